Source: an optimization exercise on an open RTL-to-GDS flow (aim: a short achievable clock period and few clock cycles). Production flows keep margins and buffers that such runs may drop. Where RTL was checked, it was by simulation tests only, not by an equivalence proof against the original. Order is by start time. A run may have started before the one above it ended, and the first run may already hold edits. Not every run is shown, and edits may drop behaviour that the tests do not exercise. Only the layout flow was run in runs 3 to 6, 8 and 9; the RTL was not checked for function there. Power figures rest on the tool's default switching activity, not on a simulated workload.

### flow/design.v
module adder #(
    parameter  WIDTH = 32
) (
    input  [WIDTH-1:0] operand_a,
    input  [WIDTH-1:0] operand_b,
    output [WIDTH-1:0] result
);
    assign result = operand_a + operand_b;
endmodule
module multiplexer #(
    parameter  WIDTH    = 32,
    parameter  CHANNELS = 2) (
        input  [(CHANNELS * WIDTH) - 1:0]   in_bus,
        input  [$clog2(CHANNELS) - 1:0]     sel,
        output [WIDTH - 1:0]                out
);
    genvar ig;
    logic  [WIDTH - 1:0] input_array [0:CHANNELS - 1];
    assign out = input_array[sel];
    for(ig = 0; ig < CHANNELS; ig = ig + 1) begin: array_assignments
        assign input_array[(CHANNELS - 1) - ig] = in_bus[(ig * WIDTH) +: WIDTH];
    end
endmodule
module multiplexer2 #(
    parameter  WIDTH = 32
) (
    input  [WIDTH-1:0] in0,
    input  [WIDTH-1:0] in1,
    input              sel,
    output [WIDTH-1:0] out
);
    multiplexer #(
        .WIDTH(WIDTH),
        .CHANNELS(2)
    ) multiplexer (
        .in_bus({in0, in1}),
        .sel(sel),
        .out(out)
    );
endmodule
module multiplexer4 #(
    parameter  WIDTH = 32
) (
    input  [WIDTH-1:0] in0,
    input  [WIDTH-1:0] in1,
    input  [WIDTH-1:0] in2,
    input  [WIDTH-1:0] in3,
    input  [1:0]       sel,
    output [WIDTH-1:0] out
);
    multiplexer #(
        .WIDTH(WIDTH),
        .CHANNELS(4)
    ) multiplexer (
        .in_bus({in0, in1, in2, in3}),
        .sel(sel),
        .out(out)
    );
endmodule
module multiplexer8 #(
    parameter  WIDTH = 32
) (
    input  [WIDTH-1:0] in0,
    input  [WIDTH-1:0] in1,
    input  [WIDTH-1:0] in2,
    input  [WIDTH-1:0] in3,
    input  [WIDTH-1:0] in4,
    input  [WIDTH-1:0] in5,
    input  [WIDTH-1:0] in6,
    input  [WIDTH-1:0] in7,
    input  [2:0]       sel,
    output [WIDTH-1:0] out
);
    multiplexer #(
        .WIDTH(WIDTH),
        .CHANNELS(8)
    ) multiplexer (
        .in_bus({in0, in1, in2, in3, in4, in5, in6, in7}),
        .sel(sel),
        .out(out)
    );
endmodule
module alu (
    input        [4:0]  alu_function,
    input signed [31:0] operand_a,
    input signed [31:0] operand_b,
    output logic [31:0] result,
    output              result_equal_zero
);
    assign result_equal_zero = (result == 32'b0);
    always_comb begin
        result = 32'b0;
        case (alu_function)
            5'b00001:   result = operand_a +    operand_b;
            5'b00010:   result = operand_a -    operand_b;
            5'b00011:   result = operand_a <<   operand_b[4:0];
            5'b00100:   result = operand_a >>   operand_b[4:0];
            5'b00101:   result = operand_a >>>  operand_b[4:0];
            5'b00110:   result = {31'b0, operand_a == operand_b};
            5'b00111:   result = {31'b0, operand_a < operand_b};
            5'b01000:  result = {31'b0, $unsigned(operand_a) < $unsigned(operand_b)};
            5'b01001:   result = operand_a ^    operand_b;
            5'b01010:    result = operand_a |    operand_b;
            5'b01011:   result = operand_a &    operand_b;
            default:
                result = 32'b0;
        endcase
    end
endmodule
module alu_control (
    input        [1:0] alu_op_type,
    input        [2:0] inst_funct3,
    input        [6:0] inst_funct7,
    output logic [4:0] alu_function
);
    logic [4:0] default_funct;
    logic [4:0] secondary_funct;
    logic [4:0] op_funct;
    logic [4:0] op_imm_funct;
    logic [4:0] branch_funct;
    always_comb
        case (alu_op_type)
            2'b00:           alu_function = 5'b00001;
            2'b10:            alu_function = op_funct;
            2'b11:        alu_function = op_imm_funct;
            2'b01:        alu_function = branch_funct;
            default:                alu_function = 5'bx;
        endcase
    always_comb
        if (inst_funct7[5])     op_funct = secondary_funct;
        else                    op_funct = default_funct;
    always_comb
        if (inst_funct7[5] && inst_funct3[1:0] == 2'b01)
                op_imm_funct = secondary_funct;
        else    op_imm_funct = default_funct;
    always_comb
        case (inst_funct3)
            3'b000:    default_funct = 5'b00001;
            3'b001:        default_funct = 5'b00011;
            3'b010:        default_funct = 5'b00111;
            3'b011:       default_funct = 5'b01000;
            3'b100:        default_funct = 5'b01001;
            3'b101:     default_funct = 5'b00100;
            3'b110:         default_funct = 5'b01010;
            3'b111:        default_funct = 5'b01011;
            default:                default_funct = 5'bx;
        endcase
    always_comb
        case (inst_funct3)
            3'b000:    secondary_funct = 5'b00010;
            3'b101:     secondary_funct = 5'b00101;
            default:                secondary_funct = 5'bx;
        endcase
    always_comb
        case (inst_funct3)
            3'b000:  branch_funct = 5'b00110;
            3'b001:  branch_funct = 5'b00110;
            3'b100:  branch_funct = 5'b00111;
            3'b101:  branch_funct = 5'b00111;
            3'b110: branch_funct = 5'b01000;
            3'b111: branch_funct = 5'b01000;
            default:            branch_funct = 5'bx;
        endcase
endmodule
module control_transfer (
    input  result_equal_zero,
    input  [2:0] inst_funct3,
    output logic take_branch
);
    always_comb
        case (inst_funct3)
            3'b000:  take_branch = !result_equal_zero;
            3'b001:  take_branch = result_equal_zero;
            3'b100:  take_branch = !result_equal_zero;
            3'b101:  take_branch = result_equal_zero;
            3'b110: take_branch = !result_equal_zero;
            3'b111: take_branch = result_equal_zero;
            default: take_branch = 1'bx;
        endcase
endmodule
module immediate_generator (
    input        [31:0] inst,
    output logic [31:0] immediate
);
    always_comb begin
        immediate = 32'b0;
        case (inst[6:0])  
            7'b0000011,
            7'b0000111,
            7'b0010011,
            7'b1100111:    
                immediate = { {21{inst[31]}}, inst[30:25], inst[24:20] };
            7'b0100111,
            7'b0100011:   
                immediate = { {21{inst[31]}}, inst[30:25], inst[11:7] };
            7'b1100011:  
                immediate = { {20{inst[31]}}, inst[7], inst[30:25], inst[11:8], 1'b0 };
            7'b0010111,
            7'b0110111:     
                immediate = { {1{inst[31]}}, inst[30:20], inst[19:12], 12'b0 };
            7'b1101111:     
                immediate = { {12{inst[31]}}, inst[19:12], inst[20], inst[30:25], inst[24:21], 1'b0 };
            default: immediate = 32'b0;
        endcase
    end
endmodule
module instruction_decoder(
    input [31:0] inst,
    output [6:0] inst_opcode,
    output [2:0] inst_funct3,
    output [6:0] inst_funct7,
    output [4:0] inst_rd,
    output [4:0] inst_rs1,
    output [4:0] inst_rs2
);
    assign inst_opcode = inst[6:0];
    assign inst_funct3 = inst[14:12];
    assign inst_funct7 = inst[31:25];
    assign inst_rd     = inst[11:7];
    assign inst_rs1    = inst[19:15];
    assign inst_rs2    = inst[24:20];
endmodule
module regfile (
    input  clock,
    input  write_enable,
    input  [4:0] rd_address,
    input  [4:0] rs1_address,
    input  [4:0] rs2_address,
    input  [31:0] rd_data,
    output [31:0] rs1_data,
    output [31:0] rs2_data
);
    logic [31:0] register [1:31];
    assign rs1_data = rs1_address == 5'b0 ? 32'b0 : register[rs1_address];
    assign rs2_data = rs2_address == 5'b0 ? 32'b0 : register[rs2_address];
    always_ff @(posedge clock)
        if (write_enable)
            if (rd_address != 5'b0) register[rd_address] <= rd_data;
endmodule
module register #(
    parameter  WIDTH    = 32,
    parameter  INITIAL  = 0
) (
    input  clock,
    input  reset,
    input  write_enable,
    input  [WIDTH-1:0] next,
    output logic [WIDTH-1:0] value
);
   always_ff @ (posedge clock or posedge reset)
       if (reset) value <= INITIAL;
       else if (write_enable) value <= next;
endmodule
module data_memory_interface (
    input  clock,
    input  read_enable,
    input  write_enable,
    input  [2:0]  data_format,
    input  [31:0] address,
    input  [31:0] write_data,
    output [31:0] read_data,
    output       [31:0] bus_address,
    input        [31:0] bus_read_data,
    output       [31:0] bus_write_data,
    output logic [3:0]  bus_byte_enable,
    output              bus_read_enable,
    output              bus_write_enable
);
    logic [31:0] position_fix;
    logic [31:0] sign_fix;
    assign bus_address      = address;
    assign bus_write_enable = write_enable;
    assign bus_read_enable  = read_enable;
    assign bus_write_data   = write_data << (8*address[1:0]);
    always_comb begin
       bus_byte_enable = 4'b0000;
       case (data_format[1:0])
           2'b00:   bus_byte_enable = 4'b0001 << address[1:0];
           2'b01:   bus_byte_enable = 4'b0011 << address[1:0];
           2'b10:   bus_byte_enable = 4'b1111 << address[1:0];
           default: bus_byte_enable = 4'b0000;
       endcase
    end
    always_comb begin
       position_fix = bus_read_data >> (8*address[1:0]);
    end
    always_comb begin
       case (data_format[1:0])
           2'b00:   sign_fix = {{24{~data_format[2] & position_fix[7]}}, position_fix[7:0]};
           2'b01:   sign_fix = {{16{~data_format[2] & position_fix[15]}}, position_fix[15:0]};
           2'b10:   sign_fix = position_fix[31:0];
           default: sign_fix = 32'bx;
       endcase
    end
    assign read_data = sign_fix;
endmodule
module pipeline_control (
    input  [6:0] inst_opcode,
    input  take_branch,
    input  [1:0] branch_status,
    input  want_stall,
    output logic pc_write_enable,
    output logic no_stall,
    output logic jump_start,
    output logic inject_bubble,
    output logic regfile_write_enable,
    output logic alu_operand_a_select,
    output logic alu_operand_b_select,
    output logic [1:0] alu_op_type,
    output logic data_mem_read_enable,
    output logic data_mem_write_enable,
    output logic [2:0] reg_writeback_select,
    output logic [1:0] next_pc_select
);
    always_comb
        if (branch_status[0])
        case (inst_opcode)
            7'b1100011: next_pc_select = take_branch ? 2'b01 : 2'b11;
            7'b1100111:   next_pc_select = 2'b10;
            7'b1101111:    next_pc_select = 2'b01;
            default:        next_pc_select = 2'b00;
        endcase
        else next_pc_select = 2'b00;
    always_comb begin
        pc_write_enable         = 1'b1;
        no_stall                = 1'b1;
        jump_start              = 1'b0;
        inject_bubble           = 1'b0;
        if (want_stall && !(|branch_status)) begin
            pc_write_enable = 1'b0;
            no_stall        = 1'b0;
            inject_bubble   = 1'b1;
        end else case (inst_opcode)
            7'b1100011, 7'b1100111, 7'b1101111:
            begin
                pc_write_enable         = |branch_status;
                no_stall                = branch_status[1];
                jump_start              = !(|branch_status);
            end
            default: ;
        endcase
    end
    always_comb begin
        regfile_write_enable    = 1'b0;
        data_mem_read_enable    = 1'b0;
        data_mem_write_enable   = 1'b0;
        case (inst_opcode)
            7'b0000011:
            begin
                regfile_write_enable    = 1'b1;
                data_mem_read_enable    = 1'b1;
            end
            7'b0100011:
                data_mem_write_enable   = 1'b1;
            7'b0110011, 7'b0010011, 7'b0110111, 7'b0010111:
                regfile_write_enable    = 1'b1;
            7'b1100111, 7'b1101111:
                regfile_write_enable    = !(|branch_status);
            default: ;
        endcase
    end
    always_comb begin
        alu_operand_a_select    = 1'b1;  
        alu_operand_b_select    = 1'b1;  
        alu_op_type             = 2'bx;
        reg_writeback_select    = 3'bx;
        case (inst_opcode)
            7'b0000011:
            begin
                alu_operand_a_select    = 1'b0;
                alu_operand_b_select    = 1'b1;
                alu_op_type             = 2'b00;
                reg_writeback_select    = 3'b001;
            end
            7'b0001111:
            begin
            end
            7'b0010011:
            begin
                alu_operand_a_select    = 1'b0;
                alu_operand_b_select    = 1'b1;
                alu_op_type             = 2'b11;
                reg_writeback_select    = 3'b000;
            end
            7'b0010111:
            begin
                alu_operand_a_select    = 1'b1;
                alu_operand_b_select    = 1'b1;
                alu_op_type             = 2'b00;
                reg_writeback_select    = 3'b000;
            end
            7'b0100011:
            begin
                alu_operand_a_select    = 1'b0;
                alu_operand_b_select    = 1'b1;
                alu_op_type             = 2'b00;
            end
            7'b0110011:
            begin
                alu_operand_a_select    = 1'b0;
                alu_operand_b_select    = 1'b0;
                reg_writeback_select    = 3'b000;
                alu_op_type             = 2'b10;
            end
            7'b0110111:
            begin
                alu_operand_a_select    = 1'b0;
                alu_operand_b_select    = 1'b0;
                reg_writeback_select    = 3'b011;
            end
            7'b1100011:
            begin
                alu_operand_a_select    = 1'b0;
                alu_operand_b_select    = 1'b0;
                alu_op_type             = 2'b01;
            end
            7'b1100111:
            begin
                alu_operand_a_select    = 1'b0;
                alu_operand_b_select    = 1'b1;
                alu_op_type             = 2'b00;
                reg_writeback_select    = 3'b010;
            end
            7'b1101111:
            begin
                alu_operand_a_select    = 1'b1;
                alu_operand_b_select    = 1'b1;
                alu_op_type             = 2'b00;
                reg_writeback_select    = 3'b010;
            end
            default: ;
        endcase
    end
endmodule
module pipeline_ctlpath (
    input  [6:0] inst_opcode,
    input  [2:0] inst_funct3,
    input  [6:0] inst_funct7,
    input  alu_result_equal_zero,
    input  [1:0] branch_status,
    input  want_stall,
    output pc_write_enable,
    output no_stall,
    output jump_start,
    output inject_bubble,
    output regfile_write_enable,
    output alu_operand_a_select,
    output alu_operand_b_select,
    output data_mem_read_enable,
    output data_mem_write_enable,
    output [2:0] reg_writeback_select,
    output [4:0] alu_function,
    output [1:0] next_pc_select
);
    logic take_branch;
    logic [1:0] alu_op_type;
    pipeline_control pipeline_control(
        .inst_opcode            (inst_opcode),
        .pc_write_enable        (pc_write_enable),
        .no_stall               (no_stall),
        .want_stall             (want_stall),
        .jump_start             (jump_start),
        .inject_bubble          (inject_bubble),
        .regfile_write_enable   (regfile_write_enable),
        .alu_operand_a_select   (alu_operand_a_select),
        .alu_operand_b_select   (alu_operand_b_select),
        .alu_op_type            (alu_op_type),
        .data_mem_read_enable   (data_mem_read_enable),
        .data_mem_write_enable  (data_mem_write_enable),
        .reg_writeback_select   (reg_writeback_select),
        .take_branch            (take_branch),
        .next_pc_select         (next_pc_select),
        .branch_status          (branch_status)
    );
    control_transfer control_transfer (
        .result_equal_zero  (alu_result_equal_zero),
        .inst_funct3        (inst_funct3),
        .take_branch        (take_branch)
    );
    alu_control alu_control(
        .alu_op_type        (alu_op_type),
        .inst_funct3        (inst_funct3),
        .inst_funct7        (inst_funct7),
        .alu_function       (alu_function)
    );
endmodule
module pipeline_datapath (
    input  clock,
    input  reset,
    input  [31:0] _data_mem_read_data,
    output [31:0] _data_mem_address,
    output [31:0] _data_mem_write_data,
    output _data_mem_read_enable,
    output _data_mem_write_enable,
    output [2:0] _data_mem_format,
    input  [31:0] _inst,
    output [31:0] _pc,
    output [6:0] inst_opcode,
    output [2:0] inst_funct3,
    output [6:0] inst_funct7,
    output alu_result_equal_zero,
    output [1:0] _branch_status,
    output want_stall,
    input pc_write_enable,
    input no_stall,
    input jump_start,
    input inject_bubble,
    input _regfile_write_enable,
    input _alu_operand_a_select,
    input _alu_operand_b_select,
    input [2:0] _reg_writeback_select,
    input [1:0] next_pc_select,
    input [4:0] _alu_function,
    input _read_enable,
    input _write_enable
);
    localparam PL_IF  = 0;  
    localparam PL_ID  = 1;  
    localparam PL_EX  = 2;  
    localparam PL_MEM = 3;  
    localparam PL_WB  = 4;  
    logic [31:0] inst[PL_IF:PL_ID];
    logic [31:0] pc[PL_IF:PL_EX];
    logic [31:0] data_mem_read_data[PL_MEM:PL_WB];
    logic regfile_write_enable[PL_ID:PL_WB];
    logic alu_operand_a_select[PL_ID:PL_EX];
    logic alu_operand_b_select[PL_ID:PL_EX];
    logic [4:0] alu_function[PL_ID:PL_EX];
    logic [2:0] reg_writeback_select[PL_ID:PL_WB];
    logic [2:0] data_mem_format[PL_ID:PL_MEM];
    logic data_mem_read_enable[PL_ID:PL_MEM];
    logic data_mem_write_enable[PL_ID:PL_MEM];
    logic branch_status[PL_ID:PL_MEM];
    logic [31:0] rd_data[PL_WB:PL_WB];
    logic [31:0] rs1_data[PL_ID:PL_EX];
    logic [31:0] rs2_data[PL_ID:PL_MEM];
    logic [31:0] pc_plus_4[PL_IF:PL_WB];
    logic [31:0] pc_plus_immediate[PL_EX:PL_EX];
    logic [31:0] next_pc;
    logic [4:0] inst_rd[PL_ID:PL_WB];
    logic [4:0] inst_rs1[PL_ID:PL_ID];
    logic [4:0] inst_rs2[PL_ID:PL_ID];
    logic [31:0] alu_operand_a[PL_EX:PL_EX];
    logic [31:0] alu_operand_b[PL_EX:PL_EX];
    logic [31:0] alu_result[PL_EX:PL_WB];
    logic [31:0] immediate[PL_ID:PL_WB];
    always_ff @(posedge clock or posedge reset) if (reset) begin
        inst[PL_ID] <= 32'h00000013;  
    end else if (no_stall) begin
        inst[PL_ID] <= inst[PL_IF];
        pc[PL_ID] <= pc[PL_IF];
        pc_plus_4[PL_ID] <= pc_plus_4[PL_IF];
    end
    always_ff @(posedge clock or posedge reset) if (reset) begin
        regfile_write_enable[PL_EX] <= 1'b0;
        data_mem_read_enable[PL_EX] <= 1'b0;
        data_mem_write_enable[PL_EX] <= 1'b0;
        branch_status[PL_EX] <= 1'b0;
    end else begin
        rs1_data[PL_EX] <= rs1_data[PL_ID];
        rs2_data[PL_EX] <= rs2_data[PL_ID];
        immediate[PL_EX] <= immediate[PL_ID];
        pc[PL_EX] <= pc[PL_ID];
        pc_plus_4[PL_EX] <= pc_plus_4[PL_ID];
        inst_rd[PL_EX] <= inst_rd[PL_ID];
        regfile_write_enable[PL_EX] <= regfile_write_enable[PL_ID];
        alu_operand_a_select[PL_EX] <= alu_operand_a_select[PL_ID];
        alu_operand_b_select[PL_EX] <= alu_operand_b_select[PL_ID];
        alu_function[PL_EX] <= alu_function[PL_ID];
        reg_writeback_select[PL_EX] <= reg_writeback_select[PL_ID];
        data_mem_format[PL_EX] <= data_mem_format[PL_ID];
        data_mem_read_enable[PL_EX] <= data_mem_read_enable[PL_ID];
        data_mem_write_enable[PL_EX] <= data_mem_write_enable[PL_ID];
        branch_status[PL_EX] <= branch_status[PL_ID];
        if (inject_bubble) begin
            branch_status[PL_EX] <= 1'b0;
            regfile_write_enable[PL_EX] <= 1'b0;
            data_mem_read_enable[PL_EX] <= 1'b0;
            data_mem_write_enable[PL_EX] <= 1'b0;
        end
    end
    always_ff @(posedge clock or posedge reset) if (reset) begin
        regfile_write_enable[PL_MEM] <= 1'b0;
        data_mem_read_enable[PL_MEM] <= 1'b0;
        data_mem_write_enable[PL_MEM] <= 1'b0;
    end else begin
        rs2_data[PL_MEM] <= rs2_data[PL_EX];
        immediate[PL_MEM] <= immediate[PL_EX];
        alu_result[PL_MEM] <= alu_result[PL_EX];
        pc_plus_4[PL_MEM] <= pc_plus_4[PL_EX];
        inst_rd[PL_MEM] <= inst_rd[PL_EX];
        regfile_write_enable[PL_MEM] <= regfile_write_enable[PL_EX];
        reg_writeback_select[PL_MEM] <= reg_writeback_select[PL_EX];
        data_mem_format[PL_MEM] <= data_mem_format[PL_EX];
        data_mem_read_enable[PL_MEM] <= data_mem_read_enable[PL_EX];
        data_mem_write_enable[PL_MEM] <= data_mem_write_enable[PL_EX];
        branch_status[PL_MEM] <= branch_status[PL_EX];
    end
    always_ff @(posedge clock or posedge reset) if (reset) begin
        regfile_write_enable[PL_WB] <= 1'b0;
    end else begin
        immediate[PL_WB] <= immediate[PL_MEM];
        alu_result[PL_WB] <= alu_result[PL_MEM];
        data_mem_read_data[PL_WB] <= data_mem_read_data[PL_MEM];
        pc_plus_4[PL_WB] <= pc_plus_4[PL_MEM];
        inst_rd[PL_WB] <= inst_rd[PL_MEM];
        regfile_write_enable[PL_WB] <= regfile_write_enable[PL_MEM];
        reg_writeback_select[PL_WB] <= reg_writeback_select[PL_MEM];
    end
    assign inst[PL_IF] = _inst;
    assign data_mem_read_data[PL_MEM]   = _data_mem_read_data;
    assign regfile_write_enable[PL_ID]  = _regfile_write_enable;
    assign alu_operand_a_select[PL_ID]  = _alu_operand_a_select;
    assign alu_operand_b_select[PL_ID]  = _alu_operand_b_select;
    assign alu_function[PL_ID]          = _alu_function;
    assign reg_writeback_select[PL_ID]  = _reg_writeback_select;
    assign data_mem_read_enable[PL_ID]  = _read_enable;
    assign data_mem_write_enable[PL_ID] = _write_enable;
    assign data_mem_format[PL_ID] = inst_funct3;
    assign branch_status[PL_ID] = jump_start;
    assign _pc = pc[PL_IF];
    assign _data_mem_address      = alu_result[PL_MEM];
    assign _data_mem_write_data   = rs2_data[PL_MEM];
    assign _data_mem_format       = data_mem_format[PL_MEM];
    assign _data_mem_read_enable  = data_mem_read_enable[PL_MEM];
    assign _data_mem_write_enable = data_mem_write_enable[PL_MEM];
    assign _branch_status         = {branch_status[PL_MEM], branch_status[PL_EX]};
    assign want_stall =
           regfile_write_enable[PL_MEM] && inst_rd[PL_MEM] == inst_rs1[PL_ID] && |inst_rd[PL_MEM] && alu_operand_a_select[PL_ID] == 1'b0
        || regfile_write_enable[PL_MEM] && inst_rd[PL_MEM] == inst_rs2[PL_ID] && |inst_rd[PL_MEM] && alu_operand_b_select[PL_ID] == 1'b0
        || regfile_write_enable[PL_MEM] && inst_rd[PL_MEM] == inst_rs2[PL_ID] && |inst_rd[PL_MEM] && (data_mem_read_enable[PL_ID] || data_mem_write_enable[PL_ID])
        || regfile_write_enable[PL_EX] && inst_rd[PL_EX] == inst_rs1[PL_ID] && |inst_rd[PL_EX] && alu_operand_a_select[PL_ID] == 1'b0
        || regfile_write_enable[PL_EX] && inst_rd[PL_EX] == inst_rs2[PL_ID] && |inst_rd[PL_EX] && alu_operand_b_select[PL_ID] == 1'b0
        || regfile_write_enable[PL_EX] && inst_rd[PL_EX] == inst_rs2[PL_ID] && |inst_rd[PL_EX] && (data_mem_read_enable[PL_ID] || data_mem_write_enable[PL_ID])
        || regfile_write_enable[PL_WB] && inst_rd[PL_WB] == inst_rs1[PL_ID] && |inst_rd[PL_WB] && alu_operand_a_select[PL_ID] == 1'b0
        || regfile_write_enable[PL_WB] && inst_rd[PL_WB] == inst_rs2[PL_ID] && |inst_rd[PL_WB] && alu_operand_b_select[PL_ID] == 1'b0
        || regfile_write_enable[PL_WB] && inst_rd[PL_WB] == inst_rs2[PL_ID] && |inst_rd[PL_WB] && (data_mem_read_enable[PL_ID] || data_mem_write_enable[PL_ID]);
    adder #(
        .WIDTH(32)
    ) adder_pc_plus_4 (
        .operand_a      (32'h00000004),
        .operand_b      (pc[PL_IF]),
        .result         (pc_plus_4[PL_IF])
    );
    adder #(
       .WIDTH(32)
    ) adder_pc_plus_immediate (
        .operand_a      (pc[PL_EX]),
        .operand_b      (immediate[PL_EX]),
        .result         (pc_plus_immediate[PL_EX])
    );
    alu alu(
        .alu_function       (alu_function[PL_EX]),
        .operand_a          (alu_operand_a[PL_EX]),
        .operand_b          (alu_operand_b[PL_EX]),
        .result             (alu_result[PL_EX]),
        .result_equal_zero  (alu_result_equal_zero)
    );
    multiplexer4 #(
        .WIDTH(32)
    ) mux_next_pc_select (
        .in0 (pc_plus_4[PL_IF]),
        .in1 (pc_plus_immediate[PL_EX]),
        .in2 ({alu_result[PL_EX][31:1], 1'b0}),
        .in3 (pc_plus_4[PL_EX]),
        .sel (next_pc_select),
        .out (next_pc)
    );
    multiplexer2 #(
        .WIDTH(32)
    ) mux_operand_a (
        .in0 (rs1_data[PL_EX]),
        .in1 (pc[PL_EX]),
        .sel (alu_operand_a_select[PL_EX]),
        .out (alu_operand_a[PL_EX])
    );
    multiplexer2 #(
        .WIDTH(32)
    ) mux_operand_b (
        .in0 (rs2_data[PL_EX]),
        .in1 (immediate[PL_EX]),
        .sel (alu_operand_b_select[PL_EX]),
        .out (alu_operand_b[PL_EX])
    );
    multiplexer8 #(
        .WIDTH(32)
    ) mux_reg_writeback (
        .in0 (alu_result[PL_WB]),
        .in1 (data_mem_read_data[PL_WB]),
        .in2 (pc_plus_4[PL_WB]),
        .in3 (immediate[PL_WB]),
        .in4 (32'b0),
        .in5 (32'b0),
        .in6 (32'b0),
        .in7 (32'b0),
        .sel (reg_writeback_select[PL_WB]),
        .out (rd_data[PL_WB])
    );
    register #(
        .WIDTH(32),
        .INITIAL(32'h00400000)
    ) program_counter(
        .clock              (clock),
        .reset              (reset),
        .write_enable       (pc_write_enable),
        .next               (next_pc),
        .value              (pc[PL_IF])
    );
    regfile regfile(
        .clock              (clock),
        .write_enable       (regfile_write_enable[PL_WB]),
        .rd_address         (inst_rd[PL_WB]),
        .rs1_address        (inst_rs1[PL_ID]),
        .rs2_address        (inst_rs2[PL_ID]),
        .rd_data            (rd_data[PL_WB]),
        .rs1_data           (rs1_data[PL_ID]),
        .rs2_data           (rs2_data[PL_ID])
    );
    instruction_decoder instruction_decoder(
        .inst                   (inst[PL_ID]),
        .inst_opcode            (inst_opcode),
        .inst_funct7            (inst_funct7),
        .inst_funct3            (inst_funct3),
        .inst_rd                (inst_rd[PL_ID]),
        .inst_rs1               (inst_rs1[PL_ID]),
        .inst_rs2               (inst_rs2[PL_ID])
    );
    immediate_generator immediate_generator(
        .inst                   (inst[PL_ID]),
        .immediate              (immediate[PL_ID])
    );
endmodule
module riscv_core (
    input  clock,
    input  reset,
    output [31:0] bus_address,
    input  [31:0] bus_read_data,
    output [31:0] bus_write_data,
    output [3:0]  bus_byte_enable,
    output        bus_read_enable,
    output        bus_write_enable,
    input  [31:0] inst,
    output [31:0] pc
);
    logic pc_write_enable;
    logic regfile_write_enable;
    logic alu_operand_a_select;
    logic alu_operand_b_select;
    logic [2:0] reg_writeback_select;
    logic [6:0] inst_opcode;
    logic [2:0] inst_funct3;
    logic [2:0] data_format;
    logic [6:0] inst_funct7;
    logic [1:0] next_pc_select;
    logic [4:0] alu_function;
    logic alu_result_equal_zero;
    logic [31:0] read_data;
    logic [31:0] write_data;
    logic [31:0] address;
    logic read_enable_id;
    logic write_enable_id;
    logic read_enable;
    logic write_enable;
    logic [1:0] branch_status;
    logic no_stall;
    logic jump_start;
    logic want_stall;
    logic inject_bubble;
    pipeline_datapath pipeline_datapath (
        .clock                  (clock),
        .reset                  (reset),
        ._inst                  (inst),
        ._data_mem_read_data    (read_data),
        ._data_mem_address      (address),
        ._data_mem_write_data   (write_data),
        ._data_mem_read_enable  (read_enable),
        ._data_mem_write_enable (write_enable),
        ._data_mem_format       (data_format),
        ._pc                    (pc),
        .inst_opcode            (inst_opcode),
        .inst_funct3            (inst_funct3),
        .inst_funct7            (inst_funct7),
        .pc_write_enable        (pc_write_enable),
        ._regfile_write_enable  (regfile_write_enable),
        ._alu_operand_a_select  (alu_operand_a_select),
        ._alu_operand_b_select  (alu_operand_b_select),
        ._reg_writeback_select  (reg_writeback_select),
        .next_pc_select         (next_pc_select),
        .alu_result_equal_zero  (alu_result_equal_zero),
        ._alu_function          (alu_function),
        ._read_enable           (read_enable_id),
        ._write_enable          (write_enable_id),
        ._branch_status         (branch_status),
        .no_stall               (no_stall),
        .jump_start             (jump_start),
        .want_stall             (want_stall),
        .inject_bubble          (inject_bubble)
    );
    pipeline_ctlpath pipeline_ctlpath(
        .inst_opcode            (inst_opcode),
        .inst_funct3            (inst_funct3),
        .inst_funct7            (inst_funct7),
        .alu_result_equal_zero  (alu_result_equal_zero),
        .pc_write_enable        (pc_write_enable),
        .regfile_write_enable   (regfile_write_enable),
        .alu_operand_a_select   (alu_operand_a_select),
        .alu_operand_b_select   (alu_operand_b_select),
        .data_mem_read_enable   (read_enable_id),
        .data_mem_write_enable  (write_enable_id),
        .reg_writeback_select   (reg_writeback_select),
        .alu_function           (alu_function),
        .next_pc_select         (next_pc_select),
        .branch_status          (branch_status),
        .no_stall               (no_stall),
        .jump_start             (jump_start),
        .want_stall             (want_stall),
        .inject_bubble          (inject_bubble)
    );
    data_memory_interface data_memory_interface (
        .clock                  (clock),
        .read_enable            (read_enable),
        .write_enable           (write_enable),
        .data_format            (data_format),
        .address                (address),
        .write_data             (write_data),
        .read_data              (read_data),
        .bus_address            (bus_address),
        .bus_read_data          (bus_read_data),
        .bus_write_data         (bus_write_data),
        .bus_read_enable        (bus_read_enable),
        .bus_write_enable       (bus_write_enable),
        .bus_byte_enable        (bus_byte_enable)
    );
endmodule
### flow/run.sh
#!/bin/bash
# synth_recipe.tcl (not shown) runs the flow's synth.tcl, then flattens the netlist and writes it again
# the make line also repeats each setting of config.mk as NAME=value (left out here)
make -C /OpenROAD-flow-scripts/flow DESIGN_CONFIG=/design/flow/config.mk WORK_HOME=/design/flow/orfs CLKGATE_MAP_FILE= SYNTH_SCRIPT=/design/flow/synth_recipe.tcl finish
### flow/config.mk
export PLATFORM = sky130hd
export DESIGN_NAME = riscv_core
export DESIGN_NICKNAME = riscv_core
export VERILOG_FILES = /design/flow/design.v
export SDC_FILE = /design/flow/constraint.sdc
export NUM_CORES = 8
export LEC_CHECK = 0
export CAP_MARGIN = 20
export CORE_MARGIN = 2
export CORE_UTILIZATION = 40
export SLEW_MARGIN = 20
### flow/constraint.sdc
create_clock -name core_clock -period 9.0 [get_ports {clock}]
set_input_delay 1.8000 -clock core_clock [delete_from_list [all_inputs] [get_ports {clock}]]
set_output_delay 1.8000 -clock core_clock [all_outputs]
set_load 0.01 [all_outputs]
==> impl_metrics.tcl, run 1 <==
set metrics [dict create \
    yosys_register_bits 1574 \
    post-place-ws_ns 1.30 \
    worst_setup_hold_path_clk_slew_ns 0.06 \
    grt_max_degree 172 \
    die_width_um 454 \
    report.final.hold_viol_count 0 \
    synth-warning-count 86 \
    via_count 55700 \
    period_needed_ns 7.97 \
    finalWirelength_mm 319 \
    async_flop_share_pct 4.57 \
    synth_mux_area_share_pct 21.9 \
    crit_chain "buf_4, mux2i_1, inv_1, buf_4, ha_1, a21oi_1, o21ai_0, a311oi_1, o22ai_1, o21ai_0, a211oi_1, a211oi_2, and3_1, a41oi_1, or4b_4, o31a_1, nor3_4, o21ai_0, o211a_1" \
    antenna_found_initial 14 \
    critical_path.n_buffers_inverters 3 \
    worst_margin_slew_ns 1.21 \
    clk-insertion-delay-late_ns 0.83 \
    postSynth.topFlopCell "sky130_fd_sc_hd__edfxtp_1" \
    clockBufferDepth 3 \
    cp_slowest_cell "sky130_fd_sc_hd__nor3_4" \
    worst_path_arrival_ns 8.69 \
    critical_path_class "reg2reg" \
    gp_routability_congestion 1.10 \
    routed_wire_length_per_instance_um 38.0 \
    most_frequent_cp_cell "sky130_fd_sc_hd__o21ai_0" \
    cp_top_family "compound AO/OA/AOI/OAI gates" \
    routed-wl-met3_mm 31.2 \
    fin_worst_skew_ns 0.0383 \
    leakagePower_nw 31.4 \
    syn_area_per_cell_um2 14.8 \
    start_util_pct 40.2 \
    powerDensity_mw_per_mm2 210 \
    detailedRoute.firstPassIterationCount 8 \
    synth_top_family_by_area "multiplexers" \
    final.period_utilization_pct 88.6 \
    initialDrtViolationCount 8283 \
    hpwlAfterDp_mm 220 \
    core_area_mm2 0.202 \
    vertical_die_dimension_um 454 \
    cts.root.buffer_cell "sky130_fd_sc_hd__clkbuf_16" \
    first_global_vias 53200 \
    nNetsFinal 5790 \
    cts.htree.levels 4 \
    ir_worst_vdd_mv 0.217 \
    syn_inst 5460 \
    cts_tree "done" \
    detailroute.wirelength.met2_mm 147 \
    post_synth_fa_ha_maj_area_fraction_pct 2.33 \
    worst-path-max-fanout 24 \
    synth_edf_count 1502 \
    detail_route.wirelength.met1_mm 119 \
    tritoncts_num_sinks 1574 \
    grt_usage_pct 30.4 \
    final_layout_size_suffix_gt1_share_pct 19.9 \
    drc_errors 0 \
    syn_area_mm2 0.0811 \
    cts_post_setup_buffers_inserted 0 \
    design.die.area_mm2 0.206 \
    crit_path_end_kind "register" \
    max-cap-violations 0 \
    grt_setup_unrepaired "false" \
    status "complete, no violations" \
    synth-seq-area-share_pct 57.9 \
    worst_hold_slack_ns 0.344 \
    max_stage_delay_ns 0.90 \
    flow.area_growth_from_synthesis_pct 13.0 \
    timing.hold.worst.class "reg2reg" \
    fin_ws_ns 1.03 \
    cts-buffers-inserted 165 \
    synth_compound_gate_area_share_pct 8.28 \
    number_of_hold_repair_buffers_added_at_the_cts_stage 0 \
    cts_resized 0 \
    final_count_of_negative_setup_slack_endpoints 0 \
    synth_simple_gate_area_share_pct 6.06 \
    portbufs 167 \
    drv_slew 0 \
    std_cell_rows 165 \
    via_per_inst 6.64 \
    req_time_crit_path_ns 9.72 \
    crit_path_start_kind "register" \
    fmax_mhz 125 \
    grt_first_pass_wirelength_mm 435 \
    top_signal_layer_used "met5" \
    ios 168 \
    synth_cell_types 102 \
    maxSlewHeadroom_pct 18.7 \
    synth-xor-area-share_pct 1.02 \
    grt.overflow.total 0 \
    ant_nets 0 \
    utilization_pct 45.4 \
]
==> where the power goes <==
| part | leakage (nW) | switching, mW | internal, mW | total (mW) |
|---|---|---|---|---|
| Sequential | 14.9 | 0.446 | 8.52 | 8.96 |
| Clock | 2.63 | 2.97 | 4.01 | 6.98 |
| Combinational | 13.9 | 2.14 | 1.14 | 3.28 |
| Total | 31.4 | 5.55 | 13.7 | 19.2 |
==> worst reg2reg max path, cell delays in order, from the launching register on <==
cell,delay [ns]
sky130_fd_sc_hd__edfxtp_1,0.89
sky130_fd_sc_hd__buf_4,0.36
sky130_fd_sc_hd__mux2i_1,0.68
sky130_fd_sc_hd__inv_1,0.09
sky130_fd_sc_hd__buf_4,0.24
sky130_fd_sc_hd__ha_1,0.23
sky130_fd_sc_hd__a21oi_1,0.15
sky130_fd_sc_hd__o21ai_0,0.21
sky130_fd_sc_hd__a311oi_1,0.89
sky130_fd_sc_hd__o22ai_1,0.22
sky130_fd_sc_hd__o21ai_0,0.48
sky130_fd_sc_hd__a211oi_1,0.16
sky130_fd_sc_hd__a211oi_2,0.43
sky130_fd_sc_hd__and3_1,0.24
sky130_fd_sc_hd__a41oi_1,0.18
sky130_fd_sc_hd__or4b_4,0.64
sky130_fd_sc_hd__o31a_1,0.35
sky130_fd_sc_hd__nor3_4,0.90
sky130_fd_sc_hd__o21ai_0,0.33
sky130_fd_sc_hd__o211a_1,0.20
==> cell type report <==
cell class              count  area [um^2]
diodes                      6         15.0
clock buffers             210         4350
clock inverters            85         1090
fillers                 17700       110000
inverters                 128          489
multi-input cells        3379        32400
flip-flops and latches   1574        46900
well taps                2672         3340
repair buffers            327         2960
==> cells in the final DEF (no fill, tap or decap), types with 26 or more instances in the layout <==
| cell type | count |
|---|---|
| sky130_fd_sc_hd__inv_1 | 122 |
| sky130_fd_sc_hd__o21ai_0 | 183 |
| sky130_fd_sc_hd__a211oi_1 | 48 |
| sky130_fd_sc_hd__o221ai_1 | 34 |
| sky130_fd_sc_hd__a21o_1 | 48 |
| sky130_fd_sc_hd__ha_1 | 146 |
| sky130_fd_sc_hd__xnor2_1 | 63 |
| sky130_fd_sc_hd__edfxtp_1 | 1502 |
| sky130_fd_sc_hd__o22ai_1 | 79 |
| sky130_fd_sc_hd__o211ai_1 | 35 |
| sky130_fd_sc_hd__nor2_4 | 31 |
| sky130_fd_sc_hd__nor4_1 | 26 |
| sky130_fd_sc_hd__nor2_1 | 395 |
| sky130_fd_sc_hd__mux2_2 | 56 |
| sky130_fd_sc_hd__clkdlybuf4s50_1 | 167 |
| sky130_fd_sc_hd__and2_1 | 26 |
| sky130_fd_sc_hd__mux2i_1 | 404 |
| sky130_fd_sc_hd__a221oi_1 | 26 |
| sky130_fd_sc_hd__mux4_2 | 568 |
| sky130_fd_sc_hd__nand3_1 | 82 |
| sky130_fd_sc_hd__xor2_1 | 31 |
| sky130_fd_sc_hd__dfrtp_1 | 58 |
| sky130_fd_sc_hd__buf_4 | 153 |
| sky130_fd_sc_hd__a21oi_1 | 295 |
| sky130_fd_sc_hd__clkbuf_1 | 41 |
| sky130_fd_sc_hd__a31oi_1 | 39 |
| sky130_fd_sc_hd__clkbuf_16 | 166 |
| sky130_fd_sc_hd__nand2_1 | 247 |
| sky130_fd_sc_hd__nor3_1 | 72 |
==> registers in the layout, indices dropped and copies added (netlist names), 2 cells and up <==
name,count
pipeline_datapath.program_counter.value,32
pipeline_datapath.rs2_data,64
pipeline_datapath.data_mem_read_enable,2
pipeline_datapath.alu_result,64
pipeline_datapath.regfile.register,992
pipeline_datapath.data_mem_write_enable,2
pipeline_datapath.data_mem_format,6
pipeline_datapath.inst,32
pipeline_datapath.data_mem_read_data,32
pipeline_datapath.inst_rd,15
pipeline_datapath.branch_status,2
pipeline_datapath.regfile_write_enable,3
pipeline_datapath.immediate,96
pipeline_datapath.pc_plus_4,128
pipeline_datapath.pc,60
pipeline_datapath.rs1_data,32
pipeline_datapath.reg_writeback_select,6
pipeline_datapath.alu_function,4
==> synth_stat cells, drive strengths merged, types with 9 or more instances <==
cell type | instances | area share (%)
a31oi | 40 | 0.33
xor2 | 31 | 0.33
nand3 | 83 | 0.51
nor2 | 427 | 2.0
o311ai | 10 | 0.11
a221o | 14 | 0.17
and3 | 21 | 0.16
or3 | 22 | 0.17
nand2 | 249 | 1.2
a221oi | 28 | 0.32
or2 | 12 | 0.093
nor4 | 30 | 0.26
a211oi | 51 | 0.49
nor3 | 76 | 0.49
a22oi | 19 | 0.18
clkbuf | 265 | 1.2
o32ai | 12 | 0.13
inv | 126 | 0.59
a32oi | 10 | 0.11
xnor2 | 63 | 0.68
nand2b | 25 | 0.19
o211ai | 35 | 0.32
mux2i | 424 | 5.3
o221ai | 34 | 0.37
mux4 | 568 | 16
o21a | 14 | 0.13
a311oi | 12 | 0.13
nand4 | 25 | 0.19
ha | 146 | 2.3
edfxtp | 1502 | 56
o21bai | 23 | 0.21
a21o | 48 | 0.44
o21ai | 184 | 1.1
nor2b | 24 | 0.19
a21oi | 297 | 1.8
a22o | 11 | 0.12
and2 | 28 | 0.22
a211o | 10 | 0.11
dfrtp | 68 | 2.1
o31ai | 12 | 0.12
buf | 114 | 0.75
mux2 | 56 | 0.78
o22ai | 79 | 0.61
o2111ai | 9 | 0.097
==> worst paths after layout <==
| kind | depth (start not counted) | slack [ns] | from | to |
|---|---|---|---|---|
| worst max-delay path | 19 | 1.03 | pipeline_datapath.alu_operand_b_select[2] | pipeline_datapath.program_counter.value[4] |
| worst min-delay path | 0 | 0.34 | pipeline_datapath.data_mem_write_enable[2] | pipeline_datapath.data_mem_write_enable[3] |
| worst max register to register | 19 | 1.03 | pipeline_datapath.alu_operand_b_select[2] | pipeline_datapath.program_counter.value[4] |
| worst min register to register | 0 | 0.34 | pipeline_datapath.data_mem_write_enable[2] | pipeline_datapath.data_mem_write_enable[3] |
| max in group asynchronous | 4 | 5.96 | reset | pipeline_datapath.regfile_write_enable[2] |
| min in group asynchronous | 2 | 1.47 | reset | pipeline_datapath.program_counter.value[30] |
==> per-stage QoR <==
stage               power [mW]  cells  instance area [um^2]  TNS (ns)
global route              19.7   8375                 91600         0
finish                    19.2   8381                 91600         0
floorplan                 10.7   5460                 81100   -565.99
CTS                       19.2   8375                 91600         0
detailed placement        12.3   8080                 86100         0
global placement          12.3   8080                 86100         0
==> routing by layer <==
| metal | vias up | global-route usage [%] |
|---|---|---|
| li1 | 22200 | - |
| met1 | 29000 | 39.7 |
| met2 | 3602 | 47.5 |
| met3 | 797 | 5.87 |
| met4 | 8 | 17.4 |
| met5 | - | 0 |
==> kinds of logic (layout without fill, tap and decap cells) <==
family                     after synthesis  in the layout
AOI/OAI and AO/OA                     1023           1023
xor gates and xnor gates                94             94
buffers and inverters                  507            750
and+or+nand+nor                       1065           1065
muxes                                 1048           1048
DFF                                   1574           1574
adders and majority gates              149            149
other                                    0              6
Testbench counts, summed over its fixed seeds: cycles 334,902.
==> run 2, diff against run 1 <==
==> flow/design.v (replaced) <==
module riscv_core (
    input  clock,
    input  reset,
    output [31:0] bus_address,
    input  [31:0] bus_read_data,
    output [31:0] bus_write_data,
    output [3:0]  bus_byte_enable,
    output        bus_read_enable,
    output        bus_write_enable,
    input  [31:0] inst,
    output [31:0] pc
);
    localparam [29:0] RESET_PC = 30'h00100000;  
    logic [31:2] pc_f;
    logic        btb_valid [0:31];
    logic [8:0]  btb_tag   [0:31];
    logic [31:2] btb_tgt   [0:31];
    logic [1:0]  btb_ctr   [0:31];
    logic        valid_d;
    logic [31:0] inst_d;
    logic [31:2] pc_d;
    logic        pt_d;        
    logic        ph_d;        
    logic [1:0]  pc_ctr_d;    
    logic [31:2] ptgt_d;      
    logic        valid_x;
    logic [31:0] opa_x, opb_x, sd_x;
    logic        fa_m_x, fa_w_x, fb_m_x, fb_w_x, fs_m_x, fs_w_x;
    logic [31:2] pc_x;
    logic [31:2] pc4_x;
    logic [31:2] pcimm_x;
    logic        pt_x, ph_x;
    logic [1:0]  ctr_x;
    logic [31:2] ptgt_x;
    logic        is_branch_x, is_jal_x, is_jalr_x, is_load_x, is_store_x, is_link_x;
    logic        wr_x;
    logic [4:0]  rd_x;
    logic [2:0]  f3_x;
    logic        op_add_x, op_sll_x, op_srl_x, op_sra_x, op_slt_x, op_sltu_x;
    logic        op_xor_x, op_or_x, op_and_x;
    logic        sub_x;
    logic        c_eq_x, c_ne_x, c_lt_x, c_ge_x, c_ltu_x, c_geu_x;
    logic        valid_m;
    logic [31:0] res_m;
    logic        wr_m;
    logic [4:0]  rd_m;
    logic        re_m, we_m;
    logic [31:0] wdata_m;
    logic [3:0]  be_m;
    logic [2:0]  f3_m;
    logic        jalr_m;
    logic        pt_m;
    logic [31:2] ptgt_m;
    logic [31:2] jtgt_m;
    logic [31:2] pc_m;
    logic [31:0] res_w;
    logic        wr_w;
    logic [4:0]  rd_w;
    logic [31:0] regs [1:31];
    logic        upd_v;
    logic [4:0]  upd_idx;
    logic [8:0]  upd_tag;
    logic [31:2] upd_tgt;
    logic [1:0]  upd_ctr;
    logic        upd_valid;
    assign pc = {pc_f, 2'b00};
    logic [4:0]  f_idx;
    logic        f_hit, f_taken;
    logic [31:2] f_tgt;
    logic [1:0]  f_ctr;
    logic [31:2] pc4_f;
    assign f_idx   = pc_f[6:2];
    assign f_hit   = btb_valid[f_idx] && btb_tag[f_idx] == pc_f[15:7];
    assign f_ctr   = btb_ctr[f_idx];
    assign f_taken = f_hit && f_ctr[1];
    assign f_tgt   = btb_tgt[f_idx];
    assign pc4_f   = pc_f + 30'd1;
    logic [6:0] opcode_d;
    logic [4:0] rd_d, rs1_d, rs2_d;
    logic [2:0] f3_d;
    logic       f7b5_d;
    assign opcode_d = inst_d[6:0];
    assign rd_d     = inst_d[11:7];
    assign f3_d     = inst_d[14:12];
    assign rs1_d    = inst_d[19:15];
    assign rs2_d    = inst_d[24:20];
    assign f7b5_d   = inst_d[30];
    logic is_lui_d, is_auipc_d, is_jal_d, is_jalr_d, is_branch_d, is_load_d;
    logic is_store_d, is_opimm_d, is_op_d;
    assign is_lui_d    = opcode_d == 7'b0110111;
    assign is_auipc_d  = opcode_d == 7'b0010111;
    assign is_jal_d    = opcode_d == 7'b1101111;
    assign is_jalr_d   = opcode_d == 7'b1100111;
    assign is_branch_d = opcode_d == 7'b1100011;
    assign is_load_d   = opcode_d == 7'b0000011;
    assign is_store_d  = opcode_d == 7'b0100011;
    assign is_opimm_d  = opcode_d == 7'b0010011;
    assign is_op_d     = opcode_d == 7'b0110011;
    logic writes_d, uses1_d, uses2_d;
    assign writes_d = (is_lui_d | is_auipc_d | is_jal_d | is_jalr_d | is_load_d |
                       is_opimm_d | is_op_d) && rd_d != 5'd0;
    assign uses1_d  = (is_jalr_d | is_branch_d | is_load_d | is_store_d | is_opimm_d |
                       is_op_d) && rs1_d != 5'd0;
    assign uses2_d  = (is_branch_d | is_store_d | is_op_d) && rs2_d != 5'd0;
    logic [31:0] imm_d;
    always_comb begin
        if (is_store_d)
            imm_d = {{21{inst_d[31]}}, inst_d[30:25], inst_d[11:7]};
        else if (is_branch_d)
            imm_d = {{20{inst_d[31]}}, inst_d[7], inst_d[30:25], inst_d[11:8], 1'b0};
        else if (is_lui_d | is_auipc_d)
            imm_d = {inst_d[31:12], 12'b0};
        else if (is_jal_d)
            imm_d = {{12{inst_d[31]}}, inst_d[19:12], inst_d[20], inst_d[30:21], 1'b0};
        else
            imm_d = {{21{inst_d[31]}}, inst_d[30:20]};
    end
    logic [31:2] pcimm_d;
    assign pcimm_d = pc_d + imm_d[31:2];
    logic [31:0] rf1_d, rf2_d, rs1v_d, rs2v_d;
    assign rf1_d = rs1_d == 5'd0 ? 32'b0 : regs[rs1_d];
    assign rf2_d = rs2_d == 5'd0 ? 32'b0 : regs[rs2_d];
    assign rs1v_d = (wr_w && rd_w == rs1_d) ? res_w : rf1_d;
    assign rs2v_d = (wr_w && rd_w == rs2_d) ? res_w : rf2_d;
    logic hx1, hx2, hm1, hm2;
    assign hx1 = valid_x && wr_x && rd_x == rs1_d;
    assign hx2 = valid_x && wr_x && rd_x == rs2_d;
    assign hm1 = valid_m && wr_m && rd_m == rs1_d;
    assign hm2 = valid_m && wr_m && rd_m == rs2_d;
    logic a_rs1_d, b_rs2_d;
    assign a_rs1_d = is_jalr_d | is_branch_d | is_load_d | is_store_d | is_opimm_d | is_op_d;
    assign b_rs2_d = is_branch_d | is_op_d;
    logic stall_d;
    assign stall_d = valid_d && valid_x && is_load_x && wr_x &&
                     ((uses1_d && rd_x == rs1_d) || (uses2_d && rd_x == rs2_d));
    logic [31:0] a_x, b_x, s_x;
    assign a_x = fa_m_x ? res_m : fa_w_x ? res_w : opa_x;
    assign b_x = fb_m_x ? res_m : fb_w_x ? res_w : opb_x;
    assign s_x = fs_m_x ? res_m : fs_w_x ? res_w : sd_x;
    logic [32:0] sum33_x;
    logic [31:0] sum_x;
    assign sum33_x = {a_x, 1'b1} + {b_x ^ {32{sub_x}}, sub_x};
    assign sum_x   = sum33_x[32:1];
    logic eq_x, ltu_x, lt_x;
    assign eq_x  = a_x == b_x;
    assign ltu_x = a_x < b_x;
    assign lt_x  = (a_x[31] ^ b_x[31]) ? a_x[31] : ltu_x;
    logic [31:0] sll_x, srl_x, sra_x;
    logic [63:0] sra64_x;
    assign sll_x   = a_x << b_x[4:0];
    assign srl_x   = a_x >> b_x[4:0];
    assign sra64_x = {{32{a_x[31]}}, a_x} >> b_x[4:0];
    assign sra_x   = sra64_x[31:0];
    logic [31:0] result_x;
    assign result_x = ({32{op_add_x}}  & sum_x)
                    | ({32{op_sll_x}}  & sll_x)
                    | ({32{op_srl_x}}  & srl_x)
                    | ({32{op_sra_x}}  & sra_x)
                    | ({32{op_slt_x}}  & {31'b0, lt_x})
                    | ({32{op_sltu_x}} & {31'b0, ltu_x})
                    | ({32{op_xor_x}}  & (a_x ^ b_x))
                    | ({32{op_or_x}}   & (a_x | b_x))
                    | ({32{op_and_x}}  & (a_x & b_x))
                    | ({32{is_link_x}} & {pc4_x, 2'b00});
    logic cond_x;
    assign cond_x = (c_eq_x & eq_x) | (c_ne_x & ~eq_x) | (c_lt_x & lt_x) | (c_ge_x & ~lt_x)
                  | (c_ltu_x & ltu_x) | (c_geu_x & ~ltu_x);
    logic redirect_m;
    logic tgt_ok_x, taken_x, mis_x, redirect_x;
    logic [31:2] rtgt_x;
    assign tgt_ok_x   = ptgt_x == pcimm_x;
    assign taken_x    = is_branch_x ? cond_x : is_jal_x;
    assign mis_x      = is_jalr_x ? 1'b0 :
                        taken_x ? !(pt_x && tgt_ok_x) : pt_x;
    assign redirect_x = valid_x && !redirect_m && mis_x;
    assign rtgt_x     = taken_x ? pcimm_x : pc4_x;
    assign redirect_m = jalr_m && !(pt_m && ptgt_m == jtgt_m);
    assign bus_address      = res_m;
    assign bus_read_enable  = re_m;
    assign bus_write_enable = we_m;
    assign bus_write_data   = wdata_m;
    assign bus_byte_enable  = be_m;
    logic [31:0] ld_sh_m, ld_m;
    assign ld_sh_m = bus_read_data >> {res_m[1:0], 3'b000};
    always_comb
        case (f3_m[1:0])
            2'b00:   ld_m = {{24{~f3_m[2] & ld_sh_m[7]}}, ld_sh_m[7:0]};
            2'b01:   ld_m = {{16{~f3_m[2] & ld_sh_m[15]}}, ld_sh_m[15:0]};
            default: ld_m = bus_read_data;
        endcase
    always_ff @(posedge clock or posedge reset)
        if (reset)
            pc_f <= RESET_PC;
        else if (redirect_m)
            pc_f <= jtgt_m;
        else if (redirect_x)
            pc_f <= rtgt_x;
        else if (!stall_d)
            pc_f <= f_taken ? f_tgt : pc4_f;
    always_ff @(posedge clock or posedge reset)
        if (reset) begin
            valid_d <= 1'b0;
            valid_x <= 1'b0;
            valid_m <= 1'b0;
            re_m    <= 1'b0;
            we_m    <= 1'b0;
            wr_m    <= 1'b0;
            jalr_m  <= 1'b0;
            wr_w    <= 1'b0;
            upd_v   <= 1'b0;
        end else begin
            if (redirect_m || redirect_x)
                valid_d <= 1'b0;
            else if (!stall_d)
                valid_d <= 1'b1;
            valid_x <= valid_d && !stall_d && !redirect_m && !redirect_x;
            valid_m <= valid_x && !redirect_m;
            re_m    <= valid_x && !redirect_m && is_load_x;
            we_m    <= valid_x && !redirect_m && is_store_x;
            wr_m    <= valid_x && !redirect_m && wr_x;
            jalr_m  <= valid_x && !redirect_m && is_jalr_x;
            wr_w    <= wr_m;
            if (redirect_m) begin
                upd_v <= 1'b1;
            end else begin
                upd_v <= valid_x && (is_jal_x || (is_branch_x && (cond_x || ph_x)));
            end
        end
    always_ff @(posedge clock)
        if (!stall_d) begin
            inst_d   <= inst;
            pc_d     <= pc_f;
            pt_d     <= f_taken;
            ph_d     <= f_hit;
            pc_ctr_d <= f_ctr;
            ptgt_d   <= f_tgt;
        end
    always_ff @(posedge clock) begin
        opa_x   <= is_lui_d ? 32'b0 : is_auipc_d ? {pc_d, 2'b00} : rs1v_d;
        opb_x   <= b_rs2_d ? rs2v_d : imm_d;
        sd_x    <= rs2v_d;
        fa_m_x  <= a_rs1_d && hx1;
        fa_w_x  <= a_rs1_d && !hx1 && hm1;
        fb_m_x  <= b_rs2_d && hx2;
        fb_w_x  <= b_rs2_d && !hx2 && hm2;
        fs_m_x  <= hx2;
        fs_w_x  <= !hx2 && hm2;
        pc_x    <= pc_d;
        pc4_x   <= pc_d + 30'd1;
        pcimm_x <= pcimm_d;
        pt_x    <= pt_d;
        ph_x    <= ph_d;
        ctr_x   <= pc_ctr_d;
        ptgt_x  <= ptgt_d;
        is_branch_x <= is_branch_d;
        is_jal_x    <= is_jal_d;
        is_jalr_x   <= is_jalr_d;
        is_load_x   <= is_load_d;
        is_store_x  <= is_store_d;
        is_link_x   <= is_jal_d | is_jalr_d;
        wr_x    <= writes_d;
        rd_x    <= rd_d;
        f3_x    <= f3_d;
        sub_x   <= is_op_d && f3_d == 3'b000 && f7b5_d;
        op_add_x  <= !(is_op_d || is_opimm_d) ? !(is_jal_d | is_jalr_d) : f3_d == 3'b000;
        op_sll_x  <= (is_op_d || is_opimm_d) && f3_d == 3'b001;
        op_slt_x  <= (is_op_d || is_opimm_d) && f3_d == 3'b010;
        op_sltu_x <= (is_op_d || is_opimm_d) && f3_d == 3'b011;
        op_xor_x  <= (is_op_d || is_opimm_d) && f3_d == 3'b100;
        op_srl_x  <= (is_op_d || is_opimm_d) && f3_d == 3'b101 && !f7b5_d;
        op_sra_x  <= (is_op_d || is_opimm_d) && f3_d == 3'b101 && f7b5_d;
        op_or_x   <= (is_op_d || is_opimm_d) && f3_d == 3'b110;
        op_and_x  <= (is_op_d || is_opimm_d) && f3_d == 3'b111;
        c_eq_x  <= f3_d == 3'b000;
        c_ne_x  <= f3_d == 3'b001;
        c_lt_x  <= f3_d == 3'b100;
        c_ge_x  <= f3_d == 3'b101;
        c_ltu_x <= f3_d == 3'b110;
        c_geu_x <= f3_d == 3'b111;
    end
    always_ff @(posedge clock) begin
        res_m  <= result_x;
        rd_m   <= rd_x;
        f3_m   <= f3_x;
        pt_m   <= pt_x;
        ptgt_m <= ptgt_x;
        jtgt_m <= sum_x[31:2];
        pc_m   <= pc_x;
        case (f3_x[1:0])
            2'b00:   wdata_m <= {4{s_x[7:0]}};
            2'b01:   wdata_m <= {2{s_x[15:0]}};
            default: wdata_m <= s_x;
        endcase
        case (f3_x[1:0])
            2'b00:   be_m <= 4'b0001 << sum_x[1:0];
            2'b01:   be_m <= sum_x[1] ? 4'b1100 : 4'b0011;
            default: be_m <= 4'b1111;
        endcase
    end
    always_ff @(posedge clock) begin
        res_w <= re_m ? ld_m : res_m;
        rd_w  <= rd_m;
    end
    always_ff @(posedge clock)
        if (wr_w)
            regs[rd_w] <= res_w;
    always_ff @(posedge clock)
        if (redirect_m) begin
            upd_idx   <= pc_m[6:2];
            upd_tag   <= pc_m[15:7];
            upd_tgt   <= jtgt_m;
            upd_ctr   <= 2'b11;
            upd_valid <= 1'b1;
        end else begin
            upd_idx   <= pc_x[6:2];
            upd_tag   <= pc_x[15:7];
            upd_tgt   <= pcimm_x;
            upd_valid <= 1'b1;
            if (is_jal_x)
                upd_ctr <= 2'b11;
            else if (cond_x)
                upd_ctr <= !ph_x ? 2'b10 : (ctr_x == 2'b11 ? 2'b11 : ctr_x + 2'd1);
            else
                upd_ctr <= ctr_x == 2'b00 ? 2'b00 : ctr_x - 2'd1;
        end
    always_ff @(posedge clock or posedge reset)
        if (reset) begin
            for (int i = 0; i < 32; i++) btb_valid[i] <= 1'b0;
        end else if (upd_v) begin
            btb_valid[upd_idx] <= upd_valid;
        end
    always_ff @(posedge clock)
        if (upd_v) begin
            btb_tag[upd_idx] <= upd_tag;
            btb_tgt[upd_idx] <= upd_tgt;
            btb_ctr[upd_idx] <= upd_ctr;
        end
endmodule
--- a/flow/config.mk
+++ b/flow/config.mk
@@ -6,6 +6,8 @@
 export NUM_CORES = 8
 export LEC_CHECK = 0
+export ABC_CLOCK_PERIOD_IN_PS = 2500
 export CAP_MARGIN = 20
 export CORE_MARGIN = 2
 export CORE_UTILIZATION = 40
+export SETUP_SLACK_MARGIN = 5
 export SLEW_MARGIN = 20
==> run 2 against run 1 <==
Against the previous run: maximum frequency up 65%; area after synthesis up 60%; non-clock buffer count up 168; clock power up 91%; still clean on timing, DRC and antenna; clock skew up 0.019 ns; largest power group unchanged; clock-buffer cell count up 219; critical path depth down 2; combinational power rose to 3.1 times the previous value; register-to-register slack better by 3.1 ns; highest routed layer unchanged; via count up 42%; critical path type unchanged.
==> impl_metrics.tcl, run 2 <==
set metrics [dict create \
    grt_usage_pct 26.5 \
    hpwlAfterDp_mm 270 \
    tritoncts_num_sinks 2956 \
    synth_edf_count 2400 \
    vertical_die_dimension_um 573 \
    share_of_yosys_cell_area_claimed_by_the_top_area_cell_type_pct 55.6 \
    biggestRegsByFlops "regs x992, btb_tgt x960, btb_tag x288" \
    cts.htree.levels 5 \
    syn_area_mm2 0.130 \
    clk-insertion-delay-late_ns 0.92 \
    gp_routability_congestion 1.01 \
    crit_chain "buf_4, mux2_2, mux2i_4, ha_1, nor4_4, nand4_1, buf_4, nor3_4, mux2i_2, nand2_1, o31ai_4, buf_12, o21a_4, buf_12, or3b_4, buf_12, mux2_4" \
    design.die.area_mm2 0.328 \
    r2r-end "pc_f[11]" \
    req_time_crit_path_ns 9.78 \
    most_common_library_cell_in_the_layout_ignoring_fill_and_taps "sky130_fd_sc_hd__edfxtp_1" \
    ant_nets 0 \
    std_cell_rows 208 \
    async_flop_share_pct 2.40 \
    holdPathStages 0 \
    top_register "regs" \
    clockBufferDepth 4 \
    largest_register_ff_count 992 \
    postSynth.topFlopCell "sky130_fd_sc_hd__edfxtp_1" \
    initialDrtViolationCount 10900 \
    grt_setup_unrepaired "true" \
    antenna_found_initial 39 \
    worst_hold_slack_ns 0.316 \
    routed_wire_length_per_instance_um 35.2 \
    post_route_setup_tns_ns 0 \
    total_power_mw 43.4 \
    syn_area_per_cell_um2 16.5 \
    reg2regPathDepth 17 \
    final_count_of_negative_setup_slack_endpoints 0 \
    max_stage_delay_ns 0.46 \
    fin_ws_ns 4.15 \
    period_needed_ns 4.85 \
    ir_worst_vdd_mv 0.263 \
    via_count 79000 \
    worst_setup_hold_path_clk_slew_ns 0.07 \
    drv_slew 0 \
    ios 168 \
    portbufs 165 \
    powerDensity_mw_per_mm2 288 \
    crit_path_start_kind "register" \
    fmax_mhz 206 \
    rrSetupSlack_ns 4.15 \
    crit_start "fa_w_x" \
    start_util_pct 40.3 \
    leakagePower_nw 50.9 \
    syn_inst 7842 \
    grt_max_degree 126 \
    synth_top_cell_by_area "sky130_fd_sc_hd__edfxtp_1" \
    crit_path_end_kind "register" \
    drc_errors 0 \
    finalWirelength_mm 448 \
    detailedRoute.firstPassIterationCount 8 \
    yosys_register_bits 2956 \
    yosys-top-cells-count "2400 x sky130_fd_sc_hd__edfxtp_1, 915 x sky130_fd_sc_hd__mux4_2, 485 x sky130_fd_sc_hd__dfxtp_1" \
    most-common-layout-cells "2400 x sky130_fd_sc_hd__edfxtp_1, 915 x sky130_fd_sc_hd__mux4_2, 462 x sky130_fd_sc_hd__nand2_1" \
    fin_worst_skew_ns 0.0578 \
    most_frequent_cp_cell "sky130_fd_sc_hd__buf_12" \
    grt_first_pass_wirelength_mm 618 \
    maxSlewHeadroom_pct 17.0 \
    worst-path-max-fanout 25 \
    flow.area_growth_from_synthesis_pct 16.3 \
    cts.root.buffer_cell "sky130_fd_sc_hd__clkbuf_16" \
    post-place-ws_ns 2.67 \
    die_width_um 573 \
    core_area_mm2 0.322 \
    synth_cell_types 95 \
    critical_path_class "reg2reg" \
    final.period_utilization_pct 53.9 \
    synth.area.top_cells "sky130_fd_sc_hd__edfxtp_1 56%, sky130_fd_sc_hd__mux4_2 16%, sky130_fd_sc_hd__dfxtp_1 7.5%" \
    cts-buffers-inserted 318 \
    synth-seq-area-share_pct 64.5 \
    synth-warning-count 2 \
    status "complete, no violations" \
    timing.hold.worst.class "reg2reg" \
    final_layout_size_suffix_gt1_share_pct 26.1 \
    nNetsFinal 8391 \
    max-cap-violations 0 \
    worst_path_arrival_ns 5.63 \
    hold-path-endpoint "ptgt_x[3]" \
    grt.overflow.total 0 \
    via_per_inst 6.20 \
    worst_margin_slew_ns 1.23 \
    first_global_vias 77900 \
    reg2reg_from "fa_w_x" \
    utilization_pct 46.8 \
    report.final.hold_viol_count 0 \
    synth.most_common_cell "sky130_fd_sc_hd__edfxtp_1" \
    cp_slowest_cell "sky130_fd_sc_hd__dfxtp_4" \
    cts_tree "done" \
    timing.hold.worst.start "ptgt_d[3]" \
]
==> run 2: changes by cell type after synthesis, sizes merged, moves of 36 or more <==
| cell | change |
|---|---|
| mux4 | +356 |
| edfxtp | +898 |
| dfxtp | +485 |
| mux2 | +52 |
| mux2i | -56 |
| buf | +88 |
| nand2 | +217 |
| xnor2 | +119 |
| a22oi | +37 |
| o21ai | +44 |
| o22ai | -46 |
| clkbuf | +36 |
==> run 2: cells by family after synthesis <==
family	count (synthesis)	share of synthesized area [%]
adders and majority gates	165	1.60
other	1	0.00290
buffers and inverters	653	2.14
muxes	1400	19.9
xor gates and xnor gates	240	1.63
and+or+nand+nor	1305	4.62
AOI/OAI and AO/OA	1122	5.62
DFF	2956	64.5
==> run 2: per-layer routing <==
| layer | GRT usage (%) | routed length [um] |
|---|---|---|
| met3 | 5.11 | 42100 |
| met2 | 41.6 | 207000 |
| met5 | 0 | 166 |
| met4 | 11.7 | 23000 |
| met1 | 36.1 | 176000 |
==> run 2: cell type report <==
| type | instances | area, um^2 |
|---|---|---|
| Tap cell | 4305 | 5390 |
| Fill cell | 27200 | 171000 |
| Clock buffer | 429 | 8890 |
| Antenna cell | 11 | 27.5 |
| Sequential cell | 2956 | 83700 |
| Inverter | 150 | 568 |
| Clock inverter | 151 | 1690 |
| Multi-Input combinational cell | 4239 | 45000 |
| Timing Repair Buffer | 495 | 5350 |
==> run 2: power breakdown <==
part | switching, mW | internal, mW
Sequential | 2.52 | 17.4
Clock | 5.51 | 7.82
Combinational | 5.94 | 4.26
Total | 14.0 | 29.5
==> run 2: repair_timing <==
item                                   in CTS  in global routing
setup buffers                              89                 37
setup endpoints to repair                 197                 80
cloned                                     19                  3
hold buffers                                0                  0
gates resized for setup                   262                 81
endpoints found under the hold margin       0                  0
pin swaps                                  39                 51
==> run 2: worst max-delay path, delay by kind of cell (launching register included) <==
kind            cells  cell delay, ns
compound gates      2            0.55
fa+ha+maj           1            0.33
buf+inv             5            0.81
flops               1            0.46
mux                 4            1.18
simple gates        5            1.40
==> run 2: how the worst max path moves through the flow <==
stage | slack, ns | end | depth (start not counted)
floorplan | 4.81 | pc_f[16] | 18
global placement | 2.69 | pc_f[8] | 16
detailed placement | 2.67 | pc_f[9] | 17
CTS | 4.27 | pc_f[11] | 19
global route | 4.13 | pc_f[11] | 17
finish | 4.15 | pc_f[11] | 17
==> run 2: stage by stage <==
step	instance area [um^2]	instances
2_1_floorplan	130000	7843
3_3_place_gp	137000	12000
3_5_place_dp	137000	12000
4_1_cts	150000	12700
5_1_grt	151000	12700
6_report	151000	12700
Testbench counts for the RTL of run 2, summed over its fixed seeds: cycles 139,780.
==> run 3, diff against run 2 <==
==> flow/design.v (replaced) <==
module riscv_core (
    input  clock,
    input  reset,
    output [31:0] bus_address,
    input  [31:0] bus_read_data,
    output [31:0] bus_write_data,
    output [3:0]  bus_byte_enable,
    output        bus_read_enable,
    output        bus_write_enable,
    input  [31:0] inst,
    output [31:0] pc
);
    localparam [29:0] RESET_PC = 30'h00100000;  
    logic [31:2] pc_f;
    logic        btb_valid [0:31];
    logic [8:0]  btb_tag   [0:31];
    logic [31:2] btb_tgt   [0:31];
    logic [1:0]  btb_ctr   [0:31];
    logic        valid_d;
    logic        stall_r;     
    logic [31:0] inst_d;
    logic [31:0] oh1_d, oh2_d;    
    logic [31:2] pc_d, pc4_d;
    logic        pt_d;        
    logic        ph_d;        
    logic [1:0]  ctr_d;       
    logic [31:2] ptgt_d;      
    logic        valid_x;
    logic [31:0] opa_x, opb_x, sd_x, rs1v_x, imm_x;
    logic        fa_m_x, fa_w_x, fb_m_x, fb_w_x, fs_m_x, fs_w_x, fj_m_x, fj_w_x;
    logic [31:2] pc_x, pc4_x, pcimm_x, ptgt_x;
    logic        pt_x, ph_x;
    logic [1:0]  ctr_x;
    logic        is_branch_x, is_jal_x, is_jalr_x, is_load_x, is_store_x, is_sfb_x;
    logic        wr_x;
    logic [4:0]  rd_x;
    logic [2:0]  f3_x;
    logic        op_add_x, op_sll_x, op_sr_x, op_sra_x, op_slt_x, op_sltu_x, sub_x;
    logic [3:0]  lut_x;       
    logic        c_eq_x, c_ne_x, c_lt_x, c_ge_x, c_ltu_x, c_geu_x;
    logic [31:0] res_m;
    logic        wr_m;
    logic [4:0]  rd_m;
    logic        re_m, we_m;
    logic [31:0] wdata_m;
    logic [3:0]  be_m;
    logic [2:0]  f3_m;
    logic        jalr_m;
    logic        pt_m;
    logic [31:2] ptgt_m, jtgt_m, pc_m;
    logic [31:0] res_w;
    logic [31:0] regs [1:31];
    logic        upd_v;
    logic [4:0]  upd_idx;
    logic [8:0]  upd_tag;
    logic [31:2] upd_tgt;
    logic [1:0]  upd_ctr;
    assign pc = {pc_f, 2'b00};
    logic [4:0]  f_idx;
    logic        f_hit, f_taken;
    logic [31:2] f_tgt;
    logic [1:0]  f_ctr;
    logic [31:2] pc4_f;
    assign f_idx   = pc_f[6:2];
    assign f_hit   = btb_valid[f_idx] && btb_tag[f_idx] == pc_f[15:7];
    assign f_ctr   = btb_ctr[f_idx];
    assign f_taken = f_hit && f_ctr[1];
    assign f_tgt   = btb_tgt[f_idx];
    assign pc4_f   = pc_f + 30'd1;
    logic [6:0] opcode_f;
    logic [4:0] rs1_f, rs2_f;
    logic       uses1_f, uses2_f;
    logic [31:0] oh1_f, oh2_f;
    assign opcode_f = inst[6:0];
    assign rs1_f    = inst[19:15];
    assign rs2_f    = inst[24:20];
    assign uses1_f  = opcode_f == 7'b1100111 || opcode_f == 7'b1100011 ||
                      opcode_f == 7'b0000011 || opcode_f == 7'b0100011 ||
                      opcode_f == 7'b0010011 || opcode_f == 7'b0110011;
    assign uses2_f  = opcode_f == 7'b1100011 || opcode_f == 7'b0100011 ||
                      opcode_f == 7'b0110011;
    always_comb begin
        for (int i = 0; i < 32; i++) begin
            oh1_f[i] = i != 0 && rs1_f == i;
            oh2_f[i] = i != 0 && rs2_f == i;
        end
    end
    logic [6:0] opcode_d;
    logic [4:0] rd_d, rs1_d, rs2_d;
    logic [2:0] f3_d;
    logic       f7b5_d;
    assign opcode_d = inst_d[6:0];
    assign rd_d     = inst_d[11:7];
    assign f3_d     = inst_d[14:12];
    assign rs1_d    = inst_d[19:15];
    assign rs2_d    = inst_d[24:20];
    assign f7b5_d   = inst_d[30];
    logic is_lui_d, is_auipc_d, is_jal_d, is_jalr_d, is_branch_d, is_load_d;
    logic is_store_d, is_opimm_d, is_op_d, is_alu_d;
    assign is_lui_d    = opcode_d == 7'b0110111;
    assign is_auipc_d  = opcode_d == 7'b0010111;
    assign is_jal_d    = opcode_d == 7'b1101111;
    assign is_jalr_d   = opcode_d == 7'b1100111;
    assign is_branch_d = opcode_d == 7'b1100011;
    assign is_load_d   = opcode_d == 7'b0000011;
    assign is_store_d  = opcode_d == 7'b0100011;
    assign is_opimm_d  = opcode_d == 7'b0010011;
    assign is_op_d     = opcode_d == 7'b0110011;
    assign is_alu_d    = is_op_d | is_opimm_d;
    logic writes_d;
    assign writes_d = (is_lui_d | is_auipc_d | is_jal_d | is_jalr_d | is_load_d | is_alu_d)
                      && rd_d != 5'd0;
    logic is_sfb_d;
    assign is_sfb_d = is_branch_d && inst_d[31:25] == 7'b0 && inst_d[11:7] == 5'b01000;
    logic [31:0] imm_d;
    always_comb begin
        if (is_store_d)
            imm_d = {{21{inst_d[31]}}, inst_d[30:25], inst_d[11:7]};
        else if (is_branch_d)
            imm_d = {{20{inst_d[31]}}, inst_d[7], inst_d[30:25], inst_d[11:8], 1'b0};
        else if (is_lui_d | is_auipc_d)
            imm_d = {inst_d[31:12], 12'b0};
        else if (is_jal_d)
            imm_d = {{12{inst_d[31]}}, inst_d[19:12], inst_d[20], inst_d[30:21], 1'b0};
        else
            imm_d = {{21{inst_d[31]}}, inst_d[30:20]};
    end
    logic [31:2] pcimm_d;
    assign pcimm_d = pc_d + imm_d[31:2];
    logic [31:0] rf1_d, rf2_d;
    always_comb begin
        rf1_d = 32'b0;
        rf2_d = 32'b0;
        for (int i = 1; i < 32; i++) begin
            rf1_d = rf1_d | ({32{oh1_d[i]}} & regs[i]);
            rf2_d = rf2_d | ({32{oh2_d[i]}} & regs[i]);
        end
    end
    logic hx1, hx2, hm1, hm2;
    assign hx1 = valid_x && wr_x && rd_x == rs1_d;
    assign hx2 = valid_x && wr_x && rd_x == rs2_d;
    assign hm1 = wr_m && rd_m == rs1_d;
    assign hm2 = wr_m && rd_m == rs2_d;
    logic a_rs1_d, b_rs2_d, link_d;
    assign a_rs1_d = is_branch_d | is_load_d | is_store_d | is_alu_d;
    assign b_rs2_d = is_branch_d | is_op_d;
    assign link_d  = is_jal_d | is_jalr_d;
    logic [31:0] a_x, b_x, s_x, j_x;
    assign a_x = fa_m_x ? res_m : fa_w_x ? res_w : opa_x;
    assign b_x = fb_m_x ? res_m : fb_w_x ? res_w : opb_x;
    assign s_x = fs_m_x ? res_m : fs_w_x ? res_w : sd_x;
    assign j_x = fj_m_x ? res_m : fj_w_x ? res_w : rs1v_x;
    logic [32:0] sum33_x;
    logic [31:0] sum_x;
    assign sum33_x = {a_x, 1'b1} + {b_x ^ {32{sub_x}}, sub_x};
    assign sum_x   = sum33_x[32:1];
    logic eq_x, ltu_x, lt_x;
    assign eq_x  = a_x == b_x;
    assign ltu_x = a_x < b_x;
    assign lt_x  = (a_x[31] ^ b_x[31]) ? a_x[31] : ltu_x;
    logic [31:0] sll_x, sr_x;
    logic [63:0] sr64_x;
    assign sll_x  = a_x << b_x[4:0];
    assign sr64_x = {{32{op_sra_x & a_x[31]}}, a_x} >> b_x[4:0];
    assign sr_x   = sr64_x[31:0];
    logic [31:0] lg_x;
    assign lg_x = ({32{lut_x[3]}} &  a_x &  b_x) | ({32{lut_x[2]}} &  a_x & ~b_x)
                | ({32{lut_x[1]}} & ~a_x &  b_x) | ({32{lut_x[0]}} & ~a_x & ~b_x);
    logic [31:0] result_x;
    assign result_x = ({32{op_add_x}} & sum_x)
                    | ({32{op_sll_x}} & sll_x)
                    | ({32{op_sr_x}}  & sr_x)
                    | lg_x
                    | {31'b0, (op_slt_x & lt_x) | (op_sltu_x & ltu_x)};
    logic cond_x;
    assign cond_x = (c_eq_x & eq_x) | (c_ne_x & ~eq_x) | (c_lt_x & lt_x) | (c_ge_x & ~lt_x)
                  | (c_ltu_x & ltu_x) | (c_geu_x & ~ltu_x);
    logic [31:0] jt_x;
    assign jt_x = j_x + imm_x;
    logic redirect_m;
    logic tgt_ok_x, taken_x, sfb_ok_x, mis_x, redirect_x, kill_d;
    logic [31:2] rtgt_x;
    assign tgt_ok_x   = ptgt_x == pcimm_x;
    assign taken_x    = is_branch_x ? cond_x : is_jal_x;
    assign sfb_ok_x   = is_sfb_x && valid_d && !pt_d;
    assign mis_x      = is_jalr_x || sfb_ok_x ? 1'b0 :
                        taken_x ? !(pt_x && tgt_ok_x) : pt_x;
    assign redirect_x = valid_x && !redirect_m && mis_x;
    assign kill_d     = valid_x && !redirect_m && sfb_ok_x && cond_x;
    assign rtgt_x     = taken_x ? pcimm_x : pc4_x;
    assign redirect_m = jalr_m && !(pt_m && ptgt_m == jtgt_m);
    assign bus_address      = res_m;
    assign bus_read_enable  = re_m;
    assign bus_write_enable = we_m;
    assign bus_write_data   = wdata_m;
    assign bus_byte_enable  = be_m;
    logic [31:0] ld_sh_m, ld_m, mres_m;
    assign ld_sh_m = bus_read_data >> {res_m[1:0], 3'b000};
    always_comb
        case (f3_m[1:0])
            2'b00:   ld_m = {{24{~f3_m[2] & ld_sh_m[7]}}, ld_sh_m[7:0]};
            2'b01:   ld_m = {{16{~f3_m[2] & ld_sh_m[15]}}, ld_sh_m[15:0]};
            default: ld_m = bus_read_data;
        endcase
    assign mres_m = re_m ? ld_m : res_m;
    logic stall_next;
    assign stall_next = !stall_r && valid_d && is_load_d && writes_d &&
                        !redirect_m && !redirect_x && !kill_d &&
                        ((uses1_f && rs1_f == rd_d) || (uses2_f && rs2_f == rd_d));
    always_ff @(posedge clock or posedge reset)
        if (reset)
            pc_f <= RESET_PC;
        else if (redirect_x)
            pc_f <= rtgt_x;
        else if (redirect_m)
            pc_f <= jtgt_m;
        else if (!stall_r)
            pc_f <= f_taken ? f_tgt : pc4_f;
    always_ff @(posedge clock or posedge reset)
        if (reset) begin
            valid_d <= 1'b0;
            stall_r <= 1'b0;
            valid_x <= 1'b0;
            re_m    <= 1'b0;
            we_m    <= 1'b0;
            wr_m    <= 1'b0;
            jalr_m  <= 1'b0;
            upd_v   <= 1'b0;
        end else begin
            if (redirect_m || redirect_x)
                valid_d <= 1'b0;
            else if (!stall_r)
                valid_d <= 1'b1;
            stall_r <= stall_next;
            valid_x <= valid_d && !stall_r && !redirect_m && !redirect_x && !kill_d;
            re_m    <= valid_x && !redirect_m && is_load_x;
            we_m    <= valid_x && !redirect_m && is_store_x;
            wr_m    <= valid_x && !redirect_m && wr_x;
            jalr_m  <= valid_x && !redirect_m && is_jalr_x;
            upd_v   <= redirect_m ||
                       (valid_x && !is_sfb_x && (is_jal_x || (is_branch_x && (cond_x || ph_x))));
        end
    always_ff @(posedge clock)
        if (!stall_r) begin
            inst_d <= inst;
            oh1_d  <= oh1_f;
            oh2_d  <= oh2_f;
            pc_d   <= pc_f;
            pc4_d  <= pc4_f;
            pt_d   <= f_taken;
            ph_d   <= f_hit;
            ctr_d  <= f_ctr;
            ptgt_d <= f_tgt;
        end
    always_ff @(posedge clock) begin
        opa_x   <= is_lui_d ? 32'b0 : is_auipc_d ? {pc_d, 2'b00} : link_d ? {pc4_d, 2'b00} : rf1_d;
        opb_x   <= b_rs2_d ? rf2_d : link_d ? 32'b0 : imm_d;
        sd_x    <= rf2_d;
        rs1v_x  <= rf1_d;
        imm_x   <= imm_d;
        fa_m_x  <= a_rs1_d && hx1;
        fa_w_x  <= a_rs1_d && !hx1 && hm1;
        fb_m_x  <= b_rs2_d && hx2;
        fb_w_x  <= b_rs2_d && !hx2 && hm2;
        fs_m_x  <= hx2;
        fs_w_x  <= !hx2 && hm2;
        fj_m_x  <= hx1;
        fj_w_x  <= !hx1 && hm1;
        pc_x    <= pc_d;
        pc4_x   <= pc4_d;
        pcimm_x <= pcimm_d;
        pt_x    <= pt_d;
        ph_x    <= ph_d;
        ctr_x   <= ctr_d;
        ptgt_x  <= ptgt_d;
        is_branch_x <= is_branch_d;
        is_jal_x    <= is_jal_d;
        is_jalr_x   <= is_jalr_d;
        is_load_x   <= is_load_d;
        is_store_x  <= is_store_d;
        is_sfb_x    <= is_sfb_d && !pt_d;
        wr_x    <= writes_d;
        rd_x    <= rd_d;
        f3_x    <= f3_d;
        sub_x     <= is_op_d && f3_d == 3'b000 && f7b5_d;
        op_add_x  <= !is_alu_d || f3_d == 3'b000;
        op_sll_x  <= is_alu_d && f3_d == 3'b001;
        op_slt_x  <= is_alu_d && f3_d == 3'b010;
        op_sltu_x <= is_alu_d && f3_d == 3'b011;
        op_sr_x   <= is_alu_d && f3_d == 3'b101;
        op_sra_x  <= f7b5_d;
        lut_x[3]  <= is_alu_d && (f3_d == 3'b110 || f3_d == 3'b111);
        lut_x[2]  <= is_alu_d && (f3_d == 3'b100 || f3_d == 3'b110);
        lut_x[1]  <= is_alu_d && (f3_d == 3'b100 || f3_d == 3'b110);
        lut_x[0]  <= 1'b0;
        c_eq_x  <= f3_d == 3'b000;
        c_ne_x  <= f3_d == 3'b001;
        c_lt_x  <= f3_d == 3'b100;
        c_ge_x  <= f3_d == 3'b101;
        c_ltu_x <= f3_d == 3'b110;
        c_geu_x <= f3_d == 3'b111;
    end
    always_ff @(posedge clock) begin
        res_m  <= result_x;
        rd_m   <= rd_x;
        f3_m   <= f3_x;
        pt_m   <= pt_x;
        ptgt_m <= ptgt_x;
        jtgt_m <= jt_x[31:2];
        pc_m   <= pc_x;
        case (f3_x[1:0])
            2'b00:   wdata_m <= {4{s_x[7:0]}};
            2'b01:   wdata_m <= {2{s_x[15:0]}};
            default: wdata_m <= s_x;
        endcase
        case (f3_x[1:0])
            2'b00:   be_m <= 4'b0001 << sum_x[1:0];
            2'b01:   be_m <= sum_x[1] ? 4'b1100 : 4'b0011;
            default: be_m <= 4'b1111;
        endcase
    end
    always_ff @(posedge clock) begin
        res_w <= mres_m;
        if (wr_m)
            regs[rd_m] <= mres_m;
    end
    always_ff @(posedge clock)
        if (redirect_m) begin
            upd_idx <= pc_m[6:2];
            upd_tag <= pc_m[15:7];
            upd_tgt <= jtgt_m;
            upd_ctr <= 2'b11;
        end else begin
            upd_idx <= pc_x[6:2];
            upd_tag <= pc_x[15:7];
            upd_tgt <= pcimm_x;
            if (is_jal_x)
                upd_ctr <= 2'b11;
            else if (cond_x)
                upd_ctr <= !ph_x ? 2'b10 : (ctr_x == 2'b11 ? 2'b11 : ctr_x + 2'd1);
            else
                upd_ctr <= ctr_x == 2'b00 ? 2'b00 : ctr_x - 2'd1;
        end
    always_ff @(posedge clock or posedge reset)
        if (reset) begin
            for (int i = 0; i < 32; i++) btb_valid[i] <= 1'b0;
        end else if (upd_v) begin
            btb_valid[upd_idx] <= 1'b1;
        end
    always_ff @(posedge clock)
        if (upd_v) begin
            btb_tag[upd_idx] <= upd_tag;
            btb_tgt[upd_idx] <= upd_tgt;
            btb_ctr[upd_idx] <= upd_ctr;
        end
endmodule
==> run 3 against run 2 <==
Against the previous run: total power grew 1.4%; largest power group unchanged; clock power is essentially flat; worst hold slack gained 0.019 ns; clock skew grew 0.027 ns; non-clock buffer count grew 95; still clean; routed wire length grew 15%; critical path depth is the same; combinational power is essentially flat; via count grew 12%.
==> impl_metrics.tcl, run 3 <==
set metrics [dict create \
    power.switching_mw 14.1 \
    most_common_library_cell_in_the_layout_ignoring_fill_and_taps "sky130_fd_sc_hd__edfxtp_1" \
    via_per_inst 6.65 \
    design.die.area_mm2 0.325 \
    finalWirelength_mm 514 \
    total_power_mw 44.0 \
    share_of_yosys_cell_area_claimed_by_the_top_area_cell_type_pct 58.4 \
    internal_power_mw 30.0 \
    fin_worst_skew_ns 0.0850 \
    number_of_hold_repair_buffers_added_at_the_cts_stage 0 \
    start_util_pct 40.2 \
    synth_edf_count 2492 \
    via_count 88600 \
    synth_cell_types 83 \
    synth_top_cell_by_area "sky130_fd_sc_hd__edfxtp_1" \
    synth.most_common_cell "sky130_fd_sc_hd__edfxtp_1" \
    timing.hold.worst.class "reg2reg" \
    top_register "regs" \
    netSwitchingFraction_pct 32.0 \
    worst_margin_slew_ns 1.22 \
    synth-seq-area-share_pct 68.1 \
    fmax_mhz 243 \
    req_time_crit_path_ns 9.78 \
    power.clock.fraction_pct 30.5 \
    fill_cells 27200 \
    grt_usage_pct 30.5 \
    final_layout_size_suffix_gt1_share_pct 19.8 \
    status "complete, no violations" \
    clockBufferDepth 4 \
    nNetsFinal 9061 \
    cts.root.buffer_cell "sky130_fd_sc_hd__clkbuf_16" \
    gp_routability_congestion 0.952 \
    period_needed_ns 4.11 \
    grt.overflow.total 0 \
    post_route_setup_tns_ns 0 \
    cts_tree "done" \
    worst_setup_hold_path_clk_slew_ns 0.06 \
    p_comb_share_pct 22.9 \
    post-place-ws_ns 3.33 \
    clk-insertion-delay-late_ns 0.95 \
    drv_slew 0 \
    routed_wire_length_per_instance_um 38.6 \
    ios 168 \
    crit_path_end_kind "register" \
    final.period_utilization_pct 45.7 \
    antenna_found_initial 26 \
    flow.area_growth_from_synthesis_pct 17.5 \
    synth.area.top_cells "sky130_fd_sc_hd__edfxtp_1 58%, sky130_fd_sc_hd__dfxtp_1 8.4%, sky130_fd_sc_hd__mux4_2 6.7%" \
    cts-buffers-inserted 323 \
    grt_max_degree 80 \
    leakagePower_nw 51.2 \
    fin_ws_ns 4.89 \
    core_area_mm2 0.319 \
    final_count_of_negative_setup_slack_endpoints 0 \
    synth-warning-count 2 \
    initialDrtViolationCount 17100 \
    most-common-layout-cells "2492 x sky130_fd_sc_hd__edfxtp_1, 658 x sky130_fd_sc_hd__a22oi_1, 490 x sky130_fd_sc_hd__nand2_1" \
    die_width_um 570 \
    yosys_register_bits 3097 \
    hpwlAfterDp_mm 286 \
    critical_path_class "reg2reg" \
    grt_first_pass_wirelength_mm 693 \
    detailedRoute.firstPassIterationCount 13 \
    ant_nets 0 \
    postSynth.topFlopCell "sky130_fd_sc_hd__edfxtp_1" \
    max-cap-violations 0 \
    vertical_die_dimension_um 570 \
    grt_setup_unrepaired "true" \
    ir_worst_vdd_mv 0.180 \
    first_global_vias 84500 \
    largest_register_ff_count 992 \
    async_flop_share_pct 2.26 \
    syn_area_mm2 0.128 \
    std_cell_rows 207 \
    portbufs 165 \
    biggestRegsByFlops "regs x992, btb_tgt x960, btb_tag x288" \
    powerDensity_mw_per_mm2 292 \
    cts.htree.levels 5 \
    syn_area_per_cell_um2 15.1 \
    worst-path-max-fanout 7 \
    drc_errors 0 \
    report.final.hold_viol_count 0 \
    seq_power_share_pct 46.6 \
    crit_path_start_kind "register" \
    syn_inst 8469 \
    yosys-top-cells-count "2492 x sky130_fd_sc_hd__edfxtp_1, 658 x sky130_fd_sc_hd__a22oi_1, 535 x sky130_fd_sc_hd__dfxtp_1" \
    maxSlewHeadroom_pct 18.7 \
    worst_path_arrival_ns 4.89 \
    tritoncts_num_sinks 3097 \
]
[run 3: cell types whose count changed in the layout (fill, tap and decap cells not counted), moves of 64 or more]
cell	change
sky130_fd_sc_hd__a22o_1	+119
sky130_fd_sc_hd__or4_1	+64
sky130_fd_sc_hd__nand3_1	+190
sky130_fd_sc_hd__mux4_2	-536
sky130_fd_sc_hd__edfxtp_1	+92
sky130_fd_sc_hd__buf_4	+98
sky130_fd_sc_hd__inv_1	-86
sky130_fd_sc_hd__a221oi_1	+107
sky130_fd_sc_hd__a22oi_1	+603
sky130_fd_sc_hd__a21oi_1	-79
[run 3: worst paths after layout]
| kind | start | to | slack, ns | cells past startpoint |
|---|---|---|---|---|
| setup reg to reg | res_w[25] | pc_f[20] | 4.89 | 17 |
| hold reg to reg | ptgt_d[23] | ptgt_x[23] | 0.34 | 0 |
| hold / removal | ptgt_d[23] | ptgt_x[23] | 0.34 | 0 |
| min in group asynchronous | reset | btb_valid[10] | 1.12 | 2 |
| setup / recovery | res_w[25] | pc_f[20] | 4.89 | 17 |
| max in group asynchronous | reset | pc_f[22] | 6.89 | 4 |
[run 3: logic make-up after synthesis]
family                     synth area share, %
AOI/OAI and AO/OA                         10.6
xor gates and xnor gates                  1.78
adders and majority gates                 1.27
buffers and inverters                     1.82
DFF                                       68.1
muxes                                     10.1
other                                  0.00292
and+or+nand+nor                           6.34
[run 3: layout make-up]
type                       instances  area [um^2]  share of cell area (%)
tap                             4180         5230                    3.47
antenna                           19         47.5                  0.0316
clock buffer                     430         8970                    5.95
inverter                          68          338                   0.224
timing repair inverter             3         43.8                  0.0291
timing repair buffer             590         6210                    4.12
sequential                      3097        87400                    58.0
clock inverter                   158         1520                    1.01
multi-input combinational       4782        40900                    27.1
[run 3: metrics by stage]
stage               hold slack (ns)  area, um^2  utilization, %  cells
floorplan                     0.310      128000               -   8470
global placement              0.324      136000            42.6  12500
detailed placement            0.327      136000            42.6  12500
CTS                           0.331      149000            46.7  13200
global route                  0.345      151000            47.3  13300
finish                        0.335      151000            47.3  13300
[run 3: per-layer routing]
layer	part of all wire, %	wire length, um	global-route usage, %	vias up
met5	0.034	174	0.149	-
met3	13	65200	8.11	1853
met4	7.7	39400	18.4	11
li1	-	-	-	34800
met1	37	190000	40.4	44700
met2	43	220000	45.0	7291
[run 3: timing repair]
item,CTS,global route
endpoints found under the setup margin,176,60
pin swaps,28,51
gates resized for setup,303,186
gates cloned,25,15
setup buffers,82,65
[run 3: critical path, stage by stage, from the launching register on]
cell and delay (ns):
sky130_fd_sc_hd__dfxtp_1 0.69, sky130_fd_sc_hd__mux2i_1 0.18, sky130_fd_sc_hd__nor2_1 0.16, sky130_fd_sc_hd__a21oi_2 0.07, sky130_fd_sc_hd__ha_1 0.34, sky130_fd_sc_hd__nand4_1 0.11
sky130_fd_sc_hd__buf_6 0.15, sky130_fd_sc_hd__nor4b_4 0.33, sky130_fd_sc_hd__nand3_2 0.14, sky130_fd_sc_hd__mux2i_1 0.22, sky130_fd_sc_hd__nand2b_1 0.13, sky130_fd_sc_hd__mux2i_4 0.25
sky130_fd_sc_hd__buf_6 0.14, sky130_fd_sc_hd__a21o_1 0.14, sky130_fd_sc_hd__nand3_4 0.23, sky130_fd_sc_hd__buf_6 0.21, sky130_fd_sc_hd__clkbuf_16 0.18, sky130_fd_sc_hd__a221oi_2 0.28
[run 3: power by group through the flow]
stage	Clock, mW	Combinational (mW)	Sequential (mW)
global placement	0	8.83	20.7
CTS	13.5	9.61	20.4
global route	14.0	10.5	20.6
finish	13.4	10.1	20.5
floorplan	0	5.52	19.5
detailed placement	0	8.90	20.8
==> run 4, diff against run 3 <==
==> flow/flow/run.sh (new file) <==
#!/bin/bash
# Standard layout, with timing repair aimed well below the 9 ns clock.
set -euo pipefail
bash standard.sh SETUP_SLACK_MARGIN=6.5 finish > standard_flow.log 2>&1
==> flow/standard.sh (new file) <==
#!/bin/bash
# synth_recipe.tcl (not shown) runs the flow's synth.tcl, then flattens the netlist and writes it again
# the make line also repeats each setting of config.mk as NAME=value (left out here)
make -C /OpenROAD-flow-scripts/flow DESIGN_CONFIG=/design/flow/config.mk WORK_HOME=/design/flow/orfs CLKGATE_MAP_FILE= SYNTH_SCRIPT=/design/flow/synth_recipe.tcl "${@:-finish}"
removed: flow/run.sh
==> run 4 against run 3 <==
Against the previous run: core utilization rose by 3.9 points; first-iteration DRC count rose by 9.4%; maximum frequency fell by 1.0%; synthesized cell count did not move; combinational power rose by 45%; largest power group unchanged.
==> impl_metrics.tcl, run 4 <==
set metrics [dict create \
    hpwlAfterDp_mm 290 \
    syn_area_per_cell_um2 15.1 \
    synth_edf_count 2492 \
    clockBufferDepth 4 \
    design.die.area_mm2 0.325 \
    synth.most_common_cell "sky130_fd_sc_hd__edfxtp_1" \
    routed_wire_length_per_instance_um 41.5 \
    crit_path_end_kind "register" \
    critical_path_class "reg2reg" \
    worst_path_arrival_ns 4.96 \
    drc_errors 0 \
    nNetsFinal 9639 \
    cts-buffers-inserted 328 \
    final.period_utilization_pct 46.1 \
    first_global_vias 90400 \
    worst-path-max-fanout 7 \
    most_common_library_cell_in_the_layout_ignoring_fill_and_taps "sky130_fd_sc_hd__edfxtp_1" \
    leakagePower_nw 56.6 \
    detailedRoute.firstPassIterationCount 14 \
    grt_setup_unrepaired "true" \
    via_per_inst 6.86 \
    via_count 95600 \
    cts_tree "done" \
    utilization_pct 51.2 \
    syn_inst 8469 \
    share_of_yosys_cell_area_claimed_by_the_top_area_cell_type_pct 58.4 \
    clk-insertion-delay-late_ns 0.96 \
    most-common-layout-cells "2492 x sky130_fd_sc_hd__edfxtp_1, 652 x sky130_fd_sc_hd__a22oi_1, 458 x sky130_fd_sc_hd__dfxtp_1" \
    std_cell_rows 207 \
    final_layout_size_suffix_gt1_share_pct 31.2 \
    synth-warning-count 2 \
    crit_path_start_kind "register" \
    gp_routability_congestion 0.977 \
    synth_top_cell_by_area "sky130_fd_sc_hd__edfxtp_1" \
    timing.hold.worst.class "reg2reg" \
    tritoncts_num_sinks 3097 \
    fin_worst_skew_ns 0.101 \
    max-cap-violations 0 \
    worst_hold_slack_ns 0.334 \
    grt_max_degree 93 \
    finalWirelength_mm 577 \
    req_time_crit_path_ns 9.81 \
    synth_cell_types 83 \
    grt_first_pass_wirelength_mm 766 \
    syn_area_mm2 0.128 \
    portbufs 165 \
    postSynth.topFlopCell "sky130_fd_sc_hd__edfxtp_1" \
    post_route_setup_tns_ns 0 \
    antenna_found_initial 40 \
    top_register "regs" \
    yosys-top-cells-count "2492 x sky130_fd_sc_hd__edfxtp_1, 658 x sky130_fd_sc_hd__a22oi_1, 535 x sky130_fd_sc_hd__dfxtp_1" \
    start_util_pct 40.2 \
    yosys_register_bits 3097 \
    flow.area_growth_from_synthesis_pct 27.3 \
    status "complete, no violations" \
    cts.root.buffer_cell "sky130_fd_sc_hd__clkbuf_16" \
    powerDensity_mw_per_mm2 299 \
    synth-seq-area-share_pct 68.1 \
    report.final.hold_viol_count 0 \
    maxSlewHeadroom_pct 13.7 \
    async_flop_share_pct 2.26 \
    worst_setup_hold_path_clk_slew_ns 0.06 \
    biggestRegsByFlops "regs x992, btb_tgt x960, btb_tag x288" \
    cts.htree.levels 5 \
    grt.overflow.total 0 \
    grt_usage_pct 34.2 \
    core_area_mm2 0.319 \
    placed_cell_area_mm2 0.136 \
    die_width_um 570 \
    final_count_of_negative_setup_slack_endpoints 0 \
    vertical_die_dimension_um 570 \
    synth.area.top_cells "sky130_fd_sc_hd__edfxtp_1 58%, sky130_fd_sc_hd__dfxtp_1 8.4%, sky130_fd_sc_hd__mux4_2 6.7%" \
    final-instance-count-excl-fill 13900 \
    ir_worst_vdd_mv 0.211 \
    largest_register_ff_count 992 \
    number_of_hold_repair_buffers_added_at_the_cts_stage 0 \
    ios 168 \
    initialDrtViolationCount 18800 \
    ant_nets 0 \
    worst_margin_slew_ns 1.29 \
    fmax_mhz 241 \
    final_design_area_no_fill_mm2 0.163 \
    post-place-cells 12500 \
    period_needed_ns 4.15 \
    drv_slew 0 \
]
## run 4: metal layers
layer | up-vias | part of all wire, % | track usage [%]
met4 | 20 | 9.3 | 23.8
li1 | 36100 | - | -
met3 | 2476 | 14 | 11.7
met1 | 48000 | 34 | 42.9
met5 | - | 0.027 | 0.0446
met2 | 8923 | 42 | 49.6
## run 4: path summary, 6_finish.rpt
kind | slack [ns] | end | startpoint | cells past startpoint
max | 4.85 | pc_f[26] | fb_w_x | 22
min | 0.33 | f3_m[2] | f3_x[2] | 0
max reg2reg | 4.85 | pc_f[26] | fb_w_x | 22
min reg2reg | 0.33 | f3_m[2] | f3_x[2] | 0
max in group asynchronous | 6.70 | pc_f[28] | reset | 3
min in group asynchronous | 1.20 | pc_f[2] | reset | 2
## run 4: power breakdown
part	internal (mW)	switching, mW	leakage, nW	total (mW)
logic	6.34	8.30	23.0	14.6
registers	18.3	1.95	28.2	20.2
clock network	8.01	5.88	5.32	13.9
## run 4: cell type report
| type | count | area [um^2] |
|---|---|---|
| Fill cell | 25700 | 155000 |
| Sequential cell | 3097 | 87500 |
| Multi-Input combinational cell | 4836 | 44800 |
| Timing Repair Buffer | 1112 | 14300 |
| Clock buffer | 437 | 9170 |
| Tap cell | 4180 | 5230 |
| Clock inverter | 166 | 1770 |
| Inverter | 68 | 313 |
| Antenna cell | 26 | 65.1 |
## run 4: metrics by stage
| stage | setup WS, ns | power, mW |
|---|---|---|
| after CTS | 5.08 | 46.9 |
| after global placement | 3.08 | 29.7 |
| after global routing | 4.80 | 49.7 |
| final | 4.85 | 48.7 |
| after detailed placement | 3.18 | 29.8 |
| after floorplan | 5.39 | 25.4 |
## run 4: what timing repair did
item,4_1_cts,5_1_grt
cloned,129,25
resized for setup,1733,565
buffers inserted,431,202
pin swaps,211,242
hold endpoints to repair,0,0
setup endpoints to repair,3411,1710
## run 4: cells by family (layout without fill, tap and decap cells)
kind of cell,after synthesis,count (layout),synth area share [%]
AND/OR/NAND/NOR,1685,1691,6.34
flip-flops,3097,3097,68.1
XOR/XNOR,261,261,1.78
AO/OA/AOI/OAI,1893,1920,10.6
other,1,28,0.00292
buffers and inverters,592,1783,1.82
multiplexers,810,832,10.1
adder cells (fa/ha/maj),130,130,1.27
## run 4: worst max-delay path: stages (launching register included)
cell and delay (ns):
sky130_fd_sc_hd__dfxtp_4 0.37, sky130_fd_sc_hd__buf_6 0.13, sky130_fd_sc_hd__buf_6 0.11, sky130_fd_sc_hd__buf_12 0.11, sky130_fd_sc_hd__mux2i_2 0.14, sky130_fd_sc_hd__o21ai_2 0.21, sky130_fd_sc_hd__buf_6 0.15, sky130_fd_sc_hd__inv_8 0.05
sky130_fd_sc_hd__ha_4 0.23, sky130_fd_sc_hd__nor2b_1 0.13, sky130_fd_sc_hd__o211ai_1 0.20, sky130_fd_sc_hd__a21bo_2 0.18, sky130_fd_sc_hd__o211ai_1 0.09, sky130_fd_sc_hd__buf_4 0.17, sky130_fd_sc_hd__a21oi_4 0.23, sky130_fd_sc_hd__mux2i_4 0.35
sky130_fd_sc_hd__buf_6 0.14, sky130_fd_sc_hd__and2_4 0.15, sky130_fd_sc_hd__a21oi_4 0.06, sky130_fd_sc_hd__buf_6 0.16, sky130_fd_sc_hd__buf_12 0.15, sky130_fd_sc_hd__mux2i_2 0.16, sky130_fd_sc_hd__a221oi_4 0.28
==> run 5, diff against run 4 <==
--- a/flow/design.v
+++ b/flow/design.v
@@ -28,5 +28,7 @@
     logic        valid_x;
     logic [31:0] opa_x, opb_x, sd_x, rs1v_x, imm_x;
-    logic        fa_m_x, fa_w_x, fb_m_x, fb_w_x, fs_m_x, fs_w_x, fj_m_x, fj_w_x;
+    logic        fa_m_x, fa_w_x, fb_m_x, fb_w_x, fs_l_x, fs_m_x, fs_w_x, fj_m_x, fj_w_x;
+    logic        emis_x;      
+    logic [31:2] etgt_x;
     logic [31:2] pc_x, pc4_x, pcimm_x, ptgt_x;
     logic        pt_x, ph_x;
@@ -46,7 +48,6 @@
     logic [3:0]  be_m;
     logic [2:0]  f3_m;
-    logic        jalr_m;
-    logic        pt_m;
-    logic [31:2] ptgt_m, jtgt_m, pc_m;
+    logic        mis_m;       
+    logic [31:2] tgt_m;
     logic [31:0] res_w;
     logic [31:0] regs [1:31];
@@ -78,6 +79,5 @@
                       opcode_f == 7'b0000011 || opcode_f == 7'b0100011 ||
                       opcode_f == 7'b0010011 || opcode_f == 7'b0110011;
-    assign uses2_f  = opcode_f == 7'b1100011 || opcode_f == 7'b0100011 ||
-                      opcode_f == 7'b0110011;
+    assign uses2_f  = opcode_f == 7'b1100011 || opcode_f == 7'b0110011;
     always_comb begin
         for (int i = 0; i < 32; i++) begin
@@ -128,4 +128,7 @@
     logic [31:2] pcimm_d;
     assign pcimm_d = pc_d + imm_d[31:2];
+    logic emis_d;
+    assign emis_d = is_jal_d ? !(pt_d && ptgt_d == pcimm_d) :
+                    pt_d && !(is_branch_d || is_jalr_d);
     logic [31:0] rf1_d, rf2_d;
     always_comb begin
@@ -149,5 +152,6 @@
     assign a_x = fa_m_x ? res_m : fa_w_x ? res_w : opa_x;
     assign b_x = fb_m_x ? res_m : fb_w_x ? res_w : opb_x;
-    assign s_x = fs_m_x ? res_m : fs_w_x ? res_w : sd_x;
+    logic [31:0] ld_m;
+    assign s_x = fs_l_x ? ld_m : fs_m_x ? res_m : fs_w_x ? res_w : sd_x;
     assign j_x = fj_m_x ? res_m : fj_w_x ? res_w : rs1v_x;
     logic [32:0] sum33_x;
@@ -179,15 +183,12 @@
     assign jt_x = j_x + imm_x;
     logic redirect_m;
-    logic tgt_ok_x, taken_x, sfb_ok_x, mis_x, redirect_x, kill_d;
-    logic [31:2] rtgt_x;
+    logic tgt_ok_x, sfb_ok_x, bmis_x, jmis_x, redirect_x, kill_d;
     assign tgt_ok_x   = ptgt_x == pcimm_x;
-    assign taken_x    = is_branch_x ? cond_x : is_jal_x;
     assign sfb_ok_x   = is_sfb_x && valid_d && !pt_d;
-    assign mis_x      = is_jalr_x || sfb_ok_x ? 1'b0 :
-                        taken_x ? !(pt_x && tgt_ok_x) : pt_x;
-    assign redirect_x = valid_x && !redirect_m && mis_x;
+    assign bmis_x     = is_branch_x && !sfb_ok_x && (cond_x ? !(pt_x && tgt_ok_x) : pt_x);
+    assign jmis_x     = is_jalr_x && !(pt_x && ptgt_x == jt_x[31:2]);
+    assign redirect_x = valid_x && !redirect_m && emis_x;
     assign kill_d     = valid_x && !redirect_m && sfb_ok_x && cond_x;
-    assign rtgt_x     = taken_x ? pcimm_x : pc4_x;
-    assign redirect_m = jalr_m && !(pt_m && ptgt_m == jtgt_m);
+    assign redirect_m = mis_m;
     assign bus_address      = res_m;
     assign bus_read_enable  = re_m;
@@ -195,5 +196,5 @@
     assign bus_write_data   = wdata_m;
     assign bus_byte_enable  = be_m;
-    logic [31:0] ld_sh_m, ld_m, mres_m;
+    logic [31:0] ld_sh_m, mres_m;
     assign ld_sh_m = bus_read_data >> {res_m[1:0], 3'b000};
     always_comb
@@ -211,8 +212,8 @@
         if (reset)
             pc_f <= RESET_PC;
-        else if (redirect_x)
-            pc_f <= rtgt_x;
         else if (redirect_m)
-            pc_f <= jtgt_m;
+            pc_f <= tgt_m;
+        else if (redirect_x)
+            pc_f <= etgt_x;
         else if (!stall_r)
             pc_f <= f_taken ? f_tgt : pc4_f;
@@ -225,5 +226,5 @@
             we_m    <= 1'b0;
             wr_m    <= 1'b0;
-            jalr_m  <= 1'b0;
+            mis_m   <= 1'b0;
             upd_v   <= 1'b0;
         end else begin
@@ -237,7 +238,7 @@
             we_m    <= valid_x && !redirect_m && is_store_x;
             wr_m    <= valid_x && !redirect_m && wr_x;
-            jalr_m  <= valid_x && !redirect_m && is_jalr_x;
-            upd_v   <= redirect_m ||
-                       (valid_x && !is_sfb_x && (is_jal_x || (is_branch_x && (cond_x || ph_x))));
+            mis_m   <= valid_x && !redirect_m && (bmis_x || jmis_x);
+            upd_v   <= valid_x && !redirect_m && !is_sfb_x &&
+                       (is_jal_x || (is_branch_x && (cond_x || ph_x)) || jmis_x);
         end
     always_ff @(posedge clock)
@@ -263,6 +264,9 @@
         fb_m_x  <= b_rs2_d && hx2;
         fb_w_x  <= b_rs2_d && !hx2 && hm2;
-        fs_m_x  <= hx2;
+        fs_l_x  <= hx2 && is_load_x;
+        fs_m_x  <= hx2 && !is_load_x;
         fs_w_x  <= !hx2 && hm2;
+        emis_x  <= emis_d;
+        etgt_x  <= is_jal_d ? pcimm_d : pc4_d;
         fj_m_x  <= hx1;
         fj_w_x  <= !hx1 && hm1;
@@ -305,8 +309,5 @@
         rd_m   <= rd_x;
         f3_m   <= f3_x;
-        pt_m   <= pt_x;
-        ptgt_m <= ptgt_x;
-        jtgt_m <= jt_x[31:2];
-        pc_m   <= pc_x;
+        tgt_m  <= is_jalr_x ? jt_x[31:2] : cond_x ? pcimm_x : pc4_x;
         case (f3_x[1:0])
             2'b00:   wdata_m <= {4{s_x[7:0]}};
@@ -325,15 +326,9 @@
             regs[rd_m] <= mres_m;
     end
-    always_ff @(posedge clock)
-        if (redirect_m) begin
-            upd_idx <= pc_m[6:2];
-            upd_tag <= pc_m[15:7];
-            upd_tgt <= jtgt_m;
-            upd_ctr <= 2'b11;
-        end else begin
+    always_ff @(posedge clock) begin
             upd_idx <= pc_x[6:2];
             upd_tag <= pc_x[15:7];
-            upd_tgt <= pcimm_x;
-            if (is_jal_x)
+            upd_tgt <= is_jalr_x ? jt_x[31:2] : pcimm_x;
+            if (is_jal_x || is_jalr_x)
                 upd_ctr <= 2'b11;
             else if (cond_x)
==> run 5 against run 4 <==
Against the previous run: still clean on timing, DRC and antenna; non-clock buffer count is 85 higher; core utilization is 0.44 points higher; critical endpoint is now mis_m; largest cell class unchanged; maximum frequency is 6.8% lower; global-route usage is 0.38 points lower; flip-flop and latch count is 13 lower; final cell count is 5.3% higher.
==> impl_metrics.tcl, run 5 <==
set metrics [dict create \
    status "complete, no violations" \
    worst-path-max-fanout 10 \
    clk-insertion-delay-late_ns 0.98 \
    design.die.area_mm2 0.331 \
    syn_inst 8990 \
    fmax_mhz 224 \
    number_of_hold_repair_buffers_added_at_the_cts_stage 0 \
    yosys-top-cells-count "2492 x sky130_fd_sc_hd__edfxtp_1, 650 x sky130_fd_sc_hd__a22oi_1, 593 x sky130_fd_sc_hd__nand2_1" \
    nNetsFinal 10200 \
    synth_edf_count 2492 \
    gp_routability_congestion 0.983 \
    tritoncts_num_sinks 3084 \
    std_cell_rows 209 \
    final_count_of_negative_setup_slack_endpoints 0 \
    period_needed_ns 4.45 \
    cts_tree "done" \
    core_area_mm2 0.325 \
    maxSlewHeadroom_pct 21.7 \
    first_global_vias 94400 \
    yosys_register_bits 3084 \
    async_flop_share_pct 2.27 \
    grt_first_pass_wirelength_mm 779 \
    grt_setup_unrepaired "true" \
    top_register "regs" \
    synth-warning-count 2 \
    syn_area_mm2 0.131 \
    via_per_inst 6.85 \
    final_design_area_no_fill_mm2 0.168 \
    worst_hold_slack_ns 0.315 \
    regArea_mm2 0.0873 \
    fill_cells 26100 \
    fin_worst_skew_ns 0.123 \
    grt_usage_pct 33.8 \
    max-cap-violations 0 \
    drv_slew 0 \
    req_time_crit_path_ns 9.79 \
    drc_errors 0 \
    placed_cell_area_mm2 0.139 \
    detailedRoute.firstPassIterationCount 17 \
    final.period_utilization_pct 49.5 \
    worst_path_arrival_ns 5.24 \
    cts-buffers-inserted 332 \
    report.final.hold_viol_count 0 \
    synth.most_common_cell "sky130_fd_sc_hd__edfxtp_1" \
    post_route_setup_tns_ns 0 \
    postSynth.topFlopCell "sky130_fd_sc_hd__edfxtp_1" \
    crit_path_start_kind "register" \
    ant_nets 0 \
    clockBufferDepth 4 \
    synth-seq-area-share_pct 66.6 \
    syn_area_per_cell_um2 14.5 \
    via_count 100000 \
    worst_setup_hold_path_clk_slew_ns 0.07 \
    cts.htree.levels 5 \
    synth_top_cell_by_area "sky130_fd_sc_hd__edfxtp_1" \
    worst_margin_slew_ns 1.18 \
    ios 168 \
    most-common-layout-cells "2492 x sky130_fd_sc_hd__edfxtp_1, 647 x sky130_fd_sc_hd__a22oi_1, 484 x sky130_fd_sc_hd__buf_4" \
    start_util_pct 40.2 \
    biggestRegsByFlops "regs x992, btb_tgt x960, btb_tag x288" \
    antenna_found_initial 40 \
    hpwlAfterDp_mm 303 \
    critical_path_class "reg2reg" \
    powerDensity_mw_per_mm2 301 \
    ir_worst_vdd_mv 0.176 \
    cts.root.buffer_cell "sky130_fd_sc_hd__clkbuf_16" \
    portbufs 165 \
    finalWirelength_mm 586 \
    final_layout_size_suffix_gt1_share_pct 31.7 \
    leakagePower_nw 57.9 \
    crit_path_end_kind "register" \
    most_common_library_cell_in_the_layout_ignoring_fill_and_taps "sky130_fd_sc_hd__edfxtp_1" \
    largest_register_ff_count 992 \
    synth.area.top_cells "sky130_fd_sc_hd__edfxtp_1 57%, sky130_fd_sc_hd__dfxtp_1 8.0%, sky130_fd_sc_hd__mux4_2 7.1%" \
    die_width_um 575 \
    vertical_die_dimension_um 575 \
    routed_wire_length_per_instance_um 40.0 \
    initialDrtViolationCount 20100 \
    share_of_yosys_cell_area_claimed_by_the_top_area_cell_type_pct 57.3 \
    grt_max_degree 87 \
    flow.area_growth_from_synthesis_pct 28.4 \
    grt.overflow.total 0 \
    synth_cell_types 91 \
    multiInputGateArea_mm2 0.0486 \
    timing.hold.worst.class "reg2reg" \
]
run 5: cell count changes in the layout (fill, tap and decap cells not counted), moves of 39 or more:
cell | previous run | this run
sky130_fd_sc_hd__a21oi_1 | 124 | 221
sky130_fd_sc_hd__buf_4 | 422 | 484
sky130_fd_sc_hd__inv_1 | 52 | 91
sky130_fd_sc_hd__mux2i_1 | 306 | 247
sky130_fd_sc_hd__nand2_1 | 401 | 451
sky130_fd_sc_hd__nand2_2 | 50 | 93
sky130_fd_sc_hd__nor2_1 | 307 | 359
sky130_fd_sc_hd__o21ai_0 | 136 | 198
sky130_fd_sc_hd__o21ai_1 | 55 | 118
sky130_fd_sc_hd__xnor2_1 | 178 | 135
run 5: layout make-up:
class / instances / share of cell area [%]
Antenna cell: 38 / 0.0567
Clock buffer: 429 / 5.40
Clock inverter: 182 / 1.04
Inverter: 112 / 0.312
Multi-Input combinational cell: 5288 / 29.0
Sequential cell: 3084 / 52.1
Tap cell: 4325 / 3.23
Timing Repair Buffer: 1197 / 8.91
Timing Repair inverter: 2 / 0.0104
run 5: cell families after synthesis:
logic type	Yosys count	share of synthesized area (%)
xor+xnor	288	1.98
other cells	1	0.00287
simple gates	1877	6.80
flops	3084	66.6
buf+inv	683	2.04
compound gates	2162	11.4
mux	765	9.86
fa+ha+maj	130	1.25
run 5: what timing repair did:
item / CTS / global route
pin swaps: 234 / 235
gates resized for setup: 1967 / 536
setup buffers: 518 / 189
endpoints found under the setup margin: 3122 / 1617
cloned: 138 / 31
run 5: path summary, 6_finish.rpt:
| path | from | to | slack (ns) | cells after the start |
|---|---|---|---|---|
| max in group asynchronous | reset | pc_f[29] | 6.63 | 3 |
| max | fj_w_x | mis_m | 4.55 | 16 |
| min | pc_x[0] | upd_idx[0] | 0.31 | 0 |
| min in group asynchronous | reset | re_m | 1.20 | 2 |
| min reg2reg | pc_x[0] | upd_idx[0] | 0.31 | 0 |
| max reg2reg | fj_w_x | mis_m | 4.55 | 16 |
run 5: per-stage QoR:
step	util, %	setup slack [ns]	cells	power (mW)
floorplan	-	4.86	8991	26.3
global placement	42.8	3.21	13100	30.7
detailed placement	42.8	3.17	13100	30.8
CTS	50.2	4.68	14400	48.6
global route	51.6	4.44	14600	51.5
finish	51.7	4.55	14700	50.4
run 5: where the power goes:
group / total [mW] / switching (mW) / internal (mW)
logic: 16.4 / 8.97 / 7.39
clock network: 13.8 / 5.91 / 7.85
registers: 20.3 / 2.16 / 18.1
run 5: routing by layer:
layer	part of all wire, %	vias to the layer above	global-route usage (%)
met4	8.6	29	21.8
met1	35	50400	42.9
met5	0.053	-	0.172
met3	15	2560	12.2
li1	-	38100	-
met2	42	9302	49.0
run 5: worst max-delay path: stages (launching register included):
cell and delay (ns):
sky130_fd_sc_hd__dfxtp_4 0.38, sky130_fd_sc_hd__buf_12 0.13, sky130_fd_sc_hd__buf_16 0.15, sky130_fd_sc_hd__mux2i_1 0.22
sky130_fd_sc_hd__o21ai_1 0.14, sky130_fd_sc_hd__ha_4 0.39, sky130_fd_sc_hd__xnor2_1 0.20, sky130_fd_sc_hd__a2111o_1 0.46
sky130_fd_sc_hd__a2111o_1 0.30, sky130_fd_sc_hd__nor4_2 0.18, sky130_fd_sc_hd__o311ai_1 0.17, sky130_fd_sc_hd__or4_1 0.53
sky130_fd_sc_hd__nor4_2 0.19, sky130_fd_sc_hd__nand4_1 0.20, sky130_fd_sc_hd__o41ai_4 0.33, sky130_fd_sc_hd__buf_6 0.18
sky130_fd_sc_hd__a31oi_1 0.08
==> run 6, diff against run 5 <==
--- a/flow/design.v
+++ b/flow/design.v
@@ -13,8 +13,6 @@
     localparam [29:0] RESET_PC = 30'h00100000;  
     logic [31:2] pc_f;
-    logic        btb_valid [0:31];
-    logic [8:0]  btb_tag   [0:31];
-    logic [31:2] btb_tgt   [0:31];
-    logic [1:0]  btb_ctr   [0:31];
+    logic [1:0]  btb_ctr [0:31];
+    logic [15:2] btb_tgt [0:31];
     logic        valid_d;
     logic        stall_r;     
@@ -23,14 +21,14 @@
     logic [31:2] pc_d, pc4_d;
     logic        pt_d;        
-    logic        ph_d;        
     logic [1:0]  ctr_d;       
     logic [31:2] ptgt_d;      
     logic        valid_x;
-    logic [31:0] opa_x, opb_x, sd_x, rs1v_x, imm_x;
-    logic        fa_m_x, fa_w_x, fb_m_x, fb_w_x, fs_l_x, fs_m_x, fs_w_x, fj_m_x, fj_w_x;
-    logic        emis_x;      
-    logic [31:2] etgt_x;
+    logic [31:0] opa_x, opb_x;    
+    logic [31:0] sha_x;           
+    logic [4:0]  shl_x, shr_x;    
+    logic [31:0] sd_x, rs1v_x, imm_x;
+    logic        fs_l_x;      
     logic [31:2] pc_x, pc4_x, pcimm_x, ptgt_x;
-    logic        pt_x, ph_x;
+    logic        pt_x;
     logic [1:0]  ctr_x;
     logic        is_branch_x, is_jal_x, is_jalr_x, is_load_x, is_store_x, is_sfb_x;
@@ -49,23 +47,22 @@
     logic [2:0]  f3_m;
     logic        mis_m;       
+    logic        jalr_m, tk_m;
+    logic [31:2] jt_m, pcimm_m, pc4_m;
     logic [31:2] tgt_m;
-    logic [31:0] res_w;
     logic [31:0] regs [1:31];
     logic        upd_v;
     logic [4:0]  upd_idx;
-    logic [8:0]  upd_tag;
-    logic [31:2] upd_tgt;
+    logic [15:2] upd_tgt;
     logic [1:0]  upd_ctr;
     assign pc = {pc_f, 2'b00};
     logic [4:0]  f_idx;
-    logic        f_hit, f_taken;
+    logic        f_taken;
     logic [31:2] f_tgt;
     logic [1:0]  f_ctr;
     logic [31:2] pc4_f;
     assign f_idx   = pc_f[6:2];
-    assign f_hit   = btb_valid[f_idx] && btb_tag[f_idx] == pc_f[15:7];
     assign f_ctr   = btb_ctr[f_idx];
-    assign f_taken = f_hit && f_ctr[1];
-    assign f_tgt   = btb_tgt[f_idx];
+    assign f_taken = f_ctr[1];
+    assign f_tgt   = {pc_f[31:16], btb_tgt[f_idx]};
     assign pc4_f   = pc_f + 30'd1;
     logic [6:0] opcode_f;
@@ -113,4 +110,7 @@
     logic is_sfb_d;
     assign is_sfb_d = is_branch_d && inst_d[31:25] == 7'b0 && inst_d[11:7] == 5'b01000;
+    logic is_sll_d, is_sr_d;
+    assign is_sll_d = is_alu_d && f3_d == 3'b001;
+    assign is_sr_d  = is_alu_d && f3_d == 3'b101;
     logic [31:0] imm_d;
     always_comb begin
@@ -128,7 +128,4 @@
     logic [31:2] pcimm_d;
     assign pcimm_d = pc_d + imm_d[31:2];
-    logic emis_d;
-    assign emis_d = is_jal_d ? !(pt_d && ptgt_d == pcimm_d) :
-                    pt_d && !(is_branch_d || is_jalr_d);
     logic [31:0] rf1_d, rf2_d;
     always_comb begin
@@ -149,10 +146,15 @@
     assign b_rs2_d = is_branch_d | is_op_d;
     assign link_d  = is_jal_d | is_jalr_d;
-    logic [31:0] a_x, b_x, s_x, j_x;
-    assign a_x = fa_m_x ? res_m : fa_w_x ? res_w : opa_x;
-    assign b_x = fb_m_x ? res_m : fb_w_x ? res_w : opb_x;
+    logic [31:0] result_x, mres_m;
+    logic [31:0] r1_d, r2_d;
+    assign r1_d = hx1 ? result_x : hm1 ? mres_m : rf1_d;
+    assign r2_d = hx2 ? result_x : hm2 ? mres_m : rf2_d;
+    logic [31:0] opb_d;
+    assign opb_d = b_rs2_d ? r2_d : link_d ? 32'b0 : imm_d;
     logic [31:0] ld_m;
-    assign s_x = fs_l_x ? ld_m : fs_m_x ? res_m : fs_w_x ? res_w : sd_x;
-    assign j_x = fj_m_x ? res_m : fj_w_x ? res_w : rs1v_x;
+    logic [31:0] a_x, b_x, s_x;
+    assign a_x = opa_x;
+    assign b_x = opb_x;
+    assign s_x = fs_l_x ? ld_m : sd_x;
     logic [32:0] sum33_x;
     logic [31:0] sum_x;
@@ -165,11 +167,10 @@
     logic [31:0] sll_x, sr_x;
     logic [63:0] sr64_x;
-    assign sll_x  = a_x << b_x[4:0];
-    assign sr64_x = {{32{op_sra_x & a_x[31]}}, a_x} >> b_x[4:0];
+    assign sll_x  = sha_x << shl_x;
+    assign sr64_x = {{32{op_sra_x & sha_x[31]}}, sha_x} >> shr_x;
     assign sr_x   = sr64_x[31:0];
     logic [31:0] lg_x;
     assign lg_x = ({32{lut_x[3]}} &  a_x &  b_x) | ({32{lut_x[2]}} &  a_x & ~b_x)
                 | ({32{lut_x[1]}} & ~a_x &  b_x) | ({32{lut_x[0]}} & ~a_x & ~b_x);
-    logic [31:0] result_x;
     assign result_x = ({32{op_add_x}} & sum_x)
                     | ({32{op_sll_x}} & sll_x)
@@ -181,14 +182,27 @@
                   | (c_ltu_x & ltu_x) | (c_geu_x & ~ltu_x);
     logic [31:0] jt_x;
-    assign jt_x = j_x + imm_x;
+    assign jt_x = rs1v_x + imm_x;
+    logic        jc2_x;
+    logic [29:0] ja_x, jb_x, jk_x, jco_x;
+    logic        jok_x;
+    assign jc2_x = (rs1v_x[1] & imm_x[1]) | ((rs1v_x[1] ^ imm_x[1]) & rs1v_x[0] & imm_x[0]);
+    assign ja_x  = rs1v_x[31:2];
+    assign jb_x  = imm_x[31:2];
+    assign jk_x  = ptgt_x;
+    assign jco_x = (ja_x & jb_x) | ((ja_x ^ jb_x) & ~jk_x);
+    assign jok_x = (ja_x ^ jb_x ^ jk_x) == {jco_x[28:0], jc2_x};
     logic redirect_m;
-    logic tgt_ok_x, sfb_ok_x, bmis_x, jmis_x, redirect_x, kill_d;
+    logic tgt_ok_x, sfb_ok_x, bmis_x, jmis_x, emis_x, redirect_x, kill_d;
+    logic [31:2] etgt_x;
     assign tgt_ok_x   = ptgt_x == pcimm_x;
     assign sfb_ok_x   = is_sfb_x && valid_d && !pt_d;
     assign bmis_x     = is_branch_x && !sfb_ok_x && (cond_x ? !(pt_x && tgt_ok_x) : pt_x);
-    assign jmis_x     = is_jalr_x && !(pt_x && ptgt_x == jt_x[31:2]);
+    assign jmis_x     = is_jalr_x && !(pt_x && jok_x);
+    assign emis_x     = is_jal_x ? !(pt_x && tgt_ok_x) : pt_x && !is_branch_x && !is_jalr_x;
+    assign etgt_x     = is_jal_x ? pcimm_x : pc4_x;
     assign redirect_x = valid_x && !redirect_m && emis_x;
     assign kill_d     = valid_x && !redirect_m && sfb_ok_x && cond_x;
     assign redirect_m = mis_m;
+    assign tgt_m      = jalr_m ? jt_m : tk_m ? pcimm_m : pc4_m;
     assign bus_address      = res_m;
     assign bus_read_enable  = re_m;
@@ -196,5 +210,5 @@
     assign bus_write_data   = wdata_m;
     assign bus_byte_enable  = be_m;
-    logic [31:0] ld_sh_m, mres_m;
+    logic [31:0] ld_sh_m;
     assign ld_sh_m = bus_read_data >> {res_m[1:0], 3'b000};
     always_comb
@@ -240,5 +254,5 @@
             mis_m   <= valid_x && !redirect_m && (bmis_x || jmis_x);
             upd_v   <= valid_x && !redirect_m && !is_sfb_x &&
-                       (is_jal_x || (is_branch_x && (cond_x || ph_x)) || jmis_x);
+                       (is_jal_x || is_branch_x || jmis_x || emis_x);
         end
     always_ff @(posedge clock)
@@ -250,30 +264,22 @@
             pc4_d  <= pc4_f;
             pt_d   <= f_taken;
-            ph_d   <= f_hit;
             ctr_d  <= f_ctr;
             ptgt_d <= f_tgt;
         end
     always_ff @(posedge clock) begin
-        opa_x   <= is_lui_d ? 32'b0 : is_auipc_d ? {pc_d, 2'b00} : link_d ? {pc4_d, 2'b00} : rf1_d;
-        opb_x   <= b_rs2_d ? rf2_d : link_d ? 32'b0 : imm_d;
-        sd_x    <= rf2_d;
-        rs1v_x  <= rf1_d;
+        opa_x   <= a_rs1_d ? r1_d :
+                   is_lui_d ? 32'b0 : is_auipc_d ? {pc_d, 2'b00} : {pc4_d, 2'b00};
+        opb_x   <= opb_d;
+        sha_x   <= is_sll_d | is_sr_d ? r1_d : 32'b0;
+        shl_x   <= is_sll_d ? opb_d[4:0] : 5'b0;
+        shr_x   <= is_sr_d ? opb_d[4:0] : 5'b0;
+        sd_x    <= r2_d;
+        rs1v_x  <= r1_d;
         imm_x   <= imm_d;
-        fa_m_x  <= a_rs1_d && hx1;
-        fa_w_x  <= a_rs1_d && !hx1 && hm1;
-        fb_m_x  <= b_rs2_d && hx2;
-        fb_w_x  <= b_rs2_d && !hx2 && hm2;
         fs_l_x  <= hx2 && is_load_x;
-        fs_m_x  <= hx2 && !is_load_x;
-        fs_w_x  <= !hx2 && hm2;
-        emis_x  <= emis_d;
-        etgt_x  <= is_jal_d ? pcimm_d : pc4_d;
-        fj_m_x  <= hx1;
-        fj_w_x  <= !hx1 && hm1;
         pc_x    <= pc_d;
         pc4_x   <= pc4_d;
         pcimm_x <= pcimm_d;
         pt_x    <= pt_d;
-        ph_x    <= ph_d;
         ctr_x   <= ctr_d;
         ptgt_x  <= ptgt_d;
@@ -289,8 +295,8 @@
         sub_x     <= is_op_d && f3_d == 3'b000 && f7b5_d;
         op_add_x  <= !is_alu_d || f3_d == 3'b000;
-        op_sll_x  <= is_alu_d && f3_d == 3'b001;
+        op_sll_x  <= is_sll_d;
         op_slt_x  <= is_alu_d && f3_d == 3'b010;
         op_sltu_x <= is_alu_d && f3_d == 3'b011;
-        op_sr_x   <= is_alu_d && f3_d == 3'b101;
+        op_sr_x   <= is_sr_d;
         op_sra_x  <= f7b5_d;
         lut_x[3]  <= is_alu_d && (f3_d == 3'b110 || f3_d == 3'b111);
@@ -309,5 +315,9 @@
         rd_m   <= rd_x;
         f3_m   <= f3_x;
-        tgt_m  <= is_jalr_x ? jt_x[31:2] : cond_x ? pcimm_x : pc4_x;
+        jalr_m  <= is_jalr_x;
+        tk_m    <= cond_x;
+        jt_m    <= jt_x[31:2];
+        pcimm_m <= pcimm_x;
+        pc4_m   <= pc4_x;
         case (f3_x[1:0])
             2'b00:   wdata_m <= {4{s_x[7:0]}};
@@ -321,31 +331,27 @@
         endcase
     end
-    always_ff @(posedge clock) begin
-        res_w <= mres_m;
+    always_ff @(posedge clock)
         if (wr_m)
             regs[rd_m] <= mres_m;
-    end
     always_ff @(posedge clock) begin
-            upd_idx <= pc_x[6:2];
-            upd_tag <= pc_x[15:7];
-            upd_tgt <= is_jalr_x ? jt_x[31:2] : pcimm_x;
-            if (is_jal_x || is_jalr_x)
-                upd_ctr <= 2'b11;
-            else if (cond_x)
-                upd_ctr <= !ph_x ? 2'b10 : (ctr_x == 2'b11 ? 2'b11 : ctr_x + 2'd1);
-            else
-                upd_ctr <= ctr_x == 2'b00 ? 2'b00 : ctr_x - 2'd1;
-        end
+        upd_idx <= pc_x[6:2];
+        upd_tgt <= is_jalr_x ? jt_x[15:2] : pcimm_x[15:2];
+        if (is_jal_x || is_jalr_x)
+            upd_ctr <= 2'b11;
+        else if (!is_branch_x)
+            upd_ctr <= 2'b01;
+        else if (cond_x)
+            upd_ctr <= ctr_x == 2'b11 ? 2'b11 : ctr_x + 2'd1;
+        else
+            upd_ctr <= ctr_x == 2'b00 ? 2'b00 : ctr_x - 2'd1;
+    end
     always_ff @(posedge clock or posedge reset)
         if (reset) begin
-            for (int i = 0; i < 32; i++) btb_valid[i] <= 1'b0;
+            for (int i = 0; i < 32; i++) btb_ctr[i] <= 2'b01;
         end else if (upd_v) begin
-            btb_valid[upd_idx] <= 1'b1;
+            btb_ctr[upd_idx] <= upd_ctr;
         end
     always_ff @(posedge clock)
-        if (upd_v) begin
-            btb_tag[upd_idx] <= upd_tag;
+        if (upd_v)
             btb_tgt[upd_idx] <= upd_tgt;
-            btb_ctr[upd_idx] <= upd_ctr;
-        end
 endmodule
==> run 6 against run 5 <==
Against the previous run: register-to-register slack gained 0.72 ns; clock skew decreased by 0.040 ns; total power down 26%; core utilization grew 0.48 points; clock power fell by 31%; first-iteration DRC count is 16% lower; routed wire length down 21%; sequential power fell by 28%; critical endpoint is now pcimm_x[31]; largest cell class unchanged; highest routed layer unchanged.
==> impl_metrics.tcl, run 6 <==
set metrics [dict create \
    portbufs 165 \
    powerDensity_mw_per_mm2 295 \
    finalWirelength_mm 460 \
    period_needed_ns 3.74 \
    synth_top_cell_by_area "sky130_fd_sc_hd__edfxtp_1" \
    grt_first_pass_wirelength_mm 610 \
    critical_path_class "reg2reg" \
    via_per_inst 7.03 \
    fin_worst_skew_ns 0.0833 \
    start_util_pct 40.3 \
    hold-path-endpoint "pc4_m[11]" \
    worst_margin_slew_ns 1.33 \
    worst_setup_hold_path_clk_slew_ns 0.07 \
    most_common_library_cell_in_the_layout_ignoring_fill_and_taps "sky130_fd_sc_hd__edfxtp_1" \
    synth_edf_count 1610 \
    yosys_register_bits 2231 \
    final_layout_size_suffix_gt1_share_pct 34.5 \
    status "complete, no violations" \
    grt_usage_pct 35.8 \
    ir_worst_vdd_mv 0.219 \
    grt_max_degree 88 \
    cts-buffers-inserted 217 \
    max-cap-violations 0 \
    clockBufferDepth 3 \
    hpwlAfterDp_mm 253 \
    timing.hold.worst.class "reg2reg" \
    total_power_mw 37.1 \
    via_count 80200 \
    largest_register_ff_count 992 \
    reg2reg_from "inst_d[4]" \
    clk-insertion-delay-late_ns 0.90 \
    yosys-top-cells-count "1610 x sky130_fd_sc_hd__edfxtp_1, 519 x sky130_fd_sc_hd__dfxtp_1, 392 x sky130_fd_sc_hd__a22oi_1, 392 x sky130_fd_sc_hd__clkbuf_1, 368 x sky130_fd_sc_hd__nor2_1" \
    final_count_of_negative_setup_slack_endpoints 0 \
    design.die.area_mm2 0.246 \
    synth.most_common_cell "sky130_fd_sc_hd__edfxtp_1" \
    syn_area_mm2 0.0970 \
    drv_slew 0 \
    routed_wire_length_per_instance_um 40.3 \
    reg2regPathDepth 18 \
    crit_start "inst_d[4]" \
    worst_path_arrival_ns 4.55 \
    antenna_found_initial 33 \
    synth-warning-count 2 \
    post-place-cells 10200 \
    flow.area_growth_from_synthesis_pct 29.4 \
    req_time_crit_path_ns 9.82 \
    cts.htree.levels 4 \
    fmax_mhz 268 \
    gp_routability_congestion 1.02 \
    initialDrtViolationCount 16800 \
    first_global_vias 75100 \
    grt.overflow.total 0 \
    ios 168 \
    std_cell_rows 180 \
    rrSetupSlack_ns 5.26 \
    cts.root.buffer_cell "sky130_fd_sc_hd__clkbuf_16" \
    core_area_mm2 0.241 \
    biggestRegsByFlops "regs x992, btb_tgt x448, btb_ctr x64" \
    drc_errors 0 \
    vertical_die_dimension_um 496 \
    timing.hold.worst.start "pc4_x[11]" \
    holdPathStages 0 \
    postSynth.topFlopCell "sky130_fd_sc_hd__edfxtp_1" \
    report.final.hold_viol_count 0 \
    number_of_hold_repair_buffers_added_at_the_cts_stage 0 \
    async_flop_share_pct 4.57 \
    ant_nets 0 \
    synth.area.top_cells "sky130_fd_sc_hd__edfxtp_1 50%, sky130_fd_sc_hd__dfxtp_1 11%, sky130_fd_sc_hd__mux4_2 4.6%" \
    top_register "regs" \
    crit_path_start_kind "register" \
    maxSlewHeadroom_pct 11.1 \
    post_route_setup_tns_ns 0 \
    crit_path_end_kind "register" \
    final-instance-count-excl-fill 11400 \
    share_of_yosys_cell_area_claimed_by_the_top_area_cell_type_pct 49.9 \
    r2r-end "pcimm_x[31]" \
    syn_inst 7108 \
    final.period_utilization_pct 41.5 \
    tritoncts_num_sinks 2231 \
    nNetsFinal 8237 \
    most-common-layout-cells "1610 x sky130_fd_sc_hd__edfxtp_1, 486 x sky130_fd_sc_hd__buf_4, 379 x sky130_fd_sc_hd__buf_6" \
    detailedRoute.firstPassIterationCount 15 \
    grt_setup_unrepaired "true" \
    die_width_um 496 \
    leakagePower_nw 44.4 \
    worst-path-max-fanout 5 \
    synth-seq-area-share_pct 63.2 \
    cts_tree "done" \
    synth_cell_types 85 \
    syn_area_per_cell_um2 13.6 \
]
==> run 6: power by group <==
group          total, mW  internal (mW)  switching (mW)
sequential          14.6           13.2            1.39
combinational       12.9           5.94            7.00
clock               9.54           5.38            4.16
==> run 6: critical path, stage by stage (launching register included) <==
cell and delay (ns):
sky130_fd_sc_hd__edfxtp_1 0.45, sky130_fd_sc_hd__buf_6 0.16, sky130_fd_sc_hd__nand2b_4 0.17, sky130_fd_sc_hd__nor2_4 0.14, sky130_fd_sc_hd__and3_4 0.22, sky130_fd_sc_hd__nand2_4 0.09, sky130_fd_sc_hd__mux2i_2 0.16, sky130_fd_sc_hd__o31ai_2 0.27
sky130_fd_sc_hd__buf_4 0.21, sky130_fd_sc_hd__ha_4 0.22, sky130_fd_sc_hd__buf_4 0.17, sky130_fd_sc_hd__nand2_1 0.17, sky130_fd_sc_hd__o31ai_4 0.09, sky130_fd_sc_hd__a41oi_2 0.26, sky130_fd_sc_hd__a31oi_4 0.18, sky130_fd_sc_hd__a221oi_4 0.30
sky130_fd_sc_hd__o21ai_1 0.13, sky130_fd_sc_hd__a21oi_2 0.14, sky130_fd_sc_hd__xnor2_1 0.12
==> run 6: worst max-delay path by stage <==
stage                   to  slack, ns  cells past startpoint
2_1_floorplan    opb_x[25]       5.28                      8
3_3_place_gp     opb_x[16]       3.71                     11
3_5_place_dp     opb_x[30]       3.66                     10
4_1_cts        pcimm_x[31]       5.29                     16
5_1_grt        pcimm_x[29]       5.19                     18
6_report       pcimm_x[31]       5.26                     18
==> run 6: cell families after synthesis <==
family / synth area share (%)
adder cells (fa/ha/maj): 2.29
multiplexers: 8.30
AND/OR/NAND/NOR: 6.63
AO/OA/AOI/OAI: 15.0
XOR/XNOR: 1.95
buffers and inverters: 2.63
flip-flops: 63.2
other: 0.00387
==> run 6: routing by layer <==
| layer | global-route usage, % | wire (um) |
|---|---|---|
| met5 | 0.251 | 276 |
| met4 | 23.9 | 42000 |
| met1 | 44.4 | 154000 |
| met2 | 49.8 | 186000 |
| met3 | 16.4 | 77800 |
==> run 6: layout make-up <==
class	instances	area, um^2
clock buffers	282	6040
well taps	3185	3990
clock inverters	124	1360
repair inverters	4	31.3
fillers	19500	115000
diodes	21	52.6
multi-input cells	4270	39400
flip-flops and latches	2231	61700
repair buffers	1105	12100
inverters	184	769
==> run 6: timing repair <==
action,CTS,global route
cloned,95,12
buffers inserted,469,196
gates resized for setup,1773,498
endpoints found under the setup margin,2503,1702
pin swaps,310,276
==> run 6: through the flow <==
step / instance area [um^2] / worst slack [ns] / util, % / hold WS (ns)
global placement: 104000 / 3.71 / 43.1 / 0.317
global route: 125000 / 5.19 / 52.1 / 0.344
floorplan: 98500 / 5.28 / - / 0.310
detailed placement: 104000 / 3.66 / 43.1 / 0.313
finish: 126000 / 5.26 / 52.1 / 0.331
CTS: 122000 / 5.29 / 50.5 / 0.332
==> run 7, diff against run 6 <==
--- a/flow/design.v
+++ b/flow/design.v
@@ -47,6 +47,4 @@
     logic [2:0]  f3_m;
     logic        mis_m;       
-    logic        jalr_m, tk_m;
-    logic [31:2] jt_m, pcimm_m, pc4_m;
     logic [31:2] tgt_m;
     logic [31:0] regs [1:31];
@@ -204,5 +202,4 @@
     assign kill_d     = valid_x && !redirect_m && sfb_ok_x && cond_x;
     assign redirect_m = mis_m;
-    assign tgt_m      = jalr_m ? jt_m : tk_m ? pcimm_m : pc4_m;
     assign bus_address      = res_m;
     assign bus_read_enable  = re_m;
@@ -315,9 +312,5 @@
         rd_m   <= rd_x;
         f3_m   <= f3_x;
-        jalr_m  <= is_jalr_x;
-        tk_m    <= cond_x;
-        jt_m    <= jt_x[31:2];
-        pcimm_m <= pcimm_x;
-        pc4_m   <= pc4_x;
+        tgt_m  <= is_jalr_x ? jt_x[31:2] : cond_x ? pcimm_x : pc4_x;
         case (f3_x[1:0])
             2'b00:   wdata_m <= {4{s_x[7:0]}};
==> run 7 against run 6 <==
Against the previous run: area after synthesis shrank 0.91%; core utilization grew 0.14 points; final cell count decreased by 0.65%; register-to-register slack improved by 0.11 ns; sequential share of layout area is 0.61 points lower; sequential power is essentially flat; worst hold slack improved by 0.0082 ns; routed wire length down 0.59%; maximum frequency grew 3.2%; largest power group unchanged; largest cell class unchanged; die area shrank 0.91%; combinational power is 3% higher.
==> impl_metrics.tcl, run 7 <==
set metrics [dict create \
    post-place-ws_ns 3.82 \
    nNetsFinal 8177 \
    fmax_mhz 276 \
    req_time_crit_path_ns 9.79 \
    post_route_setup_tns_ns 0 \
    most-common-layout-cells "1610 x sky130_fd_sc_hd__edfxtp_1, 465 x sky130_fd_sc_hd__buf_4, 384 x sky130_fd_sc_hd__a22oi_1" \
    worst_margin_slew_ns 1.27 \
    worst-path-max-fanout 4 \
    final.period_utilization_pct 40.3 \
    final_design_area_no_fill_mm2 0.125 \
    synth.most_common_cell "sky130_fd_sc_hd__edfxtp_1" \
    placed_cell_area_mm2 0.103 \
    antenna_found_initial 22 \
    synth.area.top_cells "sky130_fd_sc_hd__edfxtp_1 50%, sky130_fd_sc_hd__dfxtp_1 9.5%, sky130_fd_sc_hd__mux4_2 4.7%" \
    via_per_inst 7.00 \
    maxSlewHeadroom_pct 15.3 \
    portbufs 165 \
    grt.overflow.total 0 \
    tritoncts_num_sinks 2169 \
    cts-buffers-inserted 218 \
    crit_chain "nor2b_4, nor4b_4, nand2_2, o2111a_1, a311o_2, ha_4, and4_4, and2_4, a31oi_4, o21ai_4, a211oi_4, or3_4, and3_4, a311oi_2" \
    crit_path_end_kind "register" \
    share_of_yosys_cell_area_claimed_by_the_top_area_cell_type_pct 50.3 \
    critical_path_class "reg2reg" \
    timing.hold.worst.start "ptgt_d[6]" \
    grt_usage_pct 36.0 \
    postSynth.topFlopCell "sky130_fd_sc_hd__edfxtp_1" \
    ios 168 \
    yosys_register_bits 2169 \
    most_common_library_cell_in_the_layout_ignoring_fill_and_taps "sky130_fd_sc_hd__edfxtp_1" \
    worst_hold_slack_ns 0.339 \
    powerDensity_mw_per_mm2 299 \
    vertical_die_dimension_um 494 \
    initialDrtViolationCount 16900 \
    clockBufferDepth 3 \
    max_stage_delay_ns 0.45 \
    via_count 79400 \
    crit_path_start_kind "register" \
    hpwlAfterDp_mm 251 \
    start_util_pct 40.3 \
    cp_slowest_cell "sky130_fd_sc_hd__edfxtp_1" \
    syn_area_per_cell_um2 13.6 \
    synth_top_cell_by_area "sky130_fd_sc_hd__edfxtp_1" \
    max-cap-violations 0 \
    ir_worst_vdd_mv 0.235 \
    final_count_of_negative_setup_slack_endpoints 0 \
    post-place-cells 10200 \
    cts_tree "done" \
    biggestRegsByFlops "regs x992, btb_tgt x448, btb_ctr x64" \
    first_global_vias 74400 \
    drv_slew 0 \
    die_width_um 494 \
    number_of_hold_repair_buffers_added_at_the_cts_stage 0 \
    final-instance-count-excl-fill 11300 \
    largest_register_ff_count 992 \
    status "complete, no violations" \
    critical_path.n_buffers_inverters 0 \
    detailedRoute.firstPassIterationCount 17 \
    fin_ws_ns 5.38 \
    yosys-top-cells-count "1610 x sky130_fd_sc_hd__edfxtp_1, 457 x sky130_fd_sc_hd__dfxtp_1, 395 x sky130_fd_sc_hd__a22oi_1" \
    leakagePower_nw 44.1 \
    timing.hold.worst.class "reg2reg" \
    syn_inst 7088 \
    grt_setup_unrepaired "true" \
    async_flop_share_pct 4.70 \
    core_area_mm2 0.238 \
    report.final.hold_viol_count 0 \
    cts.htree.levels 4 \
    cts.root.buffer_cell "sky130_fd_sc_hd__clkbuf_16" \
    clk-insertion-delay-late_ns 0.91 \
    flow.area_growth_from_synthesis_pct 29.6 \
    top_register "regs" \
    finalWirelength_mm 457 \
    fin_worst_skew_ns 0.118 \
    std_cell_rows 179 \
    design.die.area_mm2 0.244 \
    ant_nets 0 \
    synth-seq-area-share_pct 62.5 \
    routed_wire_length_per_instance_um 40.3 \
    worst_path_arrival_ns 4.42 \
    syn_area_mm2 0.0961 \
    gp_routability_congestion 0.996 \
    grt_first_pass_wirelength_mm 611 \
    rrSetupSlack_ns 5.38 \
    worst_setup_hold_path_clk_slew_ns 0.06 \
    period_needed_ns 3.62 \
    final_layout_size_suffix_gt1_share_pct 33.9 \
    synth_edf_count 1610 \
    drc_errors 0 \
    cp_top_family "simple AND/OR/NAND/NOR gates" \
    grt_max_degree 153 \
    synth-warning-count 2 \
    crit_start "inst_d[4]" \
    synth_cell_types 101 \
    reg2reg_from "inst_d[4]" \
]
## run 7: cell types whose count changed after synthesis, sizes merged, moves of 36 or more
cell    previous run  this run
mux2             184       120
dfxtp            519       457
mux2i            147       203
nor2             368       325
nand2            316       357
inv              178       215
a21oi            321       285
buf               82       118
clkbuf           392       356
## run 7: area by class of cell
cell class,instances,area [um^2]
multi-input combinational,4278,39700
fill,19600,114000
clock inverter,131,1660
timing repair buffer,1066,11900
antenna,20,50.0
tap,3167,3960
sequential,2169,60500
inverter,216,872
timing repair inverter,4,37.5
clock buffer,281,5930
## run 7: kinds of logic (layout without fill, tap and decap cells)
logic type                 Yosys count  count (layout)  share of synthesized area (%)
AOI/OAI and AO/OA                 1953            1974                           15.1
xor gates and xnor gates           210             210                           1.91
adders and majority gates          160             160                           2.31
buffers and inverters              690            1698                           2.86
DFF                               2169            2169                           62.5
muxes                              525             549                           8.25
other                                1              22                        0.00390
and+or+nand+nor                   1380            1383                           7.06
## run 7: final timing paths
check	to	cells after the start
min in group asynchronous	we_m	2
worst min register to register	ptgt_x[6]	0
max in group asynchronous	pc_f[3]	3
worst min-delay path	ptgt_x[6]	0
worst max register to register	pcimm_x[31]	14
worst max-delay path	pcimm_x[31]	14
## run 7: per-stage QoR
step	util [%]	total power [mW]
after floorplan	-	18.8
after global placement	43.2	22.2
after detailed placement	43.2	22.3
after CTS	50.5	35.3
after global routing	52.3	38.1
final	52.3	37.3
## run 7: power by group
group	total (mW)	switching [mW]	internal, mW
Sequential	14.3	1.46	12.9
Clock	9.65	4.13	5.52
Combinational	13.3	7.21	6.11
Total	37.3	12.8	24.5
## run 7: repair_timing
action	4_1_cts	5_1_grt
resized for setup	1753	518
pin swaps	260	279
buffers inserted	421	193
setup endpoints to repair	2507	1565
cloned	85	15
## run 7: per-layer routing
layer | track usage, % | part of all wire, %
met4 | 24.2 | 9.4
met1 | 45.0 | 34
met3 | 15.1 | 16
met2 | 50.7 | 40
met5 | 0.450 | 0.089
Testbench counts for the RTL of run 7, summed over its fixed seeds: cycles 138,391.
==> run 8, diff against run 7 <==
--- a/flow/design.v
+++ b/flow/design.v
@@ -13,4 +13,5 @@
     localparam [29:0] RESET_PC = 30'h00100000;  
     logic [31:2] pc_f;
+    logic [31:0] idx_f;       
     logic [1:0]  btb_ctr [0:31];
     logic [15:2] btb_tgt [0:31];
@@ -43,8 +44,12 @@
     logic [4:0]  rd_m;
     logic        re_m, we_m;
+    logic        ld_m_sel;    
+    logic [31:0] addr_m;      
     logic [31:0] wdata_m;
     logic [3:0]  be_m;
     logic [2:0]  f3_m;
     logic        mis_m;       
+    logic        jalr_m, tk_m;
+    logic [31:2] jt_m, pcimm_m, pc4_m;
     logic [31:2] tgt_m;
     logic [31:0] regs [1:31];
@@ -54,13 +59,19 @@
     logic [1:0]  upd_ctr;
     assign pc = {pc_f, 2'b00};
-    logic [4:0]  f_idx;
     logic        f_taken;
     logic [31:2] f_tgt;
     logic [1:0]  f_ctr;
     logic [31:2] pc4_f;
-    assign f_idx   = pc_f[6:2];
-    assign f_ctr   = btb_ctr[f_idx];
+    logic [15:2] f_tgtl;
+    always_comb begin
+        f_ctr  = 2'b00;
+        f_tgtl = 14'b0;
+        for (int i = 0; i < 32; i++) begin
+            f_ctr  = f_ctr  | ({2{idx_f[i]}} & btb_ctr[i]);
+            f_tgtl = f_tgtl | ({14{idx_f[i]}} & btb_tgt[i]);
+        end
+    end
     assign f_taken = f_ctr[1];
-    assign f_tgt   = {pc_f[31:16], btb_tgt[f_idx]};
+    assign f_tgt   = {pc_f[31:16], f_tgtl};
     assign pc4_f   = pc_f + 30'd1;
     logic [6:0] opcode_f;
@@ -81,47 +92,51 @@
         end
     end
-    logic [6:0] opcode_d;
-    logic [4:0] rd_d, rs1_d, rs2_d;
-    logic [2:0] f3_d;
-    logic       f7b5_d;
-    assign opcode_d = inst_d[6:0];
-    assign rd_d     = inst_d[11:7];
-    assign f3_d     = inst_d[14:12];
-    assign rs1_d    = inst_d[19:15];
-    assign rs2_d    = inst_d[24:20];
-    assign f7b5_d   = inst_d[30];
-    logic is_lui_d, is_auipc_d, is_jal_d, is_jalr_d, is_branch_d, is_load_d;
-    logic is_store_d, is_opimm_d, is_op_d, is_alu_d;
-    assign is_lui_d    = opcode_d == 7'b0110111;
-    assign is_auipc_d  = opcode_d == 7'b0010111;
-    assign is_jal_d    = opcode_d == 7'b1101111;
-    assign is_jalr_d   = opcode_d == 7'b1100111;
-    assign is_branch_d = opcode_d == 7'b1100011;
-    assign is_load_d   = opcode_d == 7'b0000011;
-    assign is_store_d  = opcode_d == 7'b0100011;
-    assign is_opimm_d  = opcode_d == 7'b0010011;
-    assign is_op_d     = opcode_d == 7'b0110011;
-    assign is_alu_d    = is_op_d | is_opimm_d;
-    logic writes_d;
-    assign writes_d = (is_lui_d | is_auipc_d | is_jal_d | is_jalr_d | is_load_d | is_alu_d)
-                      && rd_d != 5'd0;
-    logic is_sfb_d;
-    assign is_sfb_d = is_branch_d && inst_d[31:25] == 7'b0 && inst_d[11:7] == 5'b01000;
-    logic is_sll_d, is_sr_d;
-    assign is_sll_d = is_alu_d && f3_d == 3'b001;
-    assign is_sr_d  = is_alu_d && f3_d == 3'b101;
-    logic [31:0] imm_d;
+    logic [4:0] rd_f;
+    logic [2:0] f3_f;
+    logic       f7b5_f;
+    assign rd_f   = inst[11:7];
+    assign f3_f   = inst[14:12];
+    assign f7b5_f = inst[30];
+    logic is_lui_f, is_auipc_f, is_jal_f, is_jalr_f, is_branch_f, is_load_f;
+    logic is_store_f, is_opimm_f, is_op_f, is_alu_f;
+    assign is_lui_f    = opcode_f == 7'b0110111;
+    assign is_auipc_f  = opcode_f == 7'b0010111;
+    assign is_jal_f    = opcode_f == 7'b1101111;
+    assign is_jalr_f   = opcode_f == 7'b1100111;
+    assign is_branch_f = opcode_f == 7'b1100011;
+    assign is_load_f   = opcode_f == 7'b0000011;
+    assign is_store_f  = opcode_f == 7'b0100011;
+    assign is_opimm_f  = opcode_f == 7'b0010011;
+    assign is_op_f     = opcode_f == 7'b0110011;
+    assign is_alu_f    = is_op_f | is_opimm_f;
+    logic writes_f;
+    assign writes_f = (is_lui_f | is_auipc_f | is_jal_f | is_jalr_f | is_load_f | is_alu_f)
+                      && rd_f != 5'd0;
+    logic is_sfb_f;
+    assign is_sfb_f = is_branch_f && inst[31:25] == 7'b0 && inst[11:7] == 5'b01000;
+    logic [31:0] imm_f;
     always_comb begin
-        if (is_store_d)
-            imm_d = {{21{inst_d[31]}}, inst_d[30:25], inst_d[11:7]};
-        else if (is_branch_d)
-            imm_d = {{20{inst_d[31]}}, inst_d[7], inst_d[30:25], inst_d[11:8], 1'b0};
-        else if (is_lui_d | is_auipc_d)
-            imm_d = {inst_d[31:12], 12'b0};
-        else if (is_jal_d)
-            imm_d = {{12{inst_d[31]}}, inst_d[19:12], inst_d[20], inst_d[30:21], 1'b0};
+        if (is_store_f)
+            imm_f = {{21{inst[31]}}, inst[30:25], inst[11:7]};
+        else if (is_branch_f)
+            imm_f = {{20{inst[31]}}, inst[7], inst[30:25], inst[11:8], 1'b0};
+        else if (is_lui_f | is_auipc_f)
+            imm_f = {inst[31:12], 12'b0};
+        else if (is_jal_f)
+            imm_f = {{12{inst[31]}}, inst[19:12], inst[20], inst[30:21], 1'b0};
         else
-            imm_d = {{21{inst_d[31]}}, inst_d[30:20]};
+            imm_f = {{21{inst[31]}}, inst[30:20]};
     end
+    logic       is_lui_d, is_auipc_d, is_jal_d, is_jalr_d, is_branch_d, is_load_d, is_store_d;
+    logic       writes_d, is_sfb_d, is_sll_d, is_sr_d, a_rs1_d, b_rs2_d, link_d;
+    logic [31:0] imm_d;
+    logic [2:0] f3_d;
+    logic       sub_d, op_add_d, op_slt_d, op_sltu_d, op_sra_d;
+    logic [3:1] lut_d;
+    logic [5:0] cond_d;    
+    logic [4:0] rd_d, rs1_d, rs2_d;
+    assign rd_d  = inst_d[11:7];
+    assign rs1_d = inst_d[19:15];
+    assign rs2_d = inst_d[24:20];
     logic [31:2] pcimm_d;
     assign pcimm_d = pc_d + imm_d[31:2];
@@ -140,8 +155,4 @@
     assign hm1 = wr_m && rd_m == rs1_d;
     assign hm2 = wr_m && rd_m == rs2_d;
-    logic a_rs1_d, b_rs2_d, link_d;
-    assign a_rs1_d = is_branch_d | is_load_d | is_store_d | is_alu_d;
-    assign b_rs2_d = is_branch_d | is_op_d;
-    assign link_d  = is_jal_d | is_jalr_d;
     logic [31:0] result_x, mres_m;
     logic [31:0] r1_d, r2_d;
@@ -155,8 +166,7 @@
     assign b_x = opb_x;
     assign s_x = fs_l_x ? ld_m : sd_x;
-    logic [32:0] sum33_x;
-    logic [31:0] sum_x;
-    assign sum33_x = {a_x, 1'b1} + {b_x ^ {32{sub_x}}, sub_x};
-    assign sum_x   = sum33_x[32:1];
+    logic [31:0] sum_x, dif_x;
+    assign sum_x = a_x + b_x;
+    assign dif_x = a_x - b_x;
     logic eq_x, ltu_x, lt_x;
     assign eq_x  = a_x == b_x;
@@ -172,4 +182,5 @@
                 | ({32{lut_x[1]}} & ~a_x &  b_x) | ({32{lut_x[0]}} & ~a_x & ~b_x);
     assign result_x = ({32{op_add_x}} & sum_x)
+                    | ({32{sub_x}}    & dif_x)
                     | ({32{op_sll_x}} & sll_x)
                     | ({32{op_sr_x}}  & sr_x)
@@ -202,5 +213,6 @@
     assign kill_d     = valid_x && !redirect_m && sfb_ok_x && cond_x;
     assign redirect_m = mis_m;
-    assign bus_address      = res_m;
+    assign tgt_m      = jalr_m ? jt_m : tk_m ? pcimm_m : pc4_m;
+    assign bus_address      = addr_m;
     assign bus_read_enable  = re_m;
     assign bus_write_enable = we_m;
@@ -215,8 +227,8 @@
             default: ld_m = bus_read_data;
         endcase
-    assign mres_m = re_m ? ld_m : res_m;
+    assign mres_m = ld_m_sel ? ld_m : res_m;
     logic stall_next;
     assign stall_next = !stall_r && valid_d && is_load_d && writes_d &&
-                        !redirect_m && !redirect_x && !kill_d &&
+                        !redirect_m && !redirect_x &&
                         ((uses1_f && rs1_f == rd_d) || (uses2_f && rs2_f == rd_d));
     always_ff @(posedge clock or posedge reset)
@@ -229,4 +241,16 @@
         else if (!stall_r)
             pc_f <= f_taken ? f_tgt : pc4_f;
+    function automatic logic [31:0] onehot5(input logic [4:0] v);
+        onehot5 = 32'b1 << v;
+    endfunction
+    always_ff @(posedge clock or posedge reset)
+        if (reset)
+            idx_f <= onehot5(RESET_PC[4:0]);
+        else if (redirect_m)
+            idx_f <= onehot5(tgt_m[6:2]);
+        else if (redirect_x)
+            idx_f <= onehot5(etgt_x[6:2]);
+        else if (!stall_r)
+            idx_f <= f_taken ? onehot5(f_tgtl[6:2]) : {idx_f[30:0], idx_f[31]};
     always_ff @(posedge clock or posedge reset)
         if (reset) begin
@@ -263,4 +287,30 @@
             ctr_d  <= f_ctr;
             ptgt_d <= f_tgt;
+            is_lui_d    <= is_lui_f;
+            is_auipc_d  <= is_auipc_f;
+            is_jal_d    <= is_jal_f;
+            is_jalr_d   <= is_jalr_f;
+            is_branch_d <= is_branch_f;
+            is_load_d   <= is_load_f;
+            is_store_d  <= is_store_f;
+            writes_d    <= writes_f;
+            is_sfb_d    <= is_sfb_f;
+            is_sll_d    <= is_alu_f && f3_f == 3'b001;
+            is_sr_d     <= is_alu_f && f3_f == 3'b101;
+            a_rs1_d     <= is_branch_f | is_load_f | is_store_f | is_alu_f;
+            b_rs2_d     <= is_branch_f | is_op_f;
+            link_d      <= is_jal_f | is_jalr_f;
+            imm_d       <= imm_f;
+            f3_d        <= f3_f;
+            sub_d       <= is_op_f && f3_f == 3'b000 && f7b5_f;
+            op_add_d    <= (!is_alu_f || f3_f == 3'b000) && !(is_op_f && f3_f == 3'b000 && f7b5_f);
+            op_slt_d    <= is_alu_f && f3_f == 3'b010;
+            op_sltu_d   <= is_alu_f && f3_f == 3'b011;
+            op_sra_d    <= f7b5_f;
+            lut_d[3]    <= is_alu_f && (f3_f == 3'b110 || f3_f == 3'b111);
+            lut_d[2]    <= is_alu_f && (f3_f == 3'b100 || f3_f == 3'b110);
+            lut_d[1]    <= is_alu_f && (f3_f == 3'b100 || f3_f == 3'b110);
+            cond_d      <= {f3_f == 3'b111, f3_f == 3'b110, f3_f == 3'b101,
+                            f3_f == 3'b100, f3_f == 3'b001, f3_f == 3'b000};
         end
     always_ff @(posedge clock) begin
@@ -290,21 +340,21 @@
         rd_x    <= rd_d;
         f3_x    <= f3_d;
-        sub_x     <= is_op_d && f3_d == 3'b000 && f7b5_d;
-        op_add_x  <= !is_alu_d || f3_d == 3'b000;
+        sub_x     <= sub_d;
+        op_add_x  <= op_add_d;
         op_sll_x  <= is_sll_d;
-        op_slt_x  <= is_alu_d && f3_d == 3'b010;
-        op_sltu_x <= is_alu_d && f3_d == 3'b011;
+        op_slt_x  <= op_slt_d;
+        op_sltu_x <= op_sltu_d;
         op_sr_x   <= is_sr_d;
-        op_sra_x  <= f7b5_d;
-        lut_x[3]  <= is_alu_d && (f3_d == 3'b110 || f3_d == 3'b111);
-        lut_x[2]  <= is_alu_d && (f3_d == 3'b100 || f3_d == 3'b110);
-        lut_x[1]  <= is_alu_d && (f3_d == 3'b100 || f3_d == 3'b110);
+        op_sra_x  <= op_sra_d;
+        lut_x[3]  <= lut_d[3];
+        lut_x[2]  <= lut_d[2];
+        lut_x[1]  <= lut_d[1];
         lut_x[0]  <= 1'b0;
-        c_eq_x  <= f3_d == 3'b000;
-        c_ne_x  <= f3_d == 3'b001;
-        c_lt_x  <= f3_d == 3'b100;
-        c_ge_x  <= f3_d == 3'b101;
-        c_ltu_x <= f3_d == 3'b110;
-        c_geu_x <= f3_d == 3'b111;
+        c_eq_x  <= cond_d[0];
+        c_ne_x  <= cond_d[1];
+        c_lt_x  <= cond_d[2];
+        c_ge_x  <= cond_d[3];
+        c_ltu_x <= cond_d[4];
+        c_geu_x <= cond_d[5];
     end
     always_ff @(posedge clock) begin
@@ -312,5 +362,11 @@
         rd_m   <= rd_x;
         f3_m   <= f3_x;
-        tgt_m  <= is_jalr_x ? jt_x[31:2] : cond_x ? pcimm_x : pc4_x;
+        addr_m <= sum_x;
+        ld_m_sel <= is_load_x;
+        jalr_m  <= is_jalr_x;
+        tk_m    <= cond_x;
+        jt_m    <= jt_x[31:2];
+        pcimm_m <= pcimm_x;
+        pc4_m   <= pc4_x;
         case (f3_x[1:0])
             2'b00:   wdata_m <= {4{s_x[7:0]}};
==> run 8 against run 7 <==
Against the previous run: die area increased by 5.5%; sequential share of layout area grew 1.0 points; routed wire length rose by 14%; sequential power is 3% higher; largest power group unchanged; synthesized cell count rose by 9.5%; clock skew down 0.016 ns; critical path depth did not move; critical endpoint is now opa_x[26]; area after synthesis rose by 5.5%; highest routed layer unchanged.
==> impl_metrics.tcl, run 8 <==
set metrics [dict create \
    largest_register_ff_count 992 \
    grt_setup_unrepaired "true" \
    final.period_utilization_pct 41.3 \
    maxSlewHeadroom_pct 12.8 \
    yosys_register_bits 2341 \
    clk-insertion-delay-late_ns 0.95 \
    via_per_inst 7.18 \
    cp_top_family "compound AO/OA/AOI/OAI gates" \
    initialDrtViolationCount 18500 \
    share_of_yosys_cell_area_claimed_by_the_top_area_cell_type_pct 49.0 \
    critical_path.n_buffers_inverters 3 \
    biggestRegsByFlops "regs x992, btb_tgt x448, btb_ctr x64" \
    cts.root.buffer_cell "sky130_fd_sc_hd__clkbuf_16" \
    portbufs 165 \
    worst_hold_slack_ns 0.317 \
    post_route_setup_tns_ns 0 \
    worst_setup_hold_path_clk_slew_ns 0.07 \
    powerDensity_mw_per_mm2 272 \
    drc_errors 0 \
    antenna_found_initial 24 \
    cp_slowest_cell "sky130_fd_sc_hd__a221o_1" \
    worst_margin_slew_ns 1.31 \
    cts.htree.levels 4 \
    crit_path_end_kind "register" \
    core_area_mm2 0.252 \
    leakagePower_nw 45.8 \
    crit_chain "ha_4, inv_2, fa_2, a21o_1, a221o_1, a211o_4, buf_12, o211a_4, buf_6, or3_4, a31oi_4, o21ai_2, a31oi_4, o22ai_1" \
    regArea_mm2 0.0645 \
    ant_nets 0 \
    nNetsFinal 8745 \
    via_count 87000 \
    syn_area_per_cell_um2 13.1 \
    cts-buffers-inserted 236 \
    tritoncts_num_sinks 2341 \
    yosys-top-cells-count "1655 x sky130_fd_sc_hd__edfxtp_1, 552 x sky130_fd_sc_hd__dfxtp_1, 537 x sky130_fd_sc_hd__a22oi_1" \
    synth-seq-area-share_pct 63.3 \
    fmax_mhz 269 \
    ios 168 \
    flow.area_growth_from_synthesis_pct 28.3 \
    die_width_um 507 \
    crit_path_start_kind "register" \
    syn_inst 7760 \
    design.die.area_mm2 0.257 \
    first_global_vias 81100 \
    clockBufferDepth 3 \
    multiInputGateArea_mm2 0.0412 \
    detailedRoute.firstPassIterationCount 15 \
    cts_tree "done" \
    timing.hold.worst.class "reg2reg" \
    final_layout_size_suffix_gt1_share_pct 30.3 \
    period_needed_ns 3.72 \
    max-cap-violations 0 \
    grt_max_degree 90 \
    most_common_library_cell_in_the_layout_ignoring_fill_and_taps "sky130_fd_sc_hd__edfxtp_1" \
    fin_worst_skew_ns 0.102 \
    final-instance-count-excl-fill 12100 \
    synth-warning-count 2 \
    hpwlAfterDp_mm 297 \
    fill_cells 20900 \
    req_time_crit_path_ns 9.70 \
    synth.area.top_cells "sky130_fd_sc_hd__edfxtp_1 49%, sky130_fd_sc_hd__dfxtp_1 11%, sky130_fd_sc_hd__a22oi_1 4.0%" \
    postSynth.topFlopCell "sky130_fd_sc_hd__edfxtp_1" \
    syn_area_mm2 0.101 \
    total_power_mw 35.3 \
    post-place-cells 11000 \
    grt_usage_pct 38.6 \
    most_frequent_cp_cell "sky130_fd_sc_hd__a31oi_4" \
    worst-path-max-fanout 4 \
    synth_cell_types 95 \
    max_stage_delay_ns 0.41 \
    worst_path_arrival_ns 4.41 \
    most-common-layout-cells "1655 x sky130_fd_sc_hd__edfxtp_1, 526 x sky130_fd_sc_hd__a22oi_1, 402 x sky130_fd_sc_hd__dfxtp_1, 402 x sky130_fd_sc_hd__buf_4, 343 x sky130_fd_sc_hd__a22o_1" \
    critical_path_class "reg2reg" \
    std_cell_rows 184 \
    status "complete, no violations" \
    grt_first_pass_wirelength_mm 684 \
    number_of_hold_repair_buffers_added_at_the_cts_stage 0 \
    ir_worst_vdd_mv 0.204 \
    top_register "regs" \
    synth_top_cell_by_area "sky130_fd_sc_hd__edfxtp_1" \
    grt.overflow.total 0 \
    routed_wire_length_per_instance_um 42.9 \
    synth.most_common_cell "sky130_fd_sc_hd__edfxtp_1" \
    start_util_pct 40.3 \
    drv_slew 0 \
    gp_routability_congestion 0.982 \
    finalWirelength_mm 520 \
    synth_edf_count 1655 \
    vertical_die_dimension_um 507 \
    final_count_of_negative_setup_slack_endpoints 0 \
    report.final.hold_viol_count 0 \
    async_flop_share_pct 5.72 \
]
## run 8: through the flow
step	cell area (um^2)	util [%]	setup slack, ns
2_1_floorplan	103000	-	4.23
3_3_place_gp	109000	43.2	3.68
3_5_place_dp	109000	43.2	3.61
4_1_cts	126000	50.0	5.35
5_1_grt	130000	51.7	5.22
6_report	130000	51.7	5.28
## run 8: repair_timing
| action | CTS | global route |
|---|---|---|
| pin swaps | 247 | 289 |
| endpoints found under the setup margin | 2806 | 1844 |
| gates cloned | 78 | 28 |
| buffers inserted | 376 | 152 |
| gates resized for setup | 1788 | 620 |
## run 8: cell families (layout without fill, tap and decap cells)
family	Yosys count	in the layout	share of synthesized area, %
buffers and inverters	745	1670	2.87
DFF	2341	2341	63.3
other	1	25	0.00370
adders and majority gates	156	156	2.16
AOI/OAI and AO/OA	2376	2395	17.6
and+or+nand+nor	1530	1541	7.38
muxes	410	430	4.98
xor gates and xnor gates	201	201	1.74
## run 8: cell type report
class                           instances  share of cell area (%)
Tap cell                             3348                    3.22
Clock buffer                          298                    4.82
Inverter                              215                   0.698
Timing Repair inverter                  8                  0.0587
Clock inverter                        152                    1.31
Sequential cell                      2341                    49.6
Timing Repair Buffer                  997                    8.59
Antenna cell                           23                  0.0443
Multi-Input combinational cell       4725                    31.7
## run 8: worst paths after layout
check                                endpoint  cells past startpoint  slack, ns   startpoint
worst max-delay path                opa_x[26]                     14       5.28     opb_x[0]
worst min-delay path              pcimm_m[30]                      0       0.32  pcimm_x[30]
worst max register to register      opa_x[26]                     14       5.28     opb_x[0]
worst min register to register    pcimm_m[30]                      0       0.32  pcimm_x[30]
max in group asynchronous       btb_ctr[0][0]                      4       6.71        reset
min in group asynchronous            idx_f[6]                      3       1.39        reset
## run 8: metal layers
layer / vias up / GRT usage, % / routed length [um]
met1: 42900 / 46.8 / 174000
met4: 24 / 27.7 / 51000
li1: 32600 / - / -
met5: - / 0.667 / 422
met2: 8766 / 54.8 / 212000
met3: 2585 / 16.6 / 82900
## run 8: power by group
part           total [mW]  internal (mW)  switching (mW)  leakage (nW)
sequential           14.8           13.5            1.28          21.7
combinational        10.3           4.25            6.05          20.3
clock                10.2           5.76            4.45          3.89
total                35.3           23.5            11.8          45.8
==> run 9, diff against run 8 <==
--- a/flow/design.v
+++ b/flow/design.v
@@ -1,2 +1,78 @@
+module fetch_decode (
+    input  [31:0]  in,
+    output [164:0] dec
+);
+    logic [6:0] op;
+    logic [4:0] rd, rs1, rs2;
+    logic [2:0] f3;
+    logic       f7b5;
+    assign op   = in[6:0];
+    assign rd   = in[11:7];
+    assign f3   = in[14:12];
+    assign rs1  = in[19:15];
+    assign rs2  = in[24:20];
+    assign f7b5 = in[30];
+    logic is_lui, is_auipc, is_jal, is_jalr, is_branch, is_load, is_store, is_opimm, is_op, is_alu;
+    assign is_lui    = op == 7'b0110111;
+    assign is_auipc  = op == 7'b0010111;
+    assign is_jal    = op == 7'b1101111;
+    assign is_jalr   = op == 7'b1100111;
+    assign is_branch = op == 7'b1100011;
+    assign is_load   = op == 7'b0000011;
+    assign is_store  = op == 7'b0100011;
+    assign is_opimm  = op == 7'b0010011;
+    assign is_op     = op == 7'b0110011;
+    assign is_alu    = is_op | is_opimm;
+    logic uses1, uses2;
+    assign uses1 = is_jalr | is_branch | is_load | is_store | is_alu;
+    assign uses2 = is_branch | is_op;
+    logic [31:0] oh1, oh2;
+    always_comb
+        for (int i = 0; i < 32; i++) begin
+            oh1[i] = i != 0 && rs1 == i;
+            oh2[i] = i != 0 && rs2 == i;
+        end
+    logic writes;
+    assign writes = (is_lui | is_auipc | is_jal | is_jalr | is_load | is_alu) && rd != 5'd0;
+    logic is_sfb;
+    assign is_sfb = is_branch && in[31:25] == 7'b0 && in[11:7] == 5'b01000;
+    logic [31:0] imm;
+    always_comb begin
+        if (is_store)
+            imm = {{21{in[31]}}, in[30:25], in[11:7]};
+        else if (is_branch)
+            imm = {{20{in[31]}}, in[7], in[30:25], in[11:8], 1'b0};
+        else if (is_lui | is_auipc)
+            imm = {in[31:12], 12'b0};
+        else if (is_jal)
+            imm = {{12{in[31]}}, in[19:12], in[20], in[30:21], 1'b0};
+        else
+            imm = {{21{in[31]}}, in[30:20]};
+    end
+    logic is_sub;
+    assign is_sub = is_op && f3 == 3'b000 && f7b5;
+    assign dec = {
+        uses1, uses2, oh1, oh2,
+        is_lui, is_auipc, is_jal, is_jalr, is_branch, is_load, is_store,
+        writes, is_sfb,
+        is_alu && f3 == 3'b001,                                   
+        is_alu && f3 == 3'b101,                                   
+        is_branch | is_load | is_store | is_alu,                  
+        is_branch | is_op,                                        
+        is_jal | is_jalr,                                         
+        imm, f3,
+        is_sub,
+        (!is_alu || f3 == 3'b000) && !is_sub,                     
+        is_alu && f3 == 3'b010,                                   
+        is_alu && f3 == 3'b011,                                   
+        f7b5,                                                     
+        is_alu && (f3 == 3'b110 || f3 == 3'b111),                 
+        is_alu && (f3 == 3'b100 || f3 == 3'b110),                 
+        is_alu && (f3 == 3'b100 || f3 == 3'b110),                 
+        f3 == 3'b111, f3 == 3'b110, f3 == 3'b101,                 
+        f3 == 3'b100, f3 == 3'b001, f3 == 3'b000,                 
+        in
+    };
+endmodule
 module riscv_core (
     input  clock,
@@ -12,9 +88,21 @@
 );
     localparam [29:0] RESET_PC = 30'h00100000;  
+    function automatic logic [31:0] onehot5(input logic [4:0] v);
+        onehot5 = 32'b1 << v;
+    endfunction
     logic [31:2] pc_f;
     logic [31:0] idx_f;       
     logic [1:0]  btb_ctr [0:31];
     logic [15:2] btb_tgt [0:31];
+    logic [31:7] lb_region;
+    logic        lb_v   [0:31];
+    logic        lb_b   [0:31];   
+    logic        lb_a   [0:31];   
+    logic [31:0] lb_inst[0:31];
     logic        valid_d;
+    logic        fused_d;     
+    logic        bne_d;       
+    logic [31:0] oh3_d;       
+    logic [4:0]  rs3_d;
     logic        stall_r;     
     logic [31:0] inst_d;
@@ -29,4 +117,6 @@
     logic [4:0]  shl_x, shr_x;    
     logic [31:0] sd_x, rs1v_x, imm_x;
+    logic [31:0] c_x;             
+    logic        fused_x, bne_x;
     logic        fs_l_x;      
     logic [31:2] pc_x, pc4_x, pcimm_x, ptgt_x;
@@ -50,7 +140,5 @@
     logic [2:0]  f3_m;
     logic        mis_m;       
-    logic        jalr_m, tk_m;
-    logic [31:2] jt_m, pcimm_m, pc4_m;
-    logic [31:2] tgt_m;
+    logic [31:2] tgt_m;       
     logic [31:0] regs [1:31];
     logic        upd_v;
@@ -75,57 +163,51 @@
     assign f_tgt   = {pc_f[31:16], f_tgtl};
     assign pc4_f   = pc_f + 30'd1;
-    logic [6:0] opcode_f;
-    logic [4:0] rs1_f, rs2_f;
-    logic       uses1_f, uses2_f;
-    logic [31:0] oh1_f, oh2_f;
-    assign opcode_f = inst[6:0];
-    assign rs1_f    = inst[19:15];
-    assign rs2_f    = inst[24:20];
-    assign uses1_f  = opcode_f == 7'b1100111 || opcode_f == 7'b1100011 ||
-                      opcode_f == 7'b0000011 || opcode_f == 7'b0100011 ||
-                      opcode_f == 7'b0010011 || opcode_f == 7'b0110011;
-    assign uses2_f  = opcode_f == 7'b1100011 || opcode_f == 7'b0110011;
+    logic [31:2] pc8_f;
+    assign pc8_f   = pc_f + 30'd2;
+    logic [31:0] nidx_f;
+    logic [31:0] lb_e;
+    assign nidx_f = {idx_f[30:0], idx_f[31]};
     always_comb begin
-        for (int i = 0; i < 32; i++) begin
-            oh1_f[i] = i != 0 && rs1_f == i;
-            oh2_f[i] = i != 0 && rs2_f == i;
-        end
+        lb_e = 32'b0;
+        for (int i = 0; i < 32; i++)
+            lb_e = lb_e | ({32{nidx_f[i]}} & lb_inst[i]);
     end
-    logic [4:0] rd_f;
-    logic [2:0] f3_f;
-    logic       f7b5_f;
-    assign rd_f   = inst[11:7];
-    assign f3_f   = inst[14:12];
-    assign f7b5_f = inst[30];
-    logic is_lui_f, is_auipc_f, is_jal_f, is_jalr_f, is_branch_f, is_load_f;
-    logic is_store_f, is_opimm_f, is_op_f, is_alu_f;
-    assign is_lui_f    = opcode_f == 7'b0110111;
-    assign is_auipc_f  = opcode_f == 7'b0010111;
-    assign is_jal_f    = opcode_f == 7'b1101111;
-    assign is_jalr_f   = opcode_f == 7'b1100111;
-    assign is_branch_f = opcode_f == 7'b1100011;
-    assign is_load_f   = opcode_f == 7'b0000011;
-    assign is_store_f  = opcode_f == 7'b0100011;
-    assign is_opimm_f  = opcode_f == 7'b0010011;
-    assign is_op_f     = opcode_f == 7'b0110011;
-    assign is_alu_f    = is_op_f | is_opimm_f;
-    logic writes_f;
-    assign writes_f = (is_lui_f | is_auipc_f | is_jal_f | is_jalr_f | is_load_f | is_alu_f)
-                      && rd_f != 5'd0;
-    logic is_sfb_f;
-    assign is_sfb_f = is_branch_f && inst[31:25] == 7'b0 && inst[11:7] == 5'b01000;
-    logic [31:0] imm_f;
+    logic in_region_f, fz_f, fuse_f;
+    logic [30:0] fz;
     always_comb begin
-        if (is_store_f)
-            imm_f = {{21{inst[31]}}, inst[30:25], inst[11:7]};
-        else if (is_branch_f)
-            imm_f = {{20{inst[31]}}, inst[7], inst[30:25], inst[11:8], 1'b0};
-        else if (is_lui_f | is_auipc_f)
-            imm_f = {inst[31:12], 12'b0};
-        else if (is_jal_f)
-            imm_f = {{12{inst[31]}}, inst[19:12], inst[20], inst[30:21], 1'b0};
-        else
-            imm_f = {{21{inst[31]}}, inst[30:20]};
+        for (int i = 0; i < 31; i++)
+            fz[i] = lb_v[i] & lb_b[i] & lb_v[i + 1] & lb_a[i + 1];
+        fz_f = 1'b0;
+        for (int i = 0; i < 31; i++)
+            fz_f = fz_f | (idx_f[i] & fz[i]);
     end
+    assign in_region_f = pc_f[31:7] == lb_region;
+    assign fuse_f      = fz_f && in_region_f && !f_taken;
+    logic sfbz_m, alu_m;
+    assign sfbz_m = inst[6:0] == 7'b1100011 && inst[14:13] == 2'b00 &&
+                    inst[24:20] == 5'd0 && inst[31:25] == 7'b0 && inst[11:7] == 5'b01000;
+    assign alu_m  = inst[6:0] == 7'b0110011 || inst[6:0] == 7'b0010011;
+    logic [164:0] dec_m, dec_l, dec_f;
+    fetch_decode dec_mem (.in(inst), .dec(dec_m));
+    fetch_decode dec_buf (.in(lb_e), .dec(dec_l));
+    assign dec_f = fuse_f ? dec_l : dec_m;
+    logic        uses1_f, uses2_f;
+    logic [31:0] oh1_f, oh2_f;
+    logic        is_lui_f, is_auipc_f, is_jal_f, is_jalr_f, is_branch_f, is_load_f, is_store_f;
+    logic        writes_f, is_sfb_f, is_sll_f, is_sr_f, a_rs1_f, b_rs2_f, link_f;
+    logic [31:0] imm_f;
+    logic [2:0]  f3_f;
+    logic        sub_f, op_add_f, op_slt_f, op_sltu_f, op_sra_f;
+    logic [3:1]  lut_f;
+    logic [5:0]  cond_f;
+    logic [31:0] finst;   
+    assign {uses1_f, uses2_f, oh1_f, oh2_f,
+            is_lui_f, is_auipc_f, is_jal_f, is_jalr_f, is_branch_f, is_load_f, is_store_f,
+            writes_f, is_sfb_f, is_sll_f, is_sr_f, a_rs1_f, b_rs2_f, link_f,
+            imm_f, f3_f, sub_f, op_add_f, op_slt_f, op_sltu_f, op_sra_f, lut_f, cond_f,
+            finst} = dec_f;
+    logic [4:0] rs1_f, rs2_f;
+    assign rs1_f = finst[19:15];
+    assign rs2_f = finst[24:20];
     logic       is_lui_d, is_auipc_d, is_jal_d, is_jalr_d, is_branch_d, is_load_d, is_store_d;
     logic       writes_d, is_sfb_d, is_sll_d, is_sr_d, a_rs1_d, b_rs2_d, link_d;
@@ -141,24 +223,33 @@
     logic [31:2] pcimm_d;
     assign pcimm_d = pc_d + imm_d[31:2];
-    logic [31:0] rf1_d, rf2_d;
+    logic [31:0] rf1_d, rf2_d, rf3_d;
     always_comb begin
         rf1_d = 32'b0;
         rf2_d = 32'b0;
+        rf3_d = 32'b0;
         for (int i = 1; i < 32; i++) begin
             rf1_d = rf1_d | ({32{oh1_d[i]}} & regs[i]);
             rf2_d = rf2_d | ({32{oh2_d[i]}} & regs[i]);
+            rf3_d = rf3_d | ({32{oh3_d[i]}} & regs[i]);
         end
     end
-    logic hx1, hx2, hm1, hm2;
-    assign hx1 = valid_x && wr_x && rd_x == rs1_d;
-    assign hx2 = valid_x && wr_x && rd_x == rs2_d;
+    logic hx1, hx2, hx3, hm1, hm2, hm3, wrx_x;
+    assign hx1 = wrx_x && rd_x == rs1_d;
+    assign hx2 = wrx_x && rd_x == rs2_d;
+    assign hx3 = wrx_x && rd_x == rs3_d;
     assign hm1 = wr_m && rd_m == rs1_d;
     assign hm2 = wr_m && rd_m == rs2_d;
+    assign hm3 = wr_m && rd_m == rs3_d;
     logic [31:0] result_x, mres_m;
     logic [31:0] r1_d, r2_d;
     assign r1_d = hx1 ? result_x : hm1 ? mres_m : rf1_d;
     assign r2_d = hx2 ? result_x : hm2 ? mres_m : rf2_d;
+    logic [31:0] r3_d;
+    assign r3_d = hx3 ? result_x : hm3 ? mres_m : rf3_d;
     logic [31:0] opb_d;
     assign opb_d = b_rs2_d ? r2_d : link_d ? 32'b0 : imm_d;
+    logic annul_x;
+    assign annul_x = fused_x && (bne_x ? c_x != 32'b0 : c_x == 32'b0);
+    assign wrx_x   = valid_x && wr_x && !annul_x;
     logic [31:0] ld_m;
     logic [31:0] a_x, b_x, s_x;
@@ -170,7 +261,37 @@
     assign dif_x = a_x - b_x;
     logic eq_x, ltu_x, lt_x;
-    assign eq_x  = a_x == b_x;
-    assign ltu_x = a_x < b_x;
-    assign lt_x  = (a_x[31] ^ b_x[31]) ? a_x[31] : ltu_x;
+    logic [30:0] cl0, ce0;
+    logic [15:0] cl1, ce1;
+    logic [7:0]  cl2, ce2;
+    logic [3:0]  cl3, ce3;
+    logic [1:0]  cl4, ce4;
+    logic        cl5, ce5;
+    always_comb begin
+        cl0 = ~a_x[30:0] & b_x[30:0];
+        ce0 = ~(a_x[30:0] ^ b_x[30:0]);
+        for (int i = 0; i < 15; i++) begin
+            cl1[i] = cl0[2*i+1] | (ce0[2*i+1] & cl0[2*i]);
+            ce1[i] = ce0[2*i+1] & ce0[2*i];
+        end
+        cl1[15] = cl0[30];
+        ce1[15] = ce0[30];
+        for (int i = 0; i < 8; i++) begin
+            cl2[i] = cl1[2*i+1] | (ce1[2*i+1] & cl1[2*i]);
+            ce2[i] = ce1[2*i+1] & ce1[2*i];
+        end
+        for (int i = 0; i < 4; i++) begin
+            cl3[i] = cl2[2*i+1] | (ce2[2*i+1] & cl2[2*i]);
+            ce3[i] = ce2[2*i+1] & ce2[2*i];
+        end
+        for (int i = 0; i < 2; i++) begin
+            cl4[i] = cl3[2*i+1] | (ce3[2*i+1] & cl3[2*i]);
+            ce4[i] = ce3[2*i+1] & ce3[2*i];
+        end
+        cl5 = cl4[1] | (ce4[1] & cl4[0]);    
+        ce5 = ce4[1] & ce4[0];               
+    end
+    assign eq_x  = ce5 & ~(a_x[31] ^ b_x[31]);
+    assign ltu_x = (~a_x[31] & b_x[31]) | (~(a_x[31] ^ b_x[31]) & cl5);
+    assign lt_x  = (a_x[31] & ~b_x[31]) | (~(a_x[31] ^ b_x[31]) & cl5);
     logic [31:0] sll_x, sr_x;
     logic [63:0] sr64_x;
@@ -202,6 +323,8 @@
     assign jok_x = (ja_x ^ jb_x ^ jk_x) == {jco_x[28:0], jc2_x};
     logic redirect_m;
+    logic kill_j;
     logic tgt_ok_x, sfb_ok_x, bmis_x, jmis_x, emis_x, redirect_x, kill_d;
-    logic [31:2] etgt_x;
+    logic [31:2] rtgt_x;
+    logic [31:0] rtgt_oh_x;
     assign tgt_ok_x   = ptgt_x == pcimm_x;
     assign sfb_ok_x   = is_sfb_x && valid_d && !pt_d;
@@ -209,9 +332,11 @@
     assign jmis_x     = is_jalr_x && !(pt_x && jok_x);
     assign emis_x     = is_jal_x ? !(pt_x && tgt_ok_x) : pt_x && !is_branch_x && !is_jalr_x;
-    assign etgt_x     = is_jal_x ? pcimm_x : pc4_x;
-    assign redirect_x = valid_x && !redirect_m && emis_x;
-    assign kill_d     = valid_x && !redirect_m && sfb_ok_x && cond_x;
+    assign kill_j     = valid_x && jmis_x;
+    assign redirect_x = valid_x && (emis_x || bmis_x);
+    assign rtgt_x     = (is_branch_x ? cond_x : is_jal_x) ? pcimm_x : pc4_x;
+    assign rtgt_oh_x  = (is_branch_x ? cond_x : is_jal_x) ? onehot5(pcimm_x[6:2]) :
+                                                             onehot5(pc4_x[6:2]);
+    assign kill_d     = valid_x && sfb_ok_x && cond_x;
     assign redirect_m = mis_m;
-    assign tgt_m      = jalr_m ? jt_m : tk_m ? pcimm_m : pc4_m;
     assign bus_address      = addr_m;
     assign bus_read_enable  = re_m;
@@ -231,26 +356,25 @@
     assign stall_next = !stall_r && valid_d && is_load_d && writes_d &&
                         !redirect_m && !redirect_x &&
-                        ((uses1_f && rs1_f == rd_d) || (uses2_f && rs2_f == rd_d));
+                        ((uses1_f && rs1_f == rd_d) || (uses2_f && rs2_f == rd_d) ||
+                         (fuse_f && inst[19:15] == rd_d));
     always_ff @(posedge clock or posedge reset)
         if (reset)
             pc_f <= RESET_PC;
+        else if (redirect_x)
+            pc_f <= rtgt_x;
         else if (redirect_m)
             pc_f <= tgt_m;
-        else if (redirect_x)
-            pc_f <= etgt_x;
         else if (!stall_r)
-            pc_f <= f_taken ? f_tgt : pc4_f;
-    function automatic logic [31:0] onehot5(input logic [4:0] v);
-        onehot5 = 32'b1 << v;
-    endfunction
+            pc_f <= f_taken ? f_tgt : fuse_f ? pc8_f : pc4_f;
     always_ff @(posedge clock or posedge reset)
         if (reset)
             idx_f <= onehot5(RESET_PC[4:0]);
+        else if (redirect_x)
+            idx_f <= rtgt_oh_x;
         else if (redirect_m)
             idx_f <= onehot5(tgt_m[6:2]);
-        else if (redirect_x)
-            idx_f <= onehot5(etgt_x[6:2]);
         else if (!stall_r)
-            idx_f <= f_taken ? onehot5(f_tgtl[6:2]) : {idx_f[30:0], idx_f[31]};
+            idx_f <= f_taken ? onehot5(f_tgtl[6:2]) :
+                     fuse_f ? {idx_f[29:0], idx_f[31:30]} : {idx_f[30:0], idx_f[31]};
     always_ff @(posedge clock or posedge reset)
         if (reset) begin
@@ -264,20 +388,24 @@
             upd_v   <= 1'b0;
         end else begin
-            if (redirect_m || redirect_x)
+            if (redirect_m || redirect_x || kill_j)
                 valid_d <= 1'b0;
             else if (!stall_r)
                 valid_d <= 1'b1;
             stall_r <= stall_next;
-            valid_x <= valid_d && !stall_r && !redirect_m && !redirect_x && !kill_d;
-            re_m    <= valid_x && !redirect_m && is_load_x;
-            we_m    <= valid_x && !redirect_m && is_store_x;
-            wr_m    <= valid_x && !redirect_m && wr_x;
-            mis_m   <= valid_x && !redirect_m && (bmis_x || jmis_x);
-            upd_v   <= valid_x && !redirect_m && !is_sfb_x &&
+            valid_x <= valid_d && !stall_r && !redirect_x && !kill_d && !kill_j;
+            re_m    <= valid_x && is_load_x;
+            we_m    <= valid_x && is_store_x;
+            wr_m    <= wrx_x;
+            mis_m   <= valid_x && jmis_x;
+            upd_v   <= valid_x && !is_sfb_x &&
                        (is_jal_x || is_branch_x || jmis_x || emis_x);
         end
     always_ff @(posedge clock)
         if (!stall_r) begin
-            inst_d <= inst;
+            inst_d <= finst;
+            fused_d <= fuse_f;
+            bne_d   <= inst[12];
+            oh3_d   <= onehot5(inst[19:15]) & 32'hFFFFFFFE;
+            rs3_d   <= inst[19:15];
             oh1_d  <= oh1_f;
             oh2_d  <= oh2_f;
@@ -296,21 +424,18 @@
             writes_d    <= writes_f;
             is_sfb_d    <= is_sfb_f;
-            is_sll_d    <= is_alu_f && f3_f == 3'b001;
-            is_sr_d     <= is_alu_f && f3_f == 3'b101;
-            a_rs1_d     <= is_branch_f | is_load_f | is_store_f | is_alu_f;
-            b_rs2_d     <= is_branch_f | is_op_f;
-            link_d      <= is_jal_f | is_jalr_f;
+            is_sll_d    <= is_sll_f;
+            is_sr_d     <= is_sr_f;
+            a_rs1_d     <= a_rs1_f;
+            b_rs2_d     <= b_rs2_f;
+            link_d      <= link_f;
             imm_d       <= imm_f;
             f3_d        <= f3_f;
-            sub_d       <= is_op_f && f3_f == 3'b000 && f7b5_f;
-            op_add_d    <= (!is_alu_f || f3_f == 3'b000) && !(is_op_f && f3_f == 3'b000 && f7b5_f);
-            op_slt_d    <= is_alu_f && f3_f == 3'b010;
-            op_sltu_d   <= is_alu_f && f3_f == 3'b011;
-            op_sra_d    <= f7b5_f;
-            lut_d[3]    <= is_alu_f && (f3_f == 3'b110 || f3_f == 3'b111);
-            lut_d[2]    <= is_alu_f && (f3_f == 3'b100 || f3_f == 3'b110);
-            lut_d[1]    <= is_alu_f && (f3_f == 3'b100 || f3_f == 3'b110);
-            cond_d      <= {f3_f == 3'b111, f3_f == 3'b110, f3_f == 3'b101,
-                            f3_f == 3'b100, f3_f == 3'b001, f3_f == 3'b000};
+            sub_d       <= sub_f;
+            op_add_d    <= op_add_f;
+            op_slt_d    <= op_slt_f;
+            op_sltu_d   <= op_sltu_f;
+            op_sra_d    <= op_sra_f;
+            lut_d       <= lut_f;
+            cond_d      <= cond_f;
         end
     always_ff @(posedge clock) begin
@@ -325,4 +450,7 @@
         imm_x   <= imm_d;
         fs_l_x  <= hx2 && is_load_x;
+        c_x     <= r3_d;
+        fused_x <= fused_d;
+        bne_x   <= bne_d;
         pc_x    <= pc_d;
         pc4_x   <= pc4_d;
@@ -364,9 +492,5 @@
         addr_m <= sum_x;
         ld_m_sel <= is_load_x;
-        jalr_m  <= is_jalr_x;
-        tk_m    <= cond_x;
-        jt_m    <= jt_x[31:2];
-        pcimm_m <= pcimm_x;
-        pc4_m   <= pc4_x;
+        tgt_m   <= jt_x[31:2];
         case (f3_x[1:0])
             2'b00:   wdata_m <= {4{s_x[7:0]}};
@@ -397,4 +521,21 @@
     always_ff @(posedge clock or posedge reset)
         if (reset) begin
+            lb_region <= RESET_PC[29:5];
+            for (int i = 0; i < 32; i++) lb_v[i] <= 1'b0;
+        end else if (!in_region_f) begin
+            lb_region <= pc_f[31:7];
+            for (int i = 0; i < 32; i++) lb_v[i] <= 1'b0;
+        end else begin
+            for (int i = 0; i < 32; i++) if (idx_f[i]) lb_v[i] <= 1'b1;
+        end
+    always_ff @(posedge clock)
+        for (int i = 0; i < 32; i++)
+            if (idx_f[i]) begin
+                lb_inst[i] <= inst;
+                lb_b[i]    <= sfbz_m;
+                lb_a[i]    <= alu_m;
+            end
+    always_ff @(posedge clock or posedge reset)
+        if (reset) begin
             for (int i = 0; i < 32; i++) btb_ctr[i] <= 2'b01;
         end else if (upd_v) begin
--- a/flow/config.mk
+++ b/flow/config.mk
@@ -9,5 +9,5 @@
 export CAP_MARGIN = 20
 export CORE_MARGIN = 2
-export CORE_UTILIZATION = 40
+export CORE_UTILIZATION = 60
 export SETUP_SLACK_MARGIN = 5
 export SLEW_MARGIN = 20
==> run 9 against run 8 <==
Against the previous run: the flow now stops in global routing; synthesized cell count increased by 43%; area after synthesis increased by 48%.
==> impl_metrics.tcl, run 9 <==
set metrics [dict create \
    status "aborted with a tool error" \
    failing_step "global routing" \
    firstError "[ERROR GRT-0232] Routing congestion too high. Check the congestion heatmap in the GUI." \
    portbufs 165 \
    postSynth.topFlopCell "sky130_fd_sc_hd__edfxtp_1" \
    synth-warning-count 7 \
    synth_mux_area_share_pct 3.28 \
    hpwlAfterDp_mm 397 \
    clockBufferDepth 4 \
    gp_routability_congestion 1.08 \
    synth_simple_gate_area_share_pct 7.40 \
    synth_top_cell_by_area "sky130_fd_sc_hd__edfxtp_1" \
    placed_cell_area_mm2 0.159 \
    start_util_pct 60.4 \
    post_synth_fa_ha_maj_area_fraction_pct 1.73 \
    yosys-top-cells-count "2779 x sky130_fd_sc_hd__edfxtp_1, 1201 x sky130_fd_sc_hd__a22oi_1, 651 x sky130_fd_sc_hd__clkbuf_1" \
    grt.overflow.total 1 \
    grt_usage_pct 63.8 \
    share_of_yosys_cell_area_claimed_by_the_top_area_cell_type_pct 55.5 \
    syn_area_per_cell_um2 13.6 \
    grt_max_degree 90 \
    cts.htree.levels 5 \
    synth_edf_count 2779 \
    die_width_um 505 \
    async_flop_share_pct 5.47 \
    tritoncts_num_sinks 3494 \
    synth.area.top_cells "sky130_fd_sc_hd__edfxtp_1 55%, sky130_fd_sc_hd__dfxtp_1 7.0%, sky130_fd_sc_hd__a22oi_1 6.0%" \
    syn_inst 11100 \
    yosys_register_bits 3494 \
    synth-seq-area-share_pct 65.6 \
    synth_top_family_by_area "compound AO/OA/AOI/OAI gates" \
    vertical_die_dimension_um 505 \
    cts-buffers-inserted 356 \
    ios 168 \
    synth_cell_types 104 \
    std_cell_rows 183 \
    synth.most_common_cell "sky130_fd_sc_hd__edfxtp_1" \
    syn_area_mm2 0.150 \
    synth_compound_gate_area_share_pct 17.4 \
    cts.root.buffer_cell "sky130_fd_sc_hd__clkbuf_16" \
    synth-xor-area-share_pct 1.65 \
]
==> run 9: cell types whose count changed after synthesis, moves of 157 or more <==
| cell | previous run | this run |
|---|---|---|
| sky130_fd_sc_hd__a22o_1 | 344 | 501 |
| sky130_fd_sc_hd__a221oi_1 | 345 | 507 |
| sky130_fd_sc_hd__a22oi_1 | 537 | 1201 |
| sky130_fd_sc_hd__edfxtp_1 | 1655 | 2779 |
| sky130_fd_sc_hd__nand4_1 | 206 | 401 |
| sky130_fd_sc_hd__clkbuf_1 | 414 | 651 |
==> run 9: metrics by stage <==
stage / std cells / utilization, % / worst slack (ns)
after floorplan: 11100 / - / 4.33
after global placement: 14100 / 63.7 / 3.68
after detailed placement: 14100 / 63.7 / 3.70
after CTS: 15800 / 75.8 / 5.19
==> run 9: kinds of logic after synthesis <==
kind of cell             Yosys count
flip-flops                      3494
AO/OA/AOI/OAI                   3425
AND/OR/NAND/NOR                 2204
buffers and inverters           1099
multiplexers                     398
XOR/XNOR                         284
adder cells (fa/ha/maj)          189
other                              1
==> run 9: worst min-delay path by stage <==
stage,start,to,slack (ns),cells after the start
2_1_floorplan,f3_x[2],f3_m[2],0.31,0
3_3_place_gp,ptgt_d[12],ptgt_x[12],0.33,0
3_5_place_dp,is_jalr_d,is_jalr_x,0.33,0
4_1_cts,is_jalr_d,is_jalr_x,0.34,0
==> run 9: routing by layer <==
layer	GRT usage, %	GRT overflow
met5	12.2	0
met4	56.1	0
met3	44.0	0
met2	81.1	1
met1	69.9	0
==> run 9: timing repair <==
action	4_1_cts
endpoints found under the setup margin	2953
buffers inserted	842
hold buffers	0
pin swaps	433
cloned	171
resized for setup	2372
==> run 9: power by group through the flow <==
stage / sequential, mW / clock, mW / combinational [mW]
2_1_floorplan: 21.2 / 0 / 6.36
3_3_place_gp: 21.9 / 0 / 10.5
3_5_place_dp: 22.0 / 0 / 10.6
4_1_cts: 21.5 / 15.1 / 15.6
==> run 10, diff against run 9 <==
--- a/flow/design.v
+++ b/flow/design.v
@@ -95,14 +95,24 @@
     logic [1:0]  btb_ctr [0:31];
     logic [15:2] btb_tgt [0:31];
-    logic [31:7] lb_region;
+    logic [31:8] lb_region;
     logic        lb_v   [0:31];
+    logic        lb_t   [0:31];
     logic        lb_b   [0:31];   
     logic        lb_a   [0:31];   
+    logic        lb_ai  [0:31];   
+    logic        lb_nj  [0:31];   
+    logic        lb_j   [0:31];   
+    logic        lb_bq  [0:31];   
+    logic        lb_pm  [0:31];   
     logic [31:0] lb_inst[0:31];
     logic        valid_d;
     logic        fused_d;     
+    logic        fused2_d;    
+    logic        pair_d;      
     logic        bne_d;       
     logic [31:0] oh3_d;       
     logic [4:0]  rs3_d;
+    logic [31:2] bpc_d;       
+    logic [31:0] bimm_d;      
     logic        stall_r;     
     logic [31:0] inst_d;
@@ -118,7 +128,12 @@
     logic [31:0] sd_x, rs1v_x, imm_x;
     logic [31:0] c_x;             
-    logic        fused_x, bne_x;
+    logic        cf_x;            
+    logic        cz_x;
+    logic        fused_x, fused2_x, bne_x;
+    logic        is_sum_x;    
     logic        fs_l_x;      
+    logic        fs_x_x, fj_x, fc_x;   
     logic [31:2] pc_x, pc4_x, pcimm_x, ptgt_x;
+    logic        tgt_ok_x;    
     logic        pt_x;
     logic [1:0]  ctr_x;
@@ -140,10 +155,19 @@
     logic [2:0]  f3_m;
     logic        mis_m;       
-    logic [31:2] tgt_m;       
+    logic [31:2] jt_m;        
+    logic [31:2] tt_m, tn_m;  
+    logic        tk_m, jl_m;  
+    logic [31:2] tgt_m;
     logic [31:0] regs [1:31];
+    logic        rz   [1:31];
+    logic [31:0] res_w;
+    logic [4:0]  rd_w;
+    logic        wr_w;
     logic        upd_v;
     logic [4:0]  upd_idx;
     logic [15:2] upd_tgt;
     logic [1:0]  upd_ctr;
+    logic [1:0]  upd_c;       
+    logic        upd_j, upd_b, upd_tk;    
     assign pc = {pc_f, 2'b00};
     logic        f_taken;
@@ -175,17 +199,61 @@
     logic in_region_f, fz_f, fuse_f;
     logic [30:0] fz;
+    logic [30:0] lbh;
+    logic        lbt_f, t_f;
+    always_comb begin
+        for (int i = 0; i < 31; i++) begin
+            lbh[i] = lb_v[i] & lb_v[i + 1] & (lb_t[i] == lb_t[i + 1]);
+            fz[i]  = lbh[i] & lb_b[i] & lb_a[i + 1];
+        end
+        fz_f  = 1'b0;
+        lbt_f = 1'b0;
+        for (int i = 0; i < 31; i++) begin
+            fz_f  = fz_f  | (idx_f[i] & fz[i]);
+            lbt_f = lbt_f | (idx_f[i] & lb_t[i]);
+        end
+    end
+    assign in_region_f = pc_f[31:8] == lb_region;
+    assign t_f         = in_region_f && lbt_f == pc_f[7];
+    assign fuse_f      = fz_f && t_f && !f_taken;
+    logic fz2_f, fuse2_f;
+    logic [30:0] fz2;
     always_comb begin
         for (int i = 0; i < 31; i++)
-            fz[i] = lb_v[i] & lb_b[i] & lb_v[i + 1] & lb_a[i + 1];
-        fz_f = 1'b0;
+            fz2[i] = lbh[i] & lb_ai[i] & lb_bq[i + 1] & lb_pm[i + 1];
+        fz2_f = 1'b0;
         for (int i = 0; i < 31; i++)
-            fz_f = fz_f | (idx_f[i] & fz[i]);
+            fz2_f = fz2_f | (idx_f[i] & fz2[i]);
     end
-    assign in_region_f = pc_f[31:7] == lb_region;
-    assign fuse_f      = fz_f && in_region_f && !f_taken;
-    logic sfbz_m, alu_m;
+    assign fuse2_f = fz2_f && t_f;
+    logic fz3_f, fuse3_f;
+    logic [30:0] fz3;
+    always_comb begin
+        for (int i = 0; i < 31; i++)
+            fz3[i] = lbh[i] & lb_nj[i] & lb_j[i + 1];
+        fz3_f = 1'b0;
+        for (int i = 0; i < 31; i++)
+            fz3_f = fz3_f | (idx_f[i] & fz3[i]);
+    end
+    assign fuse3_f = fz3_f && t_f;
+    logic [4:0]  rs3_f;
+    logic        bne_f;
+    logic [31:2] bpc_f;
+    logic [31:0] bimm_f;
+    assign rs3_f  = inst[19:15];
+    assign bne_f  = fuse2_f ? lb_e[12] : inst[12];
+    assign bpc_f  = fuse2_f || fuse3_f ? pc4_f : pc_f;
+    logic sfbz_m, alu_m, addi_m, bq_m, nj_m, j_m;
     assign sfbz_m = inst[6:0] == 7'b1100011 && inst[14:13] == 2'b00 &&
                     inst[24:20] == 5'd0 && inst[31:25] == 7'b0 && inst[11:7] == 5'b01000;
     assign alu_m  = inst[6:0] == 7'b0110011 || inst[6:0] == 7'b0010011;
+    assign addi_m = inst[11:7] != 5'd0 &&
+                    (inst[14:12] == 3'b000 || inst[14:12] == 3'b100 || inst[14:13] == 2'b11) &&
+                    (inst[6:0] == 7'b0010011 ||
+                     (inst[6:0] == 7'b0110011 &&
+                      (inst[31:25] == 7'b0 || (inst[31:25] == 7'b0100000 && inst[14:12] == 3'b000))));
+    assign nj_m   = inst[6:0] != 7'b1100011 && inst[6:0] != 7'b1101111 && inst[6:0] != 7'b1100111;
+    assign j_m    = inst[6:0] == 7'b1101111 && inst[11:7] == 5'd0;
+    assign bq_m   = inst[6:0] == 7'b1100011 && inst[14:13] == 2'b00 &&
+                    !(inst[31:25] == 7'b0 && inst[11:7] == 5'b01000);
     logic [164:0] dec_m, dec_l, dec_f;
     fetch_decode dec_mem (.in(inst), .dec(dec_m));
@@ -210,4 +278,6 @@
     assign rs1_f = finst[19:15];
     assign rs2_f = finst[24:20];
+    assign bimm_f = fuse2_f ? {{20{lb_e[31]}}, lb_e[7], lb_e[30:25], lb_e[11:8], 1'b0} :
+                    fuse3_f ? {{12{lb_e[31]}}, lb_e[19:12], lb_e[20], lb_e[30:21], 1'b0} : imm_f;
     logic       is_lui_d, is_auipc_d, is_jal_d, is_jalr_d, is_branch_d, is_load_d, is_store_d;
     logic       writes_d, is_sfb_d, is_sll_d, is_sr_d, a_rs1_d, b_rs2_d, link_d;
@@ -222,14 +292,19 @@
     assign rs2_d = inst_d[24:20];
     logic [31:2] pcimm_d;
-    assign pcimm_d = pc_d + imm_d[31:2];
-    logic [31:0] rf1_d, rf2_d, rf3_d;
+    assign pcimm_d = bpc_d + bimm_d[31:2];
+    logic [31:2] tco_d;
+    logic        tok_d;
+    assign tco_d = (bpc_d & bimm_d[31:2]) | ((bpc_d ^ bimm_d[31:2]) & ~ptgt_d);
+    assign tok_d = (bpc_d ^ bimm_d[31:2] ^ ptgt_d) == {tco_d[30:2], 1'b0};
+    logic [31:0] rf1_d, rf2_d;
+    logic        rz3_d;
     always_comb begin
         rf1_d = 32'b0;
         rf2_d = 32'b0;
-        rf3_d = 32'b0;
+        rz3_d = 1'b0;
         for (int i = 1; i < 32; i++) begin
             rf1_d = rf1_d | ({32{oh1_d[i]}} & regs[i]);
             rf2_d = rf2_d | ({32{oh2_d[i]}} & regs[i]);
-            rf3_d = rf3_d | ({32{oh3_d[i]}} & regs[i]);
+            rz3_d = rz3_d | (oh3_d[i] & rz[i]);
         end
     end
@@ -246,9 +321,13 @@
     assign r2_d = hx2 ? result_x : hm2 ? mres_m : rf2_d;
     logic [31:0] r3_d;
-    assign r3_d = hx3 ? result_x : hm3 ? mres_m : rf3_d;
+    logic hw3;
+    assign hw3  = wr_w && rd_w == rs3_d;
+    assign r3_d = hm3 ? mres_m : res_w;
     logic [31:0] opb_d;
     assign opb_d = b_rs2_d ? r2_d : link_d ? 32'b0 : imm_d;
     logic annul_x;
-    assign annul_x = fused_x && (bne_x ? c_x != 32'b0 : c_x == 32'b0);
+    logic c0_x;
+    assign c0_x    = cf_x ? (fc_x ? res_m : c_x) == 32'b0 : cz_x;
+    assign annul_x = fused_x && (bne_x ? !c0_x : c0_x);
     assign wrx_x   = valid_x && wr_x && !annul_x;
     logic [31:0] ld_m;
@@ -256,5 +335,5 @@
     assign a_x = opa_x;
     assign b_x = opb_x;
-    assign s_x = fs_l_x ? ld_m : sd_x;
+    assign s_x = fs_l_x ? ld_m : fs_x_x ? res_m : sd_x;
     logic [31:0] sum_x, dif_x;
     assign sum_x = a_x + b_x;
@@ -309,13 +388,19 @@
                     | {31'b0, (op_slt_x & lt_x) | (op_sltu_x & ltu_x)};
     logic cond_x;
-    assign cond_x = (c_eq_x & eq_x) | (c_ne_x & ~eq_x) | (c_lt_x & lt_x) | (c_ge_x & ~lt_x)
+    logic        feq_x, leq_x;
+    assign feq_x = (a_x ^ b_x) == {(a_x[30:0] | b_x[30:0]), 1'b0};
+    assign leq_x = lg_x == 32'b0;
+    assign cond_x = fused2_x ? (sub_x ? eq_x : is_sum_x ? feq_x : leq_x) ^ bne_x :
+                    (c_eq_x & eq_x) | (c_ne_x & ~eq_x) | (c_lt_x & lt_x) | (c_ge_x & ~lt_x)
                   | (c_ltu_x & ltu_x) | (c_geu_x & ~ltu_x);
     logic [31:0] jt_x;
-    assign jt_x = rs1v_x + imm_x;
+    logic [31:0] j_x;
+    assign j_x  = fj_x ? res_m : rs1v_x;
+    assign jt_x = j_x + imm_x;
     logic        jc2_x;
     logic [29:0] ja_x, jb_x, jk_x, jco_x;
     logic        jok_x;
-    assign jc2_x = (rs1v_x[1] & imm_x[1]) | ((rs1v_x[1] ^ imm_x[1]) & rs1v_x[0] & imm_x[0]);
-    assign ja_x  = rs1v_x[31:2];
+    assign jc2_x = (j_x[1] & imm_x[1]) | ((j_x[1] ^ imm_x[1]) & j_x[0] & imm_x[0]);
+    assign ja_x  = j_x[31:2];
     assign jb_x  = imm_x[31:2];
     assign jk_x  = ptgt_x;
@@ -324,19 +409,19 @@
     logic redirect_m;
     logic kill_j;
-    logic tgt_ok_x, sfb_ok_x, bmis_x, jmis_x, emis_x, redirect_x, kill_d;
-    logic [31:2] rtgt_x;
-    logic [31:0] rtgt_oh_x;
-    assign tgt_ok_x   = ptgt_x == pcimm_x;
-    assign sfb_ok_x   = is_sfb_x && valid_d && !pt_d;
-    assign bmis_x     = is_branch_x && !sfb_ok_x && (cond_x ? !(pt_x && tgt_ok_x) : pt_x);
+    logic sfb_ok_x, jmis_x, emis_x, redirect_x, kill_d;
+    assign sfb_ok_x   = is_sfb_x && valid_d && !pt_d && !pair_d;
     assign jmis_x     = is_jalr_x && !(pt_x && jok_x);
     assign emis_x     = is_jal_x ? !(pt_x && tgt_ok_x) : pt_x && !is_branch_x && !is_jalr_x;
     assign kill_j     = valid_x && jmis_x;
-    assign redirect_x = valid_x && (emis_x || bmis_x);
-    assign rtgt_x     = (is_branch_x ? cond_x : is_jal_x) ? pcimm_x : pc4_x;
-    assign rtgt_oh_x  = (is_branch_x ? cond_x : is_jal_x) ? onehot5(pcimm_x[6:2]) :
-                                                             onehot5(pc4_x[6:2]);
+    logic flush_t_x, flush_n_x;
+    logic [31:2] tgt_t_x, tgt_n_x;
+    assign flush_t_x  = valid_x && (emis_x || (is_branch_x && !sfb_ok_x && !(pt_x && tgt_ok_x)));
+    assign flush_n_x  = valid_x && (emis_x || (is_branch_x && !sfb_ok_x && pt_x));
+    assign tgt_t_x    = is_branch_x || is_jal_x ? pcimm_x : pc4_x;
+    assign tgt_n_x    = is_jal_x ? pcimm_x : pc4_x;
+    assign redirect_x = cond_x ? flush_t_x : flush_n_x;
     assign kill_d     = valid_x && sfb_ok_x && cond_x;
     assign redirect_m = mis_m;
+    assign tgt_m      = jl_m ? jt_m : tk_m ? tt_m : tn_m;
     assign bus_address      = addr_m;
     assign bus_read_enable  = re_m;
@@ -354,27 +439,25 @@
     assign mres_m = ld_m_sel ? ld_m : res_m;
     logic stall_next;
-    assign stall_next = !stall_r && valid_d && is_load_d && writes_d &&
-                        !redirect_m && !redirect_x &&
+    assign stall_next = !stall_r && valid_d && is_load_d && writes_d && !redirect_m &&
                         ((uses1_f && rs1_f == rd_d) || (uses2_f && rs2_f == rd_d) ||
-                         (fuse_f && inst[19:15] == rd_d));
+                         (sfbz_m && inst[19:15] == rd_d));
+    logic [31:2] pcn_f;
+    logic [31:0] idxn_f;
+    assign pcn_f  = redirect_m ? tgt_m : stall_r ? pc_f :
+                    f_taken ? f_tgt : fuse_f || fuse2_f || fuse3_f ? pc8_f : pc4_f;
+    assign idxn_f = redirect_m ? onehot5(tgt_m[6:2]) : stall_r ? idx_f :
+                    f_taken ? onehot5(f_tgtl[6:2]) :
+                    fuse_f || fuse2_f || fuse3_f ? {idx_f[29:0], idx_f[31:30]} :
+                                                   {idx_f[30:0], idx_f[31]};
     always_ff @(posedge clock or posedge reset)
         if (reset)
             pc_f <= RESET_PC;
-        else if (redirect_x)
-            pc_f <= rtgt_x;
-        else if (redirect_m)
-            pc_f <= tgt_m;
-        else if (!stall_r)
-            pc_f <= f_taken ? f_tgt : fuse_f ? pc8_f : pc4_f;
+        else
+            pc_f <= pcn_f;
     always_ff @(posedge clock or posedge reset)
         if (reset)
             idx_f <= onehot5(RESET_PC[4:0]);
-        else if (redirect_x)
-            idx_f <= rtgt_oh_x;
-        else if (redirect_m)
-            idx_f <= onehot5(tgt_m[6:2]);
-        else if (!stall_r)
-            idx_f <= f_taken ? onehot5(f_tgtl[6:2]) :
-                     fuse_f ? {idx_f[29:0], idx_f[31:30]} : {idx_f[30:0], idx_f[31]};
+        else
+            idx_f <= idxn_f;
     always_ff @(posedge clock or posedge reset)
         if (reset) begin
@@ -397,5 +480,5 @@
             we_m    <= valid_x && is_store_x;
             wr_m    <= wrx_x;
-            mis_m   <= valid_x && jmis_x;
+            mis_m   <= redirect_x || kill_j;
             upd_v   <= valid_x && !is_sfb_x &&
                        (is_jal_x || is_branch_x || jmis_x || emis_x);
@@ -404,12 +487,16 @@
         if (!stall_r) begin
             inst_d <= finst;
-            fused_d <= fuse_f;
-            bne_d   <= inst[12];
-            oh3_d   <= onehot5(inst[19:15]) & 32'hFFFFFFFE;
-            rs3_d   <= inst[19:15];
+            fused_d  <= fuse_f;
+            fused2_d <= fuse2_f;
+            pair_d   <= fuse_f || fuse2_f || fuse3_f;
+            bne_d    <= bne_f;
+            oh3_d    <= onehot5(rs3_f) & 32'hFFFFFFFE;
+            rs3_d    <= rs3_f;
+            bpc_d    <= bpc_f;
+            bimm_d   <= bimm_f;
             oh1_d  <= oh1_f;
             oh2_d  <= oh2_f;
             pc_d   <= pc_f;
-            pc4_d  <= pc4_f;
+            pc4_d  <= fuse2_f || fuse3_f ? pc8_f : pc4_f;
             pt_d   <= f_taken;
             ctr_d  <= f_ctr;
@@ -417,7 +504,7 @@
             is_lui_d    <= is_lui_f;
             is_auipc_d  <= is_auipc_f;
-            is_jal_d    <= is_jal_f;
             is_jalr_d   <= is_jalr_f;
-            is_branch_d <= is_branch_f;
+            is_branch_d <= is_branch_f || fuse2_f;
+            is_jal_d    <= is_jal_f || fuse3_f;
             is_load_d   <= is_load_f;
             is_store_d  <= is_store_f;
@@ -446,14 +533,22 @@
         shl_x   <= is_sll_d ? opb_d[4:0] : 5'b0;
         shr_x   <= is_sr_d ? opb_d[4:0] : 5'b0;
-        sd_x    <= r2_d;
-        rs1v_x  <= r1_d;
+        sd_x    <= hm2 ? mres_m : rf2_d;
+        rs1v_x  <= hm1 ? mres_m : rf1_d;
+        fs_x_x  <= hx2 && !is_load_x;
+        fj_x    <= hx1;
+        fc_x    <= hx3;
         imm_x   <= imm_d;
         fs_l_x  <= hx2 && is_load_x;
         c_x     <= r3_d;
+        cf_x    <= hx3 || hm3 || hw3;
+        cz_x    <= rz3_d || oh3_d == 32'b0;
         fused_x <= fused_d;
+        fused2_x <= fused2_d;
+        is_sum_x <= op_add_d;
         bne_x   <= bne_d;
         pc_x    <= pc_d;
         pc4_x   <= pc4_d;
         pcimm_x <= pcimm_d;
+        tgt_ok_x <= tok_d;
         pt_x    <= pt_d;
         ctr_x   <= ctr_d;
@@ -492,5 +587,9 @@
         addr_m <= sum_x;
         ld_m_sel <= is_load_x;
-        tgt_m   <= jt_x[31:2];
+        jt_m    <= jt_x[31:2];
+        tt_m    <= tgt_t_x;
+        tn_m    <= tgt_n_x;
+        tk_m    <= cond_x;
+        jl_m    <= is_jalr_x;
         case (f3_x[1:0])
             2'b00:   wdata_m <= {4{s_x[7:0]}};
@@ -508,21 +607,37 @@
             regs[rd_m] <= mres_m;
     always_ff @(posedge clock) begin
+        res_w <= mres_m;
+        rd_w  <= rd_m;
+        if (wr_w)
+            rz[rd_w] <= res_w == 32'b0;
+    end
+    always_ff @(posedge clock or posedge reset)
+        if (reset)
+            wr_w <= 1'b0;
+        else
+            wr_w <= wr_m;
+    always_ff @(posedge clock) begin
         upd_idx <= pc_x[6:2];
         upd_tgt <= is_jalr_x ? jt_x[15:2] : pcimm_x[15:2];
-        if (is_jal_x || is_jalr_x)
-            upd_ctr <= 2'b11;
-        else if (!is_branch_x)
-            upd_ctr <= 2'b01;
-        else if (cond_x)
-            upd_ctr <= ctr_x == 2'b11 ? 2'b11 : ctr_x + 2'd1;
-        else
-            upd_ctr <= ctr_x == 2'b00 ? 2'b00 : ctr_x - 2'd1;
+        upd_c   <= ctr_x;
+        upd_j   <= is_jal_x || is_jalr_x;
+        upd_b   <= is_branch_x;
+        upd_tk  <= cond_x;
     end
+    always_comb
+        if (upd_j)
+            upd_ctr = 2'b11;
+        else if (!upd_b)
+            upd_ctr = 2'b01;
+        else if (upd_tk)
+            upd_ctr = upd_c == 2'b11 ? 2'b11 : upd_c + 2'd1;
+        else
+            upd_ctr = upd_c == 2'b00 ? 2'b00 : upd_c - 2'd1;
     always_ff @(posedge clock or posedge reset)
         if (reset) begin
-            lb_region <= RESET_PC[29:5];
+            lb_region <= RESET_PC[29:6];
             for (int i = 0; i < 32; i++) lb_v[i] <= 1'b0;
         end else if (!in_region_f) begin
-            lb_region <= pc_f[31:7];
+            lb_region <= pc_f[31:8];
             for (int i = 0; i < 32; i++) lb_v[i] <= 1'b0;
         end else begin
@@ -532,7 +647,21 @@
         for (int i = 0; i < 32; i++)
             if (idx_f[i]) begin
+                lb_pm[i] <= (lb_inst[(i + 31) % 32][11:7] == inst[19:15] && inst[24:20] == 5'd0) ||
+                            (lb_inst[(i + 31) % 32][11:7] == inst[24:20] && inst[19:15] == 5'd0);
+            end else if (idx_f[(i + 31) % 32]) begin
+                lb_pm[i] <= (inst[11:7] == lb_inst[i][19:15] && lb_inst[i][24:20] == 5'd0) ||
+                            (inst[11:7] == lb_inst[i][24:20] && lb_inst[i][19:15] == 5'd0);
+            end
+    always_ff @(posedge clock)
+        for (int i = 0; i < 32; i++)
+            if (idx_f[i]) begin
                 lb_inst[i] <= inst;
+                lb_t[i]    <= pc_f[7];
                 lb_b[i]    <= sfbz_m;
                 lb_a[i]    <= alu_m;
+                lb_ai[i]   <= addi_m;
+                lb_nj[i]   <= nj_m;
+                lb_j[i]    <= j_m;
+                lb_bq[i]   <= bq_m;
             end
     always_ff @(posedge clock or posedge reset)
--- a/flow/config.mk
+++ b/flow/config.mk
@@ -7,7 +7,8 @@
 export LEC_CHECK = 0
 export ABC_CLOCK_PERIOD_IN_PS = 2500
-export CAP_MARGIN = 20
+export CAP_MARGIN = 40
 export CORE_MARGIN = 2
-export CORE_UTILIZATION = 60
+export CORE_UTILIZATION = 40
+export PLACE_DENSITY = 0.5
 export SETUP_SLACK_MARGIN = 5
-export SLEW_MARGIN = 20
+export SLEW_MARGIN = 40
==> run 10 against run 9 <==
Against the previous run: the run now finishes clean; area after synthesis is 12% higher; synthesized cell count rose by 14%.
==> impl_metrics.tcl, run 10 <==
set metrics [dict create \
    crit_path_end_kind "register" \
    top_register "lb_inst" \
    tritoncts_num_sinks 3882 \
    most_common_library_cell_in_the_layout_ignoring_fill_and_taps "sky130_fd_sc_hd__edfxtp_1" \
    async_flop_share_pct 4.92 \
    reg2reg_from "res_m[11]" \
    final_count_of_negative_setup_slack_endpoints 0 \
    grt.overflow.total 0 \
    portbufs 165 \
    yosys-top-cells-count "3059 x sky130_fd_sc_hd__edfxtp_1, 940 x sky130_fd_sc_hd__a22oi_1, 690 x sky130_fd_sc_hd__nor2_1" \
    hpwlAfterDp_mm 490 \
    die_width_um 654 \
    maxSlewHeadroom_pct 21.4 \
    initialDrtViolationCount 24600 \
    clockBufferDepth 4 \
    routed_wire_length_per_instance_um 43.4 \
    cts.root.buffer_cell "sky130_fd_sc_hd__clkbuf_16" \
    postSynth.topFlopCell "sky130_fd_sc_hd__edfxtp_1" \
    ir_worst_vdd_mv 0.331 \
    nNetsFinal 14700 \
    first_global_vias 131000 \
    worst-path-max-fanout 6 \
    design.die.area_mm2 0.428 \
    synth-seq-area-share_pct 64.6 \
    req_time_crit_path_ns 9.95 \
    via_count 138000 \
    final_design_area_no_fill_mm2 0.227 \
    utilization_pct 54.0 \
    final.period_utilization_pct 44.3 \
    critical_path.endpoint "valid_x" \
    leakagePower_nw 80.0 \
    syn_inst 12700 \
    start_util_pct 40.2 \
    finalWirelength_mm 885 \
    status "complete, no violations" \
    share_of_yosys_cell_area_claimed_by_the_top_area_cell_type_pct 54.3 \
    worst_setup_hold_path_clk_slew_ns 0.06 \
    synth.area.top_cells "sky130_fd_sc_hd__edfxtp_1 54%, sky130_fd_sc_hd__dfxtp_1 7.5%, sky130_fd_sc_hd__a22oi_1 4.2%" \
    std_cell_rows 238 \
    clk-insertion-delay-late_ns 1.05 \
    r2r-end "valid_x" \
    worst_margin_slew_ns 1.18 \
    gp_routability_congestion 0.966 \
    placed_cell_area_mm2 0.182 \
    flow.area_growth_from_synthesis_pct 34.2 \
    crit_path_start_kind "register" \
    most-common-layout-cells "3059 x sky130_fd_sc_hd__edfxtp_1, 867 x sky130_fd_sc_hd__buf_4, 859 x sky130_fd_sc_hd__a22oi_1" \
    timing.hold.worst.class "reg2reg" \
    rrSetupSlack_ns 5.01 \
    cts.htree.levels 5 \
    report.final.hold_viol_count 0 \
    final-instance-count-excl-fill 20400 \
    synth_edf_count 3059 \
    final_layout_size_suffix_gt1_share_pct 33.3 \
    total_power_mw 71.3 \
    synth_top_cell_by_area "sky130_fd_sc_hd__edfxtp_1" \
    cts_tree "done" \
    antenna_found_initial 46 \
    synth_cell_types 100 \
    ios 168 \
    grt_max_degree 82 \
    yosys_register_bits 3882 \
    critical_path_class "reg2reg" \
    biggestRegsByFlops "lb_inst x1024, regs x992, btb_tgt x448" \
    via_per_inst 6.79 \
    syn_area_per_cell_um2 13.4 \
    syn_area_mm2 0.169 \
    largest_register_ff_count 1024 \
    vertical_die_dimension_um 654 \
    grt_setup_unrepaired "true" \
    powerDensity_mw_per_mm2 314 \
    drv_slew 0 \
    grt_usage_pct 39.6 \
    cts-buffers-inserted 420 \
    synth.most_common_cell "sky130_fd_sc_hd__edfxtp_1" \
    drc_errors 0 \
    fill_cells 34300 \
    core_area_mm2 0.420 \
    max-cap-violations 0 \
    detailedRoute.firstPassIterationCount 14 \
    worst_path_arrival_ns 4.94 \
    post-place-cells 18100 \
    reg2regPathDepth 11 \
    fin_worst_skew_ns 0.0774 \
    period_needed_ns 3.99 \
    post_route_setup_tns_ns 0 \
    ant_nets 0 \
    crit_start "res_m[11]" \
    synth-warning-count 13 \
    fmax_mhz 251 \
    grt_first_pass_wirelength_mm 1160 \
]
run 10: cell type report:
class                      instances  area (um^2)  area share, %
timing repair inverter             4         65.1         0.0287
timing repair buffer            2060        27000           11.9
clock buffer                     563        11800           5.18
tap                             5640         7060           3.11
multi-input combinational       7716        67600           29.8
sequential                      3882       110000           48.4
inverter                         273         1200          0.528
antenna                           32         80.1         0.0353
clock inverter                   219         2290           1.01
run 10: per-stage QoR:
stage,setup WS [ns],hold WS (ns)
floorplan,3.32,0.310
global placement,3.32,0.315
detailed placement,3.44,0.314
CTS,5.24,0.328
global route,5.03,0.336
finish,5.01,0.326
run 10: layer usage:
layer | global-route usage [%] | wire (um) | vias up
met5 | 0.0679 | 639 | -
met4 | 26.6 | 79600 | 40
met3 | 11.2 | 114000 | 3190
met2 | 59.2 | 379000 | 11700
met1 | 50.0 | 313000 | 70200
li1 | - | - | 53300
run 10: critical path, cell delays in order (launching register included):
cell and delay, ns:
sky130_fd_sc_hd__dfxtp_1 0.86, sky130_fd_sc_hd__mux2_4 0.36, sky130_fd_sc_hd__fa_1 0.45, sky130_fd_sc_hd__xnor2_1 0.18, sky130_fd_sc_hd__nor4_1 0.28, sky130_fd_sc_hd__nand4_1 0.19, sky130_fd_sc_hd__o41a_1 0.43, sky130_fd_sc_hd__a221o_1 0.32
sky130_fd_sc_hd__or2_4 0.27, sky130_fd_sc_hd__a211oi_4 0.29, sky130_fd_sc_hd__a211oi_2 0.09, sky130_fd_sc_hd__a311oi_1 0.25
run 10: what timing repair did:
action                     in CTS  in global routing
pin swaps                     605                500
setup buffers                 947                318
hold buffers                    0                  0
gates cloned                  209                 44
resized for setup            2898                843
setup endpoints to repair    2417               2103
run 10: logic make-up after synthesis:
family	synth area share, %
flops	64.6
other cells	0.00222
simple gates	8.41
fa+ha+maj	2.11
buf+inv	2.58
mux	3.59
xor+xnor	5.14
compound gates	13.5
run 10: power by group:
group | internal [mW] | total [mW] | switching, mW
Combinational | 11.0 | 27.9 | 16.9
Sequential | 23.1 | 25.5 | 2.35
Clock | 10.3 | 17.9 | 7.65
Total | 44.4 | 71.3 | 26.9
run 10: worst min-delay path by stage:
stage,from,to,slack [ns],cells after the start
6_report,ctr_x[0],upd_c[0],0.33,0
2_1_floorplan,f3_x[2],f3_m[2],0.31,0
3_3_place_gp,pc_x[2],upd_idx[2],0.31,0
5_1_grt,ctr_x[0],upd_c[0],0.34,0
4_1_cts,ctr_x[0],upd_c[0],0.33,0
3_5_place_dp,ctr_x[0],upd_c[0],0.31,0
Testbench counts for the RTL of run 10, summed over its fixed seeds: cycles 116,679.
==> run 11, diff against run 10 <==
--- a/flow/design.v
+++ b/flow/design.v
@@ -133,5 +133,5 @@
     logic        is_sum_x;    
     logic        fs_l_x;      
-    logic        fs_x_x, fj_x, fc_x;   
+    logic        fs_x_x, fc_x;   
     logic [31:2] pc_x, pc4_x, pcimm_x, ptgt_x;
     logic        tgt_ok_x;    
@@ -396,5 +396,5 @@
     logic [31:0] jt_x;
     logic [31:0] j_x;
-    assign j_x  = fj_x ? res_m : rs1v_x;
+    assign j_x  = rs1v_x;
     assign jt_x = j_x + imm_x;
     logic        jc2_x;
@@ -439,7 +439,9 @@
     assign mres_m = ld_m_sel ? ld_m : res_m;
     logic stall_next;
-    assign stall_next = !stall_r && valid_d && is_load_d && writes_d && !redirect_m &&
-                        ((uses1_f && rs1_f == rd_d) || (uses2_f && rs2_f == rd_d) ||
-                         (sfbz_m && inst[19:15] == rd_d));
+    assign stall_next = !stall_r && valid_d && writes_d && !redirect_m &&
+                        ((is_load_d &&
+                          ((uses1_f && rs1_f == rd_d) || (uses2_f && rs2_f == rd_d) ||
+                           (sfbz_m && inst[19:15] == rd_d))) ||
+                         (inst[6:0] == 7'b1100111 && inst[19:15] == rd_d));
     logic [31:2] pcn_f;
     logic [31:0] idxn_f;
@@ -536,5 +538,4 @@
         rs1v_x  <= hm1 ? mres_m : rf1_d;
         fs_x_x  <= hx2 && !is_load_x;
-        fj_x    <= hx1;
         fc_x    <= hx3;
         imm_x   <= imm_d;
==> run 11 against run 10 <==
Against the previous run: still clean; first-iteration DRC count rose by 4.6%; critical path type unchanged; combinational power is 49% lower; non-clock buffer count grew 102; register-to-register slack better by 0.18 ns; total power fell by 24%; die area about the same; flip-flop and latch count down 1.
==> impl_metrics.tcl, run 11 <==
set metrics [dict create \
    status "complete, no violations" \
    crit_path_start_kind "register" \
    cts.root.buffer_cell "sky130_fd_sc_hd__clkbuf_16" \
    grt_setup_unrepaired "true" \
    most_frequent_cp_cell "sky130_fd_sc_hd__buf_12" \
    detailedRoute.firstPassIterationCount 13 \
    cts-buffers-inserted 413 \
    grt_max_degree 81 \
    syn_area_per_cell_um2 13.4 \
    max-cap-violations 0 \
    syn_inst 12600 \
    critical_path_class "reg2reg" \
    period_needed_ns 3.81 \
    vertical_die_dimension_um 654 \
    post-place-ws_ns 3.71 \
    gp_routability_congestion 0.960 \
    worst_path_arrival_ns 4.71 \
    final_layout_size_suffix_gt1_share_pct 33.5 \
    die_width_um 654 \
    biggestRegsByFlops "lb_inst x1024, regs x992, btb_tgt x448" \
    synth_cell_types 115 \
    ir_worst_vdd_mv 0.212 \
    finalWirelength_mm 892 \
    fin_worst_skew_ns 0.0600 \
    hpwlAfterDp_mm 486 \
    leakagePower_nw 80.5 \
    timing.hold.worst.class "reg2reg" \
    crit_path_end_kind "register" \
    synth_edf_count 3059 \
    grt.overflow.total 0 \
    clk-insertion-delay-late_ns 1.04 \
    synth_top_cell_by_area "sky130_fd_sc_hd__edfxtp_1" \
    via_count 140000 \
    postSynth.topFlopCell "sky130_fd_sc_hd__edfxtp_1" \
    cp_slowest_cell "sky130_fd_sc_hd__or4_4" \
    nNetsFinal 14700 \
    worst_setup_hold_path_clk_slew_ns 0.06 \
    crit_chain "buf_12, buf_16, a22oi_2, nand4_1, or4_4, buf_12, clkinv_8, o21ai_4, nor2_4, buf_12, buf_6, nor2_4, buf_12, buf_12, buf_16, mux2_4, a222oi_1, a21oi_1" \
    std_cell_rows 238 \
    drv_slew 0 \
    synth-seq-area-share_pct 64.6 \
    req_time_crit_path_ns 9.90 \
    portbufs 165 \
    clockBufferDepth 4 \
    drc_errors 0 \
    async_flop_share_pct 4.92 \
    holdPathStages 0 \
    routed_wire_length_per_instance_um 43.6 \
    most-common-layout-cells "3059 x sky130_fd_sc_hd__edfxtp_1, 881 x sky130_fd_sc_hd__a22oi_1, 856 x sky130_fd_sc_hd__buf_4" \
    most_common_library_cell_in_the_layout_ignoring_fill_and_taps "sky130_fd_sc_hd__edfxtp_1" \
    cts.htree.levels 5 \
    first_global_vias 132000 \
    tritoncts_num_sinks 3881 \
    synth.most_common_cell "sky130_fd_sc_hd__edfxtp_1" \
    yosys-top-cells-count "3059 x sky130_fd_sc_hd__edfxtp_1, 939 x sky130_fd_sc_hd__a22oi_1, 658 x sky130_fd_sc_hd__nor2_1, 658 x sky130_fd_sc_hd__xor2_1, 631 x sky130_fd_sc_hd__dfxtp_1" \
    ant_nets 0 \
    grt_first_pass_wirelength_mm 1170 \
    report.final.hold_viol_count 0 \
    fmax_mhz 262 \
    ios 168 \
    maxSlewHeadroom_pct 36.1 \
    share_of_yosys_cell_area_claimed_by_the_top_area_cell_type_pct 54.3 \
    number_of_hold_repair_buffers_added_at_the_cts_stage 0 \
    cts_tree "done" \
    largest_register_ff_count 1024 \
    top_register "lb_inst" \
    fill_cells 34100 \
    grt_usage_pct 40.0 \
    yosys_register_bits 3881 \
    worst-path-max-fanout 6 \
    reg2regPathDepth 18 \
    via_per_inst 6.86 \
    final_count_of_negative_setup_slack_endpoints 0 \
    post_route_setup_tns_ns 0 \
    design.die.area_mm2 0.428 \
    core_area_mm2 0.420 \
    syn_area_mm2 0.169 \
    fin_ws_ns 5.19 \
    final.period_utilization_pct 42.4 \
    synth.area.top_cells "sky130_fd_sc_hd__edfxtp_1 54%, sky130_fd_sc_hd__dfxtp_1 7.5%, sky130_fd_sc_hd__a22oi_1 4.2%" \
    max_stage_delay_ns 0.58 \
    initialDrtViolationCount 25700 \
    worst_margin_slew_ns 0.958 \
    antenna_found_initial 68 \
    synth-warning-count 13 \
    powerDensity_mw_per_mm2 239 \
    flow.area_growth_from_synthesis_pct 34.7 \
    start_util_pct 40.2 \
]
-- run 11: cell types whose count changed after synthesis, moves of 38 or more --
cell                       change
sky130_fd_sc_hd__nand2_1      -52
sky130_fd_sc_hd__clkbuf_1     -43
sky130_fd_sc_hd__o21ai_0      +50
sky130_fd_sc_hd__buf_2        +50
sky130_fd_sc_hd__nand4_1      -42
sky130_fd_sc_hd__nand3_1      +38
-- run 11: final cells by class --
| class | instances | area [um^2] | area share, % |
|---|---|---|---|
| clock buffers | 562 | 11400 | 5.01 |
| multi-input cells | 7640 | 67000 | 29.4 |
| repair buffers | 2162 | 28800 | 12.7 |
| flip-flops and latches | 3881 | 110000 | 48.2 |
| well taps | 5640 | 7060 | 3.10 |
| diodes | 50 | 125 | 0.0549 |
| clock inverters | 207 | 2140 | 0.939 |
| inverters | 301 | 1260 | 0.554 |
| repair inverters | 1 | 11.3 | 0.00494 |
-- run 11: cells by family after synthesis --
| family | share of synthesized area [%] |
|---|---|
| adders and majority gates | 2.11 |
| other | 0.00222 |
| AOI/OAI and AO/OA | 13.7 |
| DFF | 64.6 |
| and+or+nand+nor | 8.31 |
| xor gates and xnor gates | 5.06 |
| muxes | 3.47 |
| buffers and inverters | 2.66 |
-- run 11: path summary, 6_finish.rpt --
| check | slack [ns] | end | start |
|---|---|---|---|
| min | 0.33 | upd_idx[2] | pc_x[2] |
| max reg2reg | 5.19 | idx_f[3] | idx_f[15] |
| min in group asynchronous | 1.05 | btb_ctr[10][1] | reset |
| min reg2reg | 0.33 | upd_idx[2] | pc_x[2] |
| max | 5.19 | idx_f[3] | idx_f[15] |
| max in group asynchronous | 7.04 | pc_f[20] | reset |
-- run 11: what timing repair did --
item	4_1_cts	5_1_grt
gates resized for setup	3590	876
hold endpoints to repair	0	0
buffers inserted	1006	329
endpoints found under the setup margin	2194	2252
pin swaps	646	451
cloned	223	27
-- run 11: power breakdown --
| group | total, mW | switching, mW | internal (mW) |
|---|---|---|---|
| logic | 14.3 | 8.54 | 5.73 |
| clock network | 17.5 | 7.53 | 9.93 |
| registers | 22.7 | 1.38 | 21.3 |
-- run 11: worst max-delay path, delay by kind of cell, from the launching register on --
kind,cells,cell delay (ns)
buffers and inverters,9,1.20
AND/OR/NAND/NOR,4,0.89
AO/OA/AOI/OAI,4,0.70
flip-flops,1,0.53
multiplexers,1,0.30
-- run 11: per-layer routing --
layer	up-vias	share of wire [%]	GRT usage, %	routed length, um
met5	-	0.060	0	536
met4	44	9.0	27.7	80500
met3	3491	13	11.9	117000
met2	12300	43	59.4	380000
met1	71000	35	50.2	315000
li1	53300	-	-	-
-- run 11: stage by stage --
step                hold WS (ns)  instance area [um^2]  instances  total power [mW]  util (%)
finish                     0.335                228000      20400              54.5      54.2
global placement           0.317                179000      18000              31.0      42.5
detailed placement         0.314                180000      18000              31.2      42.8
global route               0.329                228000      20400              55.3      54.1
CTS                        0.330                220000      20000              52.8      52.4
floorplan                  0.310                170000      12600              26.5         -
Testbench counts for the RTL of run 11, summed over its fixed seeds: cycles 116,679.
==> run 12, diff against run 11 <==
==> flow/flow/run.sh (replaced) <==
#!/bin/bash
# Standard layout, with timing repair aimed well below the 9 ns clock.
set -euo pipefail
bash standard.sh SETUP_SLACK_MARGIN=5.5 finish > standard_flow.log 2>&1
==> run 12 against run 11 <==
Against the previous run: global-route usage is 3.5 points lower; sequential share of layout area is 5.1 points higher; final cell count is 4.7% lower; worst hold slack worse by 0.0079 ns; critical endpoint is now opa_x[30]; largest cell class unchanged.
==> impl_metrics.tcl, run 12 <==
set metrics [dict create \
    clk-insertion-delay-late_ns 1.03 \
    fin_worst_skew_ns 0.0656 \
    hpwlAfterDp_mm 488 \
    portbufs 165 \
    fin_ws_ns 5.22 \
    grt.overflow.total 0 \
    yosys_register_bits 3881 \
    first_global_vias 124000 \
    initialDrtViolationCount 23100 \
    cp_slowest_cell "sky130_fd_sc_hd__edfxtp_1" \
    worst_margin_slew_ns 1.02 \
    worst_setup_hold_path_clk_slew_ns 0.06 \
    cts.htree.levels 5 \
    std_cell_rows 238 \
    synth-seq-area-share_pct 64.6 \
    cts_tree "done" \
    grt_usage_pct 36.5 \
    period_needed_ns 3.78 \
    timing.hold.worst.class "reg2reg" \
    flow.area_growth_from_synthesis_pct 21.6 \
    yosys-top-cells-count "3059 x sky130_fd_sc_hd__edfxtp_1, 939 x sky130_fd_sc_hd__a22oi_1, 658 x sky130_fd_sc_hd__nor2_1, 658 x sky130_fd_sc_hd__xor2_1, 631 x sky130_fd_sc_hd__dfxtp_1" \
    hold-path-endpoint "upd_c[0]" \
    grt_first_pass_wirelength_mm 1080 \
    fmax_mhz 264 \
    worst_hold_slack_ns 0.327 \
    critical_path_class "reg2reg" \
    final_count_of_negative_setup_slack_endpoints 0 \
    crit_chain "buf_4, a22o_1, a221oi_1, nand4_1, nor3_2, nand2_1, o21ai_1, inv_1, o31ai_1, a31oi_2" \
    crit_path_end_kind "register" \
    postSynth.topFlopCell "sky130_fd_sc_hd__edfxtp_1" \
    biggestRegsByFlops "lb_inst x1024, regs x992, btb_tgt x448" \
    regArea_mm2 0.110 \
    top_register "lb_inst" \
    report.final.hold_viol_count 0 \
    largest_register_ff_count 1024 \
    ir_worst_vdd_mv 0.183 \
    fill_cells 36400 \
    worst-path-max-fanout 25 \
    gp_routability_congestion 0.959 \
    routed_wire_length_per_instance_um 42.1 \
    max_stage_delay_ns 0.73 \
    max-cap-violations 0 \
    final_layout_size_suffix_gt1_share_pct 22.3 \
    finalWirelength_mm 819 \
    cts.root.buffer_cell "sky130_fd_sc_hd__clkbuf_16" \
    r2r-end "opa_x[30]" \
    nNetsFinal 13800 \
    cts-buffers-inserted 415 \
    start_util_pct 40.2 \
    crit_path_start_kind "register" \
    ios 168 \
    synth.most_common_cell "sky130_fd_sc_hd__edfxtp_1" \
    post_route_setup_tns_ns 0 \
    clockBufferDepth 4 \
    synth_cell_types 115 \
    share_of_yosys_cell_area_claimed_by_the_top_area_cell_type_pct 54.3 \
    powerDensity_mw_per_mm2 248 \
    detailedRoute.firstPassIterationCount 10 \
    final-instance-count-excl-fill 19500 \
    holdPathStages 0 \
    drc_errors 0 \
    final_design_area_no_fill_mm2 0.206 \
    timing.hold.worst.start "ctr_x[0]" \
    reg2regPathDepth 10 \
    number_of_hold_repair_buffers_added_at_the_cts_stage 0 \
    maxSlewHeadroom_pct 30.4 \
    most-common-layout-cells "3059 x sky130_fd_sc_hd__edfxtp_1, 901 x sky130_fd_sc_hd__a22oi_1, 736 x sky130_fd_sc_hd__buf_4" \
    reg2reg_from "oh1_d[12]" \
    leakagePower_nw 71.1 \
    grt_max_degree 129 \
    post-place-ws_ns 3.70 \
    cp_top_family "compound AO/OA/AOI/OAI gates" \
    synth-warning-count 13 \
    async_flop_share_pct 4.92 \
    status "complete, no violations" \
    multiInputGateArea_mm2 0.0608 \
    core_area_mm2 0.420 \
    grt_setup_unrepaired "true" \
    syn_area_mm2 0.169 \
    tritoncts_num_sinks 3881 \
    design.die.area_mm2 0.428 \
    via_per_inst 6.74 \
    syn_inst 12600 \
    synth_top_cell_by_area "sky130_fd_sc_hd__edfxtp_1" \
    vertical_die_dimension_um 654 \
    worst_path_arrival_ns 4.65 \
    total_power_mw 51.0 \
    utilization_pct 48.9 \
    placed_cell_area_mm2 0.180 \
    die_width_um 654 \
    syn_area_per_cell_um2 13.4 \
    req_time_crit_path_ns 9.86 \
    drv_slew 0 \
    most_common_library_cell_in_the_layout_ignoring_fill_and_taps "sky130_fd_sc_hd__edfxtp_1" \
    synth_edf_count 3059 \
    post-place-cells 18000 \
    ant_nets 0 \
    critical_path.n_buffers_inverters 2 \
    rrSetupSlack_ns 5.22 \
    synth.area.top_cells "sky130_fd_sc_hd__edfxtp_1 54%, sky130_fd_sc_hd__dfxtp_1 7.5%, sky130_fd_sc_hd__a22oi_1 4.2%" \
    via_count 131000 \
    antenna_found_initial 63 \
    final.period_utilization_pct 42.0 \
]
[run 12: metal layers]
| layer | wire length, um | GRT usage, % |
|---|---|---|
| met1 | 301000 | 47.4 |
| met2 | 355000 | 55.4 |
| met3 | 99900 | 9.45 |
| met4 | 63300 | 20.8 |
| met5 | 280 | 0 |
[run 12: power breakdown]
part | internal, mW | switching [mW] | total [mW]
clock | 10.0 | 7.50 | 17.5
sequential | 21.3 | 1.34 | 22.7
combinational | 3.61 | 7.16 | 10.8
[run 12: area by class of cell]
class	instances	area share (%)
antenna	19	0.0231
timing repair buffer	1248	6.37
clock inverter	210	1.03
tap	5640	3.43
clock buffer	563	5.64
timing repair inverter	1	0.00426
multi-input combinational	7620	29.6
inverter	301	0.583
sequential	3881	53.3
[run 12: worst max path at each step]
stage / start / cells past startpoint / to
final: oh1_d[12] / 10 / opa_x[30]
after global routing: lb_t[16] / 15 / idx_f[25]
after CTS: opa_x[0] / 15 / opa_x[30]
after detailed placement: bus_read_data[23] / 11 / opb_x[13]
after global placement: bus_read_data[15] / 12 / opa_x[27]
after floorplan: stall_r / 7 / pc_f[16]
[run 12: what timing repair did]
action,CTS,global route
resized for setup,1003,504
pin swaps,153,252
cloned,42,24
setup endpoints to repair,1363,568
buffers inserted,322,258
[run 12: kinds of logic (layout without fill, tap and decap cells)]
kind of cell               after synthesis  count (layout)  synth area share [%]
DFF                                   3881            3881                  64.6
AOI/OAI and AO/OA                     3113            3116                  13.7
and+or+nand+nor                       2770            2776                  8.31
buffers and inverters                 1129            2323                  2.66
xor gates and xnor gates               977             977                  5.06
muxes                                  488             501                  3.47
adders and majority gates              248             248                  2.11
other                                    1              21               0.00222
==> run 13, diff against run 12 <==
--- a/flow/design.v
+++ b/flow/design.v
@@ -118,4 +118,5 @@
     logic [31:0] inst_d;
     logic [31:0] oh1_d, oh2_d;    
+    logic [31:0] oh1h_d, oh2h_d;  
     logic [31:2] pc_d, pc4_d;
     logic        pt_d;        
@@ -304,6 +305,6 @@
         rz3_d = 1'b0;
         for (int i = 1; i < 32; i++) begin
-            rf1_d = rf1_d | ({32{oh1_d[i]}} & regs[i]);
-            rf2_d = rf2_d | ({32{oh2_d[i]}} & regs[i]);
+            rf1_d = rf1_d | ({{16{oh1h_d[i]}}, {16{oh1_d[i]}}} & regs[i]);
+            rf2_d = rf2_d | ({{16{oh2h_d[i]}}, {16{oh2_d[i]}}} & regs[i]);
             rz3_d = rz3_d | (oh3_d[i] & rz[i]);
         end
@@ -499,4 +500,6 @@
             oh1_d  <= oh1_f;
             oh2_d  <= oh2_f;
+            oh1h_d <= oh1_f & {32{uses1_f}};
+            oh2h_d <= oh2_f & {32{uses2_f | is_store_f}};
             pc_d   <= pc_f;
             pc4_d  <= fuse2_f || fuse3_f ? pc8_f : pc4_f;
==> flow/flow/run.sh (replaced) <==
#!/bin/bash
# Standard layout, with timing repair aimed well below the 9 ns clock.
set -euo pipefail
bash standard.sh SETUP_SLACK_MARGIN=6.5 finish > standard_flow.log 2>&1
==> run 13 against run 12 <==
Against the previous run: clock power grew 3%; routed wire length is 10% higher; clock-buffer cell count is 4 higher; total power up 28%; critical path depth rose by 7; maximum frequency rose by 3.4%; synthesized cell count is 2.2% higher; combinational power rose by 110%; first-iteration DRC count grew 4.7%; largest power group unchanged.
==> impl_metrics.tcl, run 13 <==
set metrics [dict create \
    power.switching_mw 23.4 \
    crit_path_end_kind "register" \
    start_util_pct 40.2 \
    via_per_inst 6.80 \
    grt_max_degree 80 \
    cts-buffers-inserted 426 \
    worst-path-max-fanout 5 \
    report.final.hold_viol_count 0 \
    drc_errors 0 \
    most_common_library_cell_in_the_layout_ignoring_fill_and_taps "sky130_fd_sc_hd__edfxtp_1" \
    syn_area_per_cell_um2 13.3 \
    cts.htree.levels 5 \
    flow.area_growth_from_synthesis_pct 34.9 \
    worst_margin_slew_ns 1.14 \
    power.clock.fraction_pct 27.6 \
    first_global_vias 133000 \
    fill_cells 34600 \
    post_route_setup_tns_ns 0 \
    synth.most_common_cell "sky130_fd_sc_hd__edfxtp_1" \
    final_design_area_no_fill_mm2 0.231 \
    worst_path_arrival_ns 4.50 \
    nNetsFinal 15000 \
    synth-seq-area-share_pct 64.8 \
    biggestRegsByFlops "lb_inst x1024, regs x992, btb_tgt x448" \
    status "complete, no violations" \
    std_cell_rows 240 \
    timing.hold.worst.class "reg2reg" \
    top_register "lb_inst" \
    final_count_of_negative_setup_slack_endpoints 0 \
    cts.root.buffer_cell "sky130_fd_sc_hd__clkbuf_16" \
    grt_setup_unrepaired "true" \
    largest_register_ff_count 1024 \
    gp_routability_congestion 0.985 \
    grt.overflow.total 0 \
    fin_worst_skew_ns 0.0791 \
    p_comb_share_pct 35.4 \
    synth.area.top_cells "sky130_fd_sc_hd__edfxtp_1 55%, sky130_fd_sc_hd__dfxtp_1 7.4%, sky130_fd_sc_hd__a22oi_1 4.1%" \
    placed_cell_area_mm2 0.182 \
    synth_edf_count 3121 \
    critical_path_class "reg2reg" \
    number_of_hold_repair_buffers_added_at_the_cts_stage 0 \
    drv_slew 0 \
    max-cap-violations 0 \
    die_width_um 659 \
    leakagePower_nw 81.9 \
    most_frequent_cp_cell "sky130_fd_sc_hd__buf_6" \
    vertical_die_dimension_um 659 \
    grt_first_pass_wirelength_mm 1180 \
    req_time_crit_path_ns 9.84 \
    syn_area_mm2 0.172 \
    yosys_register_bits 3943 \
    routed_wire_length_per_instance_um 43.5 \
    internal_power_mw 41.9 \
    powerDensity_mw_per_mm2 282 \
    initialDrtViolationCount 24200 \
    async_flop_share_pct 4.84 \
    most-common-layout-cells "3121 x sky130_fd_sc_hd__edfxtp_1, 928 x sky130_fd_sc_hd__buf_4, 863 x sky130_fd_sc_hd__a22oi_1" \
    via_count 141000 \
    tritoncts_num_sinks 3943 \
    total_power_mw 65.3 \
    maxSlewHeadroom_pct 23.3 \
    design.die.area_mm2 0.434 \
    yosys-top-cells-count "3121 x sky130_fd_sc_hd__edfxtp_1, 940 x sky130_fd_sc_hd__a22oi_1, 746 x sky130_fd_sc_hd__nor2_1" \
    final_layout_size_suffix_gt1_share_pct 34.8 \
    period_needed_ns 3.66 \
    finalWirelength_mm 902 \
    ios 168 \
    ir_worst_vdd_mv 0.272 \
    worst_setup_hold_path_clk_slew_ns 0.06 \
    seq_power_share_pct 37.0 \
    postSynth.topFlopCell "sky130_fd_sc_hd__edfxtp_1" \
    cp_slowest_cell "sky130_fd_sc_hd__or4_4" \
    netSwitchingFraction_pct 35.8 \
    critical_path.n_buffers_inverters 6 \
    synth-warning-count 13 \
    hpwlAfterDp_mm 495 \
    cp_top_family "compound AO/OA/AOI/OAI gates" \
    portbufs 165 \
    crit_path_start_kind "register" \
    clockBufferDepth 4 \
    clk-insertion-delay-late_ns 1.05 \
    detailedRoute.firstPassIterationCount 13 \
    share_of_yosys_cell_area_claimed_by_the_top_area_cell_type_pct 54.6 \
    grt_usage_pct 39.6 \
    max_stage_delay_ns 0.60 \
    final.period_utilization_pct 40.7 \
    synth_cell_types 104 \
    fmax_mhz 273 \
    crit_chain "inv_4, ha_4, or4_4, nand4b_1, a21o_1, o21ba_4, a311oi_4, buf_6, buf_4, buf_6, buf_6, buf_6, nor3_2, a21o_1, a21oi_4, and2_4, a31oi_1" \
    core_area_mm2 0.427 \
    syn_inst 12900 \
    ant_nets 0 \
    antenna_found_initial 48 \
    synth_top_cell_by_area "sky130_fd_sc_hd__edfxtp_1" \
    cts_tree "done" \
]
==> run 13: repair_timing <==
item | in CTS | in global routing
pin swaps | 777 | 593
buffers inserted | 1021 | 331
gates cloned | 200 | 47
endpoints found under the setup margin | 3257 | 1975
resized for setup | 3703 | 1039
==> run 13: cells by family (layout without fill, tap and decap cells) <==
family	count (synthesis)	count (layout)	synth area share, %
flops	3943	3943	64.8
compound gates	3080	3088	13.4
simple gates	2952	2965	8.58
buf+inv	1209	3275	2.79
xor+xnor	983	983	5.02
mux	473	504	3.34
fa+ha+maj	248	248	2.08
other cells	1	31	0.00219
==> run 13: final timing paths <==
| path | from | end | slack [ns] | cells after the start |
|---|---|---|---|---|
| hold / removal | pc_x[2] | upd_idx[2] | 0.33 | 0 |
| min in group asynchronous | reset | btb_ctr[31][0] | 1.22 | 2 |
| hold reg to reg | pc_x[2] | upd_idx[2] | 0.33 | 0 |
| setup / recovery | opb_x[11] | opa_x[23] | 5.34 | 17 |
| setup reg to reg | opb_x[11] | opa_x[23] | 5.34 | 17 |
| max in group asynchronous | reset | wr_m | 6.59 | 4 |
==> run 13: area by class of cell <==
cell class	count	area, um^2	area share, %
sequential	3943	112000	48.3
multi-input combinational	7790	69000	29.8
timing repair buffer	2183	28200	12.2
clock buffer	567	11600	5.03
tap	5687	7120	3.08
clock inverter	229	2420	1.05
inverter	296	1220	0.526
antenna	29	72.6	0.0314
==> run 13: through the flow <==
stage	instances	worst slack [ns]	hold slack (ns)	util (%)
finish	20700	5.34	0.331	54.2
global route	20700	5.31	0.332	54.2
CTS	20300	5.39	0.331	52.2
detailed placement	18300	3.40	0.313	42.6
global placement	18300	3.45	0.318	42.4
floorplan	12900	1.88	0.310	-
==> run 13: per-layer routing <==
layer,global-route usage (%),up-vias,part of all wire [%]
met5,0,-,0.026
met2,58.9,12000,43
met3,11.6,3254,13
met1,50.2,71700,36
li1,-,54000,-
met4,26.2,28,8.8
==> run 13: power groups by stage <==
stage               registers (mW)  clock network, mW  logic, mW
floorplan                     23.8                  0       6.14
finish                        24.2               18.0       23.1
CTS                           24.1               18.0       20.1
detailed placement            24.6                  0       12.6
global placement              24.5                  0       12.4
global route                  24.2               18.7       23.4
==> run 13: worst reg2reg max path, stage by stage (launching register included) <==
cell and delay, ns:
sky130_fd_sc_hd__dfxtp_4 0.36, sky130_fd_sc_hd__inv_4 0.05, sky130_fd_sc_hd__ha_4 0.27, sky130_fd_sc_hd__or4_4 0.60, sky130_fd_sc_hd__nand4b_1 0.21, sky130_fd_sc_hd__a21o_1 0.25
sky130_fd_sc_hd__o21ba_4 0.24, sky130_fd_sc_hd__a311oi_4 0.21, sky130_fd_sc_hd__buf_6 0.17, sky130_fd_sc_hd__buf_4 0.11, sky130_fd_sc_hd__buf_6 0.08, sky130_fd_sc_hd__buf_6 0.08
sky130_fd_sc_hd__buf_6 0.08, sky130_fd_sc_hd__nor3_2 0.03, sky130_fd_sc_hd__a21o_1 0.18, sky130_fd_sc_hd__a21oi_4 0.28, sky130_fd_sc_hd__and2_4 0.23, sky130_fd_sc_hd__a31oi_1 0.08
Testbench counts for the RTL of run 13, summed over its fixed seeds: cycles 116,679.
==> run 14, diff against run 13 <==
==> flow/flow/run.sh (replaced) <==
#!/bin/bash
# Standard layout, with timing repair aimed well below the 9 ns clock.
set -euo pipefail
bash standard.sh SETUP_SLACK_MARGIN=5.0 finish > standard_flow.log 2>&1
==> run 14 against run 13 <==
Against the previous run: sequential share of layout area rose by 7.6 points; final cell count fell by 6.9%; clock skew fell by 0.010 ns; worst hold slack improved by 0.0022 ns; first-iteration DRC count fell by 8.9%; flip-flop and latch count did not move.
==> impl_metrics.tcl, run 14 <==
set metrics [dict create \
    via_count 129000 \
    final_layout_size_suffix_gt1_share_pct 16.0 \
    seq_power_share_pct 42.9 \
    p_comb_share_pct 25.3 \
    yosys_register_bits 3943 \
    finalWirelength_mm 793 \
    cts.root.buffer_cell "sky130_fd_sc_hd__clkbuf_16" \
    final-instance-count-excl-fill 19300 \
    netSwitchingFraction_pct 34.6 \
    maxSlewHeadroom_pct 33.8 \
    largest_register_ff_count 1024 \
    synth_top_cell_by_area "sky130_fd_sc_hd__edfxtp_1" \
    crit_path_end_kind "register" \
    final.period_utilization_pct 45.0 \
    placed_cell_area_mm2 0.181 \
    report.final.hold_viol_count 0 \
    biggestRegsByFlops "lb_inst x1024, regs x992, btb_tgt x448" \
    critical_path_class "in2reg" \
    design.die.area_mm2 0.434 \
    core_area_mm2 0.427 \
    gp_routability_congestion 0.987 \
    worst-path-max-fanout 38 \
    ios 168 \
    async_flop_share_pct 4.84 \
    regArea_mm2 0.111 \
    drv_slew 0 \
    internal_power_mw 36.8 \
    synth_edf_count 3121 \
    synth.area.top_cells "sky130_fd_sc_hd__edfxtp_1 55%, sky130_fd_sc_hd__dfxtp_1 7.4%, sky130_fd_sc_hd__a22oi_1 4.1%" \
    multiInputGateArea_mm2 0.0581 \
    cts.htree.levels 5 \
    power.clock.fraction_pct 31.8 \
    top_register "lb_inst" \
    fill_cells 37700 \
    die_width_um 659 \
    req_time_crit_path_ns 9.71 \
    routed_wire_length_per_instance_um 41.1 \
    tritoncts_num_sinks 3943 \
    ant_nets 0 \
    detailedRoute.firstPassIterationCount 13 \
    synth.most_common_cell "sky130_fd_sc_hd__edfxtp_1" \
    syn_area_mm2 0.172 \
    via_per_inst 6.68 \
    grt_setup_unrepaired "true" \
    ir_worst_vdd_mv 0.281 \
    std_cell_rows 240 \
    number_of_hold_repair_buffers_added_at_the_cts_stage 0 \
    synth_cell_types 104 \
    crit_path_start_kind "primary input" \
    synth-warning-count 13 \
    grt_first_pass_wirelength_mm 1060 \
    antenna_found_initial 55 \
    grt.overflow.total 0 \
    fin_worst_skew_ns 0.0691 \
    period_needed_ns 4.05 \
    timing.hold.worst.class "reg2reg" \
    start_util_pct 40.2 \
    cp_slowest_cell "sky130_fd_sc_hd__buf_4" \
    max-cap-violations 0 \
    most-common-layout-cells "3121 x sky130_fd_sc_hd__edfxtp_1, 936 x sky130_fd_sc_hd__a22oi_1, 678 x sky130_fd_sc_hd__nor2_1" \
    final_design_area_no_fill_mm2 0.199 \
    share_of_yosys_cell_area_claimed_by_the_top_area_cell_type_pct 54.6 \
    max_stage_delay_ns 0.74 \
    power.switching_mw 19.5 \
    post_route_setup_tns_ns 0 \
    yosys-top-cells-count "3121 x sky130_fd_sc_hd__edfxtp_1, 940 x sky130_fd_sc_hd__a22oi_1, 746 x sky130_fd_sc_hd__nor2_1" \
    status "complete, no violations" \
    vertical_die_dimension_um 659 \
    syn_area_per_cell_um2 13.3 \
    clockBufferDepth 4 \
    powerDensity_mw_per_mm2 282 \
    leakagePower_nw 68.4 \
    worst_path_arrival_ns 4.76 \
    portbufs 165 \
    postSynth.topFlopCell "sky130_fd_sc_hd__edfxtp_1" \
    crit_chain "buf_4, buf_4, xor2_1, nor4_1, a221oi_1, buf_4, a31oi_1" \
    flow.area_growth_from_synthesis_pct 16.2 \
    initialDrtViolationCount 22100 \
    most_frequent_cp_cell "sky130_fd_sc_hd__buf_4" \
    nNetsFinal 13500 \
    syn_inst 12900 \
    hpwlAfterDp_mm 487 \
    cts-buffers-inserted 426 \
    grt_usage_pct 35.2 \
    drc_errors 0 \
    first_global_vias 123000 \
    post-place-cells 18300 \
    final_count_of_negative_setup_slack_endpoints 0 \
    most_common_library_cell_in_the_layout_ignoring_fill_and_taps "sky130_fd_sc_hd__edfxtp_1" \
    synth-seq-area-share_pct 64.8 \
    fmax_mhz 247 \
    clk-insertion-delay-late_ns 1.02 \
    worst_setup_hold_path_clk_slew_ns 0.06 \
    cts_tree "done" \
    grt_max_degree 166 \
    worst_margin_slew_ns 0.965 \
]
==> run 14: cell types whose count changed in the layout (fill, tap and decap cells not counted), moves of 87 or more <==
cell                              previous run  this run
sky130_fd_sc_hd__mux2_4                    125        14
sky130_fd_sc_hd__mux2_2                    121       208
sky130_fd_sc_hd__a221oi_1                  359       447
sky130_fd_sc_hd__dfxtp_1                   458       570
sky130_fd_sc_hd__buf_6                     527        71
sky130_fd_sc_hd__nand2_1                   438       534
sky130_fd_sc_hd__a21oi_1                   194       343
sky130_fd_sc_hd__o21ai_0                   116       278
sky130_fd_sc_hd__nor2_4                    151        40
sky130_fd_sc_hd__nor2_1                    486       678
sky130_fd_sc_hd__buf_12                    302        41
sky130_fd_sc_hd__buf_4                     928       494
sky130_fd_sc_hd__buf_16                    149        12
sky130_fd_sc_hd__clkdlybuf4s50_1             6       141
==> run 14: path summary, 6_finish.rpt <==
path | from | to | slack, ns | depth (start not counted)
min in group asynchronous | reset | btb_ctr[10][1] | 1.14 | 2
worst max register to register | idx_f[27] | oh2h_d[20] | 4.95 | 8
worst min register to register | pc_x[0] | upd_idx[0] | 0.33 | 0
worst max-delay path | inst[11] | lb_pm[24] | 4.95 | 7
max in group asynchronous | reset | pc_f[20] | 6.49 | 4
worst min-delay path | pc_x[0] | upd_idx[0] | 0.33 | 0
==> run 14: logic make-up after synthesis <==
group / synth area share, %
xor+xnor: 5.02
simple gates: 8.58
mux: 3.34
buf+inv: 2.79
compound gates: 13.4
other cells: 0.00219
fa+ha+maj: 2.08
flops: 64.8
==> run 14: critical path, delay by kind of cell <==
family / cells / cell delay, ns
compound gates: 2 / 0.75
xor+xnor: 1 / 0.17
buf+inv: 3 / 1.58
simple gates: 1 / 0.36
==> run 14: what timing repair did <==
action / 4_1_cts / 5_1_grt
cloned: 22 / 4
endpoints found under the setup margin: 649 / 380
buffers inserted: 112 / 47
resized for setup: 260 / 145
pin swaps: 36 / 29
==> run 14: power by group through the flow <==
stage / clock, mW / sequential, mW / combinational [mW]
4_1_cts: 18.0 / 24.1 / 13.4
3_3_place_gp: 0 / 24.6 / 12.2
3_5_place_dp: 0 / 24.6 / 12.3
2_1_floorplan: 0 / 23.8 / 6.13
5_1_grt: 18.7 / 24.2 / 14.6
6_report: 17.9 / 24.1 / 14.2
==> run 14: per-layer routing <==
metal | part of all wire [%] | up-vias | global-route usage, %
met5 | 0.033 | - | 0.122
met2 | 43 | 9996 | 52.5
met3 | 12 | 2342 | 9.27
li1 | - | 50900 | -
met4 | 6.8 | 30 | 18.4
met1 | 38 | 65600 | 47.1
==> run 14: metrics by stage <==
| stage | util, % | setup WS, ns | power [mW] | hold WS [ns] |
|---|---|---|---|---|
| floorplan | - | 1.88 | 29.9 | 0.310 |
| global placement | 42.4 | 2.97 | 36.8 | 0.319 |
| detailed placement | 42.5 | 3.41 | 37.0 | 0.317 |
| CTS | 46.4 | 4.87 | 55.4 | 0.334 |
| global route | 46.7 | 4.95 | 57.5 | 0.333 |
| finish | 46.7 | 4.95 | 56.3 | 0.333 |
==> run 14: cell type report <==
cell class | count | area share [%]
Clock inverter | 235 | 1.22
Tap cell | 5687 | 3.57
Clock buffer | 559 | 5.83
Multi-Input combinational cell | 7761 | 29.1
Timing Repair Buffer | 794 | 3.76
Sequential cell | 3943 | 55.9
Inverter | 296 | 0.563
Antenna cell | 27 | 0.0339
==> run 15, diff against run 14 <==
==> flow/flow/run.sh (replaced) <==
#!/bin/bash
# Standard layout, with timing repair aimed well below the 9 ns clock.
set -euo pipefail
bash standard.sh SETUP_SLACK_MARGIN=7.5 finish > standard_flow.log 2>&1
==> run 15 against run 14 <==
Against the previous run: largest power group is now combinational logic; critical path depth up 9; die area unchanged; via count up 18%; critical endpoint is now pc_f[10].
==> impl_metrics.tcl, run 15 <==
set metrics [dict create \
    core_area_mm2 0.427 \
    ir_worst_vdd_mv 0.294 \
    period_needed_ns 3.70 \
    worst_hold_slack_ns 0.327 \
    crit_start "idx_f[2]" \
    critical_path.n_buffers_inverters 6 \
    worst-path-max-fanout 5 \
    grt_usage_pct 43.7 \
    final_layout_size_suffix_gt1_share_pct 40.5 \
    detailedRoute.firstPassIterationCount 22 \
    synth_top_cell_by_area "sky130_fd_sc_hd__edfxtp_1" \
    reg2reg_from "idx_f[2]" \
    crit_path_end_kind "register" \
    grt.overflow.total 0 \
    design.die.area_mm2 0.434 \
    hpwlAfterDp_mm 495 \
    share_of_yosys_cell_area_claimed_by_the_top_area_cell_type_pct 54.6 \
    clk-insertion-delay-late_ns 1.07 \
    cts.htree.levels 5 \
    biggestRegsByFlops "lb_inst x1024, regs x992, btb_tgt x448" \
    max_stage_delay_ns 0.57 \
    syn_area_per_cell_um2 13.3 \
    timing.hold.worst.start "pc_x[2]" \
    worst_margin_slew_ns 1.09 \
    yosys-top-cells-count "3121 x sky130_fd_sc_hd__edfxtp_1, 940 x sky130_fd_sc_hd__a22oi_1, 746 x sky130_fd_sc_hd__nor2_1" \
    most_common_library_cell_in_the_layout_ignoring_fill_and_taps "sky130_fd_sc_hd__edfxtp_1" \
    largest_register_ff_count 1024 \
    antenna_found_initial 79 \
    fmax_mhz 270 \
    synth_cell_types 104 \
    gp_routability_congestion 0.985 \
    std_cell_rows 240 \
    postSynth.topFlopCell "sky130_fd_sc_hd__edfxtp_1" \
    die_width_um 659 \
    fill_cells 32200 \
    synth.most_common_cell "sky130_fd_sc_hd__edfxtp_1" \
    cts.root.buffer_cell "sky130_fd_sc_hd__clkbuf_16" \
    critical_path_class "reg2reg" \
    ios 168 \
    max-cap-violations 0 \
    top_register "lb_inst" \
    ant_nets 0 \
    powerDensity_mw_per_mm2 268 \
    worst_path_arrival_ns 4.63 \
    status "complete, no violations" \
    routed_wire_length_per_instance_um 46.3 \
    first_global_vias 140000 \
    drc_errors 0 \
    cts-buffers-inserted 426 \
    timing.hold.worst.class "reg2reg" \
    start_util_pct 40.2 \
    via_per_inst 7.02 \
    worst_setup_hold_path_clk_slew_ns 0.07 \
    finalWirelength_mm 1010 \
    yosys_register_bits 3943 \
    grt_first_pass_wirelength_mm 1280 \
    utilization_pct 59.0 \
    fin_worst_skew_ns 0.0960 \
    cp_slowest_cell "sky130_fd_sc_hd__dfrtp_4" \
    post_route_setup_tns_ns 0 \
    final_count_of_negative_setup_slack_endpoints 0 \
    maxSlewHeadroom_pct 27.0 \
    nNetsFinal 15900 \
    crit_path_start_kind "register" \
    flow.area_growth_from_synthesis_pct 46.9 \
    multiInputGateArea_mm2 0.0712 \
    synth-warning-count 13 \
    via_count 153000 \
    regArea_mm2 0.112 \
    tritoncts_num_sinks 3943 \
    most_frequent_cp_cell "sky130_fd_sc_hd__buf_12" \
    cts_tree "done" \
    synth_edf_count 3121 \
    number_of_hold_repair_buffers_added_at_the_cts_stage 0 \
    placed_cell_area_mm2 0.182 \
    leakagePower_nw 91.0 \
    synth.area.top_cells "sky130_fd_sc_hd__edfxtp_1 55%, sky130_fd_sc_hd__dfxtp_1 7.4%, sky130_fd_sc_hd__a22oi_1 4.1%" \
    total_power_mw 67.5 \
    drv_slew 0 \
    syn_inst 12900 \
    async_flop_share_pct 4.84 \
    grt_max_degree 75 \
    final_design_area_no_fill_mm2 0.252 \
    final.period_utilization_pct 41.1 \
    cp_top_family "buffers and inverters" \
    report.final.hold_viol_count 0 \
    crit_chain "buf_12, buf_12, a22oi_2, nand4_1, nor3_2, and2_4, buf_12, o21ai_4, a21o_4, buf_12, buf_12, mux2i_4, buf_6, or2_4, o311ai_2, o211ai_1" \
    portbufs 165 \
    grt_setup_unrepaired "true" \
    req_time_crit_path_ns 9.93 \
    most-common-layout-cells "3121 x sky130_fd_sc_hd__edfxtp_1, 1062 x sky130_fd_sc_hd__buf_4, 858 x sky130_fd_sc_hd__a22oi_1" \
    synth-seq-area-share_pct 64.8 \
    syn_area_mm2 0.172 \
    initialDrtViolationCount 28600 \
    vertical_die_dimension_um 659 \
    clockBufferDepth 4 \
]
-- run 15: cell counts after synthesis --
Identical to the previous run, type by type.
-- run 15: worst register-to-register path: stages (launching register included) --
cell and delay, ns:
sky130_fd_sc_hd__dfrtp_4 0.57, sky130_fd_sc_hd__buf_12 0.17, sky130_fd_sc_hd__buf_12 0.15, sky130_fd_sc_hd__a22oi_2 0.15
sky130_fd_sc_hd__nand4_1 0.16, sky130_fd_sc_hd__nor3_2 0.28, sky130_fd_sc_hd__and2_4 0.21, sky130_fd_sc_hd__buf_12 0.15
sky130_fd_sc_hd__o21ai_4 0.11, sky130_fd_sc_hd__a21o_4 0.25, sky130_fd_sc_hd__buf_12 0.15, sky130_fd_sc_hd__buf_12 0.16
sky130_fd_sc_hd__mux2i_4 0.21, sky130_fd_sc_hd__buf_6 0.18, sky130_fd_sc_hd__or2_4 0.25, sky130_fd_sc_hd__o311ai_2 0.26
sky130_fd_sc_hd__o211ai_1 0.16
-- run 15: metal layers --
metal	global-route usage, %	part of all wire, %	vias up
met5	2.33	0.16	-
met4	33.3	11	62
met3	17.4	15	4706
met2	62.6	41	15100
met1	52.5	33	76700
li1	-	-	56200
-- run 15: worst paths after layout --
| check | slack (ns) | depth (start not counted) | to |
|---|---|---|---|
| setup / recovery | 5.30 | 16 | pc_f[10] |
| setup reg to reg | 5.30 | 16 | pc_f[10] |
| hold / removal | 0.33 | 0 | upd_idx[2] |
| min in group asynchronous | 0.98 | 3 | btb_ctr[31][0] |
| max in group asynchronous | 7.52 | 7 | lb_v[1] |
| hold reg to reg | 0.33 | 0 | upd_idx[2] |
-- run 15: power by group --
group	switching [mW]	total [mW]	internal [mW]
combinational	14.8	25.0	10.2
clock	7.87	18.1	10.3
sequential	1.92	24.3	22.4
total	24.6	67.5	42.9
-- run 15: cell families (layout without fill, tap and decap cells) --
family	after synthesis	count (layout)	share of synthesized area (%)
AO/OA/AOI/OAI	3080	3088	13.4
multiplexers	473	518	3.34
AND/OR/NAND/NOR	2952	2965	8.58
buffers and inverters	1209	4249	2.79
adder cells (fa/ha/maj)	248	248	2.08
XOR/XNOR	983	983	5.02
flip-flops	3943	3943	64.8
other	1	67	0.00219
-- run 15: stage by stage --
step	std cells	setup WS [ns]
after floorplan	12900	1.88
after global placement	18300	3.45
after detailed placement	18300	3.40
after CTS	21100	5.39
after global routing	21700	5.31
final	21700	5.30
-- run 15: final cells by class --
cell class | instances | area share, %
Clock inverter | 229 | 0.961
Timing Repair inverter | 14 | 0.0894
Clock buffer | 567 | 4.62
Sequential cell | 3943 | 44.4
Antenna cell | 65 | 0.0645
Inverter | 296 | 0.562
Multi-Input combinational cell | 7804 | 28.2
Tap cell | 5687 | 2.82
Timing Repair Buffer | 3143 | 18.3
-- run 15: what timing repair did --
| action | 4_1_cts | 5_1_grt |
|---|---|---|
| gates resized for setup | 5267 | 1300 |
| cloned | 456 | 68 |
| pin swaps | 958 | 681 |
| setup buffers | 1530 | 528 |
| setup endpoints to repair | 6238 | 4664 |
==> run 16, diff against run 15 <==
==> flow/flow/run.sh (replaced) <==
#!/bin/bash
# Standard layout, with timing repair aimed well below the 9 ns clock.
set -euo pipefail
bash standard.sh SETUP_SLACK_MARGIN=6.5 finish > standard_flow.log 2>&1
--- a/flow/config.mk
+++ b/flow/config.mk
@@ -9,5 +9,5 @@
 export CAP_MARGIN = 40
 export CORE_MARGIN = 2
-export CORE_UTILIZATION = 40
+export CORE_UTILIZATION = 45
 export PLACE_DENSITY = 0.5
 export SETUP_SLACK_MARGIN = 5
==> run 16 against run 15 <==
Against the previous run: combinational power decreased by 12%; register-to-register slack got worse by 0.08 ns; still clean on timing, DRC and antenna; worst hold slack improved by 0.0035 ns.
==> impl_metrics.tcl, run 16 <==
set metrics [dict create \
    timing.hold.worst.start "ctr_x[0]" \
    cts-buffers-inserted 422 \
    reg2reg_from "lb_t[11]" \
    cp_slowest_cell "sky130_fd_sc_hd__edfxtp_1" \
    synth.area.top_cells "sky130_fd_sc_hd__edfxtp_1 55%, sky130_fd_sc_hd__dfxtp_1 7.4%, sky130_fd_sc_hd__a22oi_1 4.1%" \
    post-place-cells 17600 \
    ir_worst_vdd_mv 0.277 \
    final.period_utilization_pct 42.0 \
    synth-warning-count 13 \
    die_width_um 621 \
    detailedRoute.firstPassIterationCount 14 \
    crit_start "lb_t[11]" \
    ios 168 \
    synth_edf_count 3121 \
    routed_wire_length_per_instance_um 44.5 \
    nNetsFinal 14900 \
    grt.overflow.total 0 \
    req_time_crit_path_ns 9.85 \
    via_per_inst 7.03 \
    biggestRegsByFlops "lb_inst x1024, regs x992, btb_tgt x448" \
    synth-xor-area-share_pct 5.02 \
    drc_errors 0 \
    status "complete, no violations" \
    vertical_die_dimension_um 621 \
    cts.root.buffer_cell "sky130_fd_sc_hd__clkbuf_16" \
    largest_register_ff_count 1024 \
    worst_margin_slew_ns 1.03 \
    utilization_pct 60.4 \
    design.die.area_mm2 0.386 \
    clk-insertion-delay-late_ns 1.04 \
    synth-seq-area-share_pct 64.8 \
    start_util_pct 45.2 \
    cp_top_family "simple AND/OR/NAND/NOR gates" \
    fmax_mhz 265 \
    crit_path_end_kind "register" \
    maxSlewHeadroom_pct 29.7 \
    syn_inst 12900 \
    powerDensity_mw_per_mm2 280 \
    std_cell_rows 226 \
    synth_simple_gate_area_share_pct 8.58 \
    yosys-top-cells-count "3121 x sky130_fd_sc_hd__edfxtp_1, 940 x sky130_fd_sc_hd__a22oi_1, 746 x sky130_fd_sc_hd__nor2_1" \
    fin_worst_skew_ns 0.0435 \
    final_layout_size_suffix_gt1_share_pct 34.2 \
    report.final.hold_viol_count 0 \
    critical_path_class "reg2reg" \
    synth_compound_gate_area_share_pct 13.4 \
    synth_cell_types 104 \
    post_route_setup_tns_ns 0 \
    flow.area_growth_from_synthesis_pct 33.6 \
    finalWirelength_mm 892 \
    yosys_register_bits 3943 \
    most-common-layout-cells "3121 x sky130_fd_sc_hd__edfxtp_1, 927 x sky130_fd_sc_hd__buf_4, 856 x sky130_fd_sc_hd__a22oi_1" \
    worst_hold_slack_ns 0.331 \
    antenna_found_initial 43 \
    ant_nets 0 \
    period_needed_ns 3.78 \
    initialDrtViolationCount 26000 \
    core_area_mm2 0.379 \
    portbufs 165 \
    syn_area_per_cell_um2 13.3 \
    share_of_yosys_cell_area_claimed_by_the_top_area_cell_type_pct 54.6 \
    synth_mux_area_share_pct 3.34 \
    synth_top_family_by_area "compound AO/OA/AOI/OAI gates" \
    critical_path.n_buffers_inverters 3 \
    grt_setup_unrepaired "true" \
    async_flop_share_pct 4.84 \
    top_register "lb_inst" \
    leakagePower_nw 81.4 \
    grt_first_pass_wirelength_mm 1170 \
    hpwlAfterDp_mm 490 \
    tritoncts_num_sinks 3943 \
    drv_slew 0 \
    grt_max_degree 100 \
    synth_top_cell_by_area "sky130_fd_sc_hd__edfxtp_1" \
    postSynth.topFlopCell "sky130_fd_sc_hd__edfxtp_1" \
    most_common_library_cell_in_the_layout_ignoring_fill_and_taps "sky130_fd_sc_hd__edfxtp_1" \
    final-instance-count-excl-fill 20000 \
    syn_area_mm2 0.172 \
    final_count_of_negative_setup_slack_endpoints 0 \
    max_stage_delay_ns 0.53 \
    cts.htree.levels 5 \
    first_global_vias 132000 \
    post_synth_fa_ha_maj_area_fraction_pct 2.08 \
    clockBufferDepth 4 \
    grt_usage_pct 44.2 \
    worst_path_arrival_ns 4.63 \
    via_count 141000 \
    worst_setup_hold_path_clk_slew_ns 0.06 \
    crit_chain "xor2_4, nor3_2, nor4_2, nand4_1, nor4_4, a21o_4, buf_12, buf_12, buf_12, mux2_4, a222oi_1, a21oi_1" \
    worst-path-max-fanout 5 \
    max-cap-violations 0 \
    timing.hold.worst.class "reg2reg" \
    most_frequent_cp_cell "sky130_fd_sc_hd__buf_12" \
    crit_path_start_kind "register" \
    cts_tree "done" \
    synth.most_common_cell "sky130_fd_sc_hd__edfxtp_1" \
    gp_routability_congestion 0.981 \
]
==> run 16: cell types whose count changed in the layout (fill, tap and decap cells not counted), sizes merged, moves of 4 or more <==
cell / before / now
a21oi: 397 / 401
buf: 3012 / 2048
mux2: 262 / 254
bufinv: 41 / 35
clkdlybuf4s50: 0 / 7
clkbuf: 633 / 597
clkinv: 155 / 162
clkinvlp: 35 / 24
inv: 308 / 295
diode: 65 / 31
==> run 16: kinds of logic after synthesis <==
logic type	after synthesis
adders and majority gates	248
buffers and inverters	1209
DFF	3943
other	1
muxes	473
and+or+nand+nor	2952
xor gates and xnor gates	983
AOI/OAI and AO/OA	3080
==> run 16: path summary, 6_finish.rpt <==
kind                                  to  slack [ns]  cells past startpoint
max in group asynchronous           wr_m        6.58                      4
min reg2reg                     upd_c[0]        0.33                      0
max reg2reg                    idx_f[15]        5.22                     12
max                            idx_f[15]        5.22                     12
min                             upd_c[0]        0.33                      0
min in group asynchronous  btb_ctr[7][1]        1.22                      3
==> run 16: what timing repair did <==
item / in CTS / in global routing
resized for setup: 3521 / 1016
buffers inserted: 983 / 350
setup endpoints to repair: 3007 / 2092
hold buffers: 0 / 0
pin swaps: 781 / 546
cloned: 199 / 39
==> run 16: cell type report <==
type	instances	area (um^2)
Fill cell	28800	150000
Sequential cell	3943	112000
Multi-Input combinational cell	7800	68600
Timing Repair Buffer	2155	27200
Clock buffer	560	11700
Tap cell	5016	6280
Clock inverter	220	2240
Inverter	296	1230
Antenna cell	31	77.6
==> run 16: per-layer routing <==
layer / up-vias / track usage (%) / part of all wire (%)
met3: 3202 / 11.7 / 13
met2: 12300 / 65.8 / 43
met4: 36 / 30.0 / 9.1
met5: - / 0 / 0.054
li1: 53900 / - / -
met1: 71300 / 56.6 / 35
==> run 16: report_power, final <==
| part | leakage [nW] | internal [mW] | switching [mW] |
|---|---|---|---|
| combinational | 37.5 | 8.75 | 13.3 |
| sequential | 37.0 | 22.4 | 1.86 |
| clock | 6.86 | 10.2 | 7.72 |
==> run 16: metrics by stage <==
| stage | setup slack [ns] | total power [mW] | instance area (um^2) |
|---|---|---|---|
| after floorplan | 1.88 | 29.9 | 172000 |
| after global placement | 3.16 | 36.8 | 180000 |
| after detailed placement | 3.38 | 37.0 | 181000 |
| after CTS | 5.34 | 61.2 | 221000 |
| after global routing | 5.23 | 65.2 | 229000 |
| final | 5.22 | 64.2 | 229000 |
==> run 17, diff against run 16 <==
--- a/flow/design.v
+++ b/flow/design.v
@@ -104,5 +104,4 @@
     logic        lb_j   [0:31];   
     logic        lb_bq  [0:31];   
-    logic        lb_pm  [0:31];   
     logic [31:0] lb_inst[0:31];
     logic        valid_d;
@@ -198,17 +197,16 @@
             lb_e = lb_e | ({32{nidx_f[i]}} & lb_inst[i]);
     end
-    logic in_region_f, fz_f, fuse_f;
-    logic [30:0] fz;
-    logic [30:0] lbh;
+    logic [30:0] fz, fz2, fz3;
+    logic        in_region_f, fz_f, fz2_f, fz3_f, fuse_f, fuse2_f, fuse3_f;
     logic        lbt_f, t_f;
     always_comb begin
-        for (int i = 0; i < 31; i++) begin
-            lbh[i] = lb_v[i] & lb_v[i + 1] & (lb_t[i] == lb_t[i + 1]);
-            fz[i]  = lbh[i] & lb_b[i] & lb_a[i + 1];
-        end
         fz_f  = 1'b0;
+        fz2_f = 1'b0;
+        fz3_f = 1'b0;
         lbt_f = 1'b0;
         for (int i = 0; i < 31; i++) begin
             fz_f  = fz_f  | (idx_f[i] & fz[i]);
+            fz2_f = fz2_f | (idx_f[i] & fz2[i]);
+            fz3_f = fz3_f | (idx_f[i] & fz3[i]);
             lbt_f = lbt_f | (idx_f[i] & lb_t[i]);
         end
@@ -217,24 +215,6 @@
     assign t_f         = in_region_f && lbt_f == pc_f[7];
     assign fuse_f      = fz_f && t_f && !f_taken;
-    logic fz2_f, fuse2_f;
-    logic [30:0] fz2;
-    always_comb begin
-        for (int i = 0; i < 31; i++)
-            fz2[i] = lbh[i] & lb_ai[i] & lb_bq[i + 1] & lb_pm[i + 1];
-        fz2_f = 1'b0;
-        for (int i = 0; i < 31; i++)
-            fz2_f = fz2_f | (idx_f[i] & fz2[i]);
-    end
-    assign fuse2_f = fz2_f && t_f;
-    logic fz3_f, fuse3_f;
-    logic [30:0] fz3;
-    always_comb begin
-        for (int i = 0; i < 31; i++)
-            fz3[i] = lbh[i] & lb_nj[i] & lb_j[i + 1];
-        fz3_f = 1'b0;
-        for (int i = 0; i < 31; i++)
-            fz3_f = fz3_f | (idx_f[i] & fz3[i]);
-    end
-    assign fuse3_f = fz3_f && t_f;
+    assign fuse2_f     = fz2_f && t_f;
+    assign fuse3_f     = fz3_f && t_f;
     logic [4:0]  rs3_f;
     logic        bne_f;
@@ -648,13 +628,29 @@
             for (int i = 0; i < 32; i++) if (idx_f[i]) lb_v[i] <= 1'b1;
         end
-    always_ff @(posedge clock)
-        for (int i = 0; i < 32; i++)
-            if (idx_f[i]) begin
-                lb_pm[i] <= (lb_inst[(i + 31) % 32][11:7] == inst[19:15] && inst[24:20] == 5'd0) ||
-                            (lb_inst[(i + 31) % 32][11:7] == inst[24:20] && inst[19:15] == 5'd0);
-            end else if (idx_f[(i + 31) % 32]) begin
-                lb_pm[i] <= (inst[11:7] == lb_inst[i][19:15] && lb_inst[i][24:20] == 5'd0) ||
-                            (inst[11:7] == lb_inst[i][24:20] && lb_inst[i][19:15] == 5'd0);
-            end
+    always_ff @(posedge clock or posedge reset)
+        if (reset) begin
+            fz  <= 31'b0;
+            fz2 <= 31'b0;
+            fz3 <= 31'b0;
+        end else if (!in_region_f) begin
+            fz  <= 31'b0;
+            fz2 <= 31'b0;
+            fz3 <= 31'b0;
+        end else begin
+            for (int i = 0; i < 31; i++)
+                if (idx_f[i]) begin
+                    fz[i]  <= lb_v[i + 1] && lb_t[i + 1] == pc_f[7] && sfbz_m && lb_a[i + 1];
+                    fz2[i] <= lb_v[i + 1] && lb_t[i + 1] == pc_f[7] && addi_m && lb_bq[i + 1] &&
+                              ((inst[11:7] == lb_inst[i + 1][19:15] && lb_inst[i + 1][24:20] == 5'd0) ||
+                               (inst[11:7] == lb_inst[i + 1][24:20] && lb_inst[i + 1][19:15] == 5'd0));
+                    fz3[i] <= lb_v[i + 1] && lb_t[i + 1] == pc_f[7] && nj_m && lb_j[i + 1];
+                end else if (idx_f[i + 1]) begin
+                    fz[i]  <= lb_v[i] && lb_t[i] == pc_f[7] && lb_b[i] && alu_m;
+                    fz2[i] <= lb_v[i] && lb_t[i] == pc_f[7] && lb_ai[i] && bq_m &&
+                              ((lb_inst[i][11:7] == inst[19:15] && inst[24:20] == 5'd0) ||
+                               (lb_inst[i][11:7] == inst[24:20] && inst[19:15] == 5'd0));
+                    fz3[i] <= lb_v[i] && lb_t[i] == pc_f[7] && lb_nj[i] && j_m;
+                end
+        end
     always_ff @(posedge clock)
         for (int i = 0; i < 32; i++)
--- a/flow/config.mk
+++ b/flow/config.mk
@@ -9,5 +9,5 @@
 export CAP_MARGIN = 40
 export CORE_MARGIN = 2
-export CORE_UTILIZATION = 45
+export CORE_UTILIZATION = 40
 export PLACE_DENSITY = 0.5
 export SETUP_SLACK_MARGIN = 5
==> run 17 against run 16 <==
Against the previous run: worst setup slack worse by 0.18 ns; flip-flop and latch count grew 62; via count up 3.6%; clock power about the same; largest power group is now combinational logic; routed wire length is 4.5% higher; sequential share of layout area shrank 1.3 points.
==> impl_metrics.tcl, run 17 <==
set metrics [dict create \
    status "complete, no violations" \
    report.final.hold_viol_count 0 \
    drv_slew 0 \
    regArea_mm2 0.113 \
    powerDensity_mw_per_mm2 311 \
    yosys_register_bits 4005 \
    detailedRoute.firstPassIterationCount 13 \
    initialDrtViolationCount 25400 \
    number_of_hold_repair_buffers_added_at_the_cts_stage 0 \
    period_needed_ns 3.95 \
    worst_setup_hold_path_clk_slew_ns 0.07 \
    antenna_found_initial 50 \
    final_design_area_no_fill_mm2 0.239 \
    most-common-layout-cells "3090 x sky130_fd_sc_hd__edfxtp_1, 989 x sky130_fd_sc_hd__buf_4, 885 x sky130_fd_sc_hd__a22oi_1" \
    first_global_vias 137000 \
    start_util_pct 40.2 \
    grt_max_degree 106 \
    critical_path_class "reg2reg" \
    clockBufferDepth 4 \
    async_flop_share_pct 7.09 \
    worst_hold_slack_ns 0.325 \
    grt_usage_pct 40.1 \
    final_count_of_negative_setup_slack_endpoints 0 \
    crit_path_start_kind "register" \
    leakagePower_nw 84.6 \
    drc_errors 0 \
    total_power_mw 74.1 \
    via_count 146000 \
    via_per_inst 6.82 \
    tritoncts_num_sinks 4005 \
    synth_top_cell_by_area "sky130_fd_sc_hd__edfxtp_1" \
    ios 168 \
    max_stage_delay_ns 0.53 \
    cts.root.buffer_cell "sky130_fd_sc_hd__clkbuf_16" \
    grt_first_pass_wirelength_mm 1220 \
    cts-buffers-inserted 431 \
    nNetsFinal 15600 \
    portbufs 165 \
    worst_margin_slew_ns 1.41 \
    postSynth.topFlopCell "sky130_fd_sc_hd__edfxtp_1" \
    flow.area_growth_from_synthesis_pct 36.4 \
    synth_cell_types 107 \
    synth-warning-count 12 \
    critical_path.n_buffers_inverters 8 \
    cp_top_family "simple AND/OR/NAND/NOR gates" \
    largest_register_ff_count 1024 \
    yosys-top-cells-count "3090 x sky130_fd_sc_hd__edfxtp_1, 991 x sky130_fd_sc_hd__a22oi_1, 962 x sky130_fd_sc_hd__nor2_1" \
    maxSlewHeadroom_pct 5.61 \
    most_common_library_cell_in_the_layout_ignoring_fill_and_taps "sky130_fd_sc_hd__edfxtp_1" \
    ant_nets 0 \
    finalWirelength_mm 932 \
    biggestRegsByFlops "lb_inst x1024, regs x992, btb_tgt x448" \
    grt_setup_unrepaired "true" \
    crit_chain "buf_12, buf_16, a222oi_1, and4_1, and3b_2, buf_6, o221ai_4, buf_12, and2_4, buf_12, buf_12, inv_16, buf_4, nand2_2, nand2_4, nor2b_4, a31oi_1, a221o_1" \
    design.die.area_mm2 0.443 \
    worst_path_arrival_ns 4.83 \
    hpwlAfterDp_mm 510 \
    routed_wire_length_per_instance_um 43.6 \
    req_time_crit_path_ns 9.87 \
    cp_slowest_cell "sky130_fd_sc_hd__dfrtp_4" \
    synth.area.top_cells "sky130_fd_sc_hd__edfxtp_1 53%, sky130_fd_sc_hd__dfxtp_1 7.2%, sky130_fd_sc_hd__a22oi_1 4.3%" \
    fill_cells 34900 \
    syn_area_per_cell_um2 13.1 \
    grt.overflow.total 0 \
    max-cap-violations 0 \
    fin_worst_skew_ns 0.0775 \
    clk-insertion-delay-late_ns 1.04 \
    synth.most_common_cell "sky130_fd_sc_hd__edfxtp_1" \
    fmax_mhz 253 \
    most_frequent_cp_cell "sky130_fd_sc_hd__buf_12" \
    vertical_die_dimension_um 665 \
    share_of_yosys_cell_area_claimed_by_the_top_area_cell_type_pct 53.0 \
    final_layout_size_suffix_gt1_share_pct 35.9 \
    timing.hold.worst.class "reg2reg" \
    cts_tree "done" \
    placed_cell_area_mm2 0.185 \
    core_area_mm2 0.435 \
    synth_edf_count 3090 \
    gp_routability_congestion 0.976 \
    synth-seq-area-share_pct 64.3 \
    std_cell_rows 242 \
    final.period_utilization_pct 43.9 \
    worst-path-max-fanout 6 \
    die_width_um 665 \
    post_route_setup_tns_ns 0 \
    cts.htree.levels 5 \
    ir_worst_vdd_mv 0.312 \
    top_register "lb_inst" \
    crit_path_end_kind "register" \
    syn_inst 13300 \
    syn_area_mm2 0.175 \
    multiInputGateArea_mm2 0.0720 \
]
[run 17: changes by cell type in the layout (fill, tap and decap cells not counted), moves of 46 or more]
| cell | change |
|---|---|
| sky130_fd_sc_hd__a211oi_2 | +47 |
| sky130_fd_sc_hd__a21oi_1 | +46 |
| sky130_fd_sc_hd__buf_4 | +62 |
| sky130_fd_sc_hd__buf_6 | +99 |
| sky130_fd_sc_hd__dfrtp_1 | +96 |
| sky130_fd_sc_hd__nand2_1 | -67 |
| sky130_fd_sc_hd__nand3_1 | +49 |
| sky130_fd_sc_hd__nor2_1 | +182 |
| sky130_fd_sc_hd__nor3_1 | -188 |
| sky130_fd_sc_hd__xnor2_1 | +269 |
| sky130_fd_sc_hd__xor2_1 | -255 |
[run 17: kinds of logic after synthesis]
kind of cell | after synthesis | synth area share (%)
mux | 484 | 3.17
xor+xnor | 993 | 4.97
flops | 4005 | 64.3
buf+inv | 1286 | 2.88
fa+ha+maj | 248 | 2.04
compound gates | 3275 | 13.9
simple gates | 3053 | 8.67
other cells | 1 | 0.00214
[run 17: worst paths after layout]
check,startpoint,slack (ns),cells after the start,endpoint
setup / recovery,idx_f[20],5.05,18,pc_f[16]
hold / removal,ctr_x[0],0.32,0,upd_c[0]
setup reg to reg,idx_f[20],5.05,18,pc_f[16]
hold reg to reg,ctr_x[0],0.32,0,upd_c[0]
max in group asynchronous,reset,6.60,5,lb_v[12]
min in group asynchronous,reset,1.28,3,lb_region[9]
[run 17: timing repair]
| item | CTS | global route |
|---|---|---|
| gates cloned | 199 | 37 |
| setup endpoints to repair | 3249 | 2336 |
| buffers inserted | 1190 | 389 |
| pin swaps | 939 | 597 |
| resized for setup | 4214 | 1127 |
[run 17: report_power, final]
group          total, mW  switching (mW)  internal [mW]
clock               17.9            7.91           9.99
combinational       30.7            18.5           12.2
sequential          25.5            2.18           23.3
total               74.1            28.6           45.5
[run 17: metrics by stage]
stage / utilization, % / setup slack (ns) / instances
final: 54.8 / 5.05 / 21400
after global routing: 54.8 / 5.03 / 21400
after CTS: 52.7 / 5.19 / 20900
after detailed placement: 42.5 / 2.61 / 18700
after global placement: 42.3 / 2.53 / 18700
after floorplan: - / 3.47 / 13300
[run 17: routing by layer]
| layer | track usage (%) | up-vias | routed length (um) |
|---|---|---|---|
| li1 | - | 55900 | - |
| met5 | 0 | - | 412 |
| met2 | 59.5 | 12600 | 395000 |
| met3 | 11.4 | 3474 | 120000 |
| met1 | 50.8 | 73800 | 330000 |
| met4 | 27.0 | 26 | 86600 |
[run 17: final cells by class]
class                           instances  area share, %
Inverter                              320          0.586
Multi-Input combinational cell       8086           30.2
Antenna cell                           20         0.0210
Sequential cell                      4005           47.4
Timing Repair Buffer                 2409           12.9
Clock inverter                        221          0.828
Tap cell                             5734           3.01
Clock buffer                          581           5.00
Timing Repair inverter                  8         0.0498
Testbench counts for the RTL of run 17, summed over its fixed seeds: cycles 116,679.
==> run 18, diff against run 17 <==
==> flow/design.v: back to that of run 13 <==
--- a/flow/config.mk
+++ b/flow/config.mk
@@ -10,5 +10,5 @@
 export CORE_MARGIN = 2
 export CORE_UTILIZATION = 40
-export PLACE_DENSITY = 0.5
+export PLACE_DENSITY = 0.45
 export SETUP_SLACK_MARGIN = 5
 export SLEW_MARGIN = 40
==> run 18 against run 17 <==
Against the previous run: final cell count down 2.7%; largest cell class unchanged; combinational power down 24%; first-iteration DRC count shrank 3.7%; register-to-register slack improved by 0.27 ns; core utilization is 0.32 points lower; global-route usage grew 1.9 points; worst setup slack improved by 0.27 ns; synthesized cell count fell by 3.4%; sequential power down 5%; largest power group is now registers.
==> impl_metrics.tcl, run 18 <==
set metrics [dict create \
    finalWirelength_mm 944 \
    start_util_pct 40.2 \
    placed_cell_area_mm2 0.182 \
    synth.area.top_cells "sky130_fd_sc_hd__edfxtp_1 55%, sky130_fd_sc_hd__dfxtp_1 7.4%, sky130_fd_sc_hd__a22oi_1 4.1%" \
    detailedRoute.firstPassIterationCount 10 \
    critical_path_class "reg2reg" \
    final_count_of_negative_setup_slack_endpoints 0 \
    cp_slowest_cell "sky130_fd_sc_hd__a2111o_1" \
    std_cell_rows 240 \
    max-cap-violations 0 \
    post_route_setup_tns_ns 0 \
    die_width_um 659 \
    timing.hold.worst.class "reg2reg" \
    power.switching_mw 23.8 \
    final_layout_size_suffix_gt1_share_pct 34.7 \
    fin_worst_skew_ns 0.0619 \
    grt_max_degree 99 \
    drv_slew 0 \
    grt.overflow.total 0 \
    drc_errors 0 \
    fmax_mhz 271 \
    nNetsFinal 15000 \
    core_area_mm2 0.427 \
    postSynth.topFlopCell "sky130_fd_sc_hd__edfxtp_1" \
    internal_power_mw 41.9 \
    initialDrtViolationCount 24400 \
    tritoncts_num_sinks 3943 \
    leakagePower_nw 82.5 \
    maxSlewHeadroom_pct 35.3 \
    grt_usage_pct 41.9 \
    first_global_vias 133000 \
    synth.most_common_cell "sky130_fd_sc_hd__edfxtp_1" \
    report.final.hold_viol_count 0 \
    period_needed_ns 3.69 \
    power.clock.fraction_pct 27.8 \
    final.period_utilization_pct 41.0 \
    req_time_crit_path_ns 9.89 \
    largest_register_ff_count 1024 \
    grt_setup_unrepaired "true" \
    syn_area_per_cell_um2 13.3 \
    portbufs 165 \
    number_of_hold_repair_buffers_added_at_the_cts_stage 0 \
    flow.area_growth_from_synthesis_pct 35.7 \
    seq_power_share_pct 36.8 \
    hpwlAfterDp_mm 504 \
    yosys-top-cells-count "3121 x sky130_fd_sc_hd__edfxtp_1, 940 x sky130_fd_sc_hd__a22oi_1, 746 x sky130_fd_sc_hd__nor2_1" \
    design.die.area_mm2 0.434 \
    gp_routability_congestion 0.961 \
    most_common_library_cell_in_the_layout_ignoring_fill_and_taps "sky130_fd_sc_hd__edfxtp_1" \
    clk-insertion-delay-late_ns 1.04 \
    vertical_die_dimension_um 659 \
    async_flop_share_pct 4.84 \
    cts_tree "done" \
    max_stage_delay_ns 0.48 \
    via_count 141000 \
    p_comb_share_pct 35.4 \
    clockBufferDepth 4 \
    ant_nets 0 \
    top_register "lb_inst" \
    most-common-layout-cells "3121 x sky130_fd_sc_hd__edfxtp_1, 921 x sky130_fd_sc_hd__buf_4, 864 x sky130_fd_sc_hd__a22oi_1" \
    crit_path_start_kind "register" \
    worst_setup_hold_path_clk_slew_ns 0.06 \
    netSwitchingFraction_pct 36.2 \
    worst_path_arrival_ns 4.58 \
    cp_top_family "compound AO/OA/AOI/OAI gates" \
    antenna_found_initial 60 \
    syn_inst 12900 \
    crit_path_end_kind "register" \
    biggestRegsByFlops "lb_inst x1024, regs x992, btb_tgt x448" \
    synth-seq-area-share_pct 64.8 \
    synth_edf_count 3121 \
    synth_cell_types 104 \
    cts-buffers-inserted 434 \
    powerDensity_mw_per_mm2 282 \
    routed_wire_length_per_instance_um 45.4 \
    grt_first_pass_wirelength_mm 1230 \
    worst_margin_slew_ns 0.971 \
    final_design_area_no_fill_mm2 0.233 \
    critical_path.n_buffers_inverters 5 \
    cts.root.buffer_cell "sky130_fd_sc_hd__clkbuf_16" \
    status "complete, no violations" \
    crit_chain "inv_1, ha_1, nor2b_1, or2_2, nor2_1, nor2_1, a2111o_1, buf_6, buf_6, buf_6, a311oi_4, o221ai_2, a311oi_4, buf_12, o21ai_2, a22o_1" \
    ir_worst_vdd_mv 0.248 \
    cts.htree.levels 5 \
    share_of_yosys_cell_area_claimed_by_the_top_area_cell_type_pct 54.6 \
    synth-warning-count 13 \
    most_frequent_cp_cell "sky130_fd_sc_hd__buf_6" \
    synth_top_cell_by_area "sky130_fd_sc_hd__edfxtp_1" \
    syn_area_mm2 0.172 \
    worst-path-max-fanout 6 \
    fill_cells 34900 \
    yosys_register_bits 3943 \
    via_per_inst 6.79 \
    ios 168 \
]
[run 18: worst reg2reg max path, delay by kind of cell, from the launching register on]
kind | cells | cell delay [ns]
AOI/OAI and AO/OA | 6 | 1.50
and+or+nand+nor | 4 | 0.79
buffers and inverters | 5 | 0.66
DFF | 1 | 0.43
adders and majority gates | 1 | 0.21
[run 18: metrics by stage]
| step | cells | setup WS, ns | hold WS [ns] | power, mW | utilization [%] |
|---|---|---|---|---|---|
| finish | 20800 | 5.31 | 0.332 | 65.7 | 54.5 |
| global route | 20800 | 5.25 | 0.340 | 66.7 | 54.5 |
| CTS | 20400 | 5.35 | 0.336 | 63.1 | 52.7 |
| detailed placement | 18300 | 3.16 | 0.312 | 37.4 | 42.6 |
| global placement | 18200 | 2.63 | 0.318 | 37.2 | 42.4 |
| floorplan | 12900 | 1.88 | 0.310 | 29.9 | - |
[run 18: power groups by stage]
stage	Combinational (mW)	Clock (mW)	Sequential, mW
after floorplan	6.14	0	23.8
after global placement	12.6	0	24.6
after detailed placement	12.8	0	24.6
final	23.3	18.3	24.2
after CTS	20.7	18.3	24.1
after global routing	23.4	19.0	24.3
[run 18: repair_timing]
item                        CTS  global route
setup buffers              1095           325
gates resized for setup    3634          1009
gates cloned                232            28
setup endpoints to repair  3345          2084
pin swaps                   705           562
[run 18: cell families after synthesis]
group           count (synthesis)  share of synthesized area, %
flops                        3943                          64.8
compound gates               3080                          13.4
mux                           473                          3.34
other cells                     1                       0.00219
simple gates                 2952                          8.58
buf+inv                      1209                          2.79
xor+xnor                      983                          5.02
fa+ha+maj                     248                          2.08
[run 18: layout make-up]
cell class	count	area [um^2]	area share (%)
antenna	44	110	0.0473
clock buffer	584	12000	5.17
clock inverter	223	2220	0.953
inverter	296	1200	0.517
multi-input combinational	7797	69300	29.8
sequential	3943	112000	48.0
tap	5687	7120	3.06
timing repair buffer	2238	29100	12.5
[run 18: final timing paths]
kind | start | end | slack, ns | cells after the start
setup / recovery | opb_x[14] | opb_x[24] | 5.31 | 16
hold / removal | pc_x[3] | upd_idx[3] | 0.33 | 0
setup reg to reg | opb_x[14] | opb_x[24] | 5.31 | 16
hold reg to reg | pc_x[3] | upd_idx[3] | 0.33 | 0
max in group asynchronous | reset | pc_f[19] | 6.62 | 4
min in group asynchronous | reset | idx_f[13] | 1.53 | 3
[run 18: routing by layer]
layer,wire length (um),track usage [%],vias to the layer above
met5,242,0,-
li1,-,-,54100
met3,111000,11.2,3116
met1,344000,53.3,72500
met4,84400,28.6,30
met2,405000,62.7,11500
Testbench counts for the RTL of run 18, summed over its fixed seeds: cycles 116,679.
==> run 19, diff against run 18 <==
--- a/flow/config.mk
+++ b/flow/config.mk
@@ -10,5 +10,5 @@
 export CORE_MARGIN = 2
 export CORE_UTILIZATION = 40
-export PLACE_DENSITY = 0.45
+export PLACE_DENSITY = 0.55
 export SETUP_SLACK_MARGIN = 5
 export SLEW_MARGIN = 40
==> run 19 against run 18 <==
Against the previous run: worst setup slack improved by 0.024 ns; total power fell by 2.0%; die area did not move; core utilization fell by 0.79 points; combinational power fell by 3%; register-to-register slack improved by 0.02 ns; still clean; critical path depth fell by 3; maximum frequency rose by 0.66%; flip-flop and latch count did not move.
==> impl_metrics.tcl, run 19 <==
set metrics [dict create \
    worst_setup_hold_path_clk_slew_ns 0.06 \
    start_util_pct 40.2 \
    period_needed_ns 3.66 \
    worst_path_arrival_ns 4.53 \
    drv_slew 0 \
    synth-seq-area-share_pct 64.8 \
    share_of_yosys_cell_area_claimed_by_the_top_area_cell_type_pct 54.6 \
    syn_inst 12900 \
    most_common_library_cell_in_the_layout_ignoring_fill_and_taps "sky130_fd_sc_hd__edfxtp_1" \
    crit_path_end_kind "register" \
    synth_top_cell_by_area "sky130_fd_sc_hd__edfxtp_1" \
    cp_slowest_cell "sky130_fd_sc_hd__dfxtp_2" \
    final_design_area_no_fill_mm2 0.229 \
    max-cap-violations 0 \
    clockBufferDepth 4 \
    critical_path.n_buffers_inverters 3 \
    synth.area.top_cells "sky130_fd_sc_hd__edfxtp_1 55%, sky130_fd_sc_hd__dfxtp_1 7.4%, sky130_fd_sc_hd__a22oi_1 4.1%" \
    portbufs 165 \
    final_layout_size_suffix_gt1_share_pct 33.7 \
    final-instance-count-excl-fill 20600 \
    timing.hold.worst.class "reg2reg" \
    first_global_vias 133000 \
    cp_top_family "simple AND/OR/NAND/NOR gates" \
    req_time_crit_path_ns 9.87 \
    fill_cells 34400 \
    critical_path_class "reg2reg" \
    ant_nets 0 \
    powerDensity_mw_per_mm2 281 \
    clk-insertion-delay-late_ns 1.08 \
    synth_cell_types 104 \
    flow.area_growth_from_synthesis_pct 33.7 \
    detailedRoute.firstPassIterationCount 13 \
    initialDrtViolationCount 27300 \
    placed_cell_area_mm2 0.182 \
    most_frequent_cp_cell "sky130_fd_sc_hd__buf_6" \
    utilization_pct 53.7 \
    fmax_mhz 273 \
    post-place-ws_ns 3.37 \
    max_stage_delay_ns 0.48 \
    gp_routability_congestion 1.00 \
    grt_max_degree 80 \
    leakagePower_nw 80.9 \
    grt_first_pass_wirelength_mm 1160 \
    post-place-cells 18300 \
    cts_tree "done" \
    fin_ws_ns 5.34 \
    routed_wire_length_per_instance_um 42.9 \
    via_count 143000 \
    antenna_found_initial 58 \
    worst_margin_slew_ns 1.06 \
    ir_worst_vdd_mv 0.235 \
    largest_register_ff_count 1024 \
    die_width_um 659 \
    cts-buffers-inserted 415 \
    nNetsFinal 14900 \
    biggestRegsByFlops "lb_inst x1024, regs x992, btb_tgt x448" \
    yosys_register_bits 3943 \
    grt_setup_unrepaired "true" \
    maxSlewHeadroom_pct 29.4 \
    yosys-top-cells-count "3121 x sky130_fd_sc_hd__edfxtp_1, 940 x sky130_fd_sc_hd__a22oi_1, 746 x sky130_fd_sc_hd__nor2_1" \
    ios 168 \
    via_per_inst 6.91 \
    cts.htree.levels 5 \
    final.period_utilization_pct 40.7 \
    syn_area_mm2 0.172 \
    design.die.area_mm2 0.434 \
    fin_worst_skew_ns 0.103 \
    post_route_setup_tns_ns 0 \
    cts.root.buffer_cell "sky130_fd_sc_hd__clkbuf_16" \
    synth.most_common_cell "sky130_fd_sc_hd__edfxtp_1" \
    core_area_mm2 0.427 \
    report.final.hold_viol_count 0 \
    crit_chain "nor4_2, nand3_1, o21ai_4, a41oi_2, xnor2_2, a21oi_4, buf_6, buf_6, and3_4, buf_6, mux2i_2, a2bb2oi_2, nor2b_1" \
    finalWirelength_mm 886 \
    total_power_mw 64.4 \
    worst_hold_slack_ns 0.328 \
    top_register "lb_inst" \
    number_of_hold_repair_buffers_added_at_the_cts_stage 0 \
    vertical_die_dimension_um 659 \
    syn_area_per_cell_um2 13.3 \
    most-common-layout-cells "3121 x sky130_fd_sc_hd__edfxtp_1, 898 x sky130_fd_sc_hd__buf_4, 876 x sky130_fd_sc_hd__a22oi_1" \
    crit_path_start_kind "register" \
    status "complete, no violations" \
    std_cell_rows 240 \
    postSynth.topFlopCell "sky130_fd_sc_hd__edfxtp_1" \
    drc_errors 0 \
    async_flop_share_pct 4.84 \
    grt_usage_pct 38.8 \
    synth_edf_count 3121 \
    grt.overflow.total 0 \
    worst-path-max-fanout 7 \
    tritoncts_num_sinks 3943 \
    synth-warning-count 13 \
    hpwlAfterDp_mm 483 \
    final_count_of_negative_setup_slack_endpoints 0 \
]
[run 19: cell counts after synthesis]
Identical to the previous run, type by type.
[run 19: final cells by class]
class | instances | area, um^2 | share of cell area [%]
Timing Repair Buffer | 2114 | 27200 | 11.9
Clock buffer | 567 | 11600 | 5.06
Sequential cell | 3943 | 112000 | 48.7
Tap cell | 5687 | 7120 | 3.10
Antenna cell | 33 | 82.6 | 0.0360
Multi-Input combinational cell | 7804 | 68300 | 29.8
Clock inverter | 203 | 2130 | 0.928
Timing Repair inverter | 1 | 8.76 | 0.00382
Inverter | 296 | 1230 | 0.535
[run 19: cells by family after synthesis]
kind of cell | share of synthesized area [%]
compound gates | 13.4
xor+xnor | 5.02
fa+ha+maj | 2.08
buf+inv | 2.79
flops | 64.8
mux | 3.34
other cells | 0.00219
simple gates | 8.58
[run 19: routing by layer]
layer | GRT usage, % | wire length, um
met5 | 0.299 | 478
met4 | 27.6 | 84500
met3 | 13.7 | 131000
met2 | 56.1 | 366000
met1 | 48.3 | 304000
[run 19: worst reg2reg max path: stages, from the launching register on]
cell and delay [ns]:
sky130_fd_sc_hd__dfxtp_2 0.48, sky130_fd_sc_hd__nor4_2 0.46, sky130_fd_sc_hd__nand3_1 0.29, sky130_fd_sc_hd__o21ai_4 0.42, sky130_fd_sc_hd__a41oi_2 0.21, sky130_fd_sc_hd__xnor2_2 0.21
sky130_fd_sc_hd__a21oi_4 0.22, sky130_fd_sc_hd__buf_6 0.12, sky130_fd_sc_hd__buf_6 0.08, sky130_fd_sc_hd__and3_4 0.32, sky130_fd_sc_hd__buf_6 0.16, sky130_fd_sc_hd__mux2i_2 0.21
sky130_fd_sc_hd__a2bb2oi_2 0.25, sky130_fd_sc_hd__nor2b_1 0.08
[run 19: path summary, 6_finish.rpt]
check / startpoint / end / slack, ns / cells past startpoint
worst max-delay path: res_m[8] / shl_x[4] / 5.34 / 13
worst min-delay path: pc_x[2] / upd_idx[2] / 0.33 / 0
worst max register to register: res_m[8] / shl_x[4] / 5.34 / 13
worst min register to register: pc_x[2] / upd_idx[2] / 0.33 / 0
max in group asynchronous: reset / lb_region[22] / 6.61 / 5
min in group asynchronous: reset / btb_ctr[22][0] / 1.44 / 2
[run 19: timing repair]
action	CTS	global route
pin swaps	712	475
setup endpoints to repair	3415	1927
gates resized for setup	3536	963
setup buffers	984	324
endpoints found under the hold margin	0	0
gates cloned	206	39
[run 19: power breakdown]
part | leakage, nW | total, mW | switching, mW | internal (mW)
clock network | 6.69 | 17.7 | 7.67 | 10.0
logic | 37.2 | 22.5 | 13.8 | 8.75
registers | 37.0 | 24.2 | 1.81 | 22.4
total | 80.9 | 64.4 | 23.3 | 41.1

## what the ideal ports hide
Ports are ideal in the flow. The routed layouts listed here were re-timed in OpenROAD.
Step 1 sets driving cells, clkbuf_16 on the clock port and buf_2 on the other inputs (assumed; they add their load-dependent delay and slew).
Step 2 adds t to the input delays and takes it off the output delays; t is the mean of the earliest and latest rising clock arrival at the registers after step 1. Input paths then give back, and output paths get back, about the clock's delay inside the block.
Three values: ideal, step 1, step 2; two values: the first two.
| run | t, ns | slack for setup (ns) | latest minus earliest clock arrival (ns) | worst register clock-pin slew, ns |
|---|---|---|---|---|
| run 1 | 0.905 | 1.025 / 1.025 / 1.025 | 0.045 / 0.045 | 0.07 / 0.07 |
| run 2 | 0.996 | 4.153 / 4.153 / 4.153 | 0.062 / 0.062 | 0.07 / 0.07 |
| run 3 | 1.012 | 4.891 / 4.891 / 4.221 | 0.085 / 0.085 | 0.07 / 0.07 |
| run 4 | 1.023 | 4.849 / 4.849 / 4.454 | 0.105 / 0.106 | 0.07 / 0.07 |
| run 5 | 1.035 | 4.546 / 4.546 / 4.546 | 0.134 / 0.134 | 0.07 / 0.07 |
| run 6 | 0.955 | 5.262 / 5.262 / 4.706 | 0.085 / 0.085 | 0.08 / 0.08 |
| run 7 | 0.948 | 5.377 / 5.377 / 4.706 | 0.125 / 0.125 | 0.07 / 0.07 |
| run 8 | 0.998 | 5.285 / 5.285 / 4.514 | 0.104 / 0.104 | 0.07 / 0.07 |
| run 10 | 1.153 | 5.010 / 5.010 / 4.523 | 0.086 / 0.086 | 0.08 / 0.08 |
| run 11 | 1.131 | 5.188 / 5.188 / 4.520 | 0.070 / 0.071 | 0.07 / 0.07 |
| run 12 | 1.134 | 5.216 / 5.216 / 4.413 | 0.066 / 0.067 | 0.07 / 0.07 |
| run 13 | 1.121 | 5.341 / 5.306 / 4.542 | 0.085 / 0.084 | 0.07 / 0.07 |
| run 14 | 1.126 | 4.949 / 4.923 / 3.925 | 0.074 / 0.075 | 0.07 / 0.07 |
| run 15 | 1.158 | 5.299 / 5.251 / 4.546 | 0.103 / 0.103 | 0.07 / 0.07 |
| run 16 | 1.151 | 5.222 / 5.222 / 4.543 | 0.051 / 0.051 | 0.07 / 0.07 |
| run 17 | 1.128 | 5.046 / 5.046 / 4.383 | 0.078 / 0.078 | 0.07 / 0.07 |
| run 18 | 1.137 | 5.314 / 5.314 / 4.381 | 0.068 / 0.069 | 0.07 / 0.07 |
| run 19 | 1.147 | 5.338 / 5.328 / 4.403 | 0.105 / 0.105 | 0.07 / 0.07 |
After both steps every run listed still meets setup and hold. The setup slack of run 14, which loses most, moves by -0.026 ns with the drivers and by -1.024 ns with both steps.
